This design comes from an exercise in tuning for small area on the open sky130 flow, not from production work. The RTL was checked by simulation tests, not by an equivalence proof against the original design. The runs stand in the order in which they began. Some may have run side by side, so a run need not build on the results above it, and the first need not be the original design. The series may have gaps, and a smaller design here may also do less where the tests do not look.

[run.sh]
#!/bin/bash
# synth_recipe.tcl (not shown) runs the flow's synth.tcl, then flattens the netlist and writes it again
# the make line also repeats each setting of config.mk as NAME=value (left out here)
make -C /OpenROAD-flow-scripts/flow DESIGN_CONFIG=/design/flow/config.mk WORK_HOME=/design/flow/orfs CLKGATE_MAP_FILE= SYNTH_SCRIPT=/design/flow/synth_recipe.tcl finish
[config.mk]
export PLATFORM = sky130hd
export DESIGN_NAME = butterfly
export DESIGN_NICKNAME = butterfly
export VERILOG_FILES = /design/flow/design.v
export SDC_FILE = /design/flow/constraint.sdc
export NUM_CORES = 4
export LEC_CHECK = 0
export CAP_MARGIN = 20
export CORE_MARGIN = 2
export CORE_UTILIZATION = 40
export PLACE_DENSITY = 0.6
export SLEW_MARGIN = 20
export SYNTH_HIERARCHICAL = 1
[constraint.sdc]
create_clock -name core_clock -period 12.0 [get_ports {clk}]
set_input_delay 2.4000 -clock core_clock [delete_from_list [all_inputs] [get_ports {clk}]]
set_output_delay 2.4000 -clock core_clock [all_outputs]
set_load 0.01 [all_outputs]
[design.v]
module complex_add (
    input  [23:0] a,
    input  [23:0] b,
    output [23:0] o,
    output        nu
);
wire s_s1;
wire s_co2;
wire s_s3;
wire s_co4;
wire s_s5;
wire s_co6;
wire s_s7;
wire s_co8;
wire s_s9;
wire s_co10;
wire s_s11;
wire s_co12;
wire s_s13;
wire s_co14;
wire s_s15;
wire s_co16;
wire s_s17;
wire s_co18;
wire s_s19;
wire s_co20;
wire s_s21;
wire s_co22;
wire s_s23;
wire s_co24;
wire s_s25;
wire s_co26;
wire s_y27;
wire s_y28;
wire s_y29;
wire s_y30;
wire s_y31;
wire s_y32;
wire s_s33;
wire s_co34;
wire s_y35;
wire s_y36;
wire s_y37;
wire s_y38;
wire s_y39;
wire s_y40;
wire s_s41;
wire s_co42;
wire s_y43;
wire s_y44;
wire s_y45;
wire s_y46;
wire s_y47;
wire s_y48;
wire s_s49;
wire s_co50;
wire s_y51;
wire s_y52;
wire s_y53;
wire s_y54;
wire s_y55;
wire s_y56;
wire s_s57;
wire s_co58;
wire s_y59;
wire s_y60;
wire s_y61;
wire s_y62;
wire s_y63;
wire s_y64;
wire s_s65;
wire s_co66;
wire s_y67;
wire s_y68;
wire s_y69;
wire s_y70;
wire s_y71;
wire s_y72;
wire s_s73;
wire s_co74;
wire s_y75;
bha u1 (.a(a[0]), .b(b[0]), .s(s_s1), .co(s_co2));
bfa u2 (.a(a[1]), .b(b[1]), .c(s_co2), .s(s_s3), .co(s_co4));
bfa u3 (.a(a[2]), .b(b[2]), .c(s_co4), .s(s_s5), .co(s_co6));
bfa u4 (.a(a[3]), .b(b[3]), .c(s_co6), .s(s_s7), .co(s_co8));
bfa u5 (.a(a[4]), .b(b[4]), .c(s_co8), .s(s_s9), .co(s_co10));
bfa u6 (.a(a[5]), .b(b[5]), .c(s_co10), .s(s_s11), .co(s_co12));
bfa u7 (.a(a[6]), .b(b[6]), .c(s_co12), .s(s_s13), .co(s_co14));
bfa u8 (.a(a[7]), .b(b[7]), .c(s_co14), .s(s_s15), .co(s_co16));
bfa u9 (.a(a[8]), .b(b[8]), .c(s_co16), .s(s_s17), .co(s_co18));
bfa u10 (.a(a[9]), .b(b[9]), .c(s_co18), .s(s_s19), .co(s_co20));
bfa u11 (.a(a[10]), .b(b[10]), .c(s_co20), .s(s_s21), .co(s_co22));
bfa u12 (.a(a[11]), .b(b[11]), .c(s_co22), .s(s_s23), .co(s_co24));
bha u13 (.a(a[12]), .b(b[12]), .s(s_s25), .co(s_co26));
bxor u14 (.a(s_s25), .b(s_co24), .y(s_y27));
baoi u15 (.g(s_co26), .p(s_s25), .c(s_co24), .y(s_y28));
bxnor u16 (.a(a[13]), .b(b[13]), .y(s_y29));
bxor u17 (.a(s_y29), .b(s_y28), .y(s_y30));
bnand u18 (.a(a[13]), .b(b[13]), .y(s_y31));
boai u19 (.gn(s_y31), .pn(s_y29), .cn(s_y28), .y(s_y32));
bha u20 (.a(a[14]), .b(b[14]), .s(s_s33), .co(s_co34));
bxor u21 (.a(s_s33), .b(s_y32), .y(s_y35));
baoi u22 (.g(s_co34), .p(s_s33), .c(s_y32), .y(s_y36));
bxnor u23 (.a(a[15]), .b(b[15]), .y(s_y37));
bxor u24 (.a(s_y37), .b(s_y36), .y(s_y38));
bnand u25 (.a(a[15]), .b(b[15]), .y(s_y39));
boai u26 (.gn(s_y39), .pn(s_y37), .cn(s_y36), .y(s_y40));
bha u27 (.a(a[16]), .b(b[16]), .s(s_s41), .co(s_co42));
bxor u28 (.a(s_s41), .b(s_y40), .y(s_y43));
baoi u29 (.g(s_co42), .p(s_s41), .c(s_y40), .y(s_y44));
bxnor u30 (.a(a[17]), .b(b[17]), .y(s_y45));
bxor u31 (.a(s_y45), .b(s_y44), .y(s_y46));
bnand u32 (.a(a[17]), .b(b[17]), .y(s_y47));
boai u33 (.gn(s_y47), .pn(s_y45), .cn(s_y44), .y(s_y48));
bha u34 (.a(a[18]), .b(b[18]), .s(s_s49), .co(s_co50));
bxor u35 (.a(s_s49), .b(s_y48), .y(s_y51));
baoi u36 (.g(s_co50), .p(s_s49), .c(s_y48), .y(s_y52));
bxnor u37 (.a(a[19]), .b(b[19]), .y(s_y53));
bxor u38 (.a(s_y53), .b(s_y52), .y(s_y54));
bnand u39 (.a(a[19]), .b(b[19]), .y(s_y55));
boai u40 (.gn(s_y55), .pn(s_y53), .cn(s_y52), .y(s_y56));
bha u41 (.a(a[20]), .b(b[20]), .s(s_s57), .co(s_co58));
bxor u42 (.a(s_s57), .b(s_y56), .y(s_y59));
baoi u43 (.g(s_co58), .p(s_s57), .c(s_y56), .y(s_y60));
bxnor u44 (.a(a[21]), .b(b[21]), .y(s_y61));
bxor u45 (.a(s_y61), .b(s_y60), .y(s_y62));
bnand u46 (.a(a[21]), .b(b[21]), .y(s_y63));
boai u47 (.gn(s_y63), .pn(s_y61), .cn(s_y60), .y(s_y64));
bha u48 (.a(a[22]), .b(b[22]), .s(s_s65), .co(s_co66));
bxor u49 (.a(s_s65), .b(s_y64), .y(s_y67));
baoi u50 (.g(s_co66), .p(s_s65), .c(s_y64), .y(s_y68));
bxnor u51 (.a(a[23]), .b(b[23]), .y(s_y69));
bxor u52 (.a(s_y69), .b(s_y68), .y(s_y70));
bnand u53 (.a(a[23]), .b(b[23]), .y(s_y71));
boai u54 (.gn(s_y71), .pn(s_y69), .cn(s_y68), .y(s_y72));
bha u55 (.a(a[23]), .b(b[23]), .s(s_s73), .co(s_co74));
bxor u56 (.a(s_s73), .b(s_y72), .y(s_y75));
wire [24:0] t;
assign t = {s_y75, s_y70, s_y67, s_y62, s_y59, s_y54, s_y51, s_y46, s_y43, s_y38, s_y35, s_y30, s_y27, s_s23, s_s21, s_s19, s_s17, s_s15, s_s13, s_s11, s_s9, s_s7, s_s5, s_s3, s_s1};
assign o  = (t[24] ^ t[23]) ? {t[24], {23{~t[24]}}} : t[23:0];
assign nu = (t[24] ^ t[23]) | (t[23] ^ t[22]);
endmodule
module complex_sub (
    input  [23:0] a,
    input  [23:0] b,
    output [23:0] o,
    output        nu
);
wire s_y1;
wire s_y2;
wire s_y3;
wire s_y4;
wire s_y5;
wire s_y6;
wire s_y7;
wire s_y8;
wire s_y9;
wire s_y10;
wire s_y11;
wire s_y12;
wire s_y13;
wire s_y14;
wire s_y15;
wire s_y16;
wire s_y17;
wire s_y18;
wire s_y19;
wire s_y20;
wire s_y21;
wire s_y22;
wire s_y23;
wire s_y24;
wire s_y25;
wire s_y26;
wire s_s27;
wire s_co28;
wire s_s29;
wire s_co30;
wire s_s31;
wire s_co32;
wire s_s33;
wire s_co34;
wire s_s35;
wire s_co36;
wire s_s37;
wire s_co38;
wire s_s39;
wire s_co40;
wire s_s41;
wire s_co42;
wire s_s43;
wire s_co44;
wire s_s45;
wire s_co46;
wire s_s47;
wire s_co48;
wire s_s49;
wire s_co50;
wire s_y51;
wire s_y52;
wire s_y53;
wire s_y54;
wire s_y55;
wire s_y56;
wire s_s57;
wire s_co58;
wire s_y59;
wire s_y60;
wire s_y61;
wire s_y62;
wire s_y63;
wire s_y64;
wire s_s65;
wire s_co66;
wire s_y67;
wire s_y68;
wire s_y69;
wire s_y70;
wire s_y71;
wire s_y72;
wire s_s73;
wire s_co74;
wire s_y75;
wire s_y76;
wire s_y77;
wire s_y78;
wire s_y79;
wire s_y80;
wire s_s81;
wire s_co82;
wire s_y83;
wire s_y84;
wire s_y85;
wire s_y86;
wire s_y87;
wire s_y88;
wire s_s89;
wire s_co90;
wire s_y91;
wire s_y92;
wire s_y93;
wire s_y94;
wire s_y95;
wire s_y96;
wire s_s97;
wire s_co98;
wire s_y99;
binv u1 (.a(b[0]), .y(s_y1));
binv u2 (.a(b[1]), .y(s_y2));
binv u3 (.a(b[2]), .y(s_y3));
binv u4 (.a(b[3]), .y(s_y4));
binv u5 (.a(b[4]), .y(s_y5));
binv u6 (.a(b[5]), .y(s_y6));
binv u7 (.a(b[6]), .y(s_y7));
binv u8 (.a(b[7]), .y(s_y8));
binv u9 (.a(b[8]), .y(s_y9));
binv u10 (.a(b[9]), .y(s_y10));
binv u11 (.a(b[10]), .y(s_y11));
binv u12 (.a(b[11]), .y(s_y12));
binv u13 (.a(b[12]), .y(s_y13));
binv u14 (.a(b[13]), .y(s_y14));
binv u15 (.a(b[14]), .y(s_y15));
binv u16 (.a(b[15]), .y(s_y16));
binv u17 (.a(b[16]), .y(s_y17));
binv u18 (.a(b[17]), .y(s_y18));
binv u19 (.a(b[18]), .y(s_y19));
binv u20 (.a(b[19]), .y(s_y20));
binv u21 (.a(b[20]), .y(s_y21));
binv u22 (.a(b[21]), .y(s_y22));
binv u23 (.a(b[22]), .y(s_y23));
binv u24 (.a(b[23]), .y(s_y24));
bxnor u25 (.a(a[0]), .b(s_y1), .y(s_y25));
bor u26 (.a(a[0]), .b(s_y1), .y(s_y26));
bfa u27 (.a(a[1]), .b(s_y2), .c(s_y26), .s(s_s27), .co(s_co28));
bfa u28 (.a(a[2]), .b(s_y3), .c(s_co28), .s(s_s29), .co(s_co30));
bfa u29 (.a(a[3]), .b(s_y4), .c(s_co30), .s(s_s31), .co(s_co32));
bfa u30 (.a(a[4]), .b(s_y5), .c(s_co32), .s(s_s33), .co(s_co34));
bfa u31 (.a(a[5]), .b(s_y6), .c(s_co34), .s(s_s35), .co(s_co36));
bfa u32 (.a(a[6]), .b(s_y7), .c(s_co36), .s(s_s37), .co(s_co38));
bfa u33 (.a(a[7]), .b(s_y8), .c(s_co38), .s(s_s39), .co(s_co40));
bfa u34 (.a(a[8]), .b(s_y9), .c(s_co40), .s(s_s41), .co(s_co42));
bfa u35 (.a(a[9]), .b(s_y10), .c(s_co42), .s(s_s43), .co(s_co44));
bfa u36 (.a(a[10]), .b(s_y11), .c(s_co44), .s(s_s45), .co(s_co46));
bfa u37 (.a(a[11]), .b(s_y12), .c(s_co46), .s(s_s47), .co(s_co48));
bha u38 (.a(a[12]), .b(s_y13), .s(s_s49), .co(s_co50));
bxor u39 (.a(s_s49), .b(s_co48), .y(s_y51));
baoi u40 (.g(s_co50), .p(s_s49), .c(s_co48), .y(s_y52));
bxnor u41 (.a(a[13]), .b(s_y14), .y(s_y53));
bxor u42 (.a(s_y53), .b(s_y52), .y(s_y54));
bnand u43 (.a(a[13]), .b(s_y14), .y(s_y55));
boai u44 (.gn(s_y55), .pn(s_y53), .cn(s_y52), .y(s_y56));
bha u45 (.a(a[14]), .b(s_y15), .s(s_s57), .co(s_co58));
bxor u46 (.a(s_s57), .b(s_y56), .y(s_y59));
baoi u47 (.g(s_co58), .p(s_s57), .c(s_y56), .y(s_y60));
bxnor u48 (.a(a[15]), .b(s_y16), .y(s_y61));
bxor u49 (.a(s_y61), .b(s_y60), .y(s_y62));
bnand u50 (.a(a[15]), .b(s_y16), .y(s_y63));
boai u51 (.gn(s_y63), .pn(s_y61), .cn(s_y60), .y(s_y64));
bha u52 (.a(a[16]), .b(s_y17), .s(s_s65), .co(s_co66));
bxor u53 (.a(s_s65), .b(s_y64), .y(s_y67));
baoi u54 (.g(s_co66), .p(s_s65), .c(s_y64), .y(s_y68));
bxnor u55 (.a(a[17]), .b(s_y18), .y(s_y69));
bxor u56 (.a(s_y69), .b(s_y68), .y(s_y70));
bnand u57 (.a(a[17]), .b(s_y18), .y(s_y71));
boai u58 (.gn(s_y71), .pn(s_y69), .cn(s_y68), .y(s_y72));
bha u59 (.a(a[18]), .b(s_y19), .s(s_s73), .co(s_co74));
bxor u60 (.a(s_s73), .b(s_y72), .y(s_y75));
baoi u61 (.g(s_co74), .p(s_s73), .c(s_y72), .y(s_y76));
bxnor u62 (.a(a[19]), .b(s_y20), .y(s_y77));
bxor u63 (.a(s_y77), .b(s_y76), .y(s_y78));
bnand u64 (.a(a[19]), .b(s_y20), .y(s_y79));
boai u65 (.gn(s_y79), .pn(s_y77), .cn(s_y76), .y(s_y80));
bha u66 (.a(a[20]), .b(s_y21), .s(s_s81), .co(s_co82));
bxor u67 (.a(s_s81), .b(s_y80), .y(s_y83));
baoi u68 (.g(s_co82), .p(s_s81), .c(s_y80), .y(s_y84));
bxnor u69 (.a(a[21]), .b(s_y22), .y(s_y85));
bxor u70 (.a(s_y85), .b(s_y84), .y(s_y86));
bnand u71 (.a(a[21]), .b(s_y22), .y(s_y87));
boai u72 (.gn(s_y87), .pn(s_y85), .cn(s_y84), .y(s_y88));
bha u73 (.a(a[22]), .b(s_y23), .s(s_s89), .co(s_co90));
bxor u74 (.a(s_s89), .b(s_y88), .y(s_y91));
baoi u75 (.g(s_co90), .p(s_s89), .c(s_y88), .y(s_y92));
bxnor u76 (.a(a[23]), .b(s_y24), .y(s_y93));
bxor u77 (.a(s_y93), .b(s_y92), .y(s_y94));
bnand u78 (.a(a[23]), .b(s_y24), .y(s_y95));
boai u79 (.gn(s_y95), .pn(s_y93), .cn(s_y92), .y(s_y96));
bha u80 (.a(a[23]), .b(s_y24), .s(s_s97), .co(s_co98));
bxor u81 (.a(s_s97), .b(s_y96), .y(s_y99));
wire [24:0] t;
assign t = {s_y99, s_y94, s_y91, s_y86, s_y83, s_y78, s_y75, s_y70, s_y67, s_y62, s_y59, s_y54, s_y51, s_s47, s_s45, s_s43, s_s41, s_s39, s_s37, s_s35, s_s33, s_s31, s_s29, s_s27, s_y25};
assign o  = (t[24] ^ t[23]) ? {t[24], {23{~t[24]}}} : t[23:0];
assign nu = (t[24] ^ t[23]) | (t[23] ^ t[22]);
endmodule
module bfa (input a, input b, input c, output s, output co);
assign s  = a ^ b ^ c;
assign co = (a & b) | (a & c) | (b & c);
endmodule
module bha (input a, input b, output s, output co);
assign s  = a ^ b;
assign co = a & b;
endmodule
module binv (input a, output y);
assign y = ~a;
endmodule
module bxor (input a, input b, output y);
assign y = a ^ b;
endmodule
module bxnor (input a, input b, output y);
assign y = ~(a ^ b);
endmodule
module bao (input g, input p, input c, output y);
assign y = g | (p & c);
endmodule
module baoi (input g, input p, input c, output y);
assign y = ~(g | (p & c));
endmodule
module boai (input gn, input pn, input cn, output y);
assign y = ~(gn & (pn | cn));
endmodule
module band (input a, input b, output y);
assign y = a & b;
endmodule
module bnand (input a, input b, output y);
assign y = ~(a & b);
endmodule
module bor (input a, input b, output y);
assign y = a | b;
endmodule
module bnor (input a, input b, output y);
assign y = ~(a | b);
endmodule
module bmux (input s, input a0, input a1, output y);
assign y = s ? a1 : a0;
endmodule
module benc4 (input a1, input a0, input am1, output one, output two, output neg);
assign one = a0 ^ am1;
assign two = (a1 & ~a0 & ~am1) | (~a1 & a0 & am1);
assign neg = a1;
endmodule
module bao22 (input a, input b, input c, input d, output y);
assign y = (a & b) | (c & d);
endmodule
module benc8 (input a2, input a1, input a0, input am1,
              output one, output two, output three, output four, output neg);
wire x1 = a1 ^ a2;
wire x0 = a0 ^ a2;
wire xm = am1 ^ a2;
wire odd = a0 ^ am1;
assign one   = ~x1 & odd;
assign three = x1 & odd;
assign two   = (~x1 & x0 & xm) | (x1 & ~x0 & ~xm);
assign four  = x1 & x0 & xm;
assign neg   = a2;
endmodule
module bpp8 (input one, input two, input three, input four,
             input b0, input b1, input b2, input t0, input neg, output pp);
assign pp = ((one & b0) | (two & b1) | (three & t0) | (four & b2)) ^ neg;
endmodule
module bpp8n (input one, input two, input three, input four,
              input b0, input b1, input b2, input t0, input neg, output pp);
assign pp = ~(((one & b0) | (two & b1) | (three & t0) | (four & b2)) ^ neg);
endmodule
module badd25c_bk (input [24:0] a, input [24:0] b, input ci, output [24:0] s);
wire [24:0] p = a ^ b;
wire [24:0] g = a & b;
wire G1 = g[0] | (p[0] & ci);
wire G2 = g[1] | (p[1] & G1);
wire P2 = p[1] & p[0];
wire G3 = g[3] | (p[3] & g[2]);
wire P3 = p[3] & p[2];
wire G4 = g[5] | (p[5] & g[4]);
wire P4 = p[5] & p[4];
wire G5 = g[7] | (p[7] & g[6]);
wire P5 = p[7] & p[6];
wire G6 = g[9] | (p[9] & g[8]);
wire P6 = p[9] & p[8];
wire G7 = g[11] | (p[11] & g[10]);
wire P7 = p[11] & p[10];
wire G8 = g[13] | (p[13] & g[12]);
wire P8 = p[13] & p[12];
wire G9 = g[15] | (p[15] & g[14]);
wire P9 = p[15] & p[14];
wire G10 = g[17] | (p[17] & g[16]);
wire P10 = p[17] & p[16];
wire G11 = g[19] | (p[19] & g[18]);
wire P11 = p[19] & p[18];
wire G12 = g[21] | (p[21] & g[20]);
wire P12 = p[21] & p[20];
wire G13 = g[23] | (p[23] & g[22]);
wire P13 = p[23] & p[22];
wire G14 = G3 | (P3 & G2);
wire P14 = P3 & P2;
wire G15 = G5 | (P5 & G4);
wire P15 = P5 & P4;
wire G16 = G7 | (P7 & G6);
wire P16 = P7 & P6;
wire G17 = G9 | (P9 & G8);
wire P17 = P9 & P8;
wire G18 = G11 | (P11 & G10);
wire P18 = P11 & P10;
wire G19 = G13 | (P13 & G12);
wire P19 = P13 & P12;
wire G20 = G15 | (P15 & G14);
wire P20 = P15 & P14;
wire G21 = G17 | (P17 & G16);
wire P21 = P17 & P16;
wire G22 = G19 | (P19 & G18);
wire P22 = P19 & P18;
wire G23 = G21 | (P21 & G20);
wire P23 = P21 & P20;
wire G24 = G22 | (P22 & G23);
wire P24 = P22 & P23;
wire G25 = G16 | (P16 & G20);
wire P25 = P16 & P20;
wire G26 = G18 | (P18 & G23);
wire P26 = P18 & P23;
wire G27 = G4 | (P4 & G14);
wire P27 = P4 & P14;
wire G28 = G6 | (P6 & G20);
wire P28 = P6 & P20;
wire G29 = G8 | (P8 & G25);
wire P29 = P8 & P25;
wire G30 = G10 | (P10 & G23);
wire P30 = P10 & P23;
wire G31 = G12 | (P12 & G26);
wire P31 = P12 & P26;
wire G32 = g[2] | (p[2] & G2);
wire P32 = p[2] & P2;
wire G33 = g[4] | (p[4] & G14);
wire P33 = p[4] & P14;
wire G34 = g[6] | (p[6] & G27);
wire P34 = p[6] & P27;
wire G35 = g[8] | (p[8] & G20);
wire P35 = p[8] & P20;
wire G36 = g[10] | (p[10] & G28);
wire P36 = p[10] & P28;
wire G37 = g[12] | (p[12] & G25);
wire P37 = p[12] & P25;
wire G38 = g[14] | (p[14] & G29);
wire P38 = p[14] & P29;
wire G39 = g[16] | (p[16] & G23);
wire P39 = p[16] & P23;
wire G40 = g[18] | (p[18] & G30);
wire P40 = p[18] & P30;
wire G41 = g[20] | (p[20] & G26);
wire P41 = p[20] & P26;
wire G42 = g[22] | (p[22] & G31);
wire P42 = p[22] & P31;
wire G43 = g[24] | (p[24] & G24);
wire P43 = p[24] & P24;
assign s[0] = p[0] ^ ci;
assign s[1] = p[1] ^ G1;
assign s[2] = p[2] ^ G2;
assign s[3] = p[3] ^ G32;
assign s[4] = p[4] ^ G14;
assign s[5] = p[5] ^ G33;
assign s[6] = p[6] ^ G27;
assign s[7] = p[7] ^ G34;
assign s[8] = p[8] ^ G20;
assign s[9] = p[9] ^ G35;
assign s[10] = p[10] ^ G28;
assign s[11] = p[11] ^ G36;
assign s[12] = p[12] ^ G25;
assign s[13] = p[13] ^ G37;
assign s[14] = p[14] ^ G29;
assign s[15] = p[15] ^ G38;
assign s[16] = p[16] ^ G23;
assign s[17] = p[17] ^ G39;
assign s[18] = p[18] ^ G30;
assign s[19] = p[19] ^ G40;
assign s[20] = p[20] ^ G26;
assign s[21] = p[21] ^ G41;
assign s[22] = p[22] ^ G31;
assign s[23] = p[23] ^ G42;
assign s[24] = p[24] ^ G24;
endmodule
module badd27c_bk (input [26:0] a, input [26:0] b, input ci, output [26:0] s);
wire [26:0] p = a ^ b;
wire [26:0] g = a & b;
wire G1 = g[0] | (p[0] & ci);
wire G2 = g[1] | (p[1] & G1);
wire P2 = p[1] & p[0];
wire G3 = g[3] | (p[3] & g[2]);
wire P3 = p[3] & p[2];
wire G4 = g[5] | (p[5] & g[4]);
wire P4 = p[5] & p[4];
wire G5 = g[7] | (p[7] & g[6]);
wire P5 = p[7] & p[6];
wire G6 = g[9] | (p[9] & g[8]);
wire P6 = p[9] & p[8];
wire G7 = g[11] | (p[11] & g[10]);
wire P7 = p[11] & p[10];
wire G8 = g[13] | (p[13] & g[12]);
wire P8 = p[13] & p[12];
wire G9 = g[15] | (p[15] & g[14]);
wire P9 = p[15] & p[14];
wire G10 = g[17] | (p[17] & g[16]);
wire P10 = p[17] & p[16];
wire G11 = g[19] | (p[19] & g[18]);
wire P11 = p[19] & p[18];
wire G12 = g[21] | (p[21] & g[20]);
wire P12 = p[21] & p[20];
wire G13 = g[23] | (p[23] & g[22]);
wire P13 = p[23] & p[22];
wire G14 = g[25] | (p[25] & g[24]);
wire P14 = p[25] & p[24];
wire G15 = G3 | (P3 & G2);
wire P15 = P3 & P2;
wire G16 = G5 | (P5 & G4);
wire P16 = P5 & P4;
wire G17 = G7 | (P7 & G6);
wire P17 = P7 & P6;
wire G18 = G9 | (P9 & G8);
wire P18 = P9 & P8;
wire G19 = G11 | (P11 & G10);
wire P19 = P11 & P10;
wire G20 = G13 | (P13 & G12);
wire P20 = P13 & P12;
wire G21 = G16 | (P16 & G15);
wire P21 = P16 & P15;
wire G22 = G18 | (P18 & G17);
wire P22 = P18 & P17;
wire G23 = G20 | (P20 & G19);
wire P23 = P20 & P19;
wire G24 = G22 | (P22 & G21);
wire P24 = P22 & P21;
wire G25 = G23 | (P23 & G24);
wire P25 = P23 & P24;
wire G26 = G17 | (P17 & G21);
wire P26 = P17 & P21;
wire G27 = G19 | (P19 & G24);
wire P27 = P19 & P24;
wire G28 = G4 | (P4 & G15);
wire P28 = P4 & P15;
wire G29 = G6 | (P6 & G21);
wire P29 = P6 & P21;
wire G30 = G8 | (P8 & G26);
wire P30 = P8 & P26;
wire G31 = G10 | (P10 & G24);
wire P31 = P10 & P24;
wire G32 = G12 | (P12 & G27);
wire P32 = P12 & P27;
wire G33 = G14 | (P14 & G25);
wire P33 = P14 & P25;
wire G34 = g[2] | (p[2] & G2);
wire P34 = p[2] & P2;
wire G35 = g[4] | (p[4] & G15);
wire P35 = p[4] & P15;
wire G36 = g[6] | (p[6] & G28);
wire P36 = p[6] & P28;
wire G37 = g[8] | (p[8] & G21);
wire P37 = p[8] & P21;
wire G38 = g[10] | (p[10] & G29);
wire P38 = p[10] & P29;
wire G39 = g[12] | (p[12] & G26);
wire P39 = p[12] & P26;
wire G40 = g[14] | (p[14] & G30);
wire P40 = p[14] & P30;
wire G41 = g[16] | (p[16] & G24);
wire P41 = p[16] & P24;
wire G42 = g[18] | (p[18] & G31);
wire P42 = p[18] & P31;
wire G43 = g[20] | (p[20] & G27);
wire P43 = p[20] & P27;
wire G44 = g[22] | (p[22] & G32);
wire P44 = p[22] & P32;
wire G45 = g[24] | (p[24] & G25);
wire P45 = p[24] & P25;
wire G46 = g[26] | (p[26] & G33);
wire P46 = p[26] & P33;
assign s[0] = p[0] ^ ci;
assign s[1] = p[1] ^ G1;
assign s[2] = p[2] ^ G2;
assign s[3] = p[3] ^ G34;
assign s[4] = p[4] ^ G15;
assign s[5] = p[5] ^ G35;
assign s[6] = p[6] ^ G28;
assign s[7] = p[7] ^ G36;
assign s[8] = p[8] ^ G21;
assign s[9] = p[9] ^ G37;
assign s[10] = p[10] ^ G29;
assign s[11] = p[11] ^ G38;
assign s[12] = p[12] ^ G26;
assign s[13] = p[13] ^ G39;
assign s[14] = p[14] ^ G30;
assign s[15] = p[15] ^ G40;
assign s[16] = p[16] ^ G24;
assign s[17] = p[17] ^ G41;
assign s[18] = p[18] ^ G31;
assign s[19] = p[19] ^ G42;
assign s[20] = p[20] ^ G27;
assign s[21] = p[21] ^ G43;
assign s[22] = p[22] ^ G32;
assign s[23] = p[23] ^ G44;
assign s[24] = p[24] ^ G25;
assign s[25] = p[25] ^ G45;
assign s[26] = p[26] ^ G33;
endmodule
module complex_mul (
    input  [23:0] ar,
    input  [23:0] ai,
    input  [24:0] b,
    output [48:0] mr,
    output [48:0] mi
);
wire m_one1;
wire m_two2;
wire m_neg3;
wire m_y4;
wire m_y5;
wire m_y6;
wire m_y7;
wire m_y8;
wire m_y9;
wire m_y10;
wire m_y11;
wire m_y12;
wire m_y13;
wire m_y14;
wire m_y15;
wire m_y16;
wire m_y17;
wire m_y18;
wire m_y19;
wire m_y20;
wire m_y21;
wire m_y22;
wire m_y23;
wire m_y24;
wire m_y25;
wire m_y26;
wire m_y27;
wire m_y28;
wire m_y29;
wire m_y30;
wire m_y31;
wire m_y32;
wire m_y33;
wire m_y34;
wire m_y35;
wire m_y36;
wire m_y37;
wire m_y38;
wire m_y39;
wire m_y40;
wire m_y41;
wire m_y42;
wire m_y43;
wire m_y44;
wire m_y45;
wire m_y46;
wire m_y47;
wire m_y48;
wire m_y49;
wire m_y50;
wire m_y51;
wire m_y52;
wire m_y53;
wire m_y54;
wire m_y55;
wire m_one56;
wire m_two57;
wire m_neg58;
wire m_y59;
wire m_y60;
wire m_y61;
wire m_y62;
wire m_y63;
wire m_y64;
wire m_y65;
wire m_y66;
wire m_y67;
wire m_y68;
wire m_y69;
wire m_y70;
wire m_y71;
wire m_y72;
wire m_y73;
wire m_y74;
wire m_y75;
wire m_y76;
wire m_y77;
wire m_y78;
wire m_y79;
wire m_y80;
wire m_y81;
wire m_y82;
wire m_y83;
wire m_y84;
wire m_y85;
wire m_y86;
wire m_y87;
wire m_y88;
wire m_y89;
wire m_y90;
wire m_y91;
wire m_y92;
wire m_y93;
wire m_y94;
wire m_y95;
wire m_y96;
wire m_y97;
wire m_y98;
wire m_y99;
wire m_y100;
wire m_y101;
wire m_y102;
wire m_y103;
wire m_y104;
wire m_y105;
wire m_y106;
wire m_y107;
wire m_y108;
wire m_y109;
wire m_y110;
wire m_one111;
wire m_two112;
wire m_neg113;
wire m_y114;
wire m_y115;
wire m_y116;
wire m_y117;
wire m_y118;
wire m_y119;
wire m_y120;
wire m_y121;
wire m_y122;
wire m_y123;
wire m_y124;
wire m_y125;
wire m_y126;
wire m_y127;
wire m_y128;
wire m_y129;
wire m_y130;
wire m_y131;
wire m_y132;
wire m_y133;
wire m_y134;
wire m_y135;
wire m_y136;
wire m_y137;
wire m_y138;
wire m_y139;
wire m_y140;
wire m_y141;
wire m_y142;
wire m_y143;
wire m_y144;
wire m_y145;
wire m_y146;
wire m_y147;
wire m_y148;
wire m_y149;
wire m_y150;
wire m_y151;
wire m_y152;
wire m_y153;
wire m_y154;
wire m_y155;
wire m_y156;
wire m_y157;
wire m_y158;
wire m_y159;
wire m_y160;
wire m_y161;
wire m_y162;
wire m_y163;
wire m_y164;
wire m_y165;
wire m_one166;
wire m_two167;
wire m_neg168;
wire m_y169;
wire m_y170;
wire m_y171;
wire m_y172;
wire m_y173;
wire m_y174;
wire m_y175;
wire m_y176;
wire m_y177;
wire m_y178;
wire m_y179;
wire m_y180;
wire m_y181;
wire m_y182;
wire m_y183;
wire m_y184;
wire m_y185;
wire m_y186;
wire m_y187;
wire m_y188;
wire m_y189;
wire m_y190;
wire m_y191;
wire m_y192;
wire m_y193;
wire m_y194;
wire m_y195;
wire m_y196;
wire m_y197;
wire m_y198;
wire m_y199;
wire m_y200;
wire m_y201;
wire m_y202;
wire m_y203;
wire m_y204;
wire m_y205;
wire m_y206;
wire m_y207;
wire m_y208;
wire m_y209;
wire m_y210;
wire m_y211;
wire m_y212;
wire m_y213;
wire m_y214;
wire m_y215;
wire m_y216;
wire m_y217;
wire m_y218;
wire m_y219;
wire m_y220;
wire m_one221;
wire m_two222;
wire m_neg223;
wire m_y224;
wire m_y225;
wire m_y226;
wire m_y227;
wire m_y228;
wire m_y229;
wire m_y230;
wire m_y231;
wire m_y232;
wire m_y233;
wire m_y234;
wire m_y235;
wire m_y236;
wire m_y237;
wire m_y238;
wire m_y239;
wire m_y240;
wire m_y241;
wire m_y242;
wire m_y243;
wire m_y244;
wire m_y245;
wire m_y246;
wire m_y247;
wire m_y248;
wire m_y249;
wire m_y250;
wire m_y251;
wire m_y252;
wire m_y253;
wire m_y254;
wire m_y255;
wire m_y256;
wire m_y257;
wire m_y258;
wire m_y259;
wire m_y260;
wire m_y261;
wire m_y262;
wire m_y263;
wire m_y264;
wire m_y265;
wire m_y266;
wire m_y267;
wire m_y268;
wire m_y269;
wire m_y270;
wire m_y271;
wire m_y272;
wire m_y273;
wire m_y274;
wire m_y275;
wire m_one276;
wire m_two277;
wire m_neg278;
wire m_y279;
wire m_y280;
wire m_y281;
wire m_y282;
wire m_y283;
wire m_y284;
wire m_y285;
wire m_y286;
wire m_y287;
wire m_y288;
wire m_y289;
wire m_y290;
wire m_y291;
wire m_y292;
wire m_y293;
wire m_y294;
wire m_y295;
wire m_y296;
wire m_y297;
wire m_y298;
wire m_y299;
wire m_y300;
wire m_y301;
wire m_y302;
wire m_y303;
wire m_y304;
wire m_y305;
wire m_y306;
wire m_y307;
wire m_y308;
wire m_y309;
wire m_y310;
wire m_y311;
wire m_y312;
wire m_y313;
wire m_y314;
wire m_y315;
wire m_y316;
wire m_y317;
wire m_y318;
wire m_y319;
wire m_y320;
wire m_y321;
wire m_y322;
wire m_y323;
wire m_y324;
wire m_y325;
wire m_y326;
wire m_y327;
wire m_y328;
wire m_y329;
wire m_y330;
wire m_one331;
wire m_two332;
wire m_neg333;
wire m_y334;
wire m_y335;
wire m_y336;
wire m_y337;
wire m_y338;
wire m_y339;
wire m_y340;
wire m_y341;
wire m_y342;
wire m_y343;
wire m_y344;
wire m_y345;
wire m_y346;
wire m_y347;
wire m_y348;
wire m_y349;
wire m_y350;
wire m_y351;
wire m_y352;
wire m_y353;
wire m_y354;
wire m_y355;
wire m_y356;
wire m_y357;
wire m_y358;
wire m_y359;
wire m_y360;
wire m_y361;
wire m_y362;
wire m_y363;
wire m_y364;
wire m_y365;
wire m_y366;
wire m_y367;
wire m_y368;
wire m_y369;
wire m_y370;
wire m_y371;
wire m_y372;
wire m_y373;
wire m_y374;
wire m_y375;
wire m_y376;
wire m_y377;
wire m_y378;
wire m_y379;
wire m_y380;
wire m_y381;
wire m_y382;
wire m_y383;
wire m_y384;
wire m_y385;
wire m_one386;
wire m_two387;
wire m_neg388;
wire m_y389;
wire m_y390;
wire m_y391;
wire m_y392;
wire m_y393;
wire m_y394;
wire m_y395;
wire m_y396;
wire m_y397;
wire m_y398;
wire m_y399;
wire m_y400;
wire m_y401;
wire m_y402;
wire m_y403;
wire m_y404;
wire m_y405;
wire m_y406;
wire m_y407;
wire m_y408;
wire m_y409;
wire m_y410;
wire m_y411;
wire m_y412;
wire m_y413;
wire m_y414;
wire m_y415;
wire m_y416;
wire m_y417;
wire m_y418;
wire m_y419;
wire m_y420;
wire m_y421;
wire m_y422;
wire m_y423;
wire m_y424;
wire m_y425;
wire m_y426;
wire m_y427;
wire m_y428;
wire m_y429;
wire m_y430;
wire m_y431;
wire m_y432;
wire m_y433;
wire m_y434;
wire m_y435;
wire m_y436;
wire m_y437;
wire m_y438;
wire m_y439;
wire m_y440;
wire m_one441;
wire m_two442;
wire m_neg443;
wire m_y444;
wire m_y445;
wire m_y446;
wire m_y447;
wire m_y448;
wire m_y449;
wire m_y450;
wire m_y451;
wire m_y452;
wire m_y453;
wire m_y454;
wire m_y455;
wire m_y456;
wire m_y457;
wire m_y458;
wire m_y459;
wire m_y460;
wire m_y461;
wire m_y462;
wire m_y463;
wire m_y464;
wire m_y465;
wire m_y466;
wire m_y467;
wire m_y468;
wire m_y469;
wire m_y470;
wire m_y471;
wire m_y472;
wire m_y473;
wire m_y474;
wire m_y475;
wire m_y476;
wire m_y477;
wire m_y478;
wire m_y479;
wire m_y480;
wire m_y481;
wire m_y482;
wire m_y483;
wire m_y484;
wire m_y485;
wire m_y486;
wire m_y487;
wire m_y488;
wire m_y489;
wire m_y490;
wire m_y491;
wire m_y492;
wire m_y493;
wire m_y494;
wire m_y495;
wire m_one496;
wire m_two497;
wire m_neg498;
wire m_y499;
wire m_y500;
wire m_y501;
wire m_y502;
wire m_y503;
wire m_y504;
wire m_y505;
wire m_y506;
wire m_y507;
wire m_y508;
wire m_y509;
wire m_y510;
wire m_y511;
wire m_y512;
wire m_y513;
wire m_y514;
wire m_y515;
wire m_y516;
wire m_y517;
wire m_y518;
wire m_y519;
wire m_y520;
wire m_y521;
wire m_y522;
wire m_y523;
wire m_y524;
wire m_y525;
wire m_y526;
wire m_y527;
wire m_y528;
wire m_y529;
wire m_y530;
wire m_y531;
wire m_y532;
wire m_y533;
wire m_y534;
wire m_y535;
wire m_y536;
wire m_y537;
wire m_y538;
wire m_y539;
wire m_y540;
wire m_y541;
wire m_y542;
wire m_y543;
wire m_y544;
wire m_y545;
wire m_y546;
wire m_y547;
wire m_y548;
wire m_y549;
wire m_y550;
wire m_one551;
wire m_two552;
wire m_neg553;
wire m_y554;
wire m_y555;
wire m_y556;
wire m_y557;
wire m_y558;
wire m_y559;
wire m_y560;
wire m_y561;
wire m_y562;
wire m_y563;
wire m_y564;
wire m_y565;
wire m_y566;
wire m_y567;
wire m_y568;
wire m_y569;
wire m_y570;
wire m_y571;
wire m_y572;
wire m_y573;
wire m_y574;
wire m_y575;
wire m_y576;
wire m_y577;
wire m_y578;
wire m_y579;
wire m_y580;
wire m_y581;
wire m_y582;
wire m_y583;
wire m_y584;
wire m_y585;
wire m_y586;
wire m_y587;
wire m_y588;
wire m_y589;
wire m_y590;
wire m_y591;
wire m_y592;
wire m_y593;
wire m_y594;
wire m_y595;
wire m_y596;
wire m_y597;
wire m_y598;
wire m_y599;
wire m_y600;
wire m_y601;
wire m_y602;
wire m_y603;
wire m_y604;
wire m_y605;
wire m_one606;
wire m_two607;
wire m_neg608;
wire m_y609;
wire m_y610;
wire m_y611;
wire m_y612;
wire m_y613;
wire m_y614;
wire m_y615;
wire m_y616;
wire m_y617;
wire m_y618;
wire m_y619;
wire m_y620;
wire m_y621;
wire m_y622;
wire m_y623;
wire m_y624;
wire m_y625;
wire m_y626;
wire m_y627;
wire m_y628;
wire m_y629;
wire m_y630;
wire m_y631;
wire m_y632;
wire m_y633;
wire m_y634;
wire m_y635;
wire m_y636;
wire m_y637;
wire m_y638;
wire m_y639;
wire m_y640;
wire m_y641;
wire m_y642;
wire m_y643;
wire m_y644;
wire m_y645;
wire m_y646;
wire m_y647;
wire m_y648;
wire m_y649;
wire m_y650;
wire m_y651;
wire m_y652;
wire m_y653;
wire m_y654;
wire m_y655;
wire m_y656;
wire m_y657;
wire m_y658;
wire m_y659;
wire m_y660;
wire m_s661;
wire m_co662;
wire m_s663;
wire m_co664;
wire m_s665;
wire m_co666;
wire m_s667;
wire m_co668;
wire m_s669;
wire m_co670;
wire m_s671;
wire m_co672;
wire m_s673;
wire m_co674;
wire m_s675;
wire m_co676;
wire m_s677;
wire m_co678;
wire m_s679;
wire m_co680;
wire m_s681;
wire m_co682;
wire m_s683;
wire m_co684;
wire m_s685;
wire m_co686;
wire m_s687;
wire m_co688;
wire m_s689;
wire m_co690;
wire m_s691;
wire m_co692;
wire m_s693;
wire m_co694;
wire m_s695;
wire m_co696;
wire m_s697;
wire m_co698;
wire m_s699;
wire m_co700;
wire m_s701;
wire m_co702;
wire m_s703;
wire m_co704;
wire m_s705;
wire m_co706;
wire m_s707;
wire m_co708;
wire m_y709;
wire m_y710;
wire m_s711;
wire m_co712;
wire m_s713;
wire m_co714;
wire m_s715;
wire m_co716;
wire m_y717;
wire m_y718;
wire m_s719;
wire m_co720;
wire m_s721;
wire m_co722;
wire m_s723;
wire m_co724;
wire m_s725;
wire m_co726;
wire m_s727;
wire m_co728;
wire m_s729;
wire m_co730;
wire m_y731;
wire m_y732;
wire m_s733;
wire m_co734;
wire m_s735;
wire m_co736;
wire m_s737;
wire m_co738;
wire m_s739;
wire m_co740;
wire m_y741;
wire m_y742;
wire m_s743;
wire m_co744;
wire m_s745;
wire m_co746;
wire m_y747;
wire m_s748;
wire m_co749;
wire m_s750;
wire m_co751;
wire m_s752;
wire m_co753;
wire m_s754;
wire m_co755;
wire m_s756;
wire m_co757;
wire m_s758;
wire m_co759;
wire m_s760;
wire m_co761;
wire m_s762;
wire m_co763;
wire m_s764;
wire m_co765;
wire m_s766;
wire m_co767;
wire m_s768;
wire m_co769;
wire m_s770;
wire m_co771;
wire m_s772;
wire m_co773;
wire m_s774;
wire m_co775;
wire m_s776;
wire m_co777;
wire m_s778;
wire m_co779;
wire m_s780;
wire m_co781;
wire m_s782;
wire m_co783;
wire m_s784;
wire m_co785;
wire m_s786;
wire m_co787;
wire m_s788;
wire m_co789;
wire m_s790;
wire m_co791;
wire m_s792;
wire m_co793;
wire m_s794;
wire m_co795;
wire m_s796;
wire m_co797;
wire m_s798;
wire m_co799;
wire m_s800;
wire m_co801;
wire m_s802;
wire m_co803;
wire m_s804;
wire m_co805;
wire m_s806;
wire m_co807;
wire m_s808;
wire m_co809;
wire m_s810;
wire m_co811;
wire m_s812;
wire m_co813;
wire m_s814;
wire m_co815;
wire m_s816;
wire m_co817;
wire m_s818;
wire m_co819;
wire m_s820;
wire m_co821;
wire m_s822;
wire m_co823;
wire m_s824;
wire m_co825;
wire m_s826;
wire m_co827;
wire m_s828;
wire m_co829;
wire m_s830;
wire m_co831;
wire m_s832;
wire m_co833;
wire m_s834;
wire m_co835;
wire m_s836;
wire m_co837;
wire m_s838;
wire m_co839;
wire m_s840;
wire m_co841;
wire m_s842;
wire m_co843;
wire m_s844;
wire m_co845;
wire m_s846;
wire m_co847;
wire m_s848;
wire m_co849;
wire m_s850;
wire m_co851;
wire m_s852;
wire m_co853;
wire m_s854;
wire m_co855;
wire m_s856;
wire m_co857;
wire m_s858;
wire m_co859;
wire m_s860;
wire m_co861;
wire m_s862;
wire m_co863;
wire m_s864;
wire m_co865;
wire m_s866;
wire m_co867;
wire m_s868;
wire m_co869;
wire m_s870;
wire m_co871;
wire m_s872;
wire m_co873;
wire m_s874;
wire m_co875;
wire m_s876;
wire m_co877;
wire m_s878;
wire m_co879;
wire m_y880;
wire m_y881;
wire m_s882;
wire m_co883;
wire m_s884;
wire m_co885;
wire m_s886;
wire m_co887;
wire m_s888;
wire m_co889;
wire m_y890;
wire m_y891;
wire m_s892;
wire m_co893;
wire m_s894;
wire m_co895;
wire m_y896;
wire m_s897;
wire m_co898;
wire m_s899;
wire m_co900;
wire m_s901;
wire m_co902;
wire m_s903;
wire m_co904;
wire m_s905;
wire m_co906;
wire m_s907;
wire m_co908;
wire m_s909;
wire m_co910;
wire m_s911;
wire m_co912;
wire m_s913;
wire m_co914;
wire m_s915;
wire m_co916;
wire m_s917;
wire m_co918;
wire m_s919;
wire m_co920;
wire m_s921;
wire m_co922;
wire m_s923;
wire m_co924;
wire m_s925;
wire m_co926;
wire m_s927;
wire m_co928;
wire m_s929;
wire m_co930;
wire m_s931;
wire m_co932;
wire m_s933;
wire m_co934;
wire m_s935;
wire m_co936;
wire m_s937;
wire m_co938;
wire m_s939;
wire m_co940;
wire m_s941;
wire m_co942;
wire m_s943;
wire m_co944;
wire m_s945;
wire m_co946;
wire m_s947;
wire m_co948;
wire m_s949;
wire m_co950;
wire m_s951;
wire m_co952;
wire m_s953;
wire m_co954;
wire m_s955;
wire m_co956;
wire m_s957;
wire m_co958;
wire m_s959;
wire m_co960;
wire m_s961;
wire m_co962;
wire m_s963;
wire m_co964;
wire m_s965;
wire m_co966;
wire m_s967;
wire m_co968;
wire m_s969;
wire m_co970;
wire m_s971;
wire m_co972;
wire m_s973;
wire m_co974;
wire m_s975;
wire m_co976;
wire m_s977;
wire m_co978;
wire m_s979;
wire m_co980;
wire m_s981;
wire m_co982;
wire m_s983;
wire m_co984;
wire m_s985;
wire m_co986;
wire m_s987;
wire m_co988;
wire m_s989;
wire m_co990;
wire m_s991;
wire m_co992;
wire m_s993;
wire m_co994;
wire m_s995;
wire m_co996;
wire m_s997;
wire m_co998;
wire m_s999;
wire m_co1000;
wire m_s1001;
wire m_co1002;
wire m_s1003;
wire m_co1004;
wire m_s1005;
wire m_co1006;
wire m_s1007;
wire m_co1008;
wire m_s1009;
wire m_co1010;
wire m_s1011;
wire m_co1012;
wire m_s1013;
wire m_co1014;
wire m_s1015;
wire m_co1016;
wire m_s1017;
wire m_co1018;
wire m_s1019;
wire m_co1020;
wire m_s1021;
wire m_co1022;
wire m_s1023;
wire m_co1024;
wire m_s1025;
wire m_co1026;
wire m_s1027;
wire m_co1028;
wire m_y1029;
wire m_y1030;
wire m_s1031;
wire m_co1032;
wire m_s1033;
wire m_co1034;
wire m_y1035;
wire m_s1036;
wire m_co1037;
wire m_s1038;
wire m_co1039;
wire m_s1040;
wire m_co1041;
wire m_s1042;
wire m_co1043;
wire m_s1044;
wire m_co1045;
wire m_s1046;
wire m_co1047;
wire m_s1048;
wire m_co1049;
wire m_s1050;
wire m_co1051;
wire m_s1052;
wire m_co1053;
wire m_s1054;
wire m_co1055;
wire m_s1056;
wire m_co1057;
wire m_s1058;
wire m_co1059;
wire m_s1060;
wire m_co1061;
wire m_s1062;
wire m_co1063;
wire m_s1064;
wire m_co1065;
wire m_s1066;
wire m_co1067;
wire m_s1068;
wire m_co1069;
wire m_s1070;
wire m_co1071;
wire m_s1072;
wire m_co1073;
wire m_s1074;
wire m_co1075;
wire m_s1076;
wire m_co1077;
wire m_s1078;
wire m_co1079;
wire m_s1080;
wire m_co1081;
wire m_s1082;
wire m_co1083;
wire m_s1084;
wire m_co1085;
wire m_s1086;
wire m_co1087;
wire m_s1088;
wire m_co1089;
wire m_s1090;
wire m_co1091;
wire m_s1092;
wire m_co1093;
wire m_s1094;
wire m_co1095;
wire m_s1096;
wire m_co1097;
wire m_s1098;
wire m_co1099;
wire m_s1100;
wire m_co1101;
wire m_s1102;
wire m_co1103;
wire m_s1104;
wire m_co1105;
wire m_s1106;
wire m_co1107;
wire m_s1108;
wire m_co1109;
wire m_s1110;
wire m_co1111;
wire m_s1112;
wire m_co1113;
wire m_s1114;
wire m_co1115;
wire m_y1116;
wire m_s1117;
wire m_co1118;
wire m_s1119;
wire m_co1120;
wire m_s1121;
wire m_co1122;
wire m_s1123;
wire m_co1124;
wire m_s1125;
wire m_co1126;
wire m_s1127;
wire m_co1128;
wire m_s1129;
wire m_co1130;
wire m_s1131;
wire m_co1132;
wire m_s1133;
wire m_co1134;
wire m_s1135;
wire m_co1136;
wire m_s1137;
wire m_co1138;
wire m_s1139;
wire m_co1140;
wire m_s1141;
wire m_co1142;
wire m_s1143;
wire m_co1144;
wire m_s1145;
wire m_co1146;
wire m_s1147;
wire m_co1148;
wire m_s1149;
wire m_co1150;
wire m_s1151;
wire m_co1152;
wire m_s1153;
wire m_co1154;
wire m_s1155;
wire m_co1156;
wire m_s1157;
wire m_co1158;
wire m_s1159;
wire m_co1160;
wire m_s1161;
wire m_co1162;
wire m_s1163;
wire m_co1164;
wire m_s1165;
wire m_co1166;
wire m_s1167;
wire m_co1168;
wire m_s1169;
wire m_co1170;
wire m_s1171;
wire m_co1172;
wire m_s1173;
wire m_co1174;
wire m_s1175;
wire m_co1176;
wire m_s1177;
wire m_co1178;
wire m_s1179;
wire m_co1180;
wire m_s1181;
wire m_co1182;
wire m_s1183;
wire m_co1184;
wire m_s1185;
wire m_co1186;
wire m_s1187;
wire m_co1188;
wire m_s1189;
wire m_co1190;
wire m_s1191;
wire m_co1192;
wire m_s1193;
wire m_co1194;
wire m_s1195;
wire m_co1196;
wire m_s1197;
wire m_co1198;
wire m_s1199;
wire m_co1200;
wire m_s1201;
wire m_co1202;
wire m_s1203;
wire m_co1204;
wire m_y1205;
wire m_s1206;
wire m_co1207;
wire m_s1208;
wire m_co1209;
wire m_s1210;
wire m_co1211;
wire m_y1212;
wire m_y1213;
wire m_y1214;
wire m_y1215;
wire m_y1216;
wire m_y1217;
wire m_s1218;
wire m_co1219;
wire m_y1220;
wire m_y1221;
wire m_y1222;
wire m_y1223;
wire m_y1224;
wire m_y1225;
wire m_s1226;
wire m_co1227;
wire m_y1228;
wire m_y1229;
wire m_y1230;
wire m_y1231;
wire m_y1232;
wire m_y1233;
wire m_s1234;
wire m_co1235;
wire m_y1236;
wire m_y1237;
wire m_y1238;
wire m_y1239;
wire m_y1240;
wire m_y1241;
wire m_s1242;
wire m_co1243;
wire m_y1244;
wire m_y1245;
wire m_y1246;
wire m_y1247;
wire m_y1248;
wire m_y1249;
wire m_s1250;
wire m_co1251;
wire m_y1252;
wire m_y1253;
wire m_y1254;
wire m_y1255;
wire m_y1256;
wire m_y1257;
wire m_s1258;
wire m_co1259;
wire m_y1260;
wire m_y1261;
wire m_y1262;
wire m_y1263;
wire m_y1264;
wire m_y1265;
wire m_s1266;
wire m_co1267;
wire m_y1268;
wire m_y1269;
wire m_y1270;
wire m_y1271;
wire m_y1272;
wire m_y1273;
wire m_s1274;
wire m_co1275;
wire m_y1276;
wire m_y1277;
wire m_y1278;
wire m_y1279;
wire m_y1280;
wire m_y1281;
wire m_s1282;
wire m_co1283;
wire m_y1284;
wire m_y1285;
wire m_y1286;
wire m_y1287;
wire m_y1288;
wire m_y1289;
wire m_s1290;
wire m_co1291;
wire m_y1292;
wire m_y1293;
wire m_y1294;
wire m_y1295;
wire m_y1296;
wire m_y1297;
wire [24:0] m_pa998;
wire m_one1298;
wire m_two1299;
wire m_neg1300;
wire m_y1301;
wire m_y1302;
wire m_y1303;
wire m_y1304;
wire m_y1305;
wire m_y1306;
wire m_y1307;
wire m_y1308;
wire m_y1309;
wire m_y1310;
wire m_y1311;
wire m_y1312;
wire m_y1313;
wire m_y1314;
wire m_y1315;
wire m_y1316;
wire m_y1317;
wire m_y1318;
wire m_y1319;
wire m_y1320;
wire m_y1321;
wire m_y1322;
wire m_y1323;
wire m_y1324;
wire m_y1325;
wire m_y1326;
wire m_y1327;
wire m_y1328;
wire m_y1329;
wire m_y1330;
wire m_y1331;
wire m_y1332;
wire m_y1333;
wire m_y1334;
wire m_y1335;
wire m_y1336;
wire m_y1337;
wire m_y1338;
wire m_y1339;
wire m_y1340;
wire m_y1341;
wire m_y1342;
wire m_y1343;
wire m_y1344;
wire m_y1345;
wire m_y1346;
wire m_y1347;
wire m_y1348;
wire m_y1349;
wire m_y1350;
wire m_y1351;
wire m_y1352;
wire m_one1353;
wire m_two1354;
wire m_neg1355;
wire m_y1356;
wire m_y1357;
wire m_y1358;
wire m_y1359;
wire m_y1360;
wire m_y1361;
wire m_y1362;
wire m_y1363;
wire m_y1364;
wire m_y1365;
wire m_y1366;
wire m_y1367;
wire m_y1368;
wire m_y1369;
wire m_y1370;
wire m_y1371;
wire m_y1372;
wire m_y1373;
wire m_y1374;
wire m_y1375;
wire m_y1376;
wire m_y1377;
wire m_y1378;
wire m_y1379;
wire m_y1380;
wire m_y1381;
wire m_y1382;
wire m_y1383;
wire m_y1384;
wire m_y1385;
wire m_y1386;
wire m_y1387;
wire m_y1388;
wire m_y1389;
wire m_y1390;
wire m_y1391;
wire m_y1392;
wire m_y1393;
wire m_y1394;
wire m_y1395;
wire m_y1396;
wire m_y1397;
wire m_y1398;
wire m_y1399;
wire m_y1400;
wire m_y1401;
wire m_y1402;
wire m_y1403;
wire m_y1404;
wire m_y1405;
wire m_y1406;
wire m_y1407;
wire m_one1408;
wire m_two1409;
wire m_neg1410;
wire m_y1411;
wire m_y1412;
wire m_y1413;
wire m_y1414;
wire m_y1415;
wire m_y1416;
wire m_y1417;
wire m_y1418;
wire m_y1419;
wire m_y1420;
wire m_y1421;
wire m_y1422;
wire m_y1423;
wire m_y1424;
wire m_y1425;
wire m_y1426;
wire m_y1427;
wire m_y1428;
wire m_y1429;
wire m_y1430;
wire m_y1431;
wire m_y1432;
wire m_y1433;
wire m_y1434;
wire m_y1435;
wire m_y1436;
wire m_y1437;
wire m_y1438;
wire m_y1439;
wire m_y1440;
wire m_y1441;
wire m_y1442;
wire m_y1443;
wire m_y1444;
wire m_y1445;
wire m_y1446;
wire m_y1447;
wire m_y1448;
wire m_y1449;
wire m_y1450;
wire m_y1451;
wire m_y1452;
wire m_y1453;
wire m_y1454;
wire m_y1455;
wire m_y1456;
wire m_y1457;
wire m_y1458;
wire m_y1459;
wire m_y1460;
wire m_y1461;
wire m_y1462;
wire m_one1463;
wire m_two1464;
wire m_neg1465;
wire m_y1466;
wire m_y1467;
wire m_y1468;
wire m_y1469;
wire m_y1470;
wire m_y1471;
wire m_y1472;
wire m_y1473;
wire m_y1474;
wire m_y1475;
wire m_y1476;
wire m_y1477;
wire m_y1478;
wire m_y1479;
wire m_y1480;
wire m_y1481;
wire m_y1482;
wire m_y1483;
wire m_y1484;
wire m_y1485;
wire m_y1486;
wire m_y1487;
wire m_y1488;
wire m_y1489;
wire m_y1490;
wire m_y1491;
wire m_y1492;
wire m_y1493;
wire m_y1494;
wire m_y1495;
wire m_y1496;
wire m_y1497;
wire m_y1498;
wire m_y1499;
wire m_y1500;
wire m_y1501;
wire m_y1502;
wire m_y1503;
wire m_y1504;
wire m_y1505;
wire m_y1506;
wire m_y1507;
wire m_y1508;
wire m_y1509;
wire m_y1510;
wire m_y1511;
wire m_y1512;
wire m_y1513;
wire m_y1514;
wire m_y1515;
wire m_y1516;
wire m_y1517;
wire m_one1518;
wire m_two1519;
wire m_neg1520;
wire m_y1521;
wire m_y1522;
wire m_y1523;
wire m_y1524;
wire m_y1525;
wire m_y1526;
wire m_y1527;
wire m_y1528;
wire m_y1529;
wire m_y1530;
wire m_y1531;
wire m_y1532;
wire m_y1533;
wire m_y1534;
wire m_y1535;
wire m_y1536;
wire m_y1537;
wire m_y1538;
wire m_y1539;
wire m_y1540;
wire m_y1541;
wire m_y1542;
wire m_y1543;
wire m_y1544;
wire m_y1545;
wire m_y1546;
wire m_y1547;
wire m_y1548;
wire m_y1549;
wire m_y1550;
wire m_y1551;
wire m_y1552;
wire m_y1553;
wire m_y1554;
wire m_y1555;
wire m_y1556;
wire m_y1557;
wire m_y1558;
wire m_y1559;
wire m_y1560;
wire m_y1561;
wire m_y1562;
wire m_y1563;
wire m_y1564;
wire m_y1565;
wire m_y1566;
wire m_y1567;
wire m_y1568;
wire m_y1569;
wire m_y1570;
wire m_y1571;
wire m_y1572;
wire m_one1573;
wire m_two1574;
wire m_neg1575;
wire m_y1576;
wire m_y1577;
wire m_y1578;
wire m_y1579;
wire m_y1580;
wire m_y1581;
wire m_y1582;
wire m_y1583;
wire m_y1584;
wire m_y1585;
wire m_y1586;
wire m_y1587;
wire m_y1588;
wire m_y1589;
wire m_y1590;
wire m_y1591;
wire m_y1592;
wire m_y1593;
wire m_y1594;
wire m_y1595;
wire m_y1596;
wire m_y1597;
wire m_y1598;
wire m_y1599;
wire m_y1600;
wire m_y1601;
wire m_y1602;
wire m_y1603;
wire m_y1604;
wire m_y1605;
wire m_y1606;
wire m_y1607;
wire m_y1608;
wire m_y1609;
wire m_y1610;
wire m_y1611;
wire m_y1612;
wire m_y1613;
wire m_y1614;
wire m_y1615;
wire m_y1616;
wire m_y1617;
wire m_y1618;
wire m_y1619;
wire m_y1620;
wire m_y1621;
wire m_y1622;
wire m_y1623;
wire m_y1624;
wire m_y1625;
wire m_y1626;
wire m_y1627;
wire m_one1628;
wire m_two1629;
wire m_neg1630;
wire m_y1631;
wire m_y1632;
wire m_y1633;
wire m_y1634;
wire m_y1635;
wire m_y1636;
wire m_y1637;
wire m_y1638;
wire m_y1639;
wire m_y1640;
wire m_y1641;
wire m_y1642;
wire m_y1643;
wire m_y1644;
wire m_y1645;
wire m_y1646;
wire m_y1647;
wire m_y1648;
wire m_y1649;
wire m_y1650;
wire m_y1651;
wire m_y1652;
wire m_y1653;
wire m_y1654;
wire m_y1655;
wire m_y1656;
wire m_y1657;
wire m_y1658;
wire m_y1659;
wire m_y1660;
wire m_y1661;
wire m_y1662;
wire m_y1663;
wire m_y1664;
wire m_y1665;
wire m_y1666;
wire m_y1667;
wire m_y1668;
wire m_y1669;
wire m_y1670;
wire m_y1671;
wire m_y1672;
wire m_y1673;
wire m_y1674;
wire m_y1675;
wire m_y1676;
wire m_y1677;
wire m_y1678;
wire m_y1679;
wire m_y1680;
wire m_y1681;
wire m_y1682;
wire m_one1683;
wire m_two1684;
wire m_neg1685;
wire m_y1686;
wire m_y1687;
wire m_y1688;
wire m_y1689;
wire m_y1690;
wire m_y1691;
wire m_y1692;
wire m_y1693;
wire m_y1694;
wire m_y1695;
wire m_y1696;
wire m_y1697;
wire m_y1698;
wire m_y1699;
wire m_y1700;
wire m_y1701;
wire m_y1702;
wire m_y1703;
wire m_y1704;
wire m_y1705;
wire m_y1706;
wire m_y1707;
wire m_y1708;
wire m_y1709;
wire m_y1710;
wire m_y1711;
wire m_y1712;
wire m_y1713;
wire m_y1714;
wire m_y1715;
wire m_y1716;
wire m_y1717;
wire m_y1718;
wire m_y1719;
wire m_y1720;
wire m_y1721;
wire m_y1722;
wire m_y1723;
wire m_y1724;
wire m_y1725;
wire m_y1726;
wire m_y1727;
wire m_y1728;
wire m_y1729;
wire m_y1730;
wire m_y1731;
wire m_y1732;
wire m_y1733;
wire m_y1734;
wire m_y1735;
wire m_y1736;
wire m_y1737;
wire m_one1738;
wire m_two1739;
wire m_neg1740;
wire m_y1741;
wire m_y1742;
wire m_y1743;
wire m_y1744;
wire m_y1745;
wire m_y1746;
wire m_y1747;
wire m_y1748;
wire m_y1749;
wire m_y1750;
wire m_y1751;
wire m_y1752;
wire m_y1753;
wire m_y1754;
wire m_y1755;
wire m_y1756;
wire m_y1757;
wire m_y1758;
wire m_y1759;
wire m_y1760;
wire m_y1761;
wire m_y1762;
wire m_y1763;
wire m_y1764;
wire m_y1765;
wire m_y1766;
wire m_y1767;
wire m_y1768;
wire m_y1769;
wire m_y1770;
wire m_y1771;
wire m_y1772;
wire m_y1773;
wire m_y1774;
wire m_y1775;
wire m_y1776;
wire m_y1777;
wire m_y1778;
wire m_y1779;
wire m_y1780;
wire m_y1781;
wire m_y1782;
wire m_y1783;
wire m_y1784;
wire m_y1785;
wire m_y1786;
wire m_y1787;
wire m_y1788;
wire m_y1789;
wire m_y1790;
wire m_y1791;
wire m_y1792;
wire m_one1793;
wire m_two1794;
wire m_neg1795;
wire m_y1796;
wire m_y1797;
wire m_y1798;
wire m_y1799;
wire m_y1800;
wire m_y1801;
wire m_y1802;
wire m_y1803;
wire m_y1804;
wire m_y1805;
wire m_y1806;
wire m_y1807;
wire m_y1808;
wire m_y1809;
wire m_y1810;
wire m_y1811;
wire m_y1812;
wire m_y1813;
wire m_y1814;
wire m_y1815;
wire m_y1816;
wire m_y1817;
wire m_y1818;
wire m_y1819;
wire m_y1820;
wire m_y1821;
wire m_y1822;
wire m_y1823;
wire m_y1824;
wire m_y1825;
wire m_y1826;
wire m_y1827;
wire m_y1828;
wire m_y1829;
wire m_y1830;
wire m_y1831;
wire m_y1832;
wire m_y1833;
wire m_y1834;
wire m_y1835;
wire m_y1836;
wire m_y1837;
wire m_y1838;
wire m_y1839;
wire m_y1840;
wire m_y1841;
wire m_y1842;
wire m_y1843;
wire m_y1844;
wire m_y1845;
wire m_y1846;
wire m_y1847;
wire m_one1848;
wire m_two1849;
wire m_neg1850;
wire m_y1851;
wire m_y1852;
wire m_y1853;
wire m_y1854;
wire m_y1855;
wire m_y1856;
wire m_y1857;
wire m_y1858;
wire m_y1859;
wire m_y1860;
wire m_y1861;
wire m_y1862;
wire m_y1863;
wire m_y1864;
wire m_y1865;
wire m_y1866;
wire m_y1867;
wire m_y1868;
wire m_y1869;
wire m_y1870;
wire m_y1871;
wire m_y1872;
wire m_y1873;
wire m_y1874;
wire m_y1875;
wire m_y1876;
wire m_y1877;
wire m_y1878;
wire m_y1879;
wire m_y1880;
wire m_y1881;
wire m_y1882;
wire m_y1883;
wire m_y1884;
wire m_y1885;
wire m_y1886;
wire m_y1887;
wire m_y1888;
wire m_y1889;
wire m_y1890;
wire m_y1891;
wire m_y1892;
wire m_y1893;
wire m_y1894;
wire m_y1895;
wire m_y1896;
wire m_y1897;
wire m_y1898;
wire m_y1899;
wire m_y1900;
wire m_y1901;
wire m_y1902;
wire m_one1903;
wire m_two1904;
wire m_neg1905;
wire m_y1906;
wire m_y1907;
wire m_y1908;
wire m_y1909;
wire m_y1910;
wire m_y1911;
wire m_y1912;
wire m_y1913;
wire m_y1914;
wire m_y1915;
wire m_y1916;
wire m_y1917;
wire m_y1918;
wire m_y1919;
wire m_y1920;
wire m_y1921;
wire m_y1922;
wire m_y1923;
wire m_y1924;
wire m_y1925;
wire m_y1926;
wire m_y1927;
wire m_y1928;
wire m_y1929;
wire m_y1930;
wire m_y1931;
wire m_y1932;
wire m_y1933;
wire m_y1934;
wire m_y1935;
wire m_y1936;
wire m_y1937;
wire m_y1938;
wire m_y1939;
wire m_y1940;
wire m_y1941;
wire m_y1942;
wire m_y1943;
wire m_y1944;
wire m_y1945;
wire m_y1946;
wire m_y1947;
wire m_y1948;
wire m_y1949;
wire m_y1950;
wire m_y1951;
wire m_y1952;
wire m_y1953;
wire m_y1954;
wire m_y1955;
wire m_y1956;
wire m_y1957;
wire m_s1958;
wire m_co1959;
wire m_s1960;
wire m_co1961;
wire m_s1962;
wire m_co1963;
wire m_s1964;
wire m_co1965;
wire m_s1966;
wire m_co1967;
wire m_s1968;
wire m_co1969;
wire m_s1970;
wire m_co1971;
wire m_s1972;
wire m_co1973;
wire m_s1974;
wire m_co1975;
wire m_s1976;
wire m_co1977;
wire m_s1978;
wire m_co1979;
wire m_s1980;
wire m_co1981;
wire m_s1982;
wire m_co1983;
wire m_s1984;
wire m_co1985;
wire m_s1986;
wire m_co1987;
wire m_s1988;
wire m_co1989;
wire m_s1990;
wire m_co1991;
wire m_s1992;
wire m_co1993;
wire m_s1994;
wire m_co1995;
wire m_s1996;
wire m_co1997;
wire m_s1998;
wire m_co1999;
wire m_s2000;
wire m_co2001;
wire m_s2002;
wire m_co2003;
wire m_s2004;
wire m_co2005;
wire m_y2006;
wire m_y2007;
wire m_s2008;
wire m_co2009;
wire m_s2010;
wire m_co2011;
wire m_s2012;
wire m_co2013;
wire m_y2014;
wire m_y2015;
wire m_s2016;
wire m_co2017;
wire m_s2018;
wire m_co2019;
wire m_s2020;
wire m_co2021;
wire m_s2022;
wire m_co2023;
wire m_s2024;
wire m_co2025;
wire m_s2026;
wire m_co2027;
wire m_y2028;
wire m_y2029;
wire m_s2030;
wire m_co2031;
wire m_s2032;
wire m_co2033;
wire m_s2034;
wire m_co2035;
wire m_s2036;
wire m_co2037;
wire m_y2038;
wire m_y2039;
wire m_s2040;
wire m_co2041;
wire m_s2042;
wire m_co2043;
wire m_y2044;
wire m_s2045;
wire m_co2046;
wire m_s2047;
wire m_co2048;
wire m_s2049;
wire m_co2050;
wire m_s2051;
wire m_co2052;
wire m_s2053;
wire m_co2054;
wire m_s2055;
wire m_co2056;
wire m_s2057;
wire m_co2058;
wire m_s2059;
wire m_co2060;
wire m_s2061;
wire m_co2062;
wire m_s2063;
wire m_co2064;
wire m_s2065;
wire m_co2066;
wire m_s2067;
wire m_co2068;
wire m_s2069;
wire m_co2070;
wire m_s2071;
wire m_co2072;
wire m_s2073;
wire m_co2074;
wire m_s2075;
wire m_co2076;
wire m_s2077;
wire m_co2078;
wire m_s2079;
wire m_co2080;
wire m_s2081;
wire m_co2082;
wire m_s2083;
wire m_co2084;
wire m_s2085;
wire m_co2086;
wire m_s2087;
wire m_co2088;
wire m_s2089;
wire m_co2090;
wire m_s2091;
wire m_co2092;
wire m_s2093;
wire m_co2094;
wire m_s2095;
wire m_co2096;
wire m_s2097;
wire m_co2098;
wire m_s2099;
wire m_co2100;
wire m_s2101;
wire m_co2102;
wire m_s2103;
wire m_co2104;
wire m_s2105;
wire m_co2106;
wire m_s2107;
wire m_co2108;
wire m_s2109;
wire m_co2110;
wire m_s2111;
wire m_co2112;
wire m_s2113;
wire m_co2114;
wire m_s2115;
wire m_co2116;
wire m_s2117;
wire m_co2118;
wire m_s2119;
wire m_co2120;
wire m_s2121;
wire m_co2122;
wire m_s2123;
wire m_co2124;
wire m_s2125;
wire m_co2126;
wire m_s2127;
wire m_co2128;
wire m_s2129;
wire m_co2130;
wire m_s2131;
wire m_co2132;
wire m_s2133;
wire m_co2134;
wire m_s2135;
wire m_co2136;
wire m_s2137;
wire m_co2138;
wire m_s2139;
wire m_co2140;
wire m_s2141;
wire m_co2142;
wire m_s2143;
wire m_co2144;
wire m_s2145;
wire m_co2146;
wire m_s2147;
wire m_co2148;
wire m_s2149;
wire m_co2150;
wire m_s2151;
wire m_co2152;
wire m_s2153;
wire m_co2154;
wire m_s2155;
wire m_co2156;
wire m_s2157;
wire m_co2158;
wire m_s2159;
wire m_co2160;
wire m_s2161;
wire m_co2162;
wire m_s2163;
wire m_co2164;
wire m_s2165;
wire m_co2166;
wire m_s2167;
wire m_co2168;
wire m_s2169;
wire m_co2170;
wire m_s2171;
wire m_co2172;
wire m_s2173;
wire m_co2174;
wire m_s2175;
wire m_co2176;
wire m_y2177;
wire m_y2178;
wire m_s2179;
wire m_co2180;
wire m_s2181;
wire m_co2182;
wire m_s2183;
wire m_co2184;
wire m_s2185;
wire m_co2186;
wire m_y2187;
wire m_y2188;
wire m_s2189;
wire m_co2190;
wire m_s2191;
wire m_co2192;
wire m_y2193;
wire m_s2194;
wire m_co2195;
wire m_s2196;
wire m_co2197;
wire m_s2198;
wire m_co2199;
wire m_s2200;
wire m_co2201;
wire m_s2202;
wire m_co2203;
wire m_s2204;
wire m_co2205;
wire m_s2206;
wire m_co2207;
wire m_s2208;
wire m_co2209;
wire m_s2210;
wire m_co2211;
wire m_s2212;
wire m_co2213;
wire m_s2214;
wire m_co2215;
wire m_s2216;
wire m_co2217;
wire m_s2218;
wire m_co2219;
wire m_s2220;
wire m_co2221;
wire m_s2222;
wire m_co2223;
wire m_s2224;
wire m_co2225;
wire m_s2226;
wire m_co2227;
wire m_s2228;
wire m_co2229;
wire m_s2230;
wire m_co2231;
wire m_s2232;
wire m_co2233;
wire m_s2234;
wire m_co2235;
wire m_s2236;
wire m_co2237;
wire m_s2238;
wire m_co2239;
wire m_s2240;
wire m_co2241;
wire m_s2242;
wire m_co2243;
wire m_s2244;
wire m_co2245;
wire m_s2246;
wire m_co2247;
wire m_s2248;
wire m_co2249;
wire m_s2250;
wire m_co2251;
wire m_s2252;
wire m_co2253;
wire m_s2254;
wire m_co2255;
wire m_s2256;
wire m_co2257;
wire m_s2258;
wire m_co2259;
wire m_s2260;
wire m_co2261;
wire m_s2262;
wire m_co2263;
wire m_s2264;
wire m_co2265;
wire m_s2266;
wire m_co2267;
wire m_s2268;
wire m_co2269;
wire m_s2270;
wire m_co2271;
wire m_s2272;
wire m_co2273;
wire m_s2274;
wire m_co2275;
wire m_s2276;
wire m_co2277;
wire m_s2278;
wire m_co2279;
wire m_s2280;
wire m_co2281;
wire m_s2282;
wire m_co2283;
wire m_s2284;
wire m_co2285;
wire m_s2286;
wire m_co2287;
wire m_s2288;
wire m_co2289;
wire m_s2290;
wire m_co2291;
wire m_s2292;
wire m_co2293;
wire m_s2294;
wire m_co2295;
wire m_s2296;
wire m_co2297;
wire m_s2298;
wire m_co2299;
wire m_s2300;
wire m_co2301;
wire m_s2302;
wire m_co2303;
wire m_s2304;
wire m_co2305;
wire m_s2306;
wire m_co2307;
wire m_s2308;
wire m_co2309;
wire m_s2310;
wire m_co2311;
wire m_s2312;
wire m_co2313;
wire m_s2314;
wire m_co2315;
wire m_s2316;
wire m_co2317;
wire m_s2318;
wire m_co2319;
wire m_s2320;
wire m_co2321;
wire m_s2322;
wire m_co2323;
wire m_s2324;
wire m_co2325;
wire m_y2326;
wire m_y2327;
wire m_s2328;
wire m_co2329;
wire m_s2330;
wire m_co2331;
wire m_y2332;
wire m_s2333;
wire m_co2334;
wire m_s2335;
wire m_co2336;
wire m_s2337;
wire m_co2338;
wire m_s2339;
wire m_co2340;
wire m_s2341;
wire m_co2342;
wire m_s2343;
wire m_co2344;
wire m_s2345;
wire m_co2346;
wire m_s2347;
wire m_co2348;
wire m_s2349;
wire m_co2350;
wire m_s2351;
wire m_co2352;
wire m_s2353;
wire m_co2354;
wire m_s2355;
wire m_co2356;
wire m_s2357;
wire m_co2358;
wire m_s2359;
wire m_co2360;
wire m_s2361;
wire m_co2362;
wire m_s2363;
wire m_co2364;
wire m_s2365;
wire m_co2366;
wire m_s2367;
wire m_co2368;
wire m_s2369;
wire m_co2370;
wire m_s2371;
wire m_co2372;
wire m_s2373;
wire m_co2374;
wire m_s2375;
wire m_co2376;
wire m_s2377;
wire m_co2378;
wire m_s2379;
wire m_co2380;
wire m_s2381;
wire m_co2382;
wire m_s2383;
wire m_co2384;
wire m_s2385;
wire m_co2386;
wire m_s2387;
wire m_co2388;
wire m_s2389;
wire m_co2390;
wire m_s2391;
wire m_co2392;
wire m_s2393;
wire m_co2394;
wire m_s2395;
wire m_co2396;
wire m_s2397;
wire m_co2398;
wire m_s2399;
wire m_co2400;
wire m_s2401;
wire m_co2402;
wire m_s2403;
wire m_co2404;
wire m_s2405;
wire m_co2406;
wire m_s2407;
wire m_co2408;
wire m_s2409;
wire m_co2410;
wire m_s2411;
wire m_co2412;
wire m_y2413;
wire m_s2414;
wire m_co2415;
wire m_s2416;
wire m_co2417;
wire m_s2418;
wire m_co2419;
wire m_s2420;
wire m_co2421;
wire m_s2422;
wire m_co2423;
wire m_s2424;
wire m_co2425;
wire m_s2426;
wire m_co2427;
wire m_s2428;
wire m_co2429;
wire m_s2430;
wire m_co2431;
wire m_s2432;
wire m_co2433;
wire m_s2434;
wire m_co2435;
wire m_s2436;
wire m_co2437;
wire m_s2438;
wire m_co2439;
wire m_s2440;
wire m_co2441;
wire m_s2442;
wire m_co2443;
wire m_s2444;
wire m_co2445;
wire m_s2446;
wire m_co2447;
wire m_s2448;
wire m_co2449;
wire m_s2450;
wire m_co2451;
wire m_s2452;
wire m_co2453;
wire m_s2454;
wire m_co2455;
wire m_s2456;
wire m_co2457;
wire m_s2458;
wire m_co2459;
wire m_s2460;
wire m_co2461;
wire m_s2462;
wire m_co2463;
wire m_s2464;
wire m_co2465;
wire m_s2466;
wire m_co2467;
wire m_s2468;
wire m_co2469;
wire m_s2470;
wire m_co2471;
wire m_s2472;
wire m_co2473;
wire m_s2474;
wire m_co2475;
wire m_s2476;
wire m_co2477;
wire m_s2478;
wire m_co2479;
wire m_s2480;
wire m_co2481;
wire m_s2482;
wire m_co2483;
wire m_s2484;
wire m_co2485;
wire m_s2486;
wire m_co2487;
wire m_s2488;
wire m_co2489;
wire m_s2490;
wire m_co2491;
wire m_s2492;
wire m_co2493;
wire m_s2494;
wire m_co2495;
wire m_s2496;
wire m_co2497;
wire m_s2498;
wire m_co2499;
wire m_s2500;
wire m_co2501;
wire m_y2502;
wire m_s2503;
wire m_co2504;
wire m_s2505;
wire m_co2506;
wire m_s2507;
wire m_co2508;
wire m_y2509;
wire m_y2510;
wire m_y2511;
wire m_y2512;
wire m_y2513;
wire m_y2514;
wire m_s2515;
wire m_co2516;
wire m_y2517;
wire m_y2518;
wire m_y2519;
wire m_y2520;
wire m_y2521;
wire m_y2522;
wire m_s2523;
wire m_co2524;
wire m_y2525;
wire m_y2526;
wire m_y2527;
wire m_y2528;
wire m_y2529;
wire m_y2530;
wire m_s2531;
wire m_co2532;
wire m_y2533;
wire m_y2534;
wire m_y2535;
wire m_y2536;
wire m_y2537;
wire m_y2538;
wire m_s2539;
wire m_co2540;
wire m_y2541;
wire m_y2542;
wire m_y2543;
wire m_y2544;
wire m_y2545;
wire m_y2546;
wire m_s2547;
wire m_co2548;
wire m_y2549;
wire m_y2550;
wire m_y2551;
wire m_y2552;
wire m_y2553;
wire m_y2554;
wire m_s2555;
wire m_co2556;
wire m_y2557;
wire m_y2558;
wire m_y2559;
wire m_y2560;
wire m_y2561;
wire m_y2562;
wire m_s2563;
wire m_co2564;
wire m_y2565;
wire m_y2566;
wire m_y2567;
wire m_y2568;
wire m_y2569;
wire m_y2570;
wire m_s2571;
wire m_co2572;
wire m_y2573;
wire m_y2574;
wire m_y2575;
wire m_y2576;
wire m_y2577;
wire m_y2578;
wire m_s2579;
wire m_co2580;
wire m_y2581;
wire m_y2582;
wire m_y2583;
wire m_y2584;
wire m_y2585;
wire m_y2586;
wire m_s2587;
wire m_co2588;
wire m_y2589;
wire m_y2590;
wire m_y2591;
wire m_y2592;
wire m_y2593;
wire m_y2594;
wire [24:0] m_pa1996;
benc4 u1 (.a1(ar[1]), .a0(ar[0]), .am1(1'b0), .one(m_one1), .two(m_two2), .neg(m_neg3));
band u2 (.a(m_one1), .b(b[0]), .y(m_y4));
bxor u3 (.a(m_y4), .b(m_neg3), .y(m_y5));
bao22 u4 (.a(m_one1), .b(b[1]), .c(m_two2), .d(b[0]), .y(m_y6));
bxor u5 (.a(m_y6), .b(m_neg3), .y(m_y7));
bao22 u6 (.a(m_one1), .b(b[2]), .c(m_two2), .d(b[1]), .y(m_y8));
bxor u7 (.a(m_y8), .b(m_neg3), .y(m_y9));
bao22 u8 (.a(m_one1), .b(b[3]), .c(m_two2), .d(b[2]), .y(m_y10));
bxor u9 (.a(m_y10), .b(m_neg3), .y(m_y11));
bao22 u10 (.a(m_one1), .b(b[4]), .c(m_two2), .d(b[3]), .y(m_y12));
bxor u11 (.a(m_y12), .b(m_neg3), .y(m_y13));
bao22 u12 (.a(m_one1), .b(b[5]), .c(m_two2), .d(b[4]), .y(m_y14));
bxor u13 (.a(m_y14), .b(m_neg3), .y(m_y15));
bao22 u14 (.a(m_one1), .b(b[6]), .c(m_two2), .d(b[5]), .y(m_y16));
bxor u15 (.a(m_y16), .b(m_neg3), .y(m_y17));
bao22 u16 (.a(m_one1), .b(b[7]), .c(m_two2), .d(b[6]), .y(m_y18));
bxor u17 (.a(m_y18), .b(m_neg3), .y(m_y19));
bao22 u18 (.a(m_one1), .b(b[8]), .c(m_two2), .d(b[7]), .y(m_y20));
bxor u19 (.a(m_y20), .b(m_neg3), .y(m_y21));
bao22 u20 (.a(m_one1), .b(b[9]), .c(m_two2), .d(b[8]), .y(m_y22));
bxor u21 (.a(m_y22), .b(m_neg3), .y(m_y23));
bao22 u22 (.a(m_one1), .b(b[10]), .c(m_two2), .d(b[9]), .y(m_y24));
bxor u23 (.a(m_y24), .b(m_neg3), .y(m_y25));
bao22 u24 (.a(m_one1), .b(b[11]), .c(m_two2), .d(b[10]), .y(m_y26));
bxor u25 (.a(m_y26), .b(m_neg3), .y(m_y27));
bao22 u26 (.a(m_one1), .b(b[12]), .c(m_two2), .d(b[11]), .y(m_y28));
bxor u27 (.a(m_y28), .b(m_neg3), .y(m_y29));
bao22 u28 (.a(m_one1), .b(b[13]), .c(m_two2), .d(b[12]), .y(m_y30));
bxor u29 (.a(m_y30), .b(m_neg3), .y(m_y31));
bao22 u30 (.a(m_one1), .b(b[14]), .c(m_two2), .d(b[13]), .y(m_y32));
bxor u31 (.a(m_y32), .b(m_neg3), .y(m_y33));
bao22 u32 (.a(m_one1), .b(b[15]), .c(m_two2), .d(b[14]), .y(m_y34));
bxor u33 (.a(m_y34), .b(m_neg3), .y(m_y35));
bao22 u34 (.a(m_one1), .b(b[16]), .c(m_two2), .d(b[15]), .y(m_y36));
bxor u35 (.a(m_y36), .b(m_neg3), .y(m_y37));
bao22 u36 (.a(m_one1), .b(b[17]), .c(m_two2), .d(b[16]), .y(m_y38));
bxor u37 (.a(m_y38), .b(m_neg3), .y(m_y39));
bao22 u38 (.a(m_one1), .b(b[18]), .c(m_two2), .d(b[17]), .y(m_y40));
bxor u39 (.a(m_y40), .b(m_neg3), .y(m_y41));
bao22 u40 (.a(m_one1), .b(b[19]), .c(m_two2), .d(b[18]), .y(m_y42));
bxor u41 (.a(m_y42), .b(m_neg3), .y(m_y43));
bao22 u42 (.a(m_one1), .b(b[20]), .c(m_two2), .d(b[19]), .y(m_y44));
bxor u43 (.a(m_y44), .b(m_neg3), .y(m_y45));
bao22 u44 (.a(m_one1), .b(b[21]), .c(m_two2), .d(b[20]), .y(m_y46));
bxor u45 (.a(m_y46), .b(m_neg3), .y(m_y47));
bao22 u46 (.a(m_one1), .b(b[22]), .c(m_two2), .d(b[21]), .y(m_y48));
bxor u47 (.a(m_y48), .b(m_neg3), .y(m_y49));
bao22 u48 (.a(m_one1), .b(b[23]), .c(m_two2), .d(b[22]), .y(m_y50));
bxor u49 (.a(m_y50), .b(m_neg3), .y(m_y51));
bao22 u50 (.a(m_one1), .b(b[24]), .c(m_two2), .d(b[23]), .y(m_y52));
bxor u51 (.a(m_y52), .b(m_neg3), .y(m_y53));
bao22 u52 (.a(m_one1), .b(b[24]), .c(m_two2), .d(b[24]), .y(m_y54));
bxnor u53 (.a(m_y54), .b(m_neg3), .y(m_y55));
benc4 u54 (.a1(ar[3]), .a0(ar[2]), .am1(ar[1]), .one(m_one56), .two(m_two57), .neg(m_neg58));
band u55 (.a(m_one56), .b(b[0]), .y(m_y59));
bxor u56 (.a(m_y59), .b(m_neg58), .y(m_y60));
bao22 u57 (.a(m_one56), .b(b[1]), .c(m_two57), .d(b[0]), .y(m_y61));
bxor u58 (.a(m_y61), .b(m_neg58), .y(m_y62));
bao22 u59 (.a(m_one56), .b(b[2]), .c(m_two57), .d(b[1]), .y(m_y63));
bxor u60 (.a(m_y63), .b(m_neg58), .y(m_y64));
bao22 u61 (.a(m_one56), .b(b[3]), .c(m_two57), .d(b[2]), .y(m_y65));
bxor u62 (.a(m_y65), .b(m_neg58), .y(m_y66));
bao22 u63 (.a(m_one56), .b(b[4]), .c(m_two57), .d(b[3]), .y(m_y67));
bxor u64 (.a(m_y67), .b(m_neg58), .y(m_y68));
bao22 u65 (.a(m_one56), .b(b[5]), .c(m_two57), .d(b[4]), .y(m_y69));
bxor u66 (.a(m_y69), .b(m_neg58), .y(m_y70));
bao22 u67 (.a(m_one56), .b(b[6]), .c(m_two57), .d(b[5]), .y(m_y71));
bxor u68 (.a(m_y71), .b(m_neg58), .y(m_y72));
bao22 u69 (.a(m_one56), .b(b[7]), .c(m_two57), .d(b[6]), .y(m_y73));
bxor u70 (.a(m_y73), .b(m_neg58), .y(m_y74));
bao22 u71 (.a(m_one56), .b(b[8]), .c(m_two57), .d(b[7]), .y(m_y75));
bxor u72 (.a(m_y75), .b(m_neg58), .y(m_y76));
bao22 u73 (.a(m_one56), .b(b[9]), .c(m_two57), .d(b[8]), .y(m_y77));
bxor u74 (.a(m_y77), .b(m_neg58), .y(m_y78));
bao22 u75 (.a(m_one56), .b(b[10]), .c(m_two57), .d(b[9]), .y(m_y79));
bxor u76 (.a(m_y79), .b(m_neg58), .y(m_y80));
bao22 u77 (.a(m_one56), .b(b[11]), .c(m_two57), .d(b[10]), .y(m_y81));
bxor u78 (.a(m_y81), .b(m_neg58), .y(m_y82));
bao22 u79 (.a(m_one56), .b(b[12]), .c(m_two57), .d(b[11]), .y(m_y83));
bxor u80 (.a(m_y83), .b(m_neg58), .y(m_y84));
bao22 u81 (.a(m_one56), .b(b[13]), .c(m_two57), .d(b[12]), .y(m_y85));
bxor u82 (.a(m_y85), .b(m_neg58), .y(m_y86));
bao22 u83 (.a(m_one56), .b(b[14]), .c(m_two57), .d(b[13]), .y(m_y87));
bxor u84 (.a(m_y87), .b(m_neg58), .y(m_y88));
bao22 u85 (.a(m_one56), .b(b[15]), .c(m_two57), .d(b[14]), .y(m_y89));
bxor u86 (.a(m_y89), .b(m_neg58), .y(m_y90));
bao22 u87 (.a(m_one56), .b(b[16]), .c(m_two57), .d(b[15]), .y(m_y91));
bxor u88 (.a(m_y91), .b(m_neg58), .y(m_y92));
bao22 u89 (.a(m_one56), .b(b[17]), .c(m_two57), .d(b[16]), .y(m_y93));
bxor u90 (.a(m_y93), .b(m_neg58), .y(m_y94));
bao22 u91 (.a(m_one56), .b(b[18]), .c(m_two57), .d(b[17]), .y(m_y95));
bxor u92 (.a(m_y95), .b(m_neg58), .y(m_y96));
bao22 u93 (.a(m_one56), .b(b[19]), .c(m_two57), .d(b[18]), .y(m_y97));
bxor u94 (.a(m_y97), .b(m_neg58), .y(m_y98));
bao22 u95 (.a(m_one56), .b(b[20]), .c(m_two57), .d(b[19]), .y(m_y99));
bxor u96 (.a(m_y99), .b(m_neg58), .y(m_y100));
bao22 u97 (.a(m_one56), .b(b[21]), .c(m_two57), .d(b[20]), .y(m_y101));
bxor u98 (.a(m_y101), .b(m_neg58), .y(m_y102));
bao22 u99 (.a(m_one56), .b(b[22]), .c(m_two57), .d(b[21]), .y(m_y103));
bxor u100 (.a(m_y103), .b(m_neg58), .y(m_y104));
bao22 u101 (.a(m_one56), .b(b[23]), .c(m_two57), .d(b[22]), .y(m_y105));
bxor u102 (.a(m_y105), .b(m_neg58), .y(m_y106));
bao22 u103 (.a(m_one56), .b(b[24]), .c(m_two57), .d(b[23]), .y(m_y107));
bxor u104 (.a(m_y107), .b(m_neg58), .y(m_y108));
bao22 u105 (.a(m_one56), .b(b[24]), .c(m_two57), .d(b[24]), .y(m_y109));
bxnor u106 (.a(m_y109), .b(m_neg58), .y(m_y110));
benc4 u107 (.a1(ar[5]), .a0(ar[4]), .am1(ar[3]), .one(m_one111), .two(m_two112), .neg(m_neg113));
band u108 (.a(m_one111), .b(b[0]), .y(m_y114));
bxor u109 (.a(m_y114), .b(m_neg113), .y(m_y115));
bao22 u110 (.a(m_one111), .b(b[1]), .c(m_two112), .d(b[0]), .y(m_y116));
bxor u111 (.a(m_y116), .b(m_neg113), .y(m_y117));
bao22 u112 (.a(m_one111), .b(b[2]), .c(m_two112), .d(b[1]), .y(m_y118));
bxor u113 (.a(m_y118), .b(m_neg113), .y(m_y119));
bao22 u114 (.a(m_one111), .b(b[3]), .c(m_two112), .d(b[2]), .y(m_y120));
bxor u115 (.a(m_y120), .b(m_neg113), .y(m_y121));
bao22 u116 (.a(m_one111), .b(b[4]), .c(m_two112), .d(b[3]), .y(m_y122));
bxor u117 (.a(m_y122), .b(m_neg113), .y(m_y123));
bao22 u118 (.a(m_one111), .b(b[5]), .c(m_two112), .d(b[4]), .y(m_y124));
bxor u119 (.a(m_y124), .b(m_neg113), .y(m_y125));
bao22 u120 (.a(m_one111), .b(b[6]), .c(m_two112), .d(b[5]), .y(m_y126));
bxor u121 (.a(m_y126), .b(m_neg113), .y(m_y127));
bao22 u122 (.a(m_one111), .b(b[7]), .c(m_two112), .d(b[6]), .y(m_y128));
bxor u123 (.a(m_y128), .b(m_neg113), .y(m_y129));
bao22 u124 (.a(m_one111), .b(b[8]), .c(m_two112), .d(b[7]), .y(m_y130));
bxor u125 (.a(m_y130), .b(m_neg113), .y(m_y131));
bao22 u126 (.a(m_one111), .b(b[9]), .c(m_two112), .d(b[8]), .y(m_y132));
bxor u127 (.a(m_y132), .b(m_neg113), .y(m_y133));
bao22 u128 (.a(m_one111), .b(b[10]), .c(m_two112), .d(b[9]), .y(m_y134));
bxor u129 (.a(m_y134), .b(m_neg113), .y(m_y135));
bao22 u130 (.a(m_one111), .b(b[11]), .c(m_two112), .d(b[10]), .y(m_y136));
bxor u131 (.a(m_y136), .b(m_neg113), .y(m_y137));
bao22 u132 (.a(m_one111), .b(b[12]), .c(m_two112), .d(b[11]), .y(m_y138));
bxor u133 (.a(m_y138), .b(m_neg113), .y(m_y139));
bao22 u134 (.a(m_one111), .b(b[13]), .c(m_two112), .d(b[12]), .y(m_y140));
bxor u135 (.a(m_y140), .b(m_neg113), .y(m_y141));
bao22 u136 (.a(m_one111), .b(b[14]), .c(m_two112), .d(b[13]), .y(m_y142));
bxor u137 (.a(m_y142), .b(m_neg113), .y(m_y143));
bao22 u138 (.a(m_one111), .b(b[15]), .c(m_two112), .d(b[14]), .y(m_y144));
bxor u139 (.a(m_y144), .b(m_neg113), .y(m_y145));
bao22 u140 (.a(m_one111), .b(b[16]), .c(m_two112), .d(b[15]), .y(m_y146));
bxor u141 (.a(m_y146), .b(m_neg113), .y(m_y147));
bao22 u142 (.a(m_one111), .b(b[17]), .c(m_two112), .d(b[16]), .y(m_y148));
bxor u143 (.a(m_y148), .b(m_neg113), .y(m_y149));
bao22 u144 (.a(m_one111), .b(b[18]), .c(m_two112), .d(b[17]), .y(m_y150));
bxor u145 (.a(m_y150), .b(m_neg113), .y(m_y151));
bao22 u146 (.a(m_one111), .b(b[19]), .c(m_two112), .d(b[18]), .y(m_y152));
bxor u147 (.a(m_y152), .b(m_neg113), .y(m_y153));
bao22 u148 (.a(m_one111), .b(b[20]), .c(m_two112), .d(b[19]), .y(m_y154));
bxor u149 (.a(m_y154), .b(m_neg113), .y(m_y155));
bao22 u150 (.a(m_one111), .b(b[21]), .c(m_two112), .d(b[20]), .y(m_y156));
bxor u151 (.a(m_y156), .b(m_neg113), .y(m_y157));
bao22 u152 (.a(m_one111), .b(b[22]), .c(m_two112), .d(b[21]), .y(m_y158));
bxor u153 (.a(m_y158), .b(m_neg113), .y(m_y159));
bao22 u154 (.a(m_one111), .b(b[23]), .c(m_two112), .d(b[22]), .y(m_y160));
bxor u155 (.a(m_y160), .b(m_neg113), .y(m_y161));
bao22 u156 (.a(m_one111), .b(b[24]), .c(m_two112), .d(b[23]), .y(m_y162));
bxor u157 (.a(m_y162), .b(m_neg113), .y(m_y163));
bao22 u158 (.a(m_one111), .b(b[24]), .c(m_two112), .d(b[24]), .y(m_y164));
bxnor u159 (.a(m_y164), .b(m_neg113), .y(m_y165));
benc4 u160 (.a1(ar[7]), .a0(ar[6]), .am1(ar[5]), .one(m_one166), .two(m_two167), .neg(m_neg168));
band u161 (.a(m_one166), .b(b[0]), .y(m_y169));
bxor u162 (.a(m_y169), .b(m_neg168), .y(m_y170));
bao22 u163 (.a(m_one166), .b(b[1]), .c(m_two167), .d(b[0]), .y(m_y171));
bxor u164 (.a(m_y171), .b(m_neg168), .y(m_y172));
bao22 u165 (.a(m_one166), .b(b[2]), .c(m_two167), .d(b[1]), .y(m_y173));
bxor u166 (.a(m_y173), .b(m_neg168), .y(m_y174));
bao22 u167 (.a(m_one166), .b(b[3]), .c(m_two167), .d(b[2]), .y(m_y175));
bxor u168 (.a(m_y175), .b(m_neg168), .y(m_y176));
bao22 u169 (.a(m_one166), .b(b[4]), .c(m_two167), .d(b[3]), .y(m_y177));
bxor u170 (.a(m_y177), .b(m_neg168), .y(m_y178));
bao22 u171 (.a(m_one166), .b(b[5]), .c(m_two167), .d(b[4]), .y(m_y179));
bxor u172 (.a(m_y179), .b(m_neg168), .y(m_y180));
bao22 u173 (.a(m_one166), .b(b[6]), .c(m_two167), .d(b[5]), .y(m_y181));
bxor u174 (.a(m_y181), .b(m_neg168), .y(m_y182));
bao22 u175 (.a(m_one166), .b(b[7]), .c(m_two167), .d(b[6]), .y(m_y183));
bxor u176 (.a(m_y183), .b(m_neg168), .y(m_y184));
bao22 u177 (.a(m_one166), .b(b[8]), .c(m_two167), .d(b[7]), .y(m_y185));
bxor u178 (.a(m_y185), .b(m_neg168), .y(m_y186));
bao22 u179 (.a(m_one166), .b(b[9]), .c(m_two167), .d(b[8]), .y(m_y187));
bxor u180 (.a(m_y187), .b(m_neg168), .y(m_y188));
bao22 u181 (.a(m_one166), .b(b[10]), .c(m_two167), .d(b[9]), .y(m_y189));
bxor u182 (.a(m_y189), .b(m_neg168), .y(m_y190));
bao22 u183 (.a(m_one166), .b(b[11]), .c(m_two167), .d(b[10]), .y(m_y191));
bxor u184 (.a(m_y191), .b(m_neg168), .y(m_y192));
bao22 u185 (.a(m_one166), .b(b[12]), .c(m_two167), .d(b[11]), .y(m_y193));
bxor u186 (.a(m_y193), .b(m_neg168), .y(m_y194));
bao22 u187 (.a(m_one166), .b(b[13]), .c(m_two167), .d(b[12]), .y(m_y195));
bxor u188 (.a(m_y195), .b(m_neg168), .y(m_y196));
bao22 u189 (.a(m_one166), .b(b[14]), .c(m_two167), .d(b[13]), .y(m_y197));
bxor u190 (.a(m_y197), .b(m_neg168), .y(m_y198));
bao22 u191 (.a(m_one166), .b(b[15]), .c(m_two167), .d(b[14]), .y(m_y199));
bxor u192 (.a(m_y199), .b(m_neg168), .y(m_y200));
bao22 u193 (.a(m_one166), .b(b[16]), .c(m_two167), .d(b[15]), .y(m_y201));
bxor u194 (.a(m_y201), .b(m_neg168), .y(m_y202));
bao22 u195 (.a(m_one166), .b(b[17]), .c(m_two167), .d(b[16]), .y(m_y203));
bxor u196 (.a(m_y203), .b(m_neg168), .y(m_y204));
bao22 u197 (.a(m_one166), .b(b[18]), .c(m_two167), .d(b[17]), .y(m_y205));
bxor u198 (.a(m_y205), .b(m_neg168), .y(m_y206));
bao22 u199 (.a(m_one166), .b(b[19]), .c(m_two167), .d(b[18]), .y(m_y207));
bxor u200 (.a(m_y207), .b(m_neg168), .y(m_y208));
bao22 u201 (.a(m_one166), .b(b[20]), .c(m_two167), .d(b[19]), .y(m_y209));
bxor u202 (.a(m_y209), .b(m_neg168), .y(m_y210));
bao22 u203 (.a(m_one166), .b(b[21]), .c(m_two167), .d(b[20]), .y(m_y211));
bxor u204 (.a(m_y211), .b(m_neg168), .y(m_y212));
bao22 u205 (.a(m_one166), .b(b[22]), .c(m_two167), .d(b[21]), .y(m_y213));
bxor u206 (.a(m_y213), .b(m_neg168), .y(m_y214));
bao22 u207 (.a(m_one166), .b(b[23]), .c(m_two167), .d(b[22]), .y(m_y215));
bxor u208 (.a(m_y215), .b(m_neg168), .y(m_y216));
bao22 u209 (.a(m_one166), .b(b[24]), .c(m_two167), .d(b[23]), .y(m_y217));
bxor u210 (.a(m_y217), .b(m_neg168), .y(m_y218));
bao22 u211 (.a(m_one166), .b(b[24]), .c(m_two167), .d(b[24]), .y(m_y219));
bxnor u212 (.a(m_y219), .b(m_neg168), .y(m_y220));
benc4 u213 (.a1(ar[9]), .a0(ar[8]), .am1(ar[7]), .one(m_one221), .two(m_two222), .neg(m_neg223));
band u214 (.a(m_one221), .b(b[0]), .y(m_y224));
bxor u215 (.a(m_y224), .b(m_neg223), .y(m_y225));
bao22 u216 (.a(m_one221), .b(b[1]), .c(m_two222), .d(b[0]), .y(m_y226));
bxor u217 (.a(m_y226), .b(m_neg223), .y(m_y227));
bao22 u218 (.a(m_one221), .b(b[2]), .c(m_two222), .d(b[1]), .y(m_y228));
bxor u219 (.a(m_y228), .b(m_neg223), .y(m_y229));
bao22 u220 (.a(m_one221), .b(b[3]), .c(m_two222), .d(b[2]), .y(m_y230));
bxor u221 (.a(m_y230), .b(m_neg223), .y(m_y231));
bao22 u222 (.a(m_one221), .b(b[4]), .c(m_two222), .d(b[3]), .y(m_y232));
bxor u223 (.a(m_y232), .b(m_neg223), .y(m_y233));
bao22 u224 (.a(m_one221), .b(b[5]), .c(m_two222), .d(b[4]), .y(m_y234));
bxor u225 (.a(m_y234), .b(m_neg223), .y(m_y235));
bao22 u226 (.a(m_one221), .b(b[6]), .c(m_two222), .d(b[5]), .y(m_y236));
bxor u227 (.a(m_y236), .b(m_neg223), .y(m_y237));
bao22 u228 (.a(m_one221), .b(b[7]), .c(m_two222), .d(b[6]), .y(m_y238));
bxor u229 (.a(m_y238), .b(m_neg223), .y(m_y239));
bao22 u230 (.a(m_one221), .b(b[8]), .c(m_two222), .d(b[7]), .y(m_y240));
bxor u231 (.a(m_y240), .b(m_neg223), .y(m_y241));
bao22 u232 (.a(m_one221), .b(b[9]), .c(m_two222), .d(b[8]), .y(m_y242));
bxor u233 (.a(m_y242), .b(m_neg223), .y(m_y243));
bao22 u234 (.a(m_one221), .b(b[10]), .c(m_two222), .d(b[9]), .y(m_y244));
bxor u235 (.a(m_y244), .b(m_neg223), .y(m_y245));
bao22 u236 (.a(m_one221), .b(b[11]), .c(m_two222), .d(b[10]), .y(m_y246));
bxor u237 (.a(m_y246), .b(m_neg223), .y(m_y247));
bao22 u238 (.a(m_one221), .b(b[12]), .c(m_two222), .d(b[11]), .y(m_y248));
bxor u239 (.a(m_y248), .b(m_neg223), .y(m_y249));
bao22 u240 (.a(m_one221), .b(b[13]), .c(m_two222), .d(b[12]), .y(m_y250));
bxor u241 (.a(m_y250), .b(m_neg223), .y(m_y251));
bao22 u242 (.a(m_one221), .b(b[14]), .c(m_two222), .d(b[13]), .y(m_y252));
bxor u243 (.a(m_y252), .b(m_neg223), .y(m_y253));
bao22 u244 (.a(m_one221), .b(b[15]), .c(m_two222), .d(b[14]), .y(m_y254));
bxor u245 (.a(m_y254), .b(m_neg223), .y(m_y255));
bao22 u246 (.a(m_one221), .b(b[16]), .c(m_two222), .d(b[15]), .y(m_y256));
bxor u247 (.a(m_y256), .b(m_neg223), .y(m_y257));
bao22 u248 (.a(m_one221), .b(b[17]), .c(m_two222), .d(b[16]), .y(m_y258));
bxor u249 (.a(m_y258), .b(m_neg223), .y(m_y259));
bao22 u250 (.a(m_one221), .b(b[18]), .c(m_two222), .d(b[17]), .y(m_y260));
bxor u251 (.a(m_y260), .b(m_neg223), .y(m_y261));
bao22 u252 (.a(m_one221), .b(b[19]), .c(m_two222), .d(b[18]), .y(m_y262));
bxor u253 (.a(m_y262), .b(m_neg223), .y(m_y263));
bao22 u254 (.a(m_one221), .b(b[20]), .c(m_two222), .d(b[19]), .y(m_y264));
bxor u255 (.a(m_y264), .b(m_neg223), .y(m_y265));
bao22 u256 (.a(m_one221), .b(b[21]), .c(m_two222), .d(b[20]), .y(m_y266));
bxor u257 (.a(m_y266), .b(m_neg223), .y(m_y267));
bao22 u258 (.a(m_one221), .b(b[22]), .c(m_two222), .d(b[21]), .y(m_y268));
bxor u259 (.a(m_y268), .b(m_neg223), .y(m_y269));
bao22 u260 (.a(m_one221), .b(b[23]), .c(m_two222), .d(b[22]), .y(m_y270));
bxor u261 (.a(m_y270), .b(m_neg223), .y(m_y271));
bao22 u262 (.a(m_one221), .b(b[24]), .c(m_two222), .d(b[23]), .y(m_y272));
bxor u263 (.a(m_y272), .b(m_neg223), .y(m_y273));
bao22 u264 (.a(m_one221), .b(b[24]), .c(m_two222), .d(b[24]), .y(m_y274));
bxnor u265 (.a(m_y274), .b(m_neg223), .y(m_y275));
benc4 u266 (.a1(ar[11]), .a0(ar[10]), .am1(ar[9]), .one(m_one276), .two(m_two277), .neg(m_neg278));
band u267 (.a(m_one276), .b(b[0]), .y(m_y279));
bxor u268 (.a(m_y279), .b(m_neg278), .y(m_y280));
bao22 u269 (.a(m_one276), .b(b[1]), .c(m_two277), .d(b[0]), .y(m_y281));
bxor u270 (.a(m_y281), .b(m_neg278), .y(m_y282));
bao22 u271 (.a(m_one276), .b(b[2]), .c(m_two277), .d(b[1]), .y(m_y283));
bxor u272 (.a(m_y283), .b(m_neg278), .y(m_y284));
bao22 u273 (.a(m_one276), .b(b[3]), .c(m_two277), .d(b[2]), .y(m_y285));
bxor u274 (.a(m_y285), .b(m_neg278), .y(m_y286));
bao22 u275 (.a(m_one276), .b(b[4]), .c(m_two277), .d(b[3]), .y(m_y287));
bxor u276 (.a(m_y287), .b(m_neg278), .y(m_y288));
bao22 u277 (.a(m_one276), .b(b[5]), .c(m_two277), .d(b[4]), .y(m_y289));
bxor u278 (.a(m_y289), .b(m_neg278), .y(m_y290));
bao22 u279 (.a(m_one276), .b(b[6]), .c(m_two277), .d(b[5]), .y(m_y291));
bxor u280 (.a(m_y291), .b(m_neg278), .y(m_y292));
bao22 u281 (.a(m_one276), .b(b[7]), .c(m_two277), .d(b[6]), .y(m_y293));
bxor u282 (.a(m_y293), .b(m_neg278), .y(m_y294));
bao22 u283 (.a(m_one276), .b(b[8]), .c(m_two277), .d(b[7]), .y(m_y295));
bxor u284 (.a(m_y295), .b(m_neg278), .y(m_y296));
bao22 u285 (.a(m_one276), .b(b[9]), .c(m_two277), .d(b[8]), .y(m_y297));
bxor u286 (.a(m_y297), .b(m_neg278), .y(m_y298));
bao22 u287 (.a(m_one276), .b(b[10]), .c(m_two277), .d(b[9]), .y(m_y299));
bxor u288 (.a(m_y299), .b(m_neg278), .y(m_y300));
bao22 u289 (.a(m_one276), .b(b[11]), .c(m_two277), .d(b[10]), .y(m_y301));
bxor u290 (.a(m_y301), .b(m_neg278), .y(m_y302));
bao22 u291 (.a(m_one276), .b(b[12]), .c(m_two277), .d(b[11]), .y(m_y303));
bxor u292 (.a(m_y303), .b(m_neg278), .y(m_y304));
bao22 u293 (.a(m_one276), .b(b[13]), .c(m_two277), .d(b[12]), .y(m_y305));
bxor u294 (.a(m_y305), .b(m_neg278), .y(m_y306));
bao22 u295 (.a(m_one276), .b(b[14]), .c(m_two277), .d(b[13]), .y(m_y307));
bxor u296 (.a(m_y307), .b(m_neg278), .y(m_y308));
bao22 u297 (.a(m_one276), .b(b[15]), .c(m_two277), .d(b[14]), .y(m_y309));
bxor u298 (.a(m_y309), .b(m_neg278), .y(m_y310));
bao22 u299 (.a(m_one276), .b(b[16]), .c(m_two277), .d(b[15]), .y(m_y311));
bxor u300 (.a(m_y311), .b(m_neg278), .y(m_y312));
bao22 u301 (.a(m_one276), .b(b[17]), .c(m_two277), .d(b[16]), .y(m_y313));
bxor u302 (.a(m_y313), .b(m_neg278), .y(m_y314));
bao22 u303 (.a(m_one276), .b(b[18]), .c(m_two277), .d(b[17]), .y(m_y315));
bxor u304 (.a(m_y315), .b(m_neg278), .y(m_y316));
bao22 u305 (.a(m_one276), .b(b[19]), .c(m_two277), .d(b[18]), .y(m_y317));
bxor u306 (.a(m_y317), .b(m_neg278), .y(m_y318));
bao22 u307 (.a(m_one276), .b(b[20]), .c(m_two277), .d(b[19]), .y(m_y319));
bxor u308 (.a(m_y319), .b(m_neg278), .y(m_y320));
bao22 u309 (.a(m_one276), .b(b[21]), .c(m_two277), .d(b[20]), .y(m_y321));
bxor u310 (.a(m_y321), .b(m_neg278), .y(m_y322));
bao22 u311 (.a(m_one276), .b(b[22]), .c(m_two277), .d(b[21]), .y(m_y323));
bxor u312 (.a(m_y323), .b(m_neg278), .y(m_y324));
bao22 u313 (.a(m_one276), .b(b[23]), .c(m_two277), .d(b[22]), .y(m_y325));
bxor u314 (.a(m_y325), .b(m_neg278), .y(m_y326));
bao22 u315 (.a(m_one276), .b(b[24]), .c(m_two277), .d(b[23]), .y(m_y327));
bxor u316 (.a(m_y327), .b(m_neg278), .y(m_y328));
bao22 u317 (.a(m_one276), .b(b[24]), .c(m_two277), .d(b[24]), .y(m_y329));
bxnor u318 (.a(m_y329), .b(m_neg278), .y(m_y330));
benc4 u319 (.a1(ar[13]), .a0(ar[12]), .am1(ar[11]), .one(m_one331), .two(m_two332), .neg(m_neg333));
band u320 (.a(m_one331), .b(b[0]), .y(m_y334));
bxor u321 (.a(m_y334), .b(m_neg333), .y(m_y335));
bao22 u322 (.a(m_one331), .b(b[1]), .c(m_two332), .d(b[0]), .y(m_y336));
bxor u323 (.a(m_y336), .b(m_neg333), .y(m_y337));
bao22 u324 (.a(m_one331), .b(b[2]), .c(m_two332), .d(b[1]), .y(m_y338));
bxor u325 (.a(m_y338), .b(m_neg333), .y(m_y339));
bao22 u326 (.a(m_one331), .b(b[3]), .c(m_two332), .d(b[2]), .y(m_y340));
bxor u327 (.a(m_y340), .b(m_neg333), .y(m_y341));
bao22 u328 (.a(m_one331), .b(b[4]), .c(m_two332), .d(b[3]), .y(m_y342));
bxor u329 (.a(m_y342), .b(m_neg333), .y(m_y343));
bao22 u330 (.a(m_one331), .b(b[5]), .c(m_two332), .d(b[4]), .y(m_y344));
bxor u331 (.a(m_y344), .b(m_neg333), .y(m_y345));
bao22 u332 (.a(m_one331), .b(b[6]), .c(m_two332), .d(b[5]), .y(m_y346));
bxor u333 (.a(m_y346), .b(m_neg333), .y(m_y347));
bao22 u334 (.a(m_one331), .b(b[7]), .c(m_two332), .d(b[6]), .y(m_y348));
bxor u335 (.a(m_y348), .b(m_neg333), .y(m_y349));
bao22 u336 (.a(m_one331), .b(b[8]), .c(m_two332), .d(b[7]), .y(m_y350));
bxor u337 (.a(m_y350), .b(m_neg333), .y(m_y351));
bao22 u338 (.a(m_one331), .b(b[9]), .c(m_two332), .d(b[8]), .y(m_y352));
bxor u339 (.a(m_y352), .b(m_neg333), .y(m_y353));
bao22 u340 (.a(m_one331), .b(b[10]), .c(m_two332), .d(b[9]), .y(m_y354));
bxor u341 (.a(m_y354), .b(m_neg333), .y(m_y355));
bao22 u342 (.a(m_one331), .b(b[11]), .c(m_two332), .d(b[10]), .y(m_y356));
bxor u343 (.a(m_y356), .b(m_neg333), .y(m_y357));
bao22 u344 (.a(m_one331), .b(b[12]), .c(m_two332), .d(b[11]), .y(m_y358));
bxor u345 (.a(m_y358), .b(m_neg333), .y(m_y359));
bao22 u346 (.a(m_one331), .b(b[13]), .c(m_two332), .d(b[12]), .y(m_y360));
bxor u347 (.a(m_y360), .b(m_neg333), .y(m_y361));
bao22 u348 (.a(m_one331), .b(b[14]), .c(m_two332), .d(b[13]), .y(m_y362));
bxor u349 (.a(m_y362), .b(m_neg333), .y(m_y363));
bao22 u350 (.a(m_one331), .b(b[15]), .c(m_two332), .d(b[14]), .y(m_y364));
bxor u351 (.a(m_y364), .b(m_neg333), .y(m_y365));
bao22 u352 (.a(m_one331), .b(b[16]), .c(m_two332), .d(b[15]), .y(m_y366));
bxor u353 (.a(m_y366), .b(m_neg333), .y(m_y367));
bao22 u354 (.a(m_one331), .b(b[17]), .c(m_two332), .d(b[16]), .y(m_y368));
bxor u355 (.a(m_y368), .b(m_neg333), .y(m_y369));
bao22 u356 (.a(m_one331), .b(b[18]), .c(m_two332), .d(b[17]), .y(m_y370));
bxor u357 (.a(m_y370), .b(m_neg333), .y(m_y371));
bao22 u358 (.a(m_one331), .b(b[19]), .c(m_two332), .d(b[18]), .y(m_y372));
bxor u359 (.a(m_y372), .b(m_neg333), .y(m_y373));
bao22 u360 (.a(m_one331), .b(b[20]), .c(m_two332), .d(b[19]), .y(m_y374));
bxor u361 (.a(m_y374), .b(m_neg333), .y(m_y375));
bao22 u362 (.a(m_one331), .b(b[21]), .c(m_two332), .d(b[20]), .y(m_y376));
bxor u363 (.a(m_y376), .b(m_neg333), .y(m_y377));
bao22 u364 (.a(m_one331), .b(b[22]), .c(m_two332), .d(b[21]), .y(m_y378));
bxor u365 (.a(m_y378), .b(m_neg333), .y(m_y379));
bao22 u366 (.a(m_one331), .b(b[23]), .c(m_two332), .d(b[22]), .y(m_y380));
bxor u367 (.a(m_y380), .b(m_neg333), .y(m_y381));
bao22 u368 (.a(m_one331), .b(b[24]), .c(m_two332), .d(b[23]), .y(m_y382));
bxor u369 (.a(m_y382), .b(m_neg333), .y(m_y383));
bao22 u370 (.a(m_one331), .b(b[24]), .c(m_two332), .d(b[24]), .y(m_y384));
bxnor u371 (.a(m_y384), .b(m_neg333), .y(m_y385));
benc4 u372 (.a1(ar[15]), .a0(ar[14]), .am1(ar[13]), .one(m_one386), .two(m_two387), .neg(m_neg388));
band u373 (.a(m_one386), .b(b[0]), .y(m_y389));
bxor u374 (.a(m_y389), .b(m_neg388), .y(m_y390));
bao22 u375 (.a(m_one386), .b(b[1]), .c(m_two387), .d(b[0]), .y(m_y391));
bxor u376 (.a(m_y391), .b(m_neg388), .y(m_y392));
bao22 u377 (.a(m_one386), .b(b[2]), .c(m_two387), .d(b[1]), .y(m_y393));
bxor u378 (.a(m_y393), .b(m_neg388), .y(m_y394));
bao22 u379 (.a(m_one386), .b(b[3]), .c(m_two387), .d(b[2]), .y(m_y395));
bxor u380 (.a(m_y395), .b(m_neg388), .y(m_y396));
bao22 u381 (.a(m_one386), .b(b[4]), .c(m_two387), .d(b[3]), .y(m_y397));
bxor u382 (.a(m_y397), .b(m_neg388), .y(m_y398));
bao22 u383 (.a(m_one386), .b(b[5]), .c(m_two387), .d(b[4]), .y(m_y399));
bxor u384 (.a(m_y399), .b(m_neg388), .y(m_y400));
bao22 u385 (.a(m_one386), .b(b[6]), .c(m_two387), .d(b[5]), .y(m_y401));
bxor u386 (.a(m_y401), .b(m_neg388), .y(m_y402));
bao22 u387 (.a(m_one386), .b(b[7]), .c(m_two387), .d(b[6]), .y(m_y403));
bxor u388 (.a(m_y403), .b(m_neg388), .y(m_y404));
bao22 u389 (.a(m_one386), .b(b[8]), .c(m_two387), .d(b[7]), .y(m_y405));
bxor u390 (.a(m_y405), .b(m_neg388), .y(m_y406));
bao22 u391 (.a(m_one386), .b(b[9]), .c(m_two387), .d(b[8]), .y(m_y407));
bxor u392 (.a(m_y407), .b(m_neg388), .y(m_y408));
bao22 u393 (.a(m_one386), .b(b[10]), .c(m_two387), .d(b[9]), .y(m_y409));
bxor u394 (.a(m_y409), .b(m_neg388), .y(m_y410));
bao22 u395 (.a(m_one386), .b(b[11]), .c(m_two387), .d(b[10]), .y(m_y411));
bxor u396 (.a(m_y411), .b(m_neg388), .y(m_y412));
bao22 u397 (.a(m_one386), .b(b[12]), .c(m_two387), .d(b[11]), .y(m_y413));
bxor u398 (.a(m_y413), .b(m_neg388), .y(m_y414));
bao22 u399 (.a(m_one386), .b(b[13]), .c(m_two387), .d(b[12]), .y(m_y415));
bxor u400 (.a(m_y415), .b(m_neg388), .y(m_y416));
bao22 u401 (.a(m_one386), .b(b[14]), .c(m_two387), .d(b[13]), .y(m_y417));
bxor u402 (.a(m_y417), .b(m_neg388), .y(m_y418));
bao22 u403 (.a(m_one386), .b(b[15]), .c(m_two387), .d(b[14]), .y(m_y419));
bxor u404 (.a(m_y419), .b(m_neg388), .y(m_y420));
bao22 u405 (.a(m_one386), .b(b[16]), .c(m_two387), .d(b[15]), .y(m_y421));
bxor u406 (.a(m_y421), .b(m_neg388), .y(m_y422));
bao22 u407 (.a(m_one386), .b(b[17]), .c(m_two387), .d(b[16]), .y(m_y423));
bxor u408 (.a(m_y423), .b(m_neg388), .y(m_y424));
bao22 u409 (.a(m_one386), .b(b[18]), .c(m_two387), .d(b[17]), .y(m_y425));
bxor u410 (.a(m_y425), .b(m_neg388), .y(m_y426));
bao22 u411 (.a(m_one386), .b(b[19]), .c(m_two387), .d(b[18]), .y(m_y427));
bxor u412 (.a(m_y427), .b(m_neg388), .y(m_y428));
bao22 u413 (.a(m_one386), .b(b[20]), .c(m_two387), .d(b[19]), .y(m_y429));
bxor u414 (.a(m_y429), .b(m_neg388), .y(m_y430));
bao22 u415 (.a(m_one386), .b(b[21]), .c(m_two387), .d(b[20]), .y(m_y431));
bxor u416 (.a(m_y431), .b(m_neg388), .y(m_y432));
bao22 u417 (.a(m_one386), .b(b[22]), .c(m_two387), .d(b[21]), .y(m_y433));
bxor u418 (.a(m_y433), .b(m_neg388), .y(m_y434));
bao22 u419 (.a(m_one386), .b(b[23]), .c(m_two387), .d(b[22]), .y(m_y435));
bxor u420 (.a(m_y435), .b(m_neg388), .y(m_y436));
bao22 u421 (.a(m_one386), .b(b[24]), .c(m_two387), .d(b[23]), .y(m_y437));
bxor u422 (.a(m_y437), .b(m_neg388), .y(m_y438));
bao22 u423 (.a(m_one386), .b(b[24]), .c(m_two387), .d(b[24]), .y(m_y439));
bxnor u424 (.a(m_y439), .b(m_neg388), .y(m_y440));
benc4 u425 (.a1(ar[17]), .a0(ar[16]), .am1(ar[15]), .one(m_one441), .two(m_two442), .neg(m_neg443));
band u426 (.a(m_one441), .b(b[0]), .y(m_y444));
bxor u427 (.a(m_y444), .b(m_neg443), .y(m_y445));
bao22 u428 (.a(m_one441), .b(b[1]), .c(m_two442), .d(b[0]), .y(m_y446));
bxor u429 (.a(m_y446), .b(m_neg443), .y(m_y447));
bao22 u430 (.a(m_one441), .b(b[2]), .c(m_two442), .d(b[1]), .y(m_y448));
bxor u431 (.a(m_y448), .b(m_neg443), .y(m_y449));
bao22 u432 (.a(m_one441), .b(b[3]), .c(m_two442), .d(b[2]), .y(m_y450));
bxor u433 (.a(m_y450), .b(m_neg443), .y(m_y451));
bao22 u434 (.a(m_one441), .b(b[4]), .c(m_two442), .d(b[3]), .y(m_y452));
bxor u435 (.a(m_y452), .b(m_neg443), .y(m_y453));
bao22 u436 (.a(m_one441), .b(b[5]), .c(m_two442), .d(b[4]), .y(m_y454));
bxor u437 (.a(m_y454), .b(m_neg443), .y(m_y455));
bao22 u438 (.a(m_one441), .b(b[6]), .c(m_two442), .d(b[5]), .y(m_y456));
bxor u439 (.a(m_y456), .b(m_neg443), .y(m_y457));
bao22 u440 (.a(m_one441), .b(b[7]), .c(m_two442), .d(b[6]), .y(m_y458));
bxor u441 (.a(m_y458), .b(m_neg443), .y(m_y459));
bao22 u442 (.a(m_one441), .b(b[8]), .c(m_two442), .d(b[7]), .y(m_y460));
bxor u443 (.a(m_y460), .b(m_neg443), .y(m_y461));
bao22 u444 (.a(m_one441), .b(b[9]), .c(m_two442), .d(b[8]), .y(m_y462));
bxor u445 (.a(m_y462), .b(m_neg443), .y(m_y463));
bao22 u446 (.a(m_one441), .b(b[10]), .c(m_two442), .d(b[9]), .y(m_y464));
bxor u447 (.a(m_y464), .b(m_neg443), .y(m_y465));
bao22 u448 (.a(m_one441), .b(b[11]), .c(m_two442), .d(b[10]), .y(m_y466));
bxor u449 (.a(m_y466), .b(m_neg443), .y(m_y467));
bao22 u450 (.a(m_one441), .b(b[12]), .c(m_two442), .d(b[11]), .y(m_y468));
bxor u451 (.a(m_y468), .b(m_neg443), .y(m_y469));
bao22 u452 (.a(m_one441), .b(b[13]), .c(m_two442), .d(b[12]), .y(m_y470));
bxor u453 (.a(m_y470), .b(m_neg443), .y(m_y471));
bao22 u454 (.a(m_one441), .b(b[14]), .c(m_two442), .d(b[13]), .y(m_y472));
bxor u455 (.a(m_y472), .b(m_neg443), .y(m_y473));
bao22 u456 (.a(m_one441), .b(b[15]), .c(m_two442), .d(b[14]), .y(m_y474));
bxor u457 (.a(m_y474), .b(m_neg443), .y(m_y475));
bao22 u458 (.a(m_one441), .b(b[16]), .c(m_two442), .d(b[15]), .y(m_y476));
bxor u459 (.a(m_y476), .b(m_neg443), .y(m_y477));
bao22 u460 (.a(m_one441), .b(b[17]), .c(m_two442), .d(b[16]), .y(m_y478));
bxor u461 (.a(m_y478), .b(m_neg443), .y(m_y479));
bao22 u462 (.a(m_one441), .b(b[18]), .c(m_two442), .d(b[17]), .y(m_y480));
bxor u463 (.a(m_y480), .b(m_neg443), .y(m_y481));
bao22 u464 (.a(m_one441), .b(b[19]), .c(m_two442), .d(b[18]), .y(m_y482));
bxor u465 (.a(m_y482), .b(m_neg443), .y(m_y483));
bao22 u466 (.a(m_one441), .b(b[20]), .c(m_two442), .d(b[19]), .y(m_y484));
bxor u467 (.a(m_y484), .b(m_neg443), .y(m_y485));
bao22 u468 (.a(m_one441), .b(b[21]), .c(m_two442), .d(b[20]), .y(m_y486));
bxor u469 (.a(m_y486), .b(m_neg443), .y(m_y487));
bao22 u470 (.a(m_one441), .b(b[22]), .c(m_two442), .d(b[21]), .y(m_y488));
bxor u471 (.a(m_y488), .b(m_neg443), .y(m_y489));
bao22 u472 (.a(m_one441), .b(b[23]), .c(m_two442), .d(b[22]), .y(m_y490));
bxor u473 (.a(m_y490), .b(m_neg443), .y(m_y491));
bao22 u474 (.a(m_one441), .b(b[24]), .c(m_two442), .d(b[23]), .y(m_y492));
bxor u475 (.a(m_y492), .b(m_neg443), .y(m_y493));
bao22 u476 (.a(m_one441), .b(b[24]), .c(m_two442), .d(b[24]), .y(m_y494));
bxnor u477 (.a(m_y494), .b(m_neg443), .y(m_y495));
benc4 u478 (.a1(ar[19]), .a0(ar[18]), .am1(ar[17]), .one(m_one496), .two(m_two497), .neg(m_neg498));
band u479 (.a(m_one496), .b(b[0]), .y(m_y499));
bxor u480 (.a(m_y499), .b(m_neg498), .y(m_y500));
bao22 u481 (.a(m_one496), .b(b[1]), .c(m_two497), .d(b[0]), .y(m_y501));
bxor u482 (.a(m_y501), .b(m_neg498), .y(m_y502));
bao22 u483 (.a(m_one496), .b(b[2]), .c(m_two497), .d(b[1]), .y(m_y503));
bxor u484 (.a(m_y503), .b(m_neg498), .y(m_y504));
bao22 u485 (.a(m_one496), .b(b[3]), .c(m_two497), .d(b[2]), .y(m_y505));
bxor u486 (.a(m_y505), .b(m_neg498), .y(m_y506));
bao22 u487 (.a(m_one496), .b(b[4]), .c(m_two497), .d(b[3]), .y(m_y507));
bxor u488 (.a(m_y507), .b(m_neg498), .y(m_y508));
bao22 u489 (.a(m_one496), .b(b[5]), .c(m_two497), .d(b[4]), .y(m_y509));
bxor u490 (.a(m_y509), .b(m_neg498), .y(m_y510));
bao22 u491 (.a(m_one496), .b(b[6]), .c(m_two497), .d(b[5]), .y(m_y511));
bxor u492 (.a(m_y511), .b(m_neg498), .y(m_y512));
bao22 u493 (.a(m_one496), .b(b[7]), .c(m_two497), .d(b[6]), .y(m_y513));
bxor u494 (.a(m_y513), .b(m_neg498), .y(m_y514));
bao22 u495 (.a(m_one496), .b(b[8]), .c(m_two497), .d(b[7]), .y(m_y515));
bxor u496 (.a(m_y515), .b(m_neg498), .y(m_y516));
bao22 u497 (.a(m_one496), .b(b[9]), .c(m_two497), .d(b[8]), .y(m_y517));
bxor u498 (.a(m_y517), .b(m_neg498), .y(m_y518));
bao22 u499 (.a(m_one496), .b(b[10]), .c(m_two497), .d(b[9]), .y(m_y519));
bxor u500 (.a(m_y519), .b(m_neg498), .y(m_y520));
bao22 u501 (.a(m_one496), .b(b[11]), .c(m_two497), .d(b[10]), .y(m_y521));
bxor u502 (.a(m_y521), .b(m_neg498), .y(m_y522));
bao22 u503 (.a(m_one496), .b(b[12]), .c(m_two497), .d(b[11]), .y(m_y523));
bxor u504 (.a(m_y523), .b(m_neg498), .y(m_y524));
bao22 u505 (.a(m_one496), .b(b[13]), .c(m_two497), .d(b[12]), .y(m_y525));
bxor u506 (.a(m_y525), .b(m_neg498), .y(m_y526));
bao22 u507 (.a(m_one496), .b(b[14]), .c(m_two497), .d(b[13]), .y(m_y527));
bxor u508 (.a(m_y527), .b(m_neg498), .y(m_y528));
bao22 u509 (.a(m_one496), .b(b[15]), .c(m_two497), .d(b[14]), .y(m_y529));
bxor u510 (.a(m_y529), .b(m_neg498), .y(m_y530));
bao22 u511 (.a(m_one496), .b(b[16]), .c(m_two497), .d(b[15]), .y(m_y531));
bxor u512 (.a(m_y531), .b(m_neg498), .y(m_y532));
bao22 u513 (.a(m_one496), .b(b[17]), .c(m_two497), .d(b[16]), .y(m_y533));
bxor u514 (.a(m_y533), .b(m_neg498), .y(m_y534));
bao22 u515 (.a(m_one496), .b(b[18]), .c(m_two497), .d(b[17]), .y(m_y535));
bxor u516 (.a(m_y535), .b(m_neg498), .y(m_y536));
bao22 u517 (.a(m_one496), .b(b[19]), .c(m_two497), .d(b[18]), .y(m_y537));
bxor u518 (.a(m_y537), .b(m_neg498), .y(m_y538));
bao22 u519 (.a(m_one496), .b(b[20]), .c(m_two497), .d(b[19]), .y(m_y539));
bxor u520 (.a(m_y539), .b(m_neg498), .y(m_y540));
bao22 u521 (.a(m_one496), .b(b[21]), .c(m_two497), .d(b[20]), .y(m_y541));
bxor u522 (.a(m_y541), .b(m_neg498), .y(m_y542));
bao22 u523 (.a(m_one496), .b(b[22]), .c(m_two497), .d(b[21]), .y(m_y543));
bxor u524 (.a(m_y543), .b(m_neg498), .y(m_y544));
bao22 u525 (.a(m_one496), .b(b[23]), .c(m_two497), .d(b[22]), .y(m_y545));
bxor u526 (.a(m_y545), .b(m_neg498), .y(m_y546));
bao22 u527 (.a(m_one496), .b(b[24]), .c(m_two497), .d(b[23]), .y(m_y547));
bxor u528 (.a(m_y547), .b(m_neg498), .y(m_y548));
bao22 u529 (.a(m_one496), .b(b[24]), .c(m_two497), .d(b[24]), .y(m_y549));
bxnor u530 (.a(m_y549), .b(m_neg498), .y(m_y550));
benc4 u531 (.a1(ar[21]), .a0(ar[20]), .am1(ar[19]), .one(m_one551), .two(m_two552), .neg(m_neg553));
band u532 (.a(m_one551), .b(b[0]), .y(m_y554));
bxor u533 (.a(m_y554), .b(m_neg553), .y(m_y555));
bao22 u534 (.a(m_one551), .b(b[1]), .c(m_two552), .d(b[0]), .y(m_y556));
bxor u535 (.a(m_y556), .b(m_neg553), .y(m_y557));
bao22 u536 (.a(m_one551), .b(b[2]), .c(m_two552), .d(b[1]), .y(m_y558));
bxor u537 (.a(m_y558), .b(m_neg553), .y(m_y559));
bao22 u538 (.a(m_one551), .b(b[3]), .c(m_two552), .d(b[2]), .y(m_y560));
bxor u539 (.a(m_y560), .b(m_neg553), .y(m_y561));
bao22 u540 (.a(m_one551), .b(b[4]), .c(m_two552), .d(b[3]), .y(m_y562));
bxor u541 (.a(m_y562), .b(m_neg553), .y(m_y563));
bao22 u542 (.a(m_one551), .b(b[5]), .c(m_two552), .d(b[4]), .y(m_y564));
bxor u543 (.a(m_y564), .b(m_neg553), .y(m_y565));
bao22 u544 (.a(m_one551), .b(b[6]), .c(m_two552), .d(b[5]), .y(m_y566));
bxor u545 (.a(m_y566), .b(m_neg553), .y(m_y567));
bao22 u546 (.a(m_one551), .b(b[7]), .c(m_two552), .d(b[6]), .y(m_y568));
bxor u547 (.a(m_y568), .b(m_neg553), .y(m_y569));
bao22 u548 (.a(m_one551), .b(b[8]), .c(m_two552), .d(b[7]), .y(m_y570));
bxor u549 (.a(m_y570), .b(m_neg553), .y(m_y571));
bao22 u550 (.a(m_one551), .b(b[9]), .c(m_two552), .d(b[8]), .y(m_y572));
bxor u551 (.a(m_y572), .b(m_neg553), .y(m_y573));
bao22 u552 (.a(m_one551), .b(b[10]), .c(m_two552), .d(b[9]), .y(m_y574));
bxor u553 (.a(m_y574), .b(m_neg553), .y(m_y575));
bao22 u554 (.a(m_one551), .b(b[11]), .c(m_two552), .d(b[10]), .y(m_y576));
bxor u555 (.a(m_y576), .b(m_neg553), .y(m_y577));
bao22 u556 (.a(m_one551), .b(b[12]), .c(m_two552), .d(b[11]), .y(m_y578));
bxor u557 (.a(m_y578), .b(m_neg553), .y(m_y579));
bao22 u558 (.a(m_one551), .b(b[13]), .c(m_two552), .d(b[12]), .y(m_y580));
bxor u559 (.a(m_y580), .b(m_neg553), .y(m_y581));
bao22 u560 (.a(m_one551), .b(b[14]), .c(m_two552), .d(b[13]), .y(m_y582));
bxor u561 (.a(m_y582), .b(m_neg553), .y(m_y583));
bao22 u562 (.a(m_one551), .b(b[15]), .c(m_two552), .d(b[14]), .y(m_y584));
bxor u563 (.a(m_y584), .b(m_neg553), .y(m_y585));
bao22 u564 (.a(m_one551), .b(b[16]), .c(m_two552), .d(b[15]), .y(m_y586));
bxor u565 (.a(m_y586), .b(m_neg553), .y(m_y587));
bao22 u566 (.a(m_one551), .b(b[17]), .c(m_two552), .d(b[16]), .y(m_y588));
bxor u567 (.a(m_y588), .b(m_neg553), .y(m_y589));
bao22 u568 (.a(m_one551), .b(b[18]), .c(m_two552), .d(b[17]), .y(m_y590));
bxor u569 (.a(m_y590), .b(m_neg553), .y(m_y591));
bao22 u570 (.a(m_one551), .b(b[19]), .c(m_two552), .d(b[18]), .y(m_y592));
bxor u571 (.a(m_y592), .b(m_neg553), .y(m_y593));
bao22 u572 (.a(m_one551), .b(b[20]), .c(m_two552), .d(b[19]), .y(m_y594));
bxor u573 (.a(m_y594), .b(m_neg553), .y(m_y595));
bao22 u574 (.a(m_one551), .b(b[21]), .c(m_two552), .d(b[20]), .y(m_y596));
bxor u575 (.a(m_y596), .b(m_neg553), .y(m_y597));
bao22 u576 (.a(m_one551), .b(b[22]), .c(m_two552), .d(b[21]), .y(m_y598));
bxor u577 (.a(m_y598), .b(m_neg553), .y(m_y599));
bao22 u578 (.a(m_one551), .b(b[23]), .c(m_two552), .d(b[22]), .y(m_y600));
bxor u579 (.a(m_y600), .b(m_neg553), .y(m_y601));
bao22 u580 (.a(m_one551), .b(b[24]), .c(m_two552), .d(b[23]), .y(m_y602));
bxor u581 (.a(m_y602), .b(m_neg553), .y(m_y603));
bao22 u582 (.a(m_one551), .b(b[24]), .c(m_two552), .d(b[24]), .y(m_y604));
bxnor u583 (.a(m_y604), .b(m_neg553), .y(m_y605));
benc4 u584 (.a1(ar[23]), .a0(ar[22]), .am1(ar[21]), .one(m_one606), .two(m_two607), .neg(m_neg608));
band u585 (.a(m_one606), .b(b[0]), .y(m_y609));
bxor u586 (.a(m_y609), .b(m_neg608), .y(m_y610));
bao22 u587 (.a(m_one606), .b(b[1]), .c(m_two607), .d(b[0]), .y(m_y611));
bxor u588 (.a(m_y611), .b(m_neg608), .y(m_y612));
bao22 u589 (.a(m_one606), .b(b[2]), .c(m_two607), .d(b[1]), .y(m_y613));
bxor u590 (.a(m_y613), .b(m_neg608), .y(m_y614));
bao22 u591 (.a(m_one606), .b(b[3]), .c(m_two607), .d(b[2]), .y(m_y615));
bxor u592 (.a(m_y615), .b(m_neg608), .y(m_y616));
bao22 u593 (.a(m_one606), .b(b[4]), .c(m_two607), .d(b[3]), .y(m_y617));
bxor u594 (.a(m_y617), .b(m_neg608), .y(m_y618));
bao22 u595 (.a(m_one606), .b(b[5]), .c(m_two607), .d(b[4]), .y(m_y619));
bxor u596 (.a(m_y619), .b(m_neg608), .y(m_y620));
bao22 u597 (.a(m_one606), .b(b[6]), .c(m_two607), .d(b[5]), .y(m_y621));
bxor u598 (.a(m_y621), .b(m_neg608), .y(m_y622));
bao22 u599 (.a(m_one606), .b(b[7]), .c(m_two607), .d(b[6]), .y(m_y623));
bxor u600 (.a(m_y623), .b(m_neg608), .y(m_y624));
bao22 u601 (.a(m_one606), .b(b[8]), .c(m_two607), .d(b[7]), .y(m_y625));
bxor u602 (.a(m_y625), .b(m_neg608), .y(m_y626));
bao22 u603 (.a(m_one606), .b(b[9]), .c(m_two607), .d(b[8]), .y(m_y627));
bxor u604 (.a(m_y627), .b(m_neg608), .y(m_y628));
bao22 u605 (.a(m_one606), .b(b[10]), .c(m_two607), .d(b[9]), .y(m_y629));
bxor u606 (.a(m_y629), .b(m_neg608), .y(m_y630));
bao22 u607 (.a(m_one606), .b(b[11]), .c(m_two607), .d(b[10]), .y(m_y631));
bxor u608 (.a(m_y631), .b(m_neg608), .y(m_y632));
bao22 u609 (.a(m_one606), .b(b[12]), .c(m_two607), .d(b[11]), .y(m_y633));
bxor u610 (.a(m_y633), .b(m_neg608), .y(m_y634));
bao22 u611 (.a(m_one606), .b(b[13]), .c(m_two607), .d(b[12]), .y(m_y635));
bxor u612 (.a(m_y635), .b(m_neg608), .y(m_y636));
bao22 u613 (.a(m_one606), .b(b[14]), .c(m_two607), .d(b[13]), .y(m_y637));
bxor u614 (.a(m_y637), .b(m_neg608), .y(m_y638));
bao22 u615 (.a(m_one606), .b(b[15]), .c(m_two607), .d(b[14]), .y(m_y639));
bxor u616 (.a(m_y639), .b(m_neg608), .y(m_y640));
bao22 u617 (.a(m_one606), .b(b[16]), .c(m_two607), .d(b[15]), .y(m_y641));
bxor u618 (.a(m_y641), .b(m_neg608), .y(m_y642));
bao22 u619 (.a(m_one606), .b(b[17]), .c(m_two607), .d(b[16]), .y(m_y643));
bxor u620 (.a(m_y643), .b(m_neg608), .y(m_y644));
bao22 u621 (.a(m_one606), .b(b[18]), .c(m_two607), .d(b[17]), .y(m_y645));
bxor u622 (.a(m_y645), .b(m_neg608), .y(m_y646));
bao22 u623 (.a(m_one606), .b(b[19]), .c(m_two607), .d(b[18]), .y(m_y647));
bxor u624 (.a(m_y647), .b(m_neg608), .y(m_y648));
bao22 u625 (.a(m_one606), .b(b[20]), .c(m_two607), .d(b[19]), .y(m_y649));
bxor u626 (.a(m_y649), .b(m_neg608), .y(m_y650));
bao22 u627 (.a(m_one606), .b(b[21]), .c(m_two607), .d(b[20]), .y(m_y651));
bxor u628 (.a(m_y651), .b(m_neg608), .y(m_y652));
bao22 u629 (.a(m_one606), .b(b[22]), .c(m_two607), .d(b[21]), .y(m_y653));
bxor u630 (.a(m_y653), .b(m_neg608), .y(m_y654));
bao22 u631 (.a(m_one606), .b(b[23]), .c(m_two607), .d(b[22]), .y(m_y655));
bxor u632 (.a(m_y655), .b(m_neg608), .y(m_y656));
bao22 u633 (.a(m_one606), .b(b[24]), .c(m_two607), .d(b[23]), .y(m_y657));
bxor u634 (.a(m_y657), .b(m_neg608), .y(m_y658));
bao22 u635 (.a(m_one606), .b(b[24]), .c(m_two607), .d(b[24]), .y(m_y659));
bxnor u636 (.a(m_y659), .b(m_neg608), .y(m_y660));
bha u637 (.a(m_y37), .b(m_y88), .s(m_s661), .co(m_co662));
bha u638 (.a(m_y39), .b(m_y90), .s(m_s663), .co(m_co664));
bfa u639 (.a(m_y41), .b(m_y92), .c(m_y143), .s(m_s665), .co(m_co666));
bha u640 (.a(m_y194), .b(m_y245), .s(m_s667), .co(m_co668));
bfa u641 (.a(m_y43), .b(m_y94), .c(m_y145), .s(m_s669), .co(m_co670));
bha u642 (.a(m_y196), .b(m_y247), .s(m_s671), .co(m_co672));
bfa u643 (.a(m_y45), .b(m_y96), .c(m_y147), .s(m_s673), .co(m_co674));
bfa u644 (.a(m_y198), .b(m_y249), .c(m_y300), .s(m_s675), .co(m_co676));
bha u645 (.a(m_y351), .b(m_y402), .s(m_s677), .co(m_co678));
bfa u646 (.a(m_y47), .b(m_y98), .c(m_y149), .s(m_s679), .co(m_co680));
bfa u647 (.a(m_y200), .b(m_y251), .c(m_y302), .s(m_s681), .co(m_co682));
bha u648 (.a(m_y353), .b(m_y404), .s(m_s683), .co(m_co684));
bfa u649 (.a(m_y49), .b(m_y100), .c(m_y151), .s(m_s685), .co(m_co686));
bfa u650 (.a(m_y202), .b(m_y253), .c(m_y304), .s(m_s687), .co(m_co688));
bfa u651 (.a(m_y355), .b(m_y406), .c(m_y457), .s(m_s689), .co(m_co690));
bha u652 (.a(m_y508), .b(m_y559), .s(m_s691), .co(m_co692));
bfa u653 (.a(m_y51), .b(m_y102), .c(m_y153), .s(m_s693), .co(m_co694));
bfa u654 (.a(m_y204), .b(m_y255), .c(m_y306), .s(m_s695), .co(m_co696));
bfa u655 (.a(m_y357), .b(m_y408), .c(m_y459), .s(m_s697), .co(m_co698));
bha u656 (.a(m_y510), .b(m_y561), .s(m_s699), .co(m_co700));
bfa u657 (.a(m_y53), .b(m_y104), .c(m_y155), .s(m_s701), .co(m_co702));
bfa u658 (.a(m_y206), .b(m_y257), .c(m_y308), .s(m_s703), .co(m_co704));
bfa u659 (.a(m_y359), .b(m_y410), .c(m_y461), .s(m_s705), .co(m_co706));
bha u660 (.a(m_y512), .b(m_y563), .s(m_s707), .co(m_co708));
bxnor u661 (.a(m_y55), .b(m_y106), .y(m_y709));
bor u662 (.a(m_y55), .b(m_y106), .y(m_y710));
bfa u663 (.a(m_y157), .b(m_y208), .c(m_y259), .s(m_s711), .co(m_co712));
bfa u664 (.a(m_y310), .b(m_y361), .c(m_y412), .s(m_s713), .co(m_co714));
bfa u665 (.a(m_y463), .b(m_y514), .c(m_y565), .s(m_s715), .co(m_co716));
bxnor u666 (.a(m_y108), .b(m_y159), .y(m_y717));
bor u667 (.a(m_y108), .b(m_y159), .y(m_y718));
bfa u668 (.a(m_y210), .b(m_y261), .c(m_y312), .s(m_s719), .co(m_co720));
bfa u669 (.a(m_y363), .b(m_y414), .c(m_y465), .s(m_s721), .co(m_co722));
bha u670 (.a(m_y516), .b(m_y567), .s(m_s723), .co(m_co724));
bfa u671 (.a(m_y110), .b(m_y161), .c(m_y212), .s(m_s725), .co(m_co726));
bfa u672 (.a(m_y263), .b(m_y314), .c(m_y365), .s(m_s727), .co(m_co728));
bfa u673 (.a(m_y416), .b(m_y467), .c(m_y518), .s(m_s729), .co(m_co730));
bxnor u674 (.a(m_y163), .b(m_y214), .y(m_y731));
bor u675 (.a(m_y163), .b(m_y214), .y(m_y732));
bfa u676 (.a(m_y265), .b(m_y316), .c(m_y367), .s(m_s733), .co(m_co734));
bha u677 (.a(m_y418), .b(m_y469), .s(m_s735), .co(m_co736));
bfa u678 (.a(m_y165), .b(m_y216), .c(m_y267), .s(m_s737), .co(m_co738));
bfa u679 (.a(m_y318), .b(m_y369), .c(m_y420), .s(m_s739), .co(m_co740));
bxnor u680 (.a(m_y218), .b(m_y269), .y(m_y741));
bor u681 (.a(m_y218), .b(m_y269), .y(m_y742));
bha u682 (.a(m_y320), .b(m_y371), .s(m_s743), .co(m_co744));
bfa u683 (.a(m_y220), .b(m_y271), .c(m_y322), .s(m_s745), .co(m_co746));
binv u684 (.a(m_y273), .y(m_y747));
bha u685 (.a(m_y25), .b(m_y76), .s(m_s748), .co(m_co749));
bha u686 (.a(m_y27), .b(m_y78), .s(m_s750), .co(m_co751));
bfa u687 (.a(m_y29), .b(m_y80), .c(m_y131), .s(m_s752), .co(m_co753));
bha u688 (.a(m_y182), .b(m_y233), .s(m_s754), .co(m_co755));
bfa u689 (.a(m_y31), .b(m_y82), .c(m_y133), .s(m_s756), .co(m_co757));
bha u690 (.a(m_y184), .b(m_y235), .s(m_s758), .co(m_co759));
bfa u691 (.a(m_y33), .b(m_y84), .c(m_y135), .s(m_s760), .co(m_co761));
bfa u692 (.a(m_y186), .b(m_y237), .c(m_y288), .s(m_s762), .co(m_co763));
bha u693 (.a(m_y339), .b(m_y390), .s(m_s764), .co(m_co765));
bfa u694 (.a(m_y35), .b(m_y86), .c(m_y137), .s(m_s766), .co(m_co767));
bfa u695 (.a(m_y188), .b(m_y239), .c(m_y290), .s(m_s768), .co(m_co769));
bha u696 (.a(m_y341), .b(m_y392), .s(m_s770), .co(m_co771));
bfa u697 (.a(m_s661), .b(m_y139), .c(m_y190), .s(m_s772), .co(m_co773));
bfa u698 (.a(m_y241), .b(m_y292), .c(m_y343), .s(m_s774), .co(m_co775));
bfa u699 (.a(m_y394), .b(m_y445), .c(m_neg443), .s(m_s776), .co(m_co777));
bfa u700 (.a(m_co662), .b(m_s663), .c(m_y141), .s(m_s778), .co(m_co779));
bfa u701 (.a(m_y192), .b(m_y243), .c(m_y294), .s(m_s780), .co(m_co781));
bfa u702 (.a(m_y345), .b(m_y396), .c(m_y447), .s(m_s782), .co(m_co783));
bfa u703 (.a(m_co664), .b(m_s665), .c(m_s667), .s(m_s784), .co(m_co785));
bfa u704 (.a(m_y296), .b(m_y347), .c(m_y398), .s(m_s786), .co(m_co787));
bfa u705 (.a(m_y449), .b(m_y500), .c(m_neg498), .s(m_s788), .co(m_co789));
bfa u706 (.a(m_co666), .b(m_co668), .c(m_s669), .s(m_s790), .co(m_co791));
bfa u707 (.a(m_s671), .b(m_y298), .c(m_y349), .s(m_s792), .co(m_co793));
bfa u708 (.a(m_y400), .b(m_y451), .c(m_y502), .s(m_s794), .co(m_co795));
bfa u709 (.a(m_co670), .b(m_co672), .c(m_s673), .s(m_s796), .co(m_co797));
bfa u710 (.a(m_s675), .b(m_s677), .c(m_y453), .s(m_s798), .co(m_co799));
bfa u711 (.a(m_y504), .b(m_y555), .c(m_neg553), .s(m_s800), .co(m_co801));
bfa u712 (.a(m_co674), .b(m_co676), .c(m_co678), .s(m_s802), .co(m_co803));
bfa u713 (.a(m_s679), .b(m_s681), .c(m_s683), .s(m_s804), .co(m_co805));
bfa u714 (.a(m_y455), .b(m_y506), .c(m_y557), .s(m_s806), .co(m_co807));
bfa u715 (.a(m_co680), .b(m_co682), .c(m_co684), .s(m_s808), .co(m_co809));
bfa u716 (.a(m_s685), .b(m_s687), .c(m_s689), .s(m_s810), .co(m_co811));
bfa u717 (.a(m_s691), .b(m_y610), .c(m_neg608), .s(m_s812), .co(m_co813));
bfa u718 (.a(m_co686), .b(m_co688), .c(m_co690), .s(m_s814), .co(m_co815));
bfa u719 (.a(m_co692), .b(m_s693), .c(m_s695), .s(m_s816), .co(m_co817));
bfa u720 (.a(m_s697), .b(m_s699), .c(m_y612), .s(m_s818), .co(m_co819));
bfa u721 (.a(m_co694), .b(m_co696), .c(m_co698), .s(m_s820), .co(m_co821));
bfa u722 (.a(m_co700), .b(m_s701), .c(m_s703), .s(m_s822), .co(m_co823));
bfa u723 (.a(m_s705), .b(m_s707), .c(m_y614), .s(m_s824), .co(m_co825));
bfa u724 (.a(m_co702), .b(m_co704), .c(m_co706), .s(m_s826), .co(m_co827));
bfa u725 (.a(m_co708), .b(m_y709), .c(m_s711), .s(m_s828), .co(m_co829));
bfa u726 (.a(m_s713), .b(m_s715), .c(m_y616), .s(m_s830), .co(m_co831));
bfa u727 (.a(m_y710), .b(m_co712), .c(m_co714), .s(m_s832), .co(m_co833));
bfa u728 (.a(m_co716), .b(m_y717), .c(m_s719), .s(m_s834), .co(m_co835));
bfa u729 (.a(m_s721), .b(m_s723), .c(m_y618), .s(m_s836), .co(m_co837));
bfa u730 (.a(m_y718), .b(m_co720), .c(m_co722), .s(m_s838), .co(m_co839));
bfa u731 (.a(m_co724), .b(m_s725), .c(m_s727), .s(m_s840), .co(m_co841));
bfa u732 (.a(m_s729), .b(m_y569), .c(m_y620), .s(m_s842), .co(m_co843));
bfa u733 (.a(m_co726), .b(m_co728), .c(m_co730), .s(m_s844), .co(m_co845));
bfa u734 (.a(m_y731), .b(m_s733), .c(m_s735), .s(m_s846), .co(m_co847));
bfa u735 (.a(m_y520), .b(m_y571), .c(m_y622), .s(m_s848), .co(m_co849));
bfa u736 (.a(m_y732), .b(m_co734), .c(m_co736), .s(m_s850), .co(m_co851));
bfa u737 (.a(m_s737), .b(m_s739), .c(m_y471), .s(m_s852), .co(m_co853));
bfa u738 (.a(m_y522), .b(m_y573), .c(m_y624), .s(m_s854), .co(m_co855));
bfa u739 (.a(m_co738), .b(m_co740), .c(m_y741), .s(m_s856), .co(m_co857));
bfa u740 (.a(m_s743), .b(m_y422), .c(m_y473), .s(m_s858), .co(m_co859));
bfa u741 (.a(m_y524), .b(m_y575), .c(m_y626), .s(m_s860), .co(m_co861));
bfa u742 (.a(m_y742), .b(m_co744), .c(m_s745), .s(m_s862), .co(m_co863));
bfa u743 (.a(m_y373), .b(m_y424), .c(m_y475), .s(m_s864), .co(m_co865));
bfa u744 (.a(m_y526), .b(m_y577), .c(m_y628), .s(m_s866), .co(m_co867));
bfa u745 (.a(m_co746), .b(m_y747), .c(m_y324), .s(m_s868), .co(m_co869));
bfa u746 (.a(m_y375), .b(m_y426), .c(m_y477), .s(m_s870), .co(m_co871));
bfa u747 (.a(m_y528), .b(m_y579), .c(m_y630), .s(m_s872), .co(m_co873));
bfa u748 (.a(m_y273), .b(m_y275), .c(m_y326), .s(m_s874), .co(m_co875));
bfa u749 (.a(m_y377), .b(m_y428), .c(m_y479), .s(m_s876), .co(m_co877));
bfa u750 (.a(m_y530), .b(m_y581), .c(m_y632), .s(m_s878), .co(m_co879));
bxnor u751 (.a(m_y328), .b(m_y379), .y(m_y880));
bor u752 (.a(m_y328), .b(m_y379), .y(m_y881));
bfa u753 (.a(m_y430), .b(m_y481), .c(m_y532), .s(m_s882), .co(m_co883));
bha u754 (.a(m_y583), .b(m_y634), .s(m_s884), .co(m_co885));
bfa u755 (.a(m_y330), .b(m_y381), .c(m_y432), .s(m_s886), .co(m_co887));
bfa u756 (.a(m_y483), .b(m_y534), .c(m_y585), .s(m_s888), .co(m_co889));
bxnor u757 (.a(m_y383), .b(m_y434), .y(m_y890));
bor u758 (.a(m_y383), .b(m_y434), .y(m_y891));
bha u759 (.a(m_y485), .b(m_y536), .s(m_s892), .co(m_co893));
bfa u760 (.a(m_y385), .b(m_y436), .c(m_y487), .s(m_s894), .co(m_co895));
binv u761 (.a(m_y438), .y(m_y896));
bha u762 (.a(m_y17), .b(m_y68), .s(m_s897), .co(m_co898));
bha u763 (.a(m_y19), .b(m_y70), .s(m_s899), .co(m_co900));
bfa u764 (.a(m_y21), .b(m_y72), .c(m_y123), .s(m_s901), .co(m_co902));
bha u765 (.a(m_y174), .b(m_y225), .s(m_s903), .co(m_co904));
bfa u766 (.a(m_y23), .b(m_y74), .c(m_y125), .s(m_s905), .co(m_co906));
bha u767 (.a(m_y176), .b(m_y227), .s(m_s907), .co(m_co908));
bfa u768 (.a(m_s748), .b(m_y127), .c(m_y178), .s(m_s909), .co(m_co910));
bfa u769 (.a(m_y229), .b(m_y280), .c(m_neg278), .s(m_s911), .co(m_co912));
bfa u770 (.a(m_co749), .b(m_s750), .c(m_y129), .s(m_s913), .co(m_co914));
bfa u771 (.a(m_y180), .b(m_y231), .c(m_y282), .s(m_s915), .co(m_co916));
bfa u772 (.a(m_co751), .b(m_s752), .c(m_s754), .s(m_s917), .co(m_co918));
bfa u773 (.a(m_y284), .b(m_y335), .c(m_neg333), .s(m_s919), .co(m_co920));
bfa u774 (.a(m_co753), .b(m_co755), .c(m_s756), .s(m_s921), .co(m_co922));
bfa u775 (.a(m_s758), .b(m_y286), .c(m_y337), .s(m_s923), .co(m_co924));
bfa u776 (.a(m_co757), .b(m_co759), .c(m_s760), .s(m_s925), .co(m_co926));
bfa u777 (.a(m_s762), .b(m_s764), .c(m_neg388), .s(m_s927), .co(m_co928));
bfa u778 (.a(m_co761), .b(m_co763), .c(m_co765), .s(m_s929), .co(m_co930));
bfa u779 (.a(m_s766), .b(m_s768), .c(m_s770), .s(m_s931), .co(m_co932));
bfa u780 (.a(m_co767), .b(m_co769), .c(m_co771), .s(m_s933), .co(m_co934));
bfa u781 (.a(m_s772), .b(m_s774), .c(m_s776), .s(m_s935), .co(m_co936));
bfa u782 (.a(m_co773), .b(m_co775), .c(m_co777), .s(m_s937), .co(m_co938));
bfa u783 (.a(m_s778), .b(m_s780), .c(m_s782), .s(m_s939), .co(m_co940));
bfa u784 (.a(m_co779), .b(m_co781), .c(m_co783), .s(m_s941), .co(m_co942));
bfa u785 (.a(m_s784), .b(m_s786), .c(m_s788), .s(m_s943), .co(m_co944));
bfa u786 (.a(m_co785), .b(m_co787), .c(m_co789), .s(m_s945), .co(m_co946));
bfa u787 (.a(m_s790), .b(m_s792), .c(m_s794), .s(m_s947), .co(m_co948));
bfa u788 (.a(m_co791), .b(m_co793), .c(m_co795), .s(m_s949), .co(m_co950));
bfa u789 (.a(m_s796), .b(m_s798), .c(m_s800), .s(m_s951), .co(m_co952));
bfa u790 (.a(m_co797), .b(m_co799), .c(m_co801), .s(m_s953), .co(m_co954));
bfa u791 (.a(m_s802), .b(m_s804), .c(m_s806), .s(m_s955), .co(m_co956));
bfa u792 (.a(m_co803), .b(m_co805), .c(m_co807), .s(m_s957), .co(m_co958));
bfa u793 (.a(m_s808), .b(m_s810), .c(m_s812), .s(m_s959), .co(m_co960));
bfa u794 (.a(m_co809), .b(m_co811), .c(m_co813), .s(m_s961), .co(m_co962));
bfa u795 (.a(m_s814), .b(m_s816), .c(m_s818), .s(m_s963), .co(m_co964));
bfa u796 (.a(m_co815), .b(m_co817), .c(m_co819), .s(m_s965), .co(m_co966));
bfa u797 (.a(m_s820), .b(m_s822), .c(m_s824), .s(m_s967), .co(m_co968));
bfa u798 (.a(m_co821), .b(m_co823), .c(m_co825), .s(m_s969), .co(m_co970));
bfa u799 (.a(m_s826), .b(m_s828), .c(m_s830), .s(m_s971), .co(m_co972));
bfa u800 (.a(m_co827), .b(m_co829), .c(m_co831), .s(m_s973), .co(m_co974));
bfa u801 (.a(m_s832), .b(m_s834), .c(m_s836), .s(m_s975), .co(m_co976));
bfa u802 (.a(m_co833), .b(m_co835), .c(m_co837), .s(m_s977), .co(m_co978));
bfa u803 (.a(m_s838), .b(m_s840), .c(m_s842), .s(m_s979), .co(m_co980));
bfa u804 (.a(m_co839), .b(m_co841), .c(m_co843), .s(m_s981), .co(m_co982));
bfa u805 (.a(m_s844), .b(m_s846), .c(m_s848), .s(m_s983), .co(m_co984));
bfa u806 (.a(m_co845), .b(m_co847), .c(m_co849), .s(m_s985), .co(m_co986));
bfa u807 (.a(m_s850), .b(m_s852), .c(m_s854), .s(m_s987), .co(m_co988));
bfa u808 (.a(m_co851), .b(m_co853), .c(m_co855), .s(m_s989), .co(m_co990));
bfa u809 (.a(m_s856), .b(m_s858), .c(m_s860), .s(m_s991), .co(m_co992));
bfa u810 (.a(m_co857), .b(m_co859), .c(m_co861), .s(m_s993), .co(m_co994));
bfa u811 (.a(m_s862), .b(m_s864), .c(m_s866), .s(m_s995), .co(m_co996));
bfa u812 (.a(m_co863), .b(m_co865), .c(m_co867), .s(m_s997), .co(m_co998));
bfa u813 (.a(m_s868), .b(m_s870), .c(m_s872), .s(m_s999), .co(m_co1000));
bfa u814 (.a(m_co869), .b(m_co871), .c(m_co873), .s(m_s1001), .co(m_co1002));
bfa u815 (.a(m_s874), .b(m_s876), .c(m_s878), .s(m_s1003), .co(m_co1004));
bfa u816 (.a(m_co875), .b(m_co877), .c(m_co879), .s(m_s1005), .co(m_co1006));
bfa u817 (.a(m_y880), .b(m_s882), .c(m_s884), .s(m_s1007), .co(m_co1008));
bfa u818 (.a(m_y881), .b(m_co883), .c(m_co885), .s(m_s1009), .co(m_co1010));
bfa u819 (.a(m_s886), .b(m_s888), .c(m_y636), .s(m_s1011), .co(m_co1012));
bfa u820 (.a(m_co887), .b(m_co889), .c(m_y890), .s(m_s1013), .co(m_co1014));
bfa u821 (.a(m_s892), .b(m_y587), .c(m_y638), .s(m_s1015), .co(m_co1016));
bfa u822 (.a(m_y891), .b(m_co893), .c(m_s894), .s(m_s1017), .co(m_co1018));
bfa u823 (.a(m_y538), .b(m_y589), .c(m_y640), .s(m_s1019), .co(m_co1020));
bfa u824 (.a(m_co895), .b(m_y896), .c(m_y489), .s(m_s1021), .co(m_co1022));
bfa u825 (.a(m_y540), .b(m_y591), .c(m_y642), .s(m_s1023), .co(m_co1024));
bfa u826 (.a(m_y438), .b(m_y440), .c(m_y491), .s(m_s1025), .co(m_co1026));
bfa u827 (.a(m_y542), .b(m_y593), .c(m_y644), .s(m_s1027), .co(m_co1028));
bxnor u828 (.a(m_y493), .b(m_y544), .y(m_y1029));
bor u829 (.a(m_y493), .b(m_y544), .y(m_y1030));
bha u830 (.a(m_y595), .b(m_y646), .s(m_s1031), .co(m_co1032));
bfa u831 (.a(m_y495), .b(m_y546), .c(m_y597), .s(m_s1033), .co(m_co1034));
binv u832 (.a(m_y548), .y(m_y1035));
bha u833 (.a(m_y13), .b(m_y64), .s(m_s1036), .co(m_co1037));
bha u834 (.a(m_y15), .b(m_y66), .s(m_s1038), .co(m_co1039));
bfa u835 (.a(m_s897), .b(m_y119), .c(m_y170), .s(m_s1040), .co(m_co1041));
bfa u836 (.a(m_co898), .b(m_s899), .c(m_y121), .s(m_s1042), .co(m_co1043));
bfa u837 (.a(m_co900), .b(m_s901), .c(m_s903), .s(m_s1044), .co(m_co1045));
bfa u838 (.a(m_co902), .b(m_co904), .c(m_s905), .s(m_s1046), .co(m_co1047));
bfa u839 (.a(m_co906), .b(m_co908), .c(m_s909), .s(m_s1048), .co(m_co1049));
bfa u840 (.a(m_co910), .b(m_co912), .c(m_s913), .s(m_s1050), .co(m_co1051));
bfa u841 (.a(m_co914), .b(m_co916), .c(m_s917), .s(m_s1052), .co(m_co1053));
bfa u842 (.a(m_co918), .b(m_co920), .c(m_s921), .s(m_s1054), .co(m_co1055));
bfa u843 (.a(m_co922), .b(m_co924), .c(m_s925), .s(m_s1056), .co(m_co1057));
bfa u844 (.a(m_co926), .b(m_co928), .c(m_s929), .s(m_s1058), .co(m_co1059));
bfa u845 (.a(m_co930), .b(m_co932), .c(m_s933), .s(m_s1060), .co(m_co1061));
bfa u846 (.a(m_co934), .b(m_co936), .c(m_s937), .s(m_s1062), .co(m_co1063));
bfa u847 (.a(m_co938), .b(m_co940), .c(m_s941), .s(m_s1064), .co(m_co1065));
bfa u848 (.a(m_co942), .b(m_co944), .c(m_s945), .s(m_s1066), .co(m_co1067));
bfa u849 (.a(m_co946), .b(m_co948), .c(m_s949), .s(m_s1068), .co(m_co1069));
bfa u850 (.a(m_co950), .b(m_co952), .c(m_s953), .s(m_s1070), .co(m_co1071));
bfa u851 (.a(m_co954), .b(m_co956), .c(m_s957), .s(m_s1072), .co(m_co1073));
bfa u852 (.a(m_co958), .b(m_co960), .c(m_s961), .s(m_s1074), .co(m_co1075));
bfa u853 (.a(m_co962), .b(m_co964), .c(m_s965), .s(m_s1076), .co(m_co1077));
bfa u854 (.a(m_co966), .b(m_co968), .c(m_s969), .s(m_s1078), .co(m_co1079));
bfa u855 (.a(m_co970), .b(m_co972), .c(m_s973), .s(m_s1080), .co(m_co1081));
bfa u856 (.a(m_co974), .b(m_co976), .c(m_s977), .s(m_s1082), .co(m_co1083));
bfa u857 (.a(m_co978), .b(m_co980), .c(m_s981), .s(m_s1084), .co(m_co1085));
bfa u858 (.a(m_co982), .b(m_co984), .c(m_s985), .s(m_s1086), .co(m_co1087));
bfa u859 (.a(m_co986), .b(m_co988), .c(m_s989), .s(m_s1088), .co(m_co1089));
bfa u860 (.a(m_co990), .b(m_co992), .c(m_s993), .s(m_s1090), .co(m_co1091));
bfa u861 (.a(m_co994), .b(m_co996), .c(m_s997), .s(m_s1092), .co(m_co1093));
bfa u862 (.a(m_co998), .b(m_co1000), .c(m_s1001), .s(m_s1094), .co(m_co1095));
bfa u863 (.a(m_co1002), .b(m_co1004), .c(m_s1005), .s(m_s1096), .co(m_co1097));
bfa u864 (.a(m_co1006), .b(m_co1008), .c(m_s1009), .s(m_s1098), .co(m_co1099));
bfa u865 (.a(m_co1010), .b(m_co1012), .c(m_s1013), .s(m_s1100), .co(m_co1101));
bfa u866 (.a(m_co1014), .b(m_co1016), .c(m_s1017), .s(m_s1102), .co(m_co1103));
bfa u867 (.a(m_co1018), .b(m_co1020), .c(m_s1021), .s(m_s1104), .co(m_co1105));
bfa u868 (.a(m_co1022), .b(m_co1024), .c(m_s1025), .s(m_s1106), .co(m_co1107));
bfa u869 (.a(m_co1026), .b(m_co1028), .c(m_y1029), .s(m_s1108), .co(m_co1109));
bfa u870 (.a(m_y1030), .b(m_co1032), .c(m_s1033), .s(m_s1110), .co(m_co1111));
bfa u871 (.a(m_co1034), .b(m_y1035), .c(m_y599), .s(m_s1112), .co(m_co1113));
bfa u872 (.a(m_y548), .b(m_y550), .c(m_y601), .s(m_s1114), .co(m_co1115));
binv u873 (.a(m_y603), .y(m_y1116));
bha u874 (.a(m_y9), .b(m_y60), .s(m_s1117), .co(m_co1118));
bha u875 (.a(m_y11), .b(m_y62), .s(m_s1119), .co(m_co1120));
bfa u876 (.a(m_s1036), .b(m_y115), .c(m_neg113), .s(m_s1121), .co(m_co1122));
bfa u877 (.a(m_co1037), .b(m_s1038), .c(m_y117), .s(m_s1123), .co(m_co1124));
bfa u878 (.a(m_co1039), .b(m_s1040), .c(m_neg168), .s(m_s1125), .co(m_co1126));
bfa u879 (.a(m_co1041), .b(m_s1042), .c(m_y172), .s(m_s1127), .co(m_co1128));
bfa u880 (.a(m_co1043), .b(m_s1044), .c(m_neg223), .s(m_s1129), .co(m_co1130));
bfa u881 (.a(m_co1045), .b(m_s1046), .c(m_s907), .s(m_s1131), .co(m_co1132));
bfa u882 (.a(m_co1047), .b(m_s1048), .c(m_s911), .s(m_s1133), .co(m_co1134));
bfa u883 (.a(m_co1049), .b(m_s1050), .c(m_s915), .s(m_s1135), .co(m_co1136));
bfa u884 (.a(m_co1051), .b(m_s1052), .c(m_s919), .s(m_s1137), .co(m_co1138));
bfa u885 (.a(m_co1053), .b(m_s1054), .c(m_s923), .s(m_s1139), .co(m_co1140));
bfa u886 (.a(m_co1055), .b(m_s1056), .c(m_s927), .s(m_s1141), .co(m_co1142));
bfa u887 (.a(m_co1057), .b(m_s1058), .c(m_s931), .s(m_s1143), .co(m_co1144));
bfa u888 (.a(m_co1059), .b(m_s1060), .c(m_s935), .s(m_s1145), .co(m_co1146));
bfa u889 (.a(m_co1061), .b(m_s1062), .c(m_s939), .s(m_s1147), .co(m_co1148));
bfa u890 (.a(m_co1063), .b(m_s1064), .c(m_s943), .s(m_s1149), .co(m_co1150));
bfa u891 (.a(m_co1065), .b(m_s1066), .c(m_s947), .s(m_s1151), .co(m_co1152));
bfa u892 (.a(m_co1067), .b(m_s1068), .c(m_s951), .s(m_s1153), .co(m_co1154));
bfa u893 (.a(m_co1069), .b(m_s1070), .c(m_s955), .s(m_s1155), .co(m_co1156));
bfa u894 (.a(m_co1071), .b(m_s1072), .c(m_s959), .s(m_s1157), .co(m_co1158));
bfa u895 (.a(m_co1073), .b(m_s1074), .c(m_s963), .s(m_s1159), .co(m_co1160));
bfa u896 (.a(m_co1075), .b(m_s1076), .c(m_s967), .s(m_s1161), .co(m_co1162));
bfa u897 (.a(m_co1077), .b(m_s1078), .c(m_s971), .s(m_s1163), .co(m_co1164));
bfa u898 (.a(m_co1079), .b(m_s1080), .c(m_s975), .s(m_s1165), .co(m_co1166));
bfa u899 (.a(m_co1081), .b(m_s1082), .c(m_s979), .s(m_s1167), .co(m_co1168));
bfa u900 (.a(m_co1083), .b(m_s1084), .c(m_s983), .s(m_s1169), .co(m_co1170));
bfa u901 (.a(m_co1085), .b(m_s1086), .c(m_s987), .s(m_s1171), .co(m_co1172));
bfa u902 (.a(m_co1087), .b(m_s1088), .c(m_s991), .s(m_s1173), .co(m_co1174));
bfa u903 (.a(m_co1089), .b(m_s1090), .c(m_s995), .s(m_s1175), .co(m_co1176));
bfa u904 (.a(m_co1091), .b(m_s1092), .c(m_s999), .s(m_s1177), .co(m_co1178));
bfa u905 (.a(m_co1093), .b(m_s1094), .c(m_s1003), .s(m_s1179), .co(m_co1180));
bfa u906 (.a(m_co1095), .b(m_s1096), .c(m_s1007), .s(m_s1181), .co(m_co1182));
bfa u907 (.a(m_co1097), .b(m_s1098), .c(m_s1011), .s(m_s1183), .co(m_co1184));
bfa u908 (.a(m_co1099), .b(m_s1100), .c(m_s1015), .s(m_s1185), .co(m_co1186));
bfa u909 (.a(m_co1101), .b(m_s1102), .c(m_s1019), .s(m_s1187), .co(m_co1188));
bfa u910 (.a(m_co1103), .b(m_s1104), .c(m_s1023), .s(m_s1189), .co(m_co1190));
bfa u911 (.a(m_co1105), .b(m_s1106), .c(m_s1027), .s(m_s1191), .co(m_co1192));
bfa u912 (.a(m_co1107), .b(m_s1108), .c(m_s1031), .s(m_s1193), .co(m_co1194));
bfa u913 (.a(m_co1109), .b(m_s1110), .c(m_y648), .s(m_s1195), .co(m_co1196));
bfa u914 (.a(m_co1111), .b(m_s1112), .c(m_y650), .s(m_s1197), .co(m_co1198));
bfa u915 (.a(m_co1113), .b(m_s1114), .c(m_y652), .s(m_s1199), .co(m_co1200));
bfa u916 (.a(m_co1115), .b(m_y1116), .c(m_y654), .s(m_s1201), .co(m_co1202));
bfa u917 (.a(m_y603), .b(m_y605), .c(m_y656), .s(m_s1203), .co(m_co1204));
binv u918 (.a(m_y658), .y(m_y1205));
bha u919 (.a(m_y5), .b(m_neg3), .s(m_s1206), .co(m_co1207));
bha u920 (.a(m_y7), .b(m_co1207), .s(m_s1208), .co(m_co1209));
bha u921 (.a(m_s1117), .b(m_neg58), .s(m_s1210), .co(m_co1211));
bxor u922 (.a(m_s1210), .b(m_co1209), .y(m_y1212));
baoi u923 (.g(m_co1211), .p(m_s1210), .c(m_co1209), .y(m_y1213));
bxnor u924 (.a(m_co1118), .b(m_s1119), .y(m_y1214));
bxor u925 (.a(m_y1214), .b(m_y1213), .y(m_y1215));
bnand u926 (.a(m_co1118), .b(m_s1119), .y(m_y1216));
boai u927 (.gn(m_y1216), .pn(m_y1214), .cn(m_y1213), .y(m_y1217));
bha u928 (.a(m_co1120), .b(m_s1121), .s(m_s1218), .co(m_co1219));
bxor u929 (.a(m_s1218), .b(m_y1217), .y(m_y1220));
baoi u930 (.g(m_co1219), .p(m_s1218), .c(m_y1217), .y(m_y1221));
bxnor u931 (.a(m_co1122), .b(m_s1123), .y(m_y1222));
bxor u932 (.a(m_y1222), .b(m_y1221), .y(m_y1223));
bnand u933 (.a(m_co1122), .b(m_s1123), .y(m_y1224));
boai u934 (.gn(m_y1224), .pn(m_y1222), .cn(m_y1221), .y(m_y1225));
bha u935 (.a(m_co1124), .b(m_s1125), .s(m_s1226), .co(m_co1227));
bxor u936 (.a(m_s1226), .b(m_y1225), .y(m_y1228));
baoi u937 (.g(m_co1227), .p(m_s1226), .c(m_y1225), .y(m_y1229));
bxnor u938 (.a(m_co1126), .b(m_s1127), .y(m_y1230));
bxor u939 (.a(m_y1230), .b(m_y1229), .y(m_y1231));
bnand u940 (.a(m_co1126), .b(m_s1127), .y(m_y1232));
boai u941 (.gn(m_y1232), .pn(m_y1230), .cn(m_y1229), .y(m_y1233));
bha u942 (.a(m_co1128), .b(m_s1129), .s(m_s1234), .co(m_co1235));
bxor u943 (.a(m_s1234), .b(m_y1233), .y(m_y1236));
baoi u944 (.g(m_co1235), .p(m_s1234), .c(m_y1233), .y(m_y1237));
bxnor u945 (.a(m_co1130), .b(m_s1131), .y(m_y1238));
bxor u946 (.a(m_y1238), .b(m_y1237), .y(m_y1239));
bnand u947 (.a(m_co1130), .b(m_s1131), .y(m_y1240));
boai u948 (.gn(m_y1240), .pn(m_y1238), .cn(m_y1237), .y(m_y1241));
bha u949 (.a(m_co1132), .b(m_s1133), .s(m_s1242), .co(m_co1243));
bxor u950 (.a(m_s1242), .b(m_y1241), .y(m_y1244));
baoi u951 (.g(m_co1243), .p(m_s1242), .c(m_y1241), .y(m_y1245));
bxnor u952 (.a(m_co1134), .b(m_s1135), .y(m_y1246));
bxor u953 (.a(m_y1246), .b(m_y1245), .y(m_y1247));
bnand u954 (.a(m_co1134), .b(m_s1135), .y(m_y1248));
boai u955 (.gn(m_y1248), .pn(m_y1246), .cn(m_y1245), .y(m_y1249));
bha u956 (.a(m_co1136), .b(m_s1137), .s(m_s1250), .co(m_co1251));
bxor u957 (.a(m_s1250), .b(m_y1249), .y(m_y1252));
baoi u958 (.g(m_co1251), .p(m_s1250), .c(m_y1249), .y(m_y1253));
bxnor u959 (.a(m_co1138), .b(m_s1139), .y(m_y1254));
bxor u960 (.a(m_y1254), .b(m_y1253), .y(m_y1255));
bnand u961 (.a(m_co1138), .b(m_s1139), .y(m_y1256));
boai u962 (.gn(m_y1256), .pn(m_y1254), .cn(m_y1253), .y(m_y1257));
bha u963 (.a(m_co1140), .b(m_s1141), .s(m_s1258), .co(m_co1259));
bxor u964 (.a(m_s1258), .b(m_y1257), .y(m_y1260));
baoi u965 (.g(m_co1259), .p(m_s1258), .c(m_y1257), .y(m_y1261));
bxnor u966 (.a(m_co1142), .b(m_s1143), .y(m_y1262));
bxor u967 (.a(m_y1262), .b(m_y1261), .y(m_y1263));
bnand u968 (.a(m_co1142), .b(m_s1143), .y(m_y1264));
boai u969 (.gn(m_y1264), .pn(m_y1262), .cn(m_y1261), .y(m_y1265));
bha u970 (.a(m_co1144), .b(m_s1145), .s(m_s1266), .co(m_co1267));
bxor u971 (.a(m_s1266), .b(m_y1265), .y(m_y1268));
baoi u972 (.g(m_co1267), .p(m_s1266), .c(m_y1265), .y(m_y1269));
bxnor u973 (.a(m_co1146), .b(m_s1147), .y(m_y1270));
bxor u974 (.a(m_y1270), .b(m_y1269), .y(m_y1271));
bnand u975 (.a(m_co1146), .b(m_s1147), .y(m_y1272));
boai u976 (.gn(m_y1272), .pn(m_y1270), .cn(m_y1269), .y(m_y1273));
bha u977 (.a(m_co1148), .b(m_s1149), .s(m_s1274), .co(m_co1275));
bxor u978 (.a(m_s1274), .b(m_y1273), .y(m_y1276));
baoi u979 (.g(m_co1275), .p(m_s1274), .c(m_y1273), .y(m_y1277));
bxnor u980 (.a(m_co1150), .b(m_s1151), .y(m_y1278));
bxor u981 (.a(m_y1278), .b(m_y1277), .y(m_y1279));
bnand u982 (.a(m_co1150), .b(m_s1151), .y(m_y1280));
boai u983 (.gn(m_y1280), .pn(m_y1278), .cn(m_y1277), .y(m_y1281));
bha u984 (.a(m_co1152), .b(m_s1153), .s(m_s1282), .co(m_co1283));
bxor u985 (.a(m_s1282), .b(m_y1281), .y(m_y1284));
baoi u986 (.g(m_co1283), .p(m_s1282), .c(m_y1281), .y(m_y1285));
bxnor u987 (.a(m_co1154), .b(m_s1155), .y(m_y1286));
bxor u988 (.a(m_y1286), .b(m_y1285), .y(m_y1287));
bnand u989 (.a(m_co1154), .b(m_s1155), .y(m_y1288));
boai u990 (.gn(m_y1288), .pn(m_y1286), .cn(m_y1285), .y(m_y1289));
bha u991 (.a(m_co1156), .b(m_s1157), .s(m_s1290), .co(m_co1291));
bxor u992 (.a(m_s1290), .b(m_y1289), .y(m_y1292));
baoi u993 (.g(m_co1291), .p(m_s1290), .c(m_y1289), .y(m_y1293));
bxnor u994 (.a(m_co1158), .b(m_s1159), .y(m_y1294));
bxor u995 (.a(m_y1294), .b(m_y1293), .y(m_y1295));
bnand u996 (.a(m_co1158), .b(m_s1159), .y(m_y1296));
boai u997 (.gn(m_y1296), .pn(m_y1294), .cn(m_y1293), .y(m_y1297));
badd25c_bk u998 (.a({1'b1, m_y658, m_co1204, m_co1202, m_co1200, m_co1198, m_co1196, m_co1194, m_co1192, m_co1190, m_co1188, m_co1186, m_co1184, m_co1182, m_co1180, m_co1178, m_co1176, m_co1174, m_co1172, m_co1170, m_co1168, m_co1166, m_co1164, m_co1162, m_co1160}), .b({1'b0, m_y660, m_y1205, m_s1203, m_s1201, m_s1199, m_s1197, m_s1195, m_s1193, m_s1191, m_s1189, m_s1187, m_s1185, m_s1183, m_s1181, m_s1179, m_s1177, m_s1175, m_s1173, m_s1171, m_s1169, m_s1167, m_s1165, m_s1163, m_s1161}), .ci(m_y1297), .s(m_pa998));
assign mr = {m_pa998[24], m_pa998[23], m_pa998[22], m_pa998[21], m_pa998[20], m_pa998[19], m_pa998[18], m_pa998[17], m_pa998[16], m_pa998[15], m_pa998[14], m_pa998[13], m_pa998[12], m_pa998[11], m_pa998[10], m_pa998[9], m_pa998[8], m_pa998[7], m_pa998[6], m_pa998[5], m_pa998[4], m_pa998[3], m_pa998[2], m_pa998[1], m_pa998[0], m_y1295, m_y1292, m_y1287, m_y1284, m_y1279, m_y1276, m_y1271, m_y1268, m_y1263, m_y1260, m_y1255, m_y1252, m_y1247, m_y1244, m_y1239, m_y1236, m_y1231, m_y1228, m_y1223, m_y1220, m_y1215, m_y1212, m_s1208, m_s1206};
benc4 u999 (.a1(ai[1]), .a0(ai[0]), .am1(1'b0), .one(m_one1298), .two(m_two1299), .neg(m_neg1300));
band u1000 (.a(m_one1298), .b(b[0]), .y(m_y1301));
bxor u1001 (.a(m_y1301), .b(m_neg1300), .y(m_y1302));
bao22 u1002 (.a(m_one1298), .b(b[1]), .c(m_two1299), .d(b[0]), .y(m_y1303));
bxor u1003 (.a(m_y1303), .b(m_neg1300), .y(m_y1304));
bao22 u1004 (.a(m_one1298), .b(b[2]), .c(m_two1299), .d(b[1]), .y(m_y1305));
bxor u1005 (.a(m_y1305), .b(m_neg1300), .y(m_y1306));
bao22 u1006 (.a(m_one1298), .b(b[3]), .c(m_two1299), .d(b[2]), .y(m_y1307));
bxor u1007 (.a(m_y1307), .b(m_neg1300), .y(m_y1308));
bao22 u1008 (.a(m_one1298), .b(b[4]), .c(m_two1299), .d(b[3]), .y(m_y1309));
bxor u1009 (.a(m_y1309), .b(m_neg1300), .y(m_y1310));
bao22 u1010 (.a(m_one1298), .b(b[5]), .c(m_two1299), .d(b[4]), .y(m_y1311));
bxor u1011 (.a(m_y1311), .b(m_neg1300), .y(m_y1312));
bao22 u1012 (.a(m_one1298), .b(b[6]), .c(m_two1299), .d(b[5]), .y(m_y1313));
bxor u1013 (.a(m_y1313), .b(m_neg1300), .y(m_y1314));
bao22 u1014 (.a(m_one1298), .b(b[7]), .c(m_two1299), .d(b[6]), .y(m_y1315));
bxor u1015 (.a(m_y1315), .b(m_neg1300), .y(m_y1316));
bao22 u1016 (.a(m_one1298), .b(b[8]), .c(m_two1299), .d(b[7]), .y(m_y1317));
bxor u1017 (.a(m_y1317), .b(m_neg1300), .y(m_y1318));
bao22 u1018 (.a(m_one1298), .b(b[9]), .c(m_two1299), .d(b[8]), .y(m_y1319));
bxor u1019 (.a(m_y1319), .b(m_neg1300), .y(m_y1320));
bao22 u1020 (.a(m_one1298), .b(b[10]), .c(m_two1299), .d(b[9]), .y(m_y1321));
bxor u1021 (.a(m_y1321), .b(m_neg1300), .y(m_y1322));
bao22 u1022 (.a(m_one1298), .b(b[11]), .c(m_two1299), .d(b[10]), .y(m_y1323));
bxor u1023 (.a(m_y1323), .b(m_neg1300), .y(m_y1324));
bao22 u1024 (.a(m_one1298), .b(b[12]), .c(m_two1299), .d(b[11]), .y(m_y1325));
bxor u1025 (.a(m_y1325), .b(m_neg1300), .y(m_y1326));
bao22 u1026 (.a(m_one1298), .b(b[13]), .c(m_two1299), .d(b[12]), .y(m_y1327));
bxor u1027 (.a(m_y1327), .b(m_neg1300), .y(m_y1328));
bao22 u1028 (.a(m_one1298), .b(b[14]), .c(m_two1299), .d(b[13]), .y(m_y1329));
bxor u1029 (.a(m_y1329), .b(m_neg1300), .y(m_y1330));
bao22 u1030 (.a(m_one1298), .b(b[15]), .c(m_two1299), .d(b[14]), .y(m_y1331));
bxor u1031 (.a(m_y1331), .b(m_neg1300), .y(m_y1332));
bao22 u1032 (.a(m_one1298), .b(b[16]), .c(m_two1299), .d(b[15]), .y(m_y1333));
bxor u1033 (.a(m_y1333), .b(m_neg1300), .y(m_y1334));
bao22 u1034 (.a(m_one1298), .b(b[17]), .c(m_two1299), .d(b[16]), .y(m_y1335));
bxor u1035 (.a(m_y1335), .b(m_neg1300), .y(m_y1336));
bao22 u1036 (.a(m_one1298), .b(b[18]), .c(m_two1299), .d(b[17]), .y(m_y1337));
bxor u1037 (.a(m_y1337), .b(m_neg1300), .y(m_y1338));
bao22 u1038 (.a(m_one1298), .b(b[19]), .c(m_two1299), .d(b[18]), .y(m_y1339));
bxor u1039 (.a(m_y1339), .b(m_neg1300), .y(m_y1340));
bao22 u1040 (.a(m_one1298), .b(b[20]), .c(m_two1299), .d(b[19]), .y(m_y1341));
bxor u1041 (.a(m_y1341), .b(m_neg1300), .y(m_y1342));
bao22 u1042 (.a(m_one1298), .b(b[21]), .c(m_two1299), .d(b[20]), .y(m_y1343));
bxor u1043 (.a(m_y1343), .b(m_neg1300), .y(m_y1344));
bao22 u1044 (.a(m_one1298), .b(b[22]), .c(m_two1299), .d(b[21]), .y(m_y1345));
bxor u1045 (.a(m_y1345), .b(m_neg1300), .y(m_y1346));
bao22 u1046 (.a(m_one1298), .b(b[23]), .c(m_two1299), .d(b[22]), .y(m_y1347));
bxor u1047 (.a(m_y1347), .b(m_neg1300), .y(m_y1348));
bao22 u1048 (.a(m_one1298), .b(b[24]), .c(m_two1299), .d(b[23]), .y(m_y1349));
bxor u1049 (.a(m_y1349), .b(m_neg1300), .y(m_y1350));
bao22 u1050 (.a(m_one1298), .b(b[24]), .c(m_two1299), .d(b[24]), .y(m_y1351));
bxnor u1051 (.a(m_y1351), .b(m_neg1300), .y(m_y1352));
benc4 u1052 (.a1(ai[3]), .a0(ai[2]), .am1(ai[1]), .one(m_one1353), .two(m_two1354), .neg(m_neg1355));
band u1053 (.a(m_one1353), .b(b[0]), .y(m_y1356));
bxor u1054 (.a(m_y1356), .b(m_neg1355), .y(m_y1357));
bao22 u1055 (.a(m_one1353), .b(b[1]), .c(m_two1354), .d(b[0]), .y(m_y1358));
bxor u1056 (.a(m_y1358), .b(m_neg1355), .y(m_y1359));
bao22 u1057 (.a(m_one1353), .b(b[2]), .c(m_two1354), .d(b[1]), .y(m_y1360));
bxor u1058 (.a(m_y1360), .b(m_neg1355), .y(m_y1361));
bao22 u1059 (.a(m_one1353), .b(b[3]), .c(m_two1354), .d(b[2]), .y(m_y1362));
bxor u1060 (.a(m_y1362), .b(m_neg1355), .y(m_y1363));
bao22 u1061 (.a(m_one1353), .b(b[4]), .c(m_two1354), .d(b[3]), .y(m_y1364));
bxor u1062 (.a(m_y1364), .b(m_neg1355), .y(m_y1365));
bao22 u1063 (.a(m_one1353), .b(b[5]), .c(m_two1354), .d(b[4]), .y(m_y1366));
bxor u1064 (.a(m_y1366), .b(m_neg1355), .y(m_y1367));
bao22 u1065 (.a(m_one1353), .b(b[6]), .c(m_two1354), .d(b[5]), .y(m_y1368));
bxor u1066 (.a(m_y1368), .b(m_neg1355), .y(m_y1369));
bao22 u1067 (.a(m_one1353), .b(b[7]), .c(m_two1354), .d(b[6]), .y(m_y1370));
bxor u1068 (.a(m_y1370), .b(m_neg1355), .y(m_y1371));
bao22 u1069 (.a(m_one1353), .b(b[8]), .c(m_two1354), .d(b[7]), .y(m_y1372));
bxor u1070 (.a(m_y1372), .b(m_neg1355), .y(m_y1373));
bao22 u1071 (.a(m_one1353), .b(b[9]), .c(m_two1354), .d(b[8]), .y(m_y1374));
bxor u1072 (.a(m_y1374), .b(m_neg1355), .y(m_y1375));
bao22 u1073 (.a(m_one1353), .b(b[10]), .c(m_two1354), .d(b[9]), .y(m_y1376));
bxor u1074 (.a(m_y1376), .b(m_neg1355), .y(m_y1377));
bao22 u1075 (.a(m_one1353), .b(b[11]), .c(m_two1354), .d(b[10]), .y(m_y1378));
bxor u1076 (.a(m_y1378), .b(m_neg1355), .y(m_y1379));
bao22 u1077 (.a(m_one1353), .b(b[12]), .c(m_two1354), .d(b[11]), .y(m_y1380));
bxor u1078 (.a(m_y1380), .b(m_neg1355), .y(m_y1381));
bao22 u1079 (.a(m_one1353), .b(b[13]), .c(m_two1354), .d(b[12]), .y(m_y1382));
bxor u1080 (.a(m_y1382), .b(m_neg1355), .y(m_y1383));
bao22 u1081 (.a(m_one1353), .b(b[14]), .c(m_two1354), .d(b[13]), .y(m_y1384));
bxor u1082 (.a(m_y1384), .b(m_neg1355), .y(m_y1385));
bao22 u1083 (.a(m_one1353), .b(b[15]), .c(m_two1354), .d(b[14]), .y(m_y1386));
bxor u1084 (.a(m_y1386), .b(m_neg1355), .y(m_y1387));
bao22 u1085 (.a(m_one1353), .b(b[16]), .c(m_two1354), .d(b[15]), .y(m_y1388));
bxor u1086 (.a(m_y1388), .b(m_neg1355), .y(m_y1389));
bao22 u1087 (.a(m_one1353), .b(b[17]), .c(m_two1354), .d(b[16]), .y(m_y1390));
bxor u1088 (.a(m_y1390), .b(m_neg1355), .y(m_y1391));
bao22 u1089 (.a(m_one1353), .b(b[18]), .c(m_two1354), .d(b[17]), .y(m_y1392));
bxor u1090 (.a(m_y1392), .b(m_neg1355), .y(m_y1393));
bao22 u1091 (.a(m_one1353), .b(b[19]), .c(m_two1354), .d(b[18]), .y(m_y1394));
bxor u1092 (.a(m_y1394), .b(m_neg1355), .y(m_y1395));
bao22 u1093 (.a(m_one1353), .b(b[20]), .c(m_two1354), .d(b[19]), .y(m_y1396));
bxor u1094 (.a(m_y1396), .b(m_neg1355), .y(m_y1397));
bao22 u1095 (.a(m_one1353), .b(b[21]), .c(m_two1354), .d(b[20]), .y(m_y1398));
bxor u1096 (.a(m_y1398), .b(m_neg1355), .y(m_y1399));
bao22 u1097 (.a(m_one1353), .b(b[22]), .c(m_two1354), .d(b[21]), .y(m_y1400));
bxor u1098 (.a(m_y1400), .b(m_neg1355), .y(m_y1401));
bao22 u1099 (.a(m_one1353), .b(b[23]), .c(m_two1354), .d(b[22]), .y(m_y1402));
bxor u1100 (.a(m_y1402), .b(m_neg1355), .y(m_y1403));
bao22 u1101 (.a(m_one1353), .b(b[24]), .c(m_two1354), .d(b[23]), .y(m_y1404));
bxor u1102 (.a(m_y1404), .b(m_neg1355), .y(m_y1405));
bao22 u1103 (.a(m_one1353), .b(b[24]), .c(m_two1354), .d(b[24]), .y(m_y1406));
bxnor u1104 (.a(m_y1406), .b(m_neg1355), .y(m_y1407));
benc4 u1105 (.a1(ai[5]), .a0(ai[4]), .am1(ai[3]), .one(m_one1408), .two(m_two1409), .neg(m_neg1410));
band u1106 (.a(m_one1408), .b(b[0]), .y(m_y1411));
bxor u1107 (.a(m_y1411), .b(m_neg1410), .y(m_y1412));
bao22 u1108 (.a(m_one1408), .b(b[1]), .c(m_two1409), .d(b[0]), .y(m_y1413));
bxor u1109 (.a(m_y1413), .b(m_neg1410), .y(m_y1414));
bao22 u1110 (.a(m_one1408), .b(b[2]), .c(m_two1409), .d(b[1]), .y(m_y1415));
bxor u1111 (.a(m_y1415), .b(m_neg1410), .y(m_y1416));
bao22 u1112 (.a(m_one1408), .b(b[3]), .c(m_two1409), .d(b[2]), .y(m_y1417));
bxor u1113 (.a(m_y1417), .b(m_neg1410), .y(m_y1418));
bao22 u1114 (.a(m_one1408), .b(b[4]), .c(m_two1409), .d(b[3]), .y(m_y1419));
bxor u1115 (.a(m_y1419), .b(m_neg1410), .y(m_y1420));
bao22 u1116 (.a(m_one1408), .b(b[5]), .c(m_two1409), .d(b[4]), .y(m_y1421));
bxor u1117 (.a(m_y1421), .b(m_neg1410), .y(m_y1422));
bao22 u1118 (.a(m_one1408), .b(b[6]), .c(m_two1409), .d(b[5]), .y(m_y1423));
bxor u1119 (.a(m_y1423), .b(m_neg1410), .y(m_y1424));
bao22 u1120 (.a(m_one1408), .b(b[7]), .c(m_two1409), .d(b[6]), .y(m_y1425));
bxor u1121 (.a(m_y1425), .b(m_neg1410), .y(m_y1426));
bao22 u1122 (.a(m_one1408), .b(b[8]), .c(m_two1409), .d(b[7]), .y(m_y1427));
bxor u1123 (.a(m_y1427), .b(m_neg1410), .y(m_y1428));
bao22 u1124 (.a(m_one1408), .b(b[9]), .c(m_two1409), .d(b[8]), .y(m_y1429));
bxor u1125 (.a(m_y1429), .b(m_neg1410), .y(m_y1430));
bao22 u1126 (.a(m_one1408), .b(b[10]), .c(m_two1409), .d(b[9]), .y(m_y1431));
bxor u1127 (.a(m_y1431), .b(m_neg1410), .y(m_y1432));
bao22 u1128 (.a(m_one1408), .b(b[11]), .c(m_two1409), .d(b[10]), .y(m_y1433));
bxor u1129 (.a(m_y1433), .b(m_neg1410), .y(m_y1434));
bao22 u1130 (.a(m_one1408), .b(b[12]), .c(m_two1409), .d(b[11]), .y(m_y1435));
bxor u1131 (.a(m_y1435), .b(m_neg1410), .y(m_y1436));
bao22 u1132 (.a(m_one1408), .b(b[13]), .c(m_two1409), .d(b[12]), .y(m_y1437));
bxor u1133 (.a(m_y1437), .b(m_neg1410), .y(m_y1438));
bao22 u1134 (.a(m_one1408), .b(b[14]), .c(m_two1409), .d(b[13]), .y(m_y1439));
bxor u1135 (.a(m_y1439), .b(m_neg1410), .y(m_y1440));
bao22 u1136 (.a(m_one1408), .b(b[15]), .c(m_two1409), .d(b[14]), .y(m_y1441));
bxor u1137 (.a(m_y1441), .b(m_neg1410), .y(m_y1442));
bao22 u1138 (.a(m_one1408), .b(b[16]), .c(m_two1409), .d(b[15]), .y(m_y1443));
bxor u1139 (.a(m_y1443), .b(m_neg1410), .y(m_y1444));
bao22 u1140 (.a(m_one1408), .b(b[17]), .c(m_two1409), .d(b[16]), .y(m_y1445));
bxor u1141 (.a(m_y1445), .b(m_neg1410), .y(m_y1446));
bao22 u1142 (.a(m_one1408), .b(b[18]), .c(m_two1409), .d(b[17]), .y(m_y1447));
bxor u1143 (.a(m_y1447), .b(m_neg1410), .y(m_y1448));
bao22 u1144 (.a(m_one1408), .b(b[19]), .c(m_two1409), .d(b[18]), .y(m_y1449));
bxor u1145 (.a(m_y1449), .b(m_neg1410), .y(m_y1450));
bao22 u1146 (.a(m_one1408), .b(b[20]), .c(m_two1409), .d(b[19]), .y(m_y1451));
bxor u1147 (.a(m_y1451), .b(m_neg1410), .y(m_y1452));
bao22 u1148 (.a(m_one1408), .b(b[21]), .c(m_two1409), .d(b[20]), .y(m_y1453));
bxor u1149 (.a(m_y1453), .b(m_neg1410), .y(m_y1454));
bao22 u1150 (.a(m_one1408), .b(b[22]), .c(m_two1409), .d(b[21]), .y(m_y1455));
bxor u1151 (.a(m_y1455), .b(m_neg1410), .y(m_y1456));
bao22 u1152 (.a(m_one1408), .b(b[23]), .c(m_two1409), .d(b[22]), .y(m_y1457));
bxor u1153 (.a(m_y1457), .b(m_neg1410), .y(m_y1458));
bao22 u1154 (.a(m_one1408), .b(b[24]), .c(m_two1409), .d(b[23]), .y(m_y1459));
bxor u1155 (.a(m_y1459), .b(m_neg1410), .y(m_y1460));
bao22 u1156 (.a(m_one1408), .b(b[24]), .c(m_two1409), .d(b[24]), .y(m_y1461));
bxnor u1157 (.a(m_y1461), .b(m_neg1410), .y(m_y1462));
benc4 u1158 (.a1(ai[7]), .a0(ai[6]), .am1(ai[5]), .one(m_one1463), .two(m_two1464), .neg(m_neg1465));
band u1159 (.a(m_one1463), .b(b[0]), .y(m_y1466));
bxor u1160 (.a(m_y1466), .b(m_neg1465), .y(m_y1467));
bao22 u1161 (.a(m_one1463), .b(b[1]), .c(m_two1464), .d(b[0]), .y(m_y1468));
bxor u1162 (.a(m_y1468), .b(m_neg1465), .y(m_y1469));
bao22 u1163 (.a(m_one1463), .b(b[2]), .c(m_two1464), .d(b[1]), .y(m_y1470));
bxor u1164 (.a(m_y1470), .b(m_neg1465), .y(m_y1471));
bao22 u1165 (.a(m_one1463), .b(b[3]), .c(m_two1464), .d(b[2]), .y(m_y1472));
bxor u1166 (.a(m_y1472), .b(m_neg1465), .y(m_y1473));
bao22 u1167 (.a(m_one1463), .b(b[4]), .c(m_two1464), .d(b[3]), .y(m_y1474));
bxor u1168 (.a(m_y1474), .b(m_neg1465), .y(m_y1475));
bao22 u1169 (.a(m_one1463), .b(b[5]), .c(m_two1464), .d(b[4]), .y(m_y1476));
bxor u1170 (.a(m_y1476), .b(m_neg1465), .y(m_y1477));
bao22 u1171 (.a(m_one1463), .b(b[6]), .c(m_two1464), .d(b[5]), .y(m_y1478));
bxor u1172 (.a(m_y1478), .b(m_neg1465), .y(m_y1479));
bao22 u1173 (.a(m_one1463), .b(b[7]), .c(m_two1464), .d(b[6]), .y(m_y1480));
bxor u1174 (.a(m_y1480), .b(m_neg1465), .y(m_y1481));
bao22 u1175 (.a(m_one1463), .b(b[8]), .c(m_two1464), .d(b[7]), .y(m_y1482));
bxor u1176 (.a(m_y1482), .b(m_neg1465), .y(m_y1483));
bao22 u1177 (.a(m_one1463), .b(b[9]), .c(m_two1464), .d(b[8]), .y(m_y1484));
bxor u1178 (.a(m_y1484), .b(m_neg1465), .y(m_y1485));
bao22 u1179 (.a(m_one1463), .b(b[10]), .c(m_two1464), .d(b[9]), .y(m_y1486));
bxor u1180 (.a(m_y1486), .b(m_neg1465), .y(m_y1487));
bao22 u1181 (.a(m_one1463), .b(b[11]), .c(m_two1464), .d(b[10]), .y(m_y1488));
bxor u1182 (.a(m_y1488), .b(m_neg1465), .y(m_y1489));
bao22 u1183 (.a(m_one1463), .b(b[12]), .c(m_two1464), .d(b[11]), .y(m_y1490));
bxor u1184 (.a(m_y1490), .b(m_neg1465), .y(m_y1491));
bao22 u1185 (.a(m_one1463), .b(b[13]), .c(m_two1464), .d(b[12]), .y(m_y1492));
bxor u1186 (.a(m_y1492), .b(m_neg1465), .y(m_y1493));
bao22 u1187 (.a(m_one1463), .b(b[14]), .c(m_two1464), .d(b[13]), .y(m_y1494));
bxor u1188 (.a(m_y1494), .b(m_neg1465), .y(m_y1495));
bao22 u1189 (.a(m_one1463), .b(b[15]), .c(m_two1464), .d(b[14]), .y(m_y1496));
bxor u1190 (.a(m_y1496), .b(m_neg1465), .y(m_y1497));
bao22 u1191 (.a(m_one1463), .b(b[16]), .c(m_two1464), .d(b[15]), .y(m_y1498));
bxor u1192 (.a(m_y1498), .b(m_neg1465), .y(m_y1499));
bao22 u1193 (.a(m_one1463), .b(b[17]), .c(m_two1464), .d(b[16]), .y(m_y1500));
bxor u1194 (.a(m_y1500), .b(m_neg1465), .y(m_y1501));
bao22 u1195 (.a(m_one1463), .b(b[18]), .c(m_two1464), .d(b[17]), .y(m_y1502));
bxor u1196 (.a(m_y1502), .b(m_neg1465), .y(m_y1503));
bao22 u1197 (.a(m_one1463), .b(b[19]), .c(m_two1464), .d(b[18]), .y(m_y1504));
bxor u1198 (.a(m_y1504), .b(m_neg1465), .y(m_y1505));
bao22 u1199 (.a(m_one1463), .b(b[20]), .c(m_two1464), .d(b[19]), .y(m_y1506));
bxor u1200 (.a(m_y1506), .b(m_neg1465), .y(m_y1507));
bao22 u1201 (.a(m_one1463), .b(b[21]), .c(m_two1464), .d(b[20]), .y(m_y1508));
bxor u1202 (.a(m_y1508), .b(m_neg1465), .y(m_y1509));
bao22 u1203 (.a(m_one1463), .b(b[22]), .c(m_two1464), .d(b[21]), .y(m_y1510));
bxor u1204 (.a(m_y1510), .b(m_neg1465), .y(m_y1511));
bao22 u1205 (.a(m_one1463), .b(b[23]), .c(m_two1464), .d(b[22]), .y(m_y1512));
bxor u1206 (.a(m_y1512), .b(m_neg1465), .y(m_y1513));
bao22 u1207 (.a(m_one1463), .b(b[24]), .c(m_two1464), .d(b[23]), .y(m_y1514));
bxor u1208 (.a(m_y1514), .b(m_neg1465), .y(m_y1515));
bao22 u1209 (.a(m_one1463), .b(b[24]), .c(m_two1464), .d(b[24]), .y(m_y1516));
bxnor u1210 (.a(m_y1516), .b(m_neg1465), .y(m_y1517));
benc4 u1211 (.a1(ai[9]), .a0(ai[8]), .am1(ai[7]), .one(m_one1518), .two(m_two1519), .neg(m_neg1520));
band u1212 (.a(m_one1518), .b(b[0]), .y(m_y1521));
bxor u1213 (.a(m_y1521), .b(m_neg1520), .y(m_y1522));
bao22 u1214 (.a(m_one1518), .b(b[1]), .c(m_two1519), .d(b[0]), .y(m_y1523));
bxor u1215 (.a(m_y1523), .b(m_neg1520), .y(m_y1524));
bao22 u1216 (.a(m_one1518), .b(b[2]), .c(m_two1519), .d(b[1]), .y(m_y1525));
bxor u1217 (.a(m_y1525), .b(m_neg1520), .y(m_y1526));
bao22 u1218 (.a(m_one1518), .b(b[3]), .c(m_two1519), .d(b[2]), .y(m_y1527));
bxor u1219 (.a(m_y1527), .b(m_neg1520), .y(m_y1528));
bao22 u1220 (.a(m_one1518), .b(b[4]), .c(m_two1519), .d(b[3]), .y(m_y1529));
bxor u1221 (.a(m_y1529), .b(m_neg1520), .y(m_y1530));
bao22 u1222 (.a(m_one1518), .b(b[5]), .c(m_two1519), .d(b[4]), .y(m_y1531));
bxor u1223 (.a(m_y1531), .b(m_neg1520), .y(m_y1532));
bao22 u1224 (.a(m_one1518), .b(b[6]), .c(m_two1519), .d(b[5]), .y(m_y1533));
bxor u1225 (.a(m_y1533), .b(m_neg1520), .y(m_y1534));
bao22 u1226 (.a(m_one1518), .b(b[7]), .c(m_two1519), .d(b[6]), .y(m_y1535));
bxor u1227 (.a(m_y1535), .b(m_neg1520), .y(m_y1536));
bao22 u1228 (.a(m_one1518), .b(b[8]), .c(m_two1519), .d(b[7]), .y(m_y1537));
bxor u1229 (.a(m_y1537), .b(m_neg1520), .y(m_y1538));
bao22 u1230 (.a(m_one1518), .b(b[9]), .c(m_two1519), .d(b[8]), .y(m_y1539));
bxor u1231 (.a(m_y1539), .b(m_neg1520), .y(m_y1540));
bao22 u1232 (.a(m_one1518), .b(b[10]), .c(m_two1519), .d(b[9]), .y(m_y1541));
bxor u1233 (.a(m_y1541), .b(m_neg1520), .y(m_y1542));
bao22 u1234 (.a(m_one1518), .b(b[11]), .c(m_two1519), .d(b[10]), .y(m_y1543));
bxor u1235 (.a(m_y1543), .b(m_neg1520), .y(m_y1544));
bao22 u1236 (.a(m_one1518), .b(b[12]), .c(m_two1519), .d(b[11]), .y(m_y1545));
bxor u1237 (.a(m_y1545), .b(m_neg1520), .y(m_y1546));
bao22 u1238 (.a(m_one1518), .b(b[13]), .c(m_two1519), .d(b[12]), .y(m_y1547));
bxor u1239 (.a(m_y1547), .b(m_neg1520), .y(m_y1548));
bao22 u1240 (.a(m_one1518), .b(b[14]), .c(m_two1519), .d(b[13]), .y(m_y1549));
bxor u1241 (.a(m_y1549), .b(m_neg1520), .y(m_y1550));
bao22 u1242 (.a(m_one1518), .b(b[15]), .c(m_two1519), .d(b[14]), .y(m_y1551));
bxor u1243 (.a(m_y1551), .b(m_neg1520), .y(m_y1552));
bao22 u1244 (.a(m_one1518), .b(b[16]), .c(m_two1519), .d(b[15]), .y(m_y1553));
bxor u1245 (.a(m_y1553), .b(m_neg1520), .y(m_y1554));
bao22 u1246 (.a(m_one1518), .b(b[17]), .c(m_two1519), .d(b[16]), .y(m_y1555));
bxor u1247 (.a(m_y1555), .b(m_neg1520), .y(m_y1556));
bao22 u1248 (.a(m_one1518), .b(b[18]), .c(m_two1519), .d(b[17]), .y(m_y1557));
bxor u1249 (.a(m_y1557), .b(m_neg1520), .y(m_y1558));
bao22 u1250 (.a(m_one1518), .b(b[19]), .c(m_two1519), .d(b[18]), .y(m_y1559));
bxor u1251 (.a(m_y1559), .b(m_neg1520), .y(m_y1560));
bao22 u1252 (.a(m_one1518), .b(b[20]), .c(m_two1519), .d(b[19]), .y(m_y1561));
bxor u1253 (.a(m_y1561), .b(m_neg1520), .y(m_y1562));
bao22 u1254 (.a(m_one1518), .b(b[21]), .c(m_two1519), .d(b[20]), .y(m_y1563));
bxor u1255 (.a(m_y1563), .b(m_neg1520), .y(m_y1564));
bao22 u1256 (.a(m_one1518), .b(b[22]), .c(m_two1519), .d(b[21]), .y(m_y1565));
bxor u1257 (.a(m_y1565), .b(m_neg1520), .y(m_y1566));
bao22 u1258 (.a(m_one1518), .b(b[23]), .c(m_two1519), .d(b[22]), .y(m_y1567));
bxor u1259 (.a(m_y1567), .b(m_neg1520), .y(m_y1568));
bao22 u1260 (.a(m_one1518), .b(b[24]), .c(m_two1519), .d(b[23]), .y(m_y1569));
bxor u1261 (.a(m_y1569), .b(m_neg1520), .y(m_y1570));
bao22 u1262 (.a(m_one1518), .b(b[24]), .c(m_two1519), .d(b[24]), .y(m_y1571));
bxnor u1263 (.a(m_y1571), .b(m_neg1520), .y(m_y1572));
benc4 u1264 (.a1(ai[11]), .a0(ai[10]), .am1(ai[9]), .one(m_one1573), .two(m_two1574), .neg(m_neg1575));
band u1265 (.a(m_one1573), .b(b[0]), .y(m_y1576));
bxor u1266 (.a(m_y1576), .b(m_neg1575), .y(m_y1577));
bao22 u1267 (.a(m_one1573), .b(b[1]), .c(m_two1574), .d(b[0]), .y(m_y1578));
bxor u1268 (.a(m_y1578), .b(m_neg1575), .y(m_y1579));
bao22 u1269 (.a(m_one1573), .b(b[2]), .c(m_two1574), .d(b[1]), .y(m_y1580));
bxor u1270 (.a(m_y1580), .b(m_neg1575), .y(m_y1581));
bao22 u1271 (.a(m_one1573), .b(b[3]), .c(m_two1574), .d(b[2]), .y(m_y1582));
bxor u1272 (.a(m_y1582), .b(m_neg1575), .y(m_y1583));
bao22 u1273 (.a(m_one1573), .b(b[4]), .c(m_two1574), .d(b[3]), .y(m_y1584));
bxor u1274 (.a(m_y1584), .b(m_neg1575), .y(m_y1585));
bao22 u1275 (.a(m_one1573), .b(b[5]), .c(m_two1574), .d(b[4]), .y(m_y1586));
bxor u1276 (.a(m_y1586), .b(m_neg1575), .y(m_y1587));
bao22 u1277 (.a(m_one1573), .b(b[6]), .c(m_two1574), .d(b[5]), .y(m_y1588));
bxor u1278 (.a(m_y1588), .b(m_neg1575), .y(m_y1589));
bao22 u1279 (.a(m_one1573), .b(b[7]), .c(m_two1574), .d(b[6]), .y(m_y1590));
bxor u1280 (.a(m_y1590), .b(m_neg1575), .y(m_y1591));
bao22 u1281 (.a(m_one1573), .b(b[8]), .c(m_two1574), .d(b[7]), .y(m_y1592));
bxor u1282 (.a(m_y1592), .b(m_neg1575), .y(m_y1593));
bao22 u1283 (.a(m_one1573), .b(b[9]), .c(m_two1574), .d(b[8]), .y(m_y1594));
bxor u1284 (.a(m_y1594), .b(m_neg1575), .y(m_y1595));
bao22 u1285 (.a(m_one1573), .b(b[10]), .c(m_two1574), .d(b[9]), .y(m_y1596));
bxor u1286 (.a(m_y1596), .b(m_neg1575), .y(m_y1597));
bao22 u1287 (.a(m_one1573), .b(b[11]), .c(m_two1574), .d(b[10]), .y(m_y1598));
bxor u1288 (.a(m_y1598), .b(m_neg1575), .y(m_y1599));
bao22 u1289 (.a(m_one1573), .b(b[12]), .c(m_two1574), .d(b[11]), .y(m_y1600));
bxor u1290 (.a(m_y1600), .b(m_neg1575), .y(m_y1601));
bao22 u1291 (.a(m_one1573), .b(b[13]), .c(m_two1574), .d(b[12]), .y(m_y1602));
bxor u1292 (.a(m_y1602), .b(m_neg1575), .y(m_y1603));
bao22 u1293 (.a(m_one1573), .b(b[14]), .c(m_two1574), .d(b[13]), .y(m_y1604));
bxor u1294 (.a(m_y1604), .b(m_neg1575), .y(m_y1605));
bao22 u1295 (.a(m_one1573), .b(b[15]), .c(m_two1574), .d(b[14]), .y(m_y1606));
bxor u1296 (.a(m_y1606), .b(m_neg1575), .y(m_y1607));
bao22 u1297 (.a(m_one1573), .b(b[16]), .c(m_two1574), .d(b[15]), .y(m_y1608));
bxor u1298 (.a(m_y1608), .b(m_neg1575), .y(m_y1609));
bao22 u1299 (.a(m_one1573), .b(b[17]), .c(m_two1574), .d(b[16]), .y(m_y1610));
bxor u1300 (.a(m_y1610), .b(m_neg1575), .y(m_y1611));
bao22 u1301 (.a(m_one1573), .b(b[18]), .c(m_two1574), .d(b[17]), .y(m_y1612));
bxor u1302 (.a(m_y1612), .b(m_neg1575), .y(m_y1613));
bao22 u1303 (.a(m_one1573), .b(b[19]), .c(m_two1574), .d(b[18]), .y(m_y1614));
bxor u1304 (.a(m_y1614), .b(m_neg1575), .y(m_y1615));
bao22 u1305 (.a(m_one1573), .b(b[20]), .c(m_two1574), .d(b[19]), .y(m_y1616));
bxor u1306 (.a(m_y1616), .b(m_neg1575), .y(m_y1617));
bao22 u1307 (.a(m_one1573), .b(b[21]), .c(m_two1574), .d(b[20]), .y(m_y1618));
bxor u1308 (.a(m_y1618), .b(m_neg1575), .y(m_y1619));
bao22 u1309 (.a(m_one1573), .b(b[22]), .c(m_two1574), .d(b[21]), .y(m_y1620));
bxor u1310 (.a(m_y1620), .b(m_neg1575), .y(m_y1621));
bao22 u1311 (.a(m_one1573), .b(b[23]), .c(m_two1574), .d(b[22]), .y(m_y1622));
bxor u1312 (.a(m_y1622), .b(m_neg1575), .y(m_y1623));
bao22 u1313 (.a(m_one1573), .b(b[24]), .c(m_two1574), .d(b[23]), .y(m_y1624));
bxor u1314 (.a(m_y1624), .b(m_neg1575), .y(m_y1625));
bao22 u1315 (.a(m_one1573), .b(b[24]), .c(m_two1574), .d(b[24]), .y(m_y1626));
bxnor u1316 (.a(m_y1626), .b(m_neg1575), .y(m_y1627));
benc4 u1317 (.a1(ai[13]), .a0(ai[12]), .am1(ai[11]), .one(m_one1628), .two(m_two1629), .neg(m_neg1630));
band u1318 (.a(m_one1628), .b(b[0]), .y(m_y1631));
bxor u1319 (.a(m_y1631), .b(m_neg1630), .y(m_y1632));
bao22 u1320 (.a(m_one1628), .b(b[1]), .c(m_two1629), .d(b[0]), .y(m_y1633));
bxor u1321 (.a(m_y1633), .b(m_neg1630), .y(m_y1634));
bao22 u1322 (.a(m_one1628), .b(b[2]), .c(m_two1629), .d(b[1]), .y(m_y1635));
bxor u1323 (.a(m_y1635), .b(m_neg1630), .y(m_y1636));
bao22 u1324 (.a(m_one1628), .b(b[3]), .c(m_two1629), .d(b[2]), .y(m_y1637));
bxor u1325 (.a(m_y1637), .b(m_neg1630), .y(m_y1638));
bao22 u1326 (.a(m_one1628), .b(b[4]), .c(m_two1629), .d(b[3]), .y(m_y1639));
bxor u1327 (.a(m_y1639), .b(m_neg1630), .y(m_y1640));
bao22 u1328 (.a(m_one1628), .b(b[5]), .c(m_two1629), .d(b[4]), .y(m_y1641));
bxor u1329 (.a(m_y1641), .b(m_neg1630), .y(m_y1642));
bao22 u1330 (.a(m_one1628), .b(b[6]), .c(m_two1629), .d(b[5]), .y(m_y1643));
bxor u1331 (.a(m_y1643), .b(m_neg1630), .y(m_y1644));
bao22 u1332 (.a(m_one1628), .b(b[7]), .c(m_two1629), .d(b[6]), .y(m_y1645));
bxor u1333 (.a(m_y1645), .b(m_neg1630), .y(m_y1646));
bao22 u1334 (.a(m_one1628), .b(b[8]), .c(m_two1629), .d(b[7]), .y(m_y1647));
bxor u1335 (.a(m_y1647), .b(m_neg1630), .y(m_y1648));
bao22 u1336 (.a(m_one1628), .b(b[9]), .c(m_two1629), .d(b[8]), .y(m_y1649));
bxor u1337 (.a(m_y1649), .b(m_neg1630), .y(m_y1650));
bao22 u1338 (.a(m_one1628), .b(b[10]), .c(m_two1629), .d(b[9]), .y(m_y1651));
bxor u1339 (.a(m_y1651), .b(m_neg1630), .y(m_y1652));
bao22 u1340 (.a(m_one1628), .b(b[11]), .c(m_two1629), .d(b[10]), .y(m_y1653));
bxor u1341 (.a(m_y1653), .b(m_neg1630), .y(m_y1654));
bao22 u1342 (.a(m_one1628), .b(b[12]), .c(m_two1629), .d(b[11]), .y(m_y1655));
bxor u1343 (.a(m_y1655), .b(m_neg1630), .y(m_y1656));
bao22 u1344 (.a(m_one1628), .b(b[13]), .c(m_two1629), .d(b[12]), .y(m_y1657));
bxor u1345 (.a(m_y1657), .b(m_neg1630), .y(m_y1658));
bao22 u1346 (.a(m_one1628), .b(b[14]), .c(m_two1629), .d(b[13]), .y(m_y1659));
bxor u1347 (.a(m_y1659), .b(m_neg1630), .y(m_y1660));
bao22 u1348 (.a(m_one1628), .b(b[15]), .c(m_two1629), .d(b[14]), .y(m_y1661));
bxor u1349 (.a(m_y1661), .b(m_neg1630), .y(m_y1662));
bao22 u1350 (.a(m_one1628), .b(b[16]), .c(m_two1629), .d(b[15]), .y(m_y1663));
bxor u1351 (.a(m_y1663), .b(m_neg1630), .y(m_y1664));
bao22 u1352 (.a(m_one1628), .b(b[17]), .c(m_two1629), .d(b[16]), .y(m_y1665));
bxor u1353 (.a(m_y1665), .b(m_neg1630), .y(m_y1666));
bao22 u1354 (.a(m_one1628), .b(b[18]), .c(m_two1629), .d(b[17]), .y(m_y1667));
bxor u1355 (.a(m_y1667), .b(m_neg1630), .y(m_y1668));
bao22 u1356 (.a(m_one1628), .b(b[19]), .c(m_two1629), .d(b[18]), .y(m_y1669));
bxor u1357 (.a(m_y1669), .b(m_neg1630), .y(m_y1670));
bao22 u1358 (.a(m_one1628), .b(b[20]), .c(m_two1629), .d(b[19]), .y(m_y1671));
bxor u1359 (.a(m_y1671), .b(m_neg1630), .y(m_y1672));
bao22 u1360 (.a(m_one1628), .b(b[21]), .c(m_two1629), .d(b[20]), .y(m_y1673));
bxor u1361 (.a(m_y1673), .b(m_neg1630), .y(m_y1674));
bao22 u1362 (.a(m_one1628), .b(b[22]), .c(m_two1629), .d(b[21]), .y(m_y1675));
bxor u1363 (.a(m_y1675), .b(m_neg1630), .y(m_y1676));
bao22 u1364 (.a(m_one1628), .b(b[23]), .c(m_two1629), .d(b[22]), .y(m_y1677));
bxor u1365 (.a(m_y1677), .b(m_neg1630), .y(m_y1678));
bao22 u1366 (.a(m_one1628), .b(b[24]), .c(m_two1629), .d(b[23]), .y(m_y1679));
bxor u1367 (.a(m_y1679), .b(m_neg1630), .y(m_y1680));
bao22 u1368 (.a(m_one1628), .b(b[24]), .c(m_two1629), .d(b[24]), .y(m_y1681));
bxnor u1369 (.a(m_y1681), .b(m_neg1630), .y(m_y1682));
benc4 u1370 (.a1(ai[15]), .a0(ai[14]), .am1(ai[13]), .one(m_one1683), .two(m_two1684), .neg(m_neg1685));
band u1371 (.a(m_one1683), .b(b[0]), .y(m_y1686));
bxor u1372 (.a(m_y1686), .b(m_neg1685), .y(m_y1687));
bao22 u1373 (.a(m_one1683), .b(b[1]), .c(m_two1684), .d(b[0]), .y(m_y1688));
bxor u1374 (.a(m_y1688), .b(m_neg1685), .y(m_y1689));
bao22 u1375 (.a(m_one1683), .b(b[2]), .c(m_two1684), .d(b[1]), .y(m_y1690));
bxor u1376 (.a(m_y1690), .b(m_neg1685), .y(m_y1691));
bao22 u1377 (.a(m_one1683), .b(b[3]), .c(m_two1684), .d(b[2]), .y(m_y1692));
bxor u1378 (.a(m_y1692), .b(m_neg1685), .y(m_y1693));
bao22 u1379 (.a(m_one1683), .b(b[4]), .c(m_two1684), .d(b[3]), .y(m_y1694));
bxor u1380 (.a(m_y1694), .b(m_neg1685), .y(m_y1695));
bao22 u1381 (.a(m_one1683), .b(b[5]), .c(m_two1684), .d(b[4]), .y(m_y1696));
bxor u1382 (.a(m_y1696), .b(m_neg1685), .y(m_y1697));
bao22 u1383 (.a(m_one1683), .b(b[6]), .c(m_two1684), .d(b[5]), .y(m_y1698));
bxor u1384 (.a(m_y1698), .b(m_neg1685), .y(m_y1699));
bao22 u1385 (.a(m_one1683), .b(b[7]), .c(m_two1684), .d(b[6]), .y(m_y1700));
bxor u1386 (.a(m_y1700), .b(m_neg1685), .y(m_y1701));
bao22 u1387 (.a(m_one1683), .b(b[8]), .c(m_two1684), .d(b[7]), .y(m_y1702));
bxor u1388 (.a(m_y1702), .b(m_neg1685), .y(m_y1703));
bao22 u1389 (.a(m_one1683), .b(b[9]), .c(m_two1684), .d(b[8]), .y(m_y1704));
bxor u1390 (.a(m_y1704), .b(m_neg1685), .y(m_y1705));
bao22 u1391 (.a(m_one1683), .b(b[10]), .c(m_two1684), .d(b[9]), .y(m_y1706));
bxor u1392 (.a(m_y1706), .b(m_neg1685), .y(m_y1707));
bao22 u1393 (.a(m_one1683), .b(b[11]), .c(m_two1684), .d(b[10]), .y(m_y1708));
bxor u1394 (.a(m_y1708), .b(m_neg1685), .y(m_y1709));
bao22 u1395 (.a(m_one1683), .b(b[12]), .c(m_two1684), .d(b[11]), .y(m_y1710));
bxor u1396 (.a(m_y1710), .b(m_neg1685), .y(m_y1711));
bao22 u1397 (.a(m_one1683), .b(b[13]), .c(m_two1684), .d(b[12]), .y(m_y1712));
bxor u1398 (.a(m_y1712), .b(m_neg1685), .y(m_y1713));
bao22 u1399 (.a(m_one1683), .b(b[14]), .c(m_two1684), .d(b[13]), .y(m_y1714));
bxor u1400 (.a(m_y1714), .b(m_neg1685), .y(m_y1715));
bao22 u1401 (.a(m_one1683), .b(b[15]), .c(m_two1684), .d(b[14]), .y(m_y1716));
bxor u1402 (.a(m_y1716), .b(m_neg1685), .y(m_y1717));
bao22 u1403 (.a(m_one1683), .b(b[16]), .c(m_two1684), .d(b[15]), .y(m_y1718));
bxor u1404 (.a(m_y1718), .b(m_neg1685), .y(m_y1719));
bao22 u1405 (.a(m_one1683), .b(b[17]), .c(m_two1684), .d(b[16]), .y(m_y1720));
bxor u1406 (.a(m_y1720), .b(m_neg1685), .y(m_y1721));
bao22 u1407 (.a(m_one1683), .b(b[18]), .c(m_two1684), .d(b[17]), .y(m_y1722));
bxor u1408 (.a(m_y1722), .b(m_neg1685), .y(m_y1723));
bao22 u1409 (.a(m_one1683), .b(b[19]), .c(m_two1684), .d(b[18]), .y(m_y1724));
bxor u1410 (.a(m_y1724), .b(m_neg1685), .y(m_y1725));
bao22 u1411 (.a(m_one1683), .b(b[20]), .c(m_two1684), .d(b[19]), .y(m_y1726));
bxor u1412 (.a(m_y1726), .b(m_neg1685), .y(m_y1727));
bao22 u1413 (.a(m_one1683), .b(b[21]), .c(m_two1684), .d(b[20]), .y(m_y1728));
bxor u1414 (.a(m_y1728), .b(m_neg1685), .y(m_y1729));
bao22 u1415 (.a(m_one1683), .b(b[22]), .c(m_two1684), .d(b[21]), .y(m_y1730));
bxor u1416 (.a(m_y1730), .b(m_neg1685), .y(m_y1731));
bao22 u1417 (.a(m_one1683), .b(b[23]), .c(m_two1684), .d(b[22]), .y(m_y1732));
bxor u1418 (.a(m_y1732), .b(m_neg1685), .y(m_y1733));
bao22 u1419 (.a(m_one1683), .b(b[24]), .c(m_two1684), .d(b[23]), .y(m_y1734));
bxor u1420 (.a(m_y1734), .b(m_neg1685), .y(m_y1735));
bao22 u1421 (.a(m_one1683), .b(b[24]), .c(m_two1684), .d(b[24]), .y(m_y1736));
bxnor u1422 (.a(m_y1736), .b(m_neg1685), .y(m_y1737));
benc4 u1423 (.a1(ai[17]), .a0(ai[16]), .am1(ai[15]), .one(m_one1738), .two(m_two1739), .neg(m_neg1740));
band u1424 (.a(m_one1738), .b(b[0]), .y(m_y1741));
bxor u1425 (.a(m_y1741), .b(m_neg1740), .y(m_y1742));
bao22 u1426 (.a(m_one1738), .b(b[1]), .c(m_two1739), .d(b[0]), .y(m_y1743));
bxor u1427 (.a(m_y1743), .b(m_neg1740), .y(m_y1744));
bao22 u1428 (.a(m_one1738), .b(b[2]), .c(m_two1739), .d(b[1]), .y(m_y1745));
bxor u1429 (.a(m_y1745), .b(m_neg1740), .y(m_y1746));
bao22 u1430 (.a(m_one1738), .b(b[3]), .c(m_two1739), .d(b[2]), .y(m_y1747));
bxor u1431 (.a(m_y1747), .b(m_neg1740), .y(m_y1748));
bao22 u1432 (.a(m_one1738), .b(b[4]), .c(m_two1739), .d(b[3]), .y(m_y1749));
bxor u1433 (.a(m_y1749), .b(m_neg1740), .y(m_y1750));
bao22 u1434 (.a(m_one1738), .b(b[5]), .c(m_two1739), .d(b[4]), .y(m_y1751));
bxor u1435 (.a(m_y1751), .b(m_neg1740), .y(m_y1752));
bao22 u1436 (.a(m_one1738), .b(b[6]), .c(m_two1739), .d(b[5]), .y(m_y1753));
bxor u1437 (.a(m_y1753), .b(m_neg1740), .y(m_y1754));
bao22 u1438 (.a(m_one1738), .b(b[7]), .c(m_two1739), .d(b[6]), .y(m_y1755));
bxor u1439 (.a(m_y1755), .b(m_neg1740), .y(m_y1756));
bao22 u1440 (.a(m_one1738), .b(b[8]), .c(m_two1739), .d(b[7]), .y(m_y1757));
bxor u1441 (.a(m_y1757), .b(m_neg1740), .y(m_y1758));
bao22 u1442 (.a(m_one1738), .b(b[9]), .c(m_two1739), .d(b[8]), .y(m_y1759));
bxor u1443 (.a(m_y1759), .b(m_neg1740), .y(m_y1760));
bao22 u1444 (.a(m_one1738), .b(b[10]), .c(m_two1739), .d(b[9]), .y(m_y1761));
bxor u1445 (.a(m_y1761), .b(m_neg1740), .y(m_y1762));
bao22 u1446 (.a(m_one1738), .b(b[11]), .c(m_two1739), .d(b[10]), .y(m_y1763));
bxor u1447 (.a(m_y1763), .b(m_neg1740), .y(m_y1764));
bao22 u1448 (.a(m_one1738), .b(b[12]), .c(m_two1739), .d(b[11]), .y(m_y1765));
bxor u1449 (.a(m_y1765), .b(m_neg1740), .y(m_y1766));
bao22 u1450 (.a(m_one1738), .b(b[13]), .c(m_two1739), .d(b[12]), .y(m_y1767));
bxor u1451 (.a(m_y1767), .b(m_neg1740), .y(m_y1768));
bao22 u1452 (.a(m_one1738), .b(b[14]), .c(m_two1739), .d(b[13]), .y(m_y1769));
bxor u1453 (.a(m_y1769), .b(m_neg1740), .y(m_y1770));
bao22 u1454 (.a(m_one1738), .b(b[15]), .c(m_two1739), .d(b[14]), .y(m_y1771));
bxor u1455 (.a(m_y1771), .b(m_neg1740), .y(m_y1772));
bao22 u1456 (.a(m_one1738), .b(b[16]), .c(m_two1739), .d(b[15]), .y(m_y1773));
bxor u1457 (.a(m_y1773), .b(m_neg1740), .y(m_y1774));
bao22 u1458 (.a(m_one1738), .b(b[17]), .c(m_two1739), .d(b[16]), .y(m_y1775));
bxor u1459 (.a(m_y1775), .b(m_neg1740), .y(m_y1776));
bao22 u1460 (.a(m_one1738), .b(b[18]), .c(m_two1739), .d(b[17]), .y(m_y1777));
bxor u1461 (.a(m_y1777), .b(m_neg1740), .y(m_y1778));
bao22 u1462 (.a(m_one1738), .b(b[19]), .c(m_two1739), .d(b[18]), .y(m_y1779));
bxor u1463 (.a(m_y1779), .b(m_neg1740), .y(m_y1780));
bao22 u1464 (.a(m_one1738), .b(b[20]), .c(m_two1739), .d(b[19]), .y(m_y1781));
bxor u1465 (.a(m_y1781), .b(m_neg1740), .y(m_y1782));
bao22 u1466 (.a(m_one1738), .b(b[21]), .c(m_two1739), .d(b[20]), .y(m_y1783));
bxor u1467 (.a(m_y1783), .b(m_neg1740), .y(m_y1784));
bao22 u1468 (.a(m_one1738), .b(b[22]), .c(m_two1739), .d(b[21]), .y(m_y1785));
bxor u1469 (.a(m_y1785), .b(m_neg1740), .y(m_y1786));
bao22 u1470 (.a(m_one1738), .b(b[23]), .c(m_two1739), .d(b[22]), .y(m_y1787));
bxor u1471 (.a(m_y1787), .b(m_neg1740), .y(m_y1788));
bao22 u1472 (.a(m_one1738), .b(b[24]), .c(m_two1739), .d(b[23]), .y(m_y1789));
bxor u1473 (.a(m_y1789), .b(m_neg1740), .y(m_y1790));
bao22 u1474 (.a(m_one1738), .b(b[24]), .c(m_two1739), .d(b[24]), .y(m_y1791));
bxnor u1475 (.a(m_y1791), .b(m_neg1740), .y(m_y1792));
benc4 u1476 (.a1(ai[19]), .a0(ai[18]), .am1(ai[17]), .one(m_one1793), .two(m_two1794), .neg(m_neg1795));
band u1477 (.a(m_one1793), .b(b[0]), .y(m_y1796));
bxor u1478 (.a(m_y1796), .b(m_neg1795), .y(m_y1797));
bao22 u1479 (.a(m_one1793), .b(b[1]), .c(m_two1794), .d(b[0]), .y(m_y1798));
bxor u1480 (.a(m_y1798), .b(m_neg1795), .y(m_y1799));
bao22 u1481 (.a(m_one1793), .b(b[2]), .c(m_two1794), .d(b[1]), .y(m_y1800));
bxor u1482 (.a(m_y1800), .b(m_neg1795), .y(m_y1801));
bao22 u1483 (.a(m_one1793), .b(b[3]), .c(m_two1794), .d(b[2]), .y(m_y1802));
bxor u1484 (.a(m_y1802), .b(m_neg1795), .y(m_y1803));
bao22 u1485 (.a(m_one1793), .b(b[4]), .c(m_two1794), .d(b[3]), .y(m_y1804));
bxor u1486 (.a(m_y1804), .b(m_neg1795), .y(m_y1805));
bao22 u1487 (.a(m_one1793), .b(b[5]), .c(m_two1794), .d(b[4]), .y(m_y1806));
bxor u1488 (.a(m_y1806), .b(m_neg1795), .y(m_y1807));
bao22 u1489 (.a(m_one1793), .b(b[6]), .c(m_two1794), .d(b[5]), .y(m_y1808));
bxor u1490 (.a(m_y1808), .b(m_neg1795), .y(m_y1809));
bao22 u1491 (.a(m_one1793), .b(b[7]), .c(m_two1794), .d(b[6]), .y(m_y1810));
bxor u1492 (.a(m_y1810), .b(m_neg1795), .y(m_y1811));
bao22 u1493 (.a(m_one1793), .b(b[8]), .c(m_two1794), .d(b[7]), .y(m_y1812));
bxor u1494 (.a(m_y1812), .b(m_neg1795), .y(m_y1813));
bao22 u1495 (.a(m_one1793), .b(b[9]), .c(m_two1794), .d(b[8]), .y(m_y1814));
bxor u1496 (.a(m_y1814), .b(m_neg1795), .y(m_y1815));
bao22 u1497 (.a(m_one1793), .b(b[10]), .c(m_two1794), .d(b[9]), .y(m_y1816));
bxor u1498 (.a(m_y1816), .b(m_neg1795), .y(m_y1817));
bao22 u1499 (.a(m_one1793), .b(b[11]), .c(m_two1794), .d(b[10]), .y(m_y1818));
bxor u1500 (.a(m_y1818), .b(m_neg1795), .y(m_y1819));
bao22 u1501 (.a(m_one1793), .b(b[12]), .c(m_two1794), .d(b[11]), .y(m_y1820));
bxor u1502 (.a(m_y1820), .b(m_neg1795), .y(m_y1821));
bao22 u1503 (.a(m_one1793), .b(b[13]), .c(m_two1794), .d(b[12]), .y(m_y1822));
bxor u1504 (.a(m_y1822), .b(m_neg1795), .y(m_y1823));
bao22 u1505 (.a(m_one1793), .b(b[14]), .c(m_two1794), .d(b[13]), .y(m_y1824));
bxor u1506 (.a(m_y1824), .b(m_neg1795), .y(m_y1825));
bao22 u1507 (.a(m_one1793), .b(b[15]), .c(m_two1794), .d(b[14]), .y(m_y1826));
bxor u1508 (.a(m_y1826), .b(m_neg1795), .y(m_y1827));
bao22 u1509 (.a(m_one1793), .b(b[16]), .c(m_two1794), .d(b[15]), .y(m_y1828));
bxor u1510 (.a(m_y1828), .b(m_neg1795), .y(m_y1829));
bao22 u1511 (.a(m_one1793), .b(b[17]), .c(m_two1794), .d(b[16]), .y(m_y1830));
bxor u1512 (.a(m_y1830), .b(m_neg1795), .y(m_y1831));
bao22 u1513 (.a(m_one1793), .b(b[18]), .c(m_two1794), .d(b[17]), .y(m_y1832));
bxor u1514 (.a(m_y1832), .b(m_neg1795), .y(m_y1833));
bao22 u1515 (.a(m_one1793), .b(b[19]), .c(m_two1794), .d(b[18]), .y(m_y1834));
bxor u1516 (.a(m_y1834), .b(m_neg1795), .y(m_y1835));
bao22 u1517 (.a(m_one1793), .b(b[20]), .c(m_two1794), .d(b[19]), .y(m_y1836));
bxor u1518 (.a(m_y1836), .b(m_neg1795), .y(m_y1837));
bao22 u1519 (.a(m_one1793), .b(b[21]), .c(m_two1794), .d(b[20]), .y(m_y1838));
bxor u1520 (.a(m_y1838), .b(m_neg1795), .y(m_y1839));
bao22 u1521 (.a(m_one1793), .b(b[22]), .c(m_two1794), .d(b[21]), .y(m_y1840));
bxor u1522 (.a(m_y1840), .b(m_neg1795), .y(m_y1841));
bao22 u1523 (.a(m_one1793), .b(b[23]), .c(m_two1794), .d(b[22]), .y(m_y1842));
bxor u1524 (.a(m_y1842), .b(m_neg1795), .y(m_y1843));
bao22 u1525 (.a(m_one1793), .b(b[24]), .c(m_two1794), .d(b[23]), .y(m_y1844));
bxor u1526 (.a(m_y1844), .b(m_neg1795), .y(m_y1845));
bao22 u1527 (.a(m_one1793), .b(b[24]), .c(m_two1794), .d(b[24]), .y(m_y1846));
bxnor u1528 (.a(m_y1846), .b(m_neg1795), .y(m_y1847));
benc4 u1529 (.a1(ai[21]), .a0(ai[20]), .am1(ai[19]), .one(m_one1848), .two(m_two1849), .neg(m_neg1850));
band u1530 (.a(m_one1848), .b(b[0]), .y(m_y1851));
bxor u1531 (.a(m_y1851), .b(m_neg1850), .y(m_y1852));
bao22 u1532 (.a(m_one1848), .b(b[1]), .c(m_two1849), .d(b[0]), .y(m_y1853));
bxor u1533 (.a(m_y1853), .b(m_neg1850), .y(m_y1854));
bao22 u1534 (.a(m_one1848), .b(b[2]), .c(m_two1849), .d(b[1]), .y(m_y1855));
bxor u1535 (.a(m_y1855), .b(m_neg1850), .y(m_y1856));
bao22 u1536 (.a(m_one1848), .b(b[3]), .c(m_two1849), .d(b[2]), .y(m_y1857));
bxor u1537 (.a(m_y1857), .b(m_neg1850), .y(m_y1858));
bao22 u1538 (.a(m_one1848), .b(b[4]), .c(m_two1849), .d(b[3]), .y(m_y1859));
bxor u1539 (.a(m_y1859), .b(m_neg1850), .y(m_y1860));
bao22 u1540 (.a(m_one1848), .b(b[5]), .c(m_two1849), .d(b[4]), .y(m_y1861));
bxor u1541 (.a(m_y1861), .b(m_neg1850), .y(m_y1862));
bao22 u1542 (.a(m_one1848), .b(b[6]), .c(m_two1849), .d(b[5]), .y(m_y1863));
bxor u1543 (.a(m_y1863), .b(m_neg1850), .y(m_y1864));
bao22 u1544 (.a(m_one1848), .b(b[7]), .c(m_two1849), .d(b[6]), .y(m_y1865));
bxor u1545 (.a(m_y1865), .b(m_neg1850), .y(m_y1866));
bao22 u1546 (.a(m_one1848), .b(b[8]), .c(m_two1849), .d(b[7]), .y(m_y1867));
bxor u1547 (.a(m_y1867), .b(m_neg1850), .y(m_y1868));
bao22 u1548 (.a(m_one1848), .b(b[9]), .c(m_two1849), .d(b[8]), .y(m_y1869));
bxor u1549 (.a(m_y1869), .b(m_neg1850), .y(m_y1870));
bao22 u1550 (.a(m_one1848), .b(b[10]), .c(m_two1849), .d(b[9]), .y(m_y1871));
bxor u1551 (.a(m_y1871), .b(m_neg1850), .y(m_y1872));
bao22 u1552 (.a(m_one1848), .b(b[11]), .c(m_two1849), .d(b[10]), .y(m_y1873));
bxor u1553 (.a(m_y1873), .b(m_neg1850), .y(m_y1874));
bao22 u1554 (.a(m_one1848), .b(b[12]), .c(m_two1849), .d(b[11]), .y(m_y1875));
bxor u1555 (.a(m_y1875), .b(m_neg1850), .y(m_y1876));
bao22 u1556 (.a(m_one1848), .b(b[13]), .c(m_two1849), .d(b[12]), .y(m_y1877));
bxor u1557 (.a(m_y1877), .b(m_neg1850), .y(m_y1878));
bao22 u1558 (.a(m_one1848), .b(b[14]), .c(m_two1849), .d(b[13]), .y(m_y1879));
bxor u1559 (.a(m_y1879), .b(m_neg1850), .y(m_y1880));
bao22 u1560 (.a(m_one1848), .b(b[15]), .c(m_two1849), .d(b[14]), .y(m_y1881));
bxor u1561 (.a(m_y1881), .b(m_neg1850), .y(m_y1882));
bao22 u1562 (.a(m_one1848), .b(b[16]), .c(m_two1849), .d(b[15]), .y(m_y1883));
bxor u1563 (.a(m_y1883), .b(m_neg1850), .y(m_y1884));
bao22 u1564 (.a(m_one1848), .b(b[17]), .c(m_two1849), .d(b[16]), .y(m_y1885));
bxor u1565 (.a(m_y1885), .b(m_neg1850), .y(m_y1886));
bao22 u1566 (.a(m_one1848), .b(b[18]), .c(m_two1849), .d(b[17]), .y(m_y1887));
bxor u1567 (.a(m_y1887), .b(m_neg1850), .y(m_y1888));
bao22 u1568 (.a(m_one1848), .b(b[19]), .c(m_two1849), .d(b[18]), .y(m_y1889));
bxor u1569 (.a(m_y1889), .b(m_neg1850), .y(m_y1890));
bao22 u1570 (.a(m_one1848), .b(b[20]), .c(m_two1849), .d(b[19]), .y(m_y1891));
bxor u1571 (.a(m_y1891), .b(m_neg1850), .y(m_y1892));
bao22 u1572 (.a(m_one1848), .b(b[21]), .c(m_two1849), .d(b[20]), .y(m_y1893));
bxor u1573 (.a(m_y1893), .b(m_neg1850), .y(m_y1894));
bao22 u1574 (.a(m_one1848), .b(b[22]), .c(m_two1849), .d(b[21]), .y(m_y1895));
bxor u1575 (.a(m_y1895), .b(m_neg1850), .y(m_y1896));
bao22 u1576 (.a(m_one1848), .b(b[23]), .c(m_two1849), .d(b[22]), .y(m_y1897));
bxor u1577 (.a(m_y1897), .b(m_neg1850), .y(m_y1898));
bao22 u1578 (.a(m_one1848), .b(b[24]), .c(m_two1849), .d(b[23]), .y(m_y1899));
bxor u1579 (.a(m_y1899), .b(m_neg1850), .y(m_y1900));
bao22 u1580 (.a(m_one1848), .b(b[24]), .c(m_two1849), .d(b[24]), .y(m_y1901));
bxnor u1581 (.a(m_y1901), .b(m_neg1850), .y(m_y1902));
benc4 u1582 (.a1(ai[23]), .a0(ai[22]), .am1(ai[21]), .one(m_one1903), .two(m_two1904), .neg(m_neg1905));
band u1583 (.a(m_one1903), .b(b[0]), .y(m_y1906));
bxor u1584 (.a(m_y1906), .b(m_neg1905), .y(m_y1907));
bao22 u1585 (.a(m_one1903), .b(b[1]), .c(m_two1904), .d(b[0]), .y(m_y1908));
bxor u1586 (.a(m_y1908), .b(m_neg1905), .y(m_y1909));
bao22 u1587 (.a(m_one1903), .b(b[2]), .c(m_two1904), .d(b[1]), .y(m_y1910));
bxor u1588 (.a(m_y1910), .b(m_neg1905), .y(m_y1911));
bao22 u1589 (.a(m_one1903), .b(b[3]), .c(m_two1904), .d(b[2]), .y(m_y1912));
bxor u1590 (.a(m_y1912), .b(m_neg1905), .y(m_y1913));
bao22 u1591 (.a(m_one1903), .b(b[4]), .c(m_two1904), .d(b[3]), .y(m_y1914));
bxor u1592 (.a(m_y1914), .b(m_neg1905), .y(m_y1915));
bao22 u1593 (.a(m_one1903), .b(b[5]), .c(m_two1904), .d(b[4]), .y(m_y1916));
bxor u1594 (.a(m_y1916), .b(m_neg1905), .y(m_y1917));
bao22 u1595 (.a(m_one1903), .b(b[6]), .c(m_two1904), .d(b[5]), .y(m_y1918));
bxor u1596 (.a(m_y1918), .b(m_neg1905), .y(m_y1919));
bao22 u1597 (.a(m_one1903), .b(b[7]), .c(m_two1904), .d(b[6]), .y(m_y1920));
bxor u1598 (.a(m_y1920), .b(m_neg1905), .y(m_y1921));
bao22 u1599 (.a(m_one1903), .b(b[8]), .c(m_two1904), .d(b[7]), .y(m_y1922));
bxor u1600 (.a(m_y1922), .b(m_neg1905), .y(m_y1923));
bao22 u1601 (.a(m_one1903), .b(b[9]), .c(m_two1904), .d(b[8]), .y(m_y1924));
bxor u1602 (.a(m_y1924), .b(m_neg1905), .y(m_y1925));
bao22 u1603 (.a(m_one1903), .b(b[10]), .c(m_two1904), .d(b[9]), .y(m_y1926));
bxor u1604 (.a(m_y1926), .b(m_neg1905), .y(m_y1927));
bao22 u1605 (.a(m_one1903), .b(b[11]), .c(m_two1904), .d(b[10]), .y(m_y1928));
bxor u1606 (.a(m_y1928), .b(m_neg1905), .y(m_y1929));
bao22 u1607 (.a(m_one1903), .b(b[12]), .c(m_two1904), .d(b[11]), .y(m_y1930));
bxor u1608 (.a(m_y1930), .b(m_neg1905), .y(m_y1931));
bao22 u1609 (.a(m_one1903), .b(b[13]), .c(m_two1904), .d(b[12]), .y(m_y1932));
bxor u1610 (.a(m_y1932), .b(m_neg1905), .y(m_y1933));
bao22 u1611 (.a(m_one1903), .b(b[14]), .c(m_two1904), .d(b[13]), .y(m_y1934));
bxor u1612 (.a(m_y1934), .b(m_neg1905), .y(m_y1935));
bao22 u1613 (.a(m_one1903), .b(b[15]), .c(m_two1904), .d(b[14]), .y(m_y1936));
bxor u1614 (.a(m_y1936), .b(m_neg1905), .y(m_y1937));
bao22 u1615 (.a(m_one1903), .b(b[16]), .c(m_two1904), .d(b[15]), .y(m_y1938));
bxor u1616 (.a(m_y1938), .b(m_neg1905), .y(m_y1939));
bao22 u1617 (.a(m_one1903), .b(b[17]), .c(m_two1904), .d(b[16]), .y(m_y1940));
bxor u1618 (.a(m_y1940), .b(m_neg1905), .y(m_y1941));
bao22 u1619 (.a(m_one1903), .b(b[18]), .c(m_two1904), .d(b[17]), .y(m_y1942));
bxor u1620 (.a(m_y1942), .b(m_neg1905), .y(m_y1943));
bao22 u1621 (.a(m_one1903), .b(b[19]), .c(m_two1904), .d(b[18]), .y(m_y1944));
bxor u1622 (.a(m_y1944), .b(m_neg1905), .y(m_y1945));
bao22 u1623 (.a(m_one1903), .b(b[20]), .c(m_two1904), .d(b[19]), .y(m_y1946));
bxor u1624 (.a(m_y1946), .b(m_neg1905), .y(m_y1947));
bao22 u1625 (.a(m_one1903), .b(b[21]), .c(m_two1904), .d(b[20]), .y(m_y1948));
bxor u1626 (.a(m_y1948), .b(m_neg1905), .y(m_y1949));
bao22 u1627 (.a(m_one1903), .b(b[22]), .c(m_two1904), .d(b[21]), .y(m_y1950));
bxor u1628 (.a(m_y1950), .b(m_neg1905), .y(m_y1951));
bao22 u1629 (.a(m_one1903), .b(b[23]), .c(m_two1904), .d(b[22]), .y(m_y1952));
bxor u1630 (.a(m_y1952), .b(m_neg1905), .y(m_y1953));
bao22 u1631 (.a(m_one1903), .b(b[24]), .c(m_two1904), .d(b[23]), .y(m_y1954));
bxor u1632 (.a(m_y1954), .b(m_neg1905), .y(m_y1955));
bao22 u1633 (.a(m_one1903), .b(b[24]), .c(m_two1904), .d(b[24]), .y(m_y1956));
bxnor u1634 (.a(m_y1956), .b(m_neg1905), .y(m_y1957));
bha u1635 (.a(m_y1334), .b(m_y1385), .s(m_s1958), .co(m_co1959));
bha u1636 (.a(m_y1336), .b(m_y1387), .s(m_s1960), .co(m_co1961));
bfa u1637 (.a(m_y1338), .b(m_y1389), .c(m_y1440), .s(m_s1962), .co(m_co1963));
bha u1638 (.a(m_y1491), .b(m_y1542), .s(m_s1964), .co(m_co1965));
bfa u1639 (.a(m_y1340), .b(m_y1391), .c(m_y1442), .s(m_s1966), .co(m_co1967));
bha u1640 (.a(m_y1493), .b(m_y1544), .s(m_s1968), .co(m_co1969));
bfa u1641 (.a(m_y1342), .b(m_y1393), .c(m_y1444), .s(m_s1970), .co(m_co1971));
bfa u1642 (.a(m_y1495), .b(m_y1546), .c(m_y1597), .s(m_s1972), .co(m_co1973));
bha u1643 (.a(m_y1648), .b(m_y1699), .s(m_s1974), .co(m_co1975));
bfa u1644 (.a(m_y1344), .b(m_y1395), .c(m_y1446), .s(m_s1976), .co(m_co1977));
bfa u1645 (.a(m_y1497), .b(m_y1548), .c(m_y1599), .s(m_s1978), .co(m_co1979));
bha u1646 (.a(m_y1650), .b(m_y1701), .s(m_s1980), .co(m_co1981));
bfa u1647 (.a(m_y1346), .b(m_y1397), .c(m_y1448), .s(m_s1982), .co(m_co1983));
bfa u1648 (.a(m_y1499), .b(m_y1550), .c(m_y1601), .s(m_s1984), .co(m_co1985));
bfa u1649 (.a(m_y1652), .b(m_y1703), .c(m_y1754), .s(m_s1986), .co(m_co1987));
bha u1650 (.a(m_y1805), .b(m_y1856), .s(m_s1988), .co(m_co1989));
bfa u1651 (.a(m_y1348), .b(m_y1399), .c(m_y1450), .s(m_s1990), .co(m_co1991));
bfa u1652 (.a(m_y1501), .b(m_y1552), .c(m_y1603), .s(m_s1992), .co(m_co1993));
bfa u1653 (.a(m_y1654), .b(m_y1705), .c(m_y1756), .s(m_s1994), .co(m_co1995));
bha u1654 (.a(m_y1807), .b(m_y1858), .s(m_s1996), .co(m_co1997));
bfa u1655 (.a(m_y1350), .b(m_y1401), .c(m_y1452), .s(m_s1998), .co(m_co1999));
bfa u1656 (.a(m_y1503), .b(m_y1554), .c(m_y1605), .s(m_s2000), .co(m_co2001));
bfa u1657 (.a(m_y1656), .b(m_y1707), .c(m_y1758), .s(m_s2002), .co(m_co2003));
bha u1658 (.a(m_y1809), .b(m_y1860), .s(m_s2004), .co(m_co2005));
bxnor u1659 (.a(m_y1352), .b(m_y1403), .y(m_y2006));
bor u1660 (.a(m_y1352), .b(m_y1403), .y(m_y2007));
bfa u1661 (.a(m_y1454), .b(m_y1505), .c(m_y1556), .s(m_s2008), .co(m_co2009));
bfa u1662 (.a(m_y1607), .b(m_y1658), .c(m_y1709), .s(m_s2010), .co(m_co2011));
bfa u1663 (.a(m_y1760), .b(m_y1811), .c(m_y1862), .s(m_s2012), .co(m_co2013));
bxnor u1664 (.a(m_y1405), .b(m_y1456), .y(m_y2014));
bor u1665 (.a(m_y1405), .b(m_y1456), .y(m_y2015));
bfa u1666 (.a(m_y1507), .b(m_y1558), .c(m_y1609), .s(m_s2016), .co(m_co2017));
bfa u1667 (.a(m_y1660), .b(m_y1711), .c(m_y1762), .s(m_s2018), .co(m_co2019));
bha u1668 (.a(m_y1813), .b(m_y1864), .s(m_s2020), .co(m_co2021));
bfa u1669 (.a(m_y1407), .b(m_y1458), .c(m_y1509), .s(m_s2022), .co(m_co2023));
bfa u1670 (.a(m_y1560), .b(m_y1611), .c(m_y1662), .s(m_s2024), .co(m_co2025));
bfa u1671 (.a(m_y1713), .b(m_y1764), .c(m_y1815), .s(m_s2026), .co(m_co2027));
bxnor u1672 (.a(m_y1460), .b(m_y1511), .y(m_y2028));
bor u1673 (.a(m_y1460), .b(m_y1511), .y(m_y2029));
bfa u1674 (.a(m_y1562), .b(m_y1613), .c(m_y1664), .s(m_s2030), .co(m_co2031));
bha u1675 (.a(m_y1715), .b(m_y1766), .s(m_s2032), .co(m_co2033));
bfa u1676 (.a(m_y1462), .b(m_y1513), .c(m_y1564), .s(m_s2034), .co(m_co2035));
bfa u1677 (.a(m_y1615), .b(m_y1666), .c(m_y1717), .s(m_s2036), .co(m_co2037));
bxnor u1678 (.a(m_y1515), .b(m_y1566), .y(m_y2038));
bor u1679 (.a(m_y1515), .b(m_y1566), .y(m_y2039));
bha u1680 (.a(m_y1617), .b(m_y1668), .s(m_s2040), .co(m_co2041));
bfa u1681 (.a(m_y1517), .b(m_y1568), .c(m_y1619), .s(m_s2042), .co(m_co2043));
binv u1682 (.a(m_y1570), .y(m_y2044));
bha u1683 (.a(m_y1322), .b(m_y1373), .s(m_s2045), .co(m_co2046));
bha u1684 (.a(m_y1324), .b(m_y1375), .s(m_s2047), .co(m_co2048));
bfa u1685 (.a(m_y1326), .b(m_y1377), .c(m_y1428), .s(m_s2049), .co(m_co2050));
bha u1686 (.a(m_y1479), .b(m_y1530), .s(m_s2051), .co(m_co2052));
bfa u1687 (.a(m_y1328), .b(m_y1379), .c(m_y1430), .s(m_s2053), .co(m_co2054));
bha u1688 (.a(m_y1481), .b(m_y1532), .s(m_s2055), .co(m_co2056));
bfa u1689 (.a(m_y1330), .b(m_y1381), .c(m_y1432), .s(m_s2057), .co(m_co2058));
bfa u1690 (.a(m_y1483), .b(m_y1534), .c(m_y1585), .s(m_s2059), .co(m_co2060));
bha u1691 (.a(m_y1636), .b(m_y1687), .s(m_s2061), .co(m_co2062));
bfa u1692 (.a(m_y1332), .b(m_y1383), .c(m_y1434), .s(m_s2063), .co(m_co2064));
bfa u1693 (.a(m_y1485), .b(m_y1536), .c(m_y1587), .s(m_s2065), .co(m_co2066));
bha u1694 (.a(m_y1638), .b(m_y1689), .s(m_s2067), .co(m_co2068));
bfa u1695 (.a(m_s1958), .b(m_y1436), .c(m_y1487), .s(m_s2069), .co(m_co2070));
bfa u1696 (.a(m_y1538), .b(m_y1589), .c(m_y1640), .s(m_s2071), .co(m_co2072));
bfa u1697 (.a(m_y1691), .b(m_y1742), .c(m_neg1740), .s(m_s2073), .co(m_co2074));
bfa u1698 (.a(m_co1959), .b(m_s1960), .c(m_y1438), .s(m_s2075), .co(m_co2076));
bfa u1699 (.a(m_y1489), .b(m_y1540), .c(m_y1591), .s(m_s2077), .co(m_co2078));
bfa u1700 (.a(m_y1642), .b(m_y1693), .c(m_y1744), .s(m_s2079), .co(m_co2080));
bfa u1701 (.a(m_co1961), .b(m_s1962), .c(m_s1964), .s(m_s2081), .co(m_co2082));
bfa u1702 (.a(m_y1593), .b(m_y1644), .c(m_y1695), .s(m_s2083), .co(m_co2084));
bfa u1703 (.a(m_y1746), .b(m_y1797), .c(m_neg1795), .s(m_s2085), .co(m_co2086));
bfa u1704 (.a(m_co1963), .b(m_co1965), .c(m_s1966), .s(m_s2087), .co(m_co2088));
bfa u1705 (.a(m_s1968), .b(m_y1595), .c(m_y1646), .s(m_s2089), .co(m_co2090));
bfa u1706 (.a(m_y1697), .b(m_y1748), .c(m_y1799), .s(m_s2091), .co(m_co2092));
bfa u1707 (.a(m_co1967), .b(m_co1969), .c(m_s1970), .s(m_s2093), .co(m_co2094));
bfa u1708 (.a(m_s1972), .b(m_s1974), .c(m_y1750), .s(m_s2095), .co(m_co2096));
bfa u1709 (.a(m_y1801), .b(m_y1852), .c(m_neg1850), .s(m_s2097), .co(m_co2098));
bfa u1710 (.a(m_co1971), .b(m_co1973), .c(m_co1975), .s(m_s2099), .co(m_co2100));
bfa u1711 (.a(m_s1976), .b(m_s1978), .c(m_s1980), .s(m_s2101), .co(m_co2102));
bfa u1712 (.a(m_y1752), .b(m_y1803), .c(m_y1854), .s(m_s2103), .co(m_co2104));
bfa u1713 (.a(m_co1977), .b(m_co1979), .c(m_co1981), .s(m_s2105), .co(m_co2106));
bfa u1714 (.a(m_s1982), .b(m_s1984), .c(m_s1986), .s(m_s2107), .co(m_co2108));
bfa u1715 (.a(m_s1988), .b(m_y1907), .c(m_neg1905), .s(m_s2109), .co(m_co2110));
bfa u1716 (.a(m_co1983), .b(m_co1985), .c(m_co1987), .s(m_s2111), .co(m_co2112));
bfa u1717 (.a(m_co1989), .b(m_s1990), .c(m_s1992), .s(m_s2113), .co(m_co2114));
bfa u1718 (.a(m_s1994), .b(m_s1996), .c(m_y1909), .s(m_s2115), .co(m_co2116));
bfa u1719 (.a(m_co1991), .b(m_co1993), .c(m_co1995), .s(m_s2117), .co(m_co2118));
bfa u1720 (.a(m_co1997), .b(m_s1998), .c(m_s2000), .s(m_s2119), .co(m_co2120));
bfa u1721 (.a(m_s2002), .b(m_s2004), .c(m_y1911), .s(m_s2121), .co(m_co2122));
bfa u1722 (.a(m_co1999), .b(m_co2001), .c(m_co2003), .s(m_s2123), .co(m_co2124));
bfa u1723 (.a(m_co2005), .b(m_y2006), .c(m_s2008), .s(m_s2125), .co(m_co2126));
bfa u1724 (.a(m_s2010), .b(m_s2012), .c(m_y1913), .s(m_s2127), .co(m_co2128));
bfa u1725 (.a(m_y2007), .b(m_co2009), .c(m_co2011), .s(m_s2129), .co(m_co2130));
bfa u1726 (.a(m_co2013), .b(m_y2014), .c(m_s2016), .s(m_s2131), .co(m_co2132));
bfa u1727 (.a(m_s2018), .b(m_s2020), .c(m_y1915), .s(m_s2133), .co(m_co2134));
bfa u1728 (.a(m_y2015), .b(m_co2017), .c(m_co2019), .s(m_s2135), .co(m_co2136));
bfa u1729 (.a(m_co2021), .b(m_s2022), .c(m_s2024), .s(m_s2137), .co(m_co2138));
bfa u1730 (.a(m_s2026), .b(m_y1866), .c(m_y1917), .s(m_s2139), .co(m_co2140));
bfa u1731 (.a(m_co2023), .b(m_co2025), .c(m_co2027), .s(m_s2141), .co(m_co2142));
bfa u1732 (.a(m_y2028), .b(m_s2030), .c(m_s2032), .s(m_s2143), .co(m_co2144));
bfa u1733 (.a(m_y1817), .b(m_y1868), .c(m_y1919), .s(m_s2145), .co(m_co2146));
bfa u1734 (.a(m_y2029), .b(m_co2031), .c(m_co2033), .s(m_s2147), .co(m_co2148));
bfa u1735 (.a(m_s2034), .b(m_s2036), .c(m_y1768), .s(m_s2149), .co(m_co2150));
bfa u1736 (.a(m_y1819), .b(m_y1870), .c(m_y1921), .s(m_s2151), .co(m_co2152));
bfa u1737 (.a(m_co2035), .b(m_co2037), .c(m_y2038), .s(m_s2153), .co(m_co2154));
bfa u1738 (.a(m_s2040), .b(m_y1719), .c(m_y1770), .s(m_s2155), .co(m_co2156));
bfa u1739 (.a(m_y1821), .b(m_y1872), .c(m_y1923), .s(m_s2157), .co(m_co2158));
bfa u1740 (.a(m_y2039), .b(m_co2041), .c(m_s2042), .s(m_s2159), .co(m_co2160));
bfa u1741 (.a(m_y1670), .b(m_y1721), .c(m_y1772), .s(m_s2161), .co(m_co2162));
bfa u1742 (.a(m_y1823), .b(m_y1874), .c(m_y1925), .s(m_s2163), .co(m_co2164));
bfa u1743 (.a(m_co2043), .b(m_y2044), .c(m_y1621), .s(m_s2165), .co(m_co2166));
bfa u1744 (.a(m_y1672), .b(m_y1723), .c(m_y1774), .s(m_s2167), .co(m_co2168));
bfa u1745 (.a(m_y1825), .b(m_y1876), .c(m_y1927), .s(m_s2169), .co(m_co2170));
bfa u1746 (.a(m_y1570), .b(m_y1572), .c(m_y1623), .s(m_s2171), .co(m_co2172));
bfa u1747 (.a(m_y1674), .b(m_y1725), .c(m_y1776), .s(m_s2173), .co(m_co2174));
bfa u1748 (.a(m_y1827), .b(m_y1878), .c(m_y1929), .s(m_s2175), .co(m_co2176));
bxnor u1749 (.a(m_y1625), .b(m_y1676), .y(m_y2177));
bor u1750 (.a(m_y1625), .b(m_y1676), .y(m_y2178));
bfa u1751 (.a(m_y1727), .b(m_y1778), .c(m_y1829), .s(m_s2179), .co(m_co2180));
bha u1752 (.a(m_y1880), .b(m_y1931), .s(m_s2181), .co(m_co2182));
bfa u1753 (.a(m_y1627), .b(m_y1678), .c(m_y1729), .s(m_s2183), .co(m_co2184));
bfa u1754 (.a(m_y1780), .b(m_y1831), .c(m_y1882), .s(m_s2185), .co(m_co2186));
bxnor u1755 (.a(m_y1680), .b(m_y1731), .y(m_y2187));
bor u1756 (.a(m_y1680), .b(m_y1731), .y(m_y2188));
bha u1757 (.a(m_y1782), .b(m_y1833), .s(m_s2189), .co(m_co2190));
bfa u1758 (.a(m_y1682), .b(m_y1733), .c(m_y1784), .s(m_s2191), .co(m_co2192));
binv u1759 (.a(m_y1735), .y(m_y2193));
bha u1760 (.a(m_y1314), .b(m_y1365), .s(m_s2194), .co(m_co2195));
bha u1761 (.a(m_y1316), .b(m_y1367), .s(m_s2196), .co(m_co2197));
bfa u1762 (.a(m_y1318), .b(m_y1369), .c(m_y1420), .s(m_s2198), .co(m_co2199));
bha u1763 (.a(m_y1471), .b(m_y1522), .s(m_s2200), .co(m_co2201));
bfa u1764 (.a(m_y1320), .b(m_y1371), .c(m_y1422), .s(m_s2202), .co(m_co2203));
bha u1765 (.a(m_y1473), .b(m_y1524), .s(m_s2204), .co(m_co2205));
bfa u1766 (.a(m_s2045), .b(m_y1424), .c(m_y1475), .s(m_s2206), .co(m_co2207));
bfa u1767 (.a(m_y1526), .b(m_y1577), .c(m_neg1575), .s(m_s2208), .co(m_co2209));
bfa u1768 (.a(m_co2046), .b(m_s2047), .c(m_y1426), .s(m_s2210), .co(m_co2211));
bfa u1769 (.a(m_y1477), .b(m_y1528), .c(m_y1579), .s(m_s2212), .co(m_co2213));
bfa u1770 (.a(m_co2048), .b(m_s2049), .c(m_s2051), .s(m_s2214), .co(m_co2215));
bfa u1771 (.a(m_y1581), .b(m_y1632), .c(m_neg1630), .s(m_s2216), .co(m_co2217));
bfa u1772 (.a(m_co2050), .b(m_co2052), .c(m_s2053), .s(m_s2218), .co(m_co2219));
bfa u1773 (.a(m_s2055), .b(m_y1583), .c(m_y1634), .s(m_s2220), .co(m_co2221));
bfa u1774 (.a(m_co2054), .b(m_co2056), .c(m_s2057), .s(m_s2222), .co(m_co2223));
bfa u1775 (.a(m_s2059), .b(m_s2061), .c(m_neg1685), .s(m_s2224), .co(m_co2225));
bfa u1776 (.a(m_co2058), .b(m_co2060), .c(m_co2062), .s(m_s2226), .co(m_co2227));
bfa u1777 (.a(m_s2063), .b(m_s2065), .c(m_s2067), .s(m_s2228), .co(m_co2229));
bfa u1778 (.a(m_co2064), .b(m_co2066), .c(m_co2068), .s(m_s2230), .co(m_co2231));
bfa u1779 (.a(m_s2069), .b(m_s2071), .c(m_s2073), .s(m_s2232), .co(m_co2233));
bfa u1780 (.a(m_co2070), .b(m_co2072), .c(m_co2074), .s(m_s2234), .co(m_co2235));
bfa u1781 (.a(m_s2075), .b(m_s2077), .c(m_s2079), .s(m_s2236), .co(m_co2237));
bfa u1782 (.a(m_co2076), .b(m_co2078), .c(m_co2080), .s(m_s2238), .co(m_co2239));
bfa u1783 (.a(m_s2081), .b(m_s2083), .c(m_s2085), .s(m_s2240), .co(m_co2241));
bfa u1784 (.a(m_co2082), .b(m_co2084), .c(m_co2086), .s(m_s2242), .co(m_co2243));
bfa u1785 (.a(m_s2087), .b(m_s2089), .c(m_s2091), .s(m_s2244), .co(m_co2245));
bfa u1786 (.a(m_co2088), .b(m_co2090), .c(m_co2092), .s(m_s2246), .co(m_co2247));
bfa u1787 (.a(m_s2093), .b(m_s2095), .c(m_s2097), .s(m_s2248), .co(m_co2249));
bfa u1788 (.a(m_co2094), .b(m_co2096), .c(m_co2098), .s(m_s2250), .co(m_co2251));
bfa u1789 (.a(m_s2099), .b(m_s2101), .c(m_s2103), .s(m_s2252), .co(m_co2253));
bfa u1790 (.a(m_co2100), .b(m_co2102), .c(m_co2104), .s(m_s2254), .co(m_co2255));
bfa u1791 (.a(m_s2105), .b(m_s2107), .c(m_s2109), .s(m_s2256), .co(m_co2257));
bfa u1792 (.a(m_co2106), .b(m_co2108), .c(m_co2110), .s(m_s2258), .co(m_co2259));
bfa u1793 (.a(m_s2111), .b(m_s2113), .c(m_s2115), .s(m_s2260), .co(m_co2261));
bfa u1794 (.a(m_co2112), .b(m_co2114), .c(m_co2116), .s(m_s2262), .co(m_co2263));
bfa u1795 (.a(m_s2117), .b(m_s2119), .c(m_s2121), .s(m_s2264), .co(m_co2265));
bfa u1796 (.a(m_co2118), .b(m_co2120), .c(m_co2122), .s(m_s2266), .co(m_co2267));
bfa u1797 (.a(m_s2123), .b(m_s2125), .c(m_s2127), .s(m_s2268), .co(m_co2269));
bfa u1798 (.a(m_co2124), .b(m_co2126), .c(m_co2128), .s(m_s2270), .co(m_co2271));
bfa u1799 (.a(m_s2129), .b(m_s2131), .c(m_s2133), .s(m_s2272), .co(m_co2273));
bfa u1800 (.a(m_co2130), .b(m_co2132), .c(m_co2134), .s(m_s2274), .co(m_co2275));
bfa u1801 (.a(m_s2135), .b(m_s2137), .c(m_s2139), .s(m_s2276), .co(m_co2277));
bfa u1802 (.a(m_co2136), .b(m_co2138), .c(m_co2140), .s(m_s2278), .co(m_co2279));
bfa u1803 (.a(m_s2141), .b(m_s2143), .c(m_s2145), .s(m_s2280), .co(m_co2281));
bfa u1804 (.a(m_co2142), .b(m_co2144), .c(m_co2146), .s(m_s2282), .co(m_co2283));
bfa u1805 (.a(m_s2147), .b(m_s2149), .c(m_s2151), .s(m_s2284), .co(m_co2285));
bfa u1806 (.a(m_co2148), .b(m_co2150), .c(m_co2152), .s(m_s2286), .co(m_co2287));
bfa u1807 (.a(m_s2153), .b(m_s2155), .c(m_s2157), .s(m_s2288), .co(m_co2289));
bfa u1808 (.a(m_co2154), .b(m_co2156), .c(m_co2158), .s(m_s2290), .co(m_co2291));
bfa u1809 (.a(m_s2159), .b(m_s2161), .c(m_s2163), .s(m_s2292), .co(m_co2293));
bfa u1810 (.a(m_co2160), .b(m_co2162), .c(m_co2164), .s(m_s2294), .co(m_co2295));
bfa u1811 (.a(m_s2165), .b(m_s2167), .c(m_s2169), .s(m_s2296), .co(m_co2297));
bfa u1812 (.a(m_co2166), .b(m_co2168), .c(m_co2170), .s(m_s2298), .co(m_co2299));
bfa u1813 (.a(m_s2171), .b(m_s2173), .c(m_s2175), .s(m_s2300), .co(m_co2301));
bfa u1814 (.a(m_co2172), .b(m_co2174), .c(m_co2176), .s(m_s2302), .co(m_co2303));
bfa u1815 (.a(m_y2177), .b(m_s2179), .c(m_s2181), .s(m_s2304), .co(m_co2305));
bfa u1816 (.a(m_y2178), .b(m_co2180), .c(m_co2182), .s(m_s2306), .co(m_co2307));
bfa u1817 (.a(m_s2183), .b(m_s2185), .c(m_y1933), .s(m_s2308), .co(m_co2309));
bfa u1818 (.a(m_co2184), .b(m_co2186), .c(m_y2187), .s(m_s2310), .co(m_co2311));
bfa u1819 (.a(m_s2189), .b(m_y1884), .c(m_y1935), .s(m_s2312), .co(m_co2313));
bfa u1820 (.a(m_y2188), .b(m_co2190), .c(m_s2191), .s(m_s2314), .co(m_co2315));
bfa u1821 (.a(m_y1835), .b(m_y1886), .c(m_y1937), .s(m_s2316), .co(m_co2317));
bfa u1822 (.a(m_co2192), .b(m_y2193), .c(m_y1786), .s(m_s2318), .co(m_co2319));
bfa u1823 (.a(m_y1837), .b(m_y1888), .c(m_y1939), .s(m_s2320), .co(m_co2321));
bfa u1824 (.a(m_y1735), .b(m_y1737), .c(m_y1788), .s(m_s2322), .co(m_co2323));
bfa u1825 (.a(m_y1839), .b(m_y1890), .c(m_y1941), .s(m_s2324), .co(m_co2325));
bxnor u1826 (.a(m_y1790), .b(m_y1841), .y(m_y2326));
bor u1827 (.a(m_y1790), .b(m_y1841), .y(m_y2327));
bha u1828 (.a(m_y1892), .b(m_y1943), .s(m_s2328), .co(m_co2329));
bfa u1829 (.a(m_y1792), .b(m_y1843), .c(m_y1894), .s(m_s2330), .co(m_co2331));
binv u1830 (.a(m_y1845), .y(m_y2332));
bha u1831 (.a(m_y1310), .b(m_y1361), .s(m_s2333), .co(m_co2334));
bha u1832 (.a(m_y1312), .b(m_y1363), .s(m_s2335), .co(m_co2336));
bfa u1833 (.a(m_s2194), .b(m_y1416), .c(m_y1467), .s(m_s2337), .co(m_co2338));
bfa u1834 (.a(m_co2195), .b(m_s2196), .c(m_y1418), .s(m_s2339), .co(m_co2340));
bfa u1835 (.a(m_co2197), .b(m_s2198), .c(m_s2200), .s(m_s2341), .co(m_co2342));
bfa u1836 (.a(m_co2199), .b(m_co2201), .c(m_s2202), .s(m_s2343), .co(m_co2344));
bfa u1837 (.a(m_co2203), .b(m_co2205), .c(m_s2206), .s(m_s2345), .co(m_co2346));
bfa u1838 (.a(m_co2207), .b(m_co2209), .c(m_s2210), .s(m_s2347), .co(m_co2348));
bfa u1839 (.a(m_co2211), .b(m_co2213), .c(m_s2214), .s(m_s2349), .co(m_co2350));
bfa u1840 (.a(m_co2215), .b(m_co2217), .c(m_s2218), .s(m_s2351), .co(m_co2352));
bfa u1841 (.a(m_co2219), .b(m_co2221), .c(m_s2222), .s(m_s2353), .co(m_co2354));
bfa u1842 (.a(m_co2223), .b(m_co2225), .c(m_s2226), .s(m_s2355), .co(m_co2356));
bfa u1843 (.a(m_co2227), .b(m_co2229), .c(m_s2230), .s(m_s2357), .co(m_co2358));
bfa u1844 (.a(m_co2231), .b(m_co2233), .c(m_s2234), .s(m_s2359), .co(m_co2360));
bfa u1845 (.a(m_co2235), .b(m_co2237), .c(m_s2238), .s(m_s2361), .co(m_co2362));
bfa u1846 (.a(m_co2239), .b(m_co2241), .c(m_s2242), .s(m_s2363), .co(m_co2364));
bfa u1847 (.a(m_co2243), .b(m_co2245), .c(m_s2246), .s(m_s2365), .co(m_co2366));
bfa u1848 (.a(m_co2247), .b(m_co2249), .c(m_s2250), .s(m_s2367), .co(m_co2368));
bfa u1849 (.a(m_co2251), .b(m_co2253), .c(m_s2254), .s(m_s2369), .co(m_co2370));
bfa u1850 (.a(m_co2255), .b(m_co2257), .c(m_s2258), .s(m_s2371), .co(m_co2372));
bfa u1851 (.a(m_co2259), .b(m_co2261), .c(m_s2262), .s(m_s2373), .co(m_co2374));
bfa u1852 (.a(m_co2263), .b(m_co2265), .c(m_s2266), .s(m_s2375), .co(m_co2376));
bfa u1853 (.a(m_co2267), .b(m_co2269), .c(m_s2270), .s(m_s2377), .co(m_co2378));
bfa u1854 (.a(m_co2271), .b(m_co2273), .c(m_s2274), .s(m_s2379), .co(m_co2380));
bfa u1855 (.a(m_co2275), .b(m_co2277), .c(m_s2278), .s(m_s2381), .co(m_co2382));
bfa u1856 (.a(m_co2279), .b(m_co2281), .c(m_s2282), .s(m_s2383), .co(m_co2384));
bfa u1857 (.a(m_co2283), .b(m_co2285), .c(m_s2286), .s(m_s2385), .co(m_co2386));
bfa u1858 (.a(m_co2287), .b(m_co2289), .c(m_s2290), .s(m_s2387), .co(m_co2388));
bfa u1859 (.a(m_co2291), .b(m_co2293), .c(m_s2294), .s(m_s2389), .co(m_co2390));
bfa u1860 (.a(m_co2295), .b(m_co2297), .c(m_s2298), .s(m_s2391), .co(m_co2392));
bfa u1861 (.a(m_co2299), .b(m_co2301), .c(m_s2302), .s(m_s2393), .co(m_co2394));
bfa u1862 (.a(m_co2303), .b(m_co2305), .c(m_s2306), .s(m_s2395), .co(m_co2396));
bfa u1863 (.a(m_co2307), .b(m_co2309), .c(m_s2310), .s(m_s2397), .co(m_co2398));
bfa u1864 (.a(m_co2311), .b(m_co2313), .c(m_s2314), .s(m_s2399), .co(m_co2400));
bfa u1865 (.a(m_co2315), .b(m_co2317), .c(m_s2318), .s(m_s2401), .co(m_co2402));
bfa u1866 (.a(m_co2319), .b(m_co2321), .c(m_s2322), .s(m_s2403), .co(m_co2404));
bfa u1867 (.a(m_co2323), .b(m_co2325), .c(m_y2326), .s(m_s2405), .co(m_co2406));
bfa u1868 (.a(m_y2327), .b(m_co2329), .c(m_s2330), .s(m_s2407), .co(m_co2408));
bfa u1869 (.a(m_co2331), .b(m_y2332), .c(m_y1896), .s(m_s2409), .co(m_co2410));
bfa u1870 (.a(m_y1845), .b(m_y1847), .c(m_y1898), .s(m_s2411), .co(m_co2412));
binv u1871 (.a(m_y1900), .y(m_y2413));
bha u1872 (.a(m_y1306), .b(m_y1357), .s(m_s2414), .co(m_co2415));
bha u1873 (.a(m_y1308), .b(m_y1359), .s(m_s2416), .co(m_co2417));
bfa u1874 (.a(m_s2333), .b(m_y1412), .c(m_neg1410), .s(m_s2418), .co(m_co2419));
bfa u1875 (.a(m_co2334), .b(m_s2335), .c(m_y1414), .s(m_s2420), .co(m_co2421));
bfa u1876 (.a(m_co2336), .b(m_s2337), .c(m_neg1465), .s(m_s2422), .co(m_co2423));
bfa u1877 (.a(m_co2338), .b(m_s2339), .c(m_y1469), .s(m_s2424), .co(m_co2425));
bfa u1878 (.a(m_co2340), .b(m_s2341), .c(m_neg1520), .s(m_s2426), .co(m_co2427));
bfa u1879 (.a(m_co2342), .b(m_s2343), .c(m_s2204), .s(m_s2428), .co(m_co2429));
bfa u1880 (.a(m_co2344), .b(m_s2345), .c(m_s2208), .s(m_s2430), .co(m_co2431));
bfa u1881 (.a(m_co2346), .b(m_s2347), .c(m_s2212), .s(m_s2432), .co(m_co2433));
bfa u1882 (.a(m_co2348), .b(m_s2349), .c(m_s2216), .s(m_s2434), .co(m_co2435));
bfa u1883 (.a(m_co2350), .b(m_s2351), .c(m_s2220), .s(m_s2436), .co(m_co2437));
bfa u1884 (.a(m_co2352), .b(m_s2353), .c(m_s2224), .s(m_s2438), .co(m_co2439));
bfa u1885 (.a(m_co2354), .b(m_s2355), .c(m_s2228), .s(m_s2440), .co(m_co2441));
bfa u1886 (.a(m_co2356), .b(m_s2357), .c(m_s2232), .s(m_s2442), .co(m_co2443));
bfa u1887 (.a(m_co2358), .b(m_s2359), .c(m_s2236), .s(m_s2444), .co(m_co2445));
bfa u1888 (.a(m_co2360), .b(m_s2361), .c(m_s2240), .s(m_s2446), .co(m_co2447));
bfa u1889 (.a(m_co2362), .b(m_s2363), .c(m_s2244), .s(m_s2448), .co(m_co2449));
bfa u1890 (.a(m_co2364), .b(m_s2365), .c(m_s2248), .s(m_s2450), .co(m_co2451));
bfa u1891 (.a(m_co2366), .b(m_s2367), .c(m_s2252), .s(m_s2452), .co(m_co2453));
bfa u1892 (.a(m_co2368), .b(m_s2369), .c(m_s2256), .s(m_s2454), .co(m_co2455));
bfa u1893 (.a(m_co2370), .b(m_s2371), .c(m_s2260), .s(m_s2456), .co(m_co2457));
bfa u1894 (.a(m_co2372), .b(m_s2373), .c(m_s2264), .s(m_s2458), .co(m_co2459));
bfa u1895 (.a(m_co2374), .b(m_s2375), .c(m_s2268), .s(m_s2460), .co(m_co2461));
bfa u1896 (.a(m_co2376), .b(m_s2377), .c(m_s2272), .s(m_s2462), .co(m_co2463));
bfa u1897 (.a(m_co2378), .b(m_s2379), .c(m_s2276), .s(m_s2464), .co(m_co2465));
bfa u1898 (.a(m_co2380), .b(m_s2381), .c(m_s2280), .s(m_s2466), .co(m_co2467));
bfa u1899 (.a(m_co2382), .b(m_s2383), .c(m_s2284), .s(m_s2468), .co(m_co2469));
bfa u1900 (.a(m_co2384), .b(m_s2385), .c(m_s2288), .s(m_s2470), .co(m_co2471));
bfa u1901 (.a(m_co2386), .b(m_s2387), .c(m_s2292), .s(m_s2472), .co(m_co2473));
bfa u1902 (.a(m_co2388), .b(m_s2389), .c(m_s2296), .s(m_s2474), .co(m_co2475));
bfa u1903 (.a(m_co2390), .b(m_s2391), .c(m_s2300), .s(m_s2476), .co(m_co2477));
bfa u1904 (.a(m_co2392), .b(m_s2393), .c(m_s2304), .s(m_s2478), .co(m_co2479));
bfa u1905 (.a(m_co2394), .b(m_s2395), .c(m_s2308), .s(m_s2480), .co(m_co2481));
bfa u1906 (.a(m_co2396), .b(m_s2397), .c(m_s2312), .s(m_s2482), .co(m_co2483));
bfa u1907 (.a(m_co2398), .b(m_s2399), .c(m_s2316), .s(m_s2484), .co(m_co2485));
bfa u1908 (.a(m_co2400), .b(m_s2401), .c(m_s2320), .s(m_s2486), .co(m_co2487));
bfa u1909 (.a(m_co2402), .b(m_s2403), .c(m_s2324), .s(m_s2488), .co(m_co2489));
bfa u1910 (.a(m_co2404), .b(m_s2405), .c(m_s2328), .s(m_s2490), .co(m_co2491));
bfa u1911 (.a(m_co2406), .b(m_s2407), .c(m_y1945), .s(m_s2492), .co(m_co2493));
bfa u1912 (.a(m_co2408), .b(m_s2409), .c(m_y1947), .s(m_s2494), .co(m_co2495));
bfa u1913 (.a(m_co2410), .b(m_s2411), .c(m_y1949), .s(m_s2496), .co(m_co2497));
bfa u1914 (.a(m_co2412), .b(m_y2413), .c(m_y1951), .s(m_s2498), .co(m_co2499));
bfa u1915 (.a(m_y1900), .b(m_y1902), .c(m_y1953), .s(m_s2500), .co(m_co2501));
binv u1916 (.a(m_y1955), .y(m_y2502));
bha u1917 (.a(m_y1302), .b(m_neg1300), .s(m_s2503), .co(m_co2504));
bha u1918 (.a(m_y1304), .b(m_co2504), .s(m_s2505), .co(m_co2506));
bha u1919 (.a(m_s2414), .b(m_neg1355), .s(m_s2507), .co(m_co2508));
bxor u1920 (.a(m_s2507), .b(m_co2506), .y(m_y2509));
baoi u1921 (.g(m_co2508), .p(m_s2507), .c(m_co2506), .y(m_y2510));
bxnor u1922 (.a(m_co2415), .b(m_s2416), .y(m_y2511));
bxor u1923 (.a(m_y2511), .b(m_y2510), .y(m_y2512));
bnand u1924 (.a(m_co2415), .b(m_s2416), .y(m_y2513));
boai u1925 (.gn(m_y2513), .pn(m_y2511), .cn(m_y2510), .y(m_y2514));
bha u1926 (.a(m_co2417), .b(m_s2418), .s(m_s2515), .co(m_co2516));
bxor u1927 (.a(m_s2515), .b(m_y2514), .y(m_y2517));
baoi u1928 (.g(m_co2516), .p(m_s2515), .c(m_y2514), .y(m_y2518));
bxnor u1929 (.a(m_co2419), .b(m_s2420), .y(m_y2519));
bxor u1930 (.a(m_y2519), .b(m_y2518), .y(m_y2520));
bnand u1931 (.a(m_co2419), .b(m_s2420), .y(m_y2521));
boai u1932 (.gn(m_y2521), .pn(m_y2519), .cn(m_y2518), .y(m_y2522));
bha u1933 (.a(m_co2421), .b(m_s2422), .s(m_s2523), .co(m_co2524));
bxor u1934 (.a(m_s2523), .b(m_y2522), .y(m_y2525));
baoi u1935 (.g(m_co2524), .p(m_s2523), .c(m_y2522), .y(m_y2526));
bxnor u1936 (.a(m_co2423), .b(m_s2424), .y(m_y2527));
bxor u1937 (.a(m_y2527), .b(m_y2526), .y(m_y2528));
bnand u1938 (.a(m_co2423), .b(m_s2424), .y(m_y2529));
boai u1939 (.gn(m_y2529), .pn(m_y2527), .cn(m_y2526), .y(m_y2530));
bha u1940 (.a(m_co2425), .b(m_s2426), .s(m_s2531), .co(m_co2532));
bxor u1941 (.a(m_s2531), .b(m_y2530), .y(m_y2533));
baoi u1942 (.g(m_co2532), .p(m_s2531), .c(m_y2530), .y(m_y2534));
bxnor u1943 (.a(m_co2427), .b(m_s2428), .y(m_y2535));
bxor u1944 (.a(m_y2535), .b(m_y2534), .y(m_y2536));
bnand u1945 (.a(m_co2427), .b(m_s2428), .y(m_y2537));
boai u1946 (.gn(m_y2537), .pn(m_y2535), .cn(m_y2534), .y(m_y2538));
bha u1947 (.a(m_co2429), .b(m_s2430), .s(m_s2539), .co(m_co2540));
bxor u1948 (.a(m_s2539), .b(m_y2538), .y(m_y2541));
baoi u1949 (.g(m_co2540), .p(m_s2539), .c(m_y2538), .y(m_y2542));
bxnor u1950 (.a(m_co2431), .b(m_s2432), .y(m_y2543));
bxor u1951 (.a(m_y2543), .b(m_y2542), .y(m_y2544));
bnand u1952 (.a(m_co2431), .b(m_s2432), .y(m_y2545));
boai u1953 (.gn(m_y2545), .pn(m_y2543), .cn(m_y2542), .y(m_y2546));
bha u1954 (.a(m_co2433), .b(m_s2434), .s(m_s2547), .co(m_co2548));
bxor u1955 (.a(m_s2547), .b(m_y2546), .y(m_y2549));
baoi u1956 (.g(m_co2548), .p(m_s2547), .c(m_y2546), .y(m_y2550));
bxnor u1957 (.a(m_co2435), .b(m_s2436), .y(m_y2551));
bxor u1958 (.a(m_y2551), .b(m_y2550), .y(m_y2552));
bnand u1959 (.a(m_co2435), .b(m_s2436), .y(m_y2553));
boai u1960 (.gn(m_y2553), .pn(m_y2551), .cn(m_y2550), .y(m_y2554));
bha u1961 (.a(m_co2437), .b(m_s2438), .s(m_s2555), .co(m_co2556));
bxor u1962 (.a(m_s2555), .b(m_y2554), .y(m_y2557));
baoi u1963 (.g(m_co2556), .p(m_s2555), .c(m_y2554), .y(m_y2558));
bxnor u1964 (.a(m_co2439), .b(m_s2440), .y(m_y2559));
bxor u1965 (.a(m_y2559), .b(m_y2558), .y(m_y2560));
bnand u1966 (.a(m_co2439), .b(m_s2440), .y(m_y2561));
boai u1967 (.gn(m_y2561), .pn(m_y2559), .cn(m_y2558), .y(m_y2562));
bha u1968 (.a(m_co2441), .b(m_s2442), .s(m_s2563), .co(m_co2564));
bxor u1969 (.a(m_s2563), .b(m_y2562), .y(m_y2565));
baoi u1970 (.g(m_co2564), .p(m_s2563), .c(m_y2562), .y(m_y2566));
bxnor u1971 (.a(m_co2443), .b(m_s2444), .y(m_y2567));
bxor u1972 (.a(m_y2567), .b(m_y2566), .y(m_y2568));
bnand u1973 (.a(m_co2443), .b(m_s2444), .y(m_y2569));
boai u1974 (.gn(m_y2569), .pn(m_y2567), .cn(m_y2566), .y(m_y2570));
bha u1975 (.a(m_co2445), .b(m_s2446), .s(m_s2571), .co(m_co2572));
bxor u1976 (.a(m_s2571), .b(m_y2570), .y(m_y2573));
baoi u1977 (.g(m_co2572), .p(m_s2571), .c(m_y2570), .y(m_y2574));
bxnor u1978 (.a(m_co2447), .b(m_s2448), .y(m_y2575));
bxor u1979 (.a(m_y2575), .b(m_y2574), .y(m_y2576));
bnand u1980 (.a(m_co2447), .b(m_s2448), .y(m_y2577));
boai u1981 (.gn(m_y2577), .pn(m_y2575), .cn(m_y2574), .y(m_y2578));
bha u1982 (.a(m_co2449), .b(m_s2450), .s(m_s2579), .co(m_co2580));
bxor u1983 (.a(m_s2579), .b(m_y2578), .y(m_y2581));
baoi u1984 (.g(m_co2580), .p(m_s2579), .c(m_y2578), .y(m_y2582));
bxnor u1985 (.a(m_co2451), .b(m_s2452), .y(m_y2583));
bxor u1986 (.a(m_y2583), .b(m_y2582), .y(m_y2584));
bnand u1987 (.a(m_co2451), .b(m_s2452), .y(m_y2585));
boai u1988 (.gn(m_y2585), .pn(m_y2583), .cn(m_y2582), .y(m_y2586));
bha u1989 (.a(m_co2453), .b(m_s2454), .s(m_s2587), .co(m_co2588));
bxor u1990 (.a(m_s2587), .b(m_y2586), .y(m_y2589));
baoi u1991 (.g(m_co2588), .p(m_s2587), .c(m_y2586), .y(m_y2590));
bxnor u1992 (.a(m_co2455), .b(m_s2456), .y(m_y2591));
bxor u1993 (.a(m_y2591), .b(m_y2590), .y(m_y2592));
bnand u1994 (.a(m_co2455), .b(m_s2456), .y(m_y2593));
boai u1995 (.gn(m_y2593), .pn(m_y2591), .cn(m_y2590), .y(m_y2594));
badd25c_bk u1996 (.a({1'b1, m_y1955, m_co2501, m_co2499, m_co2497, m_co2495, m_co2493, m_co2491, m_co2489, m_co2487, m_co2485, m_co2483, m_co2481, m_co2479, m_co2477, m_co2475, m_co2473, m_co2471, m_co2469, m_co2467, m_co2465, m_co2463, m_co2461, m_co2459, m_co2457}), .b({1'b0, m_y1957, m_y2502, m_s2500, m_s2498, m_s2496, m_s2494, m_s2492, m_s2490, m_s2488, m_s2486, m_s2484, m_s2482, m_s2480, m_s2478, m_s2476, m_s2474, m_s2472, m_s2470, m_s2468, m_s2466, m_s2464, m_s2462, m_s2460, m_s2458}), .ci(m_y2594), .s(m_pa1996));
assign mi = {m_pa1996[24], m_pa1996[23], m_pa1996[22], m_pa1996[21], m_pa1996[20], m_pa1996[19], m_pa1996[18], m_pa1996[17], m_pa1996[16], m_pa1996[15], m_pa1996[14], m_pa1996[13], m_pa1996[12], m_pa1996[11], m_pa1996[10], m_pa1996[9], m_pa1996[8], m_pa1996[7], m_pa1996[6], m_pa1996[5], m_pa1996[4], m_pa1996[3], m_pa1996[2], m_pa1996[1], m_pa1996[0], m_y2592, m_y2589, m_y2584, m_y2581, m_y2576, m_y2573, m_y2568, m_y2565, m_y2560, m_y2557, m_y2552, m_y2549, m_y2544, m_y2541, m_y2536, m_y2533, m_y2528, m_y2525, m_y2520, m_y2517, m_y2512, m_y2509, m_s2505, m_s2503};
endmodule
module bfly_out_sub (
    input  [48:0] p,
    input  [48:0] m,
    output [47:0] prod,
    output [23:0] q,
    output        nu
);
wire o_y1;
wire o_y2;
wire o_y3;
wire o_y4;
wire o_y5;
wire o_y6;
wire o_y7;
wire o_y8;
wire o_y9;
wire o_y10;
wire o_y11;
wire o_y12;
wire o_y13;
wire o_y14;
wire o_y15;
wire o_y16;
wire o_y17;
wire o_y18;
wire o_y19;
wire o_y20;
wire o_y21;
wire o_y22;
wire o_y23;
wire o_y24;
wire o_y25;
wire o_y26;
wire o_y27;
wire o_y28;
wire o_y29;
wire o_y30;
wire o_y31;
wire o_y32;
wire o_y33;
wire o_y34;
wire o_y35;
wire o_y36;
wire o_y37;
wire o_y38;
wire o_y39;
wire o_y40;
wire o_y41;
wire o_y42;
wire o_y43;
wire o_y44;
wire o_y45;
wire o_y46;
wire o_y47;
wire o_y48;
wire o_y49;
wire o_y50;
wire o_y51;
wire o_s52;
wire o_co53;
wire o_y54;
wire o_y55;
wire o_y56;
wire o_y57;
wire o_y58;
wire o_y59;
wire o_s60;
wire o_co61;
wire o_y62;
wire o_y63;
wire o_y64;
wire o_y65;
wire o_y66;
wire o_y67;
wire o_s68;
wire o_co69;
wire o_y70;
wire o_y71;
wire o_y72;
wire o_y73;
wire o_y74;
wire o_y75;
wire o_s76;
wire o_co77;
wire o_y78;
wire o_y79;
wire o_y80;
wire o_y81;
wire o_y82;
wire o_y83;
wire o_s84;
wire o_co85;
wire o_y86;
wire o_y87;
wire o_y88;
wire o_y89;
wire o_y90;
wire o_y91;
wire o_s92;
wire o_co93;
wire o_y94;
wire o_y95;
wire o_y96;
wire o_y97;
wire o_y98;
wire o_y99;
wire o_s100;
wire o_co101;
wire o_y102;
wire o_y103;
wire o_y104;
wire o_y105;
wire o_y106;
wire o_y107;
wire o_s108;
wire o_co109;
wire o_y110;
wire o_y111;
wire o_y112;
wire o_y113;
wire o_y114;
wire o_y115;
wire o_s116;
wire o_co117;
wire o_y118;
wire o_y119;
wire o_y120;
wire o_y121;
wire o_y122;
wire o_y123;
wire o_s124;
wire o_co125;
wire o_y126;
wire o_y127;
wire o_y128;
wire o_y129;
wire o_y130;
wire o_y131;
wire o_s132;
wire o_co133;
wire o_y134;
wire o_y135;
wire o_y136;
wire [26:0] o_pa126;
wire o_y137;
wire o_y138;
wire o_y139;
wire o_y140;
wire o_y141;
wire o_y142;
wire o_y143;
wire o_y144;
wire o_y145;
wire o_y146;
wire o_y147;
wire o_y148;
wire o_y149;
wire o_y150;
wire o_y151;
wire o_y152;
wire o_y153;
wire o_y154;
wire o_y155;
wire o_y156;
wire o_y157;
wire o_y158;
wire o_y159;
wire o_y160;
wire o_y161;
wire o_y162;
wire o_y163;
wire o_y164;
wire o_y165;
wire o_y166;
wire o_y167;
wire o_y168;
wire o_y169;
wire o_y170;
wire o_y171;
wire o_y172;
wire o_y173;
wire o_y174;
wire o_y175;
wire o_y176;
wire o_y177;
wire o_y178;
wire o_y179;
wire o_y180;
wire o_y181;
wire o_y182;
wire o_y183;
wire o_y184;
wire o_y185;
wire o_y186;
wire o_y187;
wire o_y188;
wire o_y189;
wire o_y190;
wire o_y191;
wire o_y192;
wire o_y193;
wire o_y194;
wire o_y195;
wire o_y196;
wire o_y197;
wire o_y198;
wire o_y199;
wire o_y200;
wire o_y201;
binv u1 (.a(m[0]), .y(o_y1));
binv u2 (.a(m[1]), .y(o_y2));
binv u3 (.a(m[2]), .y(o_y3));
binv u4 (.a(m[3]), .y(o_y4));
binv u5 (.a(m[4]), .y(o_y5));
binv u6 (.a(m[5]), .y(o_y6));
binv u7 (.a(m[6]), .y(o_y7));
binv u8 (.a(m[7]), .y(o_y8));
binv u9 (.a(m[8]), .y(o_y9));
binv u10 (.a(m[9]), .y(o_y10));
binv u11 (.a(m[10]), .y(o_y11));
binv u12 (.a(m[11]), .y(o_y12));
binv u13 (.a(m[12]), .y(o_y13));
binv u14 (.a(m[13]), .y(o_y14));
binv u15 (.a(m[14]), .y(o_y15));
binv u16 (.a(m[15]), .y(o_y16));
binv u17 (.a(m[16]), .y(o_y17));
binv u18 (.a(m[17]), .y(o_y18));
binv u19 (.a(m[18]), .y(o_y19));
binv u20 (.a(m[19]), .y(o_y20));
binv u21 (.a(m[20]), .y(o_y21));
binv u22 (.a(m[21]), .y(o_y22));
binv u23 (.a(m[22]), .y(o_y23));
binv u24 (.a(m[23]), .y(o_y24));
binv u25 (.a(m[24]), .y(o_y25));
binv u26 (.a(m[25]), .y(o_y26));
binv u27 (.a(m[26]), .y(o_y27));
binv u28 (.a(m[27]), .y(o_y28));
binv u29 (.a(m[28]), .y(o_y29));
binv u30 (.a(m[29]), .y(o_y30));
binv u31 (.a(m[30]), .y(o_y31));
binv u32 (.a(m[31]), .y(o_y32));
binv u33 (.a(m[32]), .y(o_y33));
binv u34 (.a(m[33]), .y(o_y34));
binv u35 (.a(m[34]), .y(o_y35));
binv u36 (.a(m[35]), .y(o_y36));
binv u37 (.a(m[36]), .y(o_y37));
binv u38 (.a(m[37]), .y(o_y38));
binv u39 (.a(m[38]), .y(o_y39));
binv u40 (.a(m[39]), .y(o_y40));
binv u41 (.a(m[40]), .y(o_y41));
binv u42 (.a(m[41]), .y(o_y42));
binv u43 (.a(m[42]), .y(o_y43));
binv u44 (.a(m[43]), .y(o_y44));
binv u45 (.a(m[44]), .y(o_y45));
binv u46 (.a(m[45]), .y(o_y46));
binv u47 (.a(m[46]), .y(o_y47));
binv u48 (.a(m[47]), .y(o_y48));
binv u49 (.a(m[48]), .y(o_y49));
bxnor u50 (.a(p[0]), .b(o_y1), .y(o_y50));
bor u51 (.a(p[0]), .b(o_y1), .y(o_y51));
bha u52 (.a(p[1]), .b(o_y2), .s(o_s52), .co(o_co53));
bxor u53 (.a(o_s52), .b(o_y51), .y(o_y54));
baoi u54 (.g(o_co53), .p(o_s52), .c(o_y51), .y(o_y55));
bxnor u55 (.a(p[2]), .b(o_y3), .y(o_y56));
bxor u56 (.a(o_y56), .b(o_y55), .y(o_y57));
bnand u57 (.a(p[2]), .b(o_y3), .y(o_y58));
boai u58 (.gn(o_y58), .pn(o_y56), .cn(o_y55), .y(o_y59));
bha u59 (.a(p[3]), .b(o_y4), .s(o_s60), .co(o_co61));
bxor u60 (.a(o_s60), .b(o_y59), .y(o_y62));
baoi u61 (.g(o_co61), .p(o_s60), .c(o_y59), .y(o_y63));
bxnor u62 (.a(p[4]), .b(o_y5), .y(o_y64));
bxor u63 (.a(o_y64), .b(o_y63), .y(o_y65));
bnand u64 (.a(p[4]), .b(o_y5), .y(o_y66));
boai u65 (.gn(o_y66), .pn(o_y64), .cn(o_y63), .y(o_y67));
bha u66 (.a(p[5]), .b(o_y6), .s(o_s68), .co(o_co69));
bxor u67 (.a(o_s68), .b(o_y67), .y(o_y70));
baoi u68 (.g(o_co69), .p(o_s68), .c(o_y67), .y(o_y71));
bxnor u69 (.a(p[6]), .b(o_y7), .y(o_y72));
bxor u70 (.a(o_y72), .b(o_y71), .y(o_y73));
bnand u71 (.a(p[6]), .b(o_y7), .y(o_y74));
boai u72 (.gn(o_y74), .pn(o_y72), .cn(o_y71), .y(o_y75));
bha u73 (.a(p[7]), .b(o_y8), .s(o_s76), .co(o_co77));
bxor u74 (.a(o_s76), .b(o_y75), .y(o_y78));
baoi u75 (.g(o_co77), .p(o_s76), .c(o_y75), .y(o_y79));
bxnor u76 (.a(p[8]), .b(o_y9), .y(o_y80));
bxor u77 (.a(o_y80), .b(o_y79), .y(o_y81));
bnand u78 (.a(p[8]), .b(o_y9), .y(o_y82));
boai u79 (.gn(o_y82), .pn(o_y80), .cn(o_y79), .y(o_y83));
bha u80 (.a(p[9]), .b(o_y10), .s(o_s84), .co(o_co85));
bxor u81 (.a(o_s84), .b(o_y83), .y(o_y86));
baoi u82 (.g(o_co85), .p(o_s84), .c(o_y83), .y(o_y87));
bxnor u83 (.a(p[10]), .b(o_y11), .y(o_y88));
bxor u84 (.a(o_y88), .b(o_y87), .y(o_y89));
bnand u85 (.a(p[10]), .b(o_y11), .y(o_y90));
boai u86 (.gn(o_y90), .pn(o_y88), .cn(o_y87), .y(o_y91));
bha u87 (.a(p[11]), .b(o_y12), .s(o_s92), .co(o_co93));
bxor u88 (.a(o_s92), .b(o_y91), .y(o_y94));
baoi u89 (.g(o_co93), .p(o_s92), .c(o_y91), .y(o_y95));
bxnor u90 (.a(p[12]), .b(o_y13), .y(o_y96));
bxor u91 (.a(o_y96), .b(o_y95), .y(o_y97));
bnand u92 (.a(p[12]), .b(o_y13), .y(o_y98));
boai u93 (.gn(o_y98), .pn(o_y96), .cn(o_y95), .y(o_y99));
bha u94 (.a(p[13]), .b(o_y14), .s(o_s100), .co(o_co101));
bxor u95 (.a(o_s100), .b(o_y99), .y(o_y102));
baoi u96 (.g(o_co101), .p(o_s100), .c(o_y99), .y(o_y103));
bxnor u97 (.a(p[14]), .b(o_y15), .y(o_y104));
bxor u98 (.a(o_y104), .b(o_y103), .y(o_y105));
bnand u99 (.a(p[14]), .b(o_y15), .y(o_y106));
boai u100 (.gn(o_y106), .pn(o_y104), .cn(o_y103), .y(o_y107));
bha u101 (.a(p[15]), .b(o_y16), .s(o_s108), .co(o_co109));
bxor u102 (.a(o_s108), .b(o_y107), .y(o_y110));
baoi u103 (.g(o_co109), .p(o_s108), .c(o_y107), .y(o_y111));
bxnor u104 (.a(p[16]), .b(o_y17), .y(o_y112));
bxor u105 (.a(o_y112), .b(o_y111), .y(o_y113));
bnand u106 (.a(p[16]), .b(o_y17), .y(o_y114));
boai u107 (.gn(o_y114), .pn(o_y112), .cn(o_y111), .y(o_y115));
bha u108 (.a(p[17]), .b(o_y18), .s(o_s116), .co(o_co117));
bxor u109 (.a(o_s116), .b(o_y115), .y(o_y118));
baoi u110 (.g(o_co117), .p(o_s116), .c(o_y115), .y(o_y119));
bxnor u111 (.a(p[18]), .b(o_y19), .y(o_y120));
bxor u112 (.a(o_y120), .b(o_y119), .y(o_y121));
bnand u113 (.a(p[18]), .b(o_y19), .y(o_y122));
boai u114 (.gn(o_y122), .pn(o_y120), .cn(o_y119), .y(o_y123));
bha u115 (.a(p[19]), .b(o_y20), .s(o_s124), .co(o_co125));
bxor u116 (.a(o_s124), .b(o_y123), .y(o_y126));
baoi u117 (.g(o_co125), .p(o_s124), .c(o_y123), .y(o_y127));
bxnor u118 (.a(p[20]), .b(o_y21), .y(o_y128));
bxor u119 (.a(o_y128), .b(o_y127), .y(o_y129));
bnand u120 (.a(p[20]), .b(o_y21), .y(o_y130));
boai u121 (.gn(o_y130), .pn(o_y128), .cn(o_y127), .y(o_y131));
bha u122 (.a(p[21]), .b(o_y22), .s(o_s132), .co(o_co133));
bxor u123 (.a(o_s132), .b(o_y131), .y(o_y134));
baoi u124 (.g(o_co133), .p(o_s132), .c(o_y131), .y(o_y135));
binv u125 (.a(o_y135), .y(o_y136));
badd27c_bk u126 (.a({p[48], p[47], p[46], p[45], p[44], p[43], p[42], p[41], p[40], p[39], p[38], p[37], p[36], p[35], p[34], p[33], p[32], p[31], p[30], p[29], p[28], p[27], p[26], p[25], p[24], p[23], p[22]}), .b({o_y49, o_y48, o_y47, o_y46, o_y45, o_y44, o_y43, o_y42, o_y41, o_y40, o_y39, o_y38, o_y37, o_y36, o_y35, o_y34, o_y33, o_y32, o_y31, o_y30, o_y29, o_y28, o_y27, o_y26, o_y25, o_y24, o_y23}), .ci(o_y136), .s(o_pa126));
band u127 (.a(o_pa126[1]), .b(o_pa126[0]), .y(o_y137));
band u128 (.a(o_pa126[3]), .b(o_pa126[2]), .y(o_y138));
band u129 (.a(o_pa126[5]), .b(o_pa126[4]), .y(o_y139));
band u130 (.a(o_pa126[7]), .b(o_pa126[6]), .y(o_y140));
band u131 (.a(o_pa126[9]), .b(o_pa126[8]), .y(o_y141));
band u132 (.a(o_pa126[11]), .b(o_pa126[10]), .y(o_y142));
band u133 (.a(o_pa126[13]), .b(o_pa126[12]), .y(o_y143));
band u134 (.a(o_pa126[15]), .b(o_pa126[14]), .y(o_y144));
band u135 (.a(o_pa126[17]), .b(o_pa126[16]), .y(o_y145));
band u136 (.a(o_pa126[19]), .b(o_pa126[18]), .y(o_y146));
band u137 (.a(o_pa126[21]), .b(o_pa126[20]), .y(o_y147));
band u138 (.a(o_pa126[23]), .b(o_pa126[22]), .y(o_y148));
band u139 (.a(o_y138), .b(o_y137), .y(o_y149));
band u140 (.a(o_y140), .b(o_y139), .y(o_y150));
band u141 (.a(o_y142), .b(o_y141), .y(o_y151));
band u142 (.a(o_y144), .b(o_y143), .y(o_y152));
band u143 (.a(o_y146), .b(o_y145), .y(o_y153));
band u144 (.a(o_y148), .b(o_y147), .y(o_y154));
band u145 (.a(o_y150), .b(o_y149), .y(o_y155));
band u146 (.a(o_y152), .b(o_y151), .y(o_y156));
band u147 (.a(o_y154), .b(o_y153), .y(o_y157));
band u148 (.a(o_y156), .b(o_y155), .y(o_y158));
band u149 (.a(o_y157), .b(o_y158), .y(o_y159));
band u150 (.a(o_y151), .b(o_y155), .y(o_y160));
band u151 (.a(o_y153), .b(o_y158), .y(o_y161));
band u152 (.a(o_y139), .b(o_y149), .y(o_y162));
band u153 (.a(o_y141), .b(o_y155), .y(o_y163));
band u154 (.a(o_y143), .b(o_y160), .y(o_y164));
band u155 (.a(o_y145), .b(o_y158), .y(o_y165));
band u156 (.a(o_y147), .b(o_y161), .y(o_y166));
band u157 (.a(o_pa126[2]), .b(o_y137), .y(o_y167));
band u158 (.a(o_pa126[4]), .b(o_y149), .y(o_y168));
band u159 (.a(o_pa126[6]), .b(o_y162), .y(o_y169));
band u160 (.a(o_pa126[8]), .b(o_y155), .y(o_y170));
band u161 (.a(o_pa126[10]), .b(o_y163), .y(o_y171));
band u162 (.a(o_pa126[12]), .b(o_y160), .y(o_y172));
band u163 (.a(o_pa126[14]), .b(o_y164), .y(o_y173));
band u164 (.a(o_pa126[16]), .b(o_y158), .y(o_y174));
band u165 (.a(o_pa126[18]), .b(o_y165), .y(o_y175));
band u166 (.a(o_pa126[20]), .b(o_y161), .y(o_y176));
band u167 (.a(o_pa126[22]), .b(o_y166), .y(o_y177));
bxor u168 (.a(o_pa126[1]), .b(o_pa126[0]), .y(o_y178));
bxor u169 (.a(o_pa126[2]), .b(o_y137), .y(o_y179));
bxor u170 (.a(o_pa126[3]), .b(o_y167), .y(o_y180));
bxor u171 (.a(o_pa126[4]), .b(o_y149), .y(o_y181));
bxor u172 (.a(o_pa126[5]), .b(o_y168), .y(o_y182));
bxor u173 (.a(o_pa126[6]), .b(o_y162), .y(o_y183));
bxor u174 (.a(o_pa126[7]), .b(o_y169), .y(o_y184));
bxor u175 (.a(o_pa126[8]), .b(o_y155), .y(o_y185));
bxor u176 (.a(o_pa126[9]), .b(o_y170), .y(o_y186));
bxor u177 (.a(o_pa126[10]), .b(o_y163), .y(o_y187));
bxor u178 (.a(o_pa126[11]), .b(o_y171), .y(o_y188));
bxor u179 (.a(o_pa126[12]), .b(o_y160), .y(o_y189));
bxor u180 (.a(o_pa126[13]), .b(o_y172), .y(o_y190));
bxor u181 (.a(o_pa126[14]), .b(o_y164), .y(o_y191));
bxor u182 (.a(o_pa126[15]), .b(o_y173), .y(o_y192));
bxor u183 (.a(o_pa126[16]), .b(o_y158), .y(o_y193));
bxor u184 (.a(o_pa126[17]), .b(o_y174), .y(o_y194));
bxor u185 (.a(o_pa126[18]), .b(o_y165), .y(o_y195));
bxor u186 (.a(o_pa126[19]), .b(o_y175), .y(o_y196));
bxor u187 (.a(o_pa126[20]), .b(o_y161), .y(o_y197));
bxor u188 (.a(o_pa126[21]), .b(o_y176), .y(o_y198));
bxor u189 (.a(o_pa126[22]), .b(o_y166), .y(o_y199));
bxor u190 (.a(o_pa126[23]), .b(o_y177), .y(o_y200));
bxor u191 (.a(o_pa126[24]), .b(o_y159), .y(o_y201));
wire [48:0] r;
assign r = {o_pa126[26], o_pa126[25], o_pa126[24], o_pa126[23], o_pa126[22], o_pa126[21], o_pa126[20], o_pa126[19], o_pa126[18], o_pa126[17], o_pa126[16], o_pa126[15], o_pa126[14], o_pa126[13], o_pa126[12], o_pa126[11], o_pa126[10], o_pa126[9], o_pa126[8], o_pa126[7], o_pa126[6], o_pa126[5], o_pa126[4], o_pa126[3], o_pa126[2], o_pa126[1], o_pa126[0], o_y134, o_y129, o_y126, o_y121, o_y118, o_y113, o_y110, o_y105, o_y102, o_y97, o_y94, o_y89, o_y86, o_y81, o_y78, o_y73, o_y70, o_y65, o_y62, o_y57, o_y54, o_y50};
assign prod = (r[48] ^ r[47]) ? {r[48], {47{~r[48]}}} : r[47:0];
wire sat = (r[48] ^ r[47]) | (r[47] ^ r[46]);
wire [23:0] rnd = {o_y201, o_y200, o_y199, o_y198, o_y197, o_y196, o_y195, o_y194, o_y193, o_y192, o_y191, o_y190, o_y189, o_y188, o_y187, o_y186, o_y185, o_y184, o_y183, o_y182, o_y181, o_y180, o_y179, o_y178};
assign q  = sat ? {r[48], {23{~r[48]}}} : rnd;
assign nu = (q[23] ^ q[22]) | (q[22] ^ q[21]);
endmodule
module bfly_out_add (
    input  [48:0] p,
    input  [48:0] m,
    output [47:0] prod,
    output [23:0] q,
    output        nu
);
wire o_s1;
wire o_co2;
wire o_s3;
wire o_co4;
wire o_y5;
wire o_y6;
wire o_y7;
wire o_y8;
wire o_y9;
wire o_y10;
wire o_s11;
wire o_co12;
wire o_y13;
wire o_y14;
wire o_y15;
wire o_y16;
wire o_y17;
wire o_y18;
wire o_s19;
wire o_co20;
wire o_y21;
wire o_y22;
wire o_y23;
wire o_y24;
wire o_y25;
wire o_y26;
wire o_s27;
wire o_co28;
wire o_y29;
wire o_y30;
wire o_y31;
wire o_y32;
wire o_y33;
wire o_y34;
wire o_s35;
wire o_co36;
wire o_y37;
wire o_y38;
wire o_y39;
wire o_y40;
wire o_y41;
wire o_y42;
wire o_s43;
wire o_co44;
wire o_y45;
wire o_y46;
wire o_y47;
wire o_y48;
wire o_y49;
wire o_y50;
wire o_s51;
wire o_co52;
wire o_y53;
wire o_y54;
wire o_y55;
wire o_y56;
wire o_y57;
wire o_y58;
wire o_s59;
wire o_co60;
wire o_y61;
wire o_y62;
wire o_y63;
wire o_y64;
wire o_y65;
wire o_y66;
wire o_s67;
wire o_co68;
wire o_y69;
wire o_y70;
wire o_y71;
wire o_y72;
wire o_y73;
wire o_y74;
wire o_s75;
wire o_co76;
wire o_y77;
wire o_y78;
wire o_y79;
wire o_y80;
wire o_y81;
wire o_y82;
wire o_s83;
wire o_co84;
wire o_y85;
wire o_y86;
wire o_y87;
wire [26:0] o_pa76;
wire o_y88;
wire o_y89;
wire o_y90;
wire o_y91;
wire o_y92;
wire o_y93;
wire o_y94;
wire o_y95;
wire o_y96;
wire o_y97;
wire o_y98;
wire o_y99;
wire o_y100;
wire o_y101;
wire o_y102;
wire o_y103;
wire o_y104;
wire o_y105;
wire o_y106;
wire o_y107;
wire o_y108;
wire o_y109;
wire o_y110;
wire o_y111;
wire o_y112;
wire o_y113;
wire o_y114;
wire o_y115;
wire o_y116;
wire o_y117;
wire o_y118;
wire o_y119;
wire o_y120;
wire o_y121;
wire o_y122;
wire o_y123;
wire o_y124;
wire o_y125;
wire o_y126;
wire o_y127;
wire o_y128;
wire o_y129;
wire o_y130;
wire o_y131;
wire o_y132;
wire o_y133;
wire o_y134;
wire o_y135;
wire o_y136;
wire o_y137;
wire o_y138;
wire o_y139;
wire o_y140;
wire o_y141;
wire o_y142;
wire o_y143;
wire o_y144;
wire o_y145;
wire o_y146;
wire o_y147;
wire o_y148;
wire o_y149;
wire o_y150;
wire o_y151;
wire o_y152;
bha u1 (.a(p[0]), .b(m[0]), .s(o_s1), .co(o_co2));
bha u2 (.a(p[1]), .b(m[1]), .s(o_s3), .co(o_co4));
bxor u3 (.a(o_s3), .b(o_co2), .y(o_y5));
baoi u4 (.g(o_co4), .p(o_s3), .c(o_co2), .y(o_y6));
bxnor u5 (.a(p[2]), .b(m[2]), .y(o_y7));
bxor u6 (.a(o_y7), .b(o_y6), .y(o_y8));
bnand u7 (.a(p[2]), .b(m[2]), .y(o_y9));
boai u8 (.gn(o_y9), .pn(o_y7), .cn(o_y6), .y(o_y10));
bha u9 (.a(p[3]), .b(m[3]), .s(o_s11), .co(o_co12));
bxor u10 (.a(o_s11), .b(o_y10), .y(o_y13));
baoi u11 (.g(o_co12), .p(o_s11), .c(o_y10), .y(o_y14));
bxnor u12 (.a(p[4]), .b(m[4]), .y(o_y15));
bxor u13 (.a(o_y15), .b(o_y14), .y(o_y16));
bnand u14 (.a(p[4]), .b(m[4]), .y(o_y17));
boai u15 (.gn(o_y17), .pn(o_y15), .cn(o_y14), .y(o_y18));
bha u16 (.a(p[5]), .b(m[5]), .s(o_s19), .co(o_co20));
bxor u17 (.a(o_s19), .b(o_y18), .y(o_y21));
baoi u18 (.g(o_co20), .p(o_s19), .c(o_y18), .y(o_y22));
bxnor u19 (.a(p[6]), .b(m[6]), .y(o_y23));
bxor u20 (.a(o_y23), .b(o_y22), .y(o_y24));
bnand u21 (.a(p[6]), .b(m[6]), .y(o_y25));
boai u22 (.gn(o_y25), .pn(o_y23), .cn(o_y22), .y(o_y26));
bha u23 (.a(p[7]), .b(m[7]), .s(o_s27), .co(o_co28));
bxor u24 (.a(o_s27), .b(o_y26), .y(o_y29));
baoi u25 (.g(o_co28), .p(o_s27), .c(o_y26), .y(o_y30));
bxnor u26 (.a(p[8]), .b(m[8]), .y(o_y31));
bxor u27 (.a(o_y31), .b(o_y30), .y(o_y32));
bnand u28 (.a(p[8]), .b(m[8]), .y(o_y33));
boai u29 (.gn(o_y33), .pn(o_y31), .cn(o_y30), .y(o_y34));
bha u30 (.a(p[9]), .b(m[9]), .s(o_s35), .co(o_co36));
bxor u31 (.a(o_s35), .b(o_y34), .y(o_y37));
baoi u32 (.g(o_co36), .p(o_s35), .c(o_y34), .y(o_y38));
bxnor u33 (.a(p[10]), .b(m[10]), .y(o_y39));
bxor u34 (.a(o_y39), .b(o_y38), .y(o_y40));
bnand u35 (.a(p[10]), .b(m[10]), .y(o_y41));
boai u36 (.gn(o_y41), .pn(o_y39), .cn(o_y38), .y(o_y42));
bha u37 (.a(p[11]), .b(m[11]), .s(o_s43), .co(o_co44));
bxor u38 (.a(o_s43), .b(o_y42), .y(o_y45));
baoi u39 (.g(o_co44), .p(o_s43), .c(o_y42), .y(o_y46));
bxnor u40 (.a(p[12]), .b(m[12]), .y(o_y47));
bxor u41 (.a(o_y47), .b(o_y46), .y(o_y48));
bnand u42 (.a(p[12]), .b(m[12]), .y(o_y49));
boai u43 (.gn(o_y49), .pn(o_y47), .cn(o_y46), .y(o_y50));
bha u44 (.a(p[13]), .b(m[13]), .s(o_s51), .co(o_co52));
bxor u45 (.a(o_s51), .b(o_y50), .y(o_y53));
baoi u46 (.g(o_co52), .p(o_s51), .c(o_y50), .y(o_y54));
bxnor u47 (.a(p[14]), .b(m[14]), .y(o_y55));
bxor u48 (.a(o_y55), .b(o_y54), .y(o_y56));
bnand u49 (.a(p[14]), .b(m[14]), .y(o_y57));
boai u50 (.gn(o_y57), .pn(o_y55), .cn(o_y54), .y(o_y58));
bha u51 (.a(p[15]), .b(m[15]), .s(o_s59), .co(o_co60));
bxor u52 (.a(o_s59), .b(o_y58), .y(o_y61));
baoi u53 (.g(o_co60), .p(o_s59), .c(o_y58), .y(o_y62));
bxnor u54 (.a(p[16]), .b(m[16]), .y(o_y63));
bxor u55 (.a(o_y63), .b(o_y62), .y(o_y64));
bnand u56 (.a(p[16]), .b(m[16]), .y(o_y65));
boai u57 (.gn(o_y65), .pn(o_y63), .cn(o_y62), .y(o_y66));
bha u58 (.a(p[17]), .b(m[17]), .s(o_s67), .co(o_co68));
bxor u59 (.a(o_s67), .b(o_y66), .y(o_y69));
baoi u60 (.g(o_co68), .p(o_s67), .c(o_y66), .y(o_y70));
bxnor u61 (.a(p[18]), .b(m[18]), .y(o_y71));
bxor u62 (.a(o_y71), .b(o_y70), .y(o_y72));
bnand u63 (.a(p[18]), .b(m[18]), .y(o_y73));
boai u64 (.gn(o_y73), .pn(o_y71), .cn(o_y70), .y(o_y74));
bha u65 (.a(p[19]), .b(m[19]), .s(o_s75), .co(o_co76));
bxor u66 (.a(o_s75), .b(o_y74), .y(o_y77));
baoi u67 (.g(o_co76), .p(o_s75), .c(o_y74), .y(o_y78));
bxnor u68 (.a(p[20]), .b(m[20]), .y(o_y79));
bxor u69 (.a(o_y79), .b(o_y78), .y(o_y80));
bnand u70 (.a(p[20]), .b(m[20]), .y(o_y81));
boai u71 (.gn(o_y81), .pn(o_y79), .cn(o_y78), .y(o_y82));
bha u72 (.a(p[21]), .b(m[21]), .s(o_s83), .co(o_co84));
bxor u73 (.a(o_s83), .b(o_y82), .y(o_y85));
baoi u74 (.g(o_co84), .p(o_s83), .c(o_y82), .y(o_y86));
binv u75 (.a(o_y86), .y(o_y87));
badd27c_bk u76 (.a({p[48], p[47], p[46], p[45], p[44], p[43], p[42], p[41], p[40], p[39], p[38], p[37], p[36], p[35], p[34], p[33], p[32], p[31], p[30], p[29], p[28], p[27], p[26], p[25], p[24], p[23], p[22]}), .b({m[48], m[47], m[46], m[45], m[44], m[43], m[42], m[41], m[40], m[39], m[38], m[37], m[36], m[35], m[34], m[33], m[32], m[31], m[30], m[29], m[28], m[27], m[26], m[25], m[24], m[23], m[22]}), .ci(o_y87), .s(o_pa76));
band u77 (.a(o_pa76[1]), .b(o_pa76[0]), .y(o_y88));
band u78 (.a(o_pa76[3]), .b(o_pa76[2]), .y(o_y89));
band u79 (.a(o_pa76[5]), .b(o_pa76[4]), .y(o_y90));
band u80 (.a(o_pa76[7]), .b(o_pa76[6]), .y(o_y91));
band u81 (.a(o_pa76[9]), .b(o_pa76[8]), .y(o_y92));
band u82 (.a(o_pa76[11]), .b(o_pa76[10]), .y(o_y93));
band u83 (.a(o_pa76[13]), .b(o_pa76[12]), .y(o_y94));
band u84 (.a(o_pa76[15]), .b(o_pa76[14]), .y(o_y95));
band u85 (.a(o_pa76[17]), .b(o_pa76[16]), .y(o_y96));
band u86 (.a(o_pa76[19]), .b(o_pa76[18]), .y(o_y97));
band u87 (.a(o_pa76[21]), .b(o_pa76[20]), .y(o_y98));
band u88 (.a(o_pa76[23]), .b(o_pa76[22]), .y(o_y99));
band u89 (.a(o_y89), .b(o_y88), .y(o_y100));
band u90 (.a(o_y91), .b(o_y90), .y(o_y101));
band u91 (.a(o_y93), .b(o_y92), .y(o_y102));
band u92 (.a(o_y95), .b(o_y94), .y(o_y103));
band u93 (.a(o_y97), .b(o_y96), .y(o_y104));
band u94 (.a(o_y99), .b(o_y98), .y(o_y105));
band u95 (.a(o_y101), .b(o_y100), .y(o_y106));
band u96 (.a(o_y103), .b(o_y102), .y(o_y107));
band u97 (.a(o_y105), .b(o_y104), .y(o_y108));
band u98 (.a(o_y107), .b(o_y106), .y(o_y109));
band u99 (.a(o_y108), .b(o_y109), .y(o_y110));
band u100 (.a(o_y102), .b(o_y106), .y(o_y111));
band u101 (.a(o_y104), .b(o_y109), .y(o_y112));
band u102 (.a(o_y90), .b(o_y100), .y(o_y113));
band u103 (.a(o_y92), .b(o_y106), .y(o_y114));
band u104 (.a(o_y94), .b(o_y111), .y(o_y115));
band u105 (.a(o_y96), .b(o_y109), .y(o_y116));
band u106 (.a(o_y98), .b(o_y112), .y(o_y117));
band u107 (.a(o_pa76[2]), .b(o_y88), .y(o_y118));
band u108 (.a(o_pa76[4]), .b(o_y100), .y(o_y119));
band u109 (.a(o_pa76[6]), .b(o_y113), .y(o_y120));
band u110 (.a(o_pa76[8]), .b(o_y106), .y(o_y121));
band u111 (.a(o_pa76[10]), .b(o_y114), .y(o_y122));
band u112 (.a(o_pa76[12]), .b(o_y111), .y(o_y123));
band u113 (.a(o_pa76[14]), .b(o_y115), .y(o_y124));
band u114 (.a(o_pa76[16]), .b(o_y109), .y(o_y125));
band u115 (.a(o_pa76[18]), .b(o_y116), .y(o_y126));
band u116 (.a(o_pa76[20]), .b(o_y112), .y(o_y127));
band u117 (.a(o_pa76[22]), .b(o_y117), .y(o_y128));
bxor u118 (.a(o_pa76[1]), .b(o_pa76[0]), .y(o_y129));
bxor u119 (.a(o_pa76[2]), .b(o_y88), .y(o_y130));
bxor u120 (.a(o_pa76[3]), .b(o_y118), .y(o_y131));
bxor u121 (.a(o_pa76[4]), .b(o_y100), .y(o_y132));
bxor u122 (.a(o_pa76[5]), .b(o_y119), .y(o_y133));
bxor u123 (.a(o_pa76[6]), .b(o_y113), .y(o_y134));
bxor u124 (.a(o_pa76[7]), .b(o_y120), .y(o_y135));
bxor u125 (.a(o_pa76[8]), .b(o_y106), .y(o_y136));
bxor u126 (.a(o_pa76[9]), .b(o_y121), .y(o_y137));
bxor u127 (.a(o_pa76[10]), .b(o_y114), .y(o_y138));
bxor u128 (.a(o_pa76[11]), .b(o_y122), .y(o_y139));
bxor u129 (.a(o_pa76[12]), .b(o_y111), .y(o_y140));
bxor u130 (.a(o_pa76[13]), .b(o_y123), .y(o_y141));
bxor u131 (.a(o_pa76[14]), .b(o_y115), .y(o_y142));
bxor u132 (.a(o_pa76[15]), .b(o_y124), .y(o_y143));
bxor u133 (.a(o_pa76[16]), .b(o_y109), .y(o_y144));
bxor u134 (.a(o_pa76[17]), .b(o_y125), .y(o_y145));
bxor u135 (.a(o_pa76[18]), .b(o_y116), .y(o_y146));
bxor u136 (.a(o_pa76[19]), .b(o_y126), .y(o_y147));
bxor u137 (.a(o_pa76[20]), .b(o_y112), .y(o_y148));
bxor u138 (.a(o_pa76[21]), .b(o_y127), .y(o_y149));
bxor u139 (.a(o_pa76[22]), .b(o_y117), .y(o_y150));
bxor u140 (.a(o_pa76[23]), .b(o_y128), .y(o_y151));
bxor u141 (.a(o_pa76[24]), .b(o_y110), .y(o_y152));
wire [48:0] r;
assign r = {o_pa76[26], o_pa76[25], o_pa76[24], o_pa76[23], o_pa76[22], o_pa76[21], o_pa76[20], o_pa76[19], o_pa76[18], o_pa76[17], o_pa76[16], o_pa76[15], o_pa76[14], o_pa76[13], o_pa76[12], o_pa76[11], o_pa76[10], o_pa76[9], o_pa76[8], o_pa76[7], o_pa76[6], o_pa76[5], o_pa76[4], o_pa76[3], o_pa76[2], o_pa76[1], o_pa76[0], o_y85, o_y80, o_y77, o_y72, o_y69, o_y64, o_y61, o_y56, o_y53, o_y48, o_y45, o_y40, o_y37, o_y32, o_y29, o_y24, o_y21, o_y16, o_y13, o_y8, o_y5, o_s1};
assign prod = (r[48] ^ r[47]) ? {r[48], {47{~r[48]}}} : r[47:0];
wire sat = (r[48] ^ r[47]) | (r[47] ^ r[46]);
wire [23:0] rnd = {o_y152, o_y151, o_y150, o_y149, o_y148, o_y147, o_y146, o_y145, o_y144, o_y143, o_y142, o_y141, o_y140, o_y139, o_y138, o_y137, o_y136, o_y135, o_y134, o_y133, o_y132, o_y131, o_y130, o_y129};
assign q  = sat ? {r[48], {23{~r[48]}}} : rnd;
assign nu = (q[23] ^ q[22]) | (q[22] ^ q[21]);
endmodule
module butterfly #(
    parameter W = 24,
    parameter REG = 1
) (
    input clk,
    input rst_n,
    input start,
    input [W-1:0] a_r,
    input [W-1:0] a_i,
    input [W-1:0] b_r,
    input [W-1:0] b_i,
    input [W:0] w_r,
    input [W:0] w_i,
    output logic [W-1:0] p_r,
    output logic [W-1:0] p_i,
    output [W-1:0] q_r,
    output [W-1:0] q_i,
    output quant_full,
    input complex_mul_en,
    input complex_mul_start,
    input [W-1:0] complex_mul_a_r,
    input [W-1:0] complex_mul_a_i,
    input [W-1:0] complex_mul_b_r,
    input [W-1:0] complex_mul_b_i,
    output [2*W-1:0] complex_mul_o_r,
    output [2*W-1:0] complex_mul_o_i
);
wire [23:0] sum_r, sum_i, dif_r, dif_i;
wire nu_ar, nu_ai, nu_sr, nu_si;
complex_add add_r (.a(a_r), .b(b_r), .o(sum_r), .nu(nu_ar));
complex_add add_i (.a(a_i), .b(b_i), .o(sum_i), .nu(nu_ai));
complex_sub sub_r (.a(a_r), .b(b_r), .o(dif_r), .nu(nu_sr));
complex_sub sub_i (.a(a_i), .b(b_i), .o(dif_i), .nu(nu_si));
logic        as_flag;
logic        start_d;
logic [23:0] diff_r_d, diff_i_d;
logic [24:0] w_d;
always_ff @(posedge clk or negedge rst_n) begin
    if (!rst_n) begin
        p_r      <= '0;
        p_i      <= '0;
        as_flag  <= 1'b0;
        start_d  <= 1'b0;
        diff_r_d <= '0;
        diff_i_d <= '0;
        w_d      <= '0;
    end else begin
        p_r      <= sum_r;
        p_i      <= sum_i;
        as_flag  <= nu_ar | nu_ai | nu_sr | nu_si;
        start_d  <= start;
        diff_r_d <= dif_r;
        diff_i_d <= dif_i;
        w_d      <= start ? w_r : w_i;
    end
end
wire        mstart = complex_mul_en ? complex_mul_start : start_d;
wire [23:0] ma_r   = complex_mul_en ? complex_mul_a_r : diff_r_d;
wire [23:0] ma_i   = complex_mul_en ? complex_mul_a_i : diff_i_d;
wire [24:0] mb     = complex_mul_en ? (complex_mul_start ? {complex_mul_b_r[23], complex_mul_b_r}
                                                         : {complex_mul_b_i[23], complex_mul_b_i})
                                    : w_d;
wire [48:0] m_r, m_i;
complex_mul mul (.ar(ma_r), .ai(ma_i), .b(mb), .mr(m_r), .mi(m_i));
logic [48:0] md_r, md_i, ph_r, ph_i;
logic        start_q;
always_ff @(posedge clk or negedge rst_n) begin
    if (!rst_n) begin
        md_r    <= '0;
        md_i    <= '0;
        start_q <= 1'b0;
    end else begin
        md_r    <= m_r;
        md_i    <= m_i;
        start_q <= mstart;
    end
end
always_ff @(posedge clk or negedge rst_n) begin
    if (!rst_n) begin
        ph_r <= '0;
        ph_i <= '0;
    end else if (start_q) begin
        ph_r <= md_r;
        ph_i <= md_i;
    end
end
wire nu_r, nu_i;
bfly_out_sub out_r (.p(ph_r), .m(md_i), .prod(complex_mul_o_r), .q(q_r), .nu(nu_r));
bfly_out_add out_i (.p(ph_i), .m(md_r), .prod(complex_mul_o_i), .q(q_i), .nu(nu_i));
assign quant_full = as_flag | nu_r | nu_i;
endmodule
==> results.txt, run 1 <==
status no timing/DRC/antenna violations; Die Width 344 um; HP Start md_i[48]$_DFF_PN0_; gr ovfl total 0; post-synthesis sequential area ratio 17.3%; Crit Reg-Reg Endpoint md_i[41]$_DFF_PN0_; worst slack, placed 0.375 ns; Slew headroom 36.9%; Netlist cell types 56; DRT Pass-1 Iters 5; CP Launch Type flip-flop; WHS Path Cells 1; commonest non-fill, non-tap cell in the layout xor2_1; 1st-iter DRT viols 2620; largest net degree at the start of global routing 151; most common flop cell mapped by yosys dfrtp_1; slowest stage cell, crit path fa_1; top area cells in the synthesized netlist fa_1 24%, dfrtp_1 17%, xor2_1 16%; crit-path max FO 5; die span in y 344 um; worst path required time 9.60 ns; flop2flop setup slack 3.17 ns; clock root cell clkbuf_16; clock slew at reported path FFs 0.06 ns; synth warn 7; CP max stage delay 0.47 ns; # rows 124; Worst setup EP type output pin; Nets 5802; Reg-to-Reg Start diff_i_d[0]$_DFF_PN0_; worst skew pair latency 0.63 ns; final setup margin 0.852 ns; min cycle time layout 11.15 ns; synthesis-to-finish area growth 20.2%; Final TNS setup 0 ns; asr flop ratio synth 100%; RSZ-0062 raised after global routing false; Total GRT Usage 25.6%; clock buffer depth 3; Final Max Slew Viols 0; DR WL/cell 24.0 um; routed vias/inst 5.54; Hold Path Class flip-flop to flip-flop; Worst R2R Path Depth 43; f_max 89.7 MHz; post-route ant nets 0; filler instances 10500; Avg Synthesized Cell Area 11.1 um2; Yosys top cell area share 24.5%; total CTS buffers 41; CTS tree built; worst slew pin tran 0.946 ns; dominant cell type by area after synthesis fa_1; Starting Density 40.4%; routability congestion estimate 0.955; Die Area 119000 um2; Post-synth EDFFs 0; via count 34900; DRC 0; Crit path arrival time 8.75 ns; met1 Usage GRT 35.2%; synthesis-stage register bit count 320; clk_skew 0.0371 ns; final hold violations 0; antenna violations before repair 15; WS Path Type flip-flop to output pin; Mapped Cells 4172; H-tree level count 2; boundary pin count 440; Core ar. 115000 um2; GR Layer Usage met2 39.4%; vias in the first global route 36800; post-route clock period utilization 92.9%; I/O Buffers 439; dpl hpwl 117000 um; CTS sink cnt 320; GR Util met3 5.55%; layout cells sized above 1 14.6%; first-pass GRT wire length 231000 um; WHS Endpoint ph_i[48]$_DFFE_PN0P_; Routed WL 151000 um; most crowded layer after global routing met2; commonest cells after routing, fill and taps aside 817 x xor2_1, 600 x a22o_1, 566 x fa_1; Setup Viol. Count Final 0; Max Cap Viol 0; Post-CTS Hold Fix Bufs 0; area of the mapped netlist 46300 um2
==> through the flow <==
step	cells	cell area [um2]	util [%]	hold slack (ns)
2_1_floorplan	4180	46400	-	0.455
3_3_place_gp	6207	53900	47.0	0.488
3_5_place_dp	6207	53900	47.0	0.489
4_1_cts	6283	55500	48.4	0.495
5_1_grt	6295	55700	48.6	0.518
6_report	6299	55700	48.6	0.498
==> Yosys cell counts, types with 6 or more instances <==
master and instances:
nand2b_1 42, o21ai_0 8, o21ai_1 82, xnor2_1 133
buf_6 16, fa_1 566, xor2_1 844, nor2_1 49
and2_1 106, buf_8 8, mux2i_1 24, ha_1 241
a21o_1 242, mux2_2 152, o21bai_1 6, or2_1 21
nand2_1 122, o211ai_1 10, inv_1 201, a21oi_1 61
buf_2 43, a22o_1 600, a21oi_2 72, buf_4 79
or2_2 6, mux2_4 22, o22ai_2 24, dfrtp_1 320
==> worst max-delay path, delay by kind of cell, from the launching register on <==
family	cells	cell delay (ns)
simple gates	11	2.14
fa+ha+maj	4	1.56
xor+xnor	1	0.19
flops	1	0.38
compound gates	26	3.58
buf+inv	3	0.27
==> flip-flops by register name, indices dropped and copies added, names as in the netlist, 24 cells and up <==
| signal | count |
|---|---|
| ph_r | 49 |
| diff_r_d | 24 |
| md_i | 49 |
| md_r | 49 |
| diff_i_d | 24 |
| w_d | 25 |
| p_i | 24 |
| ph_i | 49 |
| p_r | 24 |
==> modules after synthesis (local to each module, per instance), a selection <==
module	flops+latches	times used	cells	area, um2
bor	0	17	1	6.26
baoi	0	68	1	8.76
bxnor	0	107	1	8.76
bfly_out_sub	0	1	97	713
benc4	0	24	5	38.8
band	0	106	1	6.26
complex_mul	0	1	50	368
badd25c_bk	0	2	125	1080
bfa	0	512	1	20.0
binv	0	109	1	3.75
bha	0	137	1	12.5
==> what timing repair did <==
item	in CTS	in global routing
setup buffers	0	10
endpoints found under the setup margin	1	53
pin swaps	0	18
resized for setup	10	27
==> routing by layer <==
layer	vias up	part of all wire, %
met5	-	0.048
met4	12	4.0
met3	283	8.5
met2	1569	44
met1	17300	44
li1	15700	-
==> final cells by class <==
class                           count  area, um2  area share, %
Multi-Input combinational cell   3509      37200           66.7
Sequential cell                   320       8010           14.4
Timing Repair Buffer              675       6370           11.4
Tap cell                         1512       1890           3.40
Clock buffer                       50       1110           1.99
Inverter                          201        754           1.36
Clock inverter                     26        362          0.649
Antenna cell                        6       15.0         0.0270
==> worst max path at each step <==
stage | startpoint | to | cells past startpoint
3_5_place_dp | ph_i[1]$_DFFE_PN0P_ | quant_full | 45
5_1_grt | ph_i[1]$_DFFE_PN0P_ | quant_full | 46
6_report | ph_r[1]$_DFFE_PN0P_ | quant_full | 45
2_1_floorplan | complex_mul_en | md_i[46]$_DFF_PN0_ | 38
4_1_cts | ph_i[1]$_DFFE_PN0P_ | quant_full | 45
3_3_place_gp | ph_r[1]$_DFFE_PN0P_ | quant_full | 45
==> cell families after synthesis <==
| kind of cell | share of synthesized area (%) |
|---|---|
| AO/OA/AOI/OAI | 19.8 |
| AND/OR/NAND/NOR | 4.50 |
| flip-flops | 17.3 |
| other | 0.0162 |
| multiplexers | 4.93 |
| buffers and inverters | 4.05 |
| adder cells (fa/ha/maj) | 31.0 |
| XOR/XNOR | 18.5 |
Power of run 1 is not shown: default switching activity piles up to over one toggle a cycle in this logic, so the estimate is an artifact.
## Run 2: large edit since run 1, in outline
design.v: 6048 -> 6086 lines; modules unchanged: 21
  bx3: new, 3 lines
  badd27_bk: new, 121 lines
  badd37c_bk: new, 172 lines
  complex_mul: edited, 4602 -> 4686 lines, shown in part
  bfly_out_sub: edited, 408 -> 355 lines, not shown
  bfly_out_add: edited, 309 -> 256 lines
  removed: badd25c_bk, badd27c_bk
==> module bx3 as of run 2 <==
module bx3 (input a, input b, input c, input d, input e, input f, output y);
assign y = ~((a & b) | (c & d) | (e & f));
endmodule
==> module badd27_bk as of run 2 <==
module badd27_bk (input [26:0] a, input [26:0] b, output [26:0] s);
wire [26:0] p = a ^ b;
wire [26:0] g = a & b;
wire G1 = g[1] | (p[1] & g[0]);
wire P1 = p[1] & p[0];
wire G2 = g[3] | (p[3] & g[2]);
wire P2 = p[3] & p[2];
wire G3 = g[5] | (p[5] & g[4]);
wire P3 = p[5] & p[4];
wire G4 = g[7] | (p[7] & g[6]);
wire P4 = p[7] & p[6];
wire G5 = g[9] | (p[9] & g[8]);
wire P5 = p[9] & p[8];
wire G6 = g[11] | (p[11] & g[10]);
wire P6 = p[11] & p[10];
wire G7 = g[13] | (p[13] & g[12]);
wire P7 = p[13] & p[12];
wire G8 = g[15] | (p[15] & g[14]);
wire P8 = p[15] & p[14];
wire G9 = g[17] | (p[17] & g[16]);
wire P9 = p[17] & p[16];
wire G10 = g[19] | (p[19] & g[18]);
wire P10 = p[19] & p[18];
wire G11 = g[21] | (p[21] & g[20]);
wire P11 = p[21] & p[20];
wire G12 = g[23] | (p[23] & g[22]);
wire P12 = p[23] & p[22];
wire G13 = g[25] | (p[25] & g[24]);
wire P13 = p[25] & p[24];
wire G14 = G2 | (P2 & G1);
wire P14 = P2 & P1;
wire G15 = G4 | (P4 & G3);
wire P15 = P4 & P3;
wire G16 = G6 | (P6 & G5);
wire P16 = P6 & P5;
wire G17 = G8 | (P8 & G7);
wire P17 = P8 & P7;
wire G18 = G10 | (P10 & G9);
wire P18 = P10 & P9;
wire G19 = G12 | (P12 & G11);
wire P19 = P12 & P11;
wire G20 = G15 | (P15 & G14);
wire P20 = P15 & P14;
wire G21 = G17 | (P17 & G16);
wire P21 = P17 & P16;
wire G22 = G19 | (P19 & G18);
wire P22 = P19 & P18;
wire G23 = G21 | (P21 & G20);
wire P23 = P21 & P20;
wire G24 = G22 | (P22 & G23);
wire P24 = P22 & P23;
wire G25 = G16 | (P16 & G20);
wire P25 = P16 & P20;
wire G26 = G18 | (P18 & G23);
wire P26 = P18 & P23;
wire G27 = G3 | (P3 & G14);
wire P27 = P3 & P14;
wire G28 = G5 | (P5 & G20);
wire P28 = P5 & P20;
wire G29 = G7 | (P7 & G25);
wire P29 = P7 & P25;
wire G30 = G9 | (P9 & G23);
wire P30 = P9 & P23;
wire G31 = G11 | (P11 & G26);
wire P31 = P11 & P26;
wire G32 = G13 | (P13 & G24);
wire P32 = P13 & P24;
wire G33 = g[2] | (p[2] & G1);
wire P33 = p[2] & P1;
wire G34 = g[4] | (p[4] & G14);
wire P34 = p[4] & P14;
wire G35 = g[6] | (p[6] & G27);
wire P35 = p[6] & P27;
wire G36 = g[8] | (p[8] & G20);
wire P36 = p[8] & P20;
wire G37 = g[10] | (p[10] & G28);
wire P37 = p[10] & P28;
wire G38 = g[12] | (p[12] & G25);
wire P38 = p[12] & P25;
wire G39 = g[14] | (p[14] & G29);
wire P39 = p[14] & P29;
wire G40 = g[16] | (p[16] & G23);
wire P40 = p[16] & P23;
wire G41 = g[18] | (p[18] & G30);
wire P41 = p[18] & P30;
wire G42 = g[20] | (p[20] & G26);
wire P42 = p[20] & P26;
wire G43 = g[22] | (p[22] & G31);
wire P43 = p[22] & P31;
wire G44 = g[24] | (p[24] & G24);
wire P44 = p[24] & P24;
wire G45 = g[26] | (p[26] & G32);
wire P45 = p[26] & P32;
assign s[0] = p[0];
assign s[1] = p[1] ^ g[0];
assign s[2] = p[2] ^ G1;
assign s[3] = p[3] ^ G33;
assign s[4] = p[4] ^ G14;
assign s[5] = p[5] ^ G34;
assign s[6] = p[6] ^ G27;
assign s[7] = p[7] ^ G35;
assign s[8] = p[8] ^ G20;
assign s[9] = p[9] ^ G36;
assign s[10] = p[10] ^ G28;
assign s[11] = p[11] ^ G37;
assign s[12] = p[12] ^ G25;
assign s[13] = p[13] ^ G38;
assign s[14] = p[14] ^ G29;
assign s[15] = p[15] ^ G39;
assign s[16] = p[16] ^ G23;
assign s[17] = p[17] ^ G40;
assign s[18] = p[18] ^ G30;
assign s[19] = p[19] ^ G41;
assign s[20] = p[20] ^ G26;
assign s[21] = p[21] ^ G42;
assign s[22] = p[22] ^ G31;
assign s[23] = p[23] ^ G43;
assign s[24] = p[24] ^ G24;
assign s[25] = p[25] ^ G44;
assign s[26] = p[26] ^ G32;
endmodule
==> module badd37c_bk as of run 2 <==
module badd37c_bk (input [36:0] a, input [36:0] b, input ci, output [36:0] s);
wire [36:0] p = a ^ b;
wire [36:0] g = a & b;
wire G1 = g[0] | (p[0] & ci);
wire G2 = g[1] | (p[1] & G1);
wire P2 = p[1] & p[0];
wire G3 = g[3] | (p[3] & g[2]);
wire P3 = p[3] & p[2];
wire G4 = g[5] | (p[5] & g[4]);
wire P4 = p[5] & p[4];
wire G5 = g[7] | (p[7] & g[6]);
wire P5 = p[7] & p[6];
wire G6 = g[9] | (p[9] & g[8]);
wire P6 = p[9] & p[8];
wire G7 = g[11] | (p[11] & g[10]);
wire P7 = p[11] & p[10];
wire G8 = g[13] | (p[13] & g[12]);
wire P8 = p[13] & p[12];
wire G9 = g[15] | (p[15] & g[14]);
wire P9 = p[15] & p[14];
wire G10 = g[17] | (p[17] & g[16]);
wire P10 = p[17] & p[16];
wire G11 = g[19] | (p[19] & g[18]);
wire P11 = p[19] & p[18];
wire G12 = g[21] | (p[21] & g[20]);
wire P12 = p[21] & p[20];
wire G13 = g[23] | (p[23] & g[22]);
wire P13 = p[23] & p[22];
wire G14 = g[25] | (p[25] & g[24]);
wire P14 = p[25] & p[24];
wire G15 = g[27] | (p[27] & g[26]);
wire P15 = p[27] & p[26];
wire G16 = g[29] | (p[29] & g[28]);
wire P16 = p[29] & p[28];
wire G17 = g[31] | (p[31] & g[30]);
wire P17 = p[31] & p[30];
wire G18 = g[33] | (p[33] & g[32]);
wire P18 = p[33] & p[32];
wire G19 = g[35] | (p[35] & g[34]);
wire P19 = p[35] & p[34];
wire G20 = G3 | (P3 & G2);
wire P20 = P3 & P2;
wire G21 = G5 | (P5 & G4);
wire P21 = P5 & P4;
wire G22 = G7 | (P7 & G6);
wire P22 = P7 & P6;
wire G23 = G9 | (P9 & G8);
wire P23 = P9 & P8;
wire G24 = G11 | (P11 & G10);
wire P24 = P11 & P10;
wire G25 = G13 | (P13 & G12);
wire P25 = P13 & P12;
wire G26 = G15 | (P15 & G14);
wire P26 = P15 & P14;
wire G27 = G17 | (P17 & G16);
wire P27 = P17 & P16;
wire G28 = G19 | (P19 & G18);
wire P28 = P19 & P18;
wire G29 = G21 | (P21 & G20);
wire P29 = P21 & P20;
wire G30 = G23 | (P23 & G22);
wire P30 = P23 & P22;
wire G31 = G25 | (P25 & G24);
wire P31 = P25 & P24;
wire G32 = G27 | (P27 & G26);
wire P32 = P27 & P26;
wire G33 = G30 | (P30 & G29);
wire P33 = P30 & P29;
wire G34 = G32 | (P32 & G31);
wire P34 = P32 & P31;
wire G35 = G34 | (P34 & G33);
wire P35 = P34 & P33;
wire G36 = G31 | (P31 & G33);
wire P36 = P31 & P33;
wire G37 = G22 | (P22 & G29);
wire P37 = P22 & P29;
wire G38 = G24 | (P24 & G33);
wire P38 = P24 & P33;
wire G39 = G26 | (P26 & G36);
wire P39 = P26 & P36;
wire G40 = G28 | (P28 & G35);
wire P40 = P28 & P35;
wire G41 = G4 | (P4 & G20);
wire P41 = P4 & P20;
wire G42 = G6 | (P6 & G29);
wire P42 = P6 & P29;
wire G43 = G8 | (P8 & G37);
wire P43 = P8 & P37;
wire G44 = G10 | (P10 & G33);
wire P44 = P10 & P33;
wire G45 = G12 | (P12 & G38);
wire P45 = P12 & P38;
wire G46 = G14 | (P14 & G36);
wire P46 = P14 & P36;
wire G47 = G16 | (P16 & G39);
wire P47 = P16 & P39;
wire G48 = G18 | (P18 & G35);
wire P48 = P18 & P35;
wire G49 = g[2] | (p[2] & G2);
wire P49 = p[2] & P2;
wire G50 = g[4] | (p[4] & G20);
wire P50 = p[4] & P20;
wire G51 = g[6] | (p[6] & G41);
wire P51 = p[6] & P41;
wire G52 = g[8] | (p[8] & G29);
wire P52 = p[8] & P29;
wire G53 = g[10] | (p[10] & G42);
wire P53 = p[10] & P42;
wire G54 = g[12] | (p[12] & G37);
wire P54 = p[12] & P37;
wire G55 = g[14] | (p[14] & G43);
wire P55 = p[14] & P43;
wire G56 = g[16] | (p[16] & G33);
wire P56 = p[16] & P33;
wire G57 = g[18] | (p[18] & G44);
wire P57 = p[18] & P44;
wire G58 = g[20] | (p[20] & G38);
wire P58 = p[20] & P38;
wire G59 = g[22] | (p[22] & G45);
wire P59 = p[22] & P45;
wire G60 = g[24] | (p[24] & G36);
wire P60 = p[24] & P36;
wire G61 = g[26] | (p[26] & G46);
wire P61 = p[26] & P46;
wire G62 = g[28] | (p[28] & G39);
wire P62 = p[28] & P39;
wire G63 = g[30] | (p[30] & G47);
wire P63 = p[30] & P47;
wire G64 = g[32] | (p[32] & G35);
wire P64 = p[32] & P35;
wire G65 = g[34] | (p[34] & G48);
wire P65 = p[34] & P48;
wire G66 = g[36] | (p[36] & G40);
wire P66 = p[36] & P40;
assign s[0] = p[0] ^ ci;
assign s[1] = p[1] ^ G1;
assign s[2] = p[2] ^ G2;
assign s[3] = p[3] ^ G49;
assign s[4] = p[4] ^ G20;
assign s[5] = p[5] ^ G50;
assign s[6] = p[6] ^ G41;
assign s[7] = p[7] ^ G51;
assign s[8] = p[8] ^ G29;
assign s[9] = p[9] ^ G52;
assign s[10] = p[10] ^ G42;
assign s[11] = p[11] ^ G53;
assign s[12] = p[12] ^ G37;
assign s[13] = p[13] ^ G54;
assign s[14] = p[14] ^ G43;
assign s[15] = p[15] ^ G55;
assign s[16] = p[16] ^ G33;
assign s[17] = p[17] ^ G56;
assign s[18] = p[18] ^ G44;
assign s[19] = p[19] ^ G57;
assign s[20] = p[20] ^ G38;
assign s[21] = p[21] ^ G58;
assign s[22] = p[22] ^ G45;
assign s[23] = p[23] ^ G59;
assign s[24] = p[24] ^ G36;
assign s[25] = p[25] ^ G60;
assign s[26] = p[26] ^ G46;
assign s[27] = p[27] ^ G61;
assign s[28] = p[28] ^ G39;
assign s[29] = p[29] ^ G62;
assign s[30] = p[30] ^ G47;
assign s[31] = p[31] ^ G63;
assign s[32] = p[32] ^ G35;
assign s[33] = p[33] ^ G64;
assign s[34] = p[34] ^ G48;
assign s[35] = p[35] ^ G65;
assign s[36] = p[36] ^ G40;
endmodule
==> module complex_mul, changes in run 2, first 119 of 6263 lines <==
@@ -5,11 +5,12 @@
     output [48:0] mr,
     output [48:0] mi
 );
+wire [26:0] m_pa1;
 wire m_one1;
 wire m_two2;
-wire m_neg3;
-wire m_y4;
-wire m_y5;
+wire m_three3;
+wire m_four4;
+wire m_neg5;
 wire m_y6;
 wire m_y7;
 wire m_y8;
@@ -60,9 +61,9 @@
 wire m_y53;
 wire m_y54;
 wire m_y55;
-wire m_one56;
-wire m_two57;
-wire m_neg58;
+wire m_y56;
+wire m_y57;
+wire m_y58;
 wire m_y59;
 wire m_y60;
 wire m_y61;
@@ -114,11 +115,11 @@
 wire m_y107;
 wire m_y108;
 wire m_y109;
-wire m_y110;
-wire m_one111;
-wire m_two112;
-wire m_neg113;
-wire m_y114;
+wire m_one110;
+wire m_two111;
+wire m_three112;
+wire m_four113;
+wire m_neg114;
 wire m_y115;
 wire m_y116;
 wire m_y117;
@@ -170,9 +171,9 @@
 wire m_y163;
 wire m_y164;
 wire m_y165;
-wire m_one166;
-wire m_two167;
-wire m_neg168;
+wire m_y166;
+wire m_y167;
+wire m_y168;
 wire m_y169;
 wire m_y170;
 wire m_y171;
@@ -223,10 +224,10 @@
 wire m_y216;
 wire m_y217;
 wire m_y218;
-wire m_y219;
-wire m_y220;
-wire m_one221;
-wire m_two222;
+wire m_one219;
+wire m_two220;
+wire m_three221;
+wire m_four222;
 wire m_neg223;
 wire m_y224;
 wire m_y225;
@@ -280,9 +281,9 @@
 wire m_y273;
 wire m_y274;
 wire m_y275;
-wire m_one276;
-wire m_two277;
-wire m_neg278;
+wire m_y276;
+wire m_y277;
+wire m_y278;
 wire m_y279;
 wire m_y280;
 wire m_y281;
@@ -332,12 +333,12 @@
 wire m_y325;
 wire m_y326;
 wire m_y327;
-wire m_y328;
-wire m_y329;
-wire m_y330;
-wire m_one331;
-wire m_two332;
-wire m_neg333;
+wire m_one328;
+wire m_two329;
+wire m_three330;
+wire m_four331;
+wire m_neg332;
+wire m_y333;
 wire m_y334;
 wire m_y335;
 wire m_y336;
@@ -390,9 +391,9 @@
 wire m_y383;
 wire m_y384;
 wire m_y385;
-wire m_one386;
-wire m_two387;
-wire m_neg388;
+wire m_y386;
+wire m_y387;
+wire m_y388;
 wire m_y389;
 wire m_y390;
 wire m_y391;
==> module bfly_out_add as of run 2 <==
module bfly_out_add (
    input  [48:0] p,
    input  [48:0] m,
    output [47:0] prod,
    output [23:0] q,
    output        nu
);
wire o_s1;
wire o_co2;
wire o_s3;
wire o_co4;
wire o_y5;
wire o_y6;
wire o_y7;
wire o_y8;
wire o_y9;
wire o_y10;
wire o_s11;
wire o_co12;
wire o_y13;
wire o_y14;
wire o_y15;
wire o_y16;
wire o_y17;
wire o_y18;
wire o_s19;
wire o_co20;
wire o_y21;
wire o_y22;
wire o_y23;
wire o_y24;
wire o_y25;
wire o_y26;
wire o_s27;
wire o_co28;
wire o_y29;
wire o_y30;
wire o_y31;
wire o_y32;
wire o_y33;
wire o_y34;
wire o_s35;
wire o_co36;
wire o_y37;
wire o_y38;
wire o_y39;
wire o_y40;
wire o_y41;
wire o_y42;
wire o_s43;
wire o_co44;
wire o_y45;
wire o_y46;
wire o_y47;
wire [36:0] o_pa41;
wire o_y48;
wire o_y49;
wire o_y50;
wire o_y51;
wire o_y52;
wire o_y53;
wire o_y54;
wire o_y55;
wire o_y56;
wire o_y57;
wire o_y58;
wire o_y59;
wire o_y60;
wire o_y61;
wire o_y62;
wire o_y63;
wire o_y64;
wire o_y65;
wire o_y66;
wire o_y67;
wire o_y68;
wire o_y69;
wire o_y70;
wire o_y71;
wire o_y72;
wire o_y73;
wire o_y74;
wire o_y75;
wire o_y76;
wire o_y77;
wire o_y78;
wire o_y79;
wire o_y80;
wire o_y81;
wire o_y82;
wire o_y83;
wire o_y84;
wire o_y85;
wire o_y86;
wire o_y87;
wire o_y88;
wire o_y89;
wire o_y90;
wire o_y91;
wire o_y92;
wire o_y93;
wire o_y94;
wire o_y95;
wire o_y96;
wire o_y97;
wire o_y98;
wire o_y99;
wire o_y100;
wire o_y101;
wire o_y102;
wire o_y103;
wire o_y104;
wire o_y105;
wire o_y106;
wire o_y107;
wire o_y108;
wire o_y109;
wire o_y110;
wire o_y111;
wire o_y112;
wire o_y113;
wire o_y114;
wire o_y115;
wire o_y116;
wire o_y117;
wire o_y118;
wire o_y119;
wire o_y120;
wire o_y121;
wire o_y122;
wire o_y123;
bha u1 (.a(p[0]), .b(m[0]), .s(o_s1), .co(o_co2));
bha u2 (.a(p[1]), .b(m[1]), .s(o_s3), .co(o_co4));
bxor u3 (.a(o_s3), .b(o_co2), .y(o_y5));
baoi u4 (.g(o_co4), .p(o_s3), .c(o_co2), .y(o_y6));
bxnor u5 (.a(p[2]), .b(m[2]), .y(o_y7));
bxor u6 (.a(o_y7), .b(o_y6), .y(o_y8));
bnand u7 (.a(p[2]), .b(m[2]), .y(o_y9));
boai u8 (.gn(o_y9), .pn(o_y7), .cn(o_y6), .y(o_y10));
bha u9 (.a(p[3]), .b(m[3]), .s(o_s11), .co(o_co12));
bxor u10 (.a(o_s11), .b(o_y10), .y(o_y13));
baoi u11 (.g(o_co12), .p(o_s11), .c(o_y10), .y(o_y14));
bxnor u12 (.a(p[4]), .b(m[4]), .y(o_y15));
bxor u13 (.a(o_y15), .b(o_y14), .y(o_y16));
bnand u14 (.a(p[4]), .b(m[4]), .y(o_y17));
boai u15 (.gn(o_y17), .pn(o_y15), .cn(o_y14), .y(o_y18));
bha u16 (.a(p[5]), .b(m[5]), .s(o_s19), .co(o_co20));
bxor u17 (.a(o_s19), .b(o_y18), .y(o_y21));
baoi u18 (.g(o_co20), .p(o_s19), .c(o_y18), .y(o_y22));
bxnor u19 (.a(p[6]), .b(m[6]), .y(o_y23));
bxor u20 (.a(o_y23), .b(o_y22), .y(o_y24));
bnand u21 (.a(p[6]), .b(m[6]), .y(o_y25));
boai u22 (.gn(o_y25), .pn(o_y23), .cn(o_y22), .y(o_y26));
bha u23 (.a(p[7]), .b(m[7]), .s(o_s27), .co(o_co28));
bxor u24 (.a(o_s27), .b(o_y26), .y(o_y29));
baoi u25 (.g(o_co28), .p(o_s27), .c(o_y26), .y(o_y30));
bxnor u26 (.a(p[8]), .b(m[8]), .y(o_y31));
bxor u27 (.a(o_y31), .b(o_y30), .y(o_y32));
bnand u28 (.a(p[8]), .b(m[8]), .y(o_y33));
boai u29 (.gn(o_y33), .pn(o_y31), .cn(o_y30), .y(o_y34));
bha u30 (.a(p[9]), .b(m[9]), .s(o_s35), .co(o_co36));
bxor u31 (.a(o_s35), .b(o_y34), .y(o_y37));
baoi u32 (.g(o_co36), .p(o_s35), .c(o_y34), .y(o_y38));
bxnor u33 (.a(p[10]), .b(m[10]), .y(o_y39));
bxor u34 (.a(o_y39), .b(o_y38), .y(o_y40));
bnand u35 (.a(p[10]), .b(m[10]), .y(o_y41));
boai u36 (.gn(o_y41), .pn(o_y39), .cn(o_y38), .y(o_y42));
bha u37 (.a(p[11]), .b(m[11]), .s(o_s43), .co(o_co44));
bxor u38 (.a(o_s43), .b(o_y42), .y(o_y45));
baoi u39 (.g(o_co44), .p(o_s43), .c(o_y42), .y(o_y46));
binv u40 (.a(o_y46), .y(o_y47));
badd37c_bk u41 (.a({p[48], p[47], p[46], p[45], p[44], p[43], p[42], p[41], p[40], p[39], p[38], p[37], p[36], p[35], p[34], p[33], p[32], p[31], p[30], p[29], p[28], p[27], p[26], p[25], p[24], p[23], p[22], p[21], p[20], p[19], p[18], p[17], p[16], p[15], p[14], p[13], p[12]}), .b({m[48], m[47], m[46], m[45], m[44], m[43], m[42], m[41], m[40], m[39], m[38], m[37], m[36], m[35], m[34], m[33], m[32], m[31], m[30], m[29], m[28], m[27], m[26], m[25], m[24], m[23], m[22], m[21], m[20], m[19], m[18], m[17], m[16], m[15], m[14], m[13], m[12]}), .ci(o_y47), .s(o_pa41));
band u42 (.a(o_pa41[11]), .b(o_pa41[10]), .y(o_y48));
band u43 (.a(o_pa41[13]), .b(o_pa41[12]), .y(o_y49));
band u44 (.a(o_pa41[15]), .b(o_pa41[14]), .y(o_y50));
band u45 (.a(o_pa41[17]), .b(o_pa41[16]), .y(o_y51));
band u46 (.a(o_pa41[19]), .b(o_pa41[18]), .y(o_y52));
band u47 (.a(o_pa41[21]), .b(o_pa41[20]), .y(o_y53));
band u48 (.a(o_pa41[23]), .b(o_pa41[22]), .y(o_y54));
band u49 (.a(o_pa41[25]), .b(o_pa41[24]), .y(o_y55));
band u50 (.a(o_pa41[27]), .b(o_pa41[26]), .y(o_y56));
band u51 (.a(o_pa41[29]), .b(o_pa41[28]), .y(o_y57));
band u52 (.a(o_pa41[31]), .b(o_pa41[30]), .y(o_y58));
band u53 (.a(o_pa41[33]), .b(o_pa41[32]), .y(o_y59));
band u54 (.a(o_pa41[12]), .b(o_y48), .y(o_y60));
band u55 (.a(o_y49), .b(o_y48), .y(o_y61));
band u56 (.a(o_pa41[16]), .b(o_y50), .y(o_y62));
band u57 (.a(o_y51), .b(o_y50), .y(o_y63));
band u58 (.a(o_pa41[20]), .b(o_y52), .y(o_y64));
band u59 (.a(o_y53), .b(o_y52), .y(o_y65));
band u60 (.a(o_pa41[24]), .b(o_y54), .y(o_y66));
band u61 (.a(o_y55), .b(o_y54), .y(o_y67));
band u62 (.a(o_pa41[28]), .b(o_y56), .y(o_y68));
band u63 (.a(o_y57), .b(o_y56), .y(o_y69));
band u64 (.a(o_pa41[32]), .b(o_y58), .y(o_y70));
band u65 (.a(o_y59), .b(o_y58), .y(o_y71));
band u66 (.a(o_pa41[14]), .b(o_y61), .y(o_y72));
band u67 (.a(o_y50), .b(o_y61), .y(o_y73));
band u68 (.a(o_y62), .b(o_y61), .y(o_y74));
band u69 (.a(o_y63), .b(o_y61), .y(o_y75));
band u70 (.a(o_pa41[22]), .b(o_y65), .y(o_y76));
band u71 (.a(o_y54), .b(o_y65), .y(o_y77));
band u72 (.a(o_y66), .b(o_y65), .y(o_y78));
band u73 (.a(o_y67), .b(o_y65), .y(o_y79));
band u74 (.a(o_pa41[30]), .b(o_y69), .y(o_y80));
band u75 (.a(o_y58), .b(o_y69), .y(o_y81));
band u76 (.a(o_y70), .b(o_y69), .y(o_y82));
band u77 (.a(o_y71), .b(o_y69), .y(o_y83));
band u78 (.a(o_pa41[18]), .b(o_y75), .y(o_y84));
band u79 (.a(o_y52), .b(o_y75), .y(o_y85));
band u80 (.a(o_y64), .b(o_y75), .y(o_y86));
band u81 (.a(o_y65), .b(o_y75), .y(o_y87));
band u82 (.a(o_y76), .b(o_y75), .y(o_y88));
band u83 (.a(o_y77), .b(o_y75), .y(o_y89));
band u84 (.a(o_y78), .b(o_y75), .y(o_y90));
band u85 (.a(o_y79), .b(o_y75), .y(o_y91));
band u86 (.a(o_pa41[26]), .b(o_y91), .y(o_y92));
band u87 (.a(o_y56), .b(o_y91), .y(o_y93));
band u88 (.a(o_y68), .b(o_y91), .y(o_y94));
band u89 (.a(o_y69), .b(o_y91), .y(o_y95));
band u90 (.a(o_y80), .b(o_y91), .y(o_y96));
band u91 (.a(o_y81), .b(o_y91), .y(o_y97));
band u92 (.a(o_y82), .b(o_y91), .y(o_y98));
band u93 (.a(o_y83), .b(o_y91), .y(o_y99));
bxor u94 (.a(o_pa41[11]), .b(o_pa41[10]), .y(o_y100));
bxor u95 (.a(o_pa41[12]), .b(o_y48), .y(o_y101));
bxor u96 (.a(o_pa41[13]), .b(o_y60), .y(o_y102));
bxor u97 (.a(o_pa41[14]), .b(o_y61), .y(o_y103));
bxor u98 (.a(o_pa41[15]), .b(o_y72), .y(o_y104));
bxor u99 (.a(o_pa41[16]), .b(o_y73), .y(o_y105));
bxor u100 (.a(o_pa41[17]), .b(o_y74), .y(o_y106));
bxor u101 (.a(o_pa41[18]), .b(o_y75), .y(o_y107));
bxor u102 (.a(o_pa41[19]), .b(o_y84), .y(o_y108));
bxor u103 (.a(o_pa41[20]), .b(o_y85), .y(o_y109));
bxor u104 (.a(o_pa41[21]), .b(o_y86), .y(o_y110));
bxor u105 (.a(o_pa41[22]), .b(o_y87), .y(o_y111));
bxor u106 (.a(o_pa41[23]), .b(o_y88), .y(o_y112));
bxor u107 (.a(o_pa41[24]), .b(o_y89), .y(o_y113));
bxor u108 (.a(o_pa41[25]), .b(o_y90), .y(o_y114));
bxor u109 (.a(o_pa41[26]), .b(o_y91), .y(o_y115));
bxor u110 (.a(o_pa41[27]), .b(o_y92), .y(o_y116));
bxor u111 (.a(o_pa41[28]), .b(o_y93), .y(o_y117));
bxor u112 (.a(o_pa41[29]), .b(o_y94), .y(o_y118));
bxor u113 (.a(o_pa41[30]), .b(o_y95), .y(o_y119));
bxor u114 (.a(o_pa41[31]), .b(o_y96), .y(o_y120));
bxor u115 (.a(o_pa41[32]), .b(o_y97), .y(o_y121));
bxor u116 (.a(o_pa41[33]), .b(o_y98), .y(o_y122));
bxor u117 (.a(o_pa41[34]), .b(o_y99), .y(o_y123));
wire [48:0] r;
assign r = {o_pa41[36], o_pa41[35], o_pa41[34], o_pa41[33], o_pa41[32], o_pa41[31], o_pa41[30], o_pa41[29], o_pa41[28], o_pa41[27], o_pa41[26], o_pa41[25], o_pa41[24], o_pa41[23], o_pa41[22], o_pa41[21], o_pa41[20], o_pa41[19], o_pa41[18], o_pa41[17], o_pa41[16], o_pa41[15], o_pa41[14], o_pa41[13], o_pa41[12], o_pa41[11], o_pa41[10], o_pa41[9], o_pa41[8], o_pa41[7], o_pa41[6], o_pa41[5], o_pa41[4], o_pa41[3], o_pa41[2], o_pa41[1], o_pa41[0], o_y45, o_y40, o_y37, o_y32, o_y29, o_y24, o_y21, o_y16, o_y13, o_y8, o_y5, o_s1};
assign prod = (r[48] ^ r[47]) ? {r[48], {47{~r[48]}}} : r[47:0];
wire sat = (r[48] ^ r[47]) | (r[47] ^ r[46]);
wire [23:0] rnd = {o_y123, o_y122, o_y121, o_y120, o_y119, o_y118, o_y117, o_y116, o_y115, o_y114, o_y113, o_y112, o_y111, o_y110, o_y109, o_y108, o_y107, o_y106, o_y105, o_y104, o_y103, o_y102, o_y101, o_y100};
assign q  = sat ? {r[48], {23{~r[48]}}} : rnd;
assign nu = (q[23] ^ q[22]) | (q[22] ^ q[21]);
endmodule
removed: run.sh
==> flow/run.sh (new file) <==
#!/bin/bash
# Layout flow: the standard flow (standard.sh), unchanged except that the
# port buffers are made from sky130_fd_sc_hd__buf_1, the smallest buffer,
# instead of the buffer that buffer_ports picks by default.
# Each step's full output goes to its own log file in the work folder.
set -euo pipefail
cd "$(dirname "$0")/.."
bash standard.sh synth > synth.log 2>&1
BUFFER_PORTS_ARGS="-buffer_cell sky130_fd_sc_hd__buf_1" bash standard.sh > layout.log 2>&1
==> standard.sh (new file) <==
#!/bin/bash
# synth_recipe.tcl (not shown) runs the flow's synth.tcl, then flattens the netlist and writes it again
# the make line also repeats each setting of config.mk as NAME=value (left out here)
make -C /OpenROAD-flow-scripts/flow DESIGN_CONFIG=/design/flow/config.mk WORK_HOME=/design/flow/orfs CLKGATE_MAP_FILE= SYNTH_SCRIPT=/design/flow/synth_recipe.tcl "${@:-finish}"
==> run 2 against run 1 <==
Sequential share of layout area increased by 1.5 points. Maximum frequency increased by 2.7%. Core utilization decreased by 3.0 points. Non-clock buffer count decreased by 74. Critical endpoint is now complex_mul_o_i[44]. Still clean. First-iteration DRC count increased to 2.6 times the previous value. Die area decreased by 3.6%. Final area decreased by 9.5%. Final cell count increased by 6.0%. Register-to-register slack improved by 0.63 ns. Flip-flop and latch count unchanged.
==> results.txt, run 2 <==
status no timing/DRC/antenna violations (unchanged); CTS tree built (unchanged); clock root cell clkbuf_16 (unchanged); Post-Synth XOR/XNOR Area 14.9% (was 18.5%); Post-CTS Setup Inserts 0 (unchanged); top area cells in the synthesized netlist fa_1 18%, dfrtp_1 18%, xor2_1 12% (was fa_1 24%, dfrtp_1 17%, xor2_1 16%); Setup Viol. Count Final 0 (unchanged); via count 39400 (was 34900); DRC 0 (unchanged); Nets 6106 (was 5802); post-synthesis sequential area ratio 17.9% (was 17.3%); count leader, synth nand2_1 (was xor2_1); most crowded layer after global routing met2 (unchanged); WP buf/inv 5 (was 3); synthesis-stage register bit count 320 (unchanged); worst slack, placed 1.16 ns (was 0.375 ns); post-route ant nets 0 (unchanged); layout cells sized above 1 11.3% (was 14.6%); CP dominant cell by count a21oi_2; Core ar. 111000 um2 (was 115000 um2); post-route clock period utilization 90.5% (was 92.9%); CTS sink cnt 320 (unchanged); final hold violations 0 (unchanged); routability congestion estimate 0.970 (was 0.955); Hold Path Class flip-flop to flip-flop (unchanged); Routed WL 161000 um (was 151000 um); GR Layer Usage met2 42.1% (was 39.4%); commonest cells after routing, fill and taps aside 916 x nand2_1, 609 x xor2_1, 435 x buf_1 (was 817 x xor2_1, 600 x a22o_1, 566 x fa_1); dominant cell type by area after synthesis fa_1 (unchanged); largest net degree at the start of global routing 141 (was 151); post-synthesis simple-gate area fraction 12.5% (was 4.50%); boundary pin count 440 (unchanged); area of the mapped netlist 44600 um2 (was 46300 um2); mux contribution to synthesized area 5.11% (was 4.93%); worst path required time 9.60 ns (about the same); Yosys top cell area share 18.3% (was 24.5%); synth cell count leaders 916 x nand2_1, 609 x xor2_1, 416 x a222oi_1 (was 844 x xor2_1, 600 x a22o_1, 566 x fa_1); Die Width 338 um (was 344 um); vias in the first global route 39200 (was 36800); Total GRT Usage 27.7% (was 25.6%); placed cell area 49000 um2 (was 53900 um2); dpl hpwl 115000 um (was 117000 um); met1 Usage GRT 36.0% (was 35.2%); Avg Synthesized Cell Area 9.65 um2 (was 11.1 um2); clk_skew 0.0349 ns (was 0.0371 ns); synth warn 7 (unchanged); GR Util met3 9.51% (was 5.55%); slowest stage cell, crit path nor2_4 (was fa_1); Die Area 114000 um2 (was 119000 um2); # rows 122 (was 124); clock buffer depth 3 (unchanged); Top Family by Delay on Critical Path compound AO/OA/AOI/OAI gates (unchanged); f_max 92.1 MHz (was 89.7 MHz); Final TNS setup 0 ns (unchanged); DR WL/cell 24.1 um (was 24.0 um); worst skew pair latency 0.62 ns (was 0.63 ns); Worst setup EP type output pin (unchanged); Max Cap Viol 0 (unchanged); Final Max Slew Viols 0 (unchanged); Post-CTS Hold Fix Bufs 0 (unchanged); 1st-iter DRT viols 6745 (was 2620); final cell utilization of the core 45.6% (was 48.6%); CP Launch Type flip-flop (unchanged); post-CTS sizing 0 (was 10); die span in y 338 um (was 344 um); asr flop ratio synth 100% (unchanged); Crit path arrival time 8.45 ns (was 8.75 ns); antenna violations before repair 4 (was 15); commonest non-fill, non-tap cell in the layout nand2_1 (was xor2_1); Post-synth EDFFs 0 (unchanged); I/O Buffers 439 (unchanged); WS Path Type flip-flop to output pin (unchanged); H-tree level count 2 (unchanged); RSZ-0062 raised after global routing false (unchanged); crit-path max FO 50 (was 5); synthesis-to-finish area growth 13.0% (was 20.2%); Compound-Gate Fraction of Synth Area 18.9% (was 19.8%); worst slew pin tran 1.16 ns (was 0.946 ns); most common flop cell mapped by yosys dfrtp_1 (unchanged); clock slew at reported path FFs 0.07 ns (was 0.06 ns); Synth Area in Adders 26.5% (was 31.0%); CP max stage delay 0.95 ns (was 0.47 ns); Slew headroom 22.8% (was 36.9%); Netlist cell types 60 (was 56); Mapped Cells 4625 (was 4172); total CTS buffers 39 (was 41); Starting Density 40.3% (was 40.4%); min cycle time layout 10.85 ns (was 11.15 ns); DRT Pass-1 Iters 17 (was 5); largest family of logic cells by synthesized area adder cells (unchanged); first-pass GRT wire length 243000 um (was 231000 um); gr ovfl total 0 (unchanged); final setup margin 1.15 ns (was 0.852 ns); finished layout cell area 50400 um2 (was 55700 um2); routed vias/inst 5.90 (was 5.54)
-- run 2: modules after synthesis, one instance, submodules excluded, a selection --
module        flip-flops and latches  cell area (um2)  times used
butterfly                        320            10700           1
badd37c_bk                         0             1540           4
bfly_out_add                       0              713           1
bfly_out_sub                       0              713           1
complex_sub                        0              292           2
benc8                              0             75.1          16
bfa                                0             20.0         320
bx3                                0             10.0         416
baoi                               0             8.76          46
bao22                              0             8.76          16
bxnor                              0             8.76          91
bxor                               0             8.76         540
bor                                0             6.26          17
band                               0             6.26         104
boai                               0             5.00          42
bnand                              0             3.75         842
-- run 2: cell families after synthesis --
family	Yosys count
other cells	2
fa+ha+maj	699
mux	198
buf+inv	375
xor+xnor	759
flops	320
simple gates	1251
compound gates	1021
-- run 2: worst reg2reg max path, delay by kind of cell, from the launching register on --
family          cells  cell delay, ns
xor+xnor            2            0.28
simple gates        5            0.73
buf+inv             4            0.42
fa+ha+maj           9            3.69
flops               1            0.32
compound gates     13            2.62
-- run 2: final timing paths --
path / endpoint / slack, ns / startpoint / cells after the start
setup / recovery: complex_mul_o_i[44] / 1.15 / md_r[1]$_DFF_PN0_ / 30
hold / removal: start_q$_DFF_PN0_ / 0.50 / start_d$_DFF_PN0_ / 1
setup reg to reg: md_r[42]$_DFF_PN0_ / 3.80 / w_d[1]$_DFF_PN0_ / 33
hold reg to reg: start_q$_DFF_PN0_ / 0.50 / start_d$_DFF_PN0_ / 1
max in group asynchronous: ph_i[41]$_DFFE_PN0P_ / 8.31 / rst_n / 3
min in group asynchronous: p_i[9]$_DFF_PN0_ / 1.79 / rst_n / 1
-- run 2: area by class of cell --
cell class              count  area (um2)
inverters                 257         965
clock buffers              46        1040
fillers                 10600       60300
flip-flops and latches    320        8010
diodes                      2        5.00
clock inverters            24         343
well taps                1488        1860
repair buffers            601        2930
multi-input cells        3941       35300
-- run 2: metal layers --
layer	part of all wire [%]	up-vias
met2	43	2499
met5	0.025	-
met1	39	18900
met4	4.3	2
li1	-	17600
met3	13	427
-- run 2: metrics by stage --
step	hold slack [ns]	std cells
4_1_cts	0.501	6675
2_1_floorplan	0.455	4636
5_1_grt	0.506	6678
3_3_place_gp	0.483	6604
6_report	0.503	6679
3_5_place_dp	0.481	6605
Power of run 2 is left out for the same reason.
## Run 3: large edit since run 2, in outline
design.v: 6086 -> 6093 lines; modules unchanged: 24
  badd25c_bk: new, 114 lines
  badd37c_bk_nb: new, 172 lines
  complex_mul: edited, 4686 -> 4602 lines, shown in part
  bfly_out_sub: edited, 355 -> 281 lines
  removed: badd27_bk
==> module badd25c_bk as of run 3 <==
module badd25c_bk (input [24:0] a, input [24:0] b, input ci, output [24:0] s);
wire [24:0] p = a ^ b;
wire [24:0] g = a & b;
wire G1 = g[0] | (p[0] & ci);
wire G2 = g[1] | (p[1] & G1);
wire P2 = p[1] & p[0];
wire G3 = g[3] | (p[3] & g[2]);
wire P3 = p[3] & p[2];
wire G4 = g[5] | (p[5] & g[4]);
wire P4 = p[5] & p[4];
wire G5 = g[7] | (p[7] & g[6]);
wire P5 = p[7] & p[6];
wire G6 = g[9] | (p[9] & g[8]);
wire P6 = p[9] & p[8];
wire G7 = g[11] | (p[11] & g[10]);
wire P7 = p[11] & p[10];
wire G8 = g[13] | (p[13] & g[12]);
wire P8 = p[13] & p[12];
wire G9 = g[15] | (p[15] & g[14]);
wire P9 = p[15] & p[14];
wire G10 = g[17] | (p[17] & g[16]);
wire P10 = p[17] & p[16];
wire G11 = g[19] | (p[19] & g[18]);
wire P11 = p[19] & p[18];
wire G12 = g[21] | (p[21] & g[20]);
wire P12 = p[21] & p[20];
wire G13 = g[23] | (p[23] & g[22]);
wire P13 = p[23] & p[22];
wire G14 = G3 | (P3 & G2);
wire P14 = P3 & P2;
wire G15 = G5 | (P5 & G4);
wire P15 = P5 & P4;
wire G16 = G7 | (P7 & G6);
wire P16 = P7 & P6;
wire G17 = G9 | (P9 & G8);
wire P17 = P9 & P8;
wire G18 = G11 | (P11 & G10);
wire P18 = P11 & P10;
wire G19 = G13 | (P13 & G12);
wire P19 = P13 & P12;
wire G20 = G15 | (P15 & G14);
wire P20 = P15 & P14;
wire G21 = G17 | (P17 & G16);
wire P21 = P17 & P16;
wire G22 = G19 | (P19 & G18);
wire P22 = P19 & P18;
wire G23 = G21 | (P21 & G20);
wire P23 = P21 & P20;
wire G24 = G22 | (P22 & G23);
wire P24 = P22 & P23;
wire G25 = G16 | (P16 & G20);
wire P25 = P16 & P20;
wire G26 = G18 | (P18 & G23);
wire P26 = P18 & P23;
wire G27 = G4 | (P4 & G14);
wire P27 = P4 & P14;
wire G28 = G6 | (P6 & G20);
wire P28 = P6 & P20;
wire G29 = G8 | (P8 & G25);
wire P29 = P8 & P25;
wire G30 = G10 | (P10 & G23);
wire P30 = P10 & P23;
wire G31 = G12 | (P12 & G26);
wire P31 = P12 & P26;
wire G32 = g[2] | (p[2] & G2);
wire P32 = p[2] & P2;
wire G33 = g[4] | (p[4] & G14);
wire P33 = p[4] & P14;
wire G34 = g[6] | (p[6] & G27);
wire P34 = p[6] & P27;
wire G35 = g[8] | (p[8] & G20);
wire P35 = p[8] & P20;
wire G36 = g[10] | (p[10] & G28);
wire P36 = p[10] & P28;
wire G37 = g[12] | (p[12] & G25);
wire P37 = p[12] & P25;
wire G38 = g[14] | (p[14] & G29);
wire P38 = p[14] & P29;
wire G39 = g[16] | (p[16] & G23);
wire P39 = p[16] & P23;
wire G40 = g[18] | (p[18] & G30);
wire P40 = p[18] & P30;
wire G41 = g[20] | (p[20] & G26);
wire P41 = p[20] & P26;
wire G42 = g[22] | (p[22] & G31);
wire P42 = p[22] & P31;
wire G43 = g[24] | (p[24] & G24);
wire P43 = p[24] & P24;
assign s[0] = p[0] ^ ci;
assign s[1] = p[1] ^ G1;
assign s[2] = p[2] ^ G2;
assign s[3] = p[3] ^ G32;
assign s[4] = p[4] ^ G14;
assign s[5] = p[5] ^ G33;
assign s[6] = p[6] ^ G27;
assign s[7] = p[7] ^ G34;
assign s[8] = p[8] ^ G20;
assign s[9] = p[9] ^ G35;
assign s[10] = p[10] ^ G28;
assign s[11] = p[11] ^ G36;
assign s[12] = p[12] ^ G25;
assign s[13] = p[13] ^ G37;
assign s[14] = p[14] ^ G29;
assign s[15] = p[15] ^ G38;
assign s[16] = p[16] ^ G23;
assign s[17] = p[17] ^ G39;
assign s[18] = p[18] ^ G30;
assign s[19] = p[19] ^ G40;
assign s[20] = p[20] ^ G26;
assign s[21] = p[21] ^ G41;
assign s[22] = p[22] ^ G31;
assign s[23] = p[23] ^ G42;
assign s[24] = p[24] ^ G24;
endmodule
==> module badd37c_bk_nb as of run 3 <==
module badd37c_bk_nb (input [36:0] a, input [36:0] b, input ci, output [36:0] s);
wire [36:0] p = ~(a ^ b);
wire [36:0] g = a & ~b;
wire G1 = g[0] | (p[0] & ci);
wire G2 = g[1] | (p[1] & G1);
wire P2 = p[1] & p[0];
wire G3 = g[3] | (p[3] & g[2]);
wire P3 = p[3] & p[2];
wire G4 = g[5] | (p[5] & g[4]);
wire P4 = p[5] & p[4];
wire G5 = g[7] | (p[7] & g[6]);
wire P5 = p[7] & p[6];
wire G6 = g[9] | (p[9] & g[8]);
wire P6 = p[9] & p[8];
wire G7 = g[11] | (p[11] & g[10]);
wire P7 = p[11] & p[10];
wire G8 = g[13] | (p[13] & g[12]);
wire P8 = p[13] & p[12];
wire G9 = g[15] | (p[15] & g[14]);
wire P9 = p[15] & p[14];
wire G10 = g[17] | (p[17] & g[16]);
wire P10 = p[17] & p[16];
wire G11 = g[19] | (p[19] & g[18]);
wire P11 = p[19] & p[18];
wire G12 = g[21] | (p[21] & g[20]);
wire P12 = p[21] & p[20];
wire G13 = g[23] | (p[23] & g[22]);
wire P13 = p[23] & p[22];
wire G14 = g[25] | (p[25] & g[24]);
wire P14 = p[25] & p[24];
wire G15 = g[27] | (p[27] & g[26]);
wire P15 = p[27] & p[26];
wire G16 = g[29] | (p[29] & g[28]);
wire P16 = p[29] & p[28];
wire G17 = g[31] | (p[31] & g[30]);
wire P17 = p[31] & p[30];
wire G18 = g[33] | (p[33] & g[32]);
wire P18 = p[33] & p[32];
wire G19 = g[35] | (p[35] & g[34]);
wire P19 = p[35] & p[34];
wire G20 = G3 | (P3 & G2);
wire P20 = P3 & P2;
wire G21 = G5 | (P5 & G4);
wire P21 = P5 & P4;
wire G22 = G7 | (P7 & G6);
wire P22 = P7 & P6;
wire G23 = G9 | (P9 & G8);
wire P23 = P9 & P8;
wire G24 = G11 | (P11 & G10);
wire P24 = P11 & P10;
wire G25 = G13 | (P13 & G12);
wire P25 = P13 & P12;
wire G26 = G15 | (P15 & G14);
wire P26 = P15 & P14;
wire G27 = G17 | (P17 & G16);
wire P27 = P17 & P16;
wire G28 = G19 | (P19 & G18);
wire P28 = P19 & P18;
wire G29 = G21 | (P21 & G20);
wire P29 = P21 & P20;
wire G30 = G23 | (P23 & G22);
wire P30 = P23 & P22;
wire G31 = G25 | (P25 & G24);
wire P31 = P25 & P24;
wire G32 = G27 | (P27 & G26);
wire P32 = P27 & P26;
wire G33 = G30 | (P30 & G29);
wire P33 = P30 & P29;
wire G34 = G32 | (P32 & G31);
wire P34 = P32 & P31;
wire G35 = G34 | (P34 & G33);
wire P35 = P34 & P33;
wire G36 = G31 | (P31 & G33);
wire P36 = P31 & P33;
wire G37 = G22 | (P22 & G29);
wire P37 = P22 & P29;
wire G38 = G24 | (P24 & G33);
wire P38 = P24 & P33;
wire G39 = G26 | (P26 & G36);
wire P39 = P26 & P36;
wire G40 = G28 | (P28 & G35);
wire P40 = P28 & P35;
wire G41 = G4 | (P4 & G20);
wire P41 = P4 & P20;
wire G42 = G6 | (P6 & G29);
wire P42 = P6 & P29;
wire G43 = G8 | (P8 & G37);
wire P43 = P8 & P37;
wire G44 = G10 | (P10 & G33);
wire P44 = P10 & P33;
wire G45 = G12 | (P12 & G38);
wire P45 = P12 & P38;
wire G46 = G14 | (P14 & G36);
wire P46 = P14 & P36;
wire G47 = G16 | (P16 & G39);
wire P47 = P16 & P39;
wire G48 = G18 | (P18 & G35);
wire P48 = P18 & P35;
wire G49 = g[2] | (p[2] & G2);
wire P49 = p[2] & P2;
wire G50 = g[4] | (p[4] & G20);
wire P50 = p[4] & P20;
wire G51 = g[6] | (p[6] & G41);
wire P51 = p[6] & P41;
wire G52 = g[8] | (p[8] & G29);
wire P52 = p[8] & P29;
wire G53 = g[10] | (p[10] & G42);
wire P53 = p[10] & P42;
wire G54 = g[12] | (p[12] & G37);
wire P54 = p[12] & P37;
wire G55 = g[14] | (p[14] & G43);
wire P55 = p[14] & P43;
wire G56 = g[16] | (p[16] & G33);
wire P56 = p[16] & P33;
wire G57 = g[18] | (p[18] & G44);
wire P57 = p[18] & P44;
wire G58 = g[20] | (p[20] & G38);
wire P58 = p[20] & P38;
wire G59 = g[22] | (p[22] & G45);
wire P59 = p[22] & P45;
wire G60 = g[24] | (p[24] & G36);
wire P60 = p[24] & P36;
wire G61 = g[26] | (p[26] & G46);
wire P61 = p[26] & P46;
wire G62 = g[28] | (p[28] & G39);
wire P62 = p[28] & P39;
wire G63 = g[30] | (p[30] & G47);
wire P63 = p[30] & P47;
wire G64 = g[32] | (p[32] & G35);
wire P64 = p[32] & P35;
wire G65 = g[34] | (p[34] & G48);
wire P65 = p[34] & P48;
wire G66 = g[36] | (p[36] & G40);
wire P66 = p[36] & P40;
assign s[0] = p[0] ^ ci;
assign s[1] = p[1] ^ G1;
assign s[2] = p[2] ^ G2;
assign s[3] = p[3] ^ G49;
assign s[4] = p[4] ^ G20;
assign s[5] = p[5] ^ G50;
assign s[6] = p[6] ^ G41;
assign s[7] = p[7] ^ G51;
assign s[8] = p[8] ^ G29;
assign s[9] = p[9] ^ G52;
assign s[10] = p[10] ^ G42;
assign s[11] = p[11] ^ G53;
assign s[12] = p[12] ^ G37;
assign s[13] = p[13] ^ G54;
assign s[14] = p[14] ^ G43;
assign s[15] = p[15] ^ G55;
assign s[16] = p[16] ^ G33;
assign s[17] = p[17] ^ G56;
assign s[18] = p[18] ^ G44;
assign s[19] = p[19] ^ G57;
assign s[20] = p[20] ^ G38;
assign s[21] = p[21] ^ G58;
assign s[22] = p[22] ^ G45;
assign s[23] = p[23] ^ G59;
assign s[24] = p[24] ^ G36;
assign s[25] = p[25] ^ G60;
assign s[26] = p[26] ^ G46;
assign s[27] = p[27] ^ G61;
assign s[28] = p[28] ^ G39;
assign s[29] = p[29] ^ G62;
assign s[30] = p[30] ^ G47;
assign s[31] = p[31] ^ G63;
assign s[32] = p[32] ^ G35;
assign s[33] = p[33] ^ G64;
assign s[34] = p[34] ^ G48;
assign s[35] = p[35] ^ G65;
assign s[36] = p[36] ^ G40;
endmodule
==> module complex_mul, changes in run 3, first 119 of 6263 lines <==
@@ -5,12 +5,11 @@
     output [48:0] mr,
     output [48:0] mi
 );
-wire [26:0] m_pa1;
 wire m_one1;
 wire m_two2;
-wire m_three3;
-wire m_four4;
-wire m_neg5;
+wire m_neg3;
+wire m_y4;
+wire m_y5;
 wire m_y6;
 wire m_y7;
 wire m_y8;
@@ -61,9 +60,9 @@
 wire m_y53;
 wire m_y54;
 wire m_y55;
-wire m_y56;
-wire m_y57;
-wire m_y58;
+wire m_one56;
+wire m_two57;
+wire m_neg58;
 wire m_y59;
 wire m_y60;
 wire m_y61;
@@ -115,11 +114,11 @@
 wire m_y107;
 wire m_y108;
 wire m_y109;
-wire m_one110;
-wire m_two111;
-wire m_three112;
-wire m_four113;
-wire m_neg114;
+wire m_y110;
+wire m_one111;
+wire m_two112;
+wire m_neg113;
+wire m_y114;
 wire m_y115;
 wire m_y116;
 wire m_y117;
@@ -171,9 +170,9 @@
 wire m_y163;
 wire m_y164;
 wire m_y165;
-wire m_y166;
-wire m_y167;
-wire m_y168;
+wire m_one166;
+wire m_two167;
+wire m_neg168;
 wire m_y169;
 wire m_y170;
 wire m_y171;
@@ -224,10 +223,10 @@
 wire m_y216;
 wire m_y217;
 wire m_y218;
-wire m_one219;
-wire m_two220;
-wire m_three221;
-wire m_four222;
+wire m_y219;
+wire m_y220;
+wire m_one221;
+wire m_two222;
 wire m_neg223;
 wire m_y224;
 wire m_y225;
@@ -281,9 +280,9 @@
 wire m_y273;
 wire m_y274;
 wire m_y275;
-wire m_y276;
-wire m_y277;
-wire m_y278;
+wire m_one276;
+wire m_two277;
+wire m_neg278;
 wire m_y279;
 wire m_y280;
 wire m_y281;
@@ -333,12 +332,12 @@
 wire m_y325;
 wire m_y326;
 wire m_y327;
-wire m_one328;
-wire m_two329;
-wire m_three330;
-wire m_four331;
-wire m_neg332;
-wire m_y333;
+wire m_y328;
+wire m_y329;
+wire m_y330;
+wire m_one331;
+wire m_two332;
+wire m_neg333;
 wire m_y334;
 wire m_y335;
 wire m_y336;
@@ -391,9 +390,9 @@
 wire m_y383;
 wire m_y384;
 wire m_y385;
-wire m_y386;
-wire m_y387;
-wire m_y388;
+wire m_one386;
+wire m_two387;
+wire m_neg388;
 wire m_y389;
 wire m_y390;
 wire m_y391;
==> module bfly_out_sub as of run 3 <==
module bfly_out_sub (
    input  [48:0] p,
    input  [48:0] m,
    output [47:0] prod,
    output [23:0] q,
    output        nu
);
wire o_y1;
wire o_y2;
wire o_y3;
wire o_y4;
wire o_s5;
wire o_co6;
wire o_y7;
wire o_y8;
wire o_y9;
wire o_y10;
wire o_y11;
wire o_y12;
wire o_y13;
wire o_y14;
wire o_s15;
wire o_co16;
wire o_y17;
wire o_y18;
wire o_y19;
wire o_y20;
wire o_y21;
wire o_y22;
wire o_y23;
wire o_y24;
wire o_s25;
wire o_co26;
wire o_y27;
wire o_y28;
wire o_y29;
wire o_y30;
wire o_y31;
wire o_y32;
wire o_y33;
wire o_y34;
wire o_s35;
wire o_co36;
wire o_y37;
wire o_y38;
wire o_y39;
wire o_y40;
wire o_y41;
wire o_y42;
wire o_y43;
wire o_y44;
wire o_s45;
wire o_co46;
wire o_y47;
wire o_y48;
wire o_y49;
wire o_y50;
wire o_y51;
wire o_y52;
wire o_y53;
wire o_y54;
wire o_s55;
wire o_co56;
wire o_y57;
wire o_y58;
wire o_y59;
wire [36:0] o_pa54;
wire o_y60;
wire o_y61;
wire o_y62;
wire o_y63;
wire o_y64;
wire o_y65;
wire o_y66;
wire o_y67;
wire o_y68;
wire o_y69;
wire o_y70;
wire o_y71;
wire o_y72;
wire o_y73;
wire o_y74;
wire o_y75;
wire o_y76;
wire o_y77;
wire o_y78;
wire o_y79;
wire o_y80;
wire o_y81;
wire o_y82;
wire o_y83;
wire o_y84;
wire o_y85;
wire o_y86;
wire o_y87;
wire o_y88;
wire o_y89;
wire o_y90;
wire o_y91;
wire o_y92;
wire o_y93;
wire o_y94;
wire o_y95;
wire o_y96;
wire o_y97;
wire o_y98;
wire o_y99;
wire o_y100;
wire o_y101;
wire o_y102;
wire o_y103;
wire o_y104;
wire o_y105;
wire o_y106;
wire o_y107;
wire o_y108;
wire o_y109;
wire o_y110;
wire o_y111;
wire o_y112;
wire o_y113;
wire o_y114;
wire o_y115;
wire o_y116;
wire o_y117;
wire o_y118;
wire o_y119;
wire o_y120;
wire o_y121;
wire o_y122;
wire o_y123;
wire o_y124;
wire o_y125;
wire o_y126;
wire o_y127;
wire o_y128;
wire o_y129;
wire o_y130;
wire o_y131;
wire o_y132;
wire o_y133;
wire o_y134;
wire o_y135;
binv u1 (.a(m[0]), .y(o_y1));
bxnor u2 (.a(p[0]), .b(o_y1), .y(o_y2));
bor u3 (.a(p[0]), .b(o_y1), .y(o_y3));
binv u4 (.a(m[1]), .y(o_y4));
bha u5 (.a(p[1]), .b(o_y4), .s(o_s5), .co(o_co6));
bxor u6 (.a(o_s5), .b(o_y3), .y(o_y7));
baoi u7 (.g(o_co6), .p(o_s5), .c(o_y3), .y(o_y8));
binv u8 (.a(m[2]), .y(o_y9));
bxnor u9 (.a(p[2]), .b(o_y9), .y(o_y10));
bxor u10 (.a(o_y10), .b(o_y8), .y(o_y11));
bnand u11 (.a(p[2]), .b(o_y9), .y(o_y12));
boai u12 (.gn(o_y12), .pn(o_y10), .cn(o_y8), .y(o_y13));
binv u13 (.a(m[3]), .y(o_y14));
bha u14 (.a(p[3]), .b(o_y14), .s(o_s15), .co(o_co16));
bxor u15 (.a(o_s15), .b(o_y13), .y(o_y17));
baoi u16 (.g(o_co16), .p(o_s15), .c(o_y13), .y(o_y18));
binv u17 (.a(m[4]), .y(o_y19));
bxnor u18 (.a(p[4]), .b(o_y19), .y(o_y20));
bxor u19 (.a(o_y20), .b(o_y18), .y(o_y21));
bnand u20 (.a(p[4]), .b(o_y19), .y(o_y22));
boai u21 (.gn(o_y22), .pn(o_y20), .cn(o_y18), .y(o_y23));
binv u22 (.a(m[5]), .y(o_y24));
bha u23 (.a(p[5]), .b(o_y24), .s(o_s25), .co(o_co26));
bxor u24 (.a(o_s25), .b(o_y23), .y(o_y27));
baoi u25 (.g(o_co26), .p(o_s25), .c(o_y23), .y(o_y28));
binv u26 (.a(m[6]), .y(o_y29));
bxnor u27 (.a(p[6]), .b(o_y29), .y(o_y30));
bxor u28 (.a(o_y30), .b(o_y28), .y(o_y31));
bnand u29 (.a(p[6]), .b(o_y29), .y(o_y32));
boai u30 (.gn(o_y32), .pn(o_y30), .cn(o_y28), .y(o_y33));
binv u31 (.a(m[7]), .y(o_y34));
bha u32 (.a(p[7]), .b(o_y34), .s(o_s35), .co(o_co36));
bxor u33 (.a(o_s35), .b(o_y33), .y(o_y37));
baoi u34 (.g(o_co36), .p(o_s35), .c(o_y33), .y(o_y38));
binv u35 (.a(m[8]), .y(o_y39));
bxnor u36 (.a(p[8]), .b(o_y39), .y(o_y40));
bxor u37 (.a(o_y40), .b(o_y38), .y(o_y41));
bnand u38 (.a(p[8]), .b(o_y39), .y(o_y42));
boai u39 (.gn(o_y42), .pn(o_y40), .cn(o_y38), .y(o_y43));
binv u40 (.a(m[9]), .y(o_y44));
bha u41 (.a(p[9]), .b(o_y44), .s(o_s45), .co(o_co46));
bxor u42 (.a(o_s45), .b(o_y43), .y(o_y47));
baoi u43 (.g(o_co46), .p(o_s45), .c(o_y43), .y(o_y48));
binv u44 (.a(m[10]), .y(o_y49));
bxnor u45 (.a(p[10]), .b(o_y49), .y(o_y50));
bxor u46 (.a(o_y50), .b(o_y48), .y(o_y51));
bnand u47 (.a(p[10]), .b(o_y49), .y(o_y52));
boai u48 (.gn(o_y52), .pn(o_y50), .cn(o_y48), .y(o_y53));
binv u49 (.a(m[11]), .y(o_y54));
bha u50 (.a(p[11]), .b(o_y54), .s(o_s55), .co(o_co56));
bxor u51 (.a(o_s55), .b(o_y53), .y(o_y57));
baoi u52 (.g(o_co56), .p(o_s55), .c(o_y53), .y(o_y58));
binv u53 (.a(o_y58), .y(o_y59));
badd37c_bk_nb u54 (.a({p[48], p[47], p[46], p[45], p[44], p[43], p[42], p[41], p[40], p[39], p[38], p[37], p[36], p[35], p[34], p[33], p[32], p[31], p[30], p[29], p[28], p[27], p[26], p[25], p[24], p[23], p[22], p[21], p[20], p[19], p[18], p[17], p[16], p[15], p[14], p[13], p[12]}), .b({m[48], m[47], m[46], m[45], m[44], m[43], m[42], m[41], m[40], m[39], m[38], m[37], m[36], m[35], m[34], m[33], m[32], m[31], m[30], m[29], m[28], m[27], m[26], m[25], m[24], m[23], m[22], m[21], m[20], m[19], m[18], m[17], m[16], m[15], m[14], m[13], m[12]}), .ci(o_y59), .s(o_pa54));
band u55 (.a(o_pa54[11]), .b(o_pa54[10]), .y(o_y60));
band u56 (.a(o_pa54[13]), .b(o_pa54[12]), .y(o_y61));
band u57 (.a(o_pa54[15]), .b(o_pa54[14]), .y(o_y62));
band u58 (.a(o_pa54[17]), .b(o_pa54[16]), .y(o_y63));
band u59 (.a(o_pa54[19]), .b(o_pa54[18]), .y(o_y64));
band u60 (.a(o_pa54[21]), .b(o_pa54[20]), .y(o_y65));
band u61 (.a(o_pa54[23]), .b(o_pa54[22]), .y(o_y66));
band u62 (.a(o_pa54[25]), .b(o_pa54[24]), .y(o_y67));
band u63 (.a(o_pa54[27]), .b(o_pa54[26]), .y(o_y68));
band u64 (.a(o_pa54[29]), .b(o_pa54[28]), .y(o_y69));
band u65 (.a(o_pa54[31]), .b(o_pa54[30]), .y(o_y70));
band u66 (.a(o_pa54[33]), .b(o_pa54[32]), .y(o_y71));
band u67 (.a(o_pa54[12]), .b(o_y60), .y(o_y72));
band u68 (.a(o_y61), .b(o_y60), .y(o_y73));
band u69 (.a(o_pa54[16]), .b(o_y62), .y(o_y74));
band u70 (.a(o_y63), .b(o_y62), .y(o_y75));
band u71 (.a(o_pa54[20]), .b(o_y64), .y(o_y76));
band u72 (.a(o_y65), .b(o_y64), .y(o_y77));
band u73 (.a(o_pa54[24]), .b(o_y66), .y(o_y78));
band u74 (.a(o_y67), .b(o_y66), .y(o_y79));
band u75 (.a(o_pa54[28]), .b(o_y68), .y(o_y80));
band u76 (.a(o_y69), .b(o_y68), .y(o_y81));
band u77 (.a(o_pa54[32]), .b(o_y70), .y(o_y82));
band u78 (.a(o_y71), .b(o_y70), .y(o_y83));
band u79 (.a(o_pa54[14]), .b(o_y73), .y(o_y84));
band u80 (.a(o_y62), .b(o_y73), .y(o_y85));
band u81 (.a(o_y74), .b(o_y73), .y(o_y86));
band u82 (.a(o_y75), .b(o_y73), .y(o_y87));
band u83 (.a(o_pa54[22]), .b(o_y77), .y(o_y88));
band u84 (.a(o_y66), .b(o_y77), .y(o_y89));
band u85 (.a(o_y78), .b(o_y77), .y(o_y90));
band u86 (.a(o_y79), .b(o_y77), .y(o_y91));
band u87 (.a(o_pa54[30]), .b(o_y81), .y(o_y92));
band u88 (.a(o_y70), .b(o_y81), .y(o_y93));
band u89 (.a(o_y82), .b(o_y81), .y(o_y94));
band u90 (.a(o_y83), .b(o_y81), .y(o_y95));
band u91 (.a(o_pa54[18]), .b(o_y87), .y(o_y96));
band u92 (.a(o_y64), .b(o_y87), .y(o_y97));
band u93 (.a(o_y76), .b(o_y87), .y(o_y98));
band u94 (.a(o_y77), .b(o_y87), .y(o_y99));
band u95 (.a(o_y88), .b(o_y87), .y(o_y100));
band u96 (.a(o_y89), .b(o_y87), .y(o_y101));
band u97 (.a(o_y90), .b(o_y87), .y(o_y102));
band u98 (.a(o_y91), .b(o_y87), .y(o_y103));
band u99 (.a(o_pa54[26]), .b(o_y103), .y(o_y104));
band u100 (.a(o_y68), .b(o_y103), .y(o_y105));
band u101 (.a(o_y80), .b(o_y103), .y(o_y106));
band u102 (.a(o_y81), .b(o_y103), .y(o_y107));
band u103 (.a(o_y92), .b(o_y103), .y(o_y108));
band u104 (.a(o_y93), .b(o_y103), .y(o_y109));
band u105 (.a(o_y94), .b(o_y103), .y(o_y110));
band u106 (.a(o_y95), .b(o_y103), .y(o_y111));
bxor u107 (.a(o_pa54[11]), .b(o_pa54[10]), .y(o_y112));
bxor u108 (.a(o_pa54[12]), .b(o_y60), .y(o_y113));
bxor u109 (.a(o_pa54[13]), .b(o_y72), .y(o_y114));
bxor u110 (.a(o_pa54[14]), .b(o_y73), .y(o_y115));
bxor u111 (.a(o_pa54[15]), .b(o_y84), .y(o_y116));
bxor u112 (.a(o_pa54[16]), .b(o_y85), .y(o_y117));
bxor u113 (.a(o_pa54[17]), .b(o_y86), .y(o_y118));
bxor u114 (.a(o_pa54[18]), .b(o_y87), .y(o_y119));
bxor u115 (.a(o_pa54[19]), .b(o_y96), .y(o_y120));
bxor u116 (.a(o_pa54[20]), .b(o_y97), .y(o_y121));
bxor u117 (.a(o_pa54[21]), .b(o_y98), .y(o_y122));
bxor u118 (.a(o_pa54[22]), .b(o_y99), .y(o_y123));
bxor u119 (.a(o_pa54[23]), .b(o_y100), .y(o_y124));
bxor u120 (.a(o_pa54[24]), .b(o_y101), .y(o_y125));
bxor u121 (.a(o_pa54[25]), .b(o_y102), .y(o_y126));
bxor u122 (.a(o_pa54[26]), .b(o_y103), .y(o_y127));
bxor u123 (.a(o_pa54[27]), .b(o_y104), .y(o_y128));
bxor u124 (.a(o_pa54[28]), .b(o_y105), .y(o_y129));
bxor u125 (.a(o_pa54[29]), .b(o_y106), .y(o_y130));
bxor u126 (.a(o_pa54[30]), .b(o_y107), .y(o_y131));
bxor u127 (.a(o_pa54[31]), .b(o_y108), .y(o_y132));
bxor u128 (.a(o_pa54[32]), .b(o_y109), .y(o_y133));
bxor u129 (.a(o_pa54[33]), .b(o_y110), .y(o_y134));
bxor u130 (.a(o_pa54[34]), .b(o_y111), .y(o_y135));
wire [48:0] r;
assign r = {o_pa54[36], o_pa54[35], o_pa54[34], o_pa54[33], o_pa54[32], o_pa54[31], o_pa54[30], o_pa54[29], o_pa54[28], o_pa54[27], o_pa54[26], o_pa54[25], o_pa54[24], o_pa54[23], o_pa54[22], o_pa54[21], o_pa54[20], o_pa54[19], o_pa54[18], o_pa54[17], o_pa54[16], o_pa54[15], o_pa54[14], o_pa54[13], o_pa54[12], o_pa54[11], o_pa54[10], o_pa54[9], o_pa54[8], o_pa54[7], o_pa54[6], o_pa54[5], o_pa54[4], o_pa54[3], o_pa54[2], o_pa54[1], o_pa54[0], o_y57, o_y51, o_y47, o_y41, o_y37, o_y31, o_y27, o_y21, o_y17, o_y11, o_y7, o_y2};
assign prod = (r[48] ^ r[47]) ? {r[48], {47{~r[48]}}} : r[47:0];
wire sat = (r[48] ^ r[47]) | (r[47] ^ r[46]);
wire [23:0] rnd = {o_y135, o_y134, o_y133, o_y132, o_y131, o_y130, o_y129, o_y128, o_y127, o_y126, o_y125, o_y124, o_y123, o_y122, o_y121, o_y120, o_y119, o_y118, o_y117, o_y116, o_y115, o_y114, o_y113, o_y112};
assign q  = sat ? {r[48], {23{~r[48]}}} : rnd;
assign nu = (q[23] ^ q[22]) | (q[22] ^ q[21]);
endmodule
==> run 3 against run 2 <==
Still clean. Non-clock buffer count increased by 2. Synthesized cell count decreased by 9.2%. Routed wire length decreased by 9.2%. Die area increased by 4.5%. Critical path depth increased by 8. Final cell count decreased by 6.3%. First-iteration DRC count decreased by 55%. Setup slack got worse by 0.27 ns. Flip-flop and latch count unchanged. Clock skew increased by 0.013 ns. Critical path type is now input port to flip-flop.
==> results.txt, run 3 <==
status no timing/DRC/antenna violations (unchanged); Post-CTS Setup Inserts 0 (unchanged); Nets 5776 (was 6106); clock buffer depth 3 (unchanged); post-route ant nets 0 (unchanged); synthesis-stage register bit count 320 (unchanged); worst slew pin tran 1.06 ns (was 1.16 ns); synthesis-to-finish area growth 12.0% (was 13.0%); Worst setup EP type flip-flop (was output pin); routability congestion estimate 0.907 (was 0.970); synth warn 7 (unchanged); Die Area 119000 um2 (was 114000 um2); boundary pin count 440 (unchanged); Worst Setup EP md_i[42]$_DFF_PN0_ (was complex_mul_o_i[44]); first-pass GRT wire length 225000 um (was 243000 um); min cycle time layout 11.12 ns (was 10.85 ns); most common flop cell mapped by yosys dfrtp_1 (unchanged); Slew headroom 29.5% (was 22.8%); asr flop ratio synth 100% (unchanged); layout cells sized above 1 12.4% (was 11.3%); clk_skew 0.0477 ns (was 0.0349 ns); Crit Reg-Reg Endpoint md_i[42]$_DFF_PN0_ (was md_r[42]$_DFF_PN0_); Final Max Slew Viols 0 (unchanged); crit-path max FO 15 (was 50); Starting Density 40.3% (about the same); total CTS buffers 39 (unchanged); # rows 125 (was 122); dominant cell type by area after synthesis fa_1 (unchanged); clock root cell clkbuf_16 (unchanged); flop2flop setup slack 2.77 ns (was 3.80 ns); WHS Path Cells 1 (unchanged); vias in the first global route 35800 (was 39200); H-tree level count 2 (unchanged); DRC 0 (unchanged); CP max stage delay 0.55 ns (was 0.95 ns); Post-CTS Hold Fix Bufs 0 (unchanged); Final TNS setup 0 ns (unchanged); Die Width 346 um (was 338 um); Hold Path Class flip-flop to flip-flop (unchanged); Crit path arrival time 11.57 ns (was 8.45 ns); Post-synth EDFFs 0 (unchanged); clock slew at reported path FFs 0.06 ns (was 0.07 ns); CP Launch Type input port (was flip-flop); final hold violations 0 (unchanged); largest net degree at the start of global routing 153 (was 141); Netlist cell types 69 (was 60); count leader, synth xor2_1 (was nand2_1); synth cell count leaders 822 x xor2_1, 600 x a22o_1, 576 x fa_1 (was 916 x nand2_1, 609 x xor2_1, 416 x a222oi_1); 1st-iter DRT viols 3002 (was 6745); worst path required time 12.45 ns (was 9.60 ns); CP Depth 38 (was 30); multi-input gate area in the final layout 37200 um2 (was 35300 um2); CP dominant cell by count a21oi_2 (unchanged); WS Path Type input port to flip-flop (was flip-flop to output pin); top area cells in the synthesized netlist fa_1 25%, dfrtp_1 17%, xor2_1 15% (was fa_1 18%, dfrtp_1 18%, xor2_1 12%); slowest stage cell, crit path fa_1 (was nor2_4); commonest cells after routing, fill and taps aside 798 x xor2_1, 600 x a22o_1, 576 x fa_1 (was 916 x nand2_1, 609 x xor2_1, 435 x buf_1); FF/Latch Area 8010 um2 (unchanged); via count 34700 (was 39400); Total GRT Usage 24.3% (was 27.7%); Yosys top cell area share 24.7% (was 18.3%); Reg-to-Reg Start diff_i_d[2]$_DFF_PN0_ (was w_d[1]$_DFF_PN0_); f_max 89.9 MHz (was 92.1 MHz); die span in y 346 um (was 338 um); commonest non-fill, non-tap cell in the layout xor2_1 (was nand2_1); Avg Synthesized Cell Area 11.1 um2 (was 9.65 um2); DRT Pass-1 Iters 5 (was 17); Mapped Cells 4200 (was 4625); filler instances 11000 (was 10600); worst skew pair latency 0.61 ns (was 0.62 ns); CP startpoint complex_mul_en (was md_r[1]$_DFF_PN0_); CTS sink cnt 320 (unchanged); Worst R2R Path Depth 36 (was 33); routed vias/inst 5.55 (was 5.90); Setup Viol. Count Final 0 (unchanged); final cell utilization of the core 45.1% (was 45.6%); RSZ-0062 raised after global routing false (unchanged); Routed WL 146000 um (was 161000 um); DR WL/cell 23.3 um (was 24.1 um); WP buf/inv 4 (was 5); Max Cap Viol 0 (unchanged); area of the mapped netlist 46700 um2 (was 44600 um2); post-synthesis sequential area ratio 17.2% (was 17.9%); Top Family by Delay on Critical Path compound AO/OA/AOI/OAI gates (unchanged); antenna violations before repair 16 (was 4); dpl hpwl 115000 um (about the same); CTS tree built (unchanged); gr ovfl total 0 (unchanged); I/O Buffers 439 (unchanged); post-CTS sizing 0 (unchanged); Core ar. 116000 um2 (was 111000 um2); post-route clock period utilization 92.7% (was 90.5%)
run 3: worst register-to-register path, delay by kind of cell (launching register included):
kind / cells / cell delay [ns]
AOI/OAI and AO/OA: 21 / 4.12
adders and majority gates: 8 / 3.28
and+or+nand+nor: 2 / 0.36
DFF: 1 / 0.38
buffers and inverters: 3 / 0.46
xor gates and xnor gates: 1 / 0.15
muxes: 1 / 0.32
run 3: metal layers:
metal	wire length, um	vias to the layer above	global-route usage [%]
met5	71	-	0
met4	4180	10	6.86
met3	12100	226	4.94
met2	65500	1522	38.0
met1	64100	17300	34.0
li1	-	15600	-
run 3: how the worst min path moves through the flow:
stage	from	to
floorplan	start_d$_DFF_PN0_	start_q$_DFF_PN0_
global placement	md_i[23]$_DFF_PN0_	ph_i[23]$_DFFE_PN0P_
detailed placement	start_d$_DFF_PN0_	start_q$_DFF_PN0_
CTS	start_d$_DFF_PN0_	start_q$_DFF_PN0_
global route	start_d$_DFF_PN0_	start_q$_DFF_PN0_
finish	start_d$_DFF_PN0_	start_q$_DFF_PN0_
run 3: stage by stage:
| stage | cell area, um2 | setup WS [ns] | cells | hold WS, ns |
|---|---|---|---|---|
| final | 52300 | 0.875 | 6258 | 0.490 |
| after global routing | 52300 | 0.347 | 6255 | 0.514 |
| after CTS | 52300 | 0.901 | 6254 | 0.492 |
| after detailed placement | 50900 | 0.270 | 6185 | 0.474 |
| after global placement | 50900 | 0.358 | 6184 | 0.491 |
| after floorplan | 46700 | 0.0952 | 4208 | 0.455 |
run 3: cell families (layout without fill, tap and decap cells):
group           after synthesis  in the layout  synth area share (%)
flops                       320            320                  17.2
buf+inv                     370            892                  4.18
simple gates                382            382                  4.44
other cells                   2             14                0.0161
mux                         198            198                  4.89
xor+xnor                    954            954                  17.9
compound gates             1147           1147                  20.0
fa+ha+maj                   827            827                  31.4
run 3: final cells by class:
class | instances | share of cell area (%)
diodes | 4 | 0.0191
repair buffers | 603 | 5.64
multi-input cells | 3518 | 71.2
clock inverters | 20 | 0.553
well taps | 1524 | 3.65
flip-flops and latches | 320 | 15.3
inverters | 220 | 1.58
clock buffers | 49 | 2.03
run 3: modules after synthesis, one instance, submodules excluded, a selection:
module	flops+latches	copies in the design
binv	0	72
bao22	0	600
bxnor	0	97
bha	0	127
butterfly	320	1
bfa	0	512
bfly_out_add	0	1
badd37c_bk_nb	0	1
bfly_out_sub	0	1
complex_add	0	2
bxor	0	766
complex_mul	0	1
Power of run 3 is left out for the same reason.
==> run 4: changes to the inputs <==
--- a/config.mk
+++ b/config.mk
@@ -5,9 +5,10 @@
 export SDC_FILE = /design/flow/constraint.sdc
 export NUM_CORES = 4
 export LEC_CHECK = 0
-export CAP_MARGIN = 20
+export CAP_MARGIN = 10
 export CORE_MARGIN = 2
 export CORE_UTILIZATION = 40
+export CTS_BUF_LIST = sky130_fd_sc_hd__clkbuf_8
 export PLACE_DENSITY = 0.6
-export SLEW_MARGIN = 20
+export SLEW_MARGIN = 10
 export SYNTH_HIERARCHICAL = 1
==> run 4 against run 3 <==
Sequential share of layout area is essentially flat. Final area barely moved. Routed wire length about the same. Clock skew up 0.030 ns. Synthesized area unchanged. Critical endpoint unchanged.
==> results.txt, run 4 <==
Die Width 346 um (unchanged); die span in y 346 um (unchanged); CTS sink cnt 320 (unchanged); Final Max Slew Viols 0 (unchanged); DRT Pass-1 Iters 6 (was 5); Non-Filler Instances 6296 (was 6258); top area cells in the synthesized netlist fa_1 25%, dfrtp_1 17%, xor2_1 15% (unchanged); WS Path Type input port to flip-flop (unchanged); min cycle time layout 11.07 ns (was 11.12 ns); Slew headroom 22.1% (was 29.5%); slowest stage cell, crit path fa_1 (unchanged); layout cells sized above 1 12.9% (was 12.4%); RSZ-0062 raised after global routing false (unchanged); placed cells 6184 (was 6185); area of the mapped netlist 46700 um2 (unchanged); synth warn 7 (unchanged); CP dominant cell by count a21oi_2 (unchanged); synthesis-stage register bit count 320 (unchanged); CP max stage delay 0.56 ns (was 0.55 ns); commonest non-fill, non-tap cell in the layout xor2_1 (unchanged); synth cell count leaders 822 x xor2_1, 600 x a22o_1, 576 x fa_1 (unchanged); # rows 125 (unchanged); Hold Path Class flip-flop to flip-flop (unchanged); post-CTS sizing 0 (unchanged); worst slew pin tran 1.17 ns (was 1.06 ns); Final TNS setup 0 ns (unchanged); Mapped Cells 4200 (unchanged); DRC 0 (unchanged); Post-CTS Setup Inserts 0 (unchanged); H-tree level count 2 (unchanged); Max Cap Viol 0 (unchanged); most common flop cell mapped by yosys dfrtp_1 (unchanged); worst skew pair latency 0.75 ns (was 0.61 ns); dominant cell type by area after synthesis fa_1 (unchanged); Total GRT Usage 24.2% (was 24.3%); Post-synth EDFFs 0 (unchanged); Yosys top cell area share 24.7% (unchanged); clock buffer depth 3 (unchanged); final hold violations 0 (unchanged); Setup Viol. Count Final 0 (unchanged); crit-path max FO 19 (was 15); Nets 5794 (was 5776); final hold slack 0.481 ns (was 0.490 ns); Core ar. 116000 um2 (unchanged); Crit path arrival time 11.62 ns (was 11.57 ns); Routed WL 146000 um (about the same); status no timing/DRC/antenna violations (unchanged); routed vias/inst 5.51 (was 5.55); count leader, synth xor2_1 (unchanged); post-route ant nets 0 (unchanged); Worst setup EP type flip-flop (unchanged); vias in the first global route 35900 (was 35800); FF/Latch Area 8010 um2 (unchanged); multi-input gate area in the final layout 37200 um2 (about the same); CTS tree built (unchanged); total CTS buffers 58 (was 39); synthesis-to-finish area growth 12.0% (about the same); first-pass GRT wire length 224000 um (was 225000 um); post-route clock period utilization 92.3% (was 92.7%); dpl hpwl 115000 um (about the same); antenna violations before repair 10 (was 16); DR WL/cell 23.2 um (was 23.3 um); clk_skew 0.0773 ns (was 0.0477 ns); via count 34700 (about the same); clock slew at reported path FFs 0.06 ns (about the same); worst path required time 12.54 ns (was 12.45 ns); clock root cell clkbuf_8 (was clkbuf_16); Starting Density 40.3% (unchanged); Die Area 119000 um2 (unchanged); 1st-iter DRT viols 2974 (was 3002); boundary pin count 440 (unchanged); CP Launch Type input port (unchanged); asr flop ratio synth 100% (unchanged); I/O Buffers 439 (unchanged); final setup margin 0.928 ns (was 0.875 ns); worst slack, placed 0.260 ns (was 0.270 ns); largest net degree at the start of global routing 153 (unchanged); commonest cells after routing, fill and taps aside 798 x xor2_1, 600 x a22o_1, 576 x fa_1 (unchanged); Netlist cell types 69 (unchanged); routability congestion estimate 0.907 (unchanged); Post-CTS Hold Fix Bufs 0 (unchanged); gr ovfl total 0 (unchanged); post-synthesis sequential area ratio 17.2% (unchanged); Avg Synthesized Cell Area 11.1 um2 (unchanged); filler instances 11000 (about the same); f_max 90.3 MHz (was 89.9 MHz)
-- run 4: area by class of cell --
| class | instances | area share (%) |
|---|---|---|
| antenna | 4 | 0.0192 |
| inverter | 220 | 1.58 |
| sequential | 320 | 15.3 |
| clock inverter | 41 | 0.802 |
| tap | 1524 | 3.65 |
| clock buffer | 67 | 1.77 |
| multi-input combinational | 3518 | 71.2 |
| timing repair buffer | 602 | 5.61 |
-- run 4: metal layers --
layer	share of wire, %	wire length [um]	track usage (%)
met4	2.9	4210	6.78
met5	0.039	57	0
met2	45	65500	37.9
met3	8.3	12100	4.85
met1	44	64100	34.0
-- run 4: logic make-up (layout without fill, tap and decap cells) --
family,count (synthesis),in the layout,share of synthesized area [%]
AO/OA/AOI/OAI,1147,1147,20.0
XOR/XNOR,954,954,17.9
adder cells (fa/ha/maj),827,827,31.4
AND/OR/NAND/NOR,382,382,4.44
buffers and inverters,370,930,4.18
flip-flops,320,320,17.2
multiplexers,198,198,4.89
other,2,14,0.0161
-- run 4: worst paths after layout --
check | startpoint | endpoint | slack, ns | cells past startpoint
worst max-delay path | complex_mul_en | md_i[42]$_DFF_PN0_ | 0.93 | 37
worst min-delay path | start_d$_DFF_PN0_ | start_q$_DFF_PN0_ | 0.48 | 1
worst max register to register | diff_i_d[2]$_DFF_PN0_ | md_i[42]$_DFF_PN0_ | 2.68 | 36
worst min register to register | start_d$_DFF_PN0_ | start_q$_DFF_PN0_ | 0.48 | 1
max in group asynchronous | rst_n | md_r[41]$_DFF_PN0_ | 8.15 | 3
min in group asynchronous | rst_n | p_i[11]$_DFF_PN0_ | 1.70 | 1
-- run 4: metrics by stage --
stage          utilization, %  cell area (um2)
6_report                 45.1            52200
3_5_place_dp             43.9            50900
4_1_cts                  45.1            52200
5_1_grt                  45.1            52200
2_1_floorplan               -            46700
3_3_place_gp             43.9            50900
-- run 4: critical path: cells and delay by family --
family / cells / cell delay (ns)
fa+ha+maj: 8 / 3.28
mux: 1 / 0.44
buf+inv: 5 / 0.99
compound gates: 21 / 4.14
xor+xnor: 1 / 0.15
simple gates: 1 / 0.19
-- run 4: Yosys stat by module, one instance, submodules excluded, excerpt --
module | area (um2) | cells | flops+latches
bha | 12.5 | 1 | 0
bfly_out_add | 713 | 97 | 0
butterfly | 10700 | 596 | 320
benc4 | 38.8 | 5 | 0
band | 6.26 | 1 | 0
bao22 | 8.76 | 1 | 0
complex_sub | 292 | 35 | 0
bnand | 3.75 | 1 | 0
bor | 6.26 | 1 | 0
badd25c_bk | 1010 | 116 | 0
baoi | 8.76 | 1 | 0
bxor | 8.76 | 1 | 0
complex_mul | 368 | 50 | 0
badd37c_bk_nb | 1670 | 203 | 0
Power of run 4 is left out for the same reason.

[afterwards: timing with drivers on the ports]
In the flow no input, the clock included, has a driving cell. The finished layouts below were timed again as built, in two steps. Step 1, drivers: a clkbuf_16 drives clk and a buf_2 each remaining input, both assumed. Step 2 moves the port delays by t, midway between the first and last clock arrival at a register: inputs arrive t later, outputs are due t later. That takes back most of the time a late clock gives input paths. a / b / c = ideal / step 1 / step 2; a / b = the first two.
run | shift t [ns] | setup WS [ns] | hold WS [ns] | latest minus earliest clock arrival (ns) | worst register clock-pin slew, ns
run 1 | 0.689 | 0.852 / 0.775 / 0.509 | 0.498 / 0.498 / 0.498 | 0.038 / 0.037 | 0.07 / 0.07
run 2 | 0.678 | 1.146 / 1.073 / 1.029 | 0.503 / 0.503 / 0.503 | 0.035 / 0.036 | 0.07 / 0.07
run 3 | 0.662 | 0.875 / 0.882 / 0.220 | 0.490 / 0.490 / 0.490 | 0.048 / 0.048 | 0.07 / 0.07
run 4 | 0.783 | 0.928 / 0.889 / 0.161 | 0.481 / 0.481 / 0.481 | 0.078 / 0.078 | 0.07 / 0.07
After both steps setup and hold are still met in every run listed. The setup slack of run 4, which loses most, moves by -0.039 ns with the drivers and by -0.767 ns with both steps.
